Background: an optimization exercise with open tools, aiming at small area. Do not read the settings as production practice. Where RTL was checked, it was by simulation tests only, not by an equivalence proof against the original. Runs are listed by start time; runs that overlapped did not see each other's results, and the first one shown may already differ from the original design. Some runs may be left out. An edit can pass the tests and still lose a function that they never use. The RTL of run 1 was laid out without a check of its function. No activity file was given, so power comes from the tool's default toggle rates.

==> flow/design.v <==
parameter
    SYNC  = 6'd0,
    IMM0  = 6'd1,
    PHA0  = 6'd2,
    PLA0  = 6'd3,
    ZPG0  = 6'd4,
    DATA  = 6'd5,
    ABS0  = 6'd6,
    ABS1  = 6'd7,
    BRA0  = 6'd8,
    JSR0  = 6'd9,
    JSR1  = 6'd10,
    JSR2  = 6'd11,
    RTS0  = 6'd12,
    RTS1  = 6'd13,
    RTS2  = 6'd14,
    JMP0  = 6'd15,
    JMP1  = 6'd16,
    IDX0  = 6'd17,
    IDX1  = 6'd18,
    IDX2  = 6'd19,
    BRK0  = 6'd20,
    BRK1  = 6'd21,
    BRK2  = 6'd22,
    BRK3  = 6'd23,
    RTI0  = 6'd24,
    IND0  = 6'd25,
    IND1  = 6'd26,
    ZPW0  = 6'd27,
    ABW0  = 6'd28,
    ABW1  = 6'd29,
    RMW0  = 6'd30,
    RMW1  = 6'd31,
    BRK4  = 6'd32,
    JMPW  = 6'd33,
    INDW  = 6'd34,
    ABSW  = 6'd35,
    ABWW  = 6'd36,
    JSRW  = 6'd37,
    JSRH  = 6'd38,
    JSRL  = 6'd39,
    JSR3  = 6'd40,
    JSR4  = 6'd41,
    RTSW  = 6'd42,
    THRD  = 6'd43,
    THR0  = 6'd44,
    THP2  = 6'd45,
    THP1  = 6'd46,
    THP0  = 6'd47;
parameter
    NOP   = 2'b00,
    LDA   = 2'b01,
    STA   = 2'b10,
    RMW   = 2'b11;
parameter
    DST__ = 2'b00,
    DST_X = 2'b01,
    DST_Y = 2'b10,
    DST_A = 2'b11;
parameter
    SRC__ = 2'b00,
    SRC_Z = 2'b00,
    SRC_X = 2'b01,
    SRC_Y = 2'b10,
    SRC_A = 2'b11;
parameter
    SEL_Z = 2'b00,
    SEL_X = 2'b01,
    SEL_Y = 2'b10,
    SEL_A = 2'b11;
parameter
    FLAG____ = 2'b00,
    FLAG_ADD = 2'b01,
    FLAG_CMP = 2'b10,
    FLAG_BIT = 2'b11;
parameter
    IZ = SEL_Z,
    IX = SEL_X,
    IY = SEL_Y;
parameter
    IDX___ = 2'b00,      
    IDX_X_ = 2'b01,      
    IDX__Y = 2'b10,      
    IDX_XY = 2'b11;      
parameter  
    ALU_____ = 9'b00_000_00_00,
    ALU_REG  = 9'b00_000_00_00,  
    ALU_INCA = 9'b00_000_00_01,  
    ALU_DECA = 9'b00_000_10_00,  
    ALU_LDA  = 9'b00_001_00_00,  
    ALU_INCM = 9'b00_001_00_01,  
    ALU_DECM = 9'b00_001_10_00,  
    ALU_ADC  = 9'b00_000_01_10,  
    ALU_CMP  = 9'b00_000_11_01,  
    ALU_SBC  = 9'b00_000_11_10,  
    ALU_ORA  = 9'b00_100_00_00,  
    ALU_AND  = 9'b00_101_00_00,  
    ALU_EOR  = 9'b00_110_00_00,  
    ALU_TSX  = 9'b00_111_00_00,  
    ALU_PLA  = 9'b01_000_00_00,  
    ALU_ASLA = 9'b10_000_00_00,  
    ALU_ROLA = 9'b10_000_00_11,  
    ALU_LSRA = 9'b11_000_00_00,  
    ALU_RORA = 9'b11_000_00_11,  
    ALU_ASLM = 9'b10_001_00_00,  
    ALU_ROLM = 9'b10_001_00_11,  
    ALU_LSRM = 9'b11_001_00_00,  
    ALU_RORM = 9'b11_001_00_11;  
parameter
    AB_ZPGX = 10'b00_1_00_00_11_0,   
    AB_ABSX = 10'b10_1_00_10_01_0,   
    AB_PUSH = 10'b01_0_00_00_00_0,   
    AB_PULL = 10'b01_0_00_00_00_1,   
    AB_HOLD = 10'b10_0_00_11_00_0,   
    AB_NEXT = 10'b10_0_00_11_00_1,   
    AB_THRD = 10'b00_0_00_01_00_0,   
    AB_OPER = 10'b00_0_01_01_00_0,   
    AB_FWRD = 10'b10_0_01_01_10_0,   
    AB_JMP1 = 10'b10_0_01_10_00_1,   
    AB_JMP0 = 10'b10_0_01_10_01_0,   
    AB_BACK = 10'b11_0_01_01_10_0,   
    AB_NMIV = 10'b01_0_10_00_00_0,   
    AB_IRQV = 10'b01_0_11_00_00_0;   
parameter
    WE___ = 2'b00,                   
    WE_1_ = 2'b01,                   
    WE_ST = 2'b10;                   
parameter
    DR___ = 1'b0,                    
    DR_DI = 1'b1;                    
parameter
    DO____ = 3'b000,
    DO_ALU = 3'b000,
    DO_PCL = 3'b001,
    DO_PCH = 3'b010,
    DO_PHP = 3'b011,
    DO_PC3 = 3'b100;
parameter
    S____  = 2'b00,
    S_INC  = 2'b01,
    S_DEC  = 2'b10;
parameter
    AB16  = 2'b00,
    AB24  = 2'b01,
    AB32  = 2'b10,
    AB48  = 2'b11;
parameter
    R08  = 2'b00,
    R16  = 2'b01,
    R24  = 2'b10,
    R32  = 2'b11;
parameter
    NUM_THREADS  = 8;
module alu(
    input [8:0] alu_op,              
    input [7:0] R,
    input [7:0] S,
    input [7:0] DI,
    input [7:0] DR,
    input C,
    output reg [7:0] alu_out,
    output reg alu_C,
    output alu_Z,
    output alu_N,
    output alu_V );
wire shift = alu_op[8];              
wire right = alu_op[7];              
reg [7:0] alu_ai;
reg [7:0] alu_bi;
reg alu_ci;
reg alu_si;
assign alu_Z = (alu_out == 8'b00);
assign alu_N = alu_out[7];
assign alu_V = alu_ai[7] ^  alu_bi[7] ^ alu_C ^ alu_N; 
always @* begin
    casez( alu_op[6:4] )             
        3'b0?0: alu_ai = R;          
        3'b0?1: alu_ai = DR;         
        3'b100: alu_ai = R | DR;     
        3'b101: alu_ai = R & DR;     
        3'b110: alu_ai = R ^ DR;     
        3'b111: alu_ai = S;          
    endcase
    casez( alu_op[3:2] )             
        2'b00: alu_bi = 0;           
        2'b01: alu_bi = DR;          
        2'b10: alu_bi = ~0;          
        2'b11: alu_bi = ~DR;         
    endcase
    casez( alu_op[1:0] )             
        2'b00: alu_ci = 0;           
        2'b01: alu_ci = 1;           
        2'b10: alu_ci = C;           
        2'b11: alu_ci = 0;           
    endcase
    {alu_C, alu_out} = alu_ai + alu_bi + alu_ci;
    alu_si = C & alu_op[0];          
    if( shift )
        if( right )
            {alu_out, alu_C} = {alu_si, alu_out};
        else
            {alu_C, alu_out} = {alu_out, alu_si};
    else if( right )
        alu_out = DI;
end
endmodule
module ab(
    input clk,
    input RST,
    input [9:0] ab_op,               
    input [2:0] T,
    input [7:0] S,
    input [7:0] DI,
    input [7:0] DR,
    input [7:0] D3,
    input [7:0] XY,
    input ABWDTH,                    
    output [23:0] AB,
    input [23:0] PCT );
reg [7:0] AB3;
reg [7:0] ABH;
reg [7:0] ABL;
assign AB = { AB3, ABH, ABL };
reg [23:0] ab_hold;
always @(posedge clk)
    if( ab_op[7] )                   
        ab_hold <= AB;
reg [23:0] base;
always @* begin
    case( ab_op[4:3] )               
       2'b00: base = {8'h00, 4'h0, {1'b0, T} + 4'd1, S};    
       2'b01: base = PCT;
       2'b10: if (ABWDTH == 1'b1) base = {DI, DR, D3};
              else base = {8'h00, DI, DR};
       2'b11: base = ab_hold;
    endcase
end
wire abl_ci = ab_op[0];      
reg abl_co;                  
reg abh_co;                  
always @* begin
    case( ab_op[2:1] )               
        2'b00: {abl_co, ABL} = base[7:0] + 00 + abl_ci;
        2'b01: {abl_co, ABL} = base[7:0] + XY + abl_ci;
        2'b10: {abl_co, ABL} = base[7:0] + DI + abl_ci;
        2'b11: {abl_co, ABL} = XY        + DI + abl_ci;
    endcase
end
wire abh_ci = ab_op[9] & abl_co;     
always @* begin
    case( ab_op[9:8] )               
        2'b00: {abh_co, ABH} = base[15:8] + 8'h00 + abh_ci;    
        2'b01: {abh_co, ABH} = base[15:8] + 8'h01 + abh_ci;    
        2'b10: {abh_co, ABH} = base[15:8] + 8'h00 + abh_ci;    
        2'b11: {abh_co, ABH} = base[15:8] + 8'hff + abh_ci;    
    endcase
end
always @* begin
    case( ab_op[9:8] )               
        2'b11: AB3 = base[23:16] + 8'hff + abh_co;   
        default: AB3 = base[23:16] + abh_co;         
    endcase    
end
endmodule
module regfile(
    input clk,
    input RST,
    input reg_we,
    input [2:0] reg_thr,
    input [1:0] reg_src,
    input [1:0] reg_dst,
    input [1:0] reg_idx,
    output [7:0] src,
    output [7:0] idx,
    input [7:0] dst,
    input txs,
    input push,
    input pull,
    input variation,
    input sync,                      
    input thy,
    input tta,
    input tat,
    input tts,
    input tst,
    output [7:0] S_cur,              
    output [7:0] Y_cur );            
 parameter
    SYNC  = 6'd0,
    IMM0  = 6'd1,
    PHA0  = 6'd2,
    PLA0  = 6'd3,
    ZPG0  = 6'd4,
    DATA  = 6'd5,
    ABS0  = 6'd6,
    ABS1  = 6'd7,
    BRA0  = 6'd8,
    JSR0  = 6'd9,
    JSR1  = 6'd10,
    JSR2  = 6'd11,
    RTS0  = 6'd12,
    RTS1  = 6'd13,
    RTS2  = 6'd14,
    JMP0  = 6'd15,
    JMP1  = 6'd16,
    IDX0  = 6'd17,
    IDX1  = 6'd18,
    IDX2  = 6'd19,
    BRK0  = 6'd20,
    BRK1  = 6'd21,
    BRK2  = 6'd22,
    BRK3  = 6'd23,
    RTI0  = 6'd24,
    IND0  = 6'd25,
    IND1  = 6'd26,
    ZPW0  = 6'd27,
    ABW0  = 6'd28,
    ABW1  = 6'd29,
    RMW0  = 6'd30,
    RMW1  = 6'd31,
    BRK4  = 6'd32,
    JMPW  = 6'd33,
    INDW  = 6'd34,
    ABSW  = 6'd35,
    ABWW  = 6'd36,
    JSRW  = 6'd37,
    JSRH  = 6'd38,
    JSRL  = 6'd39,
    JSR3  = 6'd40,
    JSR4  = 6'd41,
    RTSW  = 6'd42,
    THRD  = 6'd43,
    THR0  = 6'd44,
    THP2  = 6'd45,
    THP1  = 6'd46,
    THP0  = 6'd47;
parameter
    NOP   = 2'b00,
    LDA   = 2'b01,
    STA   = 2'b10,
    RMW   = 2'b11;
parameter
    DST__ = 2'b00,
    DST_X = 2'b01,
    DST_Y = 2'b10,
    DST_A = 2'b11;
parameter
    SRC__ = 2'b00,
    SRC_Z = 2'b00,
    SRC_X = 2'b01,
    SRC_Y = 2'b10,
    SRC_A = 2'b11;
parameter
    SEL_Z = 2'b00,
    SEL_X = 2'b01,
    SEL_Y = 2'b10,
    SEL_A = 2'b11;
parameter
    FLAG____ = 2'b00,
    FLAG_ADD = 2'b01,
    FLAG_CMP = 2'b10,
    FLAG_BIT = 2'b11;
parameter
    IZ = SEL_Z,
    IX = SEL_X,
    IY = SEL_Y;
parameter
    IDX___ = 2'b00,      
    IDX_X_ = 2'b01,      
    IDX__Y = 2'b10,      
    IDX_XY = 2'b11;      
parameter  
    ALU_____ = 9'b00_000_00_00,
    ALU_REG  = 9'b00_000_00_00,  
    ALU_INCA = 9'b00_000_00_01,  
    ALU_DECA = 9'b00_000_10_00,  
    ALU_LDA  = 9'b00_001_00_00,  
    ALU_INCM = 9'b00_001_00_01,  
    ALU_DECM = 9'b00_001_10_00,  
    ALU_ADC  = 9'b00_000_01_10,  
    ALU_CMP  = 9'b00_000_11_01,  
    ALU_SBC  = 9'b00_000_11_10,  
    ALU_ORA  = 9'b00_100_00_00,  
    ALU_AND  = 9'b00_101_00_00,  
    ALU_EOR  = 9'b00_110_00_00,  
    ALU_TSX  = 9'b00_111_00_00,  
    ALU_PLA  = 9'b01_000_00_00,  
    ALU_ASLA = 9'b10_000_00_00,  
    ALU_ROLA = 9'b10_000_00_11,  
    ALU_LSRA = 9'b11_000_00_00,  
    ALU_RORA = 9'b11_000_00_11,  
    ALU_ASLM = 9'b10_001_00_00,  
    ALU_ROLM = 9'b10_001_00_11,  
    ALU_LSRM = 9'b11_001_00_00,  
    ALU_RORM = 9'b11_001_00_11;  
parameter
    AB_ZPGX = 10'b00_1_00_00_11_0,   
    AB_ABSX = 10'b10_1_00_10_01_0,   
    AB_PUSH = 10'b01_0_00_00_00_0,   
    AB_PULL = 10'b01_0_00_00_00_1,   
    AB_HOLD = 10'b10_0_00_11_00_0,   
    AB_NEXT = 10'b10_0_00_11_00_1,   
    AB_THRD = 10'b00_0_00_01_00_0,   
    AB_OPER = 10'b00_0_01_01_00_0,   
    AB_FWRD = 10'b10_0_01_01_10_0,   
    AB_JMP1 = 10'b10_0_01_10_00_1,   
    AB_JMP0 = 10'b10_0_01_10_01_0,   
    AB_BACK = 10'b11_0_01_01_10_0,   
    AB_NMIV = 10'b01_0_10_00_00_0,   
    AB_IRQV = 10'b01_0_11_00_00_0;   
parameter
    WE___ = 2'b00,                   
    WE_1_ = 2'b01,                   
    WE_ST = 2'b10;                   
parameter
    DR___ = 1'b0,                    
    DR_DI = 1'b1;                    
parameter
    DO____ = 3'b000,
    DO_ALU = 3'b000,
    DO_PCL = 3'b001,
    DO_PCH = 3'b010,
    DO_PHP = 3'b011,
    DO_PC3 = 3'b100;
parameter
    S____  = 2'b00,
    S_INC  = 2'b01,
    S_DEC  = 2'b10;
parameter
    AB16  = 2'b00,
    AB24  = 2'b01,
    AB32  = 2'b10,
    AB48  = 2'b11;
parameter
    R08  = 2'b00,
    R16  = 2'b01,
    R24  = 2'b10,
    R32  = 2'b11;
parameter
    NUM_THREADS  = 8;
reg [7:0] X[7:0];        
reg [7:0] Y[7:0];        
reg [7:0] A[7:0];        
reg [7:0] S[7:0];        
assign S_cur = S[reg_thr];
assign Y_cur = Y[reg_thr];
wire [2:0] ty = Y[reg_thr][2:0];     
assign src = (reg_src == SEL_X) ? X[reg_thr] :
             (reg_src == SEL_Y) ? Y[reg_thr] :
             (reg_src == SEL_A) ? A[reg_thr] : 0;
assign idx = (reg_idx == IDX_X_) ? X[reg_thr] :
             (reg_idx == IDX__Y) ? Y[reg_thr] :
             (reg_idx == IDX_XY) ? A[reg_thr] : 0;
always @(posedge clk)
    if( RST ) begin
        for (integer i = 0; i < NUM_THREADS; i++) begin
            X[i] <= 8'h00;
            Y[i] <= 8'h00;
            A[i] <= 8'h00;
        end
    end else begin
        if( reg_we )
            case (reg_dst)
                SEL_X: X[reg_thr] <= dst;
                SEL_Y: Y[reg_thr] <= dst;
                SEL_A: A[reg_thr] <= dst;
                default:;
            endcase
        if( sync ) begin
            if( thy )           Y[reg_thr] <= {5'b0, reg_thr};
            else if( tta )      A[reg_thr] <= A[ty];
            else if( tat )      A[ty] <= A[reg_thr];
            else if( tts )      X[reg_thr] <= S[ty];
        end
        if( variation ) A[reg_thr] <= {AB24, R08, 4'h8};     
    end
always @(posedge clk)
    if( RST ) begin
        for (integer i = 0; i < NUM_THREADS; i++)
            S[i] <= 8'hff;
    end else begin
        if( txs )       S[reg_thr] <= src;
        else if( push ) S[reg_thr] <= S[reg_thr] - 1;
        else if( pull ) S[reg_thr] <= S[reg_thr] + 1;
        if( sync & tst ) S[ty] <= X[reg_thr];
    end
endmodule
module cpu( 
    input clk,                           
    input RST,                           
    output [23:0] AB,                    
    output sync,                         
    input [7:0] DI,                      
    output reg [7:0] DO,                 
    output WE,                           
    input IRQ,                           
    input NMI,                           
    input RDY,                           
    input debug );                       
 parameter
    SYNC  = 6'd0,
    IMM0  = 6'd1,
    PHA0  = 6'd2,
    PLA0  = 6'd3,
    ZPG0  = 6'd4,
    DATA  = 6'd5,
    ABS0  = 6'd6,
    ABS1  = 6'd7,
    BRA0  = 6'd8,
    JSR0  = 6'd9,
    JSR1  = 6'd10,
    JSR2  = 6'd11,
    RTS0  = 6'd12,
    RTS1  = 6'd13,
    RTS2  = 6'd14,
    JMP0  = 6'd15,
    JMP1  = 6'd16,
    IDX0  = 6'd17,
    IDX1  = 6'd18,
    IDX2  = 6'd19,
    BRK0  = 6'd20,
    BRK1  = 6'd21,
    BRK2  = 6'd22,
    BRK3  = 6'd23,
    RTI0  = 6'd24,
    IND0  = 6'd25,
    IND1  = 6'd26,
    ZPW0  = 6'd27,
    ABW0  = 6'd28,
    ABW1  = 6'd29,
    RMW0  = 6'd30,
    RMW1  = 6'd31,
    BRK4  = 6'd32,
    JMPW  = 6'd33,
    INDW  = 6'd34,
    ABSW  = 6'd35,
    ABWW  = 6'd36,
    JSRW  = 6'd37,
    JSRH  = 6'd38,
    JSRL  = 6'd39,
    JSR3  = 6'd40,
    JSR4  = 6'd41,
    RTSW  = 6'd42,
    THRD  = 6'd43,
    THR0  = 6'd44,
    THP2  = 6'd45,
    THP1  = 6'd46,
    THP0  = 6'd47;
parameter
    NOP   = 2'b00,
    LDA   = 2'b01,
    STA   = 2'b10,
    RMW   = 2'b11;
parameter
    DST__ = 2'b00,
    DST_X = 2'b01,
    DST_Y = 2'b10,
    DST_A = 2'b11;
parameter
    SRC__ = 2'b00,
    SRC_Z = 2'b00,
    SRC_X = 2'b01,
    SRC_Y = 2'b10,
    SRC_A = 2'b11;
parameter
    SEL_Z = 2'b00,
    SEL_X = 2'b01,
    SEL_Y = 2'b10,
    SEL_A = 2'b11;
parameter
    FLAG____ = 2'b00,
    FLAG_ADD = 2'b01,
    FLAG_CMP = 2'b10,
    FLAG_BIT = 2'b11;
parameter
    IZ = SEL_Z,
    IX = SEL_X,
    IY = SEL_Y;
parameter
    IDX___ = 2'b00,      
    IDX_X_ = 2'b01,      
    IDX__Y = 2'b10,      
    IDX_XY = 2'b11;      
parameter  
    ALU_____ = 9'b00_000_00_00,
    ALU_REG  = 9'b00_000_00_00,  
    ALU_INCA = 9'b00_000_00_01,  
    ALU_DECA = 9'b00_000_10_00,  
    ALU_LDA  = 9'b00_001_00_00,  
    ALU_INCM = 9'b00_001_00_01,  
    ALU_DECM = 9'b00_001_10_00,  
    ALU_ADC  = 9'b00_000_01_10,  
    ALU_CMP  = 9'b00_000_11_01,  
    ALU_SBC  = 9'b00_000_11_10,  
    ALU_ORA  = 9'b00_100_00_00,  
    ALU_AND  = 9'b00_101_00_00,  
    ALU_EOR  = 9'b00_110_00_00,  
    ALU_TSX  = 9'b00_111_00_00,  
    ALU_PLA  = 9'b01_000_00_00,  
    ALU_ASLA = 9'b10_000_00_00,  
    ALU_ROLA = 9'b10_000_00_11,  
    ALU_LSRA = 9'b11_000_00_00,  
    ALU_RORA = 9'b11_000_00_11,  
    ALU_ASLM = 9'b10_001_00_00,  
    ALU_ROLM = 9'b10_001_00_11,  
    ALU_LSRM = 9'b11_001_00_00,  
    ALU_RORM = 9'b11_001_00_11;  
parameter
    AB_ZPGX = 10'b00_1_00_00_11_0,   
    AB_ABSX = 10'b10_1_00_10_01_0,   
    AB_PUSH = 10'b01_0_00_00_00_0,   
    AB_PULL = 10'b01_0_00_00_00_1,   
    AB_HOLD = 10'b10_0_00_11_00_0,   
    AB_NEXT = 10'b10_0_00_11_00_1,   
    AB_THRD = 10'b00_0_00_01_00_0,   
    AB_OPER = 10'b00_0_01_01_00_0,   
    AB_FWRD = 10'b10_0_01_01_10_0,   
    AB_JMP1 = 10'b10_0_01_10_00_1,   
    AB_JMP0 = 10'b10_0_01_10_01_0,   
    AB_BACK = 10'b11_0_01_01_10_0,   
    AB_NMIV = 10'b01_0_10_00_00_0,   
    AB_IRQV = 10'b01_0_11_00_00_0;   
parameter
    WE___ = 2'b00,                   
    WE_1_ = 2'b01,                   
    WE_ST = 2'b10;                   
parameter
    DR___ = 1'b0,                    
    DR_DI = 1'b1;                    
parameter
    DO____ = 3'b000,
    DO_ALU = 3'b000,
    DO_PCL = 3'b001,
    DO_PCH = 3'b010,
    DO_PHP = 3'b011,
    DO_PC3 = 3'b100;
parameter
    S____  = 2'b00,
    S_INC  = 2'b01,
    S_DEC  = 2'b10;
parameter
    AB16  = 2'b00,
    AB24  = 2'b01,
    AB32  = 2'b10,
    AB48  = 2'b11;
parameter
    R08  = 2'b00,
    R16  = 2'b01,
    R24  = 2'b10,
    R32  = 2'b11;
parameter
    NUM_THREADS  = 8;
reg [23:0] PC[7:0];                      
reg [7:0] PF[7:0];                       
reg [7:0] D3;                            
reg [7:0] DR;                            
wire [7:0] IR;                           
reg PREFIX;                              
reg ABW_Q;                               
wire ABWDTH;                             
wire B = 1;
reg N, V, D, I, Z, C;                    
wire [7:0] P = { N, V, 1'b1, B, D, I, Z, C };
reg [2:0] T;                             
wire alu_C, alu_Z, alu_V, alu_N;
wire [7:0] alu_out;
reg [5:0] state;
wire [5:0] init_state;
assign sync = (state == SYNC);
reg [18:0] control;
wire [1:0] ins_type = control[18:17];
wire adc_sbc = (ins_type == FLAG_ADD);
wire cmp     = (ins_type == FLAG_CMP);
wire bit_isn = (ins_type == FLAG_BIT);
reg clc, sec, cld, sed, cli, sei, clv, plp, php, rti, txs, variation;
reg thr, thw, thy, thi, tta, tat, tts, tst;
wire store = control[16];
wire load = control[15];
wire [8:0] alu_op = control[10:2];
wire shift = alu_op[8];
reg [3:0] cond_code;
reg cond;
reg [19:0] bus_op;
wire [9:0] ab_op = bus_op[9:0];
wire [1:0] we_op = bus_op[11:10];
wire dr_di = bus_op[12];
wire [2:0] do_op = bus_op[15:13];
wire pull = bus_op[18];
wire push = bus_op[19];
wire [7:0] S;                          
wire [7:0] Y_cur;                      
wire [2:0] TY = Y_cur[2:0];            
wire [7:0] R;                          
wire [7:0] XY;                         
regfile regfile( 
    .clk(clk),
    .RST(RST),
    .reg_thr(T),                                 
    .reg_idx(control[1:0] & bus_op[17:16]),      
    .reg_src(control[14:13]),                    
    .reg_dst(control[12:11]),                    
    .reg_we(load & ~store & sync),               
    .src(R),
    .idx(XY),
    .dst(alu_out),
    .txs(txs),
    .push(push),
    .pull(pull),
    .variation(variation),
    .sync(sync),
    .thy(thy),
    .tta(tta),
    .tat(tat),
    .tts(tts),
    .tst(tst),
    .S_cur(S),
    .Y_cur(Y_cur) );
alu alu(
    .alu_op(alu_op),         
    .R(R),
    .S(S),
    .DR(DR),
    .DI(DI),
    .C(C),
    .alu_out(alu_out),
    .alu_C(alu_C), 
    .alu_Z(alu_Z), 
    .alu_N(alu_N), 
    .alu_V(alu_V) );
ab ab(
    .clk(clk),
    .RST(RST),
    .ab_op(ab_op),           
    .T(T),
    .S(S),
    .DI(DI),
    .DR(DR),
    .D3(D3),
    .XY(XY),
    .ABWDTH(ABWDTH),
    .AB(AB),
    .PCT(PC[T]) );
assign WE = we_op[0] | (we_op[1] & store);   
always @(posedge clk)
    if( RST ) begin
        PC[0] <= 24'hfffffa;                     
        for (integer i = 1; i < NUM_THREADS; i++)
            PC[i] <= 0;                          
    end else begin
        case( ab_op[6:5] )                       
            2'b01: PC[T] <= AB + 1'b1;
            2'b10: PC[T] <= 24'hfffff7;
            2'b11: PC[T] <= 24'hfffffd;
          default:;  
        endcase
        if( state == THRD )
            PC[T] <= PC[T] - 1;                  
        if( state == THP0 )
            PC[TY] <= { DI, DR, D3 };
    end
always @(posedge clk)
    if( dr_di ) begin
        D3 <= DR;
        DR <= DI;
    end 
wire [2:0] T_next = thr ? TY : 3'd0;     
wire [7:0] PF_next = (T_next == T) ? P : PF[T_next];
always @(posedge clk)
    if( RST )
        T <= 0;                                  
    else if( state == THRD )
        T <= T_next;
always @(posedge clk)
    if( RST ) begin
        for (integer i = 1; i < NUM_THREADS; i++)
            PF[i] <= 8'b00100100;
    end else if( state == THRD )
        PF[T] <= P;                              
always @*
    case( do_op )
        DO_ALU: DO = alu_out;
        DO_PHP: DO = php ? P : alu_out;
        DO_PCL: DO = PC[T][7:0];
        DO_PCH: DO = PC[T][15:8];
        DO_PC3: DO = PC[T][23:16];
        default: DO = alu_out;
    endcase
always @(posedge clk)
    if( RST )
        N <= 1'b0;
    else case( state )
        THRD:                                   N <= PF_next[7];
        RTS0: if( rti )                         N <= DI[7];
        SYNC: if( plp )                         N <= DI[7];
              else if( bit_isn )                N <= DR[7];
              else if( load | cmp )             N <= alu_N;
     default:;  
    endcase
always @(posedge clk)
    if( RST )
        V <= 1'b0;
    else case( state )
        THRD:                                   V <= PF_next[6];
        RTS0: if( rti )                         V <= DI[6];
        SYNC: if( plp )                         V <= DI[6];
              else if( clv )                    V <= 0;
              else if( bit_isn )                V <= DR[6];
              else if( adc_sbc )                V <= alu_V;
     default:;  
    endcase
always @(posedge clk)
    if( RST )
        D <= 1'b0;
    else case( state )
        THRD:                                   D <= PF_next[3];
        RTS0: if( rti )                         D <= DI[3];
        SYNC: if( plp )                         D <= DI[3];
              else if( cld )                    D <= 0;
              else if( sed )                    D <= 1;
     default:;  
    endcase
always @(posedge clk)
    if( RST )
        I <= 1'b1;
    else case( state )
        THRD:                                   I <= PF_next[2];
        BRK4:                                   I <= 1;
        RTS0: if( rti )                         I <= DI[2];
        SYNC: if( plp )                         I <= DI[2]; 
              else if( cli )                    I <= 0;
              else if( sei )                    I <= 1;
     default:;  
    endcase
always @(posedge clk)
    if( RST )
        Z <= 1'b0;
    else case( state )
        THRD:                                   Z <= PF_next[1];
        RTS0: if( rti )                         Z <= DI[1];
        SYNC: if( plp )                         Z <= DI[1]; 
              else if( load | cmp | bit_isn )   Z <= alu_Z;
     default:;  
    endcase
always @(posedge clk) begin
    if( RST )
        C <= 1'b0;
    else case( state )
        THRD:                                   C <= PF_next[0];
        RTS0: if( rti )                         C <= DI[0];
        SYNC: if( plp )                         C <= DI[0];
              else if( clc )                    C <= 0;
              else if( sec )                    C <= 1;
              else if( cmp | shift | adc_sbc )  C <= alu_C;
     default:;  
    endcase
end
reg [8:0] DIHOLD;
always @(posedge clk)
    case( state )
        PLA0: DIHOLD <= {1'b1, DI};
        PHA0: DIHOLD <= {1'b1, DI};
        RMW1: DIHOLD <= {1'b1, DI};
        THRD: DIHOLD <= {1'b1, 8'hF3};
      default: DIHOLD <= {1'b0, DI};
    endcase
assign IR = DIHOLD[8] ? DIHOLD[7:0] : DI;
always @(posedge clk) 
    cond_code <= IR[7:4];
always @*
    casez( cond_code )
        4'b000?: cond = ~N;
        4'b001?: cond =  N;
        4'b010?: cond = ~V;
        4'b011?: cond =  V;
        4'b1000: cond =  1;
        4'b1001: cond = ~C;
        4'b101?: cond =  C;
        4'b110?: cond = ~Z;
        4'b111?: cond =  Z;
        default: cond =  1;
    endcase
always @(posedge clk)
    if( RST )
        state <= BRK4;
    else case( state )
        SYNC:  state <= init_state;
        ABSW:  state <= ABS0;
        ABS0:  state <= ABS1;
        ABS1:  state <= DATA;
        ABWW:  state <= ABW0;
        ABW0:  state <= ABW1;
        ABW1:  state <= RMW0;
        BRA0:  state <= SYNC;
        BRK0:  state <= BRK1;
        BRK1:  state <= BRK2;
        BRK2:  state <= BRK3;
        BRK3:  state <= JMP0;
        BRK4:  state <= BRK3;
        DATA:  state <= SYNC;
        IDX0:  state <= IDX1;
        IDX1:  state <= IDX2;
        IDX2:  state <= DATA;
        IMM0:  state <= SYNC;
        INDW:  state <= IND0;
        IND0:  state <= IND1;
        IND1:  state <= (ABWDTH === 1'b0) ? JMP0 : JMPW;
        JMPW:  state <= JMP0;
        JMP0:  state <= JMP1;
        JMP1:  state <= SYNC;
        JSRW:  state <= JSRH;
        JSRH:  state <= JSR3;
        JSR3:  state <= JSRL;
        JSRL:  state <= JSR4;
        JSR4:  state <= JMP1;
        JSR0:  state <= JSR1;
        JSR1:  state <= JSR2;
        JSR2:  state <= JMP1;
        PHA0:  state <= SYNC;
        PLA0:  state <= SYNC;
        RMW0:  state <= RMW1;
        RMW1:  state <= SYNC;
        RTI0:  state <= RTS0;
        RTS0:  state <= (ABWDTH === 1'b0) ? RTS1 : RTSW;
        RTSW:  state <= RTS1;
        RTS1:  state <= RTS2;
        RTS2:  state <= SYNC;
        ZPG0:  state <= DATA;
        ZPW0:  state <= RMW0;
        THRD:  state <= SYNC;
        THR0:  state <= SYNC;
        THP2:  state <= THP1;
        THP1:  state <= THP0;
        THP0:  state <= SYNC;
        default:  state <= SYNC;
    endcase
reg [24:0] decode;
assign init_state = decode[5:0];
always @* begin
    case( state )
       ABSW:                    bus_op = { S____, IDX___, DO____, DR_DI, WE___, AB_OPER };          
       ABS0:                    bus_op = { S____, IDX___, DO____, DR_DI, WE___, AB_OPER };          
       ABS1:                    bus_op = { S____, IDX_XY, DO_ALU, DR___, WE_ST, AB_ABSX };			
       ABWW:                    bus_op = { S____, IDX___, DO____, DR_DI, WE___, AB_OPER };          
       ABW0:                    bus_op = { S____, IDX___, DO____, DR_DI, WE___, AB_OPER };          
       ABW1:                    bus_op = { S____, IDX_XY, DO____, DR___, WE___, AB_ABSX };			
       BRA0: if( cond & DI[7] ) bus_op = { S____, IDX___, DO____, DR___, WE___, AB_BACK };
             else if( cond )    bus_op = { S____, IDX___, DO____, DR___, WE___, AB_FWRD };
             else               bus_op = { S____, IDX___, DO____, DR___, WE___, AB_OPER };
       BRK0:                    bus_op = { S_DEC, IDX___, DO_PCH, DR___, WE_1_, AB_PUSH };			
       BRK1:                    bus_op = { S_DEC, IDX___, DO_PCL, DR___, WE_1_, AB_PUSH };			
       BRK2:                    bus_op = { S_DEC, IDX___, DO_PHP, DR___, WE_1_, AB_IRQV };			
       BRK3:                    bus_op = { S____, IDX___, DO____, DR_DI, WE___, AB_OPER };          
       BRK4:                    bus_op = { S____, IDX___, DO____, DR___, WE___, AB_OPER };          
       DATA:                    bus_op = { S____, IDX___, DO____, DR_DI, WE___, AB_OPER };			
       IDX0:                    bus_op = { S____, IDX_X_, DO____, DR_DI, WE___, AB_ZPGX };			
       IDX1:                    bus_op = { S____, IDX___, DO____, DR_DI, WE___, AB_NEXT };			
       IDX2:                    bus_op = { S____, IDX__Y, DO_ALU, DR___, WE_ST, AB_ABSX };			
       IMM0:                    bus_op = { S____, IDX___, DO____, DR_DI, WE___, AB_OPER };          
       INDW:                    bus_op = { S____, IDX___, DO____, DR_DI, WE___, AB_OPER };          
       IND0:                    bus_op = { S____, IDX___, DO____, DR_DI, WE___, AB_OPER };          
       IND1:                    bus_op = { S____, IDX_X_, DO____, DR___, WE___, AB_JMP0 };          
       JMPW:                    bus_op = { S____, IDX___, DO____, DR_DI, WE___, AB_OPER };          
       JMP0:                    bus_op = { S____, IDX___, DO____, DR_DI, WE___, AB_OPER };   
       JMP1:                    bus_op = { S____, IDX___, DO____, DR___, WE___, AB_JMP0 };          
       JSRW:                    bus_op = { S_DEC, IDX___, DO_PC3, DR_DI, WE_1_, AB_PUSH };          
       JSRH:                    bus_op = { S_DEC, IDX___, DO_PCH, DR___, WE_1_, AB_PUSH };          
       JSR3:                    bus_op = { S____, IDX___, DO____, DR___, WE___, AB_OPER };          
       JSR4:                    bus_op = { S____, IDX___, DO____, DR___, WE___, AB_OPER };          
       JSRL:                    bus_op = { S_DEC, IDX___, DO_PCL, DR_DI, WE_1_, AB_PUSH };          
       JSR0:                    bus_op = { S_DEC, IDX___, DO_PCH, DR_DI, WE_1_, AB_PUSH };          
       JSR1:                    bus_op = { S_DEC, IDX___, DO_PCL, DR___, WE_1_, AB_PUSH };			
       JSR2:                    bus_op = { S____, IDX___, DO____, DR___, WE___, AB_OPER };          
       PHA0:                    bus_op = { S_DEC, IDX___, DO_PHP, DR___, WE_1_, AB_PUSH };			
       PLA0:                    bus_op = { S_INC, IDX___, DO____, DR_DI, WE___, AB_PULL };			
       RMW0:                    bus_op = { S____, IDX___, DO____, DR_DI, WE___, AB_OPER };			
       RMW1:                    bus_op = { S____, IDX___, DO_ALU, DR___, WE_1_, AB_HOLD };			
       RTI0:                    bus_op = { S_INC, IDX___, DO____, DR___, WE___, AB_PULL };          
       RTS0:                    bus_op = { S_INC, IDX___, DO____, DR___, WE___, AB_PULL };          
       RTS1:                    bus_op = { S_INC, IDX___, DO____, DR_DI, WE___, AB_PULL };          
       RTSW:                    bus_op = { S_INC, IDX___, DO____, DR_DI, WE___, AB_PULL };          
       RTS2: if( rti )          bus_op = { S____, IDX___, DO____, DR___, WE___, AB_JMP0 };
             else               bus_op = { S____, IDX___, DO____, DR___, WE___, AB_JMP1 };
       THRD:                    bus_op = { S____, IDX___, DO____, DR_DI, WE___, AB_THRD };          
       THR0:                    bus_op = { S____, IDX___, DO____, DR_DI, WE___, AB_THRD };          
       THP2:                    bus_op = { S____, IDX_X_, DO____, DR_DI, WE___, AB_OPER };          
       THP1:                    bus_op = { S____, IDX_X_, DO____, DR_DI, WE___, AB_OPER };          
       THP0:                    bus_op = { S____, IDX___, DO____, DR___, WE___, AB_OPER };          
       SYNC:                    bus_op = { S____, IDX___, DO____, DR___, WE___, AB_OPER };		
       ZPG0:                    bus_op = { S____, IDX_XY, DO_ALU, DR___, WE_ST, AB_ZPGX };			
       ZPW0:                    bus_op = { S____, IDX_XY, DO____, DR___, WE___, AB_ZPGX };			
       default:                 bus_op = { S____, IDX___, DO____, DR___, WE___, AB_OPER };           
    endcase
end
assign ABWDTH = sync ? ((IR == 8'h1F) || (IR == 8'h40) || (PREFIX == 1'b1)) : ABW_Q;
always @(posedge clk)
    if( RST ) begin
        PREFIX <= 1'b1;                          
        ABW_Q <= 1'b1;
    end else if( sync ) begin
        PREFIX <= (IR == 8'h1F);
        ABW_Q <= ABWDTH;
    end
always @(posedge clk)
    if( RST ) begin
        control <= 0;
        { clc, sec, cld, sed, cli, sei, rti, clv, php, plp, txs, variation } <= 0;
        { thr, thw, thy, thi, tta, tat, tts, tst } <= 0;
    end else if( sync ) begin
        control <= decode[24:6];
        clc <= (IR == 8'h18);
        sec <= (IR == 8'h38);
        cld <= (IR == 8'hD8);
        sed <= (IR == 8'hF8);
        cli <= (IR == 8'h58);
        sei <= (IR == 8'h78);
        rti <= (IR == 8'h40);
        clv <= (IR == 8'hB8);
        php <= (IR == 8'h08) || (IR == 8'h00);
        plp <= (IR == 8'h28);
        txs <= (IR == 8'h9A);
        variation <= (IR == 8'h0F);
        thr <= (IR == 8'h03);
        thw <= (IR == 8'h13);
        thy <= (IR == 8'h23);
        thi <= (IR == 8'h33);
        tta <= (IR == 8'h43);
        tat <= (IR == 8'h53);
        tts <= (IR == 8'h63);
        tst <= (IR == 8'h73);
    end
always @* begin
    case( IR )
         8'h6D: decode = { FLAG_ADD, LDA, SRC_A, DST_A, ALU_ADC , IZ, (ABWDTH == 1'b1) ? ABSW : ABS0 };  
         8'h7D: decode = { FLAG_ADD, LDA, SRC_A, DST_A, ALU_ADC , IX, (ABWDTH == 1'b1) ? ABSW : ABS0 };  
         8'h79: decode = { FLAG_ADD, LDA, SRC_A, DST_A, ALU_ADC , IY, (ABWDTH == 1'b1) ? ABSW : ABS0 };  
         8'h69: decode = { FLAG_ADD, LDA, SRC_A, DST_A, ALU_ADC , IZ, IMM0 };  
         8'h65: decode = { FLAG_ADD, LDA, SRC_A, DST_A, ALU_ADC , IZ, ZPG0 };  
         8'h72: decode = { FLAG_ADD, LDA, SRC_A, DST_A, ALU_ADC , IZ, IDX0 };  
         8'h61: decode = { FLAG_ADD, LDA, SRC_A, DST_A, ALU_ADC , IX, IDX0 };  
         8'h75: decode = { FLAG_ADD, LDA, SRC_A, DST_A, ALU_ADC , IX, ZPG0 };  
         8'h71: decode = { FLAG_ADD, LDA, SRC_A, DST_A, ALU_ADC , IY, IDX0 };  
         8'hED: decode = { FLAG_ADD, LDA, SRC_A, DST_A, ALU_SBC , IZ, (ABWDTH == 1'b1) ? ABSW : ABS0 };  
         8'hFD: decode = { FLAG_ADD, LDA, SRC_A, DST_A, ALU_SBC , IX, (ABWDTH == 1'b1) ? ABSW : ABS0 };  
         8'hF9: decode = { FLAG_ADD, LDA, SRC_A, DST_A, ALU_SBC , IY, (ABWDTH == 1'b1) ? ABSW : ABS0 };  
         8'hE9: decode = { FLAG_ADD, LDA, SRC_A, DST_A, ALU_SBC , IZ, IMM0 };  
         8'hE5: decode = { FLAG_ADD, LDA, SRC_A, DST_A, ALU_SBC , IZ, ZPG0 };  
         8'hF2: decode = { FLAG_ADD, LDA, SRC_A, DST_A, ALU_SBC , IZ, IDX0 };  
         8'hE1: decode = { FLAG_ADD, LDA, SRC_A, DST_A, ALU_SBC , IX, IDX0 };  
         8'hF5: decode = { FLAG_ADD, LDA, SRC_A, DST_A, ALU_SBC , IX, ZPG0 };  
         8'hF1: decode = { FLAG_ADD, LDA, SRC_A, DST_A, ALU_SBC , IY, IDX0 };  
         8'h2D: decode = { FLAG____, LDA, SRC_A, DST_A, ALU_AND , IZ, (ABWDTH == 1'b1) ? ABSW : ABS0 };  
         8'h3D: decode = { FLAG____, LDA, SRC_A, DST_A, ALU_AND , IX, (ABWDTH == 1'b1) ? ABSW : ABS0 };  
         8'h39: decode = { FLAG____, LDA, SRC_A, DST_A, ALU_AND , IY, (ABWDTH == 1'b1) ? ABSW : ABS0 };  
         8'h29: decode = { FLAG____, LDA, SRC_A, DST_A, ALU_AND , IZ, IMM0 };  
         8'h25: decode = { FLAG____, LDA, SRC_A, DST_A, ALU_AND , IZ, ZPG0 };  
         8'h32: decode = { FLAG____, LDA, SRC_A, DST_A, ALU_AND , IZ, IDX0 };  
         8'h21: decode = { FLAG____, LDA, SRC_A, DST_A, ALU_AND , IX, IDX0 };  
         8'h35: decode = { FLAG____, LDA, SRC_A, DST_A, ALU_AND , IX, ZPG0 };  
         8'h31: decode = { FLAG____, LDA, SRC_A, DST_A, ALU_AND , IY, IDX0 };  
         8'h0D: decode = { FLAG____, LDA, SRC_A, DST_A, ALU_ORA , IZ, (ABWDTH == 1'b1) ? ABSW : ABS0 };  
         8'h1D: decode = { FLAG____, LDA, SRC_A, DST_A, ALU_ORA , IX, (ABWDTH == 1'b1) ? ABSW : ABS0 };  
         8'h19: decode = { FLAG____, LDA, SRC_A, DST_A, ALU_ORA , IY, (ABWDTH == 1'b1) ? ABSW : ABS0 };  
         8'h09: decode = { FLAG____, LDA, SRC_A, DST_A, ALU_ORA , IZ, IMM0 };  
         8'h05: decode = { FLAG____, LDA, SRC_A, DST_A, ALU_ORA , IZ, ZPG0 };  
         8'h12: decode = { FLAG____, LDA, SRC_A, DST_A, ALU_ORA , IZ, IDX0 };  
         8'h01: decode = { FLAG____, LDA, SRC_A, DST_A, ALU_ORA , IX, IDX0 };  
         8'h15: decode = { FLAG____, LDA, SRC_A, DST_A, ALU_ORA , IX, ZPG0 };  
         8'h11: decode = { FLAG____, LDA, SRC_A, DST_A, ALU_ORA , IY, IDX0 };  
         8'hAD: decode = { FLAG____, LDA, SRC_A, DST_A, ALU_LDA , IZ, (ABWDTH == 1'b1) ? ABSW : ABS0 };  
         8'hBD: decode = { FLAG____, LDA, SRC_A, DST_A, ALU_LDA , IX, (ABWDTH == 1'b1) ? ABSW : ABS0 };  
         8'hB9: decode = { FLAG____, LDA, SRC_A, DST_A, ALU_LDA , IY, (ABWDTH == 1'b1) ? ABSW : ABS0 };  
         8'hA9: decode = { FLAG____, LDA, SRC_A, DST_A, ALU_LDA , IZ, IMM0 };  
         8'hA5: decode = { FLAG____, LDA, SRC_A, DST_A, ALU_LDA , IZ, ZPG0 };  
         8'hB2: decode = { FLAG____, LDA, SRC_A, DST_A, ALU_LDA , IZ, IDX0 };  
         8'hA1: decode = { FLAG____, LDA, SRC_A, DST_A, ALU_LDA , IX, IDX0 };  
         8'hB5: decode = { FLAG____, LDA, SRC_A, DST_A, ALU_LDA , IX, ZPG0 };  
         8'hB1: decode = { FLAG____, LDA, SRC_A, DST_A, ALU_LDA , IY, IDX0 };  
         8'hCD: decode = { FLAG_CMP, NOP, SRC_A, DST__, ALU_CMP , IZ, (ABWDTH == 1'b1) ? ABSW : ABS0 };  
         8'hDD: decode = { FLAG_CMP, NOP, SRC_A, DST__, ALU_CMP , IX, (ABWDTH == 1'b1) ? ABSW : ABS0 };  
         8'hD9: decode = { FLAG_CMP, NOP, SRC_A, DST__, ALU_CMP , IY, (ABWDTH == 1'b1) ? ABSW : ABS0 };  
         8'hC9: decode = { FLAG_CMP, NOP, SRC_A, DST__, ALU_CMP , IZ, IMM0 };  
         8'hC5: decode = { FLAG_CMP, NOP, SRC_A, DST__, ALU_CMP , IZ, ZPG0 };  
         8'hD2: decode = { FLAG_CMP, NOP, SRC_A, DST__, ALU_CMP , IZ, IDX0 };  
         8'hC1: decode = { FLAG_CMP, NOP, SRC_A, DST__, ALU_CMP , IX, IDX0 };  
         8'hD5: decode = { FLAG_CMP, NOP, SRC_A, DST__, ALU_CMP , IX, ZPG0 };  
         8'hD1: decode = { FLAG_CMP, NOP, SRC_A, DST__, ALU_CMP , IY, IDX0 };  
         8'h4D: decode = { FLAG____, LDA, SRC_A, DST_A, ALU_EOR , IZ, (ABWDTH == 1'b1) ? ABSW : ABS0 };  
         8'h5D: decode = { FLAG____, LDA, SRC_A, DST_A, ALU_EOR , IX, (ABWDTH == 1'b1) ? ABSW : ABS0 };  
         8'h59: decode = { FLAG____, LDA, SRC_A, DST_A, ALU_EOR , IY, (ABWDTH == 1'b1) ? ABSW : ABS0 };  
         8'h49: decode = { FLAG____, LDA, SRC_A, DST_A, ALU_EOR , IZ, IMM0 };  
         8'h45: decode = { FLAG____, LDA, SRC_A, DST_A, ALU_EOR , IZ, ZPG0 };  
         8'h52: decode = { FLAG____, LDA, SRC_A, DST_A, ALU_EOR , IZ, IDX0 };  
         8'h41: decode = { FLAG____, LDA, SRC_A, DST_A, ALU_EOR , IX, IDX0 };  
         8'h55: decode = { FLAG____, LDA, SRC_A, DST_A, ALU_EOR , IX, ZPG0 };  
         8'h51: decode = { FLAG____, LDA, SRC_A, DST_A, ALU_EOR , IY, IDX0 };  
         8'h8D: decode = { FLAG____, STA, SRC_A, DST__, ALU_REG , IZ, (ABWDTH == 1'b1) ? ABSW : ABS0 };  
         8'h9D: decode = { FLAG____, STA, SRC_A, DST__, ALU_REG , IX, (ABWDTH == 1'b1) ? ABSW : ABS0 };  
         8'h99: decode = { FLAG____, STA, SRC_A, DST__, ALU_REG , IY, (ABWDTH == 1'b1) ? ABSW : ABS0 };  
         8'h85: decode = { FLAG____, STA, SRC_A, DST__, ALU_REG , IZ, ZPG0 };  
         8'h92: decode = { FLAG____, STA, SRC_A, DST__, ALU_REG , IZ, IDX0 };  
         8'h81: decode = { FLAG____, STA, SRC_A, DST__, ALU_REG , IX, IDX0 };  
         8'h95: decode = { FLAG____, STA, SRC_A, DST__, ALU_REG , IX, ZPG0 };  
         8'h91: decode = { FLAG____, STA, SRC_A, DST__, ALU_REG , IY, IDX0 };  
         8'h0A: decode = { FLAG____, LDA, SRC_A, DST_A, ALU_ASLA, IZ, SYNC };  
         8'h4A: decode = { FLAG____, LDA, SRC_A, DST_A, ALU_LSRA, IZ, SYNC };  
         8'h2A: decode = { FLAG____, LDA, SRC_A, DST_A, ALU_ROLA, IZ, SYNC };  
         8'h6A: decode = { FLAG____, LDA, SRC_A, DST_A, ALU_RORA, IZ, SYNC };  
         8'h0E: decode = { FLAG____, RMW, SRC__, DST__, ALU_ASLM, IZ, (ABWDTH == 1'b1) ? ABWW : ABW0 };  
         8'h1E: decode = { FLAG____, RMW, SRC__, DST__, ALU_ASLM, IX, (ABWDTH == 1'b1) ? ABWW : ABW0 };  
         8'h06: decode = { FLAG____, RMW, SRC__, DST__, ALU_ASLM, IZ, ZPW0 };  
         8'h16: decode = { FLAG____, RMW, SRC__, DST__, ALU_ASLM, IX, ZPW0 };  
         8'h4E: decode = { FLAG____, RMW, SRC__, DST__, ALU_LSRM, IZ, (ABWDTH == 1'b1) ? ABWW : ABW0 };  
         8'h5E: decode = { FLAG____, RMW, SRC__, DST__, ALU_LSRM, IX, (ABWDTH == 1'b1) ? ABWW : ABW0 };  
         8'h46: decode = { FLAG____, RMW, SRC__, DST__, ALU_LSRM, IZ, ZPW0 };  
         8'h56: decode = { FLAG____, RMW, SRC__, DST__, ALU_LSRM, IX, ZPW0 };  
         8'h2E: decode = { FLAG____, RMW, SRC__, DST__, ALU_ROLM, IZ, (ABWDTH == 1'b1) ? ABWW : ABW0 };  
         8'h3E: decode = { FLAG____, RMW, SRC__, DST__, ALU_ROLM, IX, (ABWDTH == 1'b1) ? ABWW : ABW0 };  
         8'h26: decode = { FLAG____, RMW, SRC__, DST__, ALU_ROLM, IZ, ZPW0 };  
         8'h36: decode = { FLAG____, RMW, SRC__, DST__, ALU_ROLM, IX, ZPW0 };  
         8'h6E: decode = { FLAG____, RMW, SRC__, DST__, ALU_RORM, IZ, (ABWDTH == 1'b1) ? ABWW : ABW0 };  
         8'h7E: decode = { FLAG____, RMW, SRC__, DST__, ALU_RORM, IX, (ABWDTH == 1'b1) ? ABWW : ABW0 };  
         8'h66: decode = { FLAG____, RMW, SRC__, DST__, ALU_RORM, IZ, ZPW0 };  
         8'h76: decode = { FLAG____, RMW, SRC__, DST__, ALU_RORM, IX, ZPW0 };  
         8'h90: decode = { FLAG____, NOP, SRC__, DST__, ALU_____, IZ, BRA0 };  
         8'hB0: decode = { FLAG____, NOP, SRC__, DST__, ALU_____, IZ, BRA0 };  
         8'hF0: decode = { FLAG____, NOP, SRC__, DST__, ALU_____, IZ, BRA0 };  
         8'h30: decode = { FLAG____, NOP, SRC__, DST__, ALU_____, IZ, BRA0 };  
         8'hD0: decode = { FLAG____, NOP, SRC__, DST__, ALU_____, IZ, BRA0 };  
         8'h10: decode = { FLAG____, NOP, SRC__, DST__, ALU_____, IZ, BRA0 };  
         8'h80: decode = { FLAG____, NOP, SRC__, DST__, ALU_____, IZ, BRA0 };  
         8'h50: decode = { FLAG____, NOP, SRC__, DST__, ALU_____, IZ, BRA0 };  
         8'h70: decode = { FLAG____, NOP, SRC__, DST__, ALU_____, IZ, BRA0 };  
         8'h2C: decode = { FLAG_BIT, NOP, SRC_A, DST__, ALU_AND , IZ, (ABWDTH == 1'b1) ? ABSW : ABS0 };  
         8'h3C: decode = { FLAG_BIT, NOP, SRC_A, DST__, ALU_AND , IX, (ABWDTH == 1'b1) ? ABSW : ABS0 };  
         8'h89: decode = { FLAG_BIT, NOP, SRC_A, DST__, ALU_AND , IZ, IMM0 };  
         8'h24: decode = { FLAG_BIT, NOP, SRC_A, DST__, ALU_AND , IZ, ZPG0 };  
         8'h34: decode = { FLAG_BIT, NOP, SRC_A, DST__, ALU_AND , IX, ZPG0 };  
         8'h18: decode = { FLAG____, NOP, SRC__, DST__, ALU_____, IZ, SYNC };  
         8'hD8: decode = { FLAG____, NOP, SRC__, DST__, ALU_____, IZ, SYNC };  
         8'h58: decode = { FLAG____, NOP, SRC__, DST__, ALU_____, IZ, SYNC };  
         8'hB8: decode = { FLAG____, NOP, SRC__, DST__, ALU_____, IZ, SYNC };  
         8'h38: decode = { FLAG____, NOP, SRC__, DST__, ALU_____, IZ, SYNC };  
         8'hF8: decode = { FLAG____, NOP, SRC__, DST__, ALU_____, IZ, SYNC };  
         8'h78: decode = { FLAG____, NOP, SRC__, DST__, ALU_____, IZ, SYNC };  
         8'hEA: decode = { FLAG____, NOP, SRC__, DST__, ALU_____, IZ, SYNC };  
         8'hEC: decode = { FLAG_CMP, NOP, SRC_X, DST__, ALU_CMP , IZ, (ABWDTH == 1'b1) ? ABSW : ABS0 };  
         8'hE0: decode = { FLAG_CMP, NOP, SRC_X, DST__, ALU_CMP , IZ, IMM0 };  
         8'hE4: decode = { FLAG_CMP, NOP, SRC_X, DST__, ALU_CMP , IZ, ZPG0 };  
         8'hCC: decode = { FLAG_CMP, NOP, SRC_Y, DST__, ALU_CMP , IZ, (ABWDTH == 1'b1) ? ABSW : ABS0 };  
         8'hC0: decode = { FLAG_CMP, NOP, SRC_Y, DST__, ALU_CMP , IZ, IMM0 };  
         8'hC4: decode = { FLAG_CMP, NOP, SRC_Y, DST__, ALU_CMP , IZ, ZPG0 };  
         8'hCE: decode = { FLAG____, RMW, SRC__, DST__, ALU_DECM, IZ, (ABWDTH == 1'b1) ? ABWW : ABW0 };  
         8'hDE: decode = { FLAG____, RMW, SRC__, DST__, ALU_DECM, IX, (ABWDTH == 1'b1) ? ABWW : ABW0 };  
         8'hC6: decode = { FLAG____, RMW, SRC__, DST__, ALU_DECM, IZ, ZPW0 };  
         8'hD6: decode = { FLAG____, RMW, SRC__, DST__, ALU_DECM, IX, ZPW0 };  
         8'hEE: decode = { FLAG____, RMW, SRC__, DST__, ALU_INCM, IZ, (ABWDTH == 1'b1) ? ABWW : ABW0 };  
         8'hFE: decode = { FLAG____, RMW, SRC__, DST__, ALU_INCM, IX, (ABWDTH == 1'b1) ? ABWW : ABW0 };  
         8'hE6: decode = { FLAG____, RMW, SRC__, DST__, ALU_INCM, IZ, ZPW0 };  
         8'hF6: decode = { FLAG____, RMW, SRC__, DST__, ALU_INCM, IX, ZPW0 };  
         8'h3A: decode = { FLAG____, LDA, SRC_A, DST_A, ALU_DECA, IZ, SYNC };  
         8'hCA: decode = { FLAG____, LDA, SRC_X, DST_X, ALU_DECA, IZ, SYNC };  
         8'h88: decode = { FLAG____, LDA, SRC_Y, DST_Y, ALU_DECA, IZ, SYNC };  
         8'h1A: decode = { FLAG____, LDA, SRC_A, DST_A, ALU_INCA, IZ, SYNC };  
         8'hE8: decode = { FLAG____, LDA, SRC_X, DST_X, ALU_INCA, IZ, SYNC };  
         8'hC8: decode = { FLAG____, LDA, SRC_Y, DST_Y, ALU_INCA, IZ, SYNC };  
         8'hAA: decode = { FLAG____, LDA, SRC_A, DST_X, ALU_REG , IZ, SYNC };  
         8'hA8: decode = { FLAG____, LDA, SRC_A, DST_Y, ALU_REG , IZ, SYNC };  
         8'hBA: decode = { FLAG____, LDA, SRC__, DST_X, ALU_TSX , IZ, SYNC };  
         8'h8A: decode = { FLAG____, LDA, SRC_X, DST_A, ALU_REG , IZ, SYNC };  
         8'h9A: decode = { FLAG____, NOP, SRC_X, DST__, ALU_REG , IZ, SYNC };  
         8'h98: decode = { FLAG____, LDA, SRC_Y, DST_A, ALU_REG , IZ, SYNC };  
         8'h00: decode = { FLAG____, NOP, SRC__, DST__, ALU_____, IZ, BRK0 };  
         8'h4C: decode = { FLAG____, NOP, SRC__, DST__, ALU_____, IZ, (ABWDTH == 1'b1) ? JMPW : JMP0 };  
         8'h6C: decode = { FLAG____, NOP, SRC__, DST__, ALU_____, IZ, (ABWDTH == 1'b1) ? INDW : IND0 };  
         8'h7C: decode = { FLAG____, NOP, SRC__, DST__, ALU_____, IX, (ABWDTH == 1'b1) ? INDW : IND0 };  
         8'h20: decode = { FLAG____, NOP, SRC__, DST__, ALU_____, IZ, (ABWDTH == 1'b1) ? JSRW : JSR0 };  
         8'h40: decode = { FLAG____, NOP, SRC__, DST__, ALU_____, IZ, RTI0 };  
         8'h60: decode = { FLAG____, NOP, SRC__, DST__, ALU_____, IZ, RTS0 };  
         8'hAE: decode = { FLAG____, LDA, SRC__, DST_X, ALU_LDA , IZ, (ABWDTH == 1'b1) ? ABSW : ABS0 };  
         8'hBE: decode = { FLAG____, LDA, SRC__, DST_X, ALU_LDA , IY, (ABWDTH == 1'b1) ? ABSW : ABS0 };  
         8'hA2: decode = { FLAG____, LDA, SRC__, DST_X, ALU_LDA , IZ, IMM0 };  
         8'hA6: decode = { FLAG____, LDA, SRC__, DST_X, ALU_LDA , IZ, ZPG0 };  
         8'hB6: decode = { FLAG____, LDA, SRC__, DST_X, ALU_LDA , IY, ZPG0 };  
         8'hAC: decode = { FLAG____, LDA, SRC__, DST_Y, ALU_LDA , IZ, (ABWDTH == 1'b1) ? ABSW : ABS0 };  
         8'hBC: decode = { FLAG____, LDA, SRC__, DST_Y, ALU_LDA , IX, (ABWDTH == 1'b1) ? ABSW : ABS0 };  
         8'hA0: decode = { FLAG____, LDA, SRC__, DST_Y, ALU_LDA , IZ, IMM0 };  
         8'hA4: decode = { FLAG____, LDA, SRC__, DST_Y, ALU_LDA , IZ, ZPG0 };  
         8'hB4: decode = { FLAG____, LDA, SRC__, DST_Y, ALU_LDA , IX, ZPG0 };  
         8'h48: decode = { FLAG____, NOP, SRC_A, DST__, ALU_REG , IZ, PHA0 };  
         8'hDA: decode = { FLAG____, NOP, SRC_X, DST__, ALU_REG , IZ, PHA0 };  
         8'h5A: decode = { FLAG____, NOP, SRC_Y, DST__, ALU_REG , IZ, PHA0 };  
         8'h68: decode = { FLAG____, LDA, SRC__, DST_A, ALU_PLA , IZ, PLA0 };  
         8'hFA: decode = { FLAG____, LDA, SRC__, DST_X, ALU_PLA , IZ, PLA0 };  
         8'h7A: decode = { FLAG____, LDA, SRC__, DST_Y, ALU_PLA , IZ, PLA0 };  
         8'h08: decode = { FLAG____, NOP, SRC__, DST__, ALU_REG , IZ, PHA0 };  
         8'h28: decode = { FLAG____, NOP, SRC__, DST__, ALU_____, IZ, PLA0 };  
         8'h8E: decode = { FLAG____, STA, SRC_X, DST__, ALU_REG , IZ, (ABWDTH == 1'b1) ? ABSW : ABS0 };  
         8'h86: decode = { FLAG____, STA, SRC_X, DST__, ALU_REG , IZ, ZPG0 };  
         8'h96: decode = { FLAG____, STA, SRC_X, DST__, ALU_REG , IY, ZPG0 };  
         8'h8C: decode = { FLAG____, STA, SRC_Y, DST__, ALU_REG , IZ, (ABWDTH == 1'b1) ? ABSW : ABS0 };  
         8'h84: decode = { FLAG____, STA, SRC_Y, DST__, ALU_REG , IZ, ZPG0 };  
         8'h94: decode = { FLAG____, STA, SRC_Y, DST__, ALU_REG , IX, ZPG0 };  
         8'h9C: decode = { FLAG____, STA, SRC_Z, DST__, ALU_REG , IZ, (ABWDTH == 1'b1) ? ABSW : ABS0 };  
         8'h9E: decode = { FLAG____, STA, SRC_Z, DST__, ALU_REG , IX, (ABWDTH == 1'b1) ? ABSW : ABS0 };  
         8'h64: decode = { FLAG____, STA, SRC_Z, DST__, ALU_REG , IZ, ZPG0 };  
         8'h74: decode = { FLAG____, STA, SRC_Z, DST__, ALU_REG , IX, ZPG0 };  
         8'h0F: decode = { FLAG____, NOP, SRC__, DST__, ALU_____, IZ, SYNC };  
         8'h1F: decode = { FLAG____, NOP, SRC__, DST__, ALU_____, IZ, SYNC };  
         8'h03: decode = { FLAG____, NOP, SRC__, DST__, ALU_____, IZ, THRD };  
         8'h13: decode = { FLAG____, NOP, SRC__, DST__, ALU_____, IZ, THRD };  
         8'h23: decode = { FLAG____, NOP, SRC__, DST__, ALU_____, IZ, SYNC };  
         8'h33: decode = { FLAG____, NOP, SRC__, DST__, ALU_____, IZ, THP2 };  
         8'h43: decode = { FLAG____, NOP, SRC__, DST__, ALU_REG , IZ, SYNC };  
         8'h53: decode = { FLAG____, NOP, SRC__, DST__, ALU_REG , IZ, SYNC };  
         8'h63: decode = { FLAG____, NOP, SRC__, DST__, ALU_REG , IZ, SYNC };  
         8'h73: decode = { FLAG____, NOP, SRC__, DST__, ALU_REG , IZ, SYNC };  
         8'h1C: decode = { 19'b00_00_00_00_000000000_00, (ABWDTH == 1'b1) ? ABSW : ABS0 };  
         8'h14: decode = { 19'b00_00_00_00_000000000_00, ZPG0 };  
         8'h0C: decode = { 19'b00_00_00_00_000000000_00, (ABWDTH == 1'b1) ? ABSW : ABS0 };  
         8'h04: decode = { 19'b00_00_00_00_000000000_00, ZPG0 };  
       default: decode = { 19'b00_00_00_00_000000000_00, SYNC }; 
    endcase
end
endmodule
==> flow/run.sh <==
#!/bin/bash
# synth_recipe.tcl (not shown) runs the flow's synth.tcl, then flattens the netlist and writes it again
# the make line also repeats each setting of config.mk as NAME=value (left out here)
make -C /OpenROAD-flow-scripts/flow DESIGN_CONFIG=/design/flow/config.mk WORK_HOME=/design/flow/orfs CLKGATE_MAP_FILE= SYNTH_SCRIPT=/design/flow/synth_recipe.tcl finish
==> flow/config.mk <==
export PLATFORM = sky130hd
export DESIGN_NAME = cpu
export DESIGN_NICKNAME = cpu
export VERILOG_FILES = /design/flow/design.v
export SDC_FILE = /design/flow/constraint.sdc
export NUM_CORES = 4
export LEC_CHECK = 0
export CAP_MARGIN = 20
export CORE_MARGIN = 2
export CORE_UTILIZATION = 40
export SLEW_MARGIN = 20
==> flow/constraint.sdc <==
create_clock -name core_clock -period 14.0 [get_ports {clk}]
set_input_delay 2.8000 -clock core_clock [delete_from_list [all_inputs] [get_ports {clk}]]
set_output_delay 2.8000 -clock core_clock [all_outputs]
set_load 0.01 [all_outputs]
==> flow_summary.toml, run 1 <==
[global_route]
grt_use_total_pct = 30.0
grt_pass1_wl_mm = 223
grt_start_max_net_pins = 61
grt.overflow.total = 0
grt_pass1_vias = 32600
antenna_found_initial = 1

[worst_setup_path]
critical_path.max_stage_delay_ns = 0.81
endpoint_kind = "output port"
critPathSlowestCell = "xnor2_1"
startpoint_type = "primary input"
critPathRequiredTime_ns = 11.20
cp.arrival_ns = 10.51
critPathMaxFanout = 18
crit_type = "in -> out"

[drt]
vias = 35200
drt-pass1-iter-count = 10
wl_per_cell_um = 29.0
wl_met2_mm = 68.6
first_iter_violations = 5274
drcViolationCount = 0
wl_met3_mm = 16.9
drtAntennaViolNets = 0
viasPerCell = 6.64
wl_mm = 154
met1_length_mm = 60.2
highest_layer = "met4"

[synth]
avgSynthCellArea_um2 = 9.87
netlist_area_um2 = 39200
synth-edff-count = 536
postSynth.asyncResetShare_pct = 0
synth_nets = 4051
synth_top_area_share_pct = 41.1
ys_types = 122
synth_top_cell_by_area = "edfxtp_1"
yosys_warnings = 4
synth_seq_area_share_pct = 44.7
syn_inst = 3967
synth_area_leaders = "edfxtp_1, mux4_2, nand2_1"
ys_ff_latch = 606
synthFlopType = "edfxtp_1"

[sta]
rsz0062_at_grt = "false"
hold_viol = 0
clock_skew_ns = 0.0364
min_period_over_period_pct = 95.1
maxSlewHeadroom_pct = 16.4
drv_slew = 0
setup_viol = 0
fin_ws_ns = 0.686
fin_tns_setup_ns = 0
tightest_slew_ns = 1.22
fmax_ghz = 0.0751
fin_crit_ns = 13.31

[power]
combPwrFrac_pct = 45.1
p_sw_mw = 3.43
irDropWorstVdd_v = 0.000123
pwr-share-clk_pct = 25.1
swShare_pct = 43.6
powerDensity_nw_per_um2 = 180
intPower_mw = 4.44
leakage_nw = 14.6
finalPower_mw = 7.87
p_seq_share_pct = 29.8

[floorplanning]
die_h_um = 317
ios = 48
core_um2 = 96900
row_count = 114
die_w_um = 317
initial_utilization_pct = 40.4
dieArea_um2 = 100000

[cts]
htreeDepth = 3
cts_resized = 0
cts.clk_slew.worst_paths_ns = 0.06
cts_tree = "done"
cts.root.buffer_cell = "clkbuf_16"
holdBufCountCts = 0
clockBufferDepth = 3
cts_buffers = 69
insertion_delay_ns = 0.65
clock_sinks = 606
post-cts-setup-buffers = 0

[cells_and_area]
layout.cells.non_filler = 5293
nNetsFinal = 4041
area_delta_synth_final_pct = 11.8
drive_gt1_share_pct = 13.4

[placed_design]
pre_cts_slack_ns = 0.845
hpwl_mm = 107
dp_cells = 5161
port-buffer-count = 43
gp_congestion = 1.00

[outcome]
status = "finished clean"

[hold_path]
worstHoldPathType = "reg -> reg"

[run]
drv_cap = 0
-- power by group through the flow --
stage | Clock (mW) | Combinational, mW | Sequential, mW
2_1_floorplan | 0 | 2.19 | 2.24
3_3_place_gp | 0 | 3.39 | 2.37
3_5_place_dp | 0 | 3.40 | 2.37
4_1_cts | 1.97 | 3.42 | 2.34
5_1_grt | 2.04 | 3.72 | 2.36
6_report | 1.97 | 3.55 | 2.35
-- kinds of logic after synthesis --
logic type | Yosys count | share of synthesized area (%)
mux | 222 | 9.64
buf+inv | 388 | 4.17
xor+xnor | 88 | 2.03
compound gates | 1146 | 20.1
flops | 606 | 44.7
simple gates | 1447 | 17.0
fa+ha+maj | 70 | 2.39
-- cell usage in the layout (no fill, tap or decap), types with 18 or more instances in the layout --
| cell | netlist | layout |
|---|---|---|
| nand2_1 | 547 | 547 |
| edfxtp_1 | 536 | 536 |
| nor2_1 | 390 | 380 |
| o21ai_0 | 258 | 251 |
| a21oi_1 | 214 | 213 |
| buf_4 | 19 | 149 |
| mux4_2 | 122 | 122 |
| inv_1 | 104 | 104 |
| a22oi_1 | 96 | 96 |
| nand3_1 | 94 | 94 |
| nor3_1 | 87 | 82 |
| mux2i_1 | 83 | 78 |
| o22ai_1 | 76 | 76 |
| clkbuf_16 | 0 | 71 |
| dfxtp_1 | 70 | 65 |
| ha_1 | 62 | 62 |
| and3_1 | 60 | 60 |
| nor2b_1 | 58 | 58 |
| xnor2_1 | 58 | 58 |
| a22o_1 | 55 | 55 |
| nand2b_1 | 47 | 47 |
| clkdlybuf4s50_1 | 0 | 42 |
| a211oi_1 | 35 | 35 |
| a31oi_1 | 35 | 32 |
| a32oi_1 | 32 | 32 |
| a221oi_1 | 28 | 28 |
| xor2_1 | 27 | 27 |
| o21ai_1 | 27 | 27 |
| a21o_1 | 25 | 25 |
| and2_1 | 22 | 22 |
| o31ai_1 | 23 | 22 |
| o221ai_1 | 20 | 20 |
| o21a_1 | 19 | 19 |
| a31o_2 | 18 | 18 |
| nand4_1 | 18 | 18 |
-- sequential cells by signal, indices dropped and copies added (netlist names), 3 cells and up, named ones only --
| name | count |
|---|---|
| D3 | 8 |
| DIHOLD | 9 |
| regfile.X | 64 |
| PC | 192 |
| T | 3 |
| DR | 8 |
| state | 6 |
| regfile.Y | 64 |
| regfile.S | 64 |
| PF | 48 |
| regfile.A | 64 |
| cond_code | 4 |
| control | 19 |
| ab.ab_hold | 24 |
-- synth_stat cells (18+ instances only) --
cell type	n
a211oi_1	35
o21ai_1	27
a22o_1	55
o21ai_0	258
a21oi_1	214
a32oi_1	32
and3_1	60
buf_1	24
buf_4	19
edfxtp_1	536
and2_1	22
ha_1	62
nand3_1	94
nand2_1	547
inv_1	104
nor3_1	87
o221ai_1	20
or3_1	25
a31oi_1	35
nand4_1	18
a22oi_1	96
nor2b_1	58
mux4_2	122
o21a_1	19
nor2_1	390
dfxtp_1	70
o31ai_1	23
a31o_2	18
o22ai_1	76
a21o_1	25
xnor2_1	58
buf_2	32
clkbuf_1	192
mux2i_1	83
a221oi_1	28
xor2_1	27
nand2b_1	47
-- critical path: cells and delay by family --
family	cells	cell delay, ns
XOR/XNOR	1	0.81
multiplexers	1	0.49
AO/OA/AOI/OAI	13	2.69
adder cells (fa/ha/maj)	4	1.08
AND/OR/NAND/NOR	5	0.59
buffers and inverters	6	2.03
-- layer usage --
metal	up-vias	track usage, %
li1	15100	-
met2	2417	46.3
met5	-	0
met4	0	13.3
met3	451	5.42
met1	17200	41.2
-- worst paths after layout --
kind,from,end,slack (ns),cells past startpoint
hold reg to reg,control[3],control[3],0.48,2
setup reg to reg,state[3],PC[1][15],4.07,33
setup / recovery,DI[4],AB[19],0.69,30
hold / removal,control[3],control[3],0.48,2
-- through the flow --
stage | area, um^2 | utilization, % | hold slack [ns]
after floorplan | 39200 | - | 0.406
after global placement | 41300 | 42.6 | 0.460
after detailed placement | 41300 | 42.6 | 0.471
after CTS | 43700 | 45.2 | 0.478
after global routing | 43800 | 45.2 | 0.508
final | 43800 | 45.2 | 0.477
-- final cells by class --
type | count | area (um^2)
Clock inverter | 42 | 554
Inverter | 113 | 424
Fill cell | 9104 | 53100
Timing Repair Buffer | 194 | 1570
Sequential cell | 606 | 17500
Multi-Input combinational cell | 2973 | 20200
Clock buffer | 86 | 1880
Antenna cell | 3 | 7.51
Tap cell | 1276 | 1600
==> inputs of run 2 (changes only) <==
==> flow/design.v (replaced) <==
parameter
    SYNC  = 6'd0,
    IMM0  = 6'd1,
    PHA0  = 6'd2,
    PLA0  = 6'd3,
    ZPG0  = 6'd4,
    DATA  = 6'd5,
    ABS0  = 6'd6,
    ABS1  = 6'd7,
    BRA0  = 6'd8,
    JSR0  = 6'd9,
    JSR1  = 6'd10,
    JSR2  = 6'd11,
    RTS0  = 6'd12,
    RTS1  = 6'd13,
    RTS2  = 6'd14,
    JMP0  = 6'd15,
    JMP1  = 6'd16,
    IDX0  = 6'd17,
    IDX1  = 6'd18,
    IDX2  = 6'd19,
    BRK0  = 6'd20,
    BRK1  = 6'd21,
    BRK2  = 6'd22,
    BRK3  = 6'd23,
    RTI0  = 6'd24,
    IND0  = 6'd25,
    IND1  = 6'd26,
    ZPW0  = 6'd27,
    ABW0  = 6'd28,
    ABW1  = 6'd29,
    RMW0  = 6'd30,
    RMW1  = 6'd31,
    BRK4  = 6'd32,
    JMPW  = 6'd33,
    INDW  = 6'd34,
    ABSW  = 6'd35,
    ABWW  = 6'd36,
    JSRW  = 6'd37,
    JSRH  = 6'd38,
    JSRL  = 6'd39,
    JSR3  = 6'd40,
    JSR4  = 6'd41,
    RTSW  = 6'd42,
    THRD  = 6'd43,
    THR0  = 6'd44,
    THP2  = 6'd45,
    THP1  = 6'd46,
    THP0  = 6'd47;
parameter
    NOP   = 2'b00,
    LDA   = 2'b01,
    STA   = 2'b10,
    RMW   = 2'b11;
parameter
    DST__ = 2'b00,
    DST_X = 2'b01,
    DST_Y = 2'b10,
    DST_A = 2'b11;
parameter
    SRC__ = 2'b00,
    SRC_Z = 2'b00,
    SRC_X = 2'b01,
    SRC_Y = 2'b10,
    SRC_A = 2'b11;
parameter
    SEL_Z = 2'b00,
    SEL_X = 2'b01,
    SEL_Y = 2'b10,
    SEL_A = 2'b11;
parameter
    FLAG____ = 2'b00,
    FLAG_ADD = 2'b01,
    FLAG_CMP = 2'b10,
    FLAG_BIT = 2'b11;
parameter
    IZ = SEL_Z,
    IX = SEL_X,
    IY = SEL_Y;
parameter
    IDX___ = 2'b00,      
    IDX_X_ = 2'b01,      
    IDX__Y = 2'b10,      
    IDX_XY = 2'b11;      
parameter  
    ALU_____ = 9'b00_000_00_00,
    ALU_REG  = 9'b00_000_00_00,  
    ALU_INCA = 9'b00_000_00_01,  
    ALU_DECA = 9'b00_000_10_00,  
    ALU_LDA  = 9'b00_001_00_00,  
    ALU_INCM = 9'b00_001_00_01,  
    ALU_DECM = 9'b00_001_10_00,  
    ALU_ADC  = 9'b00_000_01_10,  
    ALU_CMP  = 9'b00_000_11_01,  
    ALU_SBC  = 9'b00_000_11_10,  
    ALU_ORA  = 9'b00_100_00_00,  
    ALU_AND  = 9'b00_101_00_00,  
    ALU_EOR  = 9'b00_110_00_00,  
    ALU_TSX  = 9'b00_111_00_00,  
    ALU_PLA  = 9'b01_000_00_00,  
    ALU_ASLA = 9'b10_000_00_00,  
    ALU_ROLA = 9'b10_000_00_11,  
    ALU_LSRA = 9'b11_000_00_00,  
    ALU_RORA = 9'b11_000_00_11,  
    ALU_ASLM = 9'b10_001_00_00,  
    ALU_ROLM = 9'b10_001_00_11,  
    ALU_LSRM = 9'b11_001_00_00,  
    ALU_RORM = 9'b11_001_00_11;  
parameter
    AB_ZPGX = 10'b00_1_00_00_11_0,   
    AB_ABSX = 10'b10_1_00_10_01_0,   
    AB_PUSH = 10'b01_0_00_00_00_0,   
    AB_PULL = 10'b01_0_00_00_00_1,   
    AB_HOLD = 10'b10_0_00_11_00_0,   
    AB_NEXT = 10'b10_0_00_11_00_1,   
    AB_THRD = 10'b00_0_00_01_00_0,   
    AB_OPER = 10'b00_0_01_01_00_0,   
    AB_FWRD = 10'b10_0_01_01_10_0,   
    AB_JMP1 = 10'b10_0_01_10_00_1,   
    AB_JMP0 = 10'b10_0_01_10_01_0,   
    AB_BACK = 10'b11_0_01_01_10_0,   
    AB_NMIV = 10'b01_0_10_00_00_0,   
    AB_IRQV = 10'b01_0_11_00_00_0;   
parameter
    WE___ = 2'b00,                   
    WE_1_ = 2'b01,                   
    WE_ST = 2'b10;                   
parameter
    DR___ = 1'b0,                    
    DR_DI = 1'b1;                    
parameter
    DO____ = 3'b000,
    DO_ALU = 3'b000,
    DO_PCL = 3'b001,
    DO_PCH = 3'b010,
    DO_PHP = 3'b011,
    DO_PC3 = 3'b100;
parameter
    S____  = 2'b00,
    S_INC  = 2'b01,
    S_DEC  = 2'b10;
parameter
    AB16  = 2'b00,
    AB24  = 2'b01,
    AB32  = 2'b10,
    AB48  = 2'b11;
parameter
    R08  = 2'b00,
    R16  = 2'b01,
    R24  = 2'b10,
    R32  = 2'b11;
parameter
    NUM_THREADS  = 8;
module cpu(
    input clk,                           
    input RST,                           
    output [23:0] AB,                    
    output sync,                         
    input [7:0] DI,                      
    output reg [7:0] DO,                 
    output WE,                           
    input IRQ,                           
    input NMI,                           
    input RDY,                           
    input debug );                       
 parameter
    SYNC  = 6'd0,
    IMM0  = 6'd1,
    PHA0  = 6'd2,
    PLA0  = 6'd3,
    ZPG0  = 6'd4,
    DATA  = 6'd5,
    ABS0  = 6'd6,
    ABS1  = 6'd7,
    BRA0  = 6'd8,
    JSR0  = 6'd9,
    JSR1  = 6'd10,
    JSR2  = 6'd11,
    RTS0  = 6'd12,
    RTS1  = 6'd13,
    RTS2  = 6'd14,
    JMP0  = 6'd15,
    JMP1  = 6'd16,
    IDX0  = 6'd17,
    IDX1  = 6'd18,
    IDX2  = 6'd19,
    BRK0  = 6'd20,
    BRK1  = 6'd21,
    BRK2  = 6'd22,
    BRK3  = 6'd23,
    RTI0  = 6'd24,
    IND0  = 6'd25,
    IND1  = 6'd26,
    ZPW0  = 6'd27,
    ABW0  = 6'd28,
    ABW1  = 6'd29,
    RMW0  = 6'd30,
    RMW1  = 6'd31,
    BRK4  = 6'd32,
    JMPW  = 6'd33,
    INDW  = 6'd34,
    ABSW  = 6'd35,
    ABWW  = 6'd36,
    JSRW  = 6'd37,
    JSRH  = 6'd38,
    JSRL  = 6'd39,
    JSR3  = 6'd40,
    JSR4  = 6'd41,
    RTSW  = 6'd42,
    THRD  = 6'd43,
    THR0  = 6'd44,
    THP2  = 6'd45,
    THP1  = 6'd46,
    THP0  = 6'd47;
parameter
    NOP   = 2'b00,
    LDA   = 2'b01,
    STA   = 2'b10,
    RMW   = 2'b11;
parameter
    DST__ = 2'b00,
    DST_X = 2'b01,
    DST_Y = 2'b10,
    DST_A = 2'b11;
parameter
    SRC__ = 2'b00,
    SRC_Z = 2'b00,
    SRC_X = 2'b01,
    SRC_Y = 2'b10,
    SRC_A = 2'b11;
parameter
    SEL_Z = 2'b00,
    SEL_X = 2'b01,
    SEL_Y = 2'b10,
    SEL_A = 2'b11;
parameter
    FLAG____ = 2'b00,
    FLAG_ADD = 2'b01,
    FLAG_CMP = 2'b10,
    FLAG_BIT = 2'b11;
parameter
    IZ = SEL_Z,
    IX = SEL_X,
    IY = SEL_Y;
parameter
    IDX___ = 2'b00,      
    IDX_X_ = 2'b01,      
    IDX__Y = 2'b10,      
    IDX_XY = 2'b11;      
parameter  
    ALU_____ = 9'b00_000_00_00,
    ALU_REG  = 9'b00_000_00_00,  
    ALU_INCA = 9'b00_000_00_01,  
    ALU_DECA = 9'b00_000_10_00,  
    ALU_LDA  = 9'b00_001_00_00,  
    ALU_INCM = 9'b00_001_00_01,  
    ALU_DECM = 9'b00_001_10_00,  
    ALU_ADC  = 9'b00_000_01_10,  
    ALU_CMP  = 9'b00_000_11_01,  
    ALU_SBC  = 9'b00_000_11_10,  
    ALU_ORA  = 9'b00_100_00_00,  
    ALU_AND  = 9'b00_101_00_00,  
    ALU_EOR  = 9'b00_110_00_00,  
    ALU_TSX  = 9'b00_111_00_00,  
    ALU_PLA  = 9'b01_000_00_00,  
    ALU_ASLA = 9'b10_000_00_00,  
    ALU_ROLA = 9'b10_000_00_11,  
    ALU_LSRA = 9'b11_000_00_00,  
    ALU_RORA = 9'b11_000_00_11,  
    ALU_ASLM = 9'b10_001_00_00,  
    ALU_ROLM = 9'b10_001_00_11,  
    ALU_LSRM = 9'b11_001_00_00,  
    ALU_RORM = 9'b11_001_00_11;  
parameter
    AB_ZPGX = 10'b00_1_00_00_11_0,   
    AB_ABSX = 10'b10_1_00_10_01_0,   
    AB_PUSH = 10'b01_0_00_00_00_0,   
    AB_PULL = 10'b01_0_00_00_00_1,   
    AB_HOLD = 10'b10_0_00_11_00_0,   
    AB_NEXT = 10'b10_0_00_11_00_1,   
    AB_THRD = 10'b00_0_00_01_00_0,   
    AB_OPER = 10'b00_0_01_01_00_0,   
    AB_FWRD = 10'b10_0_01_01_10_0,   
    AB_JMP1 = 10'b10_0_01_10_00_1,   
    AB_JMP0 = 10'b10_0_01_10_01_0,   
    AB_BACK = 10'b11_0_01_01_10_0,   
    AB_NMIV = 10'b01_0_10_00_00_0,   
    AB_IRQV = 10'b01_0_11_00_00_0;   
parameter
    WE___ = 2'b00,                   
    WE_1_ = 2'b01,                   
    WE_ST = 2'b10;                   
parameter
    DR___ = 1'b0,                    
    DR_DI = 1'b1;                    
parameter
    DO____ = 3'b000,
    DO_ALU = 3'b000,
    DO_PCL = 3'b001,
    DO_PCH = 3'b010,
    DO_PHP = 3'b011,
    DO_PC3 = 3'b100;
parameter
    S____  = 2'b00,
    S_INC  = 2'b01,
    S_DEC  = 2'b10;
parameter
    AB16  = 2'b00,
    AB24  = 2'b01,
    AB32  = 2'b10,
    AB48  = 2'b11;
parameter
    R08  = 2'b00,
    R16  = 2'b01,
    R24  = 2'b10,
    R32  = 2'b11;
parameter
    NUM_THREADS  = 8;
wire [63:0]  A_all;
wire [63:0]  X_all;
wire [63:0]  Y_all;
wire [63:0]  S_all;
wire [191:0] PC_all;
wire [47:0]  PF_all;                     
reg [7:0] D3;                            
reg [7:0] DR;                            
reg [7:0] OPC;                         
reg hold_q;                              
reg lag;                                 
reg ABW_Q;                               
wire ABWDTH;
reg N, V, D, I, Z, C;
wire [7:0] P = { N, V, 1'b1, 1'b1, D, I, Z, C };
reg [2:0] T;                             
reg [5:0] state;
assign sync = (state == SYNC);
wire [7:0] IR = hold_q ? D3 : DI;
reg [24:0] dec_c;
always @* begin
    case( OPC )
         8'h6D: dec_c = { FLAG_ADD, LDA, SRC_A, DST_A, ALU_ADC , IZ, (ABWDTH == 1'b1) ? ABSW : ABS0 };  
         8'h7D: dec_c = { FLAG_ADD, LDA, SRC_A, DST_A, ALU_ADC , IX, (ABWDTH == 1'b1) ? ABSW : ABS0 };  
         8'h79: dec_c = { FLAG_ADD, LDA, SRC_A, DST_A, ALU_ADC , IY, (ABWDTH == 1'b1) ? ABSW : ABS0 };  
         8'h69: dec_c = { FLAG_ADD, LDA, SRC_A, DST_A, ALU_ADC , IZ, IMM0 };  
         8'h65: dec_c = { FLAG_ADD, LDA, SRC_A, DST_A, ALU_ADC , IZ, ZPG0 };  
         8'h72: dec_c = { FLAG_ADD, LDA, SRC_A, DST_A, ALU_ADC , IZ, IDX0 };  
         8'h61: dec_c = { FLAG_ADD, LDA, SRC_A, DST_A, ALU_ADC , IX, IDX0 };  
         8'h75: dec_c = { FLAG_ADD, LDA, SRC_A, DST_A, ALU_ADC , IX, ZPG0 };  
         8'h71: dec_c = { FLAG_ADD, LDA, SRC_A, DST_A, ALU_ADC , IY, IDX0 };  
         8'hED: dec_c = { FLAG_ADD, LDA, SRC_A, DST_A, ALU_SBC , IZ, (ABWDTH == 1'b1) ? ABSW : ABS0 };  
         8'hFD: dec_c = { FLAG_ADD, LDA, SRC_A, DST_A, ALU_SBC , IX, (ABWDTH == 1'b1) ? ABSW : ABS0 };  
         8'hF9: dec_c = { FLAG_ADD, LDA, SRC_A, DST_A, ALU_SBC , IY, (ABWDTH == 1'b1) ? ABSW : ABS0 };  
         8'hE9: dec_c = { FLAG_ADD, LDA, SRC_A, DST_A, ALU_SBC , IZ, IMM0 };  
         8'hE5: dec_c = { FLAG_ADD, LDA, SRC_A, DST_A, ALU_SBC , IZ, ZPG0 };  
         8'hF2: dec_c = { FLAG_ADD, LDA, SRC_A, DST_A, ALU_SBC , IZ, IDX0 };  
         8'hE1: dec_c = { FLAG_ADD, LDA, SRC_A, DST_A, ALU_SBC , IX, IDX0 };  
         8'hF5: dec_c = { FLAG_ADD, LDA, SRC_A, DST_A, ALU_SBC , IX, ZPG0 };  
         8'hF1: dec_c = { FLAG_ADD, LDA, SRC_A, DST_A, ALU_SBC , IY, IDX0 };  
         8'h2D: dec_c = { FLAG____, LDA, SRC_A, DST_A, ALU_AND , IZ, (ABWDTH == 1'b1) ? ABSW : ABS0 };  
         8'h3D: dec_c = { FLAG____, LDA, SRC_A, DST_A, ALU_AND , IX, (ABWDTH == 1'b1) ? ABSW : ABS0 };  
         8'h39: dec_c = { FLAG____, LDA, SRC_A, DST_A, ALU_AND , IY, (ABWDTH == 1'b1) ? ABSW : ABS0 };  
         8'h29: dec_c = { FLAG____, LDA, SRC_A, DST_A, ALU_AND , IZ, IMM0 };  
         8'h25: dec_c = { FLAG____, LDA, SRC_A, DST_A, ALU_AND , IZ, ZPG0 };  
         8'h32: dec_c = { FLAG____, LDA, SRC_A, DST_A, ALU_AND , IZ, IDX0 };  
         8'h21: dec_c = { FLAG____, LDA, SRC_A, DST_A, ALU_AND , IX, IDX0 };  
         8'h35: dec_c = { FLAG____, LDA, SRC_A, DST_A, ALU_AND , IX, ZPG0 };  
         8'h31: dec_c = { FLAG____, LDA, SRC_A, DST_A, ALU_AND , IY, IDX0 };  
         8'h0D: dec_c = { FLAG____, LDA, SRC_A, DST_A, ALU_ORA , IZ, (ABWDTH == 1'b1) ? ABSW : ABS0 };  
         8'h1D: dec_c = { FLAG____, LDA, SRC_A, DST_A, ALU_ORA , IX, (ABWDTH == 1'b1) ? ABSW : ABS0 };  
         8'h19: dec_c = { FLAG____, LDA, SRC_A, DST_A, ALU_ORA , IY, (ABWDTH == 1'b1) ? ABSW : ABS0 };  
         8'h09: dec_c = { FLAG____, LDA, SRC_A, DST_A, ALU_ORA , IZ, IMM0 };  
         8'h05: dec_c = { FLAG____, LDA, SRC_A, DST_A, ALU_ORA , IZ, ZPG0 };  
         8'h12: dec_c = { FLAG____, LDA, SRC_A, DST_A, ALU_ORA , IZ, IDX0 };  
         8'h01: dec_c = { FLAG____, LDA, SRC_A, DST_A, ALU_ORA , IX, IDX0 };  
         8'h15: dec_c = { FLAG____, LDA, SRC_A, DST_A, ALU_ORA , IX, ZPG0 };  
         8'h11: dec_c = { FLAG____, LDA, SRC_A, DST_A, ALU_ORA , IY, IDX0 };  
         8'hAD: dec_c = { FLAG____, LDA, SRC_A, DST_A, ALU_LDA , IZ, (ABWDTH == 1'b1) ? ABSW : ABS0 };  
         8'hBD: dec_c = { FLAG____, LDA, SRC_A, DST_A, ALU_LDA , IX, (ABWDTH == 1'b1) ? ABSW : ABS0 };  
         8'hB9: dec_c = { FLAG____, LDA, SRC_A, DST_A, ALU_LDA , IY, (ABWDTH == 1'b1) ? ABSW : ABS0 };  
         8'hA9: dec_c = { FLAG____, LDA, SRC_A, DST_A, ALU_LDA , IZ, IMM0 };  
         8'hA5: dec_c = { FLAG____, LDA, SRC_A, DST_A, ALU_LDA , IZ, ZPG0 };  
         8'hB2: dec_c = { FLAG____, LDA, SRC_A, DST_A, ALU_LDA , IZ, IDX0 };  
         8'hA1: dec_c = { FLAG____, LDA, SRC_A, DST_A, ALU_LDA , IX, IDX0 };  
         8'hB5: dec_c = { FLAG____, LDA, SRC_A, DST_A, ALU_LDA , IX, ZPG0 };  
         8'hB1: dec_c = { FLAG____, LDA, SRC_A, DST_A, ALU_LDA , IY, IDX0 };  
         8'hCD: dec_c = { FLAG_CMP, NOP, SRC_A, DST__, ALU_CMP , IZ, (ABWDTH == 1'b1) ? ABSW : ABS0 };  
         8'hDD: dec_c = { FLAG_CMP, NOP, SRC_A, DST__, ALU_CMP , IX, (ABWDTH == 1'b1) ? ABSW : ABS0 };  
         8'hD9: dec_c = { FLAG_CMP, NOP, SRC_A, DST__, ALU_CMP , IY, (ABWDTH == 1'b1) ? ABSW : ABS0 };  
         8'hC9: dec_c = { FLAG_CMP, NOP, SRC_A, DST__, ALU_CMP , IZ, IMM0 };  
         8'hC5: dec_c = { FLAG_CMP, NOP, SRC_A, DST__, ALU_CMP , IZ, ZPG0 };  
         8'hD2: dec_c = { FLAG_CMP, NOP, SRC_A, DST__, ALU_CMP , IZ, IDX0 };  
         8'hC1: dec_c = { FLAG_CMP, NOP, SRC_A, DST__, ALU_CMP , IX, IDX0 };  
         8'hD5: dec_c = { FLAG_CMP, NOP, SRC_A, DST__, ALU_CMP , IX, ZPG0 };  
         8'hD1: dec_c = { FLAG_CMP, NOP, SRC_A, DST__, ALU_CMP , IY, IDX0 };  
         8'h4D: dec_c = { FLAG____, LDA, SRC_A, DST_A, ALU_EOR , IZ, (ABWDTH == 1'b1) ? ABSW : ABS0 };  
         8'h5D: dec_c = { FLAG____, LDA, SRC_A, DST_A, ALU_EOR , IX, (ABWDTH == 1'b1) ? ABSW : ABS0 };  
         8'h59: dec_c = { FLAG____, LDA, SRC_A, DST_A, ALU_EOR , IY, (ABWDTH == 1'b1) ? ABSW : ABS0 };  
         8'h49: dec_c = { FLAG____, LDA, SRC_A, DST_A, ALU_EOR , IZ, IMM0 };  
         8'h45: dec_c = { FLAG____, LDA, SRC_A, DST_A, ALU_EOR , IZ, ZPG0 };  
         8'h52: dec_c = { FLAG____, LDA, SRC_A, DST_A, ALU_EOR , IZ, IDX0 };  
         8'h41: dec_c = { FLAG____, LDA, SRC_A, DST_A, ALU_EOR , IX, IDX0 };  
         8'h55: dec_c = { FLAG____, LDA, SRC_A, DST_A, ALU_EOR , IX, ZPG0 };  
         8'h51: dec_c = { FLAG____, LDA, SRC_A, DST_A, ALU_EOR , IY, IDX0 };  
         8'h8D: dec_c = { FLAG____, STA, SRC_A, DST__, ALU_REG , IZ, (ABWDTH == 1'b1) ? ABSW : ABS0 };  
         8'h9D: dec_c = { FLAG____, STA, SRC_A, DST__, ALU_REG , IX, (ABWDTH == 1'b1) ? ABSW : ABS0 };  
         8'h99: dec_c = { FLAG____, STA, SRC_A, DST__, ALU_REG , IY, (ABWDTH == 1'b1) ? ABSW : ABS0 };  
         8'h85: dec_c = { FLAG____, STA, SRC_A, DST__, ALU_REG , IZ, ZPG0 };  
         8'h92: dec_c = { FLAG____, STA, SRC_A, DST__, ALU_REG , IZ, IDX0 };  
         8'h81: dec_c = { FLAG____, STA, SRC_A, DST__, ALU_REG , IX, IDX0 };  
         8'h95: dec_c = { FLAG____, STA, SRC_A, DST__, ALU_REG , IX, ZPG0 };  
         8'h91: dec_c = { FLAG____, STA, SRC_A, DST__, ALU_REG , IY, IDX0 };  
         8'h0A: dec_c = { FLAG____, LDA, SRC_A, DST_A, ALU_ASLA, IZ, SYNC };  
         8'h4A: dec_c = { FLAG____, LDA, SRC_A, DST_A, ALU_LSRA, IZ, SYNC };  
         8'h2A: dec_c = { FLAG____, LDA, SRC_A, DST_A, ALU_ROLA, IZ, SYNC };  
         8'h6A: dec_c = { FLAG____, LDA, SRC_A, DST_A, ALU_RORA, IZ, SYNC };  
         8'h0E: dec_c = { FLAG____, RMW, SRC__, DST__, ALU_ASLM, IZ, (ABWDTH == 1'b1) ? ABWW : ABW0 };  
         8'h1E: dec_c = { FLAG____, RMW, SRC__, DST__, ALU_ASLM, IX, (ABWDTH == 1'b1) ? ABWW : ABW0 };  
         8'h06: dec_c = { FLAG____, RMW, SRC__, DST__, ALU_ASLM, IZ, ZPW0 };  
         8'h16: dec_c = { FLAG____, RMW, SRC__, DST__, ALU_ASLM, IX, ZPW0 };  
         8'h4E: dec_c = { FLAG____, RMW, SRC__, DST__, ALU_LSRM, IZ, (ABWDTH == 1'b1) ? ABWW : ABW0 };  
         8'h5E: dec_c = { FLAG____, RMW, SRC__, DST__, ALU_LSRM, IX, (ABWDTH == 1'b1) ? ABWW : ABW0 };  
         8'h46: dec_c = { FLAG____, RMW, SRC__, DST__, ALU_LSRM, IZ, ZPW0 };  
         8'h56: dec_c = { FLAG____, RMW, SRC__, DST__, ALU_LSRM, IX, ZPW0 };  
         8'h2E: dec_c = { FLAG____, RMW, SRC__, DST__, ALU_ROLM, IZ, (ABWDTH == 1'b1) ? ABWW : ABW0 };  
         8'h3E: dec_c = { FLAG____, RMW, SRC__, DST__, ALU_ROLM, IX, (ABWDTH == 1'b1) ? ABWW : ABW0 };  
         8'h26: dec_c = { FLAG____, RMW, SRC__, DST__, ALU_ROLM, IZ, ZPW0 };  
         8'h36: dec_c = { FLAG____, RMW, SRC__, DST__, ALU_ROLM, IX, ZPW0 };  
         8'h6E: dec_c = { FLAG____, RMW, SRC__, DST__, ALU_RORM, IZ, (ABWDTH == 1'b1) ? ABWW : ABW0 };  
         8'h7E: dec_c = { FLAG____, RMW, SRC__, DST__, ALU_RORM, IX, (ABWDTH == 1'b1) ? ABWW : ABW0 };  
         8'h66: dec_c = { FLAG____, RMW, SRC__, DST__, ALU_RORM, IZ, ZPW0 };  
         8'h76: dec_c = { FLAG____, RMW, SRC__, DST__, ALU_RORM, IX, ZPW0 };  
         8'h90: dec_c = { FLAG____, NOP, SRC__, DST__, ALU_____, IZ, BRA0 };  
         8'hB0: dec_c = { FLAG____, NOP, SRC__, DST__, ALU_____, IZ, BRA0 };  
         8'hF0: dec_c = { FLAG____, NOP, SRC__, DST__, ALU_____, IZ, BRA0 };  
         8'h30: dec_c = { FLAG____, NOP, SRC__, DST__, ALU_____, IZ, BRA0 };  
         8'hD0: dec_c = { FLAG____, NOP, SRC__, DST__, ALU_____, IZ, BRA0 };  
         8'h10: dec_c = { FLAG____, NOP, SRC__, DST__, ALU_____, IZ, BRA0 };  
         8'h80: dec_c = { FLAG____, NOP, SRC__, DST__, ALU_____, IZ, BRA0 };  
         8'h50: dec_c = { FLAG____, NOP, SRC__, DST__, ALU_____, IZ, BRA0 };  
         8'h70: dec_c = { FLAG____, NOP, SRC__, DST__, ALU_____, IZ, BRA0 };  
         8'h2C: dec_c = { FLAG_BIT, NOP, SRC_A, DST__, ALU_AND , IZ, (ABWDTH == 1'b1) ? ABSW : ABS0 };  
         8'h3C: dec_c = { FLAG_BIT, NOP, SRC_A, DST__, ALU_AND , IX, (ABWDTH == 1'b1) ? ABSW : ABS0 };  
         8'h89: dec_c = { FLAG_BIT, NOP, SRC_A, DST__, ALU_AND , IZ, IMM0 };  
         8'h24: dec_c = { FLAG_BIT, NOP, SRC_A, DST__, ALU_AND , IZ, ZPG0 };  
         8'h34: dec_c = { FLAG_BIT, NOP, SRC_A, DST__, ALU_AND , IX, ZPG0 };  
         8'h18: dec_c = { FLAG____, NOP, SRC__, DST__, ALU_____, IZ, SYNC };  
         8'hD8: dec_c = { FLAG____, NOP, SRC__, DST__, ALU_____, IZ, SYNC };  
         8'h58: dec_c = { FLAG____, NOP, SRC__, DST__, ALU_____, IZ, SYNC };  
         8'hB8: dec_c = { FLAG____, NOP, SRC__, DST__, ALU_____, IZ, SYNC };  
         8'h38: dec_c = { FLAG____, NOP, SRC__, DST__, ALU_____, IZ, SYNC };  
         8'hF8: dec_c = { FLAG____, NOP, SRC__, DST__, ALU_____, IZ, SYNC };  
         8'h78: dec_c = { FLAG____, NOP, SRC__, DST__, ALU_____, IZ, SYNC };  
         8'hEA: dec_c = { FLAG____, NOP, SRC__, DST__, ALU_____, IZ, SYNC };  
         8'hEC: dec_c = { FLAG_CMP, NOP, SRC_X, DST__, ALU_CMP , IZ, (ABWDTH == 1'b1) ? ABSW : ABS0 };  
         8'hE0: dec_c = { FLAG_CMP, NOP, SRC_X, DST__, ALU_CMP , IZ, IMM0 };  
         8'hE4: dec_c = { FLAG_CMP, NOP, SRC_X, DST__, ALU_CMP , IZ, ZPG0 };  
         8'hCC: dec_c = { FLAG_CMP, NOP, SRC_Y, DST__, ALU_CMP , IZ, (ABWDTH == 1'b1) ? ABSW : ABS0 };  
         8'hC0: dec_c = { FLAG_CMP, NOP, SRC_Y, DST__, ALU_CMP , IZ, IMM0 };  
         8'hC4: dec_c = { FLAG_CMP, NOP, SRC_Y, DST__, ALU_CMP , IZ, ZPG0 };  
         8'hCE: dec_c = { FLAG____, RMW, SRC__, DST__, ALU_DECM, IZ, (ABWDTH == 1'b1) ? ABWW : ABW0 };  
         8'hDE: dec_c = { FLAG____, RMW, SRC__, DST__, ALU_DECM, IX, (ABWDTH == 1'b1) ? ABWW : ABW0 };  
         8'hC6: dec_c = { FLAG____, RMW, SRC__, DST__, ALU_DECM, IZ, ZPW0 };  
         8'hD6: dec_c = { FLAG____, RMW, SRC__, DST__, ALU_DECM, IX, ZPW0 };  
         8'hEE: dec_c = { FLAG____, RMW, SRC__, DST__, ALU_INCM, IZ, (ABWDTH == 1'b1) ? ABWW : ABW0 };  
         8'hFE: dec_c = { FLAG____, RMW, SRC__, DST__, ALU_INCM, IX, (ABWDTH == 1'b1) ? ABWW : ABW0 };  
         8'hE6: dec_c = { FLAG____, RMW, SRC__, DST__, ALU_INCM, IZ, ZPW0 };  
         8'hF6: dec_c = { FLAG____, RMW, SRC__, DST__, ALU_INCM, IX, ZPW0 };  
         8'h3A: dec_c = { FLAG____, LDA, SRC_A, DST_A, ALU_DECA, IZ, SYNC };  
         8'hCA: dec_c = { FLAG____, LDA, SRC_X, DST_X, ALU_DECA, IZ, SYNC };  
         8'h88: dec_c = { FLAG____, LDA, SRC_Y, DST_Y, ALU_DECA, IZ, SYNC };  
         8'h1A: dec_c = { FLAG____, LDA, SRC_A, DST_A, ALU_INCA, IZ, SYNC };  
         8'hE8: dec_c = { FLAG____, LDA, SRC_X, DST_X, ALU_INCA, IZ, SYNC };  
         8'hC8: dec_c = { FLAG____, LDA, SRC_Y, DST_Y, ALU_INCA, IZ, SYNC };  
         8'hAA: dec_c = { FLAG____, LDA, SRC_A, DST_X, ALU_REG , IZ, SYNC };  
         8'hA8: dec_c = { FLAG____, LDA, SRC_A, DST_Y, ALU_REG , IZ, SYNC };  
         8'hBA: dec_c = { FLAG____, LDA, SRC__, DST_X, ALU_TSX , IZ, SYNC };  
         8'h8A: dec_c = { FLAG____, LDA, SRC_X, DST_A, ALU_REG , IZ, SYNC };  
         8'h9A: dec_c = { FLAG____, NOP, SRC_X, DST__, ALU_REG , IZ, SYNC };  
         8'h98: dec_c = { FLAG____, LDA, SRC_Y, DST_A, ALU_REG , IZ, SYNC };  
         8'h00: dec_c = { FLAG____, NOP, SRC__, DST__, ALU_____, IZ, BRK0 };  
         8'h4C: dec_c = { FLAG____, NOP, SRC__, DST__, ALU_____, IZ, (ABWDTH == 1'b1) ? JMPW : JMP0 };  
         8'h6C: dec_c = { FLAG____, NOP, SRC__, DST__, ALU_____, IZ, (ABWDTH == 1'b1) ? INDW : IND0 };  
         8'h7C: dec_c = { FLAG____, NOP, SRC__, DST__, ALU_____, IX, (ABWDTH == 1'b1) ? INDW : IND0 };  
         8'h20: dec_c = { FLAG____, NOP, SRC__, DST__, ALU_____, IZ, (ABWDTH == 1'b1) ? JSRW : JSR0 };  
         8'h40: dec_c = { FLAG____, NOP, SRC__, DST__, ALU_____, IZ, RTI0 };  
         8'h60: dec_c = { FLAG____, NOP, SRC__, DST__, ALU_____, IZ, RTS0 };  
         8'hAE: dec_c = { FLAG____, LDA, SRC__, DST_X, ALU_LDA , IZ, (ABWDTH == 1'b1) ? ABSW : ABS0 };  
         8'hBE: dec_c = { FLAG____, LDA, SRC__, DST_X, ALU_LDA , IY, (ABWDTH == 1'b1) ? ABSW : ABS0 };  
         8'hA2: dec_c = { FLAG____, LDA, SRC__, DST_X, ALU_LDA , IZ, IMM0 };  
         8'hA6: dec_c = { FLAG____, LDA, SRC__, DST_X, ALU_LDA , IZ, ZPG0 };  
         8'hB6: dec_c = { FLAG____, LDA, SRC__, DST_X, ALU_LDA , IY, ZPG0 };  
         8'hAC: dec_c = { FLAG____, LDA, SRC__, DST_Y, ALU_LDA , IZ, (ABWDTH == 1'b1) ? ABSW : ABS0 };  
         8'hBC: dec_c = { FLAG____, LDA, SRC__, DST_Y, ALU_LDA , IX, (ABWDTH == 1'b1) ? ABSW : ABS0 };  
         8'hA0: dec_c = { FLAG____, LDA, SRC__, DST_Y, ALU_LDA , IZ, IMM0 };  
         8'hA4: dec_c = { FLAG____, LDA, SRC__, DST_Y, ALU_LDA , IZ, ZPG0 };  
         8'hB4: dec_c = { FLAG____, LDA, SRC__, DST_Y, ALU_LDA , IX, ZPG0 };  
         8'h48: dec_c = { FLAG____, NOP, SRC_A, DST__, ALU_REG , IZ, PHA0 };  
         8'hDA: dec_c = { FLAG____, NOP, SRC_X, DST__, ALU_REG , IZ, PHA0 };  
         8'h5A: dec_c = { FLAG____, NOP, SRC_Y, DST__, ALU_REG , IZ, PHA0 };  
         8'h68: dec_c = { FLAG____, LDA, SRC__, DST_A, ALU_PLA , IZ, PLA0 };  
         8'hFA: dec_c = { FLAG____, LDA, SRC__, DST_X, ALU_PLA , IZ, PLA0 };  
         8'h7A: dec_c = { FLAG____, LDA, SRC__, DST_Y, ALU_PLA , IZ, PLA0 };  
         8'h08: dec_c = { FLAG____, NOP, SRC__, DST__, ALU_REG , IZ, PHA0 };  
         8'h28: dec_c = { FLAG____, NOP, SRC__, DST__, ALU_____, IZ, PLA0 };  
         8'h8E: dec_c = { FLAG____, STA, SRC_X, DST__, ALU_REG , IZ, (ABWDTH == 1'b1) ? ABSW : ABS0 };  
         8'h86: dec_c = { FLAG____, STA, SRC_X, DST__, ALU_REG , IZ, ZPG0 };  
         8'h96: dec_c = { FLAG____, STA, SRC_X, DST__, ALU_REG , IY, ZPG0 };  
         8'h8C: dec_c = { FLAG____, STA, SRC_Y, DST__, ALU_REG , IZ, (ABWDTH == 1'b1) ? ABSW : ABS0 };  
         8'h84: dec_c = { FLAG____, STA, SRC_Y, DST__, ALU_REG , IZ, ZPG0 };  
         8'h94: dec_c = { FLAG____, STA, SRC_Y, DST__, ALU_REG , IX, ZPG0 };  
         8'h9C: dec_c = { FLAG____, STA, SRC_Z, DST__, ALU_REG , IZ, (ABWDTH == 1'b1) ? ABSW : ABS0 };  
         8'h9E: dec_c = { FLAG____, STA, SRC_Z, DST__, ALU_REG , IX, (ABWDTH == 1'b1) ? ABSW : ABS0 };  
         8'h64: dec_c = { FLAG____, STA, SRC_Z, DST__, ALU_REG , IZ, ZPG0 };  
         8'h74: dec_c = { FLAG____, STA, SRC_Z, DST__, ALU_REG , IX, ZPG0 };  
         8'h0F: dec_c = { FLAG____, NOP, SRC__, DST__, ALU_____, IZ, SYNC };  
         8'h1F: dec_c = { FLAG____, NOP, SRC__, DST__, ALU_____, IZ, SYNC };  
         8'h03: dec_c = { FLAG____, NOP, SRC__, DST__, ALU_____, IZ, THRD };  
         8'h13: dec_c = { FLAG____, NOP, SRC__, DST__, ALU_____, IZ, THRD };  
         8'h23: dec_c = { FLAG____, NOP, SRC__, DST__, ALU_____, IZ, SYNC };  
         8'h33: dec_c = { FLAG____, NOP, SRC__, DST__, ALU_____, IZ, THP2 };  
         8'h43: dec_c = { FLAG____, NOP, SRC_A, DST__, ALU_REG , IZ, SYNC };  
         8'h53: dec_c = { FLAG____, NOP, SRC_A, DST__, ALU_REG , IZ, SYNC };  
         8'h63: dec_c = { FLAG____, NOP, SRC__, DST__, ALU_TSX , IZ, SYNC };  
         8'h73: dec_c = { FLAG____, NOP, SRC_X, DST__, ALU_REG , IZ, SYNC };  
         8'h1C: dec_c = { 19'b00_00_00_00_000000000_00, (ABWDTH == 1'b1) ? ABSW : ABS0 };  
         8'h14: dec_c = { 19'b00_00_00_00_000000000_00, ZPG0 };  
         8'h0C: dec_c = { 19'b00_00_00_00_000000000_00, (ABWDTH == 1'b1) ? ABSW : ABS0 };  
         8'h04: dec_c = { 19'b00_00_00_00_000000000_00, ZPG0 };  
       default: dec_c = { 19'b00_00_00_00_000000000_00, SYNC }; 
    endcase
end
wire [18:0] control = dec_c[24:6];
wire [1:0] ins_type = control[18:17];
wire adc_sbc = (ins_type == FLAG_ADD);
wire cmp     = (ins_type == FLAG_CMP);
wire bit_isn = (ins_type == FLAG_BIT);
wire store = control[16];
wire load  = control[15];
wire [1:0] reg_src = control[14:13];
wire [1:0] reg_dst = control[12:11];
wire [8:0] alu_op = control[10:2];
wire [1:0] yx = control[1:0];
wire shift = alu_op[8];
wire clc = (OPC == 8'h18);
wire sec = (OPC == 8'h38);
wire cld = (OPC == 8'hD8);
wire sed = (OPC == 8'hF8);
wire cli = (OPC == 8'h58);
wire sei = (OPC == 8'h78);
wire rti = (OPC == 8'h40);
wire clv = (OPC == 8'hB8);
wire php = (OPC == 8'h08) || (OPC == 8'h00);
wire plp = (OPC == 8'h28);
wire txs = (OPC == 8'h9A);
wire variation = (OPC == 8'h0F);
wire thr = (OPC == 8'h03);
wire thy = (OPC == 8'h23);
wire tta = (OPC == 8'h43);
wire tat = (OPC == 8'h53);
wire tts = (OPC == 8'h63);
wire tst = (OPC == 8'h73);
wire prefix = (OPC == 8'h1F);
reg [24:0] dec_s;
always @* begin
    case( IR )
         8'h6D: dec_s = { FLAG_ADD, LDA, SRC_A, DST_A, ALU_ADC , IZ, (ABWDTH == 1'b1) ? ABSW : ABS0 };  
         8'h7D: dec_s = { FLAG_ADD, LDA, SRC_A, DST_A, ALU_ADC , IX, (ABWDTH == 1'b1) ? ABSW : ABS0 };  
         8'h79: dec_s = { FLAG_ADD, LDA, SRC_A, DST_A, ALU_ADC , IY, (ABWDTH == 1'b1) ? ABSW : ABS0 };  
         8'h69: dec_s = { FLAG_ADD, LDA, SRC_A, DST_A, ALU_ADC , IZ, IMM0 };  
         8'h65: dec_s = { FLAG_ADD, LDA, SRC_A, DST_A, ALU_ADC , IZ, ZPG0 };  
         8'h72: dec_s = { FLAG_ADD, LDA, SRC_A, DST_A, ALU_ADC , IZ, IDX0 };  
         8'h61: dec_s = { FLAG_ADD, LDA, SRC_A, DST_A, ALU_ADC , IX, IDX0 };  
         8'h75: dec_s = { FLAG_ADD, LDA, SRC_A, DST_A, ALU_ADC , IX, ZPG0 };  
         8'h71: dec_s = { FLAG_ADD, LDA, SRC_A, DST_A, ALU_ADC , IY, IDX0 };  
         8'hED: dec_s = { FLAG_ADD, LDA, SRC_A, DST_A, ALU_SBC , IZ, (ABWDTH == 1'b1) ? ABSW : ABS0 };  
         8'hFD: dec_s = { FLAG_ADD, LDA, SRC_A, DST_A, ALU_SBC , IX, (ABWDTH == 1'b1) ? ABSW : ABS0 };  
         8'hF9: dec_s = { FLAG_ADD, LDA, SRC_A, DST_A, ALU_SBC , IY, (ABWDTH == 1'b1) ? ABSW : ABS0 };  
         8'hE9: dec_s = { FLAG_ADD, LDA, SRC_A, DST_A, ALU_SBC , IZ, IMM0 };  
         8'hE5: dec_s = { FLAG_ADD, LDA, SRC_A, DST_A, ALU_SBC , IZ, ZPG0 };  
         8'hF2: dec_s = { FLAG_ADD, LDA, SRC_A, DST_A, ALU_SBC , IZ, IDX0 };  
         8'hE1: dec_s = { FLAG_ADD, LDA, SRC_A, DST_A, ALU_SBC , IX, IDX0 };  
         8'hF5: dec_s = { FLAG_ADD, LDA, SRC_A, DST_A, ALU_SBC , IX, ZPG0 };  
         8'hF1: dec_s = { FLAG_ADD, LDA, SRC_A, DST_A, ALU_SBC , IY, IDX0 };  
         8'h2D: dec_s = { FLAG____, LDA, SRC_A, DST_A, ALU_AND , IZ, (ABWDTH == 1'b1) ? ABSW : ABS0 };  
         8'h3D: dec_s = { FLAG____, LDA, SRC_A, DST_A, ALU_AND , IX, (ABWDTH == 1'b1) ? ABSW : ABS0 };  
         8'h39: dec_s = { FLAG____, LDA, SRC_A, DST_A, ALU_AND , IY, (ABWDTH == 1'b1) ? ABSW : ABS0 };  
         8'h29: dec_s = { FLAG____, LDA, SRC_A, DST_A, ALU_AND , IZ, IMM0 };  
         8'h25: dec_s = { FLAG____, LDA, SRC_A, DST_A, ALU_AND , IZ, ZPG0 };  
         8'h32: dec_s = { FLAG____, LDA, SRC_A, DST_A, ALU_AND , IZ, IDX0 };  
         8'h21: dec_s = { FLAG____, LDA, SRC_A, DST_A, ALU_AND , IX, IDX0 };  
         8'h35: dec_s = { FLAG____, LDA, SRC_A, DST_A, ALU_AND , IX, ZPG0 };  
         8'h31: dec_s = { FLAG____, LDA, SRC_A, DST_A, ALU_AND , IY, IDX0 };  
         8'h0D: dec_s = { FLAG____, LDA, SRC_A, DST_A, ALU_ORA , IZ, (ABWDTH == 1'b1) ? ABSW : ABS0 };  
         8'h1D: dec_s = { FLAG____, LDA, SRC_A, DST_A, ALU_ORA , IX, (ABWDTH == 1'b1) ? ABSW : ABS0 };  
         8'h19: dec_s = { FLAG____, LDA, SRC_A, DST_A, ALU_ORA , IY, (ABWDTH == 1'b1) ? ABSW : ABS0 };  
         8'h09: dec_s = { FLAG____, LDA, SRC_A, DST_A, ALU_ORA , IZ, IMM0 };  
         8'h05: dec_s = { FLAG____, LDA, SRC_A, DST_A, ALU_ORA , IZ, ZPG0 };  
         8'h12: dec_s = { FLAG____, LDA, SRC_A, DST_A, ALU_ORA , IZ, IDX0 };  
         8'h01: dec_s = { FLAG____, LDA, SRC_A, DST_A, ALU_ORA , IX, IDX0 };  
         8'h15: dec_s = { FLAG____, LDA, SRC_A, DST_A, ALU_ORA , IX, ZPG0 };  
         8'h11: dec_s = { FLAG____, LDA, SRC_A, DST_A, ALU_ORA , IY, IDX0 };  
         8'hAD: dec_s = { FLAG____, LDA, SRC_A, DST_A, ALU_LDA , IZ, (ABWDTH == 1'b1) ? ABSW : ABS0 };  
         8'hBD: dec_s = { FLAG____, LDA, SRC_A, DST_A, ALU_LDA , IX, (ABWDTH == 1'b1) ? ABSW : ABS0 };  
         8'hB9: dec_s = { FLAG____, LDA, SRC_A, DST_A, ALU_LDA , IY, (ABWDTH == 1'b1) ? ABSW : ABS0 };  
         8'hA9: dec_s = { FLAG____, LDA, SRC_A, DST_A, ALU_LDA , IZ, IMM0 };  
         8'hA5: dec_s = { FLAG____, LDA, SRC_A, DST_A, ALU_LDA , IZ, ZPG0 };  
         8'hB2: dec_s = { FLAG____, LDA, SRC_A, DST_A, ALU_LDA , IZ, IDX0 };  
         8'hA1: dec_s = { FLAG____, LDA, SRC_A, DST_A, ALU_LDA , IX, IDX0 };  
         8'hB5: dec_s = { FLAG____, LDA, SRC_A, DST_A, ALU_LDA , IX, ZPG0 };  
         8'hB1: dec_s = { FLAG____, LDA, SRC_A, DST_A, ALU_LDA , IY, IDX0 };  
         8'hCD: dec_s = { FLAG_CMP, NOP, SRC_A, DST__, ALU_CMP , IZ, (ABWDTH == 1'b1) ? ABSW : ABS0 };  
         8'hDD: dec_s = { FLAG_CMP, NOP, SRC_A, DST__, ALU_CMP , IX, (ABWDTH == 1'b1) ? ABSW : ABS0 };  
         8'hD9: dec_s = { FLAG_CMP, NOP, SRC_A, DST__, ALU_CMP , IY, (ABWDTH == 1'b1) ? ABSW : ABS0 };  
         8'hC9: dec_s = { FLAG_CMP, NOP, SRC_A, DST__, ALU_CMP , IZ, IMM0 };  
         8'hC5: dec_s = { FLAG_CMP, NOP, SRC_A, DST__, ALU_CMP , IZ, ZPG0 };  
         8'hD2: dec_s = { FLAG_CMP, NOP, SRC_A, DST__, ALU_CMP , IZ, IDX0 };  
         8'hC1: dec_s = { FLAG_CMP, NOP, SRC_A, DST__, ALU_CMP , IX, IDX0 };  
         8'hD5: dec_s = { FLAG_CMP, NOP, SRC_A, DST__, ALU_CMP , IX, ZPG0 };  
         8'hD1: dec_s = { FLAG_CMP, NOP, SRC_A, DST__, ALU_CMP , IY, IDX0 };  
         8'h4D: dec_s = { FLAG____, LDA, SRC_A, DST_A, ALU_EOR , IZ, (ABWDTH == 1'b1) ? ABSW : ABS0 };  
         8'h5D: dec_s = { FLAG____, LDA, SRC_A, DST_A, ALU_EOR , IX, (ABWDTH == 1'b1) ? ABSW : ABS0 };  
         8'h59: dec_s = { FLAG____, LDA, SRC_A, DST_A, ALU_EOR , IY, (ABWDTH == 1'b1) ? ABSW : ABS0 };  
         8'h49: dec_s = { FLAG____, LDA, SRC_A, DST_A, ALU_EOR , IZ, IMM0 };  
         8'h45: dec_s = { FLAG____, LDA, SRC_A, DST_A, ALU_EOR , IZ, ZPG0 };  
         8'h52: dec_s = { FLAG____, LDA, SRC_A, DST_A, ALU_EOR , IZ, IDX0 };  
         8'h41: dec_s = { FLAG____, LDA, SRC_A, DST_A, ALU_EOR , IX, IDX0 };  
         8'h55: dec_s = { FLAG____, LDA, SRC_A, DST_A, ALU_EOR , IX, ZPG0 };  
         8'h51: dec_s = { FLAG____, LDA, SRC_A, DST_A, ALU_EOR , IY, IDX0 };  
         8'h8D: dec_s = { FLAG____, STA, SRC_A, DST__, ALU_REG , IZ, (ABWDTH == 1'b1) ? ABSW : ABS0 };  
         8'h9D: dec_s = { FLAG____, STA, SRC_A, DST__, ALU_REG , IX, (ABWDTH == 1'b1) ? ABSW : ABS0 };  
         8'h99: dec_s = { FLAG____, STA, SRC_A, DST__, ALU_REG , IY, (ABWDTH == 1'b1) ? ABSW : ABS0 };  
         8'h85: dec_s = { FLAG____, STA, SRC_A, DST__, ALU_REG , IZ, ZPG0 };  
         8'h92: dec_s = { FLAG____, STA, SRC_A, DST__, ALU_REG , IZ, IDX0 };  
         8'h81: dec_s = { FLAG____, STA, SRC_A, DST__, ALU_REG , IX, IDX0 };  
         8'h95: dec_s = { FLAG____, STA, SRC_A, DST__, ALU_REG , IX, ZPG0 };  
         8'h91: dec_s = { FLAG____, STA, SRC_A, DST__, ALU_REG , IY, IDX0 };  
         8'h0A: dec_s = { FLAG____, LDA, SRC_A, DST_A, ALU_ASLA, IZ, SYNC };  
         8'h4A: dec_s = { FLAG____, LDA, SRC_A, DST_A, ALU_LSRA, IZ, SYNC };  
         8'h2A: dec_s = { FLAG____, LDA, SRC_A, DST_A, ALU_ROLA, IZ, SYNC };  
         8'h6A: dec_s = { FLAG____, LDA, SRC_A, DST_A, ALU_RORA, IZ, SYNC };  
         8'h0E: dec_s = { FLAG____, RMW, SRC__, DST__, ALU_ASLM, IZ, (ABWDTH == 1'b1) ? ABWW : ABW0 };  
         8'h1E: dec_s = { FLAG____, RMW, SRC__, DST__, ALU_ASLM, IX, (ABWDTH == 1'b1) ? ABWW : ABW0 };  
         8'h06: dec_s = { FLAG____, RMW, SRC__, DST__, ALU_ASLM, IZ, ZPW0 };  
         8'h16: dec_s = { FLAG____, RMW, SRC__, DST__, ALU_ASLM, IX, ZPW0 };  
         8'h4E: dec_s = { FLAG____, RMW, SRC__, DST__, ALU_LSRM, IZ, (ABWDTH == 1'b1) ? ABWW : ABW0 };  
         8'h5E: dec_s = { FLAG____, RMW, SRC__, DST__, ALU_LSRM, IX, (ABWDTH == 1'b1) ? ABWW : ABW0 };  
         8'h46: dec_s = { FLAG____, RMW, SRC__, DST__, ALU_LSRM, IZ, ZPW0 };  
         8'h56: dec_s = { FLAG____, RMW, SRC__, DST__, ALU_LSRM, IX, ZPW0 };  
         8'h2E: dec_s = { FLAG____, RMW, SRC__, DST__, ALU_ROLM, IZ, (ABWDTH == 1'b1) ? ABWW : ABW0 };  
         8'h3E: dec_s = { FLAG____, RMW, SRC__, DST__, ALU_ROLM, IX, (ABWDTH == 1'b1) ? ABWW : ABW0 };  
         8'h26: dec_s = { FLAG____, RMW, SRC__, DST__, ALU_ROLM, IZ, ZPW0 };  
         8'h36: dec_s = { FLAG____, RMW, SRC__, DST__, ALU_ROLM, IX, ZPW0 };  
         8'h6E: dec_s = { FLAG____, RMW, SRC__, DST__, ALU_RORM, IZ, (ABWDTH == 1'b1) ? ABWW : ABW0 };  
         8'h7E: dec_s = { FLAG____, RMW, SRC__, DST__, ALU_RORM, IX, (ABWDTH == 1'b1) ? ABWW : ABW0 };  
         8'h66: dec_s = { FLAG____, RMW, SRC__, DST__, ALU_RORM, IZ, ZPW0 };  
         8'h76: dec_s = { FLAG____, RMW, SRC__, DST__, ALU_RORM, IX, ZPW0 };  
         8'h90: dec_s = { FLAG____, NOP, SRC__, DST__, ALU_____, IZ, BRA0 };  
         8'hB0: dec_s = { FLAG____, NOP, SRC__, DST__, ALU_____, IZ, BRA0 };  
         8'hF0: dec_s = { FLAG____, NOP, SRC__, DST__, ALU_____, IZ, BRA0 };  
         8'h30: dec_s = { FLAG____, NOP, SRC__, DST__, ALU_____, IZ, BRA0 };  
         8'hD0: dec_s = { FLAG____, NOP, SRC__, DST__, ALU_____, IZ, BRA0 };  
         8'h10: dec_s = { FLAG____, NOP, SRC__, DST__, ALU_____, IZ, BRA0 };  
         8'h80: dec_s = { FLAG____, NOP, SRC__, DST__, ALU_____, IZ, BRA0 };  
         8'h50: dec_s = { FLAG____, NOP, SRC__, DST__, ALU_____, IZ, BRA0 };  
         8'h70: dec_s = { FLAG____, NOP, SRC__, DST__, ALU_____, IZ, BRA0 };  
         8'h2C: dec_s = { FLAG_BIT, NOP, SRC_A, DST__, ALU_AND , IZ, (ABWDTH == 1'b1) ? ABSW : ABS0 };  
         8'h3C: dec_s = { FLAG_BIT, NOP, SRC_A, DST__, ALU_AND , IX, (ABWDTH == 1'b1) ? ABSW : ABS0 };  
         8'h89: dec_s = { FLAG_BIT, NOP, SRC_A, DST__, ALU_AND , IZ, IMM0 };  
         8'h24: dec_s = { FLAG_BIT, NOP, SRC_A, DST__, ALU_AND , IZ, ZPG0 };  
         8'h34: dec_s = { FLAG_BIT, NOP, SRC_A, DST__, ALU_AND , IX, ZPG0 };  
         8'h18: dec_s = { FLAG____, NOP, SRC__, DST__, ALU_____, IZ, SYNC };  
         8'hD8: dec_s = { FLAG____, NOP, SRC__, DST__, ALU_____, IZ, SYNC };  
         8'h58: dec_s = { FLAG____, NOP, SRC__, DST__, ALU_____, IZ, SYNC };  
         8'hB8: dec_s = { FLAG____, NOP, SRC__, DST__, ALU_____, IZ, SYNC };  
         8'h38: dec_s = { FLAG____, NOP, SRC__, DST__, ALU_____, IZ, SYNC };  
         8'hF8: dec_s = { FLAG____, NOP, SRC__, DST__, ALU_____, IZ, SYNC };  
         8'h78: dec_s = { FLAG____, NOP, SRC__, DST__, ALU_____, IZ, SYNC };  
         8'hEA: dec_s = { FLAG____, NOP, SRC__, DST__, ALU_____, IZ, SYNC };  
         8'hEC: dec_s = { FLAG_CMP, NOP, SRC_X, DST__, ALU_CMP , IZ, (ABWDTH == 1'b1) ? ABSW : ABS0 };  
         8'hE0: dec_s = { FLAG_CMP, NOP, SRC_X, DST__, ALU_CMP , IZ, IMM0 };  
         8'hE4: dec_s = { FLAG_CMP, NOP, SRC_X, DST__, ALU_CMP , IZ, ZPG0 };  
         8'hCC: dec_s = { FLAG_CMP, NOP, SRC_Y, DST__, ALU_CMP , IZ, (ABWDTH == 1'b1) ? ABSW : ABS0 };  
         8'hC0: dec_s = { FLAG_CMP, NOP, SRC_Y, DST__, ALU_CMP , IZ, IMM0 };  
         8'hC4: dec_s = { FLAG_CMP, NOP, SRC_Y, DST__, ALU_CMP , IZ, ZPG0 };  
         8'hCE: dec_s = { FLAG____, RMW, SRC__, DST__, ALU_DECM, IZ, (ABWDTH == 1'b1) ? ABWW : ABW0 };  
         8'hDE: dec_s = { FLAG____, RMW, SRC__, DST__, ALU_DECM, IX, (ABWDTH == 1'b1) ? ABWW : ABW0 };  
         8'hC6: dec_s = { FLAG____, RMW, SRC__, DST__, ALU_DECM, IZ, ZPW0 };  
         8'hD6: dec_s = { FLAG____, RMW, SRC__, DST__, ALU_DECM, IX, ZPW0 };  
         8'hEE: dec_s = { FLAG____, RMW, SRC__, DST__, ALU_INCM, IZ, (ABWDTH == 1'b1) ? ABWW : ABW0 };  
         8'hFE: dec_s = { FLAG____, RMW, SRC__, DST__, ALU_INCM, IX, (ABWDTH == 1'b1) ? ABWW : ABW0 };  
         8'hE6: dec_s = { FLAG____, RMW, SRC__, DST__, ALU_INCM, IZ, ZPW0 };  
         8'hF6: dec_s = { FLAG____, RMW, SRC__, DST__, ALU_INCM, IX, ZPW0 };  
         8'h3A: dec_s = { FLAG____, LDA, SRC_A, DST_A, ALU_DECA, IZ, SYNC };  
         8'hCA: dec_s = { FLAG____, LDA, SRC_X, DST_X, ALU_DECA, IZ, SYNC };  
         8'h88: dec_s = { FLAG____, LDA, SRC_Y, DST_Y, ALU_DECA, IZ, SYNC };  
         8'h1A: dec_s = { FLAG____, LDA, SRC_A, DST_A, ALU_INCA, IZ, SYNC };  
         8'hE8: dec_s = { FLAG____, LDA, SRC_X, DST_X, ALU_INCA, IZ, SYNC };  
         8'hC8: dec_s = { FLAG____, LDA, SRC_Y, DST_Y, ALU_INCA, IZ, SYNC };  
         8'hAA: dec_s = { FLAG____, LDA, SRC_A, DST_X, ALU_REG , IZ, SYNC };  
         8'hA8: dec_s = { FLAG____, LDA, SRC_A, DST_Y, ALU_REG , IZ, SYNC };  
         8'hBA: dec_s = { FLAG____, LDA, SRC__, DST_X, ALU_TSX , IZ, SYNC };  
         8'h8A: dec_s = { FLAG____, LDA, SRC_X, DST_A, ALU_REG , IZ, SYNC };  
         8'h9A: dec_s = { FLAG____, NOP, SRC_X, DST__, ALU_REG , IZ, SYNC };  
         8'h98: dec_s = { FLAG____, LDA, SRC_Y, DST_A, ALU_REG , IZ, SYNC };  
         8'h00: dec_s = { FLAG____, NOP, SRC__, DST__, ALU_____, IZ, BRK0 };  
         8'h4C: dec_s = { FLAG____, NOP, SRC__, DST__, ALU_____, IZ, (ABWDTH == 1'b1) ? JMPW : JMP0 };  
         8'h6C: dec_s = { FLAG____, NOP, SRC__, DST__, ALU_____, IZ, (ABWDTH == 1'b1) ? INDW : IND0 };  
         8'h7C: dec_s = { FLAG____, NOP, SRC__, DST__, ALU_____, IX, (ABWDTH == 1'b1) ? INDW : IND0 };  
         8'h20: dec_s = { FLAG____, NOP, SRC__, DST__, ALU_____, IZ, (ABWDTH == 1'b1) ? JSRW : JSR0 };  
         8'h40: dec_s = { FLAG____, NOP, SRC__, DST__, ALU_____, IZ, RTI0 };  
         8'h60: dec_s = { FLAG____, NOP, SRC__, DST__, ALU_____, IZ, RTS0 };  
         8'hAE: dec_s = { FLAG____, LDA, SRC__, DST_X, ALU_LDA , IZ, (ABWDTH == 1'b1) ? ABSW : ABS0 };  
         8'hBE: dec_s = { FLAG____, LDA, SRC__, DST_X, ALU_LDA , IY, (ABWDTH == 1'b1) ? ABSW : ABS0 };  
         8'hA2: dec_s = { FLAG____, LDA, SRC__, DST_X, ALU_LDA , IZ, IMM0 };  
         8'hA6: dec_s = { FLAG____, LDA, SRC__, DST_X, ALU_LDA , IZ, ZPG0 };  
         8'hB6: dec_s = { FLAG____, LDA, SRC__, DST_X, ALU_LDA , IY, ZPG0 };  
         8'hAC: dec_s = { FLAG____, LDA, SRC__, DST_Y, ALU_LDA , IZ, (ABWDTH == 1'b1) ? ABSW : ABS0 };  
         8'hBC: dec_s = { FLAG____, LDA, SRC__, DST_Y, ALU_LDA , IX, (ABWDTH == 1'b1) ? ABSW : ABS0 };  
         8'hA0: dec_s = { FLAG____, LDA, SRC__, DST_Y, ALU_LDA , IZ, IMM0 };  
         8'hA4: dec_s = { FLAG____, LDA, SRC__, DST_Y, ALU_LDA , IZ, ZPG0 };  
         8'hB4: dec_s = { FLAG____, LDA, SRC__, DST_Y, ALU_LDA , IX, ZPG0 };  
         8'h48: dec_s = { FLAG____, NOP, SRC_A, DST__, ALU_REG , IZ, PHA0 };  
         8'hDA: dec_s = { FLAG____, NOP, SRC_X, DST__, ALU_REG , IZ, PHA0 };  
         8'h5A: dec_s = { FLAG____, NOP, SRC_Y, DST__, ALU_REG , IZ, PHA0 };  
         8'h68: dec_s = { FLAG____, LDA, SRC__, DST_A, ALU_PLA , IZ, PLA0 };  
         8'hFA: dec_s = { FLAG____, LDA, SRC__, DST_X, ALU_PLA , IZ, PLA0 };  
         8'h7A: dec_s = { FLAG____, LDA, SRC__, DST_Y, ALU_PLA , IZ, PLA0 };  
         8'h08: dec_s = { FLAG____, NOP, SRC__, DST__, ALU_REG , IZ, PHA0 };  
         8'h28: dec_s = { FLAG____, NOP, SRC__, DST__, ALU_____, IZ, PLA0 };  
         8'h8E: dec_s = { FLAG____, STA, SRC_X, DST__, ALU_REG , IZ, (ABWDTH == 1'b1) ? ABSW : ABS0 };  
         8'h86: dec_s = { FLAG____, STA, SRC_X, DST__, ALU_REG , IZ, ZPG0 };  
         8'h96: dec_s = { FLAG____, STA, SRC_X, DST__, ALU_REG , IY, ZPG0 };  
         8'h8C: dec_s = { FLAG____, STA, SRC_Y, DST__, ALU_REG , IZ, (ABWDTH == 1'b1) ? ABSW : ABS0 };  
         8'h84: dec_s = { FLAG____, STA, SRC_Y, DST__, ALU_REG , IZ, ZPG0 };  
         8'h94: dec_s = { FLAG____, STA, SRC_Y, DST__, ALU_REG , IX, ZPG0 };  
         8'h9C: dec_s = { FLAG____, STA, SRC_Z, DST__, ALU_REG , IZ, (ABWDTH == 1'b1) ? ABSW : ABS0 };  
         8'h9E: dec_s = { FLAG____, STA, SRC_Z, DST__, ALU_REG , IX, (ABWDTH == 1'b1) ? ABSW : ABS0 };  
         8'h64: dec_s = { FLAG____, STA, SRC_Z, DST__, ALU_REG , IZ, ZPG0 };  
         8'h74: dec_s = { FLAG____, STA, SRC_Z, DST__, ALU_REG , IX, ZPG0 };  
         8'h0F: dec_s = { FLAG____, NOP, SRC__, DST__, ALU_____, IZ, SYNC };  
         8'h1F: dec_s = { FLAG____, NOP, SRC__, DST__, ALU_____, IZ, SYNC };  
         8'h03: dec_s = { FLAG____, NOP, SRC__, DST__, ALU_____, IZ, THRD };  
         8'h13: dec_s = { FLAG____, NOP, SRC__, DST__, ALU_____, IZ, THRD };  
         8'h23: dec_s = { FLAG____, NOP, SRC__, DST__, ALU_____, IZ, SYNC };  
         8'h33: dec_s = { FLAG____, NOP, SRC__, DST__, ALU_____, IZ, THP2 };  
         8'h43: dec_s = { FLAG____, NOP, SRC_A, DST__, ALU_REG , IZ, SYNC };  
         8'h53: dec_s = { FLAG____, NOP, SRC_A, DST__, ALU_REG , IZ, SYNC };  
         8'h63: dec_s = { FLAG____, NOP, SRC__, DST__, ALU_TSX , IZ, SYNC };  
         8'h73: dec_s = { FLAG____, NOP, SRC_X, DST__, ALU_REG , IZ, SYNC };  
         8'h1C: dec_s = { 19'b00_00_00_00_000000000_00, (ABWDTH == 1'b1) ? ABSW : ABS0 };  
         8'h14: dec_s = { 19'b00_00_00_00_000000000_00, ZPG0 };  
         8'h0C: dec_s = { 19'b00_00_00_00_000000000_00, (ABWDTH == 1'b1) ? ABSW : ABS0 };  
         8'h04: dec_s = { 19'b00_00_00_00_000000000_00, ZPG0 };  
       default: dec_s = { 19'b00_00_00_00_000000000_00, SYNC }; 
    endcase
end
wire [5:0] init_state = dec_s[5:0];
assign ABWDTH = sync ? ((IR == 8'h1F) || (IR == 8'h40) || prefix) : ABW_Q;
always @(posedge clk)
    if( RST ) begin
        OPC <= 8'h1F;                  
        ABW_Q <= 1'b1;
    end else if( sync ) begin
        OPC <= IR;
        ABW_Q <= ABWDTH;
    end
reg [19:0] bus_op;
wire [9:0] ab_op = bus_op[9:0];
wire [1:0] we_op = bus_op[11:10];
wire dr_di = bus_op[12];
wire [2:0] do_op = bus_op[15:13];
wire [1:0] idx_op = bus_op[17:16];
wire pull = bus_op[18];
wire push = bus_op[19];
reg [3:0] cond_code;
reg cond;
always @*
    casez( OPC[7:4] )
        4'b000?: cond = ~N;
        4'b001?: cond =  N;
        4'b010?: cond = ~V;
        4'b011?: cond =  V;
        4'b1000: cond =  1;
        4'b1001: cond = ~C;
        4'b101?: cond =  C;
        4'b110?: cond = ~Z;
        4'b111?: cond =  Z;
        default: cond =  1;
    endcase
parameter
    AB_SYNC = 10'b00_0_01_01_00_0,   
    AB_SLAG = 10'b10_0_01_01_00_1,   
    AB_TSTP = 10'b10_0_00_01_00_1;   
always @* begin
    case( state )
       ABSW:                    bus_op = { S____, IDX___, DO____, DR_DI, WE___, AB_OPER };
       ABS0:                    bus_op = { S____, IDX___, DO____, DR_DI, WE___, AB_OPER };
       ABS1:                    bus_op = { S____, IDX_XY, DO_ALU, DR___, WE_ST, AB_ABSX };
       ABWW:                    bus_op = { S____, IDX___, DO____, DR_DI, WE___, AB_OPER };
       ABW0:                    bus_op = { S____, IDX___, DO____, DR_DI, WE___, AB_OPER };
       ABW1:                    bus_op = { S____, IDX_XY, DO____, DR___, WE___, AB_ABSX };
       BRA0: if( cond & DI[7] ) bus_op = { S____, IDX___, DO____, DR___, WE___, AB_BACK };
             else if( cond )    bus_op = { S____, IDX___, DO____, DR___, WE___, AB_FWRD };
             else               bus_op = { S____, IDX___, DO____, DR___, WE___, AB_OPER };
       BRK0:                    bus_op = { S_DEC, IDX___, DO_PCH, DR___, WE_1_, AB_PUSH };
       BRK1:                    bus_op = { S_DEC, IDX___, DO_PCL, DR___, WE_1_, AB_PUSH };
       BRK2:                    bus_op = { S_DEC, IDX___, DO_PHP, DR___, WE_1_, AB_IRQV };
       BRK3:                    bus_op = { S____, IDX___, DO____, DR_DI, WE___, AB_OPER };
       BRK4:                    bus_op = { S____, IDX___, DO____, DR___, WE___, AB_OPER };
       DATA:                    bus_op = { S____, IDX___, DO____, DR_DI, WE___, AB_OPER };
       IDX0:                    bus_op = { S____, IDX_X_, DO____, DR_DI, WE___, AB_ZPGX };
       IDX1:                    bus_op = { S____, IDX___, DO____, DR_DI, WE___, AB_NEXT };
       IDX2:                    bus_op = { S____, IDX__Y, DO_ALU, DR___, WE_ST, AB_ABSX };
       IMM0:                    bus_op = { S____, IDX___, DO____, DR_DI, WE___, AB_OPER };
       INDW:                    bus_op = { S____, IDX___, DO____, DR_DI, WE___, AB_OPER };
       IND0:                    bus_op = { S____, IDX___, DO____, DR_DI, WE___, AB_OPER };
       IND1:                    bus_op = { S____, IDX_X_, DO____, DR___, WE___, AB_JMP0 };
       JMPW:                    bus_op = { S____, IDX___, DO____, DR_DI, WE___, AB_OPER };
       JMP0:                    bus_op = { S____, IDX___, DO____, DR_DI, WE___, AB_OPER };
       JMP1:                    bus_op = { S____, IDX___, DO____, DR___, WE___, AB_JMP0 };
       JSRW:                    bus_op = { S_DEC, IDX___, DO_PC3, DR_DI, WE_1_, AB_PUSH };
       JSRH:                    bus_op = { S_DEC, IDX___, DO_PCH, DR___, WE_1_, AB_PUSH };
       JSR3:                    bus_op = { S____, IDX___, DO____, DR___, WE___, AB_OPER };
       JSR4:                    bus_op = { S____, IDX___, DO____, DR___, WE___, AB_OPER };
       JSRL:                    bus_op = { S_DEC, IDX___, DO_PCL, DR_DI, WE_1_, AB_PUSH };
       JSR0:                    bus_op = { S_DEC, IDX___, DO_PCH, DR_DI, WE_1_, AB_PUSH };
       JSR1:                    bus_op = { S_DEC, IDX___, DO_PCL, DR___, WE_1_, AB_PUSH };
       JSR2:                    bus_op = { S____, IDX___, DO____, DR___, WE___, AB_OPER };
       PHA0:                    bus_op = { S_DEC, IDX___, DO_PHP, DR___, WE_1_, AB_PUSH };
       PLA0:                    bus_op = { S_INC, IDX___, DO____, DR___, WE___, AB_PULL };
       RMW0:                    bus_op = { S____, IDX___, DO____, DR_DI, WE___, AB_OPER };
       RMW1:                    bus_op = { S____, IDX___, DO_ALU, DR___, WE_1_, AB_HOLD };
       RTI0:                    bus_op = { S_INC, IDX___, DO____, DR___, WE___, AB_PULL };
       RTS0:                    bus_op = { S_INC, IDX___, DO____, DR___, WE___, AB_PULL };
       RTS1:                    bus_op = { S_INC, IDX___, DO____, DR_DI, WE___, AB_PULL };
       RTSW:                    bus_op = { S_INC, IDX___, DO____, DR_DI, WE___, AB_PULL };
       RTS2: if( rti )          bus_op = { S____, IDX___, DO____, DR___, WE___, AB_JMP0 };
             else               bus_op = { S____, IDX___, DO____, DR___, WE___, AB_JMP1 };
       THRD:                    bus_op = { S____, IDX___, DO____, DR___, WE___, AB_TSTP };
       THP2:                    bus_op = { S____, IDX_X_, DO____, DR_DI, WE___, AB_OPER };
       THP1:                    bus_op = { S____, IDX_X_, DO____, DR_DI, WE___, AB_OPER };
       THP0:                    bus_op = { S____, IDX___, DO____, DR___, WE___, AB_THRD };
       ZPG0:                    bus_op = { S____, IDX_XY, DO_ALU, DR___, WE_ST, AB_ZPGX };
       ZPW0:                    bus_op = { S____, IDX_XY, DO____, DR___, WE___, AB_ZPGX };
       SYNC: if( lag )          bus_op = { S____, IDX___, DO____, DR___, WE___, AB_SLAG };
             else               bus_op = { S____, IDX___, DO____, DR___, WE___, AB_SYNC };
       default:                 bus_op = { S____, IDX___, DO____, DR___, WE___, AB_OPER };
    endcase
end
always @(posedge clk)
    if( RST )
        state <= BRK4;
    else case( state )
        SYNC:  state <= init_state;
        ABSW:  state <= ABS0;
        ABS0:  state <= ABS1;
        ABS1:  state <= DATA;
        ABWW:  state <= ABW0;
        ABW0:  state <= ABW1;
        ABW1:  state <= RMW0;
        BRA0:  state <= SYNC;
        BRK0:  state <= BRK1;
        BRK1:  state <= BRK2;
        BRK2:  state <= BRK3;
        BRK3:  state <= JMP0;
        BRK4:  state <= BRK3;
        DATA:  state <= SYNC;
        IDX0:  state <= IDX1;
        IDX1:  state <= IDX2;
        IDX2:  state <= DATA;
        IMM0:  state <= SYNC;
        INDW:  state <= IND0;
        IND0:  state <= IND1;
        IND1:  state <= ABWDTH ? JMPW : JMP0;
        JMPW:  state <= JMP0;
        JMP0:  state <= JMP1;
        JMP1:  state <= SYNC;
        JSRW:  state <= JSRH;
        JSRH:  state <= JSR3;
        JSR3:  state <= JSRL;
        JSRL:  state <= JSR4;
        JSR4:  state <= JMP1;
        JSR0:  state <= JSR1;
        JSR1:  state <= JSR2;
        JSR2:  state <= JMP1;
        PHA0:  state <= SYNC;
        PLA0:  state <= SYNC;
        RMW0:  state <= RMW1;
        RMW1:  state <= SYNC;
        RTI0:  state <= RTS0;
        RTS0:  state <= ABWDTH ? RTSW : RTS1;
        RTSW:  state <= RTS1;
        RTS1:  state <= RTS2;
        RTS2:  state <= SYNC;
        ZPG0:  state <= DATA;
        ZPW0:  state <= RMW0;
        THRD:  state <= SYNC;
        THP2:  state <= THP1;
        THP1:  state <= THP0;
        THP0:  state <= SYNC;
        default:  state <= SYNC;
    endcase
wire st_thrd = (state == THRD);
wire st_thp0 = (state == THP0);
wire st_hold = (state == PLA0) | (state == PHA0) | (state == RMW1);
function [23:0] sel8;
    input [191:0] v;
    input [7:0] oh;
    input integer w;
    integer k;
    begin
        sel8 = 24'h0;
        for (k = 0; k < 8; k = k + 1)
            sel8 = sel8 | ((v >> (w*k)) & {24{oh[k]}});
    end
endfunction
wire [7:0] T_oh = 8'b1 << T;
wire [7:0] X_r = sel8(X_all, T_oh, 8);
wire [7:0] Y_r = sel8(Y_all, T_oh, 8);
wire [2:0] TY = Y_r[2:0];                            
wire [2:0] RT = (sync & (tta | tts)) ? TY : T;       
wire [7:0] RT_oh = 8'b1 << RT;
wire [7:0] A_r = sel8(A_all, RT_oh, 8);
wire [7:0] S_r = sel8(S_all, RT_oh, 8);
wire [23:0] PCT = sel8(PC_all, T_oh, 24);
wire [7:0] R = (reg_src == SEL_X) ? X_r :
               (reg_src == SEL_Y) ? Y_r :
               (reg_src == SEL_A) ? A_r : 8'h00;
wire [1:0] ridx = yx & idx_op;
wire [7:0] XY = ridx[0] ? X_r : ridx[1] ? Y_r : 8'h00;
reg [7:0] alu_ai;
reg [7:0] alu_bi;
reg alu_ci;
reg [7:0] alu_out;
reg alu_C;
wire alu_si = C & alu_op[0];
wire alu_Z = (alu_out == 8'h00);
wire alu_N = alu_out[7];
wire alu_V = alu_ai[7] ^ alu_bi[7] ^ alu_C ^ alu_N;
always @* begin
    casez( alu_op[6:4] )
        3'b0?0: alu_ai = R;
        3'b0?1: alu_ai = DR;
        3'b100: alu_ai = R | DR;
        3'b101: alu_ai = R & DR;
        3'b110: alu_ai = R ^ DR;
        3'b111: alu_ai = S_r;
    endcase
    case( alu_op[3:2] )
        2'b00: alu_bi = 8'h00;
        2'b01: alu_bi = DR;
        2'b10: alu_bi = 8'hff;
        2'b11: alu_bi = ~DR;
    endcase
    case( alu_op[1:0] )
        2'b01: alu_ci = 1'b1;
        2'b10: alu_ci = C;
        default: alu_ci = 1'b0;
    endcase
    {alu_C, alu_out} = alu_ai + alu_bi + alu_ci;
    if( alu_op[8] )
        if( alu_op[7] )
            {alu_out, alu_C} = {alu_si, alu_out};
        else
            {alu_C, alu_out} = {alu_out, alu_si};
    else if( alu_op[7] )
        alu_out = DI;
end
reg [23:0] ab_hold;
always @(posedge clk)
    if( ab_op[7] )
        ab_hold <= AB;
reg [23:0] base;
always @* begin
    case( ab_op[4:3] )
       2'b00: base = {8'h00, 4'h0, {1'b0, T} + 4'd1, S_r};
       2'b01: base = PCT;
       2'b10: base = ABWDTH ? {DI, DR, D3} : {8'h00, DI, DR};
       2'b11: base = ab_hold;
    endcase
end
wire abl_ci = ab_op[0];
wire [7:0] abl_a = (ab_op[2:1] == 2'b11) ? XY : base[7:0];
wire [7:0] abl_b = (ab_op[2:1] == 2'b01) ? XY :
                   ab_op[2]              ? DI : 8'h00;
wire [8:0] abl_sum = abl_a + abl_b + abl_ci;
wire [7:0] ABL = abl_sum[7:0];
wire abh_ci = ab_op[9] & abl_sum[8];
wire back = (ab_op[9:8] == 2'b11);
wire [15:0] abh_b = { {15{back}}, back | (ab_op[9:8] == 2'b01) };
wire [15:0] abh_sum = base[23:8] + abh_b + abh_ci;
wire [7:0] ABH = abh_sum[7:0];
wire [7:0] AB3 = abh_sum[15:8];
assign AB = { AB3, ABH, ABL };
assign WE = we_op[0] | (we_op[1] & store);
always @*
    case( do_op )
        DO_PHP: DO = php ? P : alu_out;
        DO_PCL: DO = PCT[7:0];
        DO_PCH: DO = PCT[15:8];
        DO_PC3: DO = PCT[23:16];
        default: DO = alu_out;
    endcase
always @(posedge clk) begin
    if( dr_di )
        DR <= DI;
    if( st_thrd )
        D3 <= 8'hF3;
    else if( st_hold )
        D3 <= DI;
    else if( dr_di )
        D3 <= DR;
    hold_q <= st_hold | st_thrd;
end
wire sync_we = sync & load & ~store;
wire [7:0] wd = alu_out | { 1'b0, variation, 2'b00, variation, {3{thy}} & T };
wire we_a = sync & ((sync_we & (reg_dst == SEL_A)) | tta | tat | variation);
wire we_x = sync & ((sync_we & (reg_dst == SEL_X)) | tts);
wire we_y = sync & ((sync_we & (reg_dst == SEL_Y)) | thy);
wire [2:0] a_thr = tat ? TY : T;
wire s_x = sync & (txs | tst);
wire we_s = s_x | push | pull;
wire [2:0] s_thr = tst ? TY : T;
wire [7:0] sd = s_x ? X_r : (S_r + { {7{push}}, 1'b1 });
wire pc_ab = (ab_op[6:5] == 2'b01);
wire pc_vec = (ab_op[6:5] == 2'b11);
wire pc_inc = ~(sync & (init_state == THRD));    
wire [23:0] pcw = st_thp0 ? { DI, DR, D3 } :
                  pc_vec  ? 24'hfffffd :
                            AB + pc_inc;
wire [2:0] pc_thr = st_thp0 ? TY : T;
wire pc_we = st_thp0 | pc_ab | pc_vec;
always @(posedge clk)
    if( RST )
        lag <= 1'b0;
    else
        lag <= st_thp0 & (TY != T);
wire [2:0] T_next = thr ? TY : 3'd0;
wire [5:0] PFn = sel8(PF_all, 8'b1 << T_next, 6);
wire swap = st_thrd & (T_next != T);
always @(posedge clk)
    if( RST )
        T <= 0;
    else if( st_thrd )
        T <= T_next;
wire [7:0] wd_r = wd & {8{~RST}};
wire [7:0] sd_r = sd | {8{RST}};
wire [23:0] pcw_r = pcw & {24{~RST}};
wire [23:0] pcw_r0 = (pcw & {24{~RST}}) | ({24{RST}} & 24'hfffffa);
wire [5:0] pf_r = ({ N, V, D, I, Z, C } & {6{~RST}}) | {3'b000, RST, 2'b00};
genvar i;
generate for( i = 0; i < 8; i = i + 1 ) begin: th
    reg [7:0] a, x, y, s;
    reg [23:0] pc;
    reg [5:0] pf;
    assign A_all[8*i +: 8] = a;
    assign X_all[8*i +: 8] = x;
    assign Y_all[8*i +: 8] = y;
    assign S_all[8*i +: 8] = s;
    assign PC_all[24*i +: 24] = pc;
    assign PF_all[6*i +: 6] = pf;
    wire en_a = RST | (we_a && a_thr == i);
    wire en_x = RST | (we_x && T == i);
    wire en_y = RST | (we_y && T == i);
    wire en_s = RST | (we_s && s_thr == i);
    wire en_pc = RST | (pc_we && pc_thr == i);
    wire en_pf = RST | (st_thrd && T == i);
    always @(posedge clk) begin
        if( en_a )  a <= wd_r;
        if( en_x )  x <= wd_r;
        if( en_y )  y <= wd_r;
        if( en_s )  s <= sd_r;
        if( en_pc ) pc <= (i == 0) ? pcw_r0 : pcw_r;
        if( en_pf ) pf <= pf_r;
    end
end endgenerate
always @(posedge clk)
    if( RST ) begin
        N <= 1'b0;
        V <= 1'b0;
        D <= 1'b0;
        I <= 1'b1;
        Z <= 1'b0;
        C <= 1'b0;
    end else if( swap ) begin
        { N, V, D, I, Z, C } <= PFn;
    end else case( state )
        BRK4: I <= 1'b1;
        RTS0: if( rti ) begin
                N <= DI[7]; V <= DI[6]; D <= DI[3]; I <= DI[2]; Z <= DI[1]; C <= DI[0];
              end
        SYNC: if( plp ) begin
                N <= DI[7]; V <= DI[6]; D <= DI[3]; I <= DI[2]; Z <= DI[1]; C <= DI[0];
              end else begin
                if( bit_isn )                   N <= DR[7];
                else if( load | cmp )           N <= alu_N;
                if( clv )                       V <= 1'b0;
                else if( bit_isn )              V <= DR[6];
                else if( adc_sbc )              V <= alu_V;
                if( cld )                       D <= 1'b0;
                else if( sed )                  D <= 1'b1;
                if( cli )                       I <= 1'b0;
                else if( sei )                  I <= 1'b1;
                if( load | cmp | bit_isn )      Z <= alu_Z;
                if( clc )                       C <= 1'b0;
                else if( sec )                  C <= 1'b1;
                else if( cmp | shift | adc_sbc ) C <= alu_C;
              end
        default:;
    endcase
endmodule
--- a/flow/config.mk
+++ b/flow/config.mk
@@ -6,4 +6,5 @@
 export NUM_CORES = 4
 export LEC_CHECK = 0
+export ABC_AREA = 1
 export CAP_MARGIN = 20
 export CORE_MARGIN = 2
==> run 2 against run 1 <==
Against the previous run: global-route usage decreased by 4.5 points; via count decreased by 28%; register-to-register slack improved by 0.81 ns; first-iteration DRC count decreased by 36%; critical endpoint is now AB[22]; clock power decreased by 17%; routed wire length decreased by 34%; sequential cell count decreased by 44; count of clock-buffer cells in the layout decreased by 13.
==> flow_summary.toml, run 2 <==
[outcome]
status = "finished clean"

[sta]
drv_slew = 0
fmax_ghz = 0.0797
clock_skew_ns = 0.0410
fin_crit_ns = 12.55
maxSlewHeadroom_pct = 19.5
whs_ns = 0.572
rsz0062_at_grt = "false"
min_period_over_period_pct = 89.6
fin_tns_setup_ns = 0
tightest_slew_ns = 1.20
setup_viol = 0
hold_viol = 0

[global_route]
grt_start_max_net_pins = 64
grt_use_total_pct = 25.5
grt_pass1_vias = 23100
antenna_found_initial = 1
grt.overflow.total = 0
grt_pass1_wl_mm = 150

[synth]
synth-edff-count = 528
synth_area_leaders = "edfxtp_1, nand2_1, inv_1"
syn_inst = 3315
synth_seq_area_share_pct = 54.6
synth.cells.most_frequent = "nand2_1, edfxtp_1, inv_1"
yosysMostFrequentCell = "nand2_1"
ys_ff_latch = 562
ys_types = 76
synth_top_area_share_pct = 52.3
postSynth.asyncResetShare_pct = 0
synth_top_cell_by_area = "edfxtp_1"
synthFlopType = "edfxtp_1"
netlist_area_um2 = 30300
yosys_warnings = 1
avgSynthCellArea_um2 = 9.14
synth_nets = 3396

[cells_and_area]
fill_cells = 7149
regArea_um2 = 16500
stdcell_area_um2 = 34000
nNetsFinal = 3463
multi_input_area_um2 = 12000
layout_commonest_cell = "nand2_1"
area_delta_synth_final_pct = 12.1
final_cell_mix = "nand2_1, edfxtp_1, inv_1, nor2_1, nand3_1"
drive_gt1_share_pct = 8.83
top_register = "th.pc"
largest_reg_flops = 192
n_antenna_cell = 0

[drt]
viasPerCell = 5.75
wl_mm = 101
vias = 25300
drtAntennaViolNets = 0
drt-pass1-iter-count = 6
wl_per_cell_um = 23.0
first_iter_violations = 3374
drcViolationCount = 0

[worst_setup_path]
critical_path.max_stage_delay_ns = 0.59
critPathRequiredTime_ns = 11.20
reg2reg_from = "T[1]"
path_depth = 36
endpoint_kind = "output port"
cp-startpoint = "DI[7]"
endpoint = "AB[22]"
path_buf_inv = 6
rr_worst_depth = 38
crit_top_cell = "nand2_1"
crit_type = "in -> out"
regToRegSetupSlack_ns = 4.88
cp.arrival_ns = 9.75
critPathSlowestCell = "clkdlybuf4s50_1"
startpoint_type = "primary input"
r2r_end = "th[5].pc[20]"
critPathMaxFanout = 18
critPathTopFamily = "simple AND/OR/NAND/NOR gates"

[run]
drv_cap = 0

[floorplanning]
initial_utilization_pct = 40.6
ios = 48
dieArea_um2 = 78000
row_count = 100
core_um2 = 74700
die_h_um = 279
die_w_um = 279

[cts]
insertion_delay_ns = 0.66
cts_buffers = 60
clock_sinks = 562
holdBufCountCts = 0
clockBufferDepth = 3
htreeDepth = 2
post-cts-setup-buffers = 0
cts.root.buffer_cell = "clkbuf_16"
cts_resized = 0
cts.clk_slew.worst_paths_ns = 0.05
cts_tree = "done"

[placed_design]
hpwl_mm = 72.1
port-buffer-count = 43
gp_congestion = 0.976
place_area_um2 = 31900

[hold_path]
worstHoldPathType = "reg -> reg"

[power]
leakage_nw = 13.9
powerDensity_nw_per_um2 = 294
irDropWorstVdd_v = 0.000204
==> run 2: per-stage QoR <==
step	setup slack (ns)	power [mW]	cells	utilization, %
3_3_place_gp	1.67	8.21	4288	42.8
2_1_floorplan	3.84	6.25	3315	-
5_1_grt	0.912	10.5	4401	45.5
6_report	1.45	9.99	4401	45.5
4_1_cts	1.60	9.89	4401	45.5
3_5_place_dp	1.59	8.24	4289	42.8
==> run 2: layer usage <==
layer / track usage, % / wire length [um]
met4: 8.67 / 3740
met5: 0 / 0
met3: 3.58 / 8490
met2: 39.1 / 44600
met1: 36.9 / 44300
==> run 2: cell families (layout without fill, tap and decap cells) <==
group / after synthesis / in the layout / synth area share (%)
adder cells (fa/ha/maj): 67 / 67 / 2.94
flip-flops: 562 / 562 / 54.6
buffers and inverters: 447 / 564 / 5.99
AO/OA/AOI/OAI: 540 / 540 / 11.2
AND/OR/NAND/NOR: 1657 / 1657 / 24.1
XOR/XNOR: 42 / 42 / 1.24
==> run 2: area by class of cell <==
| cell class | instances | share of cell area [%] |
|---|---|---|
| clock buffers | 73 | 4.56 |
| inverters | 350 | 3.90 |
| flip-flops and latches | 562 | 48.7 |
| well taps | 969 | 3.57 |
| multi-input cells | 2306 | 35.4 |
| repair buffers | 102 | 2.55 |
| clock inverters | 39 | 1.38 |
==> run 2: tightest hold or removal path: cells and delay by family, from the launching register on <==
kind	cells	cell delay [ns]
flops	1	0.36
buf+inv	1	0.10
compound gates	1	0.06
==> run 2: worst min-delay path by stage <==
stage	start	to	slack [ns]	cells after the start
final	OPC[7]	OPC[7]	0.57	2
after global routing	OPC[6]	OPC[6]	0.59	2
after CTS	D3[2]	D3[2]	0.57	2
after detailed placement	D3[2]	D3[2]	0.56	2
after global placement	OPC[7]	OPC[7]	0.56	2
after floorplan	I	I	0.46	2
==> run 2: report_power, final <==
part / switching (mW) / internal [mW]
registers: 0.266 / 3.10
logic: 3.56 / 1.44
clock network: 0.687 / 0.940
==> inputs of run 3 (changes only) <==
==> flow/flow/run.sh (new file) <==
#!/bin/bash
# Own layout flow: the standard flow (standard.sh), with two changes in how
# the layout is made:
#  - synthesis maps the logic with an area-oriented ABC script (flow/abc_area.script)
#    instead of ORFS's, which buffers and upsizes; registers are untouched
#  - CTS uses smaller clock buffers and no dummy loads (optional, see CTS_ARGS)
set -euo pipefail
W=$PWD
rm -rf "$W/own_scripts"
cp -r "$FLOW_HOME/scripts" "$W/own_scripts"
cp "$W/flow/abc_area.script" "$W/own_scripts/abc_area.script"
export SCRIPTS_DIR="$W/own_scripts"
if [[ -f "$W/flow/cts_args" ]]; then
  export CTS_ARGS="$(cat "$W/flow/cts_args")"
fi
bash standard.sh > "$W/standard_flow.log" 2>&1
==> flow/flow/abc_area.script (new file) <==
strash
dch -f
amap
strash
dch -f
amap
topo
==> flow/standard.sh (new file) <==
#!/bin/bash
# synth_recipe.tcl (not shown) runs the flow's synth.tcl, then flattens the netlist and writes it again
# the make line also repeats each setting of config.mk as NAME=value (left out here)
make -C /OpenROAD-flow-scripts/flow DESIGN_CONFIG=/design/flow/config.mk WORK_HOME=/design/flow/orfs CLKGATE_MAP_FILE= SYNTH_SCRIPT=/design/flow/synth_recipe.tcl "${@:-finish}"
removed: flow/run.sh
==> run 3 against run 2 <==
Against the previous run: still clean; sequential power shrank 3%; hold slack lost 0.028 ns; fmax shrank 5.6%; clock power shrank 3%; non-clock buffer count grew 70; highest routed layer unchanged.
==> flow_summary.toml, run 3 <==
[synth]
synth_top_area_share_pct = 58.8
yosys_warnings = 1
synth_seq_area_share_pct = 61.3
synthSimpleGateAreaFrac_pct = 12.2
postSynth.asyncResetShare_pct = 0
synth-edff-count = 528
synth_nets = 2440
yosysMostFrequentCell = "edfxtp_1"
synth_top_cell_by_area = "edfxtp_1"
synth_fa_ha_area_share_pct = 3.30
synth_area_leaders = "edfxtp_1, nor2_1, a222oi_1"
netlist_area_um2 = 27000
syn_inst = 2359
synth_xor_area_share_pct = 0.0325
ys_ff_latch = 562
synth.cells.most_frequent = "edfxtp_1, nor2_1, clkinv_1"
ys_types = 50
synthFlopType = "edfxtp_1"
synth_top_family_by_area = "compound AO/OA/AOI/OAI gates"
synth_compound_area_share_pct = 20.0
avgSynthCellArea_um2 = 11.4
synth_mux_area_share_pct = 0

[worst_setup_path]
critPathTopFamily = "compound AO/OA/AOI/OAI gates"
cp-startpoint = "DI[4]"
path_buf_inv = 9
startpoint_type = "primary input"
crit_type = "in -> out"
critPathSlowestCell = "clkdlybuf4s50_1"
cp.arrival_ns = 10.48
reg2reg_from = "OPC[4]"
critPathMaxFanout = 4
critPathRequiredTime_ns = 11.20
endpoint_kind = "output port"
crit_top_cell = "a21oi_1"
critical_path.max_stage_delay_ns = 0.56

[floorplanning]
die_w_um = 264
dieArea_um2 = 69500
core_um2 = 66900
ios = 48
die_h_um = 264
initial_utilization_pct = 40.3
row_count = 95

[cells_and_area]
top_register = "th.pc"
n_antenna_cell = 0
fill_cells = 6106
nNetsFinal = 2673
largest_reg_flops = 192
layout_commonest_cell = "edfxtp_1"
drive_gt1_share_pct = 9.65
final_cell_mix = "edfxtp_1, nor2_1, clkinv_1, nand2_1, o21ai_0"
area_delta_synth_final_pct = 17.2
finalCoreUtilization_pct = 47.2

[sta]
drv_slew = 0
tightest_slew_ns = 1.14
fin_crit_ns = 13.28
maxSlewHeadroom_pct = 23.4
clock_skew_ns = 0.0336
hold_viol = 0
fin_tns_setup_ns = 0
setup_viol = 0
fmax_ghz = 0.0753
rsz0062_at_grt = "false"
min_period_over_period_pct = 94.9

[drt]
drcViolationCount = 0
highest_layer = "met4"
wl_per_cell_um = 27.5
drtAntennaViolNets = 0
wl_met3_mm = 8.74
drt-pass1-iter-count = 8
met1_length_mm = 40.0
viasPerCell = 6.37
vias = 22400
wl_mm = 96.8
first_iter_violations = 2931
wl_met2_mm = 44.1

[power]
leakage_nw = 10.8
irDropWorstVdd_v = 0.000230
powerDensity_nw_per_um2 = 277

[hold_path]
worstHoldPathType = "reg -> reg"
hp-start = "OPC[7]"

[cts]
cts.root.buffer_cell = "clkbuf_16"
htreeDepth = 2
insertion_delay_ns = 0.65
clock_sinks = 562
cts_buffers = 59
clockBufferDepth = 3
cts.clk_slew.worst_paths_ns = 0.06
cts_tree = "done"
holdBufCountCts = 0

[global_route]
grt_start_max_net_pins = 80
grt_pass1_vias = 21400
antenna_found_initial = 0
grt_use_total_pct = 27.2
grt.overflow.total = 0
grt_pass1_wl_mm = 141

[placed_design]
port-buffer-count = 43
hpwl_mm = 67.8
gp_congestion = 0.978

[outcome]
status = "finished clean"

[run]
drv_cap = 0
-- run 3: cell count changes after synthesis, sizes merged, moves of 39 or more --
cell / delta
a222oi: +100
buf: -39
clkbuf: -58
clkinv: +218
inv: -346
nand2: -785
nand3: -160
nand4: -57
o21ai: -42
o221ai: +39
o22ai: +78
-- run 3: metrics by stage --
stage	power [mW]	cell area (um^2)	hold WS, ns	cells	setup WS, ns
after floorplan	5.33	27000	0.452	2359	0.828
after global placement	6.97	29500	0.523	3402	0.312
after detailed placement	7.07	29600	0.532	3403	0.234
after CTS	8.67	31500	0.541	3514	0.192
after global routing	9.18	31600	0.566	3515	0.0428
final	8.75	31600	0.544	3515	0.715
-- run 3: power by group --
group / internal (mW) / switching, mW / total [mW]
Clock: 0.917 / 0.667 / 1.58
Combinational: 1.25 / 2.67 / 3.92
Sequential: 2.99 / 0.261 / 3.25
Total: 5.16 / 3.60 / 8.75
-- run 3: final timing paths --
| kind | end | slack, ns | cells after the start |
|---|---|---|---|
| max | AB[20] | 0.72 | 44 |
| min | OPC[7] | 0.54 | 2 |
| max reg2reg | th[4].pc[23] | 3.17 | 43 |
| min reg2reg | OPC[7] | 0.54 | 2 |
-- run 3: timing repair --
item / CTS / global route
setup endpoints to repair: 0 / 3
buffers inserted: 0 / 1
gates resized for setup: 0 / 13
-- run 3: metal layers --
metal / vias up / global-route usage [%]
met5: - / 0
met4: 0 / 10.4
met3: 227 / 5.22
met2: 1219 / 42.9
met1: 11000 / 37.1
li1: 9928 / -
-- run 3: worst register-to-register path, delay by kind of cell (launching register included) --
family / cells / cell delay (ns)
AO/OA/AOI/OAI: 15 / 3.39
AND/OR/NAND/NOR: 17 / 3.25
adder cells (fa/ha/maj): 4 / 1.67
buffers and inverters: 7 / 1.50
flip-flops: 1 / 0.70
-- run 3: cells by family (layout without fill, tap and decap cells) --
logic type / Yosys count / after routing
fa+ha+maj: 67 / 67
simple gates: 745 / 745
compound gates: 762 / 762
buf+inv: 222 / 505
xor+xnor: 1 / 1
flops: 562 / 562
-- run 3: cell type report --
cell class,instances,area (um^2),share of cell area [%]
well taps,873,1090,3.46
clock inverters,41,424,1.34
repair buffers,172,1390,4.41
inverters,222,833,2.64
clock buffers,70,1540,4.87
multi-input cells,1575,9770,30.9
flip-flops and latches,562,16500,52.3
==> inputs of run 4 (changes only) <==
==> flow/flow/abc_area.script (replaced) <==
strash
&get -n
&deepsyn -T 120
&put
dch -f
amap
topo
--- a/flow/config.mk
+++ b/flow/config.mk
@@ -7,6 +7,7 @@
 export LEC_CHECK = 0
 export ABC_AREA = 1
-export CAP_MARGIN = 20
+export CAP_MARGIN = 0
 export CORE_MARGIN = 2
-export CORE_UTILIZATION = 40
-export SLEW_MARGIN = 20
+export CORE_UTILIZATION = 65
+export GPL_TIMING_DRIVEN = 0
+export SLEW_MARGIN = 0
==> run 4 against run 3 <==
Against the previous run: now fails the layout checks on capacitance limit, slew limit; first-iteration DRC count rose by 68%; area after synthesis shrank 2.9%; fmax decreased by 1.3%; final area is 4.6% lower; sequential share of layout area increased by 2.5 points; non-clock buffer count shrank 85; count of clock-buffer cells in the layout grew 2; total power is 18% lower; clock skew shrank 0.0074 ns; critical path depth grew 12; sequential power down 12%; hold slack worse by 0.027 ns; critical endpoint is now AB[23]; highest routed layer is now met5.
==> flow_summary.toml, run 4 <==
[synth]
postSynth.asyncResetShare_pct = 0
synth_seq_area_share_pct = 63.2
syn_inst = 2210
ys_types = 50
synth-edff-count = 528
yosysMostFrequentCell = "edfxtp_1"
ys_ff_latch = 562
synthSimpleGateAreaFrac_pct = 11.0
synth_compound_area_share_pct = 19.3
synth_area_leaders = "edfxtp_1, nor2_1, a222oi_1"
netlist_area_um2 = 26200
synth_fa_ha_area_share_pct = 3.40
synth_top_family_by_area = "compound AO/OA/AOI/OAI gates"
synth_top_cell_by_area = "edfxtp_1"
synth_nets = 2291
synth_mux_area_share_pct = 0
synth_xor_area_share_pct = 0
avgSynthCellArea_um2 = 11.8
yosys_warnings = 1
synth_top_area_share_pct = 60.6
synth.cells.most_frequent = "edfxtp_1, nor2_1, clkinv_1"
synthFlopType = "edfxtp_1"

[cells_and_area]
stdcell_area_um2 = 30200
largest_reg_flops = 192
area_delta_synth_final_pct = 15.2
layout_commonest_cell = "edfxtp_1"
drive_gt1_share_pct = 8.71
final_cell_mix = "edfxtp_1, nor2_1, clkinv_1, nand2_1, a222oi_1"
top_register = "th.pc"
layout.cells.non_filler = 2927
nNetsFinal = 2435
finalCoreUtilization_pct = 75.9

[placed_design]
place_area_um2 = 27900
pre_cts_slack_ns = -3.12
hpwl_mm = 60.1
port-buffer-count = 43
gp_congestion = 1.04
dp_cells = 2801

[power]
combPwrFrac_pct = 39.4
pwr-share-clk_pct = 20.4
intPower_mw = 4.27
irDropWorstVdd_v = 0.000190
p_seq_share_pct = 40.2
swShare_pct = 40.3
p_sw_mw = 2.88
leakage_nw = 10.1
powerDensity_nw_per_um2 = 237

[worst_setup_path]
critical_path.max_stage_delay_ns = 0.47
crit_top_cell = "nor2_1"
critPathRequiredTime_ns = 11.20
critPathSlowestCell = "dfxtp_1"
startpoint_type = "register"
endpoint_kind = "output port"
cp.arrival_ns = 10.66
critPathMaxFanout = 31
crit_type = "reg -> out"

[drt]
drtAntennaViolNets = 0
wl_mm = 96.0
drcViolationCount = 0
vias = 22700
wl_per_cell_um = 32.8
first_iter_violations = 4915
viasPerCell = 7.75
drt-pass1-iter-count = 10

[global_route]
grt.overflow.total = 0
grt_pass1_wl_mm = 140
grt_start_max_net_pins = 64
grt_pass1_vias = 21400
grt_use_total_pct = 45.8
antenna_found_initial = 5

[cts]
cts_buffers = 54
cts.clk_slew.worst_paths_ns = 0.07
cts.root.buffer_cell = "clkbuf_16"
clock_sinks = 562
clockBufferDepth = 3
htreeDepth = 2
holdBufCountCts = 0
insertion_delay_ns = 0.65
cts_tree = "done"

[sta]
fin_crit_ns = 13.46
hold_viol = 0
min_period_over_period_pct = 96.1
clock_skew_ns = 0.0262
fmax_ghz = 0.0743
drv_slew = 1
setup_viol = 0
maxSlewHeadroom_pct = -0.262
tightest_slew_ns = 1.49
fin_ws_ns = 0.542

[outcome]
so.violations = "capacitance limit, slew limit"
status = "complete, but fails checks"

[floorplanning]
dieArea_um2 = 41900
die_w_um = 205
row_count = 73
initial_utilization_pct = 65.9
core_um2 = 39700
ios = 48
die_h_um = 205

[hold_path]
worstHoldPathType = "reg -> reg"

[run]
drv_cap = 3
[run 4: cell count changes in the layout (fill, tap and decap cells not counted), moves of 30 or more]
cell      before  now
a21oi_1      110   80
a221oi_1      48   15
a22oi_1       38   81
and3_1        13   45
buf_4        128   21
nand2_1      185  126
o21ai_0      132   95
o22ai_1      117   67
[run 4: what timing repair did]
action	in CTS	in global routing
cloned	1	0
gates resized for setup	67	50
endpoints found under the setup margin	34	6
pin swaps	3	10
setup buffers	4	12
[run 4: cells by family after synthesis]
family,after synthesis
buffers and inverters,218
adders and majority gates,67
DFF,562
AOI/OAI and AO/OA,699
and+or+nand+nor,664
[run 4: power by group through the flow]
stage | clock (mW) | combinational, mW | sequential (mW)
after floorplan | 0 | 1.50 | 2.76
after global placement | 0 | 2.42 | 2.83
after detailed placement | 0 | 2.52 | 2.85
after CTS | 1.44 | 2.61 | 2.85
after global routing | 1.49 | 2.92 | 2.90
final | 1.46 | 2.81 | 2.87
[run 4: through the flow]
| step | hold slack (ns) | power [mW] | setup TNS, ns |
|---|---|---|---|
| after floorplan | 0.475 | 4.25 | 0 |
| after global placement | 0.486 | 5.25 | -61.30 |
| after detailed placement | 0.494 | 5.37 | -57.20 |
| after CTS | 0.503 | 6.90 | 0 |
| after global routing | 0.560 | 7.32 | -0.0605 |
| final | 0.517 | 7.14 | 0 |
[run 4: critical path, delay by kind of cell, from the launching register on]
family | cells | cell delay [ns]
and+or+nand+nor | 22 | 2.77
AOI/OAI and AO/OA | 20 | 3.82
DFF | 1 | 0.47
adders and majority gates | 4 | 1.23
buffers and inverters | 10 | 1.73
[run 4: final timing paths]
kind	cells past startpoint	slack [ns]	end	startpoint
setup / recovery	56	0.54	AB[23]	T[1]
hold / removal	2	0.52	D3[0]	D3[0]
setup reg to reg	59	2.85	th[4].pc[23]	T[1]
hold reg to reg	2	0.52	D3[0]	D3[0]
[run 4: final cells by class]
class | instances | area (um^2)
Sequential cell | 562 | 16500
Fill cell | 2333 | 9580
Clock inverter | 30 | 290
Tap cell | 525 | 657
Antenna cell | 2 | 5.00
Timing Repair Buffer | 87 | 1030
Multi-Input combinational cell | 1431 | 9370
Inverter | 218 | 852
Clock buffer | 72 | 1420
[run 4: metal layers]
layer	vias up	routed length, um	track usage, %
met5	-	127	1.90
met4	6	6370	23.2
met3	533	15900	13.9
met2	2507	42400	68.9
met1	10600	31200	60.6
li1	9078	-	-
==> inputs of run 5 (changes only) <==
==> flow/flow/cts_args (new file) <==
-sink_clustering_enable -repair_clock_nets -dont_use_dummy_load -buf_list {sky130_fd_sc_hd__clkbuf_4 sky130_fd_sc_hd__clkbuf_8}
==> run 5 against run 4 <==
Against the previous run: still fails the layout checks on capacitance limit, slew limit; routed wire length is 5.9% lower; hold slack worse by 0.0027 ns; global-route usage decreased by 2.7 points; largest cell class unchanged; area after synthesis stayed put; clock skew increased by 0.058 ns; cell count down 0.55%; clock power fell by 23%; final area down 1.7%; fmax about the same; die area did not move; combinational power fell by 2%.
==> flow_summary.toml, run 5 <==
[outcome]
status = "complete, but fails checks"
so.violations = "capacitance limit, slew limit"

[synth]
synth_area_leaders = "edfxtp_1, nor2_1, a222oi_1"
synth_fa_ha_area_share_pct = 3.40
synthFlopType = "edfxtp_1"
synth.cells.most_frequent = "edfxtp_1, nor2_1, clkinv_1"
synth_top_family_by_area = "compound AO/OA/AOI/OAI gates"
synth-edff-count = 528
postSynth.asyncResetShare_pct = 0
synth_top_cell_by_area = "edfxtp_1"
avgSynthCellArea_um2 = 11.8
netlist_area_um2 = 26200
synth_xor_area_share_pct = 0
synth_seq_area_share_pct = 63.2
yosys_warnings = 1
yosysMostFrequentCell = "edfxtp_1"
synthSimpleGateAreaFrac_pct = 11.0
synth_top_area_share_pct = 60.6
syn_inst = 2210
ys_ff_latch = 562
ys_types = 50
synth_compound_area_share_pct = 19.3
synth_mux_area_share_pct = 0
synth_nets = 2291

[floorplanning]
initial_utilization_pct = 65.9
core_um2 = 39700
dieArea_um2 = 41900
die_w_um = 205
row_count = 73
die_h_um = 205
ios = 48

[worst_setup_path]
startpoint_type = "primary input"
critPathSlowestCell = "fa_2"
path_buf_inv = 9
crit_type = "in -> out"
cp.arrival_ns = 10.66
endpoint_kind = "output port"
critPathRequiredTime_ns = 11.20
critPathTopFamily = "compound AO/OA/AOI/OAI gates"
crit_top_cell = "nor2_1"
critPathMaxFanout = 16
critical_path.max_stage_delay_ns = 0.47

[sta]
maxSlewHeadroom_pct = -0.114
fin_ws_ns = 0.540
fin_tns_setup_ns = 0
hold_viol = 0
fin_crit_ns = 13.46
min_period_over_period_pct = 96.1
clock_skew_ns = 0.0839
tightest_slew_ns = 1.49
setup_viol = 0
drv_slew = 1
fmax_ghz = 0.0743

[cts]
cts.clk_slew.worst_paths_ns = 0.06
insertion_delay_ns = 0.73
cts.root.buffer_cell = "clkbuf_8"
clock_sinks = 562
clockBufferDepth = 3
cts_buffers = 87
cts_tree = "done"
htreeDepth = 3

[global_route]
grt_start_max_net_pins = 64
grt.overflow.total = 0
grt_pass1_wl_mm = 131
grt_use_total_pct = 43.1
grt_pass1_vias = 20900
antenna_found_initial = 4

[placed_design]
hpwl_mm = 60.1
port-buffer-count = 43
gp_congestion = 1.04
pre_cts_slack_ns = -3.12

[drt]
drcViolationCount = 0
wl_mm = 90.3
wl_per_cell_um = 31.0
vias = 22200
drt-pass1-iter-count = 9
first_iter_violations = 4073
drtAntennaViolNets = 0
viasPerCell = 7.63

[power]
leakage_nw = 9.93
irDropWorstVdd_v = 0.000189
powerDensity_nw_per_um2 = 227

[cells_and_area]
area_delta_synth_final_pct = 13.3
top_register = "th.pc"
layout_commonest_cell = "edfxtp_1"
final_cell_mix = "edfxtp_1, nor2_1, clkinv_1, nand2_1, a222oi_1"
drive_gt1_share_pct = 9.39
largest_reg_flops = 192
nNetsFinal = 2468
fill_cells = 2470

[hold_path]
worstHoldPathType = "reg -> reg"

[run]
drv_cap = 2
run 5: changes by cell type in the layout (fill, tap and decap cells not counted), sizes merged:
cell / before / now
clkinvlp: 3 / 1
bufinv: 3 / 0
clkbuf: 77 / 91
inv: 10 / 8
clkinv: 232 / 209
clkdlybuf4s15: 4 / 3
diode: 2 / 1
clkdlybuf4s18: 2 / 1
buf: 42 / 45
run 5: worst paths after layout:
check,startpoint,endpoint,slack (ns),depth (start not counted)
min,D3[1],D3[1],0.51,2
min reg2reg,D3[1],D3[1],0.51,2
max,DI[6],AB[23],0.54,52
max reg2reg,T[0],th[4].pc[23],3.03,59
run 5: timing repair:
action / 4_1_cts / 5_1_grt
hold buffers: 0 / 0
setup endpoints to repair: 33 / 6
resized for setup: 72 / 48
cloned: 1 / 0
buffers inserted: 3 / 17
pin swaps: 3 / 11
run 5: cell families (layout without fill, tap and decap cells):
group | count (synthesis) | after routing
buffers and inverters | 218 | 392
and+or+nand+nor | 664 | 665
other | 0 | 1
AOI/OAI and AO/OA | 699 | 699
adders and majority gates | 67 | 67
DFF | 562 | 562
run 5: routing by layer:
metal | global-route usage, % | vias up | share of wire (%)
met5 | 0 | - | 0.12
met2 | 63.9 | 2192 | 43
met4 | 21.9 | 8 | 6.4
li1 | - | 9089 | -
met1 | 57.1 | 10400 | 34
met3 | 14.6 | 473 | 16
run 5: worst register-to-register path: cells and delay by family (launching register included):
kind,cells,cell delay (ns)
AND/OR/NAND/NOR,23,3.35
AO/OA/AOI/OAI,24,4.39
adder cells (fa/ha/maj),4,1.26
flip-flops,1,0.49
buffers and inverters,8,1.23
run 5: report_power, final:
part           internal [mW]  switching [mW]  leakage (nW)
clock network          0.546           0.581         0.626
logic                  0.866            1.88          3.92
registers               2.62           0.230          5.38
run 5: cell type report:
type                    instances  area (um^2)  area share (%)
repair buffers                 87         1030            3.47
diodes                          1         2.50         0.00844
inverters                     218          858            2.90
well taps                     525          657            2.22
flip-flops and latches        562        16500            55.8
multi-input cells            1431         9360            31.6
clock buffers                  87         1200            4.04
run 5: through the flow:
stage | power [mW] | instances | util [%] | instance area, um^2 | hold slack (ns)
3_5_place_dp | 5.37 | 2801 | 70.2 | 27900 | 0.494
4_1_cts | 6.51 | 2892 | 73.8 | 29300 | 0.501
5_1_grt | 6.93 | 2911 | 74.6 | 29600 | 0.537
3_3_place_gp | 5.25 | 2778 | 68.6 | 27300 | 0.486
2_1_floorplan | 4.25 | 2210 | - | 26200 | 0.475
6_report | 6.72 | 2911 | 74.6 | 29600 | 0.514
==> inputs of run 6 (changes only) <==
==> flow/flow/run.sh (replaced) <==
#!/bin/bash
# Own layout flow: the standard flow (standard.sh) with these changes in how
# the layout is made:
#  - synthesis maps the logic with an area-oriented ABC script (flow/abc_area.script)
#    instead of ORFS's; the registers are the standard synthesis's
#  - CTS clusters more sinks per buffer and inserts no dummy loads (flow/cts_args)
#  - the port buffers are the smallest buffer cell (flow/buffer_ports_args)
# Each tool's output is in the ORFS logs; make's own output is in standard_flow.log.
set -euo pipefail
W=$PWD
rm -rf "$W/own_scripts"
cp -r "$FLOW_HOME/scripts" "$W/own_scripts"
cp "$W/flow/abc_area.script" "$W/own_scripts/abc_area.script"
export SCRIPTS_DIR="$W/own_scripts"
if [[ -f "$W/flow/cts_args" ]]; then
  export CTS_ARGS="$(cat "$W/flow/cts_args")"
fi
if [[ -f "$W/flow/buffer_ports_args" ]]; then
  export BUFFER_PORTS_ARGS="$(cat "$W/flow/buffer_ports_args")"
fi
bash standard.sh > "$W/standard_flow.log" 2>&1
==> flow/flow/abc_area.script (replaced) <==
strash
&get -n
&deepsyn -T 300
&put
dch -f
amap
strash
dch -f
amap
topo
==> flow/flow/buffer_ports_args (new file) <==
-buffer_cell sky130_fd_sc_hd__buf_1
==> flow/flow/cts_args (replaced) <==
-sink_clustering_enable -repair_clock_nets -dont_use_dummy_load -sink_clustering_size 25 -sink_clustering_max_diameter 80
--- a/flow/config.mk
+++ b/flow/config.mk
@@ -7,7 +7,7 @@
 export LEC_CHECK = 0
 export ABC_AREA = 1
-export CAP_MARGIN = 0
+export CAP_MARGIN = 20
 export CORE_MARGIN = 2
 export CORE_UTILIZATION = 65
 export GPL_TIMING_DRIVEN = 0
-export SLEW_MARGIN = 0
+export SLEW_MARGIN = 20
==> run 6 against run 5 <==
Against the previous run: global-route usage shrank 1.7 points; highest routed layer unchanged; critical path depth shrank 1; area after synthesis shrank 0.61%; hold slack gained 0.039 ns; die area shrank 0.60%; total power grew 4.4%; worst setup slack gained 0.015 ns; first-iteration DRC count grew 7.1%; count of clock-buffer cells in the layout shrank 59; now clean on timing, DRC and antenna.
==> flow_summary.toml, run 6 <==
[floorplanning]
die_h_um = 204
die_w_um = 204
initial_utilization_pct = 65.6
dieArea_um2 = 41600
core_um2 = 39600
ios = 48
row_count = 73

[global_route]
grt_pass1_vias = 19800
grt.overflow.total = 0
antenna_found_initial = 0
grt_start_max_net_pins = 46
grt_pass1_wl_mm = 127
grt_use_total_pct = 41.5

[cells_and_area]
layout_commonest_cell = "edfxtp_1"
final_cell_mix = "edfxtp_1, nor2_1, clkinv_1, nand2_1, o21ai_0"
fill_cells = 2636
nNetsFinal = 2422
drive_gt1_share_pct = 7.31
n_antenna_cell = 0
largest_reg_flops = 192
area_delta_synth_final_pct = 11.0
top_register = "th.pc"

[drt]
wl_mm = 87.2
highest_layer = "met5"
wl_met3_mm = 13.6
met1_length_mm = 30.3
wl_met2_mm = 38.5
viasPerCell = 7.52
drtAntennaViolNets = 0
vias = 21500
drt-pass1-iter-count = 14
drcViolationCount = 0
first_iter_violations = 4362
wl_per_cell_um = 30.5

[power]
leakage_nw = 9.49
irDropWorstVdd_v = 0.000147
powerDensity_nw_per_um2 = 243

[sta]
drv_slew = 0
fin_ws_ns = 0.555
hold_viol = 0
min_period_over_period_pct = 96.0
clock_skew_ns = 0.0772
tightest_slew_ns = 1.27
maxSlewHeadroom_pct = 14.8
setup_viol = 0
fmax_ghz = 0.0744
whs_ns = 0.553
fin_crit_ns = 13.44

[worst_setup_path]
cp-startpoint = "T[0]"
critical_path.max_stage_delay_ns = 0.53
critPathSlowestCell = "a222oi_1"
endpoint_kind = "output port"
reg2reg_from = "T[0]"
r2r_end = "th[7].pc[23]"
crit_top_cell = "clkinv_1"
rr_worst_depth = 48
critPathRequiredTime_ns = 11.20
startpoint_type = "register"
endpoint = "AB[22]"
cp.arrival_ns = 10.64
critPathMaxFanout = 22
regToRegSetupSlack_ns = 2.52
crit_type = "reg -> out"

[synth]
synth-edff-count = 528
synth_top_cell_by_area = "edfxtp_1"
synth_seq_area_share_pct = 63.6
synthFlopType = "edfxtp_1"
postSynth.asyncResetShare_pct = 0
yosysMostFrequentCell = "edfxtp_1"
synth_area_leaders = "edfxtp_1, nor2_1, a222oi_1"
netlist_area_um2 = 26000
syn_inst = 2205
synth.cells.most_frequent = "edfxtp_1, nor2_1, clkinv_1"
ys_types = 52
synth_top_area_share_pct = 61.0
yosys_warnings = 1
avgSynthCellArea_um2 = 11.8
synth_nets = 2286
ys_ff_latch = 562

[cts]
holdBufCountCts = 0
cts_tree = "done"
insertion_delay_ns = 0.62
cts_buffers = 28
cts.clk_slew.worst_paths_ns = 0.10
htreeDepth = 1
clockBufferDepth = 3
clock_sinks = 562
cts.root.buffer_cell = "clkbuf_16"

[placed_design]
port-buffer-count = 43
pre_cts_slack_ns = -1.37
gp_congestion = 0.992
hpwl_mm = 61.0

[run]
drv_cap = 0

[outcome]
status = "finished clean"

[hold_path]
worstHoldPathType = "reg -> reg"
## run 6: changes by cell type after synthesis, sizes merged, moves of 6 or more
cell	previous run	this run
nor3	40	58
a221oi	16	23
o21a	34	28
a211oi	25	10
o21ai	116	130
o22ai	83	97
o22a	18	11
nor2	351	341
a21oi	84	103
clkinv	218	208
nand2	134	150
a22oi	81	60
and3	45	28
a41oi	2	8
## run 6: final cells by class
class	instances	area (um^2)	area share, %
Clock buffer	28	701	2.43
Tap cell	525	657	2.28
Inverter	208	808	2.80
Sequential cell	562	16500	57.3
Multi-Input combinational cell	1436	9130	31.6
Timing Repair Buffer	105	1020	3.55
## run 6: worst max-delay path: cells and delay by family, from the launching register on
kind                     cells  cell delay, ns
adder cells (fa/ha/maj)      5            1.98
buffers and inverters       10            1.96
AND/OR/NAND/NOR             16            1.70
AO/OA/AOI/OAI               20            3.89
flip-flops                   1            0.46
## run 6: worst min-delay path by stage
stage | startpoint | to | slack, ns | cells after the start
after floorplan | C | C | 0.50 | 2
after global placement | C | C | 0.53 | 2
after detailed placement | C | C | 0.54 | 2
after CTS | C | C | 0.55 | 2
after global routing | D3[0] | D3[0] | 0.63 | 2
final | C | C | 0.55 | 2
## run 6: logic make-up (layout without fill, tap and decap cells)
kind of cell / count (synthesis) / count (layout) / share of synthesized area [%]
flip-flops: 562 / 562 / 63.6
buffers and inverters: 208 / 341 / 3.00
AND/OR/NAND/NOR: 664 / 665 / 10.9
AO/OA/AOI/OAI: 704 / 704 / 19.1
adder cells (fa/ha/maj): 67 / 67 / 3.43
## run 6: routing by layer
layer  vias up  track usage [%]
met5         -                0
met4         2             18.5
met3       360             11.4
met2      1937             61.9
met1     10300             57.6
li1       8971                -
## run 6: repair_timing
action / CTS / global route
pin swaps: 1 / 7
buffers inserted: 1 / 15
setup endpoints to repair: 10 / 8
gates resized for setup: 20 / 32
gates cloned: 0 / 1
## run 6: where the power goes
part / total [mW] / switching (mW) / leakage [nW] / internal (mW)
sequential: 2.97 / 0.247 / 5.39 / 2.72
combinational: 3.20 / 2.31 / 3.75 / 0.899
clock: 0.843 / 0.488 / 0.345 / 0.355
total: 7.02 / 3.04 / 9.49 / 3.98
## run 6: through the flow
| step | instance area (um^2) | util [%] | TNS [ns] | cells | total power, mW |
|---|---|---|---|---|---|
| floorplan | 26000 | - | 0 | 2205 | 4.73 |
| global placement | 26800 | 67.7 | -60.48 | 2773 | 5.74 |
| detailed placement | 27800 | 70.1 | -5.70 | 2817 | 5.91 |
| CTS | 28600 | 72.1 | 0 | 2846 | 6.76 |
| global route | 28900 | 72.8 | -0.0108 | 2864 | 7.28 |
| finish | 28900 | 72.8 | 0 | 2864 | 7.02 |
==> inputs of run 7 (changes only) <==
--- a/flow/design.v
+++ b/flow/design.v
@@ -904,4 +904,19 @@
 wire st_thp0 = (state == THP0);
 wire st_hold = (state == PLA0) | (state == PHA0) | (state == RMW1);
+function [24:0] radd;
+    input [23:0] a;
+    input [23:0] b;
+    input ci;
+    integer k;
+    reg c;
+    begin
+        c = ci;
+        for (k = 0; k < 24; k = k + 1) begin
+            radd[k] = a[k] ^ b[k] ^ c;
+            c = (a[k] & b[k]) | (c & (a[k] ^ b[k]));
+        end
+        radd[24] = c;
+    end
+endfunction
 function [23:0] sel8;
     input [191:0] v;
@@ -958,5 +973,5 @@
         default: alu_ci = 1'b0;
     endcase
-    {alu_C, alu_out} = alu_ai + alu_bi + alu_ci;
+    { alu_C, alu_out } = radd(alu_ai, alu_bi, alu_ci);
     if( alu_op[8] )
         if( alu_op[7] )
@@ -971,8 +986,9 @@
     if( ab_op[7] )
         ab_hold <= AB;
+wire [3:0] T_p1 = {1'b0, T} + 4'd1;
 reg [23:0] base;
 always @* begin
     case( ab_op[4:3] )
-       2'b00: base = {8'h00, 4'h0, {1'b0, T} + 4'd1, S_r};
+       2'b00: base = {8'h00, 4'h0, T_p1, S_r};
        2'b01: base = PCT;
        2'b10: base = ABWDTH ? {DI, DR, D3} : {8'h00, DI, DR};
@@ -984,10 +1000,10 @@
 wire [7:0] abl_b = (ab_op[2:1] == 2'b01) ? XY :
                    ab_op[2]              ? DI : 8'h00;
-wire [8:0] abl_sum = abl_a + abl_b + abl_ci;
+wire [24:0] abl_sum = radd(abl_a, abl_b, abl_ci);
 wire [7:0] ABL = abl_sum[7:0];
 wire abh_ci = ab_op[9] & abl_sum[8];
 wire back = (ab_op[9:8] == 2'b11);
 wire [15:0] abh_b = { {15{back}}, back | (ab_op[9:8] == 2'b01) };
-wire [15:0] abh_sum = base[23:8] + abh_b + abh_ci;
+wire [24:0] abh_sum = radd(base[23:8], abh_b, abh_ci);
 wire [7:0] ABH = abh_sum[7:0];
 wire [7:0] AB3 = abh_sum[15:8];
@@ -1022,11 +1038,13 @@
 wire we_s = s_x | push | pull;
 wire [2:0] s_thr = tst ? TY : T;
-wire [7:0] sd = s_x ? X_r : (S_r + { {7{push}}, 1'b1 });
+wire [24:0] s_sum = radd(S_r, { {7{push}}, 1'b1 }, 1'b0);
+wire [7:0] sd = s_x ? X_r : s_sum[7:0];
 wire pc_ab = (ab_op[6:5] == 2'b01);
 wire pc_vec = (ab_op[6:5] == 2'b11);
 wire pc_inc = ~(sync & (init_state == THRD));    
+wire [24:0] pc_sum = radd(AB, 24'h0, pc_inc);
 wire [23:0] pcw = st_thp0 ? { DI, DR, D3 } :
                   pc_vec  ? 24'hfffffd :
-                            AB + pc_inc;
+                            pc_sum[23:0];
 wire [2:0] pc_thr = st_thp0 ? TY : T;
 wire pc_we = st_thp0 | pc_ab | pc_vec;
==> flow/flow/abc_area.script (replaced) <==
strash
&get -n
&deepsyn -T 120
&put
strash
dch -f
amap
strash
dch -f
amap
strash
dch -f
amap
strash
dch -f
amap
strash
dch -f
amap
strash
dch -f
amap
topo
==> run 7 against run 6 <==
Against the previous run: the layout now fails its checks (setup timing); clock power about the same; die area decreased by 2.2%; sequential power decreased by 6%; synthesized cell count decreased by 11%; critical path type unchanged; highest routed layer is now met4.
==> flow_summary.toml, run 7 <==
[worst_setup_path]
cp.arrival_ns = 12.87
rr_worst_depth = 41
startpoint_type = "register"
critPathMaxFanout = 14
endpoint_kind = "output port"
crit_type = "reg -> out"
critPathSlowestCell = "dfxtp_1"
crit_top_cell = "fa_2"
critPathRequiredTime_ns = 11.20
critical_path.max_stage_delay_ns = 0.63

[synth]
yosys_warnings = 1
synth_seq_area_share_pct = 65.1
ys_types = 49
avgSynthCellArea_um2 = 12.9
ys_ff_latch = 562
synth_area_leaders = "edfxtp_1, nor2_1, a222oi_1"
syn_inst = 1970
netlist_area_um2 = 25400
yosysMostFrequentCell = "edfxtp_1"
synth.cells.most_frequent = "edfxtp_1, nor2_1, clkinv_1"
synth_top_cell_by_area = "edfxtp_1"
synth_nets = 2069
synthFlopType = "edfxtp_1"
synth_top_area_share_pct = 62.4
postSynth.asyncResetShare_pct = 0
synth-edff-count = 528

[drt]
viasPerCell = 7.66
drcViolationCount = 0
wl_met2_mm = 38.5
vias = 20400
drt-pass1-iter-count = 10
wl_mm = 85.8
met1_length_mm = 29.3
highest_layer = "met4"
wl_per_cell_um = 32.1
wl_met3_mm = 12.6
first_iter_violations = 3893
drtAntennaViolNets = 0

[cells_and_area]
drive_gt1_share_pct = 13.2
area_delta_synth_final_pct = 14.0
layout.cells.non_filler = 2669
largest_reg_flops = 192
layout_commonest_cell = "edfxtp_1"
final_cell_mix = "edfxtp_1, nor2_1, clkinv_1, nand2_1, a222oi_1"
nNetsFinal = 2250
top_register = "th.pc"
fill_cells = 2399

[cts]
htreeDepth = 1
cts_buffers = 28
clock_sinks = 562
cts.root.buffer_cell = "clkbuf_16"
cts_tree = "done"
holdBufCountCts = 0
insertion_delay_ns = 0.63
cts.clk_slew.worst_paths_ns = 0.08
clockBufferDepth = 3

[sta]
min_period_over_period_pct = 112
drv_slew = 0
setup_viol = 6
clock_skew_ns = 0.0874
fin_crit_ns = 15.67
fmax_ghz = 0.0638
whs_ns = 0.524
maxSlewHeadroom_pct = 14.4
hold_viol = 0
tightest_slew_ns = 1.28
rsz0062_at_grt = "true"
fin_ws_ns = -1.67

[floorplanning]
dieArea_um2 = 40700
ios = 48
initial_utilization_pct = 65.8
core_um2 = 38600
die_h_um = 202
row_count = 72
die_w_um = 202

[placed_design]
pre_cts_slack_ns = -2.66
port-buffer-count = 43
gp_congestion = 1.03
hpwl_mm = 58.9
dp_cells = 2577

[global_route]
grt_use_total_pct = 42.0
grt_pass1_wl_mm = 126
antenna_found_initial = 2
grt_pass1_vias = 19500
grt_start_max_net_pins = 48
grt.overflow.total = 0

[hold_path]
holdPathStages = 2
worstHoldPathType = "reg -> reg"

[power]
irDropWorstVdd_v = 0.000127
finalPower_mw = 6.02
powerDensity_nw_per_um2 = 208
leakage_nw = 9.51

[run]
drv_cap = 0

[outcome]
status = "complete, but fails checks"
so.violations = "setup timing"
run 7: cell count changes after synthesis, sizes merged, moves of 18 or more:
cell | before | now
a22oi | 60 | 26
nor3 | 58 | 34
a21oi | 103 | 55
a221oi | 23 | 55
o21a | 28 | 5
and3 | 28 | 5
clkinv | 208 | 176
fa | 7 | 37
nor2 | 341 | 267
o21ai | 130 | 81
a211oi | 10 | 28
run 7: worst paths after layout:
path                 start            to  slack [ns]
setup / recovery  state[4]        AB[23]       -1.67
hold / removal           D             D        0.52
setup reg to reg  state[4]  th[3].pc[23]        0.19
hold reg to reg          D             D        0.52
run 7: per-layer routing:
layer	vias to the layer above	track usage (%)
met3	382	10.8
met4	0	20.2
met1	9851	56.5
li1	8301	-
met5	-	0
met2	1906	64.6
run 7: logic make-up after synthesis:
family	synth area share (%)
buffers and inverters	2.60
flip-flops	65.1
adder cells (fa/ha/maj)	5.28
AO/OA/AOI/OAI	18.1
AND/OR/NAND/NOR	8.97
run 7: final cells by class:
| cell class | instances | area [um^2] | share of cell area (%) |
|---|---|---|---|
| antenna | 2 | 5.00 | 0.0173 |
| clock buffer | 28 | 701 | 2.42 |
| inverter | 176 | 717 | 2.47 |
| multi-input combinational | 1234 | 8930 | 30.8 |
| sequential | 562 | 16500 | 57.1 |
| tap | 518 | 648 | 2.24 |
| timing repair buffer | 149 | 1430 | 4.94 |
run 7: critical path, delay by kind of cell, from the launching register on:
kind / cells / cell delay [ns]
AOI/OAI and AO/OA: 7 / 2.54
adders and majority gates: 23 / 7.24
DFF: 1 / 0.63
buffers and inverters: 6 / 0.89
and+or+nand+nor: 5 / 1.01
run 7: per-stage QoR:
step	cell area, um^2	setup TNS (ns)	util, %
6_report	29000	-5.72	75.0
3_5_place_dp	27400	-41.14	70.9
5_1_grt	29000	-6.56	75.0
3_3_place_gp	26400	-236.31	68.3
2_1_floorplan	25600	-2.88	-
4_1_cts	28600	-5.22	74.1
run 7: repair_timing:
item	CTS	global route
hold endpoints to repair	0	0
pin swaps	18	10
gates cloned	1	1
endpoints found under the setup margin	38	33
resized for setup	70	39
buffers inserted	36	21
run 7: report_power, final:
group / internal (mW) / switching (mW)
clock network: 0.355 / 0.486
registers: 2.57 / 0.230
logic: 0.759 / 1.62
total: 3.68 / 2.34
==> inputs of run 8 (changes only) <==
--- a/flow/design.v
+++ b/flow/design.v
@@ -1000,10 +1000,10 @@
 wire [7:0] abl_b = (ab_op[2:1] == 2'b01) ? XY :
                    ab_op[2]              ? DI : 8'h00;
-wire [24:0] abl_sum = radd(abl_a, abl_b, abl_ci);
+wire [8:0] abl_sum = abl_a + abl_b + abl_ci;
 wire [7:0] ABL = abl_sum[7:0];
 wire abh_ci = ab_op[9] & abl_sum[8];
 wire back = (ab_op[9:8] == 2'b11);
 wire [15:0] abh_b = { {15{back}}, back | (ab_op[9:8] == 2'b01) };
-wire [24:0] abh_sum = radd(base[23:8], abh_b, abh_ci);
+wire [15:0] abh_sum = base[23:8] + abh_b + abh_ci;
 wire [7:0] ABH = abh_sum[7:0];
 wire [7:0] AB3 = abh_sum[15:8];
@@ -1043,5 +1043,5 @@
 wire pc_vec = (ab_op[6:5] == 2'b11);
 wire pc_inc = ~(sync & (init_state == THRD));    
-wire [24:0] pc_sum = radd(AB, 24'h0, pc_inc);
+wire [23:0] pc_sum = AB + pc_inc;
 wire [23:0] pcw = st_thp0 ? { DI, DR, D3 } :
                   pc_vec  ? 24'hfffffd :
==> flow/flow/run.sh (replaced) <==
#!/bin/bash
# Own layout flow: the standard flow (standard.sh) with these changes in how
# the layout is made:
#  - synthesis maps the logic with an area-oriented ABC script (flow/abc_area.script)
#    instead of ORFS's; the registers are the standard synthesis's
#  - the repair_design after global placement may not use the large drive strengths
#    listed in flow/place_dont_use (later steps, CTS and timing repair, may)
#  - CTS clusters more sinks per buffer and inserts no dummy loads (flow/cts_args)
#  - the port buffers are the smallest buffer cell (flow/buffer_ports_args)
# Each tool's output is in the ORFS logs; make's own output is in standard_flow.log.
set -euo pipefail
W=$PWD
rm -rf "$W/own_scripts"
cp -r "$FLOW_HOME/scripts" "$W/own_scripts"
cp "$W/flow/abc_area.script" "$W/own_scripts/abc_area.script"
# placement repair_design: extra dont_use list
python3 - "$W/own_scripts/resize.tcl" "$W/flow/place_dont_use" <<'PY'
import sys
f, du = sys.argv[1], open(sys.argv[2]).read().split()
t = open(f).read()
old = "set_dont_use $::env(DONT_USE_CELLS)\n"
assert old in t
t = t.replace(old, old + "set_dont_use {%s}\n" % " ".join(du), 1)
open(f, "w").write(t)
PY
export SCRIPTS_DIR="$W/own_scripts"
export CTS_ARGS="$(cat "$W/flow/cts_args")"
export BUFFER_PORTS_ARGS="$(cat "$W/flow/buffer_ports_args")"
bash standard.sh > "$W/standard_flow.log" 2>&1
==> flow/flow/place_dont_use (new file) <==
sky130_fd_sc_hd__*_4 sky130_fd_sc_hd__*_8 sky130_fd_sc_hd__*_12 sky130_fd_sc_hd__*_16 sky130_fd_sc_hd__buf_6
==> run 8 against run 7 <==
Against the previous run: largest cell class unchanged; the run now finishes clean; global-route usage down 1.9 points; die area increased by 1.6%; worst setup slack improved by 2.0 ns.
==> flow_summary.toml, run 8 <==
[cells_and_area]
area_delta_synth_final_pct = 9.71
layout_commonest_cell = "edfxtp_1"
largest_reg_flops = 192
final_cell_mix = "edfxtp_1, nor2_1, clkinv_1, nand2_1, a222oi_1"
nNetsFinal = 2361
fill_cells = 2752
drive_gt1_share_pct = 9.00
top_register = "th.pc"

[synth]
yosysMostFrequentCell = "edfxtp_1"
yosys_warnings = 1
synth_seq_area_share_pct = 64.0
synth_mux_area_share_pct = 0
ys_types = 51
synth_top_area_share_pct = 61.4
synth.cells.most_frequent = "edfxtp_1, nor2_1, clkinv_1"
ys_ff_latch = 562
synth_nets = 2214
postSynth.asyncResetShare_pct = 0
synth_top_cell_by_area = "edfxtp_1"
synth_compound_area_share_pct = 19.1
synthSimpleGateAreaFrac_pct = 10.3
synth_xor_area_share_pct = 0.0339
netlist_area_um2 = 25800
synthFlopType = "edfxtp_1"
syn_inst = 2134
synth_area_leaders = "edfxtp_1, nor2_1, a222oi_1"
synth_top_family_by_area = "compound AO/OA/AOI/OAI gates"
synth_fa_ha_area_share_pct = 3.72
synth-edff-count = 528
avgSynthCellArea_um2 = 12.1

[power]
irDropWorstVdd_v = 0.000135
p_sw_mw = 2.55
powerDensity_nw_per_um2 = 222
pwr-share-clk_pct = 13.9
p_seq_share_pct = 45.4
leakage_nw = 9.42
intPower_mw = 3.73
combPwrFrac_pct = 40.7
swShare_pct = 40.6
finalPower_mw = 6.29

[sta]
clock_skew_ns = 0.0926
tightest_slew_ns = 1.28
hold_viol = 0
min_period_over_period_pct = 97.6
fmax_ghz = 0.0732
fin_crit_ns = 13.67
maxSlewHeadroom_pct = 14.7
fin_tns_setup_ns = 0
drv_slew = 0
setup_viol = 0

[worst_setup_path]
cp.arrival_ns = 10.87
critPathRequiredTime_ns = 11.20
critPathMaxFanout = 11
path_buf_inv = 9
endpoint_kind = "output port"
startpoint_type = "primary input"
critPathTopFamily = "compound AO/OA/AOI/OAI gates"
path_depth = 53
rr_worst_depth = 55
critPathSlowestCell = "a2111oi_1"
critical_path.max_stage_delay_ns = 0.66
crit_type = "in -> out"
crit_top_cell = "nor2_1"

[floorplanning]
initial_utilization_pct = 65.4
dieArea_um2 = 41300
die_w_um = 203
core_um2 = 39500
row_count = 73
ios = 48
die_h_um = 203

[global_route]
grt_pass1_vias = 19500
grt.overflow.total = 0
grt_use_total_pct = 40.0
grt_start_max_net_pins = 41
grt_pass1_wl_mm = 123
antenna_found_initial = 2

[run]
drv_cap = 0

[cts]
holdBufCountCts = 0
cts_tree = "done"
clockBufferDepth = 3
cts.root.buffer_cell = "clkbuf_16"
insertion_delay_ns = 0.64
clock_sinks = 562
cts_buffers = 30
cts.clk_slew.worst_paths_ns = 0.07
htreeDepth = 1

[drt]
viasPerCell = 7.47
wl_mm = 83.3
wl_per_cell_um = 29.7
vias = 21000
first_iter_violations = 3816
drt-pass1-iter-count = 7
drcViolationCount = 0
drtAntennaViolNets = 0

[placed_design]
port-buffer-count = 43
hpwl_mm = 59.1
gp_congestion = 1.02

[hold_path]
worstHoldPathType = "reg -> reg"
holdPathStages = 2

[outcome]
status = "finished clean"
-- run 8: changes by cell type in the layout (fill, tap and decap cells not counted), moves of 16 or more --
| cell | previous run | this run |
|---|---|---|
| o22a_1 | 20 | 3 |
| clkinv_1 | 152 | 174 |
| fa_2 | 23 | 3 |
| a21oi_1 | 52 | 99 |
| buf_2 | 8 | 62 |
| nand2_1 | 133 | 172 |
| buf_4 | 70 | 17 |
| o21a_1 | 5 | 26 |
| nor3_1 | 32 | 48 |
| nor2_2 | 10 | 26 |
| nor2_1 | 249 | 286 |
-- run 8: worst paths after layout --
| check | slack, ns | to | start |
|---|---|---|---|
| worst max-delay path | 0.33 | AB[23] | DI[4] |
| worst min-delay path | 0.62 | OPC[0] | OPC[0] |
| worst max register to register | 3.07 | th[3].pc[22] | T[1] |
| worst min register to register | 0.62 | OPC[0] | OPC[0] |
-- run 8: final cells by class --
type,instances,area [um^2],area share [%]
Antenna cell,3,7.51,0.0265
Clock buffer,30,751,2.65
Inverter,190,753,2.66
Multi-Input combinational cell,1382,9020,31.8
Sequential cell,562,16500,58.4
Tap cell,525,657,2.32
Timing Repair Buffer,115,602,2.12
-- run 8: what timing repair did --
item | in CTS | in global routing
pin swaps | 5 | 7
endpoints found under the setup margin | 12 | 9
resized for setup | 49 | 47
setup buffers | 7 | 9
-- run 8: power by group through the flow --
stage                     combinational [mW]  clock, mW  sequential, mW
after global placement                  2.26          0            2.86
after detailed placement                2.35          0            2.87
after global routing                    2.74      0.922            2.89
after floorplan                         1.51          0            2.77
final                                   2.56      0.874            2.85
after CTS                               2.41      0.867            2.84
-- run 8: logic make-up (layout without fill, tap and decap cells) --
family,Yosys count,after routing
AND/OR/NAND/NOR,635,635
AO/OA/AOI/OAI,680,680
other,0,3
buffers and inverters,190,335
flip-flops,562,562
adder cells (fa/ha/maj),66,66
XOR/XNOR,1,1
-- run 8: stage by stage --
| stage | worst slack, ns | utilization, % | area, um^2 | instances | hold WS [ns] |
|---|---|---|---|---|---|
| 6_report | 0.330 | 71.8 | 28300 | 2807 | 0.620 |
| 3_3_place_gp | -1.90 | 67.5 | 26600 | 2702 | 0.572 |
| 5_1_grt | -0.0146 | 71.8 | 28300 | 2804 | 0.611 |
| 3_5_place_dp | -1.93 | 68.5 | 27000 | 2756 | 0.589 |
| 4_1_cts | 0.000999 | 71.0 | 28000 | 2793 | 0.598 |
| 2_1_floorplan | 0.830 | - | 25800 | 2134 | 0.449 |
-- run 8: routing by layer --
layer | global-route usage (%) | share of wire, % | up-vias
li1 | - | - | 8795
met4 | 17.2 | 5.5 | 0
met3 | 8.64 | 14 | 337
met1 | 56.6 | 36 | 10000
met2 | 60.8 | 44 | 1801
met5 | 0 | 0 | -
-- run 8: worst reg2reg max path, delay by kind of cell, from the launching register on --
family / cells / cell delay, ns
compound gates: 19 / 4.14
simple gates: 22 / 2.32
fa+ha+maj: 5 / 1.94
buf+inv: 9 / 1.67
flops: 1 / 0.54
==> inputs of run 9 (changes only) <==
--- a/flow/design.v
+++ b/flow/design.v
@@ -919,4 +919,29 @@
     end
 endfunction
+function [23:0] pfx_and24;
+    input [23:0] a;
+    integer j, k;
+    reg blk;
+    reg run;
+    begin
+        blk = 1'b1;
+        for (j = 0; j < 6; j = j + 1) begin
+            run = blk;
+            for (k = 0; k < 4; k = k + 1) begin
+                pfx_and24[4*j+k] = run;
+                run = run & a[4*j+k];
+            end
+            blk = blk & (&a[4*j +: 4]);
+        end
+    end
+endfunction
+function [15:0] pfx_and16;
+    input [15:0] a;
+    reg [23:0] p;
+    begin
+        p = pfx_and24({8'hff, a});
+        pfx_and16 = p[15:0];
+    end
+endfunction
 function [23:0] sel8;
     input [191:0] v;
@@ -1004,6 +1029,9 @@
 wire abh_ci = ab_op[9] & abl_sum[8];
 wire back = (ab_op[9:8] == 2'b11);
-wire [15:0] abh_b = { {15{back}}, back | (ab_op[9:8] == 2'b01) };
-wire [15:0] abh_sum = base[23:8] + abh_b + abh_ci;
+wire abh_inc = (ab_op[9:8] == 2'b01) | (~back & abh_ci);
+wire abh_dec = back & ~abh_ci;
+wire [15:0] abh_all1 = pfx_and16(base[23:8]);
+wire [15:0] abh_all0 = pfx_and16(~base[23:8]);
+wire [15:0] abh_sum = base[23:8] ^ ((abh_all1 & {16{abh_inc}}) | (abh_all0 & {16{abh_dec}}));
 wire [7:0] ABH = abh_sum[7:0];
 wire [7:0] AB3 = abh_sum[15:8];
@@ -1043,5 +1071,6 @@
 wire pc_vec = (ab_op[6:5] == 2'b11);
 wire pc_inc = ~(sync & (init_state == THRD));    
-wire [23:0] pc_sum = AB + pc_inc;
+wire [23:0] pc_all1 = pfx_and24(AB);
+wire [23:0] pc_sum = AB ^ (pc_all1 & {24{pc_inc}});
 wire [23:0] pcw = st_thp0 ? { DI, DR, D3 } :
                   pc_vec  ? 24'hfffffd :
==> run 9 against run 8 <==
Against the previous run: worst setup slack better by 0.0022 ns; via count is 1.6% lower; count of clock-buffer cells in the layout is 2 lower; routed wire length is 2.2% lower; hold slack worse by 0.013 ns; utilization is 0.34 points lower; fmax hardly changed; critical path type is now reg -> out; critical path depth is 23 lower.
==> flow_summary.toml, run 9 <==
[cts]
insertion_delay_ns = 0.60
clock_sinks = 562
htreeDepth = 1
clockBufferDepth = 3
cts_buffers = 28
cts_tree = "done"
holdBufCountCts = 0
cts.root.buffer_cell = "clkbuf_16"
cts.clk_slew.worst_paths_ns = 0.10

[synth]
synth_nets = 2191
ys_ff_latch = 562
yosys_warnings = 1
avgSynthCellArea_um2 = 12.0
netlist_area_um2 = 25500
ys_types = 53
synth-edff-count = 528
synth_area_leaders = "edfxtp_1, nor2_1, a222oi_1"
synth_seq_area_share_pct = 64.9
synth_top_area_share_pct = 62.2
postSynth.asyncResetShare_pct = 0
synthFlopType = "edfxtp_1"
yosysMostFrequentCell = "edfxtp_1"
syn_inst = 2128
synth_top_cell_by_area = "edfxtp_1"
synth.cells.most_frequent = "edfxtp_1, nor2_1, nand2_1"

[hold_path]
worstHoldPathType = "reg -> reg"

[sta]
fmax_ghz = 0.0732
fin_crit_ns = 13.67
hold_viol = 0
fin_tns_setup_ns = 0
setup_viol = 0
maxSlewHeadroom_pct = 16.0
clock_skew_ns = 0.0483
tightest_slew_ns = 1.25
drv_slew = 0
min_period_over_period_pct = 97.6

[worst_setup_path]
critPathSlowestCell = "nor3_2"
regToRegSetupSlack_ns = 2.57
startpoint_type = "register"
critical_path.max_stage_delay_ns = 0.59
endpoint_kind = "output port"
cp.arrival_ns = 10.87
crit_type = "reg -> out"
critPathMaxFanout = 14
critPathRequiredTime_ns = 11.20
crit_top_cell = "fa_1"

[power]
irDropWorstVdd_v = 0.000152
leakage_nw = 9.01
combPwrFrac_pct = 36.7
finalPower_mw = 5.73
p_seq_share_pct = 48.6
swShare_pct = 39.2
p_sw_mw = 2.25
powerDensity_nw_per_um2 = 208
pwr-share-clk_pct = 14.6
intPower_mw = 3.49

[global_route]
antenna_found_initial = 1
grt_pass1_vias = 19200
grt_use_total_pct = 39.8
grt.overflow.total = 0
grt_pass1_wl_mm = 121
grt_start_max_net_pins = 38

[placed_design]
port-buffer-count = 43
place_area_um2 = 26800
gp_congestion = 1.04
hpwl_mm = 59.0

[cells_and_area]
largest_reg_flops = 192
stdcell_area_um2 = 27600
nNetsFinal = 2334
layout_commonest_cell = "edfxtp_1"
drive_gt1_share_pct = 6.74
final_cell_mix = "edfxtp_1, nor2_1, nand2_1, clkinv_1, a222oi_1"
regArea_um2 = 16500
fill_cells = 2647
multi_input_area_um2 = 8540
n_antenna_cell = 0
area_delta_synth_final_pct = 8.31
top_register = "th.pc"

[floorplanning]
ios = 48
die_h_um = 202
dieArea_um2 = 40800
initial_utilization_pct = 66.0
row_count = 72
die_w_um = 202
core_um2 = 38600

[drt]
wl_mm = 81.5
drtAntennaViolNets = 0
viasPerCell = 7.40
first_iter_violations = 3833
drcViolationCount = 0
vias = 20600
drt-pass1-iter-count = 12
wl_per_cell_um = 29.2

[outcome]
status = "finished clean"

[run]
drv_cap = 0
run 9: cell types whose count changed in the layout (fill, tap and decap cells not counted), moves of 10 or more:
cell / change
buf_4: -11
ha_1: -15
o21ai_0: +14
nor3_1: -19
o221ai_1: -10
a221oi_1: -10
nor2_1: +51
o22ai_1: +21
nand2_1: +26
nor2_2: -11
o21a_1: -13
run 9: layer usage:
metal | global-route usage (%) | part of all wire [%] | vias to the layer above
li1 | - | - | 8745
met1 | 55.5 | 36 | 9825
met2 | 60.4 | 44 | 1760
met3 | 9.92 | 15 | 287
met4 | 16.4 | 5.0 | 2
met5 | 0 | 0.016 | -
run 9: layout make-up:
type / count / share of cell area, %
Timing Repair Buffer: 113 / 1.91
Tap cell: 518 / 2.35
Clock buffer: 28 / 2.54
Inverter: 174 / 2.40
Multi-Input combinational cell: 1392 / 30.9
Sequential cell: 562 / 59.9
run 9: kinds of logic (layout without fill, tap and decap cells):
group | count (synthesis) | count (layout) | share of synthesized area [%]
and+or+nand+nor | 682 | 682 | 11.1
AOI/OAI and AO/OA | 661 | 661 | 18.6
DFF | 562 | 562 | 64.9
buffers and inverters | 174 | 315 | 2.56
adders and majority gates | 49 | 49 | 2.88
run 9: path summary, 6_finish.rpt:
kind              startpoint           end  depth (start not counted)
hold reg to reg   th[7].y[0]          T[0]                          2
setup reg to reg    state[1]  th[3].pc[23]                         51
hold / removal    th[7].y[0]          T[0]                          2
setup / recovery    state[1]         DO[7]                         30
run 9: critical path: cells and delay by family, from the launching register on:
kind                     cells  cell delay (ns)
adder cells (fa/ha/maj)      9             3.85
AND/OR/NAND/NOR              8             2.53
AO/OA/AOI/OAI                6             1.93
buffers and inverters        7             1.51
flip-flops                   1             0.44
run 9: what timing repair did:
item | in CTS | in global routing
setup buffers | 0 | 6
endpoints found under the setup margin | 7 | 10
cloned | 0 | 0
resized for setup | 5 | 16
run 9: stage by stage:
stage,instances,utilization (%),hold WS [ns],setup slack [ns]
after global placement,2689,68.1,0.584,-2.01
after detailed placement,2752,69.2,0.580,-0.453
after global routing,2787,71.4,0.613,-0.0371
after CTS,2780,71.1,0.594,0.00261
final,2787,71.4,0.606,0.333
after floorplan,2128,-,0.436,2.17
run 9: power by group through the flow:
stage	sequential (mW)	clock, mW	combinational [mW]
4_1_cts	2.78	0.835	2.00
5_1_grt	2.82	0.883	2.26
3_3_place_gp	2.80	0	1.91
2_1_floorplan	2.71	0	1.28
3_5_place_dp	2.81	0	1.99
6_report	2.79	0.839	2.11
==> inputs of run 10 (changes only) <==
--- a/flow/design.v
+++ b/flow/design.v
@@ -872,5 +872,5 @@
         INDW:  state <= IND0;
         IND0:  state <= IND1;
-        IND1:  state <= ABWDTH ? JMPW : JMP0;
+        IND1:  state <= ABW_Q ? JMPW : JMP0;
         JMPW:  state <= JMP0;
         JMP0:  state <= JMP1;
@@ -889,5 +889,5 @@
         RMW1:  state <= SYNC;
         RTI0:  state <= RTS0;
-        RTS0:  state <= ABWDTH ? RTSW : RTS1;
+        RTS0:  state <= ABW_Q ? RTSW : RTS1;
         RTSW:  state <= RTS1;
         RTS1:  state <= RTS2;
@@ -1017,5 +1017,5 @@
        2'b00: base = {8'h00, 4'h0, T_p1, S_r};
        2'b01: base = PCT;
-       2'b10: base = ABWDTH ? {DI, DR, D3} : {8'h00, DI, DR};
+       2'b10: base = ABW_Q ? {DI, DR, D3} : {8'h00, DI, DR};      
        2'b11: base = ab_hold;
     endcase
--- a/flow/flow/abc_area.script
+++ b/flow/flow/abc_area.script
@@ -1,5 +1,5 @@
 strash
 &get -n
-&deepsyn -T 120
+&deepsyn -T 400
 &put
 strash
==> run 10 against run 9 <==
Against the previous run: die area fell by 0.12%; synthesized cell count down 1.1%; via count up 0.51%; routed wire length rose by 2.7%; critical path depth increased by 7; sequential power hardly changed; cell count fell by 0.61%.
==> flow_summary.toml, run 10 <==
[floorplanning]
core_um2 = 38600
dieArea_um2 = 40800
initial_utilization_pct = 65.9
row_count = 72
die_h_um = 202
ios = 48
die_w_um = 202

[global_route]
grt_pass1_vias = 19500
grt_pass1_wl_mm = 124
grt_start_max_net_pins = 42
antenna_found_initial = 2
grt.overflow.total = 0
grt_use_total_pct = 40.8

[outcome]
status = "finished clean"

[sta]
fin_crit_ns = 13.46
tightest_slew_ns = 1.24
min_period_over_period_pct = 96.2
hold_viol = 0
fin_ws_ns = 0.535
rsz0062_at_grt = "false"
maxSlewHeadroom_pct = 17.4
clock_skew_ns = 0.118
setup_viol = 0
fmax_ghz = 0.0743
drv_slew = 0

[worst_setup_path]
crit_type = "reg -> out"
critical_path.max_stage_delay_ns = 0.61
endpoint_kind = "output port"
crit_top_cell = "fa_1"
critPathMaxFanout = 15
critPathRequiredTime_ns = 11.20
critPathSlowestCell = "fa_1"
cp.arrival_ns = 10.66
startpoint_type = "register"

[synth]
synthFlopType = "edfxtp_1"
ys_types = 50
synth-edff-count = 528
yosysMostFrequentCell = "edfxtp_1"
synth_top_cell_by_area = "edfxtp_1"
netlist_area_um2 = 25500
syn_inst = 2104
synth.cells.most_frequent = "edfxtp_1, nor2_1, nand2_1"
ys_ff_latch = 562
yosys_warnings = 1
avgSynthCellArea_um2 = 12.1
synth_area_leaders = "edfxtp_1, nor2_1, a222oi_1"
postSynth.asyncResetShare_pct = 0
synth_seq_area_share_pct = 64.9
synth_top_area_share_pct = 62.3
synth_nets = 2167

[placed_design]
port-buffer-count = 43
hpwl_mm = 58.9
pre_cts_slack_ns = 0.143
place_area_um2 = 26700
gp_congestion = 1.06

[cts]
htreeDepth = 1
clockBufferDepth = 3
cts.clk_slew.worst_paths_ns = 0.10
clock_sinks = 562
cts.root.buffer_cell = "clkbuf_16"
insertion_delay_ns = 0.64
cts_tree = "done"
cts_buffers = 30
holdBufCountCts = 0

[cells_and_area]
largest_reg_flops = 192
nNetsFinal = 2315
layout_commonest_cell = "edfxtp_1"
top_register = "th.pc"
stdcell_area_um2 = 27700
final_cell_mix = "edfxtp_1, nor2_1, nand2_1, clkinv_1, o22ai_1"
area_delta_synth_final_pct = 8.78
drive_gt1_share_pct = 7.07

[drt]
wl_per_cell_um = 30.2
vias = 20700
drcViolationCount = 0
drt-pass1-iter-count = 10
viasPerCell = 7.48
first_iter_violations = 3732
drtAntennaViolNets = 0
wl_mm = 83.7

[power]
powerDensity_nw_per_um2 = 216
leakage_nw = 9.08
irDropWorstVdd_v = 0.000135

[run]
drv_cap = 0

[hold_path]
worstHoldPathType = "reg -> reg"
## run 10: path summary, 6_finish.rpt
kind                            startpoint           end  slack (ns)  cells after the start
worst max-delay path                  T[1]         DO[7]        0.54                     37
worst min-delay path                 ABW_Q         ABW_Q        0.52                      2
worst max register to register        T[1]  th[7].pc[23]        2.55                     52
worst min register to register       ABW_Q         ABW_Q        0.52                      2
## run 10: layout make-up
type	count	area, um^2
Timing Repair Buffer	116	556
Tap cell	518	648
Fill cell	2671	11000
Inverter	180	691
Clock buffer	30	751
Multi-Input combinational cell	1362	8510
Antenna cell	2	5.00
Sequential cell	562	16500
## run 10: report_power, final
part / switching (mW) / internal [mW] / leakage (nW)
clock: 0.496 / 0.379 / 0.370
combinational: 1.67 / 0.622 / 3.31
sequential: 0.230 / 2.59 / 5.40
## run 10: stage by stage
stage / setup TNS, ns / power [mW] / instances / util (%) / hold slack, ns
after global placement: -23.55 / 4.89 / 2665 / 68.0 / 0.503
after global routing: 0 / 6.22 / 2768 / 71.6 / 0.547
final: 0 / 5.99 / 2770 / 71.7 / 0.519
after floorplan: 0 / 4.12 / 2104 / - / 0.470
after CTS: 0 / 5.85 / 2759 / 71.2 / 0.517
after detailed placement: 0 / 4.99 / 2728 / 69.2 / 0.505
## run 10: metal layers
layer / up-vias / global-route usage (%) / part of all wire (%)
met3: 316 / 10.2 / 15
met2: 1833 / 62.7 / 45
li1: 8689 / - / -
met5: - / 0 / 0.016
met1: 9885 / 56.0 / 35
met4: 2 / 17.6 / 5.4
## run 10: kinds of logic after synthesis
kind of cell | Yosys count | share of synthesized area [%]
AO/OA/AOI/OAI | 636 | 18.3
adder cells (fa/ha/maj) | 49 | 2.88
buffers and inverters | 180 | 2.65
AND/OR/NAND/NOR | 677 | 11.2
flip-flops | 562 | 64.9
## run 10: what timing repair did
| item | in CTS | in global routing |
|---|---|---|
| pin swaps | 1 | 0 |
| buffers inserted | 1 | 7 |
| gates resized for setup | 7 | 22 |
| endpoints found under the setup margin | 6 | 9 |
| hold endpoints to repair | 0 | 0 |
## run 10: worst max-delay path, delay by kind of cell, from the launching register on
kind                     cells  cell delay, ns
AO/OA/AOI/OAI               10            2.33
adder cells (fa/ha/maj)     10            3.93
buffers and inverters       11            2.28
flip-flops                   1            0.51
AND/OR/NAND/NOR              6            0.93
==> inputs of run 11 (changes only) <==
--- a/flow/design.v
+++ b/flow/design.v
@@ -1011,5 +1011,6 @@
     if( ab_op[7] )
         ab_hold <= AB;
-wire [3:0] T_p1 = {1'b0, T} + 4'd1;
+wire [24:0] T_sum = radd(T, 24'h1, 1'b0);
+wire [3:0] T_p1 = T_sum[3:0];
 reg [23:0] base;
 always @* begin
@@ -1025,5 +1026,5 @@
 wire [7:0] abl_b = (ab_op[2:1] == 2'b01) ? XY :
                    ab_op[2]              ? DI : 8'h00;
-wire [8:0] abl_sum = abl_a + abl_b + abl_ci;
+wire [24:0] abl_sum = radd(abl_a, abl_b, abl_ci);
 wire [7:0] ABL = abl_sum[7:0];
 wire abh_ci = ab_op[9] & abl_sum[8];
==> flow/flow/cts_args (replaced) <==
-sink_clustering_enable -repair_clock_nets -dont_use_dummy_load -sink_clustering_size 25 -sink_clustering_max_diameter 100
==> run 11 against run 10 <==
Against the previous run: sequential cell count stayed put; largest cell class unchanged; sequential power fell by 2%; final area rose by 0.20%; die area decreased by 0.31%; clock skew shrank 0.060 ns.
==> flow_summary.toml, run 11 <==
[outcome]
status = "finished clean"

[floorplanning]
die_w_um = 202
die_h_um = 202
initial_utilization_pct = 65.8
row_count = 72
ios = 48
core_um2 = 38600
dieArea_um2 = 40600

[cells_and_area]
drive_gt1_share_pct = 8.51
area_delta_synth_final_pct = 9.35
stdcell_area_um2 = 27800
final_cell_mix = "edfxtp_1, nor2_1, clkinv_1, nand2_1, o22ai_1"
nNetsFinal = 2286
finalCoreUtilization_pct = 72.0
fill_cells = 2607
top_register = "th.pc"
largest_reg_flops = 192
layout_commonest_cell = "edfxtp_1"

[worst_setup_path]
critPathMaxFanout = 13
critPathRequiredTime_ns = 11.20
crit_type = "reg -> out"
endpoint_kind = "output port"
critical_path.max_stage_delay_ns = 0.48
startpoint_type = "register"
r2r_end = "th[1].pc[22]"
rr_worst_depth = 53
cp-startpoint = "T[0]"
regToRegSetupSlack_ns = 1.71
reg2reg_from = "T[0]"
cp.arrival_ns = 10.77
crit_top_cell = "fa_1"
critPathSlowestCell = "fa_1"

[synth]
synth_nets = 2135
synth_top_cell_by_area = "edfxtp_1"
syn_inst = 2073
synth-edff-count = 528
yosysMostFrequentCell = "edfxtp_1"
synth.cells.most_frequent = "edfxtp_1, nor2_1, clkinv_1"
ys_ff_latch = 562
synth_seq_area_share_pct = 65.2
synthFlopType = "edfxtp_1"
synth_top_area_share_pct = 62.5
yosys_warnings = 1
ys_types = 50
synth_area_leaders = "edfxtp_1, nor2_1, a222oi_1"
netlist_area_um2 = 25400
avgSynthCellArea_um2 = 12.2
postSynth.asyncResetShare_pct = 0

[run]
drv_cap = 0

[drt]
first_iter_violations = 4036
viasPerCell = 7.56
drt-pass1-iter-count = 10
wl_per_cell_um = 30.9
drcViolationCount = 0
vias = 20700
drtAntennaViolNets = 0
wl_mm = 84.6

[cts]
cts_tree = "done"
cts.root.buffer_cell = "clkbuf_16"
htreeDepth = 1
clockBufferDepth = 3
insertion_delay_ns = 0.59
cts.clk_slew.worst_paths_ns = 0.11
clock_sinks = 562
cts_buffers = 27
holdBufCountCts = 0

[sta]
min_period_over_period_pct = 96.9
tightest_slew_ns = 1.33
setup_viol = 0
fin_crit_ns = 13.57
maxSlewHeadroom_pct = 11.6
hold_viol = 0
clock_skew_ns = 0.0576
fin_ws_ns = 0.428
fmax_ghz = 0.0737
drv_slew = 0

[placed_design]
gp_congestion = 1.03
pre_cts_slack_ns = -0.771
port-buffer-count = 43
place_area_um2 = 26700
hpwl_mm = 59.6

[power]
irDropWorstVdd_v = 0.000164
finalPower_mw = 5.93
powerDensity_nw_per_um2 = 214
leakage_nw = 8.94

[hold_path]
worstHoldPathType = "reg -> reg"
hp-start = "D3[4]"
min_to = "D3[4]"
holdPathStages = 2

[global_route]
antenna_found_initial = 1
grt.overflow.total = 0
grt_pass1_vias = 19400
grt_start_max_net_pins = 42
grt_use_total_pct = 41.2
grt_pass1_wl_mm = 124
==> run 11: metal layers <==
metal | up-vias | routed length [um] | global-route usage (%)
met3 | 352 | 12700 | 9.59
met1 | 9824 | 29100 | 56.9
met5 | - | 14 | 0
met4 | 2 | 5340 | 21.3
li1 | 8583 | - | -
met2 | 1969 | 37500 | 62.0
==> run 11: through the flow <==
| stage | hold slack (ns) | setup TNS (ns) | instances |
|---|---|---|---|
| after global placement | 0.522 | -102.03 | 2634 |
| after floorplan | 0.450 | 0 | 2073 |
| after detailed placement | 0.523 | -2.53 | 2693 |
| after global routing | 0.573 | -0.363 | 2740 |
| after CTS | 0.546 | 0 | 2718 |
| final | 0.546 | 0 | 2741 |
==> run 11: worst max-delay path by stage <==
| stage | end | slack [ns] | depth (start not counted) |
|---|---|---|---|
| after global placement | AB[23] | -2.59 | 38 |
| final | AB[23] | 0.43 | 46 |
| after detailed placement | AB[23] | -0.77 | 46 |
| after floorplan | AB[23] | 1.42 | 37 |
| after global routing | AB[23] | -0.15 | 46 |
| after CTS | AB[23] | 0.02 | 46 |
==> run 11: critical path: cells and delay by family, from the launching register on <==
family	cells	cell delay, ns
adder cells (fa/ha/maj)	9	3.44
flip-flops	1	0.43
AND/OR/NAND/NOR	14	1.92
AO/OA/AOI/OAI	11	2.42
buffers and inverters	12	1.94
==> run 11: cell type report <==
class | count | area (um^2) | area share, %
Sequential cell | 562 | 16500 | 59.6
Tap cell | 518 | 648 | 2.34
Antenna cell | 1 | 2.50 | 0.00902
Timing Repair Buffer | 122 | 639 | 2.30
Clock buffer | 27 | 676 | 2.43
Inverter | 190 | 746 | 2.69
Multi-Input combinational cell | 1321 | 8490 | 30.6
==> run 11: logic make-up after synthesis <==
kind of cell,Yosys count,share of synthesized area (%)
fa+ha+maj,48,3.02
simple gates,621,10.4
flops,562,65.2
compound gates,652,18.6
buf+inv,190,2.81
==> run 11: repair_timing <==
item | CTS | global route
gates resized for setup | 28 | 45
endpoints found under the setup margin | 13 | 9
pin swaps | 1 | 10
setup buffers | 0 | 20
==> run 11: where the power goes <==
| group | internal [mW] | switching, mW | leakage [nW] |
|---|---|---|---|
| sequential | 2.55 | 0.219 | 5.38 |
| combinational | 0.638 | 1.70 | 3.23 |
| clock | 0.344 | 0.476 | 0.333 |
| total | 3.54 | 2.39 | 8.94 |
==> inputs of run 12 (changes only) <==
--- a/flow/design.v
+++ b/flow/design.v
@@ -872,5 +872,5 @@
         INDW:  state <= IND0;
         IND0:  state <= IND1;
-        IND1:  state <= ABW_Q ? JMPW : JMP0;
+        IND1:  state <= ABWDTH ? JMPW : JMP0;
         JMPW:  state <= JMP0;
         JMP0:  state <= JMP1;
@@ -889,5 +889,5 @@
         RMW1:  state <= SYNC;
         RTI0:  state <= RTS0;
-        RTS0:  state <= ABW_Q ? RTSW : RTS1;
+        RTS0:  state <= ABWDTH ? RTSW : RTS1;
         RTSW:  state <= RTS1;
         RTS1:  state <= RTS2;
@@ -1011,6 +1011,5 @@
     if( ab_op[7] )
         ab_hold <= AB;
-wire [24:0] T_sum = radd(T, 24'h1, 1'b0);
-wire [3:0] T_p1 = T_sum[3:0];
+wire [3:0] T_p1 = {1'b0, T} + 4'd1;
 reg [23:0] base;
 always @* begin
@@ -1018,5 +1017,5 @@
        2'b00: base = {8'h00, 4'h0, T_p1, S_r};
        2'b01: base = PCT;
-       2'b10: base = ABW_Q ? {DI, DR, D3} : {8'h00, DI, DR};      
+       2'b10: base = ABWDTH ? {DI, DR, D3} : {8'h00, DI, DR};
        2'b11: base = ab_hold;
     endcase
@@ -1026,5 +1025,5 @@
 wire [7:0] abl_b = (ab_op[2:1] == 2'b01) ? XY :
                    ab_op[2]              ? DI : 8'h00;
-wire [24:0] abl_sum = radd(abl_a, abl_b, abl_ci);
+wire [8:0] abl_sum = abl_a + abl_b + abl_ci;
 wire [7:0] ABL = abl_sum[7:0];
 wire abh_ci = ab_op[9] & abl_sum[8];
--- a/flow/flow/abc_area.script
+++ b/flow/flow/abc_area.script
@@ -1,5 +1,5 @@
 strash
 &get -n
-&deepsyn -T 400
+&deepsyn -T 120
 &put
 strash
==> flow/flow/cts_args (replaced) <==
-sink_clustering_enable -repair_clock_nets -dont_use_dummy_load -sink_clustering_size 25 -sink_clustering_max_diameter 80
--- a/flow/config.mk
+++ b/flow/config.mk
@@ -9,5 +9,5 @@
 export CAP_MARGIN = 20
 export CORE_MARGIN = 2
-export CORE_UTILIZATION = 65
+export CORE_UTILIZATION = 75
 export GPL_TIMING_DRIVEN = 0
 export SLEW_MARGIN = 20
==> run 12 against run 11 <==
Against the previous run: the flow now stops in global routing; synthesized cell count grew 3.0%; area after synthesis grew 0.65%.
==> flow_summary.toml, run 12 <==
[placed_design]
port-buffer-count = 43
hpwl_mm = 62.6
gp_congestion = 1.03

[synth]
synthFlopType = "edfxtp_1"
ys_types = 51
synth_top_area_share_pct = 62.1
syn_inst = 2136
synth_nets = 2199
postSynth.asyncResetShare_pct = 0
netlist_area_um2 = 25500
yosys_warnings = 1
synth.cells.most_frequent = "edfxtp_1, nor2_1, clkinv_1"
synth_top_cell_by_area = "edfxtp_1"
ys_ff_latch = 562
yosysMostFrequentCell = "edfxtp_1"
synth-edff-count = 528
synth_seq_area_share_pct = 64.7
synth_area_leaders = "edfxtp_1, nor2_1, a222oi_1"
avgSynthCellArea_um2 = 12.0

[cts]
clockBufferDepth = 3
post-cts-setup-buffers = 0
htreeDepth = 1
cts.root.buffer_cell = "clkbuf_16"
cts_buffers = 29
clock_sinks = 562

[floorplanning]
initial_utilization_pct = 76.2
row_count = 67
die_w_um = 189
die_h_um = 189
ios = 48

[sta]
grt_repair_worst_endpoint = "AB[23]"
worst-ep-kind = "top-level output"

[outcome]
error_line = "[ERROR GRT-0232] Routing congestion too high. Check the congestion heatmap in the GUI."
stop_stage = "global routing"
status = "did not finish"

[global_route]
grt.overflow.total = 8
grt_start_max_net_pins = 41
grt_use_total_pct = 70.2
[run 12: power groups by stage]
stage	sequential, mW	clock [mW]	combinational [mW]
2_1_floorplan	2.82	0	1.55
3_5_place_dp	2.95	0	2.49
3_3_place_gp	2.91	0	2.29
4_1_cts	2.95	0.857	2.59
[run 12: how the worst min path moves through the flow]
stage	from	endpoint	slack (ns)	cells after the start
after floorplan	OPC[3]	OPC[3]	0.49	2
after detailed placement	D	D	0.52	2
after global placement	D	D	0.50	2
after CTS	OPC[3]	OPC[3]	0.54	2
[run 12: cells by family after synthesis]
logic type	share of synthesized area [%]
AOI/OAI and AO/OA	18.6
and+or+nand+nor	10.9
adders and majority gates	2.87
buffers and inverters	2.84
DFF	64.7
[run 12: metal layers]
metal	GRT usage, %	GRT overflow
met1	72.5	0
met2	86.1	1
met3	58.3	4
met4	59.7	3
met5	27.2	0
[run 12: what timing repair did]
| action | in CTS |
|---|---|
| hold buffers | 0 |
| setup endpoints to repair | 10 |
| pin swaps | 3 |
| gates resized for setup | 27 |
[run 12: per-stage QoR]
step / area [um^2] / std cells / setup WS, ns
after floorplan: 25500 / 2136 / 1.77
after global placement: 26300 / 2627 / -2.47
after detailed placement: 26700 / 2680 / -0.308
after CTS: 27500 / 2709 / 0.0613
==> inputs of run 13 (changes only) <==
--- a/flow/design.v
+++ b/flow/design.v
@@ -414,20 +414,20 @@
          8'h2A: dec_c = { FLAG____, LDA, SRC_A, DST_A, ALU_ROLA, IZ, SYNC };  
          8'h6A: dec_c = { FLAG____, LDA, SRC_A, DST_A, ALU_RORA, IZ, SYNC };  
-         8'h0E: dec_c = { FLAG____, RMW, SRC__, DST__, ALU_ASLM, IZ, (ABWDTH == 1'b1) ? ABWW : ABW0 };  
-         8'h1E: dec_c = { FLAG____, RMW, SRC__, DST__, ALU_ASLM, IX, (ABWDTH == 1'b1) ? ABWW : ABW0 };  
-         8'h06: dec_c = { FLAG____, RMW, SRC__, DST__, ALU_ASLM, IZ, ZPW0 };  
-         8'h16: dec_c = { FLAG____, RMW, SRC__, DST__, ALU_ASLM, IX, ZPW0 };  
-         8'h4E: dec_c = { FLAG____, RMW, SRC__, DST__, ALU_LSRM, IZ, (ABWDTH == 1'b1) ? ABWW : ABW0 };  
-         8'h5E: dec_c = { FLAG____, RMW, SRC__, DST__, ALU_LSRM, IX, (ABWDTH == 1'b1) ? ABWW : ABW0 };  
-         8'h46: dec_c = { FLAG____, RMW, SRC__, DST__, ALU_LSRM, IZ, ZPW0 };  
-         8'h56: dec_c = { FLAG____, RMW, SRC__, DST__, ALU_LSRM, IX, ZPW0 };  
-         8'h2E: dec_c = { FLAG____, RMW, SRC__, DST__, ALU_ROLM, IZ, (ABWDTH == 1'b1) ? ABWW : ABW0 };  
-         8'h3E: dec_c = { FLAG____, RMW, SRC__, DST__, ALU_ROLM, IX, (ABWDTH == 1'b1) ? ABWW : ABW0 };  
-         8'h26: dec_c = { FLAG____, RMW, SRC__, DST__, ALU_ROLM, IZ, ZPW0 };  
-         8'h36: dec_c = { FLAG____, RMW, SRC__, DST__, ALU_ROLM, IX, ZPW0 };  
-         8'h6E: dec_c = { FLAG____, RMW, SRC__, DST__, ALU_RORM, IZ, (ABWDTH == 1'b1) ? ABWW : ABW0 };  
-         8'h7E: dec_c = { FLAG____, RMW, SRC__, DST__, ALU_RORM, IX, (ABWDTH == 1'b1) ? ABWW : ABW0 };  
-         8'h66: dec_c = { FLAG____, RMW, SRC__, DST__, ALU_RORM, IZ, ZPW0 };  
-         8'h76: dec_c = { FLAG____, RMW, SRC__, DST__, ALU_RORM, IX, ZPW0 };  
+         8'h0E: dec_c = { FLAG____, RMW, SRC__, DST__, ALU_ASLM, IZ, (ABWDTH == 1'b1) ? ABSW : ABS0 };  
+         8'h1E: dec_c = { FLAG____, RMW, SRC__, DST__, ALU_ASLM, IX, (ABWDTH == 1'b1) ? ABSW : ABS0 };  
+         8'h06: dec_c = { FLAG____, RMW, SRC__, DST__, ALU_ASLM, IZ, ZPG0 };  
+         8'h16: dec_c = { FLAG____, RMW, SRC__, DST__, ALU_ASLM, IX, ZPG0 };  
+         8'h4E: dec_c = { FLAG____, RMW, SRC__, DST__, ALU_LSRM, IZ, (ABWDTH == 1'b1) ? ABSW : ABS0 };  
+         8'h5E: dec_c = { FLAG____, RMW, SRC__, DST__, ALU_LSRM, IX, (ABWDTH == 1'b1) ? ABSW : ABS0 };  
+         8'h46: dec_c = { FLAG____, RMW, SRC__, DST__, ALU_LSRM, IZ, ZPG0 };  
+         8'h56: dec_c = { FLAG____, RMW, SRC__, DST__, ALU_LSRM, IX, ZPG0 };  
+         8'h2E: dec_c = { FLAG____, RMW, SRC__, DST__, ALU_ROLM, IZ, (ABWDTH == 1'b1) ? ABSW : ABS0 };  
+         8'h3E: dec_c = { FLAG____, RMW, SRC__, DST__, ALU_ROLM, IX, (ABWDTH == 1'b1) ? ABSW : ABS0 };  
+         8'h26: dec_c = { FLAG____, RMW, SRC__, DST__, ALU_ROLM, IZ, ZPG0 };  
+         8'h36: dec_c = { FLAG____, RMW, SRC__, DST__, ALU_ROLM, IX, ZPG0 };  
+         8'h6E: dec_c = { FLAG____, RMW, SRC__, DST__, ALU_RORM, IZ, (ABWDTH == 1'b1) ? ABSW : ABS0 };  
+         8'h7E: dec_c = { FLAG____, RMW, SRC__, DST__, ALU_RORM, IX, (ABWDTH == 1'b1) ? ABSW : ABS0 };  
+         8'h66: dec_c = { FLAG____, RMW, SRC__, DST__, ALU_RORM, IZ, ZPG0 };  
+         8'h76: dec_c = { FLAG____, RMW, SRC__, DST__, ALU_RORM, IX, ZPG0 };  
          8'h90: dec_c = { FLAG____, NOP, SRC__, DST__, ALU_____, IZ, BRA0 };  
          8'hB0: dec_c = { FLAG____, NOP, SRC__, DST__, ALU_____, IZ, BRA0 };  
@@ -458,12 +458,12 @@
          8'hC0: dec_c = { FLAG_CMP, NOP, SRC_Y, DST__, ALU_CMP , IZ, IMM0 };  
          8'hC4: dec_c = { FLAG_CMP, NOP, SRC_Y, DST__, ALU_CMP , IZ, ZPG0 };  
-         8'hCE: dec_c = { FLAG____, RMW, SRC__, DST__, ALU_DECM, IZ, (ABWDTH == 1'b1) ? ABWW : ABW0 };  
-         8'hDE: dec_c = { FLAG____, RMW, SRC__, DST__, ALU_DECM, IX, (ABWDTH == 1'b1) ? ABWW : ABW0 };  
-         8'hC6: dec_c = { FLAG____, RMW, SRC__, DST__, ALU_DECM, IZ, ZPW0 };  
-         8'hD6: dec_c = { FLAG____, RMW, SRC__, DST__, ALU_DECM, IX, ZPW0 };  
-         8'hEE: dec_c = { FLAG____, RMW, SRC__, DST__, ALU_INCM, IZ, (ABWDTH == 1'b1) ? ABWW : ABW0 };  
-         8'hFE: dec_c = { FLAG____, RMW, SRC__, DST__, ALU_INCM, IX, (ABWDTH == 1'b1) ? ABWW : ABW0 };  
-         8'hE6: dec_c = { FLAG____, RMW, SRC__, DST__, ALU_INCM, IZ, ZPW0 };  
-         8'hF6: dec_c = { FLAG____, RMW, SRC__, DST__, ALU_INCM, IX, ZPW0 };  
+         8'hCE: dec_c = { FLAG____, RMW, SRC__, DST__, ALU_DECM, IZ, (ABWDTH == 1'b1) ? ABSW : ABS0 };  
+         8'hDE: dec_c = { FLAG____, RMW, SRC__, DST__, ALU_DECM, IX, (ABWDTH == 1'b1) ? ABSW : ABS0 };  
+         8'hC6: dec_c = { FLAG____, RMW, SRC__, DST__, ALU_DECM, IZ, ZPG0 };  
+         8'hD6: dec_c = { FLAG____, RMW, SRC__, DST__, ALU_DECM, IX, ZPG0 };  
+         8'hEE: dec_c = { FLAG____, RMW, SRC__, DST__, ALU_INCM, IZ, (ABWDTH == 1'b1) ? ABSW : ABS0 };  
+         8'hFE: dec_c = { FLAG____, RMW, SRC__, DST__, ALU_INCM, IX, (ABWDTH == 1'b1) ? ABSW : ABS0 };  
+         8'hE6: dec_c = { FLAG____, RMW, SRC__, DST__, ALU_INCM, IZ, ZPG0 };  
+         8'hF6: dec_c = { FLAG____, RMW, SRC__, DST__, ALU_INCM, IX, ZPG0 };  
          8'h3A: dec_c = { FLAG____, LDA, SRC_A, DST_A, ALU_DECA, IZ, SYNC };  
          8'hCA: dec_c = { FLAG____, LDA, SRC_X, DST_X, ALU_DECA, IZ, SYNC };  
@@ -537,4 +537,5 @@
 wire store = control[16];
 wire load  = control[15];
+wire rmw = store & load;
 wire [1:0] reg_src = control[14:13];
 wire [1:0] reg_dst = control[12:11];
@@ -639,20 +640,20 @@
          8'h2A: dec_s = { FLAG____, LDA, SRC_A, DST_A, ALU_ROLA, IZ, SYNC };  
          8'h6A: dec_s = { FLAG____, LDA, SRC_A, DST_A, ALU_RORA, IZ, SYNC };  
-         8'h0E: dec_s = { FLAG____, RMW, SRC__, DST__, ALU_ASLM, IZ, (ABWDTH == 1'b1) ? ABWW : ABW0 };  
-         8'h1E: dec_s = { FLAG____, RMW, SRC__, DST__, ALU_ASLM, IX, (ABWDTH == 1'b1) ? ABWW : ABW0 };  
-         8'h06: dec_s = { FLAG____, RMW, SRC__, DST__, ALU_ASLM, IZ, ZPW0 };  
-         8'h16: dec_s = { FLAG____, RMW, SRC__, DST__, ALU_ASLM, IX, ZPW0 };  
-         8'h4E: dec_s = { FLAG____, RMW, SRC__, DST__, ALU_LSRM, IZ, (ABWDTH == 1'b1) ? ABWW : ABW0 };  
-         8'h5E: dec_s = { FLAG____, RMW, SRC__, DST__, ALU_LSRM, IX, (ABWDTH == 1'b1) ? ABWW : ABW0 };  
-         8'h46: dec_s = { FLAG____, RMW, SRC__, DST__, ALU_LSRM, IZ, ZPW0 };  
-         8'h56: dec_s = { FLAG____, RMW, SRC__, DST__, ALU_LSRM, IX, ZPW0 };  
-         8'h2E: dec_s = { FLAG____, RMW, SRC__, DST__, ALU_ROLM, IZ, (ABWDTH == 1'b1) ? ABWW : ABW0 };  
-         8'h3E: dec_s = { FLAG____, RMW, SRC__, DST__, ALU_ROLM, IX, (ABWDTH == 1'b1) ? ABWW : ABW0 };  
-         8'h26: dec_s = { FLAG____, RMW, SRC__, DST__, ALU_ROLM, IZ, ZPW0 };  
-         8'h36: dec_s = { FLAG____, RMW, SRC__, DST__, ALU_ROLM, IX, ZPW0 };  
-         8'h6E: dec_s = { FLAG____, RMW, SRC__, DST__, ALU_RORM, IZ, (ABWDTH == 1'b1) ? ABWW : ABW0 };  
-         8'h7E: dec_s = { FLAG____, RMW, SRC__, DST__, ALU_RORM, IX, (ABWDTH == 1'b1) ? ABWW : ABW0 };  
-         8'h66: dec_s = { FLAG____, RMW, SRC__, DST__, ALU_RORM, IZ, ZPW0 };  
-         8'h76: dec_s = { FLAG____, RMW, SRC__, DST__, ALU_RORM, IX, ZPW0 };  
+         8'h0E: dec_s = { FLAG____, RMW, SRC__, DST__, ALU_ASLM, IZ, (ABWDTH == 1'b1) ? ABSW : ABS0 };  
+         8'h1E: dec_s = { FLAG____, RMW, SRC__, DST__, ALU_ASLM, IX, (ABWDTH == 1'b1) ? ABSW : ABS0 };  
+         8'h06: dec_s = { FLAG____, RMW, SRC__, DST__, ALU_ASLM, IZ, ZPG0 };  
+         8'h16: dec_s = { FLAG____, RMW, SRC__, DST__, ALU_ASLM, IX, ZPG0 };  
+         8'h4E: dec_s = { FLAG____, RMW, SRC__, DST__, ALU_LSRM, IZ, (ABWDTH == 1'b1) ? ABSW : ABS0 };  
+         8'h5E: dec_s = { FLAG____, RMW, SRC__, DST__, ALU_LSRM, IX, (ABWDTH == 1'b1) ? ABSW : ABS0 };  
+         8'h46: dec_s = { FLAG____, RMW, SRC__, DST__, ALU_LSRM, IZ, ZPG0 };  
+         8'h56: dec_s = { FLAG____, RMW, SRC__, DST__, ALU_LSRM, IX, ZPG0 };  
+         8'h2E: dec_s = { FLAG____, RMW, SRC__, DST__, ALU_ROLM, IZ, (ABWDTH == 1'b1) ? ABSW : ABS0 };  
+         8'h3E: dec_s = { FLAG____, RMW, SRC__, DST__, ALU_ROLM, IX, (ABWDTH == 1'b1) ? ABSW : ABS0 };  
+         8'h26: dec_s = { FLAG____, RMW, SRC__, DST__, ALU_ROLM, IZ, ZPG0 };  
+         8'h36: dec_s = { FLAG____, RMW, SRC__, DST__, ALU_ROLM, IX, ZPG0 };  
+         8'h6E: dec_s = { FLAG____, RMW, SRC__, DST__, ALU_RORM, IZ, (ABWDTH == 1'b1) ? ABSW : ABS0 };  
+         8'h7E: dec_s = { FLAG____, RMW, SRC__, DST__, ALU_RORM, IX, (ABWDTH == 1'b1) ? ABSW : ABS0 };  
+         8'h66: dec_s = { FLAG____, RMW, SRC__, DST__, ALU_RORM, IZ, ZPG0 };  
+         8'h76: dec_s = { FLAG____, RMW, SRC__, DST__, ALU_RORM, IX, ZPG0 };  
          8'h90: dec_s = { FLAG____, NOP, SRC__, DST__, ALU_____, IZ, BRA0 };  
          8'hB0: dec_s = { FLAG____, NOP, SRC__, DST__, ALU_____, IZ, BRA0 };  
@@ -683,12 +684,12 @@
          8'hC0: dec_s = { FLAG_CMP, NOP, SRC_Y, DST__, ALU_CMP , IZ, IMM0 };  
          8'hC4: dec_s = { FLAG_CMP, NOP, SRC_Y, DST__, ALU_CMP , IZ, ZPG0 };  
-         8'hCE: dec_s = { FLAG____, RMW, SRC__, DST__, ALU_DECM, IZ, (ABWDTH == 1'b1) ? ABWW : ABW0 };  
-         8'hDE: dec_s = { FLAG____, RMW, SRC__, DST__, ALU_DECM, IX, (ABWDTH == 1'b1) ? ABWW : ABW0 };  
-         8'hC6: dec_s = { FLAG____, RMW, SRC__, DST__, ALU_DECM, IZ, ZPW0 };  
-         8'hD6: dec_s = { FLAG____, RMW, SRC__, DST__, ALU_DECM, IX, ZPW0 };  
-         8'hEE: dec_s = { FLAG____, RMW, SRC__, DST__, ALU_INCM, IZ, (ABWDTH == 1'b1) ? ABWW : ABW0 };  
-         8'hFE: dec_s = { FLAG____, RMW, SRC__, DST__, ALU_INCM, IX, (ABWDTH == 1'b1) ? ABWW : ABW0 };  
-         8'hE6: dec_s = { FLAG____, RMW, SRC__, DST__, ALU_INCM, IZ, ZPW0 };  
-         8'hF6: dec_s = { FLAG____, RMW, SRC__, DST__, ALU_INCM, IX, ZPW0 };  
+         8'hCE: dec_s = { FLAG____, RMW, SRC__, DST__, ALU_DECM, IZ, (ABWDTH == 1'b1) ? ABSW : ABS0 };  
+         8'hDE: dec_s = { FLAG____, RMW, SRC__, DST__, ALU_DECM, IX, (ABWDTH == 1'b1) ? ABSW : ABS0 };  
+         8'hC6: dec_s = { FLAG____, RMW, SRC__, DST__, ALU_DECM, IZ, ZPG0 };  
+         8'hD6: dec_s = { FLAG____, RMW, SRC__, DST__, ALU_DECM, IX, ZPG0 };  
+         8'hEE: dec_s = { FLAG____, RMW, SRC__, DST__, ALU_INCM, IZ, (ABWDTH == 1'b1) ? ABSW : ABS0 };  
+         8'hFE: dec_s = { FLAG____, RMW, SRC__, DST__, ALU_INCM, IX, (ABWDTH == 1'b1) ? ABSW : ABS0 };  
+         8'hE6: dec_s = { FLAG____, RMW, SRC__, DST__, ALU_INCM, IZ, ZPG0 };  
+         8'hF6: dec_s = { FLAG____, RMW, SRC__, DST__, ALU_INCM, IX, ZPG0 };  
          8'h3A: dec_s = { FLAG____, LDA, SRC_A, DST_A, ALU_DECA, IZ, SYNC };  
          8'hCA: dec_s = { FLAG____, LDA, SRC_X, DST_X, ALU_DECA, IZ, SYNC };  
@@ -797,7 +798,4 @@
        ABS0:                    bus_op = { S____, IDX___, DO____, DR_DI, WE___, AB_OPER };
        ABS1:                    bus_op = { S____, IDX_XY, DO_ALU, DR___, WE_ST, AB_ABSX };
-       ABWW:                    bus_op = { S____, IDX___, DO____, DR_DI, WE___, AB_OPER };
-       ABW0:                    bus_op = { S____, IDX___, DO____, DR_DI, WE___, AB_OPER };
-       ABW1:                    bus_op = { S____, IDX_XY, DO____, DR___, WE___, AB_ABSX };
        BRA0: if( cond & DI[7] ) bus_op = { S____, IDX___, DO____, DR___, WE___, AB_BACK };
              else if( cond )    bus_op = { S____, IDX___, DO____, DR___, WE___, AB_FWRD };
@@ -842,5 +840,4 @@
        THP0:                    bus_op = { S____, IDX___, DO____, DR___, WE___, AB_THRD };
        ZPG0:                    bus_op = { S____, IDX_XY, DO_ALU, DR___, WE_ST, AB_ZPGX };
-       ZPW0:                    bus_op = { S____, IDX_XY, DO____, DR___, WE___, AB_ZPGX };
        SYNC: if( lag )          bus_op = { S____, IDX___, DO____, DR___, WE___, AB_SLAG };
              else               bus_op = { S____, IDX___, DO____, DR___, WE___, AB_SYNC };
@@ -855,8 +852,5 @@
         ABSW:  state <= ABS0;
         ABS0:  state <= ABS1;
-        ABS1:  state <= DATA;
-        ABWW:  state <= ABW0;
-        ABW0:  state <= ABW1;
-        ABW1:  state <= RMW0;
+        ABS1:  state <= rmw ? RMW0 : DATA;
         BRA0:  state <= SYNC;
         BRK0:  state <= BRK1;
@@ -872,5 +866,5 @@
         INDW:  state <= IND0;
         IND0:  state <= IND1;
-        IND1:  state <= ABWDTH ? JMPW : JMP0;
+        IND1:  state <= ABW_Q ? JMPW : JMP0;
         JMPW:  state <= JMP0;
         JMP0:  state <= JMP1;
@@ -889,10 +883,9 @@
         RMW1:  state <= SYNC;
         RTI0:  state <= RTS0;
-        RTS0:  state <= ABWDTH ? RTSW : RTS1;
+        RTS0:  state <= ABW_Q ? RTSW : RTS1;
         RTSW:  state <= RTS1;
         RTS1:  state <= RTS2;
         RTS2:  state <= SYNC;
-        ZPG0:  state <= DATA;
-        ZPW0:  state <= RMW0;
+        ZPG0:  state <= rmw ? RMW0 : DATA;
         THRD:  state <= SYNC;
         THP2:  state <= THP1;
@@ -1017,5 +1010,5 @@
        2'b00: base = {8'h00, 4'h0, T_p1, S_r};
        2'b01: base = PCT;
-       2'b10: base = ABWDTH ? {DI, DR, D3} : {8'h00, DI, DR};
+       2'b10: base = ABW_Q ? {DI, DR, D3} : {8'h00, DI, DR};      
        2'b11: base = ab_hold;
     endcase
@@ -1037,5 +1030,5 @@
 wire [7:0] AB3 = abh_sum[15:8];
 assign AB = { AB3, ABH, ABL };
-assign WE = we_op[0] | (we_op[1] & store);
+assign WE = we_op[0] | (we_op[1] & store & ~load);   
 always @*
     case( do_op )
--- a/flow/config.mk
+++ b/flow/config.mk
@@ -9,5 +9,5 @@
 export CAP_MARGIN = 20
 export CORE_MARGIN = 2
-export CORE_UTILIZATION = 75
+export CORE_UTILIZATION = 65
 export GPL_TIMING_DRIVEN = 0
 export SLEW_MARGIN = 20
==> run 13 against run 12 <==
Against the previous run: the run now finishes clean; synthesized cell count fell by 1.6%; area after synthesis fell by 0.53%.
==> flow_summary.toml, run 13 <==
[sta]
min_period_over_period_pct = 97.9
drv_slew = 0
hold_viol = 0
clock_skew_ns = 0.0875
fmax_ghz = 0.0729
maxSlewHeadroom_pct = 23.8
setup_viol = 0
tightest_slew_ns = 1.14
fin_crit_ns = 13.71

[synth]
synth-edff-count = 528
avgSynthCellArea_um2 = 12.1
synth.cells.most_frequent = "edfxtp_1, nor2_1, clkinv_1"
ys_types = 49
netlist_area_um2 = 25400
synth_seq_area_share_pct = 65.1
postSynth.asyncResetShare_pct = 0
yosysMostFrequentCell = "edfxtp_1"
yosys_warnings = 1
synth_top_area_share_pct = 62.4
synthFlopType = "edfxtp_1"
synth_nets = 2164
synth_top_cell_by_area = "edfxtp_1"
synth_area_leaders = "edfxtp_1, nor2_1, a222oi_1"
ys_ff_latch = 562
syn_inst = 2101

[cells_and_area]
area_delta_synth_final_pct = 8.67
drive_gt1_share_pct = 6.74
nNetsFinal = 2306
largest_reg_flops = 192
final_cell_mix = "edfxtp_1, nor2_1, nand2_1, clkinv_1, a222oi_1"
layout_commonest_cell = "edfxtp_1"
n_antenna_cell = 0
layout.cells.non_filler = 2759
top_register = "th.pc"
finalCoreUtilization_pct = 71.4

[power]
leakage_nw = 8.98
irDropWorstVdd_v = 0.000159
powerDensity_nw_per_um2 = 219

[worst_setup_path]
cp-startpoint = "T[1]"
regToRegSetupSlack_ns = 1.76
reg2reg_from = "T[1]"
critPathMaxFanout = 13
crit_type = "reg -> out"
startpoint_type = "register"
r2r_end = "th[2].pc[23]"
crit_top_cell = "fa_1"
critPathRequiredTime_ns = 11.20
endpoint = "DO[6]"
rr_worst_depth = 49
critPathSlowestCell = "fa_1"
critical_path.max_stage_delay_ns = 0.55
cp.arrival_ns = 10.91
endpoint_kind = "output port"

[drt]
wl_per_cell_um = 29.8
wl_mm = 82.2
drt-pass1-iter-count = 8
first_iter_violations = 4118
drtAntennaViolNets = 0
vias = 20600
viasPerCell = 7.46
drcViolationCount = 0

[run]
drv_cap = 0

[cts]
clockBufferDepth = 3
cts_buffers = 30
cts_tree = "done"
clock_sinks = 562
cts.root.buffer_cell = "clkbuf_16"
insertion_delay_ns = 0.64
cts.clk_slew.worst_paths_ns = 0.09
htreeDepth = 1

[placed_design]
dp_cells = 2725
gp_congestion = 0.989
port-buffer-count = 43
hpwl_mm = 59.3

[global_route]
grt_start_max_net_pins = 36
grt_use_total_pct = 40.1
grt_pass1_wl_mm = 121
grt_use_met3_pct = 9.33
antenna_found_initial = 0
gr-usage-met1_pct = 54.5
grt.overflow.total = 0
use_met2_pct = 61.8
grt.busiest_layer = "met2"
grt_pass1_vias = 19200

[floorplanning]
dieArea_um2 = 40700
initial_utilization_pct = 65.7
row_count = 72
die_h_um = 202
ios = 48
core_um2 = 38600
die_w_um = 202

[hold_path]
worstHoldPathType = "reg -> reg"

[outcome]
status = "finished clean"
## run 13: per-stage QoR
step,worst slack [ns],total power [mW],area [um^2],hold WS [ns],setup TNS (ns)
floorplan,1.95,4.18,25400,0.434,0
global placement,-2.60,4.96,26200,0.485,-68.88
detailed placement,-0.320,5.07,26700,0.497,-0.320
CTS,0.0585,5.92,27500,0.503,0
global route,-0.0502,6.29,27600,0.533,-0.0770
finish,0.289,6.05,27600,0.503,0
## run 13: timing repair
action                                  CTS  global route
gates cloned                              0             0
endpoints found under the setup margin    4             8
gates resized for setup                   8            17
pin swaps                                 0             2
setup buffers                             0             4
endpoints found under the hold margin     0             0
hold buffers                              0             0
## run 13: cell type report
class	instances	area, um^2
Timing Repair Buffer	110	513
Tap cell	518	648
Clock buffer	30	751
Fill cell	2567	11000
Inverter	186	704
Sequential cell	562	16500
Multi-Input combinational cell	1353	8460
## run 13: routing by layer
layer / wire [um] / vias up
met1: 28700 / 9783
met5: 0 / -
met3: 11700 / 345
met2: 36800 / 1835
met4: 4980 / 0
li1: - / 8609
## run 13: power breakdown
group / internal, mW / switching, mW / total [mW]
sequential: 2.64 / 0.224 / 2.86
clock: 0.378 / 0.491 / 0.869
combinational: 0.630 / 1.69 / 2.32
total: 3.65 / 2.40 / 6.05
## run 13: worst max-delay path, delay by kind of cell (launching register included)
kind,cells,cell delay [ns]
fa+ha+maj,10,4.05
simple gates,5,0.92
compound gates,11,2.87
flops,1,0.46
buf+inv,9,1.97
## run 13: kinds of logic (layout without fill, tap and decap cells)
group	count (synthesis)	count (layout)	synth area share (%)
AOI/OAI and AO/OA	649	649	18.5
adders and majority gates	49	49	2.89
buffers and inverters	186	326	2.75
DFF	562	562	65.1
and+or+nand+nor	655	655	10.8
## run 13: how the worst min path moves through the flow
stage | startpoint | end | slack [ns] | cells past startpoint
detailed placement | D3[0] | D3[0] | 0.50 | 2
global route | D | D | 0.53 | 2
global placement | D3[0] | D3[0] | 0.49 | 2
finish | D3[0] | D3[0] | 0.50 | 2
floorplan | D | D | 0.43 | 2
CTS | D3[0] | D3[0] | 0.50 | 2
==> inputs of run 14 (changes only) <==
--- a/flow/design.v
+++ b/flow/design.v
@@ -342,5 +342,5 @@
          8'h7D: dec_c = { FLAG_ADD, LDA, SRC_A, DST_A, ALU_ADC , IX, (ABWDTH == 1'b1) ? ABSW : ABS0 };  
          8'h79: dec_c = { FLAG_ADD, LDA, SRC_A, DST_A, ALU_ADC , IY, (ABWDTH == 1'b1) ? ABSW : ABS0 };  
-         8'h69: dec_c = { FLAG_ADD, LDA, SRC_A, DST_A, ALU_ADC , IZ, IMM0 };  
+         8'h69: dec_c = { FLAG_ADD, LDA, SRC_A, DST_A, ALU_ADC , IZ, DATA };  
          8'h65: dec_c = { FLAG_ADD, LDA, SRC_A, DST_A, ALU_ADC , IZ, ZPG0 };  
          8'h72: dec_c = { FLAG_ADD, LDA, SRC_A, DST_A, ALU_ADC , IZ, IDX0 };  
@@ -351,5 +351,5 @@
          8'hFD: dec_c = { FLAG_ADD, LDA, SRC_A, DST_A, ALU_SBC , IX, (ABWDTH == 1'b1) ? ABSW : ABS0 };  
          8'hF9: dec_c = { FLAG_ADD, LDA, SRC_A, DST_A, ALU_SBC , IY, (ABWDTH == 1'b1) ? ABSW : ABS0 };  
-         8'hE9: dec_c = { FLAG_ADD, LDA, SRC_A, DST_A, ALU_SBC , IZ, IMM0 };  
+         8'hE9: dec_c = { FLAG_ADD, LDA, SRC_A, DST_A, ALU_SBC , IZ, DATA };  
          8'hE5: dec_c = { FLAG_ADD, LDA, SRC_A, DST_A, ALU_SBC , IZ, ZPG0 };  
          8'hF2: dec_c = { FLAG_ADD, LDA, SRC_A, DST_A, ALU_SBC , IZ, IDX0 };  
@@ -360,5 +360,5 @@
          8'h3D: dec_c = { FLAG____, LDA, SRC_A, DST_A, ALU_AND , IX, (ABWDTH == 1'b1) ? ABSW : ABS0 };  
          8'h39: dec_c = { FLAG____, LDA, SRC_A, DST_A, ALU_AND , IY, (ABWDTH == 1'b1) ? ABSW : ABS0 };  
-         8'h29: dec_c = { FLAG____, LDA, SRC_A, DST_A, ALU_AND , IZ, IMM0 };  
+         8'h29: dec_c = { FLAG____, LDA, SRC_A, DST_A, ALU_AND , IZ, DATA };  
          8'h25: dec_c = { FLAG____, LDA, SRC_A, DST_A, ALU_AND , IZ, ZPG0 };  
          8'h32: dec_c = { FLAG____, LDA, SRC_A, DST_A, ALU_AND , IZ, IDX0 };  
@@ -369,5 +369,5 @@
          8'h1D: dec_c = { FLAG____, LDA, SRC_A, DST_A, ALU_ORA , IX, (ABWDTH == 1'b1) ? ABSW : ABS0 };  
          8'h19: dec_c = { FLAG____, LDA, SRC_A, DST_A, ALU_ORA , IY, (ABWDTH == 1'b1) ? ABSW : ABS0 };  
-         8'h09: dec_c = { FLAG____, LDA, SRC_A, DST_A, ALU_ORA , IZ, IMM0 };  
+         8'h09: dec_c = { FLAG____, LDA, SRC_A, DST_A, ALU_ORA , IZ, DATA };  
          8'h05: dec_c = { FLAG____, LDA, SRC_A, DST_A, ALU_ORA , IZ, ZPG0 };  
          8'h12: dec_c = { FLAG____, LDA, SRC_A, DST_A, ALU_ORA , IZ, IDX0 };  
@@ -378,5 +378,5 @@
          8'hBD: dec_c = { FLAG____, LDA, SRC_A, DST_A, ALU_LDA , IX, (ABWDTH == 1'b1) ? ABSW : ABS0 };  
          8'hB9: dec_c = { FLAG____, LDA, SRC_A, DST_A, ALU_LDA , IY, (ABWDTH == 1'b1) ? ABSW : ABS0 };  
-         8'hA9: dec_c = { FLAG____, LDA, SRC_A, DST_A, ALU_LDA , IZ, IMM0 };  
+         8'hA9: dec_c = { FLAG____, LDA, SRC_A, DST_A, ALU_LDA , IZ, DATA };  
          8'hA5: dec_c = { FLAG____, LDA, SRC_A, DST_A, ALU_LDA , IZ, ZPG0 };  
          8'hB2: dec_c = { FLAG____, LDA, SRC_A, DST_A, ALU_LDA , IZ, IDX0 };  
@@ -387,5 +387,5 @@
          8'hDD: dec_c = { FLAG_CMP, NOP, SRC_A, DST__, ALU_CMP , IX, (ABWDTH == 1'b1) ? ABSW : ABS0 };  
          8'hD9: dec_c = { FLAG_CMP, NOP, SRC_A, DST__, ALU_CMP , IY, (ABWDTH == 1'b1) ? ABSW : ABS0 };  
-         8'hC9: dec_c = { FLAG_CMP, NOP, SRC_A, DST__, ALU_CMP , IZ, IMM0 };  
+         8'hC9: dec_c = { FLAG_CMP, NOP, SRC_A, DST__, ALU_CMP , IZ, DATA };  
          8'hC5: dec_c = { FLAG_CMP, NOP, SRC_A, DST__, ALU_CMP , IZ, ZPG0 };  
          8'hD2: dec_c = { FLAG_CMP, NOP, SRC_A, DST__, ALU_CMP , IZ, IDX0 };  
@@ -396,5 +396,5 @@
          8'h5D: dec_c = { FLAG____, LDA, SRC_A, DST_A, ALU_EOR , IX, (ABWDTH == 1'b1) ? ABSW : ABS0 };  
          8'h59: dec_c = { FLAG____, LDA, SRC_A, DST_A, ALU_EOR , IY, (ABWDTH == 1'b1) ? ABSW : ABS0 };  
-         8'h49: dec_c = { FLAG____, LDA, SRC_A, DST_A, ALU_EOR , IZ, IMM0 };  
+         8'h49: dec_c = { FLAG____, LDA, SRC_A, DST_A, ALU_EOR , IZ, DATA };  
          8'h45: dec_c = { FLAG____, LDA, SRC_A, DST_A, ALU_EOR , IZ, ZPG0 };  
          8'h52: dec_c = { FLAG____, LDA, SRC_A, DST_A, ALU_EOR , IZ, IDX0 };  
@@ -441,5 +441,5 @@
          8'h2C: dec_c = { FLAG_BIT, NOP, SRC_A, DST__, ALU_AND , IZ, (ABWDTH == 1'b1) ? ABSW : ABS0 };  
          8'h3C: dec_c = { FLAG_BIT, NOP, SRC_A, DST__, ALU_AND , IX, (ABWDTH == 1'b1) ? ABSW : ABS0 };  
-         8'h89: dec_c = { FLAG_BIT, NOP, SRC_A, DST__, ALU_AND , IZ, IMM0 };  
+         8'h89: dec_c = { FLAG_BIT, NOP, SRC_A, DST__, ALU_AND , IZ, DATA };  
          8'h24: dec_c = { FLAG_BIT, NOP, SRC_A, DST__, ALU_AND , IZ, ZPG0 };  
          8'h34: dec_c = { FLAG_BIT, NOP, SRC_A, DST__, ALU_AND , IX, ZPG0 };  
@@ -453,8 +453,8 @@
          8'hEA: dec_c = { FLAG____, NOP, SRC__, DST__, ALU_____, IZ, SYNC };  
          8'hEC: dec_c = { FLAG_CMP, NOP, SRC_X, DST__, ALU_CMP , IZ, (ABWDTH == 1'b1) ? ABSW : ABS0 };  
-         8'hE0: dec_c = { FLAG_CMP, NOP, SRC_X, DST__, ALU_CMP , IZ, IMM0 };  
+         8'hE0: dec_c = { FLAG_CMP, NOP, SRC_X, DST__, ALU_CMP , IZ, DATA };  
          8'hE4: dec_c = { FLAG_CMP, NOP, SRC_X, DST__, ALU_CMP , IZ, ZPG0 };  
          8'hCC: dec_c = { FLAG_CMP, NOP, SRC_Y, DST__, ALU_CMP , IZ, (ABWDTH == 1'b1) ? ABSW : ABS0 };  
-         8'hC0: dec_c = { FLAG_CMP, NOP, SRC_Y, DST__, ALU_CMP , IZ, IMM0 };  
+         8'hC0: dec_c = { FLAG_CMP, NOP, SRC_Y, DST__, ALU_CMP , IZ, DATA };  
          8'hC4: dec_c = { FLAG_CMP, NOP, SRC_Y, DST__, ALU_CMP , IZ, ZPG0 };  
          8'hCE: dec_c = { FLAG____, RMW, SRC__, DST__, ALU_DECM, IZ, (ABWDTH == 1'b1) ? ABSW : ABS0 };  
@@ -487,10 +487,10 @@
          8'hAE: dec_c = { FLAG____, LDA, SRC__, DST_X, ALU_LDA , IZ, (ABWDTH == 1'b1) ? ABSW : ABS0 };  
          8'hBE: dec_c = { FLAG____, LDA, SRC__, DST_X, ALU_LDA , IY, (ABWDTH == 1'b1) ? ABSW : ABS0 };  
-         8'hA2: dec_c = { FLAG____, LDA, SRC__, DST_X, ALU_LDA , IZ, IMM0 };  
+         8'hA2: dec_c = { FLAG____, LDA, SRC__, DST_X, ALU_LDA , IZ, DATA };  
          8'hA6: dec_c = { FLAG____, LDA, SRC__, DST_X, ALU_LDA , IZ, ZPG0 };  
          8'hB6: dec_c = { FLAG____, LDA, SRC__, DST_X, ALU_LDA , IY, ZPG0 };  
          8'hAC: dec_c = { FLAG____, LDA, SRC__, DST_Y, ALU_LDA , IZ, (ABWDTH == 1'b1) ? ABSW : ABS0 };  
          8'hBC: dec_c = { FLAG____, LDA, SRC__, DST_Y, ALU_LDA , IX, (ABWDTH == 1'b1) ? ABSW : ABS0 };  
-         8'hA0: dec_c = { FLAG____, LDA, SRC__, DST_Y, ALU_LDA , IZ, IMM0 };  
+         8'hA0: dec_c = { FLAG____, LDA, SRC__, DST_Y, ALU_LDA , IZ, DATA };  
          8'hA4: dec_c = { FLAG____, LDA, SRC__, DST_Y, ALU_LDA , IZ, ZPG0 };  
          8'hB4: dec_c = { FLAG____, LDA, SRC__, DST_Y, ALU_LDA , IX, ZPG0 };  
@@ -568,5 +568,5 @@
          8'h7D: dec_s = { FLAG_ADD, LDA, SRC_A, DST_A, ALU_ADC , IX, (ABWDTH == 1'b1) ? ABSW : ABS0 };  
          8'h79: dec_s = { FLAG_ADD, LDA, SRC_A, DST_A, ALU_ADC , IY, (ABWDTH == 1'b1) ? ABSW : ABS0 };  
-         8'h69: dec_s = { FLAG_ADD, LDA, SRC_A, DST_A, ALU_ADC , IZ, IMM0 };  
+         8'h69: dec_s = { FLAG_ADD, LDA, SRC_A, DST_A, ALU_ADC , IZ, DATA };  
          8'h65: dec_s = { FLAG_ADD, LDA, SRC_A, DST_A, ALU_ADC , IZ, ZPG0 };  
          8'h72: dec_s = { FLAG_ADD, LDA, SRC_A, DST_A, ALU_ADC , IZ, IDX0 };  
@@ -577,5 +577,5 @@
          8'hFD: dec_s = { FLAG_ADD, LDA, SRC_A, DST_A, ALU_SBC , IX, (ABWDTH == 1'b1) ? ABSW : ABS0 };  
          8'hF9: dec_s = { FLAG_ADD, LDA, SRC_A, DST_A, ALU_SBC , IY, (ABWDTH == 1'b1) ? ABSW : ABS0 };  
-         8'hE9: dec_s = { FLAG_ADD, LDA, SRC_A, DST_A, ALU_SBC , IZ, IMM0 };  
+         8'hE9: dec_s = { FLAG_ADD, LDA, SRC_A, DST_A, ALU_SBC , IZ, DATA };  
          8'hE5: dec_s = { FLAG_ADD, LDA, SRC_A, DST_A, ALU_SBC , IZ, ZPG0 };  
          8'hF2: dec_s = { FLAG_ADD, LDA, SRC_A, DST_A, ALU_SBC , IZ, IDX0 };  
@@ -586,5 +586,5 @@
          8'h3D: dec_s = { FLAG____, LDA, SRC_A, DST_A, ALU_AND , IX, (ABWDTH == 1'b1) ? ABSW : ABS0 };  
          8'h39: dec_s = { FLAG____, LDA, SRC_A, DST_A, ALU_AND , IY, (ABWDTH == 1'b1) ? ABSW : ABS0 };  
-         8'h29: dec_s = { FLAG____, LDA, SRC_A, DST_A, ALU_AND , IZ, IMM0 };  
+         8'h29: dec_s = { FLAG____, LDA, SRC_A, DST_A, ALU_AND , IZ, DATA };  
          8'h25: dec_s = { FLAG____, LDA, SRC_A, DST_A, ALU_AND , IZ, ZPG0 };  
          8'h32: dec_s = { FLAG____, LDA, SRC_A, DST_A, ALU_AND , IZ, IDX0 };  
@@ -595,5 +595,5 @@
          8'h1D: dec_s = { FLAG____, LDA, SRC_A, DST_A, ALU_ORA , IX, (ABWDTH == 1'b1) ? ABSW : ABS0 };  
          8'h19: dec_s = { FLAG____, LDA, SRC_A, DST_A, ALU_ORA , IY, (ABWDTH == 1'b1) ? ABSW : ABS0 };  
-         8'h09: dec_s = { FLAG____, LDA, SRC_A, DST_A, ALU_ORA , IZ, IMM0 };  
+         8'h09: dec_s = { FLAG____, LDA, SRC_A, DST_A, ALU_ORA , IZ, DATA };  
          8'h05: dec_s = { FLAG____, LDA, SRC_A, DST_A, ALU_ORA , IZ, ZPG0 };  
          8'h12: dec_s = { FLAG____, LDA, SRC_A, DST_A, ALU_ORA , IZ, IDX0 };  
@@ -604,5 +604,5 @@
          8'hBD: dec_s = { FLAG____, LDA, SRC_A, DST_A, ALU_LDA , IX, (ABWDTH == 1'b1) ? ABSW : ABS0 };  
          8'hB9: dec_s = { FLAG____, LDA, SRC_A, DST_A, ALU_LDA , IY, (ABWDTH == 1'b1) ? ABSW : ABS0 };  
-         8'hA9: dec_s = { FLAG____, LDA, SRC_A, DST_A, ALU_LDA , IZ, IMM0 };  
+         8'hA9: dec_s = { FLAG____, LDA, SRC_A, DST_A, ALU_LDA , IZ, DATA };  
          8'hA5: dec_s = { FLAG____, LDA, SRC_A, DST_A, ALU_LDA , IZ, ZPG0 };  
          8'hB2: dec_s = { FLAG____, LDA, SRC_A, DST_A, ALU_LDA , IZ, IDX0 };  
@@ -613,5 +613,5 @@
          8'hDD: dec_s = { FLAG_CMP, NOP, SRC_A, DST__, ALU_CMP , IX, (ABWDTH == 1'b1) ? ABSW : ABS0 };  
          8'hD9: dec_s = { FLAG_CMP, NOP, SRC_A, DST__, ALU_CMP , IY, (ABWDTH == 1'b1) ? ABSW : ABS0 };  
-         8'hC9: dec_s = { FLAG_CMP, NOP, SRC_A, DST__, ALU_CMP , IZ, IMM0 };  
+         8'hC9: dec_s = { FLAG_CMP, NOP, SRC_A, DST__, ALU_CMP , IZ, DATA };  
          8'hC5: dec_s = { FLAG_CMP, NOP, SRC_A, DST__, ALU_CMP , IZ, ZPG0 };  
          8'hD2: dec_s = { FLAG_CMP, NOP, SRC_A, DST__, ALU_CMP , IZ, IDX0 };  
@@ -622,5 +622,5 @@
          8'h5D: dec_s = { FLAG____, LDA, SRC_A, DST_A, ALU_EOR , IX, (ABWDTH == 1'b1) ? ABSW : ABS0 };  
          8'h59: dec_s = { FLAG____, LDA, SRC_A, DST_A, ALU_EOR , IY, (ABWDTH == 1'b1) ? ABSW : ABS0 };  
-         8'h49: dec_s = { FLAG____, LDA, SRC_A, DST_A, ALU_EOR , IZ, IMM0 };  
+         8'h49: dec_s = { FLAG____, LDA, SRC_A, DST_A, ALU_EOR , IZ, DATA };  
          8'h45: dec_s = { FLAG____, LDA, SRC_A, DST_A, ALU_EOR , IZ, ZPG0 };  
          8'h52: dec_s = { FLAG____, LDA, SRC_A, DST_A, ALU_EOR , IZ, IDX0 };  
@@ -667,5 +667,5 @@
          8'h2C: dec_s = { FLAG_BIT, NOP, SRC_A, DST__, ALU_AND , IZ, (ABWDTH == 1'b1) ? ABSW : ABS0 };  
          8'h3C: dec_s = { FLAG_BIT, NOP, SRC_A, DST__, ALU_AND , IX, (ABWDTH == 1'b1) ? ABSW : ABS0 };  
-         8'h89: dec_s = { FLAG_BIT, NOP, SRC_A, DST__, ALU_AND , IZ, IMM0 };  
+         8'h89: dec_s = { FLAG_BIT, NOP, SRC_A, DST__, ALU_AND , IZ, DATA };  
          8'h24: dec_s = { FLAG_BIT, NOP, SRC_A, DST__, ALU_AND , IZ, ZPG0 };  
          8'h34: dec_s = { FLAG_BIT, NOP, SRC_A, DST__, ALU_AND , IX, ZPG0 };  
@@ -679,8 +679,8 @@
          8'hEA: dec_s = { FLAG____, NOP, SRC__, DST__, ALU_____, IZ, SYNC };  
          8'hEC: dec_s = { FLAG_CMP, NOP, SRC_X, DST__, ALU_CMP , IZ, (ABWDTH == 1'b1) ? ABSW : ABS0 };  
-         8'hE0: dec_s = { FLAG_CMP, NOP, SRC_X, DST__, ALU_CMP , IZ, IMM0 };  
+         8'hE0: dec_s = { FLAG_CMP, NOP, SRC_X, DST__, ALU_CMP , IZ, DATA };  
          8'hE4: dec_s = { FLAG_CMP, NOP, SRC_X, DST__, ALU_CMP , IZ, ZPG0 };  
          8'hCC: dec_s = { FLAG_CMP, NOP, SRC_Y, DST__, ALU_CMP , IZ, (ABWDTH == 1'b1) ? ABSW : ABS0 };  
-         8'hC0: dec_s = { FLAG_CMP, NOP, SRC_Y, DST__, ALU_CMP , IZ, IMM0 };  
+         8'hC0: dec_s = { FLAG_CMP, NOP, SRC_Y, DST__, ALU_CMP , IZ, DATA };  
          8'hC4: dec_s = { FLAG_CMP, NOP, SRC_Y, DST__, ALU_CMP , IZ, ZPG0 };  
          8'hCE: dec_s = { FLAG____, RMW, SRC__, DST__, ALU_DECM, IZ, (ABWDTH == 1'b1) ? ABSW : ABS0 };  
@@ -713,10 +713,10 @@
          8'hAE: dec_s = { FLAG____, LDA, SRC__, DST_X, ALU_LDA , IZ, (ABWDTH == 1'b1) ? ABSW : ABS0 };  
          8'hBE: dec_s = { FLAG____, LDA, SRC__, DST_X, ALU_LDA , IY, (ABWDTH == 1'b1) ? ABSW : ABS0 };  
-         8'hA2: dec_s = { FLAG____, LDA, SRC__, DST_X, ALU_LDA , IZ, IMM0 };  
+         8'hA2: dec_s = { FLAG____, LDA, SRC__, DST_X, ALU_LDA , IZ, DATA };  
          8'hA6: dec_s = { FLAG____, LDA, SRC__, DST_X, ALU_LDA , IZ, ZPG0 };  
          8'hB6: dec_s = { FLAG____, LDA, SRC__, DST_X, ALU_LDA , IY, ZPG0 };  
          8'hAC: dec_s = { FLAG____, LDA, SRC__, DST_Y, ALU_LDA , IZ, (ABWDTH == 1'b1) ? ABSW : ABS0 };  
          8'hBC: dec_s = { FLAG____, LDA, SRC__, DST_Y, ALU_LDA , IX, (ABWDTH == 1'b1) ? ABSW : ABS0 };  
-         8'hA0: dec_s = { FLAG____, LDA, SRC__, DST_Y, ALU_LDA , IZ, IMM0 };  
+         8'hA0: dec_s = { FLAG____, LDA, SRC__, DST_Y, ALU_LDA , IZ, DATA };  
          8'hA4: dec_s = { FLAG____, LDA, SRC__, DST_Y, ALU_LDA , IZ, ZPG0 };  
          8'hB4: dec_s = { FLAG____, LDA, SRC__, DST_Y, ALU_LDA , IX, ZPG0 };  
@@ -810,5 +810,4 @@
        IDX1:                    bus_op = { S____, IDX___, DO____, DR_DI, WE___, AB_NEXT };
        IDX2:                    bus_op = { S____, IDX__Y, DO_ALU, DR___, WE_ST, AB_ABSX };
-       IMM0:                    bus_op = { S____, IDX___, DO____, DR_DI, WE___, AB_OPER };
        INDW:                    bus_op = { S____, IDX___, DO____, DR_DI, WE___, AB_OPER };
        IND0:                    bus_op = { S____, IDX___, DO____, DR_DI, WE___, AB_OPER };
@@ -820,5 +819,4 @@
        JSRH:                    bus_op = { S_DEC, IDX___, DO_PCH, DR___, WE_1_, AB_PUSH };
        JSR3:                    bus_op = { S____, IDX___, DO____, DR___, WE___, AB_OPER };
-       JSR4:                    bus_op = { S____, IDX___, DO____, DR___, WE___, AB_OPER };
        JSRL:                    bus_op = { S_DEC, IDX___, DO_PCL, DR_DI, WE_1_, AB_PUSH };
        JSR0:                    bus_op = { S_DEC, IDX___, DO_PCH, DR_DI, WE_1_, AB_PUSH };
@@ -863,5 +861,4 @@
         IDX1:  state <= IDX2;
         IDX2:  state <= DATA;
-        IMM0:  state <= SYNC;
         INDW:  state <= IND0;
         IND0:  state <= IND1;
@@ -873,6 +870,5 @@
         JSRH:  state <= JSR3;
         JSR3:  state <= JSRL;
-        JSRL:  state <= JSR4;
-        JSR4:  state <= JMP1;
+        JSRL:  state <= JSR2;                   
         JSR0:  state <= JSR1;
         JSR1:  state <= JSR2;
==> run 14 against run 13 <==
Against the previous run: combinational power about the same; largest cell class unchanged; sequential cell count did not move; critical path depth is 1 higher; critical endpoint unchanged; still clean; global-route usage up 1.4 points; worst setup slack improved by 0.11 ns.
==> flow_summary.toml, run 14 <==
[cells_and_area]
top_register = "th.pc"
final_cell_mix = "edfxtp_1, nor2_1, clkinv_1, nand2_1, o22ai_1"
regArea_um2 = 16500
drive_gt1_share_pct = 7.00
nNetsFinal = 2294
n_antenna_cell = 0
largest_reg_flops = 192
area_delta_synth_final_pct = 8.47
layout_commonest_cell = "edfxtp_1"
multi_input_area_um2 = 8430
fill_cells = 2598
finalCoreUtilization_pct = 71.3
stdcell_area_um2 = 27500

[synth]
ys_ff_latch = 562
syn_inst = 2093
yosysMostFrequentCell = "edfxtp_1"
synth.cells.most_frequent = "edfxtp_1, nor2_1, clkinv_1"
synthFlopType = "edfxtp_1"
synth_nets = 2156
postSynth.asyncResetShare_pct = 0
netlist_area_um2 = 25400
synth_top_cell_by_area = "edfxtp_1"
synth_seq_area_share_pct = 65.1
avgSynthCellArea_um2 = 12.1
synth_area_leaders = "edfxtp_1, nor2_1, a222oi_1"
synth-edff-count = 528
ys_types = 49
yosys_warnings = 1
synth_top_area_share_pct = 62.4

[worst_setup_path]
startpoint_type = "register"
cp.arrival_ns = 10.80
critPathSlowestCell = "dfxtp_1"
critPathMaxFanout = 14
crit_top_cell = "fa_1"
critical_path.max_stage_delay_ns = 0.59
crit_type = "reg -> out"
endpoint_kind = "output port"
critPathRequiredTime_ns = 11.20

[drt]
wl_per_cell_um = 30.8
wl_mm = 84.6
drtAntennaViolNets = 0
first_iter_violations = 4355
viasPerCell = 7.61
drcViolationCount = 0
drt-pass1-iter-count = 9
vias = 20900

[floorplanning]
die_h_um = 202
dieArea_um2 = 40700
core_um2 = 38600
row_count = 72
die_w_um = 202
initial_utilization_pct = 65.7
ios = 48

[global_route]
grt_pass1_wl_mm = 126
grt_use_total_pct = 41.5
grt_pass1_vias = 19700
grt.overflow.total = 0
grt_start_max_net_pins = 35
antenna_found_initial = 3

[cts]
cts_tree = "done"
holdBufCountCts = 0
clock_sinks = 562
cts_buffers = 29
htreeDepth = 1
cts.clk_slew.worst_paths_ns = 0.07
clockBufferDepth = 3
cts.root.buffer_cell = "clkbuf_16"
insertion_delay_ns = 0.64

[power]
leakage_nw = 9.02
irDropWorstVdd_v = 0.000146
powerDensity_nw_per_um2 = 218

[sta]
drv_slew = 0
tightest_slew_ns = 1.21
min_period_over_period_pct = 97.2
rsz0062_at_grt = "true"
maxSlewHeadroom_pct = 18.7
setup_viol = 0
whs_ns = 0.592
fin_ws_ns = 0.396
fmax_ghz = 0.0735
clock_skew_ns = 0.106
hold_viol = 0
fin_crit_ns = 13.60

[run]
drv_cap = 0

[placed_design]
pre_cts_slack_ns = -0.148
port-buffer-count = 43
gp_congestion = 1.02
hpwl_mm = 59.9
place_area_um2 = 26700

[hold_path]
worstHoldPathType = "reg -> reg"

[outcome]
status = "finished clean"
-- run 14: through the flow --
stage	setup TNS, ns	power (mW)	std cells
6_report	0	6.01	2747
5_1_grt	-0.129	6.22	2747
4_1_cts	0	5.87	2746
3_5_place_dp	-0.148	5.00	2717
3_3_place_gp	-136.27	4.89	2654
2_1_floorplan	0	4.10	2093
-- run 14: where the power goes --
| group | leakage [nW] | internal [mW] | switching (mW) | total, mW |
|---|---|---|---|---|
| sequential | 5.41 | 2.61 | 0.230 | 2.84 |
| combinational | 3.25 | 0.613 | 1.69 | 2.31 |
| clock | 0.357 | 0.367 | 0.496 | 0.864 |
-- run 14: cell families after synthesis --
logic type               share of synthesized area (%)
buffers and inverters                             2.75
AO/OA/AOI/OAI                                     18.7
flip-flops                                        65.1
adder cells (fa/ha/maj)                           2.89
AND/OR/NAND/NOR                                   10.6
-- run 14: timing repair --
action | 4_1_cts | 5_1_grt
setup buffers | 0 | 0
pin swaps | 0 | 0
resized for setup | 5 | 20
setup endpoints to repair | 4 | 26
-- run 14: worst paths after layout --
check        startpoint            to  slack, ns  cells past startpoint
max                T[2]         DO[6]       0.40                     36
min              OPC[2]        OPC[2]       0.59                      2
max reg2reg        T[0]  th[4].pc[23]       0.95                     59
min reg2reg      OPC[2]        OPC[2]       0.59                      2
-- run 14: final cells by class --
cell class,count,area share [%]
clock buffer,29,2.63
inverter,186,2.61
multi-input combinational,1345,30.6
sequential,562,60.0
tap,518,2.35
timing repair buffer,107,1.78
-- run 14: worst max-delay path: cells and delay by family (launching register included) --
family                     cells  cell delay, ns
AOI/OAI and AO/OA             13            2.56
buffers and inverters          9            2.45
DFF                            1            0.59
adders and majority gates      9            3.69
and+or+nand+nor                5            0.87
-- run 14: layer usage --
| metal | vias up | routed length (um) | GRT usage [%] |
|---|---|---|---|
| met5 | - | 41 | 0 |
| met4 | 6 | 4920 | 18.2 |
| met3 | 375 | 13400 | 10.6 |
| met2 | 2073 | 37100 | 62.4 |
| met1 | 9868 | 29200 | 58.0 |
| li1 | 8584 | - | - |
==> inputs of run 15 (changes only) <==
==> flow/flow/abc_area.script (replaced) <==
strash
&get -n
&deepsyn -T 120
&put
strash
dch -f
amap -F 3 -A 8
strash
dch -f
amap -F 3 -A 8
strash
dch -f
amap -F 3 -A 8
strash
dch -f
amap -F 3 -A 8
strash
dch -f
amap -F 3 -A 8
topo
==> run 15 against run 14 <==
Against the previous run: worst setup slack got worse by 0.054 ns; sequential power barely moved; clock skew fell by 0.021 ns; register-to-register slack improved by 1.1 ns; sequential share of layout area rose by 0.46 points; clock power fell by 3.2%; count of clock-buffer cells in the layout fell by 1; combinational power rose by 3%; die area fell by 0.73%; via count fell by 4.3%; cell count fell by 2.1%; synthesized cell count fell by 2.9%; critical path type unchanged; critical endpoint unchanged.
==> flow_summary.toml, run 15 <==
[drt]
wl_mm = 80.3
wl_per_cell_um = 29.9
first_iter_violations = 3915
drtAntennaViolNets = 0
vias = 20000
drcViolationCount = 0
viasPerCell = 7.45
drt-pass1-iter-count = 9

[synth]
synth.cells.most_frequent = "edfxtp_1, nor2_1, clkinv_1"
synth_area_leaders = "edfxtp_1, a222oi_1, nor2_1"
yosys_warnings = 1
ys_types = 51
ys_ff_latch = 562
netlist_area_um2 = 25200
synth-edff-count = 528
synth_top_cell_by_area = "edfxtp_1"
syn_inst = 2032
synthFlopType = "edfxtp_1"
synth_nets = 2095
synth_top_area_share_pct = 62.9
avgSynthCellArea_um2 = 12.4
yosysMostFrequentCell = "edfxtp_1"
postSynth.asyncResetShare_pct = 0
synth_seq_area_share_pct = 65.6

[global_route]
grt_pass1_wl_mm = 119
grt_start_max_net_pins = 39
antenna_found_initial = 3
grt_pass1_vias = 18700
grt_use_total_pct = 39.6
grt.overflow.total = 0

[cts]
cts_buffers = 28
insertion_delay_ns = 0.62
cts.clk_slew.worst_paths_ns = 0.08
htreeDepth = 1
clock_sinks = 562
cts.root.buffer_cell = "clkbuf_16"
clockBufferDepth = 3
cts_tree = "done"

[cells_and_area]
multi_input_area_um2 = 8210
final_cell_mix = "edfxtp_1, nor2_1, clkinv_1, a222oi_1, nand2_1"
regArea_um2 = 16500
stdcell_area_um2 = 27300
drive_gt1_share_pct = 7.05
top_register = "th.pc"
layout_commonest_cell = "edfxtp_1"
fill_cells = 2701
largest_reg_flops = 192
area_delta_synth_final_pct = 8.47
n_antenna_cell = 0
nNetsFinal = 2235

[floorplanning]
dieArea_um2 = 40400
ios = 48
row_count = 72
initial_utilization_pct = 65.5
core_um2 = 38500
die_w_um = 201
die_h_um = 201

[worst_setup_path]
crit_top_cell = "fa_1"
startpoint_type = "register"
critPathRequiredTime_ns = 11.20
cp.arrival_ns = 10.86
endpoint_kind = "output port"
critical_path.max_stage_delay_ns = 0.60
crit_type = "reg -> out"
critPathSlowestCell = "fa_1"
critPathMaxFanout = 17

[outcome]
status = "finished clean"

[sta]
setup_viol = 0
fin_tns_setup_ns = 0
maxSlewHeadroom_pct = 22.7
hold_viol = 0
clock_skew_ns = 0.0847
drv_slew = 0
fin_crit_ns = 13.66
tightest_slew_ns = 1.16
fmax_ghz = 0.0732
min_period_over_period_pct = 97.6

[power]
intPower_mw = 3.63
powerDensity_nw_per_um2 = 222
p_seq_share_pct = 47.1
pwr-share-clk_pct = 13.8
finalPower_mw = 6.07
leakage_nw = 8.95
swShare_pct = 40.3
p_sw_mw = 2.44
combPwrFrac_pct = 39.1
irDropWorstVdd_v = 0.000167

[placed_design]
place_area_um2 = 26500
gp_congestion = 0.993
port-buffer-count = 43
hpwl_mm = 58.1

[run]
drv_cap = 0

[hold_path]
worstHoldPathType = "reg -> reg"
run 15: cell count changes after synthesis, sizes merged, moves of 12 or more:
cell / before / now
nand2: 175 / 150
o22ai: 125 / 98
a222oi: 103 / 151
nor2: 314 / 294
nor2b: 14 / 2
a2111oi: 17 / 3
run 15: routing by layer:
layer  vias to the layer above  global-route usage [%]  routed length, um
li1                       8479                       -                  -
met1                      9512                    56.8              28900
met2                      1704                    58.7              35100
met3                       315                    8.31              11700
met4                         4                    18.6               4590
met5                         -                       0                 34
run 15: worst max-delay path: cells and delay by family (launching register included):
kind / cells / cell delay (ns)
compound gates: 11 / 2.71
simple gates: 7 / 2.08
buf+inv: 7 / 1.44
flops: 1 / 0.39
fa+ha+maj: 9 / 3.63
run 15: path summary, 6_finish.rpt:
| kind | start | endpoint | slack [ns] | depth (start not counted) |
|---|---|---|---|---|
| max | state[1] | DO[6] | 0.34 | 34 |
| min | D3[0] | D3[0] | 0.55 | 2 |
| max reg2reg | T[0] | th[1].pc[23] | 2.04 | 61 |
| min reg2reg | D3[0] | D3[0] | 0.55 | 2 |
run 15: metrics by stage:
step / utilization, % / setup slack [ns] / hold slack (ns) / instances
floorplan: - / 2.03 / 0.476 / 2032
finish: 71.1 / 0.342 / 0.555 / 2688
global placement: 67.6 / -2.48 / 0.512 / 2593
global route: 71.1 / -0.0152 / 0.563 / 2688
detailed placement: 68.9 / -0.133 / 0.535 / 2658
CTS: 70.8 / 0.0582 / 0.546 / 2686
run 15: what timing repair did:
item | CTS | global route
setup buffers | 0 | 2
endpoints found under the setup margin | 4 | 8
gates resized for setup | 9 | 21
hold buffers | 0 | 0
run 15: power groups by stage:
stage	clock network [mW]	registers, mW	logic, mW
after floorplan	0	2.79	1.42
after global placement	0	2.87	2.15
after detailed placement	0	2.88	2.24
after CTS	0.832	2.85	2.26
after global routing	0.884	2.90	2.54
final	0.836	2.86	2.38
run 15: logic make-up (layout without fill, tap and decap cells):
kind of cell             count (synthesis)  count (layout)  synth area share [%]
XOR/XNOR                                 2               2                0.0695
flip-flops                             562             562                  65.6
AO/OA/AOI/OAI                          655             655                  19.1
adder cells (fa/ha/maj)                 49              49                  2.91
buffers and inverters                  190             328                  2.83
AND/OR/NAND/NOR                        574             574                  9.52
run 15: final cells by class:
type | instances | area share [%]
inverter | 190 | 2.65
clock buffer | 28 | 2.56
sequential | 562 | 60.5
tap | 518 | 2.37
timing repair buffer | 110 | 1.90
multi-input combinational | 1280 | 30.0
==> inputs of run 16 (changes only) <==
==> flow/flow/abc_area.script (replaced) <==
strash
&get -n
&deepsyn -T 120
&put
strash
dch -f
amap -F 4 -A 16
strash
dch -f
amap -F 4 -A 16
strash
dch -f
amap -F 4 -A 16
strash
dch -f
amap -F 4 -A 16
strash
dch -f
amap -F 4 -A 16
topo
==> run 16 against run 15 <==
Against the previous run: largest cell class unchanged; still clean; via count is 2.3% higher; largest power group unchanged; total power is 8.7% higher; critical path depth is 1 higher; highest routed layer is now met4.
==> flow_summary.toml, run 16 <==
[cells_and_area]
nNetsFinal = 2238
stdcell_area_um2 = 27500
largest_reg_flops = 192
drive_gt1_share_pct = 7.27
top_register = "th.pc"
final_cell_mix = "edfxtp_1, nor2_1, clkinv_1, a222oi_1, nand2_1"
fill_cells = 2565
area_delta_synth_final_pct = 8.96
layout_commonest_cell = "edfxtp_1"
layout.cells.non_filler = 2692

[drt]
drt-pass1-iter-count = 12
first_iter_violations = 3868
drtAntennaViolNets = 0
drcViolationCount = 0
wl_mm = 82.6
vias = 20500
wl_per_cell_um = 30.7
viasPerCell = 7.61

[worst_setup_path]
crit_top_cell = "fa_1"
critPathSlowestCell = "a222oi_1"
r2r_end = "th[4].pc[23]"
critPathTopFamily = "adder cells"
reg2reg_from = "T[1]"
critical_path.max_stage_delay_ns = 0.60
path_buf_inv = 11
crit_type = "reg -> out"
rr_worst_depth = 59
critPathMaxFanout = 14
endpoint_kind = "output port"
cp.arrival_ns = 10.95
regToRegSetupSlack_ns = 2.20
critPathRequiredTime_ns = 11.20
startpoint_type = "register"

[global_route]
grt_use_total_pct = 40.2
grt_pass1_vias = 19100
grt_pass1_wl_mm = 121
antenna_found_initial = 3
grt_start_max_net_pins = 36
grt.overflow.total = 0

[sta]
fin_crit_ns = 13.75
hold_viol = 0
drv_slew = 0
fmax_ghz = 0.0727
tightest_slew_ns = 1.26
clock_skew_ns = 0.140
maxSlewHeadroom_pct = 15.9
setup_viol = 0
min_period_over_period_pct = 98.2
whs_ns = 0.523

[synth]
synthFlopType = "edfxtp_1"
avgSynthCellArea_um2 = 12.4
synth.cells.most_frequent = "edfxtp_1, nor2_1, clkinv_1"
synth_top_area_share_pct = 62.8
yosysMostFrequentCell = "edfxtp_1"
yosys_warnings = 1
ys_types = 51
synth_area_leaders = "edfxtp_1, a222oi_1, nor2_1"
ys_ff_latch = 562
netlist_area_um2 = 25200
synth-edff-count = 528
synth_top_cell_by_area = "edfxtp_1"
postSynth.asyncResetShare_pct = 0
syn_inst = 2033
synth_nets = 2096
synth_seq_area_share_pct = 65.5

[cts]
clock_sinks = 562
cts_tree = "done"
htreeDepth = 1
holdBufCountCts = 0
insertion_delay_ns = 0.65
cts.root.buffer_cell = "clkbuf_16"
cts.clk_slew.worst_paths_ns = 0.10
clockBufferDepth = 3
cts_buffers = 30

[placed_design]
hpwl_mm = 58.9
place_area_um2 = 26500
gp_congestion = 1.02
dp_cells = 2654
port-buffer-count = 43

[floorplanning]
initial_utilization_pct = 65.6
die_w_um = 201
dieArea_um2 = 40400
ios = 48
row_count = 72
die_h_um = 201
core_um2 = 38500

[hold_path]
min_to = "D3[0]"
hp-start = "D3[0]"
worstHoldPathType = "reg -> reg"
holdPathStages = 2

[power]
leakage_nw = 8.94
irDropWorstVdd_v = 0.000159
powerDensity_nw_per_um2 = 240
finalPower_mw = 6.60

[outcome]
status = "finished clean"

[run]
drv_cap = 0
## run 16: cell count changes in the layout (fill, tap and decap cells not counted), sizes merged, moves of 10 or more
cell,before,now
o22a,17,6
nor2,294,279
a21oi,90,100
nor3,36,25
a31oi,28,16
o22ai,98,86
a22oi,33,47
nand2,150,134
clkinv,186,208
## run 16: cell families after synthesis
logic type,Yosys count,share of synthesized area [%]
AOI/OAI and AO/OA,660,19.2
xor gates and xnor gates,1,0.0347
adders and majority gates,49,2.90
buffers and inverters,214,3.18
DFF,562,65.5
and+or+nand+nor,547,9.16
## run 16: per-layer routing
metal / share of wire [%] / track usage (%)
met5: 0 / 0
met4: 6.2 / 19.9
met3: 14 / 7.99
met2: 45 / 62.8
met1: 34 / 54.4
## run 16: worst max path at each step
stage | from | endpoint | slack [ns] | depth (start not counted)
floorplan | T[0] | DO[7] | 2.05 | 30
global placement | T[2] | DO[7] | -2.74 | 29
detailed placement | T[0] | AB[23] | -0.24 | 48
CTS | T[1] | AB[23] | 0.008 | 48
global route | T[1] | AB[22] | -0.11 | 47
finish | T[1] | DO[6] | 0.25 | 35
## run 16: area by class of cell
type / instances / area (um^2) / area share (%)
antenna: 1 / 2.50 / 0.00910
multi-input combinational: 1257 / 8210 / 29.8
inverter: 214 / 826 / 3.00
timing repair buffer: 110 / 529 / 1.92
clock buffer: 30 / 751 / 2.73
tap: 518 / 648 / 2.36
sequential: 562 / 16500 / 60.1
## run 16: report_power, final
group	switching, mW	total [mW]	internal [mW]	leakage (nW)
Combinational	1.97	2.69	0.715	3.17
Sequential	0.263	3.04	2.78	5.40
Clock	0.492	0.871	0.379	0.370
## run 16: what timing repair did
| action | in CTS | in global routing |
|---|---|---|
| setup buffers | 0 | 7 |
| setup endpoints to repair | 10 | 9 |
| resized for setup | 11 | 34 |
| gates cloned | 0 | 0 |
| pin swaps | 0 | 5 |
## run 16: tightest hold or removal path, stage by stage (launching register included)
cell,delay [ns]
dfxtp_1,0.30
clkinv_1,0.07
a222oi_1,0.09
## run 16: stage by stage
stage | setup slack [ns] | setup TNS [ns] | utilization (%)
global route | -0.107 | -0.208 | 71.5
finish | 0.245 | 0 | 71.5
CTS | 0.00772 | 0 | 71.0
detailed placement | -0.239 | -0.601 | 68.9
global placement | -2.74 | -83.23 | 67.7
floorplan | 2.05 | 0 | -
==> inputs of run 17 (changes only) <==
==> flow/flow/abc_area.script (replaced) <==
strash
&get -n
&deepsyn -T 120
&put
strash
dch -f
amap -F 3 -A 8
strash
dch -f
amap -F 3 -A 8
strash
dch -f
amap -F 3 -A 8
strash
dch -f
amap -F 3 -A 8
strash
dch -f
amap -F 3 -A 8
topo
==> flow/flow/cts_args (replaced) <==
-sink_clustering_enable -repair_clock_nets -dont_use_dummy_load -sink_clustering_size 15 -sink_clustering_max_diameter 60 -buf_list {sky130_fd_sc_hd__clkbuf_8}
==> run 17 against run 16 <==
Against the previous run: area after synthesis about the same; critical endpoint unchanged; first-iteration DRC count up 7.9%; sequential power about the same; fmax up 1.2%; utilization down 0.47 points; sequential share of layout area up 0.40 points; final area down 0.65%; highest routed layer unchanged.
==> flow_summary.toml, run 17 <==
[synth]
synth_top_area_share_pct = 62.9
synth_fa_ha_area_share_pct = 2.91
synthFlopType = "edfxtp_1"
postSynth.asyncResetShare_pct = 0
yosysMostFrequentCell = "edfxtp_1"
avgSynthCellArea_um2 = 12.4
netlist_area_um2 = 25200
synth_xor_area_share_pct = 0.0347
synth-edff-count = 528
yosys_warnings = 1
syn_inst = 2031
synth_area_leaders = "edfxtp_1, a222oi_1, nor2_1"
synth_top_cell_by_area = "edfxtp_1"
ys_types = 52
ys_ff_latch = 562
synth_mux_area_share_pct = 0
synth.cells.most_frequent = "edfxtp_1, nor2_1, clkinv_1"
synth_seq_area_share_pct = 65.6
synthSimpleGateAreaFrac_pct = 9.50
synth_top_family_by_area = "compound AO/OA/AOI/OAI gates"
synth_nets = 2094
synth_compound_area_share_pct = 19.2

[worst_setup_path]
crit_top_cell = "fa_1"
startpoint_type = "register"
crit_type = "reg -> out"
critPathRequiredTime_ns = 11.20
critical_path.max_stage_delay_ns = 0.91
critPathMaxFanout = 9
endpoint_kind = "output port"
rr_worst_depth = 53
reg2reg_from = "state[2]"
cp-startpoint = "OPC[1]"
critPathSlowestCell = "o31ai_1"
cp.arrival_ns = 10.80

[sta]
drv_slew = 0
fmax_ghz = 0.0735
fin_crit_ns = 13.60
maxSlewHeadroom_pct = 15.2
tightest_slew_ns = 1.27
setup_viol = 0
min_period_over_period_pct = 97.1
clock_skew_ns = 0.0792
hold_viol = 0

[drt]
wl_mm = 83.7
drtAntennaViolNets = 0
drcViolationCount = 0
viasPerCell = 7.64
wl_per_cell_um = 30.9
drt-pass1-iter-count = 10
first_iter_violations = 4174
vias = 20600

[cells_and_area]
stdcell_area_um2 = 27300
finalCoreUtilization_pct = 71.0
layout_commonest_cell = "edfxtp_1"
largest_reg_flops = 192
n_antenna_cell = 0
multi_input_area_um2 = 8270
fill_cells = 2651
top_register = "th.pc"
drive_gt1_share_pct = 8.14
area_delta_synth_final_pct = 8.34
final_cell_mix = "edfxtp_1, nor2_1, clkinv_1, nand2_1, a222oi_1"
nNetsFinal = 2251
regArea_um2 = 16500

[power]
irDropWorstVdd_v = 0.000154
powerDensity_nw_per_um2 = 243
p_sw_mw = 2.81
p_seq_share_pct = 46.0
combPwrFrac_pct = 42.2
intPower_mw = 3.82
leakage_nw = 8.88
pwr-share-clk_pct = 11.9
swShare_pct = 42.4

[floorplanning]
core_um2 = 38500
die_h_um = 201
initial_utilization_pct = 65.6
row_count = 72
die_w_um = 201
ios = 48
dieArea_um2 = 40400

[cts]
cts_tree = "done"
clockBufferDepth = 3
cts.root.buffer_cell = "clkbuf_8"
cts.clk_slew.worst_paths_ns = 0.09
htreeDepth = 2
insertion_delay_ns = 0.69
clock_sinks = 562
cts_buffers = 45

[run]
drv_cap = 0

[placed_design]
place_area_um2 = 26500
port-buffer-count = 43
gp_congestion = 1.03
hpwl_mm = 60.0

[global_route]
grt_pass1_vias = 19600
grt.overflow.total = 0
antenna_found_initial = 0
grt_pass1_wl_mm = 123
grt_use_total_pct = 41.1
grt_start_max_net_pins = 36

[hold_path]
holdPathStages = 2
hp-start = "D3[0]"
worstHoldPathType = "reg -> reg"

[outcome]
status = "finished clean"
==> run 17: cell types whose count changed in the layout (fill, tap and decap cells not counted), moves of 18 or more <==
cell,before,now
clkinv_1,207,182
a22oi_1,47,26
clkbuf_8,0,45
a221oi_1,34,52
clkbuf_16,30,0
o22ai_1,78,102
==> run 17: per-stage QoR <==
| step | worst slack [ns] | power [mW] | TNS [ns] | hold WS, ns | std cells |
|---|---|---|---|---|---|
| after floorplan | 1.92 | 4.56 | 0 | 0.480 | 2031 |
| after CTS | 0.0624 | 6.44 | 0 | 0.530 | 2701 |
| after detailed placement | -0.451 | 5.66 | -0.950 | 0.515 | 2655 |
| after global routing | -0.0313 | 6.86 | -0.0446 | 0.567 | 2704 |
| final | 0.404 | 6.63 | 0 | 0.543 | 2704 |
| after global placement | -3.03 | 5.52 | -97.93 | 0.507 | 2592 |
==> run 17: per-layer routing <==
layer	vias to the layer above	GRT usage [%]	part of all wire, %	wire length, um
met5	-	0	0	0
met4	0	18.0	5.4	4560
met3	356	11.0	16	13500
met2	2004	62.6	44	37200
met1	9782	56.3	34	28400
li1	8504	-	-	-
==> run 17: power groups by stage <==
stage                     logic [mW]  registers [mW]  clock network, mW
after floorplan                 1.60            2.96                  0
after global placement          2.48            3.04                  0
after detailed placement        2.59            3.07                  0
after CTS                       2.63            3.04              0.776
after global routing            2.94            3.09              0.828
final                           2.79            3.05              0.787
==> run 17: worst paths after layout <==
check,endpoint,slack [ns]
max reg2reg,th[1].pc[23],1.81
min,D3[0],0.54
min reg2reg,D3[0],0.54
max,DO[6],0.40
==> run 17: critical path: cells and delay by family (launching register included) <==
kind | cells | cell delay (ns)
AO/OA/AOI/OAI | 10 | 3.20
adder cells (fa/ha/maj) | 9 | 3.86
buffers and inverters | 5 | 0.83
flip-flops | 1 | 0.51
AND/OR/NAND/NOR | 7 | 1.77
==> run 17: logic make-up (layout without fill, tap and decap cells) <==
kind of cell / after synthesis / after routing
adder cells (fa/ha/maj): 49 / 49
buffers and inverters: 190 / 345
flip-flops: 562 / 562
AND/OR/NAND/NOR: 563 / 563
AO/OA/AOI/OAI: 666 / 666
XOR/XNOR: 1 / 1
==> run 17: area by class of cell <==
cell class / count / share of cell area, %
sequential: 562 / 60.5
clock buffer: 45 / 2.27
inverter: 190 / 2.66
tap: 518 / 2.37
timing repair buffer: 110 / 1.88
multi-input combinational: 1279 / 30.3
==> run 17: repair_timing <==
item,CTS,global route
hold buffers,0,0
pin swaps,0,4
gates resized for setup,13,27
buffers inserted,1,2
setup endpoints to repair,15,10

-- static timing again, ports no longer ideal --
The results above use ideal ports. As a check the final layouts listed here were re-extracted and re-timed, cells and wires unchanged. Step 1 sets driving cells, clkbuf_16 on the clock port and buf_2 on the other inputs (assumed; they add their load-dependent delay and slew). Step 2 also shifts input and output timing later by t, the mid clock arrival at the registers, as if the neighbouring blocks saw the same clock. Three values: no drivers, after step 1, after step 2; two values: the first two.
| run | shift t [ns] | setup slack, ns | worst setup path at the end | slew at the worst register clock pin (ns) | worst data-port slew with drivers (ns) |
|---|---|---|---|---|---|
| run 1 | 0.700 | 0.686 / 0.628 / 0.628 | input to output | 0.07 / 0.07 | 0.07 |
| run 2 | 0.703 | 1.453 / 1.425 / 1.425 | input to output | 0.07 / 0.07 | 0.03 |
| run 3 | 0.704 | 0.715 / 0.688 / 0.688 | input to output | 0.07 / 0.07 | 0.04 |
| run 4 | 0.693 | 0.542 / 0.483 / 0.541 | input to output | 0.08 / 0.08 | 0.04 |
| run 5 | 0.740 | 0.540 / 0.496 / 0.511 | input to output | 0.09 / 0.09 | 0.04 |
| run 6 | 0.639 | 0.555 / 0.497 / 0.565 | input to output | 0.10 / 0.10 | 0.03 |
| run 7 | 0.645 | -1.673 / -1.733 / -1.605 | input to output | 0.10 / 0.10 | 0.07 |
| run 8 | 0.654 | 0.330 / 0.279 / 0.305 | input to output | 0.10 / 0.10 | 0.03 |
| run 9 | 0.641 | 0.333 / 0.272 / 0.803 | input to output | 0.10 / 0.10 | 0.04 |
| run 10 | 0.638 | 0.535 / 0.480 / 1.118 | register to output | 0.10 / 0.10 | 0.03 |
| run 11 | 0.621 | 0.428 / 0.370 / 0.990 | register to output | 0.11 / 0.11 | 0.05 |
| run 13 | 0.656 | 0.289 / 0.231 / 0.887 | register to output | 0.10 / 0.10 | 0.03 |
| run 14 | 0.641 | 0.396 / 0.340 / 0.947 | register to register | 0.10 / 0.10 | 0.04 |
| run 15 | 0.639 | 0.342 / 0.284 / 0.923 | register to output | 0.10 / 0.10 | 0.04 |
| run 16 | 0.636 | 0.245 / 0.188 / 0.824 | register to output | 0.10 / 0.10 | 0.03 |
| run 17 | 0.702 | 0.404 / 0.348 / 1.050 | register to output | 0.11 / 0.11 | 0.03 |
For run 1, which loses most, drivers alone change the setup slack by -0.058 ns; drivers and shift together by -0.058 ns.
